This design comes from an exercise in tuning for small area, a short achievable clock period and few clock cycles on the open sky130 flow, not from production work.
At most, simulation tests tie the RTL to the original design; equivalence was not proved.
Order is by start time. A run may have started before the one above it ended, and the first run may already hold edits.
Not every run is shown, and edits may drop behaviour that the tests do not exercise.
The RTL of runs 2, 4 to 6, 9, 12, 13 and 17 was laid out without a check of its function.
Power figures rest on the tool's default switching activity, not on a simulated workload.

<file path="run.sh">
#!/bin/bash
# synth_recipe.tcl (not shown) runs the flow's synth.tcl, then flattens the netlist and writes it again
# the make line also repeats each setting of config.mk as NAME=value (left out here)
make -C /OpenROAD-flow-scripts/flow DESIGN_CONFIG=/design/flow/config.mk WORK_HOME=/design/flow/orfs CLKGATE_MAP_FILE= SYNTH_SCRIPT=/design/flow/synth_recipe.tcl finish
</file>
<file path="config.mk">
export PLATFORM = sky130hd
export DESIGN_NAME = seq_mult
export DESIGN_NICKNAME = seq_mult
export VERILOG_FILES = /design/flow/design.v
export SDC_FILE = /design/flow/constraint.sdc
export NUM_CORES = 4
export LEC_CHECK = 0
export CAP_MARGIN = 20
export CORE_MARGIN = 2
export CORE_UTILIZATION = 40
export PLACE_DENSITY = 0.6
export SLEW_MARGIN = 20
</file>
<file path="constraint.sdc">
create_clock -name core_clock -period 3.3 [get_ports {clk}]
set_input_delay 0.6600 -clock core_clock [delete_from_list [all_inputs] [get_ports {clk}]]
set_output_delay 0.6600 -clock core_clock [all_outputs]
set_load 0.01 [all_outputs]
</file>
<file path="design.v">
module seq_mult(d, done, clk, a, b, go, reset);
  parameter n=32, log2n=5;
  output [2*n-1:0] d;
  output reg done;
	input clk;
	input [n-1:0] a, b;
	input go, reset;
	reg c;
	reg [n-1:0] p, q, m;
	reg [log2n:0]count;
	reg [n:0] sum;
	reg [log2n:0] count_n;
	always @(posedge clk, posedge reset)
		if(reset == 1) begin
			done <= 0;
		end
    else if(reset == 0) begin
			if(go) begin
				c <= 0;
        p <= 0;
				q <= a;
				m <= b;
				done <= 0;
				count <= n;
      end
			else if (!done) begin
				if (q[0] == 0) begin
					sum = 0 + p; 
				end
				else begin
					sum = m + p; 
				end
				{c,p,q} <= {sum,q} >> 1;
				count_n = count - 1;
				count <= count_n;
				if (count_n == 0) begin
					done <= 1;
				end
			end
		end
	assign d = {p,q};
endmodule
</file>
==> reports/metrics.cfg, run 1 <==
[worst_setup_path]
crit_arrival_ns = 3.03
crit_type = reg -> reg
cpMostUsedCell = a21oi_1
r2r-start = p[0]$_SDFFCE_PP0P_
critical_path.endpoint_type = flop
cp_max_fo = 4
crit_required_ns = 3.42
crit_family = compound AO/OA/AOI/OAI gates
r2r_cells = 9
crit_chain = ha_1 -> fa_1 -> a21o_1 -> nand4_1 -> a21oi_1 -> o211ai_2 -> a21oi_1 -> or3_1 -> a32o_1
critical_path.slowest_cell = edfxtp_1
rr_endpoint = p[27]$_SDFFCE_PP0P_
rrSetupSlack_ns = 0.40
startpoint_type = flop
slowest_delay_ns = 0.42
path_buf_inv = 0

[timing]
hold_ws_ns = 0.5654
final.period_utilization_pct = 87.99
slew-limit-headroom_pct = 59.10
fmax_ghz = 0.3444
finClkSkew_ns = 0.008039
hold_viol = 0
worst_slew_pin_slew_ns = 0.6135
finalSetupTns_ns = 0
rsz0062_at_grt = false
setup_viol_count_final = 0
min_period_ns = 2.904
finalMaxSlewViolations = 0

[logic_synthesis]
avgSynthCellArea_um2 = 11.93
synthFlopType = edfxtp_1
yosysWarnings = 1
synthArstFlopShare_pct = 0.9709
synth_edf_count = 102
seq_area_frac_synth_pct = 52.74
synth_fp_nets = 593
ys_ff_latch = 103
synth_area_um2 = 5856
synthCells = 491
yosysUniqueCellTypes = 60

[clocking]
cts_tree = done
root_buffer = clkbuf_16
cts_hold_buffers = 0
clkLatencyLatePin_ns = 0.36
clkSinkCount = 103
post_cts_resized = 0
cts_buffer_depth = 2
htree_levels = 3
cts_buffers = 9
clk_pin_slew_worst_paths_ns = 0.07
cts_setup_buffers = 0

[final_layout]
antennaDiodeCount = 0
final_cell_mix = 130 x clkdlybuf4s50_1, 102 x edfxtp_1, 36 x nor2_1
final_common_cell = clkdlybuf4s50_1
instances_no_fill = 814
syn2layout_area_growth_pct = 31.09
fin_util_pct = 53.22
finalNetCount = 727
drive_above_1_share_pct = 12.06

[grt]
grt_pass1_vias = 4612
grt_first_pass_wirelength_um = 23650
grt_usage_pct = 19.13
grt_max_degree = 49
grt_antenna_before_repair = 0
grt_overflow = 0

[die]
die_area_um2 = 15620
io_pins = 132
die_w_um = 125.0
rows = 44
start_util_pct = 40.60
core_um2 = 14420
die_h_um = 125.0

[route]
drt-met1-wl_um = 6633
vias = 4421
drt-initial-drc-count = 300
route.met2.wl_um = 6606
drtAntennaViolNets = 0
met3_length_um = 1221
wl_per_cell_um = 18.08
dr.pass1.iters = 4
finalWirelength_um = 14710
viasPerCell = 5.431
dr.max_layer_used = met4
drcViolationCount = 0

[place]
placedCellCount = 798
place.gp.congestion = 0.8896
port-buffer-count = 131
dp_hpwl_um = 10490

[run]
max-cap-violations = 0

[outcome]
status = timing/DRC/antenna clean

[power]
leakagePower_nw = 2.877
p_per_area_nw_per_um2 = 481.7
total_power_mw = 3.698
ir_drop_v = 0.0003143

[min_path]
hold_class = in -> async

-- stage by stage --
step	setup WS, ns	instance area (um^2)
after floorplan	0.3767	5867
after global placement	0.4449	7405
after detailed placement	0.4245	7405
after CTS	0.4055	7676
after global routing	0.2090	7676
final	0.3965	7676
-- worst register-to-register path: stages, from the launching register on --
cell and delay (ns):
edfxtp_1 0.42, ha_1 0.25, fa_1 0.41, a21o_1 0.22, nand4_1 0.19, a21oi_1 0.14
o211ai_2 0.28, a21oi_1 0.14, or3_1 0.37, a32o_1 0.25
-- flip-flops by register name, indices dropped and copies added (netlist names) --
signal	cells
m	32
p	32
q	32
count	6
done	1
-- cells in the mapped netlist, types with 2 or more instances --
cell,number,share of area [%]
nor4_1,2,0.21
o21a_1,6,0.77
a32o_1,8,1.4
mux2_2,31,6.0
and3_1,5,0.53
edfxtp_1,102,52
mux2i_1,9,1.5
nand2_1,34,2.2
a21oi_1,33,2.8
nor2_1,37,2.4
or3_1,9,0.96
o21bai_1,6,0.77
o21ai_1,6,0.51
nand4_1,8,0.85
a21oi_2,5,0.75
o31ai_1,4,0.51
xnor2_1,13,1.9
nand3_1,7,0.60
inv_1,10,0.64
a211oi_1,8,1.0
o211ai_2,2,0.43
buf_2,4,0.34
ha_1,34,7.3
o211ai_1,2,0.26
and2_1,2,0.21
nor3_1,6,0.51
clkbuf_1,8,0.51
a21o_1,16,2.1
nor2b_1,2,0.21
buf_1,5,0.32
nand2b_1,7,0.75
xor2_1,6,0.90
a221o_1,3,0.51
o21ai_0,25,2.1
-- cell families after synthesis --
| family | Yosys count | share of synthesized area [%] |
|---|---|---|
| adder cells (fa/ha/maj) | 35 | 7.607 |
| XOR/XNOR | 19 | 2.842 |
| multiplexers | 41 | 7.692 |
| AND/OR/NAND/NOR | 128 | 10.96 |
| AO/OA/AOI/OAI | 137 | 16.28 |
| buffers and inverters | 28 | 1.880 |
| flip-flops | 103 | 52.74 |
-- layer usage --
| metal | vias to the layer above | GRT usage, % |
|---|---|---|
| li1 | 2163 | - |
| met1 | 2107 | 25.29 |
| met2 | 133 | 29.48 |
| met3 | 18 | 6.504 |
| met4 | 0 | 6.797 |
| met5 | - | 0 |
-- area by class of cell --
type	count	area (um^2)
clock buffers	10	229.0
flip-flops and latches	103	3088
repair buffers	140	1374
fillers	1316	6748
well taps	184	230.2
clock inverters	6	42.54
inverters	11	41.29
multi-input cells	360	2671
-- worst max-delay path by stage --
stage          cells after the start                   to  slack (ns)                from
2_1_floorplan                      3       m[0]$_DFFE_PP_        0.38                  go
3_3_place_gp                       9  p[27]$_SDFFCE_PP0P_        0.44  p[0]$_SDFFCE_PP0P_
3_5_place_dp                       9  p[27]$_SDFFCE_PP0P_        0.42  p[0]$_SDFFCE_PP0P_
4_1_cts                            9  p[27]$_SDFFCE_PP0P_        0.41  p[0]$_SDFFCE_PP0P_
5_1_grt                            9  p[27]$_SDFFCE_PP0P_        0.21  p[0]$_SDFFCE_PP0P_
6_report                           9  p[27]$_SDFFCE_PP0P_        0.40  p[0]$_SDFFCE_PP0P_
-- power by group --
group / switching, mW / total, mW / internal [mW]
clock network: 0.508 / 1.02 / 0.515
logic: 0.521 / 1.02 / 0.500
registers: 0.0754 / 1.65 / 1.58
Testbench counts, summed over its fixed seeds: cycles 79,208.
==> run 2, diff against run 1 <==
==> design.v (replaced) <==
module seq_mult(d, done, clk, a, b, go, reset);
  output [63:0] d;
  output reg done;
  input clk;
  input [31:0] a, b;
  input go, reset;
  reg [31:0] m;               
  reg [31:0] q;               
  reg [3:0] e1, e2, ng;      
  reg [33:0] s, c;           
  reg [7:0] slo, clo;        
  reg cin;                    
  reg first;                  
  reg [1:0] cnt;
  function [11:0] benc(input [8:0] v);
    integer i;
    begin
      for (i = 0; i < 4; i = i + 1) begin
        benc[i] = v[2*i+1] ^ v[2*i];
        benc[4+i] = (v[2*i+2] & ~v[2*i+1] & ~v[2*i]) | (~v[2*i+2] & v[2*i+1] & v[2*i]);
        benc[8+i] = v[2*i+2];
      end
    end
  endfunction
  wire [11:0] enc_go = benc({a[7:0], 1'b0});
  wire [11:0] enc_nx = benc(q[15:7]);
  wire last = cnt == 2'd3;
  wire [33:0] si = first ? 34'd1 << 33 : s;
  wire [33:0] ci = first ? 34'd0 : c;
  wire [31:0] ar = m & {32{last & q[7]}};
  wire [32:0] mx = {1'b0, m};
  wire [32:0] m2 = {m, 1'b0};
  wire [32:0] pp0 = (mx & {33{e1[0]}} | m2 & {33{e2[0]}}) ^ {33{ng[0]}};
  wire [32:0] pp1 = (mx & {33{e1[1]}} | m2 & {33{e2[1]}}) ^ {33{ng[1]}};
  wire [32:0] pp2 = (mx & {33{e1[2]}} | m2 & {33{e2[2]}}) ^ {33{ng[2]}};
  wire [32:0] pp3 = (mx & {33{e1[3]}} | m2 & {33{e2[3]}}) ^ {33{ng[3]}};
  wire hs1;
  wire hc2;
  wire hs3;
  wire hc4;
  wire fs5;
  wire fc6;
  wire fs7;
  wire fc8;
  wire fs9;
  wire fc10;
  wire fs11;
  wire fc12;
  wire fs13;
  wire fc14;
  wire fs15;
  wire fc16;
  wire fs17;
  wire fc18;
  wire fs19;
  wire fc20;
  wire fs21;
  wire fc22;
  wire fs23;
  wire fc24;
  wire fs25;
  wire fc26;
  wire fs27;
  wire fc28;
  wire fs29;
  wire fc30;
  wire fs31;
  wire fc32;
  wire fs33;
  wire fc34;
  wire fs35;
  wire fc36;
  wire fs37;
  wire fc38;
  wire fs39;
  wire fc40;
  wire fs41;
  wire fc42;
  wire fs43;
  wire fc44;
  wire fs45;
  wire fc46;
  wire fs47;
  wire fc48;
  wire fs49;
  wire fc50;
  wire fs51;
  wire fc52;
  wire fs53;
  wire fc54;
  wire fs55;
  wire fc56;
  wire hs57;
  wire hc58;
  wire hs59;
  wire hc60;
  wire fs61;
  wire fc62;
  wire hs63;
  wire hc64;
  wire fs65;
  wire fc66;
  wire hs67;
  wire hc68;
  wire fs69;
  wire fc70;
  wire fs71;
  wire fc72;
  wire fs73;
  wire fc74;
  wire fs75;
  wire fc76;
  wire fs77;
  wire fc78;
  wire fs79;
  wire fc80;
  wire fs81;
  wire fc82;
  wire fs83;
  wire fc84;
  wire fs85;
  wire fc86;
  wire fs87;
  wire fc88;
  wire fs89;
  wire fc90;
  wire fs91;
  wire fc92;
  wire fs93;
  wire fc94;
  wire fs95;
  wire fc96;
  wire fs97;
  wire fc98;
  wire fs99;
  wire fc100;
  wire fs101;
  wire fc102;
  wire fs103;
  wire fc104;
  wire fs105;
  wire fc106;
  wire fs107;
  wire fc108;
  wire fs109;
  wire fc110;
  wire fs111;
  wire fc112;
  wire fs113;
  wire fc114;
  wire fs115;
  wire fc116;
  wire fs117;
  wire fc118;
  wire fs119;
  wire fc120;
  wire fs121;
  wire fc122;
  wire fs123;
  wire fc124;
  wire fs125;
  wire fc126;
  wire fs127;
  wire fc128;
  wire fs129;
  wire fc130;
  wire fs131;
  wire fc132;
  wire fs133;
  wire fc134;
  wire fs135;
  wire fc136;
  wire fs137;
  wire fc138;
  wire fs139;
  wire fc140;
  wire fs141;
  wire fc142;
  wire fs143;
  wire fc144;
  wire fs145;
  wire fc146;
  wire fs147;
  wire fc148;
  wire fs149;
  wire fc150;
  wire fs151;
  wire fc152;
  wire fs153;
  wire fc154;
  wire fs155;
  wire fc156;
  wire fs157;
  wire fc158;
  wire fs159;
  wire fc160;
  wire fs161;
  wire fc162;
  wire fs163;
  wire fc164;
  wire fs165;
  wire fc166;
  wire fs167;
  wire fc168;
  wire fs169;
  wire fc170;
  wire fs171;
  wire fc172;
  wire fs173;
  wire fc174;
  wire fs175;
  wire fc176;
  wire fs177;
  wire fc178;
  wire fs179;
  wire fc180;
  wire fs181;
  wire fc182;
  wire fs183;
  wire fc184;
  wire fs185;
  wire fc186;
  wire hs187;
  wire hc188;
  wire hs189;
  wire hc190;
  wire hs191;
  wire hc192;
  wire fs193;
  wire fc194;
  wire fs195;
  wire fc196;
  wire fs197;
  wire fc198;
  wire fs199;
  wire fc200;
  wire fs201;
  wire fc202;
  wire fs203;
  wire fc204;
  wire fs205;
  wire fc206;
  wire fs207;
  wire fc208;
  wire fs209;
  wire fc210;
  wire fs211;
  wire fc212;
  wire fs213;
  wire fc214;
  wire fs215;
  wire fc216;
  wire fs217;
  wire fc218;
  wire fs219;
  wire fc220;
  wire fs221;
  wire fc222;
  wire fs223;
  wire fc224;
  wire fs225;
  wire fc226;
  wire fs227;
  wire fc228;
  wire fs229;
  wire fc230;
  wire fs231;
  wire fc232;
  wire fs233;
  wire fc234;
  wire fs235;
  wire fc236;
  wire fs237;
  wire fc238;
  wire fs239;
  wire fc240;
  wire fs241;
  wire fc242;
  wire fs243;
  wire fc244;
  wire fs245;
  wire fc246;
  wire fs247;
  wire fc248;
  wire fs249;
  wire fc250;
  wire fs251;
  wire fc252;
  wire fs253;
  wire fc254;
  wire fs255;
  wire fc256;
  wire fs257;
  wire fc258;
  wire fs259;
  wire fc260;
  wire fs261;
  wire fc262;
  wire fs263;
  wire fc264;
  wire hs265;
  wire hc266;
  wire hs267;
  wire hc268;
  wire fs269;
  wire fc270;
  wire fs271;
  wire fc272;
  wire fs273;
  wire fc274;
  wire fs275;
  wire fc276;
  wire fs277;
  wire fc278;
  wire fs279;
  wire fc280;
  wire fs281;
  wire fc282;
  wire fs283;
  wire fc284;
  wire fs285;
  wire fc286;
  wire fs287;
  wire fc288;
  wire fs289;
  wire fc290;
  wire fs291;
  wire fc292;
  wire fs293;
  wire fc294;
  wire fs295;
  wire fc296;
  wire fs297;
  wire fc298;
  wire fs299;
  wire fc300;
  wire fs301;
  wire fc302;
  wire fs303;
  wire fc304;
  wire fs305;
  wire fc306;
  wire fs307;
  wire fc308;
  wire fs309;
  wire fc310;
  wire fs311;
  wire fc312;
  wire fs313;
  wire fc314;
  wire fs315;
  wire fc316;
  wire fs317;
  wire fc318;
  wire fs319;
  wire fc320;
  wire fs321;
  wire fc322;
  wire fs323;
  wire fc324;
  wire fs325;
  wire fc326;
  wire fs327;
  wire fc328;
  wire fs329;
  wire fc330;
  wire fs331;
  wire fc332;
  wire fs333;
  wire fc334;
  wire fs335;
  wire fc336;
  wire fs337;
  wire fc338;
  wire fs339;
  wire fc340;
  wire fs341;
  wire fc342;
  wire fs343;
  wire fc344;
  wire fs345;
  wire fc346;
  assign hs1 = ng[3] ^ ci[6];
  assign hc2 = ng[3] & ci[6];
  assign hs3 = ci[7] ^ si[7];
  assign hc4 = ci[7] & si[7];
  assign fs5 = ci[8] ^ si[8] ^ ar[0];
  assign fc6 = (ci[8] & si[8]) | (ci[8] & ar[0]) | (si[8] & ar[0]);
  assign fs7 = ci[9] ^ si[9] ^ ar[1];
  assign fc8 = (ci[9] & si[9]) | (ci[9] & ar[1]) | (si[9] & ar[1]);
  assign fs9 = ci[10] ^ si[10] ^ ar[2];
  assign fc10 = (ci[10] & si[10]) | (ci[10] & ar[2]) | (si[10] & ar[2]);
  assign fs11 = ci[11] ^ si[11] ^ ar[3];
  assign fc12 = (ci[11] & si[11]) | (ci[11] & ar[3]) | (si[11] & ar[3]);
  assign fs13 = ci[12] ^ si[12] ^ ar[4];
  assign fc14 = (ci[12] & si[12]) | (ci[12] & ar[4]) | (si[12] & ar[4]);
  assign fs15 = ci[13] ^ si[13] ^ ar[5];
  assign fc16 = (ci[13] & si[13]) | (ci[13] & ar[5]) | (si[13] & ar[5]);
  assign fs17 = ci[14] ^ si[14] ^ ar[6];
  assign fc18 = (ci[14] & si[14]) | (ci[14] & ar[6]) | (si[14] & ar[6]);
  assign fs19 = ci[15] ^ si[15] ^ ar[7];
  assign fc20 = (ci[15] & si[15]) | (ci[15] & ar[7]) | (si[15] & ar[7]);
  assign fs21 = ci[16] ^ si[16] ^ ar[8];
  assign fc22 = (ci[16] & si[16]) | (ci[16] & ar[8]) | (si[16] & ar[8]);
  assign fs23 = ci[17] ^ si[17] ^ ar[9];
  assign fc24 = (ci[17] & si[17]) | (ci[17] & ar[9]) | (si[17] & ar[9]);
  assign fs25 = ci[18] ^ si[18] ^ ar[10];
  assign fc26 = (ci[18] & si[18]) | (ci[18] & ar[10]) | (si[18] & ar[10]);
  assign fs27 = ci[19] ^ si[19] ^ ar[11];
  assign fc28 = (ci[19] & si[19]) | (ci[19] & ar[11]) | (si[19] & ar[11]);
  assign fs29 = ci[20] ^ si[20] ^ ar[12];
  assign fc30 = (ci[20] & si[20]) | (ci[20] & ar[12]) | (si[20] & ar[12]);
  assign fs31 = ci[21] ^ si[21] ^ ar[13];
  assign fc32 = (ci[21] & si[21]) | (ci[21] & ar[13]) | (si[21] & ar[13]);
  assign fs33 = ci[22] ^ si[22] ^ ar[14];
  assign fc34 = (ci[22] & si[22]) | (ci[22] & ar[14]) | (si[22] & ar[14]);
  assign fs35 = ci[23] ^ si[23] ^ ar[15];
  assign fc36 = (ci[23] & si[23]) | (ci[23] & ar[15]) | (si[23] & ar[15]);
  assign fs37 = ci[24] ^ si[24] ^ ar[16];
  assign fc38 = (ci[24] & si[24]) | (ci[24] & ar[16]) | (si[24] & ar[16]);
  assign fs39 = ci[25] ^ si[25] ^ ar[17];
  assign fc40 = (ci[25] & si[25]) | (ci[25] & ar[17]) | (si[25] & ar[17]);
  assign fs41 = ci[26] ^ si[26] ^ ar[18];
  assign fc42 = (ci[26] & si[26]) | (ci[26] & ar[18]) | (si[26] & ar[18]);
  assign fs43 = ci[27] ^ si[27] ^ ar[19];
  assign fc44 = (ci[27] & si[27]) | (ci[27] & ar[19]) | (si[27] & ar[19]);
  assign fs45 = ci[28] ^ si[28] ^ ar[20];
  assign fc46 = (ci[28] & si[28]) | (ci[28] & ar[20]) | (si[28] & ar[20]);
  assign fs47 = ci[29] ^ si[29] ^ ar[21];
  assign fc48 = (ci[29] & si[29]) | (ci[29] & ar[21]) | (si[29] & ar[21]);
  assign fs49 = ci[30] ^ si[30] ^ ar[22];
  assign fc50 = (ci[30] & si[30]) | (ci[30] & ar[22]) | (si[30] & ar[22]);
  assign fs51 = ci[31] ^ si[31] ^ ar[23];
  assign fc52 = (ci[31] & si[31]) | (ci[31] & ar[23]) | (si[31] & ar[23]);
  assign fs53 = ci[32] ^ si[32] ^ ar[24];
  assign fc54 = (ci[32] & si[32]) | (ci[32] & ar[24]) | (si[32] & ar[24]);
  assign fs55 = ~ng[0] ^ ci[33] ^ si[33];
  assign fc56 = (~ng[0] & ci[33]) | (~ng[0] & si[33]) | (ci[33] & si[33]);
  assign hs57 = ng[1] ^ ci[2];
  assign hc58 = ng[1] & ci[2];
  assign hs59 = ci[3] ^ si[3];
  assign hc60 = ci[3] & si[3];
  assign fs61 = ng[2] ^ ci[4] ^ si[4];
  assign fc62 = (ng[2] & ci[4]) | (ng[2] & si[4]) | (ci[4] & si[4]);
  assign hs63 = hc60 ^ fs61;
  assign hc64 = hc60 & fs61;
  assign fs65 = ci[5] ^ si[5] ^ fc62;
  assign fc66 = (ci[5] & si[5]) | (ci[5] & fc62) | (si[5] & fc62);
  assign hs67 = pp0[5] ^ pp1[3];
  assign hc68 = pp0[5] & pp1[3];
  assign fs69 = si[6] ^ hs1 ^ pp0[6];
  assign fc70 = (si[6] & hs1) | (si[6] & pp0[6]) | (hs1 & pp0[6]);
  assign fs71 = pp1[4] ^ pp2[2] ^ pp3[0];
  assign fc72 = (pp1[4] & pp2[2]) | (pp1[4] & pp3[0]) | (pp2[2] & pp3[0]);
  assign fs73 = hc2 ^ hs3 ^ pp0[7];
  assign fc74 = (hc2 & hs3) | (hc2 & pp0[7]) | (hs3 & pp0[7]);
  assign fs75 = pp1[5] ^ pp2[3] ^ pp3[1];
  assign fc76 = (pp1[5] & pp2[3]) | (pp1[5] & pp3[1]) | (pp2[3] & pp3[1]);
  assign fs77 = hc4 ^ pp0[8] ^ pp1[6];
  assign fc78 = (hc4 & pp0[8]) | (hc4 & pp1[6]) | (pp0[8] & pp1[6]);
  assign fs79 = pp2[4] ^ pp3[2] ^ fs5;
  assign fc80 = (pp2[4] & pp3[2]) | (pp2[4] & fs5) | (pp3[2] & fs5);
  assign fs81 = pp0[9] ^ pp1[7] ^ pp2[5];
  assign fc82 = (pp0[9] & pp1[7]) | (pp0[9] & pp2[5]) | (pp1[7] & pp2[5]);
  assign fs83 = pp3[3] ^ fc6 ^ fs7;
  assign fc84 = (pp3[3] & fc6) | (pp3[3] & fs7) | (fc6 & fs7);
  assign fs85 = pp0[10] ^ pp1[8] ^ pp2[6];
  assign fc86 = (pp0[10] & pp1[8]) | (pp0[10] & pp2[6]) | (pp1[8] & pp2[6]);
  assign fs87 = pp3[4] ^ fc8 ^ fs9;
  assign fc88 = (pp3[4] & fc8) | (pp3[4] & fs9) | (fc8 & fs9);
  assign fs89 = pp0[11] ^ pp1[9] ^ pp2[7];
  assign fc90 = (pp0[11] & pp1[9]) | (pp0[11] & pp2[7]) | (pp1[9] & pp2[7]);
  assign fs91 = pp3[5] ^ fc10 ^ fs11;
  assign fc92 = (pp3[5] & fc10) | (pp3[5] & fs11) | (fc10 & fs11);
  assign fs93 = pp0[12] ^ pp1[10] ^ pp2[8];
  assign fc94 = (pp0[12] & pp1[10]) | (pp0[12] & pp2[8]) | (pp1[10] & pp2[8]);
  assign fs95 = pp3[6] ^ fc12 ^ fs13;
  assign fc96 = (pp3[6] & fc12) | (pp3[6] & fs13) | (fc12 & fs13);
  assign fs97 = pp0[13] ^ pp1[11] ^ pp2[9];
  assign fc98 = (pp0[13] & pp1[11]) | (pp0[13] & pp2[9]) | (pp1[11] & pp2[9]);
  assign fs99 = pp3[7] ^ fc14 ^ fs15;
  assign fc100 = (pp3[7] & fc14) | (pp3[7] & fs15) | (fc14 & fs15);
  assign fs101 = pp0[14] ^ pp1[12] ^ pp2[10];
  assign fc102 = (pp0[14] & pp1[12]) | (pp0[14] & pp2[10]) | (pp1[12] & pp2[10]);
  assign fs103 = pp3[8] ^ fc16 ^ fs17;
  assign fc104 = (pp3[8] & fc16) | (pp3[8] & fs17) | (fc16 & fs17);
  assign fs105 = pp0[15] ^ pp1[13] ^ pp2[11];
  assign fc106 = (pp0[15] & pp1[13]) | (pp0[15] & pp2[11]) | (pp1[13] & pp2[11]);
  assign fs107 = pp3[9] ^ fc18 ^ fs19;
  assign fc108 = (pp3[9] & fc18) | (pp3[9] & fs19) | (fc18 & fs19);
  assign fs109 = pp0[16] ^ pp1[14] ^ pp2[12];
  assign fc110 = (pp0[16] & pp1[14]) | (pp0[16] & pp2[12]) | (pp1[14] & pp2[12]);
  assign fs111 = pp3[10] ^ fc20 ^ fs21;
  assign fc112 = (pp3[10] & fc20) | (pp3[10] & fs21) | (fc20 & fs21);
  assign fs113 = pp0[17] ^ pp1[15] ^ pp2[13];
  assign fc114 = (pp0[17] & pp1[15]) | (pp0[17] & pp2[13]) | (pp1[15] & pp2[13]);
  assign fs115 = pp3[11] ^ fc22 ^ fs23;
  assign fc116 = (pp3[11] & fc22) | (pp3[11] & fs23) | (fc22 & fs23);
  assign fs117 = pp0[18] ^ pp1[16] ^ pp2[14];
  assign fc118 = (pp0[18] & pp1[16]) | (pp0[18] & pp2[14]) | (pp1[16] & pp2[14]);
  assign fs119 = pp3[12] ^ fc24 ^ fs25;
  assign fc120 = (pp3[12] & fc24) | (pp3[12] & fs25) | (fc24 & fs25);
  assign fs121 = pp0[19] ^ pp1[17] ^ pp2[15];
  assign fc122 = (pp0[19] & pp1[17]) | (pp0[19] & pp2[15]) | (pp1[17] & pp2[15]);
  assign fs123 = pp3[13] ^ fc26 ^ fs27;
  assign fc124 = (pp3[13] & fc26) | (pp3[13] & fs27) | (fc26 & fs27);
  assign fs125 = pp0[20] ^ pp1[18] ^ pp2[16];
  assign fc126 = (pp0[20] & pp1[18]) | (pp0[20] & pp2[16]) | (pp1[18] & pp2[16]);
  assign fs127 = pp3[14] ^ fc28 ^ fs29;
  assign fc128 = (pp3[14] & fc28) | (pp3[14] & fs29) | (fc28 & fs29);
  assign fs129 = pp0[21] ^ pp1[19] ^ pp2[17];
  assign fc130 = (pp0[21] & pp1[19]) | (pp0[21] & pp2[17]) | (pp1[19] & pp2[17]);
  assign fs131 = pp3[15] ^ fc30 ^ fs31;
  assign fc132 = (pp3[15] & fc30) | (pp3[15] & fs31) | (fc30 & fs31);
  assign fs133 = pp0[22] ^ pp1[20] ^ pp2[18];
  assign fc134 = (pp0[22] & pp1[20]) | (pp0[22] & pp2[18]) | (pp1[20] & pp2[18]);
  assign fs135 = pp3[16] ^ fc32 ^ fs33;
  assign fc136 = (pp3[16] & fc32) | (pp3[16] & fs33) | (fc32 & fs33);
  assign fs137 = pp0[23] ^ pp1[21] ^ pp2[19];
  assign fc138 = (pp0[23] & pp1[21]) | (pp0[23] & pp2[19]) | (pp1[21] & pp2[19]);
  assign fs139 = pp3[17] ^ fc34 ^ fs35;
  assign fc140 = (pp3[17] & fc34) | (pp3[17] & fs35) | (fc34 & fs35);
  assign fs141 = pp0[24] ^ pp1[22] ^ pp2[20];
  assign fc142 = (pp0[24] & pp1[22]) | (pp0[24] & pp2[20]) | (pp1[22] & pp2[20]);
  assign fs143 = pp3[18] ^ fc36 ^ fs37;
  assign fc144 = (pp3[18] & fc36) | (pp3[18] & fs37) | (fc36 & fs37);
  assign fs145 = pp0[25] ^ pp1[23] ^ pp2[21];
  assign fc146 = (pp0[25] & pp1[23]) | (pp0[25] & pp2[21]) | (pp1[23] & pp2[21]);
  assign fs147 = pp3[19] ^ fc38 ^ fs39;
  assign fc148 = (pp3[19] & fc38) | (pp3[19] & fs39) | (fc38 & fs39);
  assign fs149 = pp0[26] ^ pp1[24] ^ pp2[22];
  assign fc150 = (pp0[26] & pp1[24]) | (pp0[26] & pp2[22]) | (pp1[24] & pp2[22]);
  assign fs151 = pp3[20] ^ fc40 ^ fs41;
  assign fc152 = (pp3[20] & fc40) | (pp3[20] & fs41) | (fc40 & fs41);
  assign fs153 = pp0[27] ^ pp1[25] ^ pp2[23];
  assign fc154 = (pp0[27] & pp1[25]) | (pp0[27] & pp2[23]) | (pp1[25] & pp2[23]);
  assign fs155 = pp3[21] ^ fc42 ^ fs43;
  assign fc156 = (pp3[21] & fc42) | (pp3[21] & fs43) | (fc42 & fs43);
  assign fs157 = pp0[28] ^ pp1[26] ^ pp2[24];
  assign fc158 = (pp0[28] & pp1[26]) | (pp0[28] & pp2[24]) | (pp1[26] & pp2[24]);
  assign fs159 = pp3[22] ^ fc44 ^ fs45;
  assign fc160 = (pp3[22] & fc44) | (pp3[22] & fs45) | (fc44 & fs45);
  assign fs161 = pp0[29] ^ pp1[27] ^ pp2[25];
  assign fc162 = (pp0[29] & pp1[27]) | (pp0[29] & pp2[25]) | (pp1[27] & pp2[25]);
  assign fs163 = pp3[23] ^ fc46 ^ fs47;
  assign fc164 = (pp3[23] & fc46) | (pp3[23] & fs47) | (fc46 & fs47);
  assign fs165 = pp0[30] ^ pp1[28] ^ pp2[26];
  assign fc166 = (pp0[30] & pp1[28]) | (pp0[30] & pp2[26]) | (pp1[28] & pp2[26]);
  assign fs167 = pp3[24] ^ fc48 ^ fs49;
  assign fc168 = (pp3[24] & fc48) | (pp3[24] & fs49) | (fc48 & fs49);
  assign fs169 = pp0[31] ^ pp1[29] ^ pp2[27];
  assign fc170 = (pp0[31] & pp1[29]) | (pp0[31] & pp2[27]) | (pp1[29] & pp2[27]);
  assign fs171 = pp3[25] ^ fc50 ^ fs51;
  assign fc172 = (pp3[25] & fc50) | (pp3[25] & fs51) | (fc50 & fs51);
  assign fs173 = pp0[32] ^ pp1[30] ^ pp2[28];
  assign fc174 = (pp0[32] & pp1[30]) | (pp0[32] & pp2[28]) | (pp1[30] & pp2[28]);
  assign fs175 = pp3[26] ^ fc52 ^ fs53;
  assign fc176 = (pp3[26] & fc52) | (pp3[26] & fs53) | (fc52 & fs53);
  assign fs177 = ar[25] ^ fs55 ^ pp1[31];
  assign fc178 = (ar[25] & fs55) | (ar[25] & pp1[31]) | (fs55 & pp1[31]);
  assign fs179 = pp2[29] ^ pp3[27] ^ fc54;
  assign fc180 = (pp2[29] & pp3[27]) | (pp2[29] & fc54) | (pp3[27] & fc54);
  assign fs181 = 1'b1 ^ ar[26] ^ fc56;
  assign fc182 = (1'b1 & ar[26]) | (1'b1 & fc56) | (ar[26] & fc56);
  assign fs183 = pp1[32] ^ pp2[30] ^ pp3[28];
  assign fc184 = (pp1[32] & pp2[30]) | (pp1[32] & pp3[28]) | (pp2[30] & pp3[28]);
  assign fs185 = ~ng[1] ^ ar[27] ^ pp2[31];
  assign fc186 = (~ng[1] & ar[27]) | (~ng[1] & pp2[31]) | (ar[27] & pp2[31]);
  assign hs187 = 1'b1 ^ ar[28];
  assign hc188 = 1'b1 & ar[28];
  assign hs189 = ng[0] ^ ci[0];
  assign hc190 = ng[0] & ci[0];
  assign hs191 = ci[1] ^ si[1];
  assign hc192 = ci[1] & si[1];
  assign fs193 = si[2] ^ hc192 ^ hs57;
  assign fc194 = (si[2] & hc192) | (si[2] & hs57) | (hc192 & hs57);
  assign fs195 = hc58 ^ hs59 ^ pp0[3];
  assign fc196 = (hc58 & hs59) | (hc58 & pp0[3]) | (hs59 & pp0[3]);
  assign fs197 = pp0[4] ^ pp1[2] ^ pp2[0];
  assign fc198 = (pp0[4] & pp1[2]) | (pp0[4] & pp2[0]) | (pp1[2] & pp2[0]);
  assign fs199 = pp2[1] ^ hc64 ^ hs67;
  assign fc200 = (pp2[1] & hc64) | (pp2[1] & hs67) | (hc64 & hs67);
  assign fs201 = hc68 ^ fc66 ^ fs69;
  assign fc202 = (hc68 & fc66) | (hc68 & fs69) | (fc66 & fs69);
  assign fs203 = fc70 ^ fc72 ^ fs73;
  assign fc204 = (fc70 & fc72) | (fc70 & fs73) | (fc72 & fs73);
  assign fs205 = fc74 ^ fc76 ^ fs77;
  assign fc206 = (fc74 & fc76) | (fc74 & fs77) | (fc76 & fs77);
  assign fs207 = fc78 ^ fs81 ^ fc80;
  assign fc208 = (fc78 & fs81) | (fc78 & fc80) | (fs81 & fc80);
  assign fs209 = fc82 ^ fs85 ^ fc84;
  assign fc210 = (fc82 & fs85) | (fc82 & fc84) | (fs85 & fc84);
  assign fs211 = fc86 ^ fs89 ^ fc88;
  assign fc212 = (fc86 & fs89) | (fc86 & fc88) | (fs89 & fc88);
  assign fs213 = fc90 ^ fs93 ^ fc92;
  assign fc214 = (fc90 & fs93) | (fc90 & fc92) | (fs93 & fc92);
  assign fs215 = fc94 ^ fs97 ^ fc96;
  assign fc216 = (fc94 & fs97) | (fc94 & fc96) | (fs97 & fc96);
  assign fs217 = fc98 ^ fs101 ^ fc100;
  assign fc218 = (fc98 & fs101) | (fc98 & fc100) | (fs101 & fc100);
  assign fs219 = fc102 ^ fs105 ^ fc104;
  assign fc220 = (fc102 & fs105) | (fc102 & fc104) | (fs105 & fc104);
  assign fs221 = fc106 ^ fs109 ^ fc108;
  assign fc222 = (fc106 & fs109) | (fc106 & fc108) | (fs109 & fc108);
  assign fs223 = fc110 ^ fs113 ^ fc112;
  assign fc224 = (fc110 & fs113) | (fc110 & fc112) | (fs113 & fc112);
  assign fs225 = fc114 ^ fs117 ^ fc116;
  assign fc226 = (fc114 & fs117) | (fc114 & fc116) | (fs117 & fc116);
  assign fs227 = fc118 ^ fs121 ^ fc120;
  assign fc228 = (fc118 & fs121) | (fc118 & fc120) | (fs121 & fc120);
  assign fs229 = fc122 ^ fs125 ^ fc124;
  assign fc230 = (fc122 & fs125) | (fc122 & fc124) | (fs125 & fc124);
  assign fs231 = fc126 ^ fs129 ^ fc128;
  assign fc232 = (fc126 & fs129) | (fc126 & fc128) | (fs129 & fc128);
  assign fs233 = fc130 ^ fs133 ^ fc132;
  assign fc234 = (fc130 & fs133) | (fc130 & fc132) | (fs133 & fc132);
  assign fs235 = fc134 ^ fs137 ^ fc136;
  assign fc236 = (fc134 & fs137) | (fc134 & fc136) | (fs137 & fc136);
  assign fs237 = fc138 ^ fs141 ^ fc140;
  assign fc238 = (fc138 & fs141) | (fc138 & fc140) | (fs141 & fc140);
  assign fs239 = fc142 ^ fs145 ^ fc144;
  assign fc240 = (fc142 & fs145) | (fc142 & fc144) | (fs145 & fc144);
  assign fs241 = fc146 ^ fs149 ^ fc148;
  assign fc242 = (fc146 & fs149) | (fc146 & fc148) | (fs149 & fc148);
  assign fs243 = fc150 ^ fs153 ^ fc152;
  assign fc244 = (fc150 & fs153) | (fc150 & fc152) | (fs153 & fc152);
  assign fs245 = fc154 ^ fs157 ^ fc156;
  assign fc246 = (fc154 & fs157) | (fc154 & fc156) | (fs157 & fc156);
  assign fs247 = fc158 ^ fs161 ^ fc160;
  assign fc248 = (fc158 & fs161) | (fc158 & fc160) | (fs161 & fc160);
  assign fs249 = fc162 ^ fs165 ^ fc164;
  assign fc250 = (fc162 & fs165) | (fc162 & fc164) | (fs165 & fc164);
  assign fs251 = fc166 ^ fs169 ^ fc168;
  assign fc252 = (fc166 & fs169) | (fc166 & fc168) | (fs169 & fc168);
  assign fs253 = fc170 ^ fs173 ^ fc172;
  assign fc254 = (fc170 & fs173) | (fc170 & fc172) | (fs173 & fc172);
  assign fs255 = fc174 ^ fs177 ^ fc176;
  assign fc256 = (fc174 & fs177) | (fc174 & fc176) | (fs177 & fc176);
  assign fs257 = fs181 ^ fc178 ^ fc180;
  assign fc258 = (fs181 & fc178) | (fs181 & fc180) | (fc178 & fc180);
  assign fs259 = pp3[29] ^ fc182 ^ fc184;
  assign fc260 = (pp3[29] & fc182) | (pp3[29] & fc184) | (fc182 & fc184);
  assign fs261 = hs187 ^ pp2[32] ^ pp3[30];
  assign fc262 = (hs187 & pp2[32]) | (hs187 & pp3[30]) | (pp2[32] & pp3[30]);
  assign fs263 = ~ng[2] ^ ar[29] ^ hc188;
  assign fc264 = (~ng[2] & ar[29]) | (~ng[2] & hc188) | (ar[29] & hc188);
  assign hs265 = 1'b1 ^ ar[30];
  assign hc266 = 1'b1 & ar[30];
  assign hs267 = si[0] ^ hs189;
  assign hc268 = si[0] & hs189;
  assign fs269 = hc190 ^ hs191 ^ hc268;
  assign fc270 = (hc190 & hs191) | (hc190 & hc268) | (hs191 & hc268);
  assign fs271 = pp0[2] ^ pp1[0] ^ fs193;
  assign fc272 = (pp0[2] & pp1[0]) | (pp0[2] & fs193) | (pp1[0] & fs193);
  assign fs273 = pp1[1] ^ fc194 ^ fs195;
  assign fc274 = (pp1[1] & fc194) | (pp1[1] & fs195) | (fc194 & fs195);
  assign fs275 = hs63 ^ fc196 ^ fs197;
  assign fc276 = (hs63 & fc196) | (hs63 & fs197) | (fc196 & fs197);
  assign fs277 = fs65 ^ fc198 ^ fs199;
  assign fc278 = (fs65 & fc198) | (fs65 & fs199) | (fc198 & fs199);
  assign fs279 = fs71 ^ fc200 ^ fs201;
  assign fc280 = (fs71 & fc200) | (fs71 & fs201) | (fc200 & fs201);
  assign fs281 = fs75 ^ fc202 ^ fs203;
  assign fc282 = (fs75 & fc202) | (fs75 & fs203) | (fc202 & fs203);
  assign fs283 = fs79 ^ fc204 ^ fs205;
  assign fc284 = (fs79 & fc204) | (fs79 & fs205) | (fc204 & fs205);
  assign fs285 = fs83 ^ fc206 ^ fs207;
  assign fc286 = (fs83 & fc206) | (fs83 & fs207) | (fc206 & fs207);
  assign fs287 = fs87 ^ fc208 ^ fs209;
  assign fc288 = (fs87 & fc208) | (fs87 & fs209) | (fc208 & fs209);
  assign fs289 = fs91 ^ fc210 ^ fs211;
  assign fc290 = (fs91 & fc210) | (fs91 & fs211) | (fc210 & fs211);
  assign fs291 = fs95 ^ fc212 ^ fs213;
  assign fc292 = (fs95 & fc212) | (fs95 & fs213) | (fc212 & fs213);
  assign fs293 = fs99 ^ fc214 ^ fs215;
  assign fc294 = (fs99 & fc214) | (fs99 & fs215) | (fc214 & fs215);
  assign fs295 = fs103 ^ fc216 ^ fs217;
  assign fc296 = (fs103 & fc216) | (fs103 & fs217) | (fc216 & fs217);
  assign fs297 = fs107 ^ fc218 ^ fs219;
  assign fc298 = (fs107 & fc218) | (fs107 & fs219) | (fc218 & fs219);
  assign fs299 = fs111 ^ fc220 ^ fs221;
  assign fc300 = (fs111 & fc220) | (fs111 & fs221) | (fc220 & fs221);
  assign fs301 = fs115 ^ fc222 ^ fs223;
  assign fc302 = (fs115 & fc222) | (fs115 & fs223) | (fc222 & fs223);
  assign fs303 = fs119 ^ fc224 ^ fs225;
  assign fc304 = (fs119 & fc224) | (fs119 & fs225) | (fc224 & fs225);
  assign fs305 = fs123 ^ fc226 ^ fs227;
  assign fc306 = (fs123 & fc226) | (fs123 & fs227) | (fc226 & fs227);
  assign fs307 = fs127 ^ fc228 ^ fs229;
  assign fc308 = (fs127 & fc228) | (fs127 & fs229) | (fc228 & fs229);
  assign fs309 = fs131 ^ fc230 ^ fs231;
  assign fc310 = (fs131 & fc230) | (fs131 & fs231) | (fc230 & fs231);
  assign fs311 = fs135 ^ fc232 ^ fs233;
  assign fc312 = (fs135 & fc232) | (fs135 & fs233) | (fc232 & fs233);
  assign fs313 = fs139 ^ fc234 ^ fs235;
  assign fc314 = (fs139 & fc234) | (fs139 & fs235) | (fc234 & fs235);
  assign fs315 = fs143 ^ fc236 ^ fs237;
  assign fc316 = (fs143 & fc236) | (fs143 & fs237) | (fc236 & fs237);
  assign fs317 = fs147 ^ fc238 ^ fs239;
  assign fc318 = (fs147 & fc238) | (fs147 & fs239) | (fc238 & fs239);
  assign fs319 = fs151 ^ fc240 ^ fs241;
  assign fc320 = (fs151 & fc240) | (fs151 & fs241) | (fc240 & fs241);
  assign fs321 = fs155 ^ fc242 ^ fs243;
  assign fc322 = (fs155 & fc242) | (fs155 & fs243) | (fc242 & fs243);
  assign fs323 = fs159 ^ fc244 ^ fs245;
  assign fc324 = (fs159 & fc244) | (fs159 & fs245) | (fc244 & fs245);
  assign fs325 = fs163 ^ fc246 ^ fs247;
  assign fc326 = (fs163 & fc246) | (fs163 & fs247) | (fc246 & fs247);
  assign fs327 = fs167 ^ fc248 ^ fs249;
  assign fc328 = (fs167 & fc248) | (fs167 & fs249) | (fc248 & fs249);
  assign fs329 = fs171 ^ fc250 ^ fs251;
  assign fc330 = (fs171 & fc250) | (fs171 & fs251) | (fc250 & fs251);
  assign fs331 = fs175 ^ fc252 ^ fs253;
  assign fc332 = (fs175 & fc252) | (fs175 & fs253) | (fc252 & fs253);
  assign fs333 = fs179 ^ fc254 ^ fs255;
  assign fc334 = (fs179 & fc254) | (fs179 & fs255) | (fc254 & fs255);
  assign fs335 = fs183 ^ fc256 ^ fs257;
  assign fc336 = (fs183 & fc256) | (fs183 & fs257) | (fc256 & fs257);
  assign fs337 = fs185 ^ fc258 ^ fs259;
  assign fc338 = (fs185 & fc258) | (fs185 & fs259) | (fc258 & fs259);
  assign fs339 = fc186 ^ fs261 ^ fc260;
  assign fc340 = (fc186 & fs261) | (fc186 & fc260) | (fs261 & fc260);
  assign fs341 = pp3[31] ^ fs263 ^ fc262;
  assign fc342 = (pp3[31] & fs263) | (pp3[31] & fc262) | (fs263 & fc262);
  assign fs343 = hs265 ^ pp3[32] ^ fc264;
  assign fc344 = (hs265 & pp3[32]) | (hs265 & fc264) | (pp3[32] & fc264);
  assign fs345 = ~ng[3] ^ ar[31] ^ hc266;
  assign fc346 = (~ng[3] & ar[31]) | (~ng[3] & hc266) | (ar[31] & hc266);
  wire [41:0] ts = {1'b0, 1'b1, fc344, fc342, fc340, fc338, fc336, fc334, fc332, fc330, fc328, fc326, fc324, fc322, fc320, fc318, fc316, fc314, fc312, fc310, fc308, fc306, fc304, fc302, fc300, fc298, fc296, fc294, fc292, fc290, fc288, fc286, fc284, fc282, fc280, fc278, fc276, fc274, fc272, fc270, pp0[1], pp0[0]};
  wire [41:0] tc = {1'b0, fc346, fs345, fs343, fs341, fs339, fs337, fs335, fs333, fs331, fs329, fs327, fs325, fs323, fs321, fs319, fs317, fs315, fs313, fs311, fs309, fs307, fs305, fs303, fs301, fs299, fs297, fs295, fs293, fs291, fs289, fs287, fs285, fs283, fs281, fs279, fs277, fs275, fs273, fs271, fs269, hs267};
  wire [8:0] lo = slo + clo + (cin & ~first);
  always @(posedge clk, posedge reset)
    if (reset) begin
      done <= 1'b0;
      first <= 1'b0;
      cnt <= 2'd0;
    end else if (go) begin
      done <= 1'b0;
      first <= 1'b1;
      cnt <= 2'd0;
    end else if (!done) begin
      done <= last;
      first <= 1'b0;
      cnt <= cnt + 2'd1;
    end
  always @(posedge clk)
    if (go) begin
      m <= b;
      q <= a;
      {ng, e2, e1} <= enc_go;
    end else if (!done) begin
      q <= {lo[7:0], q[31:8]};
      {ng, e2, e1} <= enc_nx;
    end
  always @(posedge clk)
    if (!done) begin
      s <= ts[41:8];
      c <= tc[41:8];
      slo <= ts[7:0];
      clo <= tc[7:0];
      cin <= lo[8] & ~first;
    end
  wire [41:0] top = {s, slo} + {c, clo} + cin;
  assign d = {top[39:0], q[31:8]};
endmodule
==> run 2 against run 1 <==
Against the previous run:
- now fails the layout checks on negative setup slack
- utilization fell by 1.8 points
- synthesized cell count grew to 2.7 times the previous value
- critical path depth increased by 6
- maximum frequency fell by 27%
- sequential share of layout area down 15 points
- wire length increased to 2.6 times the previous value
- global-route usage increased by 1.4 points
- die area increased by 140%
- non-clock buffer count rose by 183
- count of clock-buffer cells in the layout increased by 7
==> reports/metrics.cfg, run 2 <==
[grt]
grt_first_pass_wirelength_um = 61060  ; was 23650 um
grt_usage_pct = 20.49  ; was 19.13%
grt_pass1_vias = 11170  ; was 4612
grt_overflow = 0  ; unchanged
grt_max_degree = 56  ; was 49
grt_antenna_before_repair = 0  ; unchanged

[timing]
finClkSkew_ns = 0.01384  ; was 0.008039 ns
min_period_ns = 3.956  ; was 2.904 ns
rsz0062_at_grt = true  ; was false
hold_viol = 0  ; unchanged
hold_ws_ns = 0.3877  ; was 0.5654 ns
worst_slew_pin_slew_ns = 0.9029  ; was 0.6135 ns
setup_viol_count_final = 28  ; was 0
layout_setup_ws_ns = -0.6562  ; was 0.3965 ns
final.period_utilization_pct = 119.9  ; was 87.99%
finalMaxSlewViolations = 0  ; unchanged
fmax_ghz = 0.2528  ; was 0.3444 GHz
slew-limit-headroom_pct = 39.81  ; was 59.10%

[worst_setup_path]
rrSetupSlack_ns = 0.08  ; was 0.40 ns
startpoint_type = flop  ; unchanged
crit_chain = inv_2 -> fa_2 -> inv_2 -> fa_2 -> nand2_2 -> o21ai_4 -> o31ai_4 -> a21oi_4 -> o21ai_2 -> a32o_2 -> o41ai_4 -> buf_4 -> a31oi_4 -> xnor2_1 -> buf_2  ; was ha_1 -> fa_1 -> a21o_1 -> nand4_1 -> a21oi_1 -> o211ai_2 -> a21oi_1 -> or3_1 -> a32o_1
path_buf_inv = 4  ; was 0
crit_type = reg -> out  ; was reg -> reg
r2r_cells = 9  ; unchanged
r2r-start = cnt[0]$_DFFE_PP0P_  ; was p[0]$_SDFFCE_PP0P_
crit_arrival_ns = 3.30  ; was 3.03 ns
slowest_delay_ns = 0.40  ; was 0.42 ns
critical_path.endpoint_type = primary output  ; was flop
crit_family = compound AO/OA/AOI/OAI gates  ; unchanged
crit_required_ns = 2.64  ; was 3.42 ns
cp_max_fo = 3  ; was 4
critical_path.slowest_cell = fa_2  ; was edfxtp_1
rr_endpoint = c[2]$_DFFE_PN_  ; was p[27]$_SDFFCE_PP0P_

[final_layout]
fin_util_pct = 51.45  ; was 53.22%
top_register = c
final_cell_mix = 178 x buf_4, 160 x fa_1, 153 x xnor2_1  ; was 130 x clkdlybuf4s50_1, 102 x edfxtp_1, 36 x nor2_1
fillers = 3201  ; was 1316
syn2layout_area_growth_pct = 26.91  ; was 31.09%
largestRegisters = c (33), m (32), s (32)  ; was m (32), p (32), q (32)
drive_above_1_share_pct = 22.58  ; was 12.06%
final_common_cell = buf_4  ; was clkdlybuf4s50_1
largest_register_ffs = 33
finalNetCount = 1848  ; was 727
antennaDiodeCount = 0  ; unchanged

[clocking]
cts_buffer_depth = 2  ; unchanged
htree_levels = 4  ; was 3
root_buffer = clkbuf_16  ; unchanged
clkSinkCount = 154  ; was 103
cts_hold_buffers = 0  ; unchanged
cts_buffers = 17  ; was 9
clkLatencyLatePin_ns = 0.45  ; was 0.36 ns
cts_tree = done  ; unchanged
clk_pin_slew_worst_paths_ns = 0.07  ; about the same

[min_path]
hold_class = in -> async  ; unchanged

[route]
vias = 10660  ; was 4421
drcViolationCount = 0  ; unchanged
viasPerCell = 5.220  ; was 5.431
dr.pass1.iters = 5  ; was 4
finalWirelength_um = 38280  ; was 14710 um
drtAntennaViolNets = 0  ; unchanged
wl_per_cell_um = 18.75  ; was 18.08 um
drt-initial-drc-count = 726  ; was 300

[die]
rows = 69  ; was 44
die_w_um = 193.9  ; was 125.0 um
io_pins = 132  ; unchanged
die_area_um2 = 37580  ; was 15620 um^2
core_um2 = 35570  ; was 14420 um^2
die_h_um = 193.9  ; was 125.0 um
start_util_pct = 40.54  ; was 40.60%

[logic_synthesis]
synth_edf_count = 150  ; was 102
ys_ff_latch = 154  ; was 103
synthCells = 1330  ; was 491
synthFlopType = edfxtp_1  ; unchanged
avgSynthCellArea_um2 = 10.84  ; was 11.93 um^2
synth_area_leader_cell = edfxtp_1  ; unchanged
yosysMostFrequentCell = fa_1  ; was edfxtp_1
yosysUniqueCellTypes = 57  ; was 60
yosysWarnings = 1  ; unchanged
synth_top_area_share_pct = 31.24  ; was 52.31%
synth_fp_nets = 1610  ; was 593
synth_area_um2 = 14420  ; was 5856 um^2
seq_area_frac_synth_pct = 31.93  ; was 52.74%
synthArstFlopShare_pct = 2.597  ; was 0.9709%
ys_top_cells_by_count = 163 x fa_1, 160 x xnor2_1, 150 x edfxtp_1  ; was 102 x edfxtp_1, 37 x nor2_1, 34 x ha_1, 34 x nand2_1, 33 x a21oi_1
synthTopCellsByArea = edfxtp_1 31%, fa_1 23%, xnor2_1 9.7%  ; was edfxtp_1 52%, ha_1 7.3%, mux2_2 6.0%

[place]
place.gp.congestion = 0.8723  ; was 0.8896
port-buffer-count = 131  ; unchanged
place_ws_ns = -0.7580  ; was 0.4245 ns
dp_hpwl_um = 29780  ; was 10490 um

[outcome]
status = finished with violations  ; was timing/DRC/antenna clean
check-failures = negative setup slack

[run]
max-cap-violations = 0  ; unchanged

[run 2: changes by cell type after synthesis, moves of 27 or more]
cell      delta
nor2b_1     +61
edfxtp_1    +48
inv_1      +131
fa_1       +162
xnor2_1    +147
nand2_1     +27
clkbuf_1    +63
a22oi_1    +124
[run 2: cell families (layout without fill, tap and decap cells)]
family          Yosys count  count (layout)  share of synthesized area [%]
fa+ha+maj               213             213                          26.97
simple gates            225             225                          8.044
mux                      22              22                          1.701
buf+inv                 247             498                          6.612
flops                   154             154                          31.93
xor+xnor                186             186                          11.30
compound gates          283             283                          13.44
[run 2: worst register-to-register path, delay by kind of cell, from the launching register on]
| kind | cells | cell delay (ns) |
|---|---|---|
| flip-flops | 1 | 0.39 |
| adder cells (fa/ha/maj) | 5 | 1.95 |
| buffers and inverters | 3 | 0.38 |
| AND/OR/NAND/NOR | 1 | 0.23 |
[run 2: worst max path at each step]
stage / end / cells after the start / slack, ns / start
2_1_floorplan: c[1]$_DFFE_PN_ / 9 / 0.01 / q[7]$_DFFE_PP_
3_3_place_gp: d[63] / 13 / -0.75 / slo[0]$_DFFE_PN_
3_5_place_dp: d[63] / 13 / -0.76 / slo[0]$_DFFE_PN_
4_1_cts: d[60] / 15 / -0.77 / cin$_DFFE_PN_
5_1_grt: d[60] / 15 / -0.82 / cin$_DFFE_PN_
6_report: d[60] / 15 / -0.66 / cin$_DFFE_PN_
[run 2: layout make-up]
class                           count  area [um^2]  area share, %
Sequential cell                   154         4608          25.18
Multi-Input combinational cell    929         9239          50.49
Clock buffer                       17        425.4          2.325
Clock inverter                     15        155.1         0.8479
Tap cell                          461        576.8          3.152
Timing Repair Buffer              323         2758          15.07
Inverter                          143        536.8          2.933
[run 2: timing repair]
action,4_1_cts,5_1_grt
buffers inserted,14,4
gates cloned,0,0
gates resized for setup,176,49
setup endpoints to repair,35,47
pin swaps,34,35
[run 2: per-stage QoR]
stage | area, um^2 | setup TNS (ns) | instances
final | 18300 | -7.646 | 2042
after global routing | 18300 | -12.22 | 2042
after CTS | 18090 | -9.666 | 2039
after detailed placement | 17330 | -11.79 | 1993
after global placement | 17330 | -11.99 | 1993
after floorplan | 14430 | 0 | 1330
[run 2: layer usage]
metal  GRT usage, %  part of all wire [%]
met1          30.15                    47
met2          31.72                    45
met3          3.722                   5.9
met4          4.349                   1.6
met5              0                     0
Power of run 2 is not shown: the default activity estimate is doubtful for this run.
==> run 3, diff against run 2 <==
==> design.v (replaced) <==
module seq_mult(d, done, clk, a, b, go, reset);
  output [63:0] d;
  output reg done;
  input clk;
  input [31:0] a, b;
  input go, reset;
  reg [31:0] m;               
  reg [31:0] q;               
  reg [31:0] hi;              
  reg [3:0] e1, e2, ng;      
  reg [34:0] s, c;           
  reg [7:0] slo;             
  reg [7:1] clo;             
  reg cin;                    
  reg first;                  
  reg [2:0] cnt;
  function [11:0] benc(input [8:0] v);
    integer i;
    begin
      for (i = 0; i < 4; i = i + 1) begin
        benc[i] = v[2*i+1] ^ v[2*i];
        benc[4+i] = (v[2*i+2] & ~v[2*i+1] & ~v[2*i]) | (~v[2*i+2] & v[2*i+1] & v[2*i]);
        benc[8+i] = v[2*i+2];
      end
    end
  endfunction
  wire [11:0] enc_go = benc({a[8:1], 1'b0});
  wire [11:0] enc_nx = benc({q[16] & ~(cnt == 3'd2), q[15:8]});
  wire [34:0] si = first ? {3'd0, m & {32{q[0]}}} : s;
  wire [34:0] ci = first ? 35'd1 << 34 : c;
  wire [32:0] mx = {1'b0, m};
  wire [32:0] m2 = {m, 1'b0};
  wire [32:0] pp0 = (mx & {33{e1[0]}} | m2 & {33{e2[0]}}) ^ {33{ng[0]}};
  wire [32:0] pp1 = (mx & {33{e1[1]}} | m2 & {33{e2[1]}}) ^ {33{ng[1]}};
  wire [32:0] pp2 = (mx & {33{e1[2]}} | m2 & {33{e2[2]}}) ^ {33{ng[2]}};
  wire [32:0] pp3 = (mx & {33{e1[3]}} | m2 & {33{e2[3]}}) ^ {33{ng[3]}};
  wire hs1;
  wire hc2;
  wire hs3;
  wire hc4;
  wire hs5;
  wire hc6;
  wire hs7;
  wire hc8;
  wire hs9;
  wire hc10;
  wire hs11;
  wire hc12;
  wire hs13;
  wire hc14;
  wire hs15;
  wire hc16;
  wire hs17;
  wire hc18;
  wire hs19;
  wire hc20;
  wire hs21;
  wire hc22;
  wire hs23;
  wire hc24;
  wire hs25;
  wire hc26;
  wire hs27;
  wire hc28;
  wire hs29;
  wire hc30;
  wire hs31;
  wire hc32;
  wire hs33;
  wire hc34;
  wire hs35;
  wire hc36;
  wire hs37;
  wire hc38;
  wire hs39;
  wire hc40;
  wire hs41;
  wire hc42;
  wire hs43;
  wire hc44;
  wire hs45;
  wire hc46;
  wire hs47;
  wire hc48;
  wire hs49;
  wire hc50;
  wire hs51;
  wire hc52;
  wire hs53;
  wire hc54;
  wire hs55;
  wire hc56;
  wire hs57;
  wire hc58;
  wire hs59;
  wire hc60;
  wire fs61;
  wire fc62;
  wire hs63;
  wire hc64;
  wire fs65;
  wire fc66;
  wire hs67;
  wire hc68;
  wire fs69;
  wire fc70;
  wire fs71;
  wire fc72;
  wire fs73;
  wire fc74;
  wire fs75;
  wire fc76;
  wire fs77;
  wire fc78;
  wire fs79;
  wire fc80;
  wire fs81;
  wire fc82;
  wire fs83;
  wire fc84;
  wire fs85;
  wire fc86;
  wire fs87;
  wire fc88;
  wire fs89;
  wire fc90;
  wire fs91;
  wire fc92;
  wire fs93;
  wire fc94;
  wire fs95;
  wire fc96;
  wire fs97;
  wire fc98;
  wire fs99;
  wire fc100;
  wire fs101;
  wire fc102;
  wire fs103;
  wire fc104;
  wire fs105;
  wire fc106;
  wire fs107;
  wire fc108;
  wire fs109;
  wire fc110;
  wire fs111;
  wire fc112;
  wire fs113;
  wire fc114;
  wire fs115;
  wire fc116;
  wire fs117;
  wire fc118;
  wire fs119;
  wire fc120;
  wire fs121;
  wire fc122;
  wire fs123;
  wire fc124;
  wire fs125;
  wire fc126;
  wire fs127;
  wire fc128;
  wire fs129;
  wire fc130;
  wire fs131;
  wire fc132;
  wire fs133;
  wire fc134;
  wire fs135;
  wire fc136;
  wire fs137;
  wire fc138;
  wire fs139;
  wire fc140;
  wire fs141;
  wire fc142;
  wire fs143;
  wire fc144;
  wire fs145;
  wire fc146;
  wire fs147;
  wire fc148;
  wire fs149;
  wire fc150;
  wire fs151;
  wire fc152;
  wire fs153;
  wire fc154;
  wire fs155;
  wire fc156;
  wire fs157;
  wire fc158;
  wire fs159;
  wire fc160;
  wire fs161;
  wire fc162;
  wire fs163;
  wire fc164;
  wire fs165;
  wire fc166;
  wire fs167;
  wire fc168;
  wire fs169;
  wire fc170;
  wire fs171;
  wire fc172;
  wire fs173;
  wire fc174;
  wire fs175;
  wire fc176;
  wire fs177;
  wire fc178;
  wire fs179;
  wire fc180;
  wire fs181;
  wire fc182;
  wire hs183;
  wire hc184;
  wire hs185;
  wire hc186;
  wire hs187;
  wire hc188;
  wire hs189;
  wire hc190;
  wire fs191;
  wire fc192;
  wire fs193;
  wire fc194;
  wire fs195;
  wire fc196;
  wire fs197;
  wire fc198;
  wire fs199;
  wire fc200;
  wire fs201;
  wire fc202;
  wire fs203;
  wire fc204;
  wire fs205;
  wire fc206;
  wire fs207;
  wire fc208;
  wire fs209;
  wire fc210;
  wire fs211;
  wire fc212;
  wire fs213;
  wire fc214;
  wire fs215;
  wire fc216;
  wire fs217;
  wire fc218;
  wire fs219;
  wire fc220;
  wire fs221;
  wire fc222;
  wire fs223;
  wire fc224;
  wire fs225;
  wire fc226;
  wire fs227;
  wire fc228;
  wire fs229;
  wire fc230;
  wire fs231;
  wire fc232;
  wire fs233;
  wire fc234;
  wire fs235;
  wire fc236;
  wire fs237;
  wire fc238;
  wire fs239;
  wire fc240;
  wire fs241;
  wire fc242;
  wire fs243;
  wire fc244;
  wire fs245;
  wire fc246;
  wire fs247;
  wire fc248;
  wire fs249;
  wire fc250;
  wire fs251;
  wire fc252;
  wire fs253;
  wire fc254;
  wire fs255;
  wire fc256;
  wire fs257;
  wire fc258;
  wire fs259;
  wire fc260;
  wire hs261;
  wire hc262;
  wire fs263;
  wire fc264;
  wire fs265;
  wire fc266;
  wire fs267;
  wire fc268;
  wire fs269;
  wire fc270;
  wire fs271;
  wire fc272;
  wire fs273;
  wire fc274;
  wire fs275;
  wire fc276;
  wire fs277;
  wire fc278;
  wire fs279;
  wire fc280;
  wire fs281;
  wire fc282;
  wire fs283;
  wire fc284;
  wire fs285;
  wire fc286;
  wire fs287;
  wire fc288;
  wire fs289;
  wire fc290;
  wire fs291;
  wire fc292;
  wire fs293;
  wire fc294;
  wire fs295;
  wire fc296;
  wire fs297;
  wire fc298;
  wire fs299;
  wire fc300;
  wire fs301;
  wire fc302;
  wire fs303;
  wire fc304;
  wire fs305;
  wire fc306;
  wire fs307;
  wire fc308;
  wire fs309;
  wire fc310;
  wire fs311;
  wire fc312;
  wire fs313;
  wire fc314;
  wire fs315;
  wire fc316;
  wire fs317;
  wire fc318;
  wire fs319;
  wire fc320;
  wire fs321;
  wire fc322;
  wire fs323;
  wire fc324;
  wire fs325;
  wire fc326;
  wire fs327;
  wire fc328;
  wire fs329;
  wire fc330;
  wire fs331;
  wire fc332;
  wire fs333;
  wire fc334;
  wire fs335;
  wire fc336;
  wire fs337;
  wire fc338;
  wire hs339;
  wire hc340;
  assign hs1 = ng[3] ^ ci[7];
  assign hc2 = ng[3] & ci[7];
  assign hs3 = ci[8] ^ si[8];
  assign hc4 = ci[8] & si[8];
  assign hs5 = ci[9] ^ si[9];
  assign hc6 = ci[9] & si[9];
  assign hs7 = ci[10] ^ si[10];
  assign hc8 = ci[10] & si[10];
  assign hs9 = ci[11] ^ si[11];
  assign hc10 = ci[11] & si[11];
  assign hs11 = ci[12] ^ si[12];
  assign hc12 = ci[12] & si[12];
  assign hs13 = ci[13] ^ si[13];
  assign hc14 = ci[13] & si[13];
  assign hs15 = ci[14] ^ si[14];
  assign hc16 = ci[14] & si[14];
  assign hs17 = ci[15] ^ si[15];
  assign hc18 = ci[15] & si[15];
  assign hs19 = ci[16] ^ si[16];
  assign hc20 = ci[16] & si[16];
  assign hs21 = ci[17] ^ si[17];
  assign hc22 = ci[17] & si[17];
  assign hs23 = ci[18] ^ si[18];
  assign hc24 = ci[18] & si[18];
  assign hs25 = ci[19] ^ si[19];
  assign hc26 = ci[19] & si[19];
  assign hs27 = ci[20] ^ si[20];
  assign hc28 = ci[20] & si[20];
  assign hs29 = ci[21] ^ si[21];
  assign hc30 = ci[21] & si[21];
  assign hs31 = ci[22] ^ si[22];
  assign hc32 = ci[22] & si[22];
  assign hs33 = ci[23] ^ si[23];
  assign hc34 = ci[23] & si[23];
  assign hs35 = ci[24] ^ si[24];
  assign hc36 = ci[24] & si[24];
  assign hs37 = ci[25] ^ si[25];
  assign hc38 = ci[25] & si[25];
  assign hs39 = ci[26] ^ si[26];
  assign hc40 = ci[26] & si[26];
  assign hs41 = ci[27] ^ si[27];
  assign hc42 = ci[27] & si[27];
  assign hs43 = ci[28] ^ si[28];
  assign hc44 = ci[28] & si[28];
  assign hs45 = ci[29] ^ si[29];
  assign hc46 = ci[29] & si[29];
  assign hs47 = ci[30] ^ si[30];
  assign hc48 = ci[30] & si[30];
  assign hs49 = ci[31] ^ si[31];
  assign hc50 = ci[31] & si[31];
  assign hs51 = ci[32] ^ si[32];
  assign hc52 = ci[32] & si[32];
  assign hs53 = ci[33] ^ si[33];
  assign hc54 = ci[33] & si[33];
  assign hs55 = ~ng[0] ^ ci[34];
  assign hc56 = ~ng[0] & ci[34];
  assign hs57 = ng[1] ^ ci[3];
  assign hc58 = ng[1] & ci[3];
  assign hs59 = ci[4] ^ si[4];
  assign hc60 = ci[4] & si[4];
  assign fs61 = ng[2] ^ ci[5] ^ si[5];
  assign fc62 = (ng[2] & ci[5]) | (ng[2] & si[5]) | (ci[5] & si[5]);
  assign hs63 = pp0[4] ^ pp1[2];
  assign hc64 = pp0[4] & pp1[2];
  assign fs65 = ci[6] ^ si[6] ^ pp0[5];
  assign fc66 = (ci[6] & si[6]) | (ci[6] & pp0[5]) | (si[6] & pp0[5]);
  assign hs67 = pp1[3] ^ pp2[1];
  assign hc68 = pp1[3] & pp2[1];
  assign fs69 = si[7] ^ pp0[6] ^ pp1[4];
  assign fc70 = (si[7] & pp0[6]) | (si[7] & pp1[4]) | (pp0[6] & pp1[4]);
  assign fs71 = pp2[2] ^ pp3[0] ^ hs1;
  assign fc72 = (pp2[2] & pp3[0]) | (pp2[2] & hs1) | (pp3[0] & hs1);
  assign fs73 = pp0[7] ^ pp1[5] ^ pp2[3];
  assign fc74 = (pp0[7] & pp1[5]) | (pp0[7] & pp2[3]) | (pp1[5] & pp2[3]);
  assign fs75 = pp3[1] ^ hc2 ^ hs3;
  assign fc76 = (pp3[1] & hc2) | (pp3[1] & hs3) | (hc2 & hs3);
  assign fs77 = pp0[8] ^ pp1[6] ^ pp2[4];
  assign fc78 = (pp0[8] & pp1[6]) | (pp0[8] & pp2[4]) | (pp1[6] & pp2[4]);
  assign fs79 = pp3[2] ^ hc4 ^ hs5;
  assign fc80 = (pp3[2] & hc4) | (pp3[2] & hs5) | (hc4 & hs5);
  assign fs81 = pp0[9] ^ pp1[7] ^ pp2[5];
  assign fc82 = (pp0[9] & pp1[7]) | (pp0[9] & pp2[5]) | (pp1[7] & pp2[5]);
  assign fs83 = pp3[3] ^ hc6 ^ hs7;
  assign fc84 = (pp3[3] & hc6) | (pp3[3] & hs7) | (hc6 & hs7);
  assign fs85 = pp0[10] ^ pp1[8] ^ pp2[6];
  assign fc86 = (pp0[10] & pp1[8]) | (pp0[10] & pp2[6]) | (pp1[8] & pp2[6]);
  assign fs87 = pp3[4] ^ hc8 ^ hs9;
  assign fc88 = (pp3[4] & hc8) | (pp3[4] & hs9) | (hc8 & hs9);
  assign fs89 = pp0[11] ^ pp1[9] ^ pp2[7];
  assign fc90 = (pp0[11] & pp1[9]) | (pp0[11] & pp2[7]) | (pp1[9] & pp2[7]);
  assign fs91 = pp3[5] ^ hc10 ^ hs11;
  assign fc92 = (pp3[5] & hc10) | (pp3[5] & hs11) | (hc10 & hs11);
  assign fs93 = pp0[12] ^ pp1[10] ^ pp2[8];
  assign fc94 = (pp0[12] & pp1[10]) | (pp0[12] & pp2[8]) | (pp1[10] & pp2[8]);
  assign fs95 = pp3[6] ^ hc12 ^ hs13;
  assign fc96 = (pp3[6] & hc12) | (pp3[6] & hs13) | (hc12 & hs13);
  assign fs97 = pp0[13] ^ pp1[11] ^ pp2[9];
  assign fc98 = (pp0[13] & pp1[11]) | (pp0[13] & pp2[9]) | (pp1[11] & pp2[9]);
  assign fs99 = pp3[7] ^ hc14 ^ hs15;
  assign fc100 = (pp3[7] & hc14) | (pp3[7] & hs15) | (hc14 & hs15);
  assign fs101 = pp0[14] ^ pp1[12] ^ pp2[10];
  assign fc102 = (pp0[14] & pp1[12]) | (pp0[14] & pp2[10]) | (pp1[12] & pp2[10]);
  assign fs103 = pp3[8] ^ hc16 ^ hs17;
  assign fc104 = (pp3[8] & hc16) | (pp3[8] & hs17) | (hc16 & hs17);
  assign fs105 = pp0[15] ^ pp1[13] ^ pp2[11];
  assign fc106 = (pp0[15] & pp1[13]) | (pp0[15] & pp2[11]) | (pp1[13] & pp2[11]);
  assign fs107 = pp3[9] ^ hc18 ^ hs19;
  assign fc108 = (pp3[9] & hc18) | (pp3[9] & hs19) | (hc18 & hs19);
  assign fs109 = pp0[16] ^ pp1[14] ^ pp2[12];
  assign fc110 = (pp0[16] & pp1[14]) | (pp0[16] & pp2[12]) | (pp1[14] & pp2[12]);
  assign fs111 = pp3[10] ^ hc20 ^ hs21;
  assign fc112 = (pp3[10] & hc20) | (pp3[10] & hs21) | (hc20 & hs21);
  assign fs113 = pp0[17] ^ pp1[15] ^ pp2[13];
  assign fc114 = (pp0[17] & pp1[15]) | (pp0[17] & pp2[13]) | (pp1[15] & pp2[13]);
  assign fs115 = pp3[11] ^ hc22 ^ hs23;
  assign fc116 = (pp3[11] & hc22) | (pp3[11] & hs23) | (hc22 & hs23);
  assign fs117 = pp0[18] ^ pp1[16] ^ pp2[14];
  assign fc118 = (pp0[18] & pp1[16]) | (pp0[18] & pp2[14]) | (pp1[16] & pp2[14]);
  assign fs119 = pp3[12] ^ hc24 ^ hs25;
  assign fc120 = (pp3[12] & hc24) | (pp3[12] & hs25) | (hc24 & hs25);
  assign fs121 = pp0[19] ^ pp1[17] ^ pp2[15];
  assign fc122 = (pp0[19] & pp1[17]) | (pp0[19] & pp2[15]) | (pp1[17] & pp2[15]);
  assign fs123 = pp3[13] ^ hc26 ^ hs27;
  assign fc124 = (pp3[13] & hc26) | (pp3[13] & hs27) | (hc26 & hs27);
  assign fs125 = pp0[20] ^ pp1[18] ^ pp2[16];
  assign fc126 = (pp0[20] & pp1[18]) | (pp0[20] & pp2[16]) | (pp1[18] & pp2[16]);
  assign fs127 = pp3[14] ^ hc28 ^ hs29;
  assign fc128 = (pp3[14] & hc28) | (pp3[14] & hs29) | (hc28 & hs29);
  assign fs129 = pp0[21] ^ pp1[19] ^ pp2[17];
  assign fc130 = (pp0[21] & pp1[19]) | (pp0[21] & pp2[17]) | (pp1[19] & pp2[17]);
  assign fs131 = pp3[15] ^ hc30 ^ hs31;
  assign fc132 = (pp3[15] & hc30) | (pp3[15] & hs31) | (hc30 & hs31);
  assign fs133 = pp0[22] ^ pp1[20] ^ pp2[18];
  assign fc134 = (pp0[22] & pp1[20]) | (pp0[22] & pp2[18]) | (pp1[20] & pp2[18]);
  assign fs135 = pp3[16] ^ hc32 ^ hs33;
  assign fc136 = (pp3[16] & hc32) | (pp3[16] & hs33) | (hc32 & hs33);
  assign fs137 = pp0[23] ^ pp1[21] ^ pp2[19];
  assign fc138 = (pp0[23] & pp1[21]) | (pp0[23] & pp2[19]) | (pp1[21] & pp2[19]);
  assign fs139 = pp3[17] ^ hc34 ^ hs35;
  assign fc140 = (pp3[17] & hc34) | (pp3[17] & hs35) | (hc34 & hs35);
  assign fs141 = pp0[24] ^ pp1[22] ^ pp2[20];
  assign fc142 = (pp0[24] & pp1[22]) | (pp0[24] & pp2[20]) | (pp1[22] & pp2[20]);
  assign fs143 = pp3[18] ^ hc36 ^ hs37;
  assign fc144 = (pp3[18] & hc36) | (pp3[18] & hs37) | (hc36 & hs37);
  assign fs145 = pp0[25] ^ pp1[23] ^ pp2[21];
  assign fc146 = (pp0[25] & pp1[23]) | (pp0[25] & pp2[21]) | (pp1[23] & pp2[21]);
  assign fs147 = pp3[19] ^ hc38 ^ hs39;
  assign fc148 = (pp3[19] & hc38) | (pp3[19] & hs39) | (hc38 & hs39);
  assign fs149 = pp0[26] ^ pp1[24] ^ pp2[22];
  assign fc150 = (pp0[26] & pp1[24]) | (pp0[26] & pp2[22]) | (pp1[24] & pp2[22]);
  assign fs151 = pp3[20] ^ hc40 ^ hs41;
  assign fc152 = (pp3[20] & hc40) | (pp3[20] & hs41) | (hc40 & hs41);
  assign fs153 = pp0[27] ^ pp1[25] ^ pp2[23];
  assign fc154 = (pp0[27] & pp1[25]) | (pp0[27] & pp2[23]) | (pp1[25] & pp2[23]);
  assign fs155 = pp3[21] ^ hc42 ^ hs43;
  assign fc156 = (pp3[21] & hc42) | (pp3[21] & hs43) | (hc42 & hs43);
  assign fs157 = pp0[28] ^ pp1[26] ^ pp2[24];
  assign fc158 = (pp0[28] & pp1[26]) | (pp0[28] & pp2[24]) | (pp1[26] & pp2[24]);
  assign fs159 = pp3[22] ^ hc44 ^ hs45;
  assign fc160 = (pp3[22] & hc44) | (pp3[22] & hs45) | (hc44 & hs45);
  assign fs161 = pp0[29] ^ pp1[27] ^ pp2[25];
  assign fc162 = (pp0[29] & pp1[27]) | (pp0[29] & pp2[25]) | (pp1[27] & pp2[25]);
  assign fs163 = pp3[23] ^ hc46 ^ hs47;
  assign fc164 = (pp3[23] & hc46) | (pp3[23] & hs47) | (hc46 & hs47);
  assign fs165 = pp0[30] ^ pp1[28] ^ pp2[26];
  assign fc166 = (pp0[30] & pp1[28]) | (pp0[30] & pp2[26]) | (pp1[28] & pp2[26]);
  assign fs167 = pp3[24] ^ hc48 ^ hs49;
  assign fc168 = (pp3[24] & hc48) | (pp3[24] & hs49) | (hc48 & hs49);
  assign fs169 = pp0[31] ^ pp1[29] ^ pp2[27];
  assign fc170 = (pp0[31] & pp1[29]) | (pp0[31] & pp2[27]) | (pp1[29] & pp2[27]);
  assign fs171 = pp3[25] ^ hc50 ^ hs51;
  assign fc172 = (pp3[25] & hc50) | (pp3[25] & hs51) | (hc50 & hs51);
  assign fs173 = pp0[32] ^ pp1[30] ^ pp2[28];
  assign fc174 = (pp0[32] & pp1[30]) | (pp0[32] & pp2[28]) | (pp1[30] & pp2[28]);
  assign fs175 = pp3[26] ^ hc52 ^ hs53;
  assign fc176 = (pp3[26] & hc52) | (pp3[26] & hs53) | (hc52 & hs53);
  assign fs177 = si[34] ^ pp1[31] ^ pp2[29];
  assign fc178 = (si[34] & pp1[31]) | (si[34] & pp2[29]) | (pp1[31] & pp2[29]);
  assign fs179 = pp3[27] ^ hc54 ^ hs55;
  assign fc180 = (pp3[27] & hc54) | (pp3[27] & hs55) | (hc54 & hs55);
  assign fs181 = 1'b1 ^ pp1[32] ^ pp2[30];
  assign fc182 = (1'b1 & pp1[32]) | (1'b1 & pp2[30]) | (pp1[32] & pp2[30]);
  assign hs183 = pp3[28] ^ hc56;
  assign hc184 = pp3[28] & hc56;
  assign hs185 = ~ng[1] ^ pp2[31];
  assign hc186 = ~ng[1] & pp2[31];
  assign hs187 = ng[0] ^ ci[1];
  assign hc188 = ng[0] & ci[1];
  assign hs189 = ci[2] ^ si[2];
  assign hc190 = ci[2] & si[2];
  assign fs191 = si[3] ^ pp0[2] ^ pp1[0];
  assign fc192 = (si[3] & pp0[2]) | (si[3] & pp1[0]) | (pp0[2] & pp1[0]);
  assign fs193 = pp0[3] ^ pp1[1] ^ hc58;
  assign fc194 = (pp0[3] & pp1[1]) | (pp0[3] & hc58) | (pp1[1] & hc58);
  assign fs195 = pp2[0] ^ hc60 ^ hs63;
  assign fc196 = (pp2[0] & hc60) | (pp2[0] & hs63) | (hc60 & hs63);
  assign fs197 = fc62 ^ hc64 ^ hs67;
  assign fc198 = (fc62 & hc64) | (fc62 & hs67) | (hc64 & hs67);
  assign fs199 = hc68 ^ fc66 ^ fs69;
  assign fc200 = (hc68 & fc66) | (hc68 & fs69) | (fc66 & fs69);
  assign fs201 = fc70 ^ fc72 ^ fs73;
  assign fc202 = (fc70 & fc72) | (fc70 & fs73) | (fc72 & fs73);
  assign fs203 = fc74 ^ fc76 ^ fs77;
  assign fc204 = (fc74 & fc76) | (fc74 & fs77) | (fc76 & fs77);
  assign fs205 = fc78 ^ fc80 ^ fs81;
  assign fc206 = (fc78 & fc80) | (fc78 & fs81) | (fc80 & fs81);
  assign fs207 = fc82 ^ fc84 ^ fs85;
  assign fc208 = (fc82 & fc84) | (fc82 & fs85) | (fc84 & fs85);
  assign fs209 = fc86 ^ fc88 ^ fs89;
  assign fc210 = (fc86 & fc88) | (fc86 & fs89) | (fc88 & fs89);
  assign fs211 = fc90 ^ fc92 ^ fs93;
  assign fc212 = (fc90 & fc92) | (fc90 & fs93) | (fc92 & fs93);
  assign fs213 = fc94 ^ fc96 ^ fs97;
  assign fc214 = (fc94 & fc96) | (fc94 & fs97) | (fc96 & fs97);
  assign fs215 = fc98 ^ fc100 ^ fs101;
  assign fc216 = (fc98 & fc100) | (fc98 & fs101) | (fc100 & fs101);
  assign fs217 = fc102 ^ fc104 ^ fs105;
  assign fc218 = (fc102 & fc104) | (fc102 & fs105) | (fc104 & fs105);
  assign fs219 = fc106 ^ fc108 ^ fs109;
  assign fc220 = (fc106 & fc108) | (fc106 & fs109) | (fc108 & fs109);
  assign fs221 = fc110 ^ fc112 ^ fs113;
  assign fc222 = (fc110 & fc112) | (fc110 & fs113) | (fc112 & fs113);
  assign fs223 = fc114 ^ fc116 ^ fs117;
  assign fc224 = (fc114 & fc116) | (fc114 & fs117) | (fc116 & fs117);
  assign fs225 = fc118 ^ fc120 ^ fs121;
  assign fc226 = (fc118 & fc120) | (fc118 & fs121) | (fc120 & fs121);
  assign fs227 = fc122 ^ fc124 ^ fs125;
  assign fc228 = (fc122 & fc124) | (fc122 & fs125) | (fc124 & fs125);
  assign fs229 = fc126 ^ fc128 ^ fs129;
  assign fc230 = (fc126 & fc128) | (fc126 & fs129) | (fc128 & fs129);
  assign fs231 = fc130 ^ fc132 ^ fs133;
  assign fc232 = (fc130 & fc132) | (fc130 & fs133) | (fc132 & fs133);
  assign fs233 = fc134 ^ fc136 ^ fs137;
  assign fc234 = (fc134 & fc136) | (fc134 & fs137) | (fc136 & fs137);
  assign fs235 = fc138 ^ fc140 ^ fs141;
  assign fc236 = (fc138 & fc140) | (fc138 & fs141) | (fc140 & fs141);
  assign fs237 = fc142 ^ fc144 ^ fs145;
  assign fc238 = (fc142 & fc144) | (fc142 & fs145) | (fc144 & fs145);
  assign fs239 = fc146 ^ fc148 ^ fs149;
  assign fc240 = (fc146 & fc148) | (fc146 & fs149) | (fc148 & fs149);
  assign fs241 = fc150 ^ fc152 ^ fs153;
  assign fc242 = (fc150 & fc152) | (fc150 & fs153) | (fc152 & fs153);
  assign fs243 = fc154 ^ fc156 ^ fs157;
  assign fc244 = (fc154 & fc156) | (fc154 & fs157) | (fc156 & fs157);
  assign fs245 = fc158 ^ fc160 ^ fs161;
  assign fc246 = (fc158 & fc160) | (fc158 & fs161) | (fc160 & fs161);
  assign fs247 = fc162 ^ fc164 ^ fs165;
  assign fc248 = (fc162 & fc164) | (fc162 & fs165) | (fc164 & fs165);
  assign fs249 = fc166 ^ fc168 ^ fs169;
  assign fc250 = (fc166 & fc168) | (fc166 & fs169) | (fc168 & fs169);
  assign fs251 = fc170 ^ fc172 ^ fs173;
  assign fc252 = (fc170 & fc172) | (fc170 & fs173) | (fc172 & fs173);
  assign fs253 = fc174 ^ fc176 ^ fs177;
  assign fc254 = (fc174 & fc176) | (fc174 & fs177) | (fc176 & fs177);
  assign fs255 = hs183 ^ fc178 ^ fc180;
  assign fc256 = (hs183 & fc178) | (hs183 & fc180) | (fc178 & fc180);
  assign fs257 = pp3[29] ^ hs185 ^ hc184;
  assign fc258 = (pp3[29] & hs185) | (pp3[29] & hc184) | (hs185 & hc184);
  assign fs259 = 1'b1 ^ pp2[32] ^ pp3[30];
  assign fc260 = (1'b1 & pp2[32]) | (1'b1 & pp3[30]) | (pp2[32] & pp3[30]);
  assign hs261 = ci[0] ^ si[0];
  assign hc262 = ci[0] & si[0];
  assign fs263 = si[1] ^ pp0[0] ^ hc262;
  assign fc264 = (si[1] & pp0[0]) | (si[1] & hc262) | (pp0[0] & hc262);
  assign fs265 = pp0[1] ^ hc188 ^ hs189;
  assign fc266 = (pp0[1] & hc188) | (pp0[1] & hs189) | (hc188 & hs189);
  assign fs267 = hc190 ^ hs57 ^ fc266;
  assign fc268 = (hc190 & hs57) | (hc190 & fc266) | (hs57 & fc266);
  assign fs269 = hs59 ^ fc192 ^ fs193;
  assign fc270 = (hs59 & fc192) | (hs59 & fs193) | (fc192 & fs193);
  assign fs271 = fs61 ^ fc194 ^ fs195;
  assign fc272 = (fs61 & fc194) | (fs61 & fs195) | (fc194 & fs195);
  assign fs273 = fs65 ^ fc196 ^ fs197;
  assign fc274 = (fs65 & fc196) | (fs65 & fs197) | (fc196 & fs197);
  assign fs275 = fs71 ^ fc198 ^ fs199;
  assign fc276 = (fs71 & fc198) | (fs71 & fs199) | (fc198 & fs199);
  assign fs277 = fs75 ^ fc200 ^ fs201;
  assign fc278 = (fs75 & fc200) | (fs75 & fs201) | (fc200 & fs201);
  assign fs279 = fs79 ^ fc202 ^ fs203;
  assign fc280 = (fs79 & fc202) | (fs79 & fs203) | (fc202 & fs203);
  assign fs281 = fs83 ^ fc204 ^ fs205;
  assign fc282 = (fs83 & fc204) | (fs83 & fs205) | (fc204 & fs205);
  assign fs283 = fs87 ^ fc206 ^ fs207;
  assign fc284 = (fs87 & fc206) | (fs87 & fs207) | (fc206 & fs207);
  assign fs285 = fs91 ^ fc208 ^ fs209;
  assign fc286 = (fs91 & fc208) | (fs91 & fs209) | (fc208 & fs209);
  assign fs287 = fs95 ^ fc210 ^ fs211;
  assign fc288 = (fs95 & fc210) | (fs95 & fs211) | (fc210 & fs211);
  assign fs289 = fs99 ^ fc212 ^ fs213;
  assign fc290 = (fs99 & fc212) | (fs99 & fs213) | (fc212 & fs213);
  assign fs291 = fs103 ^ fc214 ^ fs215;
  assign fc292 = (fs103 & fc214) | (fs103 & fs215) | (fc214 & fs215);
  assign fs293 = fs107 ^ fc216 ^ fs217;
  assign fc294 = (fs107 & fc216) | (fs107 & fs217) | (fc216 & fs217);
  assign fs295 = fs111 ^ fc218 ^ fs219;
  assign fc296 = (fs111 & fc218) | (fs111 & fs219) | (fc218 & fs219);
  assign fs297 = fs115 ^ fc220 ^ fs221;
  assign fc298 = (fs115 & fc220) | (fs115 & fs221) | (fc220 & fs221);
  assign fs299 = fs119 ^ fc222 ^ fs223;
  assign fc300 = (fs119 & fc222) | (fs119 & fs223) | (fc222 & fs223);
  assign fs301 = fs123 ^ fc224 ^ fs225;
  assign fc302 = (fs123 & fc224) | (fs123 & fs225) | (fc224 & fs225);
  assign fs303 = fs127 ^ fc226 ^ fs227;
  assign fc304 = (fs127 & fc226) | (fs127 & fs227) | (fc226 & fs227);
  assign fs305 = fs131 ^ fc228 ^ fs229;
  assign fc306 = (fs131 & fc228) | (fs131 & fs229) | (fc228 & fs229);
  assign fs307 = fs135 ^ fc230 ^ fs231;
  assign fc308 = (fs135 & fc230) | (fs135 & fs231) | (fc230 & fs231);
  assign fs309 = fs139 ^ fc232 ^ fs233;
  assign fc310 = (fs139 & fc232) | (fs139 & fs233) | (fc232 & fs233);
  assign fs311 = fs143 ^ fc234 ^ fs235;
  assign fc312 = (fs143 & fc234) | (fs143 & fs235) | (fc234 & fs235);
  assign fs313 = fs147 ^ fc236 ^ fs237;
  assign fc314 = (fs147 & fc236) | (fs147 & fs237) | (fc236 & fs237);
  assign fs315 = fs151 ^ fc238 ^ fs239;
  assign fc316 = (fs151 & fc238) | (fs151 & fs239) | (fc238 & fs239);
  assign fs317 = fs155 ^ fc240 ^ fs241;
  assign fc318 = (fs155 & fc240) | (fs155 & fs241) | (fc240 & fs241);
  assign fs319 = fs159 ^ fc242 ^ fs243;
  assign fc320 = (fs159 & fc242) | (fs159 & fs243) | (fc242 & fs243);
  assign fs321 = fs163 ^ fc244 ^ fs245;
  assign fc322 = (fs163 & fc244) | (fs163 & fs245) | (fc244 & fs245);
  assign fs323 = fs167 ^ fc246 ^ fs247;
  assign fc324 = (fs167 & fc246) | (fs167 & fs247) | (fc246 & fs247);
  assign fs325 = fs171 ^ fc248 ^ fs249;
  assign fc326 = (fs171 & fc248) | (fs171 & fs249) | (fc248 & fs249);
  assign fs327 = fs175 ^ fc250 ^ fs251;
  assign fc328 = (fs175 & fc250) | (fs175 & fs251) | (fc250 & fs251);
  assign fs329 = fs179 ^ fc252 ^ fs253;
  assign fc330 = (fs179 & fc252) | (fs179 & fs253) | (fc252 & fs253);
  assign fs331 = fs181 ^ fc254 ^ fs255;
  assign fc332 = (fs181 & fc254) | (fs181 & fs255) | (fc254 & fs255);
  assign fs333 = fc182 ^ fs257 ^ fc256;
  assign fc334 = (fc182 & fs257) | (fc182 & fc256) | (fs257 & fc256);
  assign fs335 = hc186 ^ fs259 ^ fc258;
  assign fc336 = (hc186 & fs259) | (hc186 & fc258) | (fs259 & fc258);
  assign fs337 = ~ng[2] ^ pp3[31] ^ fc260;
  assign fc338 = (~ng[2] & pp3[31]) | (~ng[2] & fc260) | (pp3[31] & fc260);
  assign hs339 = 1'b1 ^ pp3[32];
  assign hc340 = 1'b1 & pp3[32];
  wire [42:0] ts = {1'b0, 1'b1, ~ng[3], fc338, fc336, fc334, fc332, fc330, fc328, fc326, fc324, fc322, fc320, fc318, fc316, fc314, fc312, fc310, fc308, fc306, fc304, fc302, fc300, fc298, fc296, fc294, fc292, fc290, fc288, fc286, fc284, fc282, fc280, fc278, fc276, fc274, fc272, fc270, fc268, fs191, fc264, hs187, hs261};
  wire [42:0] tc = {1'b0, 1'b0, hc340, hs339, fs337, fs335, fs333, fs331, fs329, fs327, fs325, fs323, fs321, fs319, fs317, fs315, fs313, fs311, fs309, fs307, fs305, fs303, fs301, fs299, fs297, fs295, fs293, fs291, fs289, fs287, fs285, fs283, fs281, fs279, fs277, fs275, fs273, fs271, fs269, fs267, fs265, fs263, 1'b0};
  wire [8:0] lo = slo + {clo, cin & ~first};
  wire [39:0] xa = {s[31:0], slo};
  wire [39:0] xb = {c[31:0], clo, cin};
  wire [39:0] kp0 = xa ^ xb;
  wire [39:0] kg0 = xa & xb;
  wire [39:0] kg1 = kg0 | (kp0 & {kg0[38:0], 1'd0});
  wire [39:0] kp1 = kp0 & {kp0[38:0], 1'd0};
  wire [39:0] kg2 = kg1 | (kp1 & {kg1[37:0], 2'd0});
  wire [39:0] kp2 = kp1 & {kp1[37:0], 2'd0};
  wire [39:0] kg3 = kg2 | (kp2 & {kg2[35:0], 4'd0});
  wire [39:0] kp3 = kp2 & {kp2[35:0], 4'd0};
  wire [39:0] kg4 = kg3 | (kp3 & {kg3[31:0], 8'd0});
  wire [39:0] kp4 = kp3 & {kp3[31:0], 8'd0};
  wire [39:0] kg5 = kg4 | (kp4 & {kg4[23:0], 16'd0});
  wire [39:0] kp5 = kp4 & {kp4[23:0], 16'd0};
  wire [39:0] kg6 = kg5 | (kp5 & {kg5[7:0], 32'd0});
  wire [39:0] kp6 = kp5 & {kp5[7:0], 32'd0};
  wire [39:0] sum = kp0 ^ {kg6[38:0], 1'b0};
  wire [31:0] top = sum[39:8];
  always @(posedge clk, posedge reset)
    if (reset)
      done <= 1'b0;
    else if (go)
      done <= 1'b0;
    else if (cnt == 3'd4)
      done <= 1'b1;
  always @(posedge clk)
    if (go) begin
      first <= 1'b1;
      cnt <= 3'd0;
      m <= b;
      q <= a;
      {ng, e2, e1} <= enc_go;
    end else begin
      first <= 1'b0;
      {ng, e2, e1} <= enc_nx;
      if (!done) begin
        cnt <= cnt + 3'd1;
        q <= {lo[7:0], q[31:8]};
      end
    end
  always @(posedge clk) begin
    s <= ts[42:8];
    c <= tc[42:8];
    slo <= ts[7:0];
    clo <= tc[7:1];
    cin <= lo[8] & ~first;
    if (!done && cnt == 3'd4)
      hi <= top;
  end
  assign d = {hi, q};
endmodule
==> run 3 against run 2 <==
Against the previous run:
- synthesized cell count grew 0.53%
- count of clock-buffer cells in the layout up 1
- hold slack got worse by 0.069 ns
- highest routed layer unchanged
- the run now finishes clean
==> reports/metrics.cfg, run 3 <==
[outcome]
status = timing/DRC/antenna clean  ; was finished with violations

[clocking]
cts_setup_buffers = 0  ; was 14
clkLatencyLatePin_ns = 0.47  ; was 0.45 ns
root_buffer = clkbuf_16  ; unchanged
cts_buffer_depth = 2  ; unchanged
cts_buffers = 17  ; unchanged
htree_levels = 4  ; unchanged
clkSinkCount = 195  ; was 154
post_cts_resized = 0  ; was 176
cts_tree = done  ; unchanged
cts_hold_buffers = 0  ; unchanged
clk_pin_slew_worst_paths_ns = 0.08  ; was 0.07 ns

[timing]
hold_viol = 0  ; unchanged
hold_ws_ns = 0.3189  ; was 0.3877 ns
min_period_ns = 3.112  ; was 3.956 ns
finalSetupTns_ns = 0  ; was -7.646 ns
slew-limit-headroom_pct = 54.59  ; was 39.81%
setup_viol_count_final = 0  ; was 28
finClkSkew_ns = 0.01946  ; was 0.01384 ns
worst_slew_pin_slew_ns = 0.6640  ; was 0.9029 ns
finalMaxSlewViolations = 0  ; unchanged
rsz0062_at_grt = false  ; was true
fmax_ghz = 0.3214  ; was 0.2528 GHz
final.period_utilization_pct = 94.30  ; was 119.9%

[final_layout]
regArea_um2 = 4870  ; was 4608 um^2
final_cell_mix = 183 x inv_1, 162 x xnor2_1, 130 x clkdlybuf4s50_1  ; was 178 x buf_4, 160 x fa_1, 153 x xnor2_1
finalNetCount = 1702  ; was 1848
antennaDiodeCount = 0  ; unchanged
syn2layout_area_growth_pct = 16.90  ; was 26.91%
drive_above_1_share_pct = 6.889  ; was 22.58%
largestRegisters = c (33), s (33)  ; was c (33), m (32), s (32)
fillers = 3270  ; was 3201
final_common_cell = inv_1  ; was buf_4
multi_input_area_um2 = 8315  ; was 9239 um^2

[route]
vias = 10050  ; was 10660
viasPerCell = 5.292  ; was 5.220
dr.pass1.iters = 7  ; was 5
drt-initial-drc-count = 910  ; was 726
drt-met1-wl_um = 16850  ; was 18110 um
drcViolationCount = 0  ; unchanged
drtAntennaViolNets = 0  ; unchanged
dr.max_layer_used = met4  ; unchanged
route.met2.wl_um = 16670  ; was 17320 um
finalWirelength_um = 36860  ; was 38280 um
wl_per_cell_um = 19.42  ; was 18.75 um
met3_length_um = 2582  ; was 2242 um

[worst_setup_path]
cp_max_fo = 16  ; was 3
startpoint_type = flop  ; unchanged
path_buf_inv = 3  ; was 4
rrSetupSlack_ns = 0.19  ; was 0.08 ns
slowest_delay_ns = 0.52  ; was 0.40 ns
crit_family = adder cells  ; was compound AO/OA/AOI/OAI gates
endpoint = c[5]$_DFF_P_  ; was d[60]
crit_start = q[0]$_DFFE_PP_  ; was cin$_DFFE_PN_
r2r-start = q[0]$_DFFE_PP_  ; was cnt[0]$_DFFE_PP0P_
crit_required_ns = 3.64  ; was 2.64 ns
critical_path.slowest_cell = fa_1  ; was fa_2
cpMostUsedCell = fa_1
crit_chain = and2_1 -> buf_4 -> a22o_1 -> ha_1 -> inv_1 -> fa_1 -> fa_1 -> inv_1 -> fa_1  ; was inv_2 -> fa_2 -> inv_2 -> fa_2 -> nand2_2 -> o21ai_4 -> o31ai_4 -> a21oi_4 -> o21ai_2 -> a32o_2 -> o41ai_4 -> buf_4 -> a31oi_4 -> xnor2_1 -> buf_2
r2r_cells = 9  ; unchanged
rr_endpoint = c[5]$_DFF_P_  ; was c[2]$_DFFE_PN_
crit_arrival_ns = 3.45  ; was 3.30 ns
critical_path.endpoint_type = flop  ; was primary output
cp.depth = 9  ; was 15
crit_type = reg -> reg  ; was reg -> out

[die]
die_area_um2 = 37080  ; was 37580 um^2
die_h_um = 192.6  ; was 193.9 um
core_um2 = 35310  ; was 35570 um^2
io_pins = 132  ; unchanged
start_util_pct = 40.28  ; was 40.54%
rows = 69  ; unchanged
die_w_um = 192.6  ; was 193.9 um

[logic_synthesis]
synth_top_area_share_pct = 20.27  ; was 31.24%
ys_top_cells_by_count = 183 x inv_1, 162 x xnor2_1, 129 x fa_1  ; was 163 x fa_1, 160 x xnor2_1, 150 x edfxtp_1
yosysUniqueCellTypes = 59  ; was 57
synthFlopType = dfxtp_1  ; was edfxtp_1
seq_area_frac_synth_pct = 34.24  ; was 31.93%
avgSynthCellArea_um2 = 10.64  ; was 10.84 um^2
synth_edf_count = 96  ; was 150
synthCells = 1337  ; was 1330
synthTopCellsByArea = edfxtp_1 20%, fa_1 18%, dfxtp_1 14%  ; was edfxtp_1 31%, fa_1 23%, xnor2_1 9.7%
synth_area_leader_cell = edfxtp_1  ; unchanged
yosysMostFrequentCell = inv_1  ; was fa_1
synthArstFlopShare_pct = 0.5128  ; was 2.597%
synth_fp_nets = 1615  ; was 1610
yosysWarnings = 1  ; unchanged
ys_ff_latch = 195  ; was 154
synth_area_um2 = 14220  ; was 14420 um^2

[grt]
grt_pass1_vias = 10340  ; was 11170
grt_max_degree = 33  ; was 56
grt_antenna_before_repair = 0  ; unchanged
grt_first_pass_wirelength_um = 58570  ; was 61060 um
grt_overflow = 0  ; unchanged
grt_usage_pct = 20.89  ; was 20.49%

[min_path]
hold_class = in -> async  ; unchanged

[run]
max-cap-violations = 0  ; unchanged

[place]
dp_hpwl_um = 27370  ; was 29780 um
port-buffer-count = 131  ; unchanged
place.gp.congestion = 0.8620  ; was 0.8723

-- run 3: cell types whose count changed after synthesis, moves of 28 or more --
cell	previous run	this run
edfxtp_1	150	96
ha_1	50	82
fa_1	163	129
a22o_1	0	28
inv_1	141	183
dfxtp_1	0	98
-- run 3: how the worst min path moves through the flow --
stage,to,slack [ns],cells after the start
after global placement,cnt[0]$_SDFFE_PP0N_,0.52,2
after floorplan,done$_DFFE_PP0P_,0.39,1
after global routing,done$_DFFE_PP0P_,0.34,2
after CTS,done$_DFFE_PP0P_,0.30,2
final,done$_DFFE_PP0P_,0.32,2
after detailed placement,done$_DFFE_PP0P_,0.54,2
-- run 3: metal layers --
layer | up-vias | track usage [%]
met1 | 4967 | 28.95
met5 | - | 0
li1 | 4666 | -
met3 | 44 | 5.183
met4 | 0 | 5.725
met2 | 368 | 32.54
-- run 3: kinds of logic (layout without fill, tap and decap cells) --
| group | Yosys count | after routing | share of synthesized area (%) |
|---|---|---|---|
| AO/OA/AOI/OAI | 283 | 283 | 14.31 |
| XOR/XNOR | 177 | 177 | 10.90 |
| adder cells (fa/ha/maj) | 211 | 211 | 25.37 |
| buffers and inverters | 278 | 378 | 7.346 |
| flip-flops | 195 | 195 | 34.24 |
| multiplexers | 25 | 25 | 1.971 |
| AND/OR/NAND/NOR | 168 | 168 | 5.859 |
-- run 3: final cells by class --
cell class / instances / area share [%]
Inverter: 186 / 4.199
Clock inverter: 14 / 0.9633
Tap cell: 461 / 3.469
Clock buffer: 18 / 2.581
Timing Repair Buffer: 160 / 9.482
Sequential cell: 195 / 29.29
Multi-Input combinational cell: 864 / 50.02
-- run 3: per-stage QoR --
stage,setup slack [ns],std cells,utilization (%),area (um^2)
5_1_grt,0.01766,1898,47.09,16630
3_5_place_dp,0.2523,1866,45.42,16040
4_1_cts,0.1830,1898,47.09,16630
6_report,0.1882,1898,47.09,16630
2_1_floorplan,0.1461,1337,-,14220
3_3_place_gp,0.2713,1866,45.42,16040
Testbench counts for the RTL of run 3, summed over its fixed seeds: cycles 14,408.
Power of run 3 is not shown: the default activity estimate is doubtful for this run.
==> run 4, diff against run 3 <==
--- a/design.v
+++ b/design.v
@@ -13,6 +13,7 @@
   reg [7:1] clo;             
   reg cin;                    
   reg first;                  
+  reg fa0;                    
   reg [2:0] cnt;
   function [11:0] benc(input [8:0] v);
     integer i;
@@ -26,7 +27,7 @@
   endfunction
   wire [11:0] enc_go = benc({a[8:1], 1'b0});
   wire [11:0] enc_nx = benc({q[16] & ~(cnt == 3'd2), q[15:8]});
-  wire [34:0] si = first ? {3'd0, m & {32{q[0]}}} : s;
+  wire [34:0] si = {3'd0, m & {32{fa0}}} | s & {35{~first}};
   wire [34:0] ci = first ? 35'd1 << 34 : c;
   wire [32:0] mx = {1'b0, m};
   wire [32:0] m2 = {m, 1'b0};
@@ -436,140 +437,140 @@
   assign hc60 = ci[4] & si[4];
   assign fs61 = ng[2] ^ ci[5] ^ si[5];
   assign fc62 = (ng[2] & ci[5]) | (ng[2] & si[5]) | (ci[5] & si[5]);
-  assign hs63 = pp0[4] ^ pp1[2];
-  assign hc64 = pp0[4] & pp1[2];
+  assign hs63 = hc60 ^ pp0[4];
+  assign hc64 = hc60 & pp0[4];
   assign fs65 = ci[6] ^ si[6] ^ pp0[5];
   assign fc66 = (ci[6] & si[6]) | (ci[6] & pp0[5]) | (si[6] & pp0[5]);
   assign hs67 = pp1[3] ^ pp2[1];
   assign hc68 = pp1[3] & pp2[1];
-  assign fs69 = si[7] ^ pp0[6] ^ pp1[4];
-  assign fc70 = (si[7] & pp0[6]) | (si[7] & pp1[4]) | (pp0[6] & pp1[4]);
-  assign fs71 = pp2[2] ^ pp3[0] ^ hs1;
-  assign fc72 = (pp2[2] & pp3[0]) | (pp2[2] & hs1) | (pp3[0] & hs1);
-  assign fs73 = pp0[7] ^ pp1[5] ^ pp2[3];
-  assign fc74 = (pp0[7] & pp1[5]) | (pp0[7] & pp2[3]) | (pp1[5] & pp2[3]);
-  assign fs75 = pp3[1] ^ hc2 ^ hs3;
-  assign fc76 = (pp3[1] & hc2) | (pp3[1] & hs3) | (hc2 & hs3);
-  assign fs77 = pp0[8] ^ pp1[6] ^ pp2[4];
-  assign fc78 = (pp0[8] & pp1[6]) | (pp0[8] & pp2[4]) | (pp1[6] & pp2[4]);
-  assign fs79 = pp3[2] ^ hc4 ^ hs5;
-  assign fc80 = (pp3[2] & hc4) | (pp3[2] & hs5) | (hc4 & hs5);
-  assign fs81 = pp0[9] ^ pp1[7] ^ pp2[5];
-  assign fc82 = (pp0[9] & pp1[7]) | (pp0[9] & pp2[5]) | (pp1[7] & pp2[5]);
-  assign fs83 = pp3[3] ^ hc6 ^ hs7;
-  assign fc84 = (pp3[3] & hc6) | (pp3[3] & hs7) | (hc6 & hs7);
-  assign fs85 = pp0[10] ^ pp1[8] ^ pp2[6];
-  assign fc86 = (pp0[10] & pp1[8]) | (pp0[10] & pp2[6]) | (pp1[8] & pp2[6]);
-  assign fs87 = pp3[4] ^ hc8 ^ hs9;
-  assign fc88 = (pp3[4] & hc8) | (pp3[4] & hs9) | (hc8 & hs9);
-  assign fs89 = pp0[11] ^ pp1[9] ^ pp2[7];
-  assign fc90 = (pp0[11] & pp1[9]) | (pp0[11] & pp2[7]) | (pp1[9] & pp2[7]);
-  assign fs91 = pp3[5] ^ hc10 ^ hs11;
-  assign fc92 = (pp3[5] & hc10) | (pp3[5] & hs11) | (hc10 & hs11);
-  assign fs93 = pp0[12] ^ pp1[10] ^ pp2[8];
-  assign fc94 = (pp0[12] & pp1[10]) | (pp0[12] & pp2[8]) | (pp1[10] & pp2[8]);
-  assign fs95 = pp3[6] ^ hc12 ^ hs13;
-  assign fc96 = (pp3[6] & hc12) | (pp3[6] & hs13) | (hc12 & hs13);
-  assign fs97 = pp0[13] ^ pp1[11] ^ pp2[9];
-  assign fc98 = (pp0[13] & pp1[11]) | (pp0[13] & pp2[9]) | (pp1[11] & pp2[9]);
-  assign fs99 = pp3[7] ^ hc14 ^ hs15;
-  assign fc100 = (pp3[7] & hc14) | (pp3[7] & hs15) | (hc14 & hs15);
-  assign fs101 = pp0[14] ^ pp1[12] ^ pp2[10];
-  assign fc102 = (pp0[14] & pp1[12]) | (pp0[14] & pp2[10]) | (pp1[12] & pp2[10]);
-  assign fs103 = pp3[8] ^ hc16 ^ hs17;
-  assign fc104 = (pp3[8] & hc16) | (pp3[8] & hs17) | (hc16 & hs17);
-  assign fs105 = pp0[15] ^ pp1[13] ^ pp2[11];
-  assign fc106 = (pp0[15] & pp1[13]) | (pp0[15] & pp2[11]) | (pp1[13] & pp2[11]);
-  assign fs107 = pp3[9] ^ hc18 ^ hs19;
-  assign fc108 = (pp3[9] & hc18) | (pp3[9] & hs19) | (hc18 & hs19);
-  assign fs109 = pp0[16] ^ pp1[14] ^ pp2[12];
-  assign fc110 = (pp0[16] & pp1[14]) | (pp0[16] & pp2[12]) | (pp1[14] & pp2[12]);
-  assign fs111 = pp3[10] ^ hc20 ^ hs21;
-  assign fc112 = (pp3[10] & hc20) | (pp3[10] & hs21) | (hc20 & hs21);
-  assign fs113 = pp0[17] ^ pp1[15] ^ pp2[13];
-  assign fc114 = (pp0[17] & pp1[15]) | (pp0[17] & pp2[13]) | (pp1[15] & pp2[13]);
-  assign fs115 = pp3[11] ^ hc22 ^ hs23;
-  assign fc116 = (pp3[11] & hc22) | (pp3[11] & hs23) | (hc22 & hs23);
-  assign fs117 = pp0[18] ^ pp1[16] ^ pp2[14];
-  assign fc118 = (pp0[18] & pp1[16]) | (pp0[18] & pp2[14]) | (pp1[16] & pp2[14]);
-  assign fs119 = pp3[12] ^ hc24 ^ hs25;
-  assign fc120 = (pp3[12] & hc24) | (pp3[12] & hs25) | (hc24 & hs25);
-  assign fs121 = pp0[19] ^ pp1[17] ^ pp2[15];
-  assign fc122 = (pp0[19] & pp1[17]) | (pp0[19] & pp2[15]) | (pp1[17] & pp2[15]);
-  assign fs123 = pp3[13] ^ hc26 ^ hs27;
-  assign fc124 = (pp3[13] & hc26) | (pp3[13] & hs27) | (hc26 & hs27);
-  assign fs125 = pp0[20] ^ pp1[18] ^ pp2[16];
-  assign fc126 = (pp0[20] & pp1[18]) | (pp0[20] & pp2[16]) | (pp1[18] & pp2[16]);
-  assign fs127 = pp3[14] ^ hc28 ^ hs29;
-  assign fc128 = (pp3[14] & hc28) | (pp3[14] & hs29) | (hc28 & hs29);
-  assign fs129 = pp0[21] ^ pp1[19] ^ pp2[17];
-  assign fc130 = (pp0[21] & pp1[19]) | (pp0[21] & pp2[17]) | (pp1[19] & pp2[17]);
-  assign fs131 = pp3[15] ^ hc30 ^ hs31;
-  assign fc132 = (pp3[15] & hc30) | (pp3[15] & hs31) | (hc30 & hs31);
-  assign fs133 = pp0[22] ^ pp1[20] ^ pp2[18];
-  assign fc134 = (pp0[22] & pp1[20]) | (pp0[22] & pp2[18]) | (pp1[20] & pp2[18]);
-  assign fs135 = pp3[16] ^ hc32 ^ hs33;
-  assign fc136 = (pp3[16] & hc32) | (pp3[16] & hs33) | (hc32 & hs33);
-  assign fs137 = pp0[23] ^ pp1[21] ^ pp2[19];
-  assign fc138 = (pp0[23] & pp1[21]) | (pp0[23] & pp2[19]) | (pp1[21] & pp2[19]);
-  assign fs139 = pp3[17] ^ hc34 ^ hs35;
-  assign fc140 = (pp3[17] & hc34) | (pp3[17] & hs35) | (hc34 & hs35);
-  assign fs141 = pp0[24] ^ pp1[22] ^ pp2[20];
-  assign fc142 = (pp0[24] & pp1[22]) | (pp0[24] & pp2[20]) | (pp1[22] & pp2[20]);
-  assign fs143 = pp3[18] ^ hc36 ^ hs37;
-  assign fc144 = (pp3[18] & hc36) | (pp3[18] & hs37) | (hc36 & hs37);
-  assign fs145 = pp0[25] ^ pp1[23] ^ pp2[21];
-  assign fc146 = (pp0[25] & pp1[23]) | (pp0[25] & pp2[21]) | (pp1[23] & pp2[21]);
-  assign fs147 = pp3[19] ^ hc38 ^ hs39;
-  assign fc148 = (pp3[19] & hc38) | (pp3[19] & hs39) | (hc38 & hs39);
-  assign fs149 = pp0[26] ^ pp1[24] ^ pp2[22];
-  assign fc150 = (pp0[26] & pp1[24]) | (pp0[26] & pp2[22]) | (pp1[24] & pp2[22]);
-  assign fs151 = pp3[20] ^ hc40 ^ hs41;
-  assign fc152 = (pp3[20] & hc40) | (pp3[20] & hs41) | (hc40 & hs41);
-  assign fs153 = pp0[27] ^ pp1[25] ^ pp2[23];
-  assign fc154 = (pp0[27] & pp1[25]) | (pp0[27] & pp2[23]) | (pp1[25] & pp2[23]);
-  assign fs155 = pp3[21] ^ hc42 ^ hs43;
-  assign fc156 = (pp3[21] & hc42) | (pp3[21] & hs43) | (hc42 & hs43);
-  assign fs157 = pp0[28] ^ pp1[26] ^ pp2[24];
-  assign fc158 = (pp0[28] & pp1[26]) | (pp0[28] & pp2[24]) | (pp1[26] & pp2[24]);
-  assign fs159 = pp3[22] ^ hc44 ^ hs45;
-  assign fc160 = (pp3[22] & hc44) | (pp3[22] & hs45) | (hc44 & hs45);
-  assign fs161 = pp0[29] ^ pp1[27] ^ pp2[25];
-  assign fc162 = (pp0[29] & pp1[27]) | (pp0[29] & pp2[25]) | (pp1[27] & pp2[25]);
-  assign fs163 = pp3[23] ^ hc46 ^ hs47;
-  assign fc164 = (pp3[23] & hc46) | (pp3[23] & hs47) | (hc46 & hs47);
-  assign fs165 = pp0[30] ^ pp1[28] ^ pp2[26];
-  assign fc166 = (pp0[30] & pp1[28]) | (pp0[30] & pp2[26]) | (pp1[28] & pp2[26]);
-  assign fs167 = pp3[24] ^ hc48 ^ hs49;
-  assign fc168 = (pp3[24] & hc48) | (pp3[24] & hs49) | (hc48 & hs49);
-  assign fs169 = pp0[31] ^ pp1[29] ^ pp2[27];
-  assign fc170 = (pp0[31] & pp1[29]) | (pp0[31] & pp2[27]) | (pp1[29] & pp2[27]);
-  assign fs171 = pp3[25] ^ hc50 ^ hs51;
-  assign fc172 = (pp3[25] & hc50) | (pp3[25] & hs51) | (hc50 & hs51);
-  assign fs173 = pp0[32] ^ pp1[30] ^ pp2[28];
-  assign fc174 = (pp0[32] & pp1[30]) | (pp0[32] & pp2[28]) | (pp1[30] & pp2[28]);
-  assign fs175 = pp3[26] ^ hc52 ^ hs53;
-  assign fc176 = (pp3[26] & hc52) | (pp3[26] & hs53) | (hc52 & hs53);
-  assign fs177 = si[34] ^ pp1[31] ^ pp2[29];
-  assign fc178 = (si[34] & pp1[31]) | (si[34] & pp2[29]) | (pp1[31] & pp2[29]);
-  assign fs179 = pp3[27] ^ hc54 ^ hs55;
-  assign fc180 = (pp3[27] & hc54) | (pp3[27] & hs55) | (hc54 & hs55);
-  assign fs181 = 1'b1 ^ pp1[32] ^ pp2[30];
-  assign fc182 = (1'b1 & pp1[32]) | (1'b1 & pp2[30]) | (pp1[32] & pp2[30]);
-  assign hs183 = pp3[28] ^ hc56;
-  assign hc184 = pp3[28] & hc56;
+  assign fs69 = si[7] ^ hs1 ^ pp0[6];
+  assign fc70 = (si[7] & hs1) | (si[7] & pp0[6]) | (hs1 & pp0[6]);
+  assign fs71 = pp1[4] ^ pp2[2] ^ pp3[0];
+  assign fc72 = (pp1[4] & pp2[2]) | (pp1[4] & pp3[0]) | (pp2[2] & pp3[0]);
+  assign fs73 = hc2 ^ hs3 ^ pp0[7];
+  assign fc74 = (hc2 & hs3) | (hc2 & pp0[7]) | (hs3 & pp0[7]);
+  assign fs75 = pp1[5] ^ pp2[3] ^ pp3[1];
+  assign fc76 = (pp1[5] & pp2[3]) | (pp1[5] & pp3[1]) | (pp2[3] & pp3[1]);
+  assign fs77 = hc4 ^ hs5 ^ pp0[8];
+  assign fc78 = (hc4 & hs5) | (hc4 & pp0[8]) | (hs5 & pp0[8]);
+  assign fs79 = pp1[6] ^ pp2[4] ^ pp3[2];
+  assign fc80 = (pp1[6] & pp2[4]) | (pp1[6] & pp3[2]) | (pp2[4] & pp3[2]);
+  assign fs81 = hc6 ^ hs7 ^ pp0[9];
+  assign fc82 = (hc6 & hs7) | (hc6 & pp0[9]) | (hs7 & pp0[9]);
+  assign fs83 = pp1[7] ^ pp2[5] ^ pp3[3];
+  assign fc84 = (pp1[7] & pp2[5]) | (pp1[7] & pp3[3]) | (pp2[5] & pp3[3]);
+  assign fs85 = hc8 ^ hs9 ^ pp0[10];
+  assign fc86 = (hc8 & hs9) | (hc8 & pp0[10]) | (hs9 & pp0[10]);
+  assign fs87 = pp1[8] ^ pp2[6] ^ pp3[4];
+  assign fc88 = (pp1[8] & pp2[6]) | (pp1[8] & pp3[4]) | (pp2[6] & pp3[4]);
+  assign fs89 = hc10 ^ hs11 ^ pp0[11];
+  assign fc90 = (hc10 & hs11) | (hc10 & pp0[11]) | (hs11 & pp0[11]);
+  assign fs91 = pp1[9] ^ pp2[7] ^ pp3[5];
+  assign fc92 = (pp1[9] & pp2[7]) | (pp1[9] & pp3[5]) | (pp2[7] & pp3[5]);
+  assign fs93 = hc12 ^ hs13 ^ pp0[12];
+  assign fc94 = (hc12 & hs13) | (hc12 & pp0[12]) | (hs13 & pp0[12]);
+  assign fs95 = pp1[10] ^ pp2[8] ^ pp3[6];
+  assign fc96 = (pp1[10] & pp2[8]) | (pp1[10] & pp3[6]) | (pp2[8] & pp3[6]);
+  assign fs97 = hc14 ^ hs15 ^ pp0[13];
+  assign fc98 = (hc14 & hs15) | (hc14 & pp0[13]) | (hs15 & pp0[13]);
+  assign fs99 = pp1[11] ^ pp2[9] ^ pp3[7];
+  assign fc100 = (pp1[11] & pp2[9]) | (pp1[11] & pp3[7]) | (pp2[9] & pp3[7]);
+  assign fs101 = hc16 ^ hs17 ^ pp0[14];
+  assign fc102 = (hc16 & hs17) | (hc16 & pp0[14]) | (hs17 & pp0[14]);
+  assign fs103 = pp1[12] ^ pp2[10] ^ pp3[8];
+  assign fc104 = (pp1[12] & pp2[10]) | (pp1[12] & pp3[8]) | (pp2[10] & pp3[8]);
+  assign fs105 = hc18 ^ hs19 ^ pp0[15];
+  assign fc106 = (hc18 & hs19) | (hc18 & pp0[15]) | (hs19 & pp0[15]);
+  assign fs107 = pp1[13] ^ pp2[11] ^ pp3[9];
+  assign fc108 = (pp1[13] & pp2[11]) | (pp1[13] & pp3[9]) | (pp2[11] & pp3[9]);
+  assign fs109 = hc20 ^ hs21 ^ pp0[16];
+  assign fc110 = (hc20 & hs21) | (hc20 & pp0[16]) | (hs21 & pp0[16]);
+  assign fs111 = pp1[14] ^ pp2[12] ^ pp3[10];
+  assign fc112 = (pp1[14] & pp2[12]) | (pp1[14] & pp3[10]) | (pp2[12] & pp3[10]);
+  assign fs113 = hc22 ^ hs23 ^ pp0[17];
+  assign fc114 = (hc22 & hs23) | (hc22 & pp0[17]) | (hs23 & pp0[17]);
+  assign fs115 = pp1[15] ^ pp2[13] ^ pp3[11];
+  assign fc116 = (pp1[15] & pp2[13]) | (pp1[15] & pp3[11]) | (pp2[13] & pp3[11]);
+  assign fs117 = hc24 ^ hs25 ^ pp0[18];
+  assign fc118 = (hc24 & hs25) | (hc24 & pp0[18]) | (hs25 & pp0[18]);
+  assign fs119 = pp1[16] ^ pp2[14] ^ pp3[12];
+  assign fc120 = (pp1[16] & pp2[14]) | (pp1[16] & pp3[12]) | (pp2[14] & pp3[12]);
+  assign fs121 = hc26 ^ hs27 ^ pp0[19];
+  assign fc122 = (hc26 & hs27) | (hc26 & pp0[19]) | (hs27 & pp0[19]);
+  assign fs123 = pp1[17] ^ pp2[15] ^ pp3[13];
+  assign fc124 = (pp1[17] & pp2[15]) | (pp1[17] & pp3[13]) | (pp2[15] & pp3[13]);
+  assign fs125 = hc28 ^ hs29 ^ pp0[20];
+  assign fc126 = (hc28 & hs29) | (hc28 & pp0[20]) | (hs29 & pp0[20]);
+  assign fs127 = pp1[18] ^ pp2[16] ^ pp3[14];
+  assign fc128 = (pp1[18] & pp2[16]) | (pp1[18] & pp3[14]) | (pp2[16] & pp3[14]);
+  assign fs129 = hc30 ^ hs31 ^ pp0[21];
+  assign fc130 = (hc30 & hs31) | (hc30 & pp0[21]) | (hs31 & pp0[21]);
+  assign fs131 = pp1[19] ^ pp2[17] ^ pp3[15];
+  assign fc132 = (pp1[19] & pp2[17]) | (pp1[19] & pp3[15]) | (pp2[17] & pp3[15]);
+  assign fs133 = hc32 ^ hs33 ^ pp0[22];
+  assign fc134 = (hc32 & hs33) | (hc32 & pp0[22]) | (hs33 & pp0[22]);
+  assign fs135 = pp1[20] ^ pp2[18] ^ pp3[16];
+  assign fc136 = (pp1[20] & pp2[18]) | (pp1[20] & pp3[16]) | (pp2[18] & pp3[16]);
+  assign fs137 = hc34 ^ hs35 ^ pp0[23];
+  assign fc138 = (hc34 & hs35) | (hc34 & pp0[23]) | (hs35 & pp0[23]);
+  assign fs139 = pp1[21] ^ pp2[19] ^ pp3[17];
+  assign fc140 = (pp1[21] & pp2[19]) | (pp1[21] & pp3[17]) | (pp2[19] & pp3[17]);
+  assign fs141 = hc36 ^ hs37 ^ pp0[24];
+  assign fc142 = (hc36 & hs37) | (hc36 & pp0[24]) | (hs37 & pp0[24]);
+  assign fs143 = pp1[22] ^ pp2[20] ^ pp3[18];
+  assign fc144 = (pp1[22] & pp2[20]) | (pp1[22] & pp3[18]) | (pp2[20] & pp3[18]);
+  assign fs145 = hc38 ^ hs39 ^ pp0[25];
+  assign fc146 = (hc38 & hs39) | (hc38 & pp0[25]) | (hs39 & pp0[25]);
+  assign fs147 = pp1[23] ^ pp2[21] ^ pp3[19];
+  assign fc148 = (pp1[23] & pp2[21]) | (pp1[23] & pp3[19]) | (pp2[21] & pp3[19]);
+  assign fs149 = hc40 ^ hs41 ^ pp0[26];
+  assign fc150 = (hc40 & hs41) | (hc40 & pp0[26]) | (hs41 & pp0[26]);
+  assign fs151 = pp1[24] ^ pp2[22] ^ pp3[20];
+  assign fc152 = (pp1[24] & pp2[22]) | (pp1[24] & pp3[20]) | (pp2[22] & pp3[20]);
+  assign fs153 = hc42 ^ hs43 ^ pp0[27];
+  assign fc154 = (hc42 & hs43) | (hc42 & pp0[27]) | (hs43 & pp0[27]);
+  assign fs155 = pp1[25] ^ pp2[23] ^ pp3[21];
+  assign fc156 = (pp1[25] & pp2[23]) | (pp1[25] & pp3[21]) | (pp2[23] & pp3[21]);
+  assign fs157 = hc44 ^ hs45 ^ pp0[28];
+  assign fc158 = (hc44 & hs45) | (hc44 & pp0[28]) | (hs45 & pp0[28]);
+  assign fs159 = pp1[26] ^ pp2[24] ^ pp3[22];
+  assign fc160 = (pp1[26] & pp2[24]) | (pp1[26] & pp3[22]) | (pp2[24] & pp3[22]);
+  assign fs161 = hc46 ^ hs47 ^ pp0[29];
+  assign fc162 = (hc46 & hs47) | (hc46 & pp0[29]) | (hs47 & pp0[29]);
+  assign fs163 = pp1[27] ^ pp2[25] ^ pp3[23];
+  assign fc164 = (pp1[27] & pp2[25]) | (pp1[27] & pp3[23]) | (pp2[25] & pp3[23]);
+  assign fs165 = hc48 ^ hs49 ^ pp0[30];
+  assign fc166 = (hc48 & hs49) | (hc48 & pp0[30]) | (hs49 & pp0[30]);
+  assign fs167 = pp1[28] ^ pp2[26] ^ pp3[24];
+  assign fc168 = (pp1[28] & pp2[26]) | (pp1[28] & pp3[24]) | (pp2[26] & pp3[24]);
+  assign fs169 = hc50 ^ hs51 ^ pp0[31];
+  assign fc170 = (hc50 & hs51) | (hc50 & pp0[31]) | (hs51 & pp0[31]);
+  assign fs171 = pp1[29] ^ pp2[27] ^ pp3[25];
+  assign fc172 = (pp1[29] & pp2[27]) | (pp1[29] & pp3[25]) | (pp2[27] & pp3[25]);
+  assign fs173 = hc52 ^ hs53 ^ pp0[32];
+  assign fc174 = (hc52 & hs53) | (hc52 & pp0[32]) | (hs53 & pp0[32]);
+  assign fs175 = pp1[30] ^ pp2[28] ^ pp3[26];
+  assign fc176 = (pp1[30] & pp2[28]) | (pp1[30] & pp3[26]) | (pp2[28] & pp3[26]);
+  assign fs177 = si[34] ^ hc54 ^ hs55;
+  assign fc178 = (si[34] & hc54) | (si[34] & hs55) | (hc54 & hs55);
+  assign fs179 = pp1[31] ^ pp2[29] ^ pp3[27];
+  assign fc180 = (pp1[31] & pp2[29]) | (pp1[31] & pp3[27]) | (pp2[29] & pp3[27]);
+  assign fs181 = 1'b1 ^ hc56 ^ pp1[32];
+  assign fc182 = (1'b1 & hc56) | (1'b1 & pp1[32]) | (hc56 & pp1[32]);
+  assign hs183 = pp2[30] ^ pp3[28];
+  assign hc184 = pp2[30] & pp3[28];
   assign hs185 = ~ng[1] ^ pp2[31];
   assign hc186 = ~ng[1] & pp2[31];
   assign hs187 = ng[0] ^ ci[1];
   assign hc188 = ng[0] & ci[1];
   assign hs189 = ci[2] ^ si[2];
   assign hc190 = ci[2] & si[2];
-  assign fs191 = si[3] ^ pp0[2] ^ pp1[0];
-  assign fc192 = (si[3] & pp0[2]) | (si[3] & pp1[0]) | (pp0[2] & pp1[0]);
-  assign fs193 = pp0[3] ^ pp1[1] ^ hc58;
-  assign fc194 = (pp0[3] & pp1[1]) | (pp0[3] & hc58) | (pp1[1] & hc58);
-  assign fs195 = pp2[0] ^ hc60 ^ hs63;
-  assign fc196 = (pp2[0] & hc60) | (pp2[0] & hs63) | (hc60 & hs63);
+  assign fs191 = si[3] ^ hc190 ^ hs57;
+  assign fc192 = (si[3] & hc190) | (si[3] & hs57) | (hc190 & hs57);
+  assign fs193 = hc58 ^ hs59 ^ pp0[3];
+  assign fc194 = (hc58 & hs59) | (hc58 & pp0[3]) | (hs59 & pp0[3]);
+  assign fs195 = pp1[2] ^ pp2[0] ^ fs61;
+  assign fc196 = (pp1[2] & pp2[0]) | (pp1[2] & fs61) | (pp2[0] & fs61);
   assign fs197 = fc62 ^ hc64 ^ hs67;
   assign fc198 = (fc62 & hc64) | (fc62 & hs67) | (hc64 & hs67);
   assign fs199 = hc68 ^ fc66 ^ fs69;
@@ -588,8 +589,8 @@
   assign fc212 = (fc90 & fc92) | (fc90 & fs93) | (fc92 & fs93);
   assign fs213 = fc94 ^ fc96 ^ fs97;
   assign fc214 = (fc94 & fc96) | (fc94 & fs97) | (fc96 & fs97);
-  assign fs215 = fc98 ^ fc100 ^ fs101;
-  assign fc216 = (fc98 & fc100) | (fc98 & fs101) | (fc100 & fs101);
+  assign fs215 = fc100 ^ fc98 ^ fs101;
+  assign fc216 = (fc100 & fc98) | (fc100 & fs101) | (fc98 & fs101);
   assign fs217 = fc102 ^ fc104 ^ fs105;
   assign fc218 = (fc102 & fc104) | (fc102 & fs105) | (fc104 & fs105);
   assign fs219 = fc106 ^ fc108 ^ fs109;
@@ -630,22 +631,22 @@
   assign fc254 = (fc174 & fc176) | (fc174 & fs177) | (fc176 & fs177);
   assign fs255 = hs183 ^ fc178 ^ fc180;
   assign fc256 = (hs183 & fc178) | (hs183 & fc180) | (fc178 & fc180);
-  assign fs257 = pp3[29] ^ hs185 ^ hc184;
-  assign fc258 = (pp3[29] & hs185) | (pp3[29] & hc184) | (hs185 & hc184);
+  assign fs257 = pp3[29] ^ hc184 ^ hs185;
+  assign fc258 = (pp3[29] & hc184) | (pp3[29] & hs185) | (hc184 & hs185);
   assign fs259 = 1'b1 ^ pp2[32] ^ pp3[30];
   assign fc260 = (1'b1 & pp2[32]) | (1'b1 & pp3[30]) | (pp2[32] & pp3[30]);
   assign hs261 = ci[0] ^ si[0];
   assign hc262 = ci[0] & si[0];
-  assign fs263 = si[1] ^ pp0[0] ^ hc262;
-  assign fc264 = (si[1] & pp0[0]) | (si[1] & hc262) | (pp0[0] & hc262);
-  assign fs265 = pp0[1] ^ hc188 ^ hs189;
-  assign fc266 = (pp0[1] & hc188) | (pp0[1] & hs189) | (hc188 & hs189);
-  assign fs267 = hc190 ^ hs57 ^ fc266;
-  assign fc268 = (hc190 & hs57) | (hc190 & fc266) | (hs57 & fc266);
-  assign fs269 = hs59 ^ fc192 ^ fs193;
-  assign fc270 = (hs59 & fc192) | (hs59 & fs193) | (fc192 & fs193);
-  assign fs271 = fs61 ^ fc194 ^ fs195;
-  assign fc272 = (fs61 & fc194) | (fs61 & fs195) | (fc194 & fs195);
+  assign fs263 = si[1] ^ hc262 ^ hs187;
+  assign fc264 = (si[1] & hc262) | (si[1] & hs187) | (hc262 & hs187);
+  assign fs265 = hc188 ^ hs189 ^ pp0[1];
+  assign fc266 = (hc188 & hs189) | (hc188 & pp0[1]) | (hs189 & pp0[1]);
+  assign fs267 = pp0[2] ^ pp1[0] ^ fc266;
+  assign fc268 = (pp0[2] & pp1[0]) | (pp0[2] & fc266) | (pp1[0] & fc266);
+  assign fs269 = pp1[1] ^ fc192 ^ fs193;
+  assign fc270 = (pp1[1] & fc192) | (pp1[1] & fs193) | (fc192 & fs193);
+  assign fs271 = hs63 ^ fc194 ^ fs195;
+  assign fc272 = (hs63 & fc194) | (hs63 & fs195) | (fc194 & fs195);
   assign fs273 = fs65 ^ fc196 ^ fs197;
   assign fc274 = (fs65 & fc196) | (fs65 & fs197) | (fc196 & fs197);
   assign fs275 = fs71 ^ fc198 ^ fs199;
@@ -714,7 +715,7 @@
   assign fc338 = (~ng[2] & pp3[31]) | (~ng[2] & fc260) | (pp3[31] & fc260);
   assign hs339 = 1'b1 ^ pp3[32];
   assign hc340 = 1'b1 & pp3[32];
-  wire [42:0] ts = {1'b0, 1'b1, ~ng[3], fc338, fc336, fc334, fc332, fc330, fc328, fc326, fc324, fc322, fc320, fc318, fc316, fc314, fc312, fc310, fc308, fc306, fc304, fc302, fc300, fc298, fc296, fc294, fc292, fc290, fc288, fc286, fc284, fc282, fc280, fc278, fc276, fc274, fc272, fc270, fc268, fs191, fc264, hs187, hs261};
+  wire [42:0] ts = {1'b0, 1'b1, ~ng[3], fc338, fc336, fc334, fc332, fc330, fc328, fc326, fc324, fc322, fc320, fc318, fc316, fc314, fc312, fc310, fc308, fc306, fc304, fc302, fc300, fc298, fc296, fc294, fc292, fc290, fc288, fc286, fc284, fc282, fc280, fc278, fc276, fc274, fc272, fc270, fc268, fs191, fc264, pp0[0], hs261};
   wire [42:0] tc = {1'b0, 1'b0, hc340, hs339, fs337, fs335, fs333, fs331, fs329, fs327, fs325, fs323, fs321, fs319, fs317, fs315, fs313, fs311, fs309, fs307, fs305, fs303, fs301, fs299, fs297, fs295, fs293, fs291, fs289, fs287, fs285, fs283, fs281, fs279, fs277, fs275, fs273, fs271, fs269, fs267, fs265, fs263, 1'b0};
   wire [8:0] lo = slo + {clo, cin & ~first};
   wire [39:0] xa = {s[31:0], slo};
@@ -745,12 +746,14 @@
   always @(posedge clk)
     if (go) begin
       first <= 1'b1;
+      fa0 <= a[0];
       cnt <= 3'd0;
       m <= b;
       q <= a;
       {ng, e2, e1} <= enc_go;
     end else begin
       first <= 1'b0;
+      fa0 <= 1'b0;
       {ng, e2, e1} <= enc_nx;
       if (!done) begin
         cnt <= cnt + 3'd1;
==> run 4 against run 3 <==
Against the previous run:
- area after synthesis increased by 1.6%
- highest routed layer unchanged
- global-route usage is 0.39 points lower
- cell count grew 2.2%
- count of clock-buffer cells in the layout stayed put
- critical endpoint is now hi[28]$_DFFE_PP_
- die area rose by 1.6%
- setup slack better by 0.14 ns
- clock skew decreased by 0.0047 ns
- still clean
- maximum frequency is 4.6% higher
- first-iteration DRC count is 19% lower
- critical path depth did not move
==> reports/metrics.cfg, run 4 <==
[clocking]
cts_hold_buffers = 0  ; unchanged
root_buffer = clkbuf_16  ; unchanged
cts_setup_buffers = 0  ; unchanged
post_cts_resized = 0  ; unchanged
clkSinkCount = 196  ; was 195
cts_buffers = 17  ; unchanged
cts_buffer_depth = 2  ; unchanged
clk_pin_slew_worst_paths_ns = 0.08  ; about the same
clkLatencyLatePin_ns = 0.47  ; about the same
cts_tree = done  ; unchanged
htree_levels = 4  ; unchanged

[timing]
hold_viol = 0  ; unchanged
fmax_ghz = 0.3360  ; was 0.3214 GHz
min_period_ns = 2.976  ; was 3.112 ns
slew-limit-headroom_pct = 54.27  ; was 54.59%
finClkSkew_ns = 0.01475  ; was 0.01946 ns
final.period_utilization_pct = 90.18  ; was 94.30%
worst_slew_pin_slew_ns = 0.6859  ; was 0.6640 ns
rsz0062_at_grt = false  ; unchanged
finalSetupTns_ns = 0  ; unchanged
setup_viol_count_final = 0  ; unchanged
finalMaxSlewViolations = 0  ; unchanged

[final_layout]
largestRegisters = c (33), s (33)  ; unchanged
syn2layout_area_growth_pct = 17.24  ; was 16.90%
fillers = 3322  ; was 3270
final_common_cell = inv_1  ; unchanged
drive_above_1_share_pct = 7.854  ; was 6.889%
final_cell_mix = 182 x inv_1, 152 x xnor2_1, 130 x clkdlybuf4s50_1  ; was 183 x inv_1, 162 x xnor2_1, 130 x clkdlybuf4s50_1
fin_area_um2 = 16950  ; was 16630 um^2
finalNetCount = 1741  ; was 1702

[logic_synthesis]
synth_fp_nets = 1645  ; was 1615
synthTopCellsByArea = edfxtp_1 20%, fa_1 18%, dfxtp_1 14%  ; unchanged
synth_fa_ha_area_share_pct = 24.88  ; was 25.37%
synthFlopType = dfxtp_1  ; unchanged
avgSynthCellArea_um2 = 10.57  ; was 10.64 um^2
synth_edf_count = 96  ; unchanged
ys_ff_latch = 196  ; was 195
yosys.area_share.simple_pct = 6.389  ; was 5.859%
synthCells = 1368  ; was 1337
synthArstFlopShare_pct = 0.5102  ; was 0.5128%
synth-compound-area-share_pct = 14.90  ; was 14.31%
synth_area_um2 = 14450  ; was 14220 um^2
yosysWarnings = 1  ; unchanged
yosysMostFrequentCell = inv_1  ; unchanged
yosysUniqueCellTypes = 63  ; was 59
synth.area.mux_share_pct = 2.008  ; was 1.971%
synth_top_area_share_pct = 19.94  ; was 20.27%
synth_area_leader_cell = edfxtp_1  ; unchanged
synth_top_family_by_area = adder cells  ; unchanged
seq_area_frac_synth_pct = 33.83  ; was 34.24%
ys_top_cells_by_count = 182 x inv_1, 152 x xnor2_1, 129 x fa_1  ; was 183 x inv_1, 162 x xnor2_1, 129 x fa_1
synthXorXnorAreaFrac_pct = 10.54  ; was 10.90%

[place]
place_area_um2 = 16330  ; was 16040 um^2
port-buffer-count = 131  ; unchanged
place.gp.congestion = 0.8471  ; was 0.8620
dp_hpwl_um = 28420  ; was 27370 um

[route]
wl_per_cell_um = 19.37  ; was 19.42 um
drtAntennaViolNets = 0  ; unchanged
drt-initial-drc-count = 736  ; was 910
viasPerCell = 5.274  ; was 5.292
finalWirelength_um = 37560  ; was 36860 um
drcViolationCount = 0  ; unchanged
dr.pass1.iters = 5  ; was 7
vias = 10230  ; was 10050

[worst_setup_path]
rrSetupSlack_ns = 0.32  ; was 0.19 ns
cp.depth = 9  ; unchanged
crit_family = compound AO/OA/AOI/OAI gates  ; was adder cells
critical_path.endpoint_type = flop  ; unchanged
crit_arrival_ns = 3.17  ; was 3.45 ns
crit_type = reg -> reg  ; unchanged
slowest_delay_ns = 0.44  ; was 0.52 ns
r2r_cells = 9  ; unchanged
crit_required_ns = 3.50  ; was 3.64 ns
rr_endpoint = hi[28]$_DFFE_PP_  ; was c[5]$_DFF_P_
path_buf_inv = 1  ; was 3
cp_max_fo = 9  ; was 16
startpoint_type = flop  ; unchanged
crit_start = c[9]$_DFF_P_  ; was q[0]$_DFFE_PP_
critical_path.slowest_cell = ha_1  ; was fa_1
endpoint = hi[28]$_DFFE_PP_  ; was c[5]$_DFF_P_
crit_chain = ha_1 -> a21oi_1 -> o21ai_0 -> a22oi_1 -> nand4_1 -> o41ai_4 -> buf_4 -> o21a_1 -> o311ai_1  ; was and2_1 -> buf_4 -> a22o_1 -> ha_1 -> inv_1 -> fa_1 -> fa_1 -> inv_1 -> fa_1
r2r-start = c[9]$_DFF_P_  ; was q[0]$_DFFE_PP_

[min_path]
hold_class = in -> async  ; unchanged

[die]
start_util_pct = 40.64  ; was 40.28%
io_pins = 132  ; unchanged
core_um2 = 35570  ; was 35310 um^2
die_area_um2 = 37670  ; was 37080 um^2
die_w_um = 194.1  ; was 192.6 um
die_h_um = 194.1  ; was 192.6 um
rows = 69  ; unchanged

[run]
max-cap-violations = 0  ; unchanged

[grt]
grt_antenna_before_repair = 1  ; was 0
grt_usage_pct = 20.50  ; was 20.89%
grt_pass1_vias = 10630  ; was 10340
grt_first_pass_wirelength_um = 59650  ; was 58570 um
grt_max_degree = 67  ; was 33
grt_overflow = 0  ; unchanged

[outcome]
status = timing/DRC/antenna clean  ; unchanged

[run 4: cell types whose count changed in the layout (fill, tap and decap cells not counted), moves of 5 or more]
cell,change
xnor2_1,-10
xor2_1,+7
nand2_1,+5
buf_4,+15
[run 4: worst min-delay path by stage]
stage / start / to / slack [ns] / depth (start not counted)
floorplan: reset / done$_DFFE_PP0P_ / 0.39 / 1
global placement: cnt[0]$_SDFFE_PP0N_ / cnt[0]$_SDFFE_PP0N_ / 0.53 / 2
detailed placement: cnt[0]$_SDFFE_PP0N_ / cnt[0]$_SDFFE_PP0N_ / 0.53 / 2
CTS: reset / done$_DFFE_PP0P_ / 0.30 / 2
global route: reset / done$_DFFE_PP0P_ / 0.30 / 2
finish: reset / done$_DFFE_PP0P_ / 0.32 / 2
[run 4: kinds of logic (layout without fill, tap and decap cells)]
kind of cell               count (synthesis)  after routing
DFF                                      196            196
adders and majority gates                210            210
muxes                                     26             26
buffers and inverters                    283            392
AOI/OAI and AO/OA                        298            298
other                                      0              1
xor gates and xnor gates                 174            174
and+or+nand+nor                          181            181
[run 4: routing by layer]
metal	part of all wire [%]	track usage, %	up-vias
met1	44	26.68	5072
met4	2.1	6.425	0
met5	0	0	-
met3	5.7	4.436	41
met2	48	34.10	299
li1	-	-	4815
[run 4: metrics by stage]
step	hold slack [ns]	util, %	instances	setup slack (ns)
after CTS	0.3008	47.63	1938	0.3055
after global routing	0.2992	47.63	1938	0.1091
after global placement	0.5320	45.91	1906	0.3336
after detailed placement	0.5343	45.91	1906	0.3203
final	0.3232	47.64	1939	0.3240
after floorplan	0.3887	-	1368	0.2397
[run 4: cell type report]
type                    count  area (um^2)  area share [%]
clock inverters            14        172.7           1.019
clock buffers              18        439.2           2.592
diodes                      1        2.502         0.01477
flip-flops and latches    196         4892           28.87
multi-input cells         889         8494           50.13
well taps                 461        576.8           3.404
repair buffers            174         1669           9.850
inverters                 186        698.2           4.120
[run 4: worst reg2reg max path, delay by kind of cell, from the launching register on]
kind / cells / cell delay (ns)
DFF: 1 / 0.35
AOI/OAI and AO/OA: 6 / 1.34
and+or+nand+nor: 1 / 0.35
adders and majority gates: 1 / 0.45
buffers and inverters: 1 / 0.22
Power of run 4 is not shown: the default activity estimate is doubtful for this run.
==> run 5, diff against run 4 <==
==> design.v (replaced) <==
module seq_mult(d, done, clk, a, b, go, reset);
  output [63:0] d;
  output reg done;
  input clk;
  input [31:0] a, b;
  input go, reset;
  reg [31:0] m;               
  reg [31:0] q;               
  reg [31:0] hi;              
  reg [3:0] e1, e2, ng;      
  reg ngl;                    
  reg [33:0] s, c;           
  reg [7:0] slo;             
  reg [7:1] clo;             
  reg first;                  
  reg fa0;                    
  reg [2:0] cnt;
  function [11:0] benc(input [8:0] v);
    integer i;
    begin
      for (i = 0; i < 4; i = i + 1) begin
        benc[i] = v[2*i+1] ^ v[2*i];
        benc[4+i] = (v[2*i+2] & ~v[2*i+1] & ~v[2*i]) | (~v[2*i+2] & v[2*i+1] & v[2*i]);
        benc[8+i] = v[2*i+2];
      end
    end
  endfunction
  wire [11:0] enc_go = benc({a[8:1], 1'b0});
  wire [11:0] enc_nx = benc({q[16] & ~(cnt == 3'd2), q[15:8]});
  wire [9:0] lo = slo + {clo, 1'b0} + {ngl, 7'd0};
  wire [1:0] cy = lo[9:8] & {2{~first}};
  wire [33:0] si = {2'd0, m & {32{fa0}}} | s & {34{~first}};
  wire [33:0] ci = {first, 33'd0} | c & {34{~first}};
  wire [32:0] mx = {1'b0, m};
  wire [32:0] m2 = {m, 1'b0};
  wire [32:0] pp0 = (mx & {33{e1[0]}} | m2 & {33{e2[0]}}) ^ {33{ng[0]}};
  wire [32:0] pp1 = (mx & {33{e1[1]}} | m2 & {33{e2[1]}}) ^ {33{ng[1]}};
  wire [32:0] pp2 = (mx & {33{e1[2]}} | m2 & {33{e2[2]}}) ^ {33{ng[2]}};
  wire [32:0] pp3 = (mx & {33{e1[3]}} | m2 & {33{e2[3]}}) ^ {33{ng[3]}};
  wire hs1;
  wire hc2;
  wire hs3;
  wire hc4;
  wire fs5;
  wire fc6;
  wire hs7;
  wire hc8;
  wire fs9;
  wire fc10;
  wire fs11;
  wire fc12;
  wire fs13;
  wire fc14;
  wire fs15;
  wire fc16;
  wire fs17;
  wire fc18;
  wire fs19;
  wire fc20;
  wire fs21;
  wire fc22;
  wire fs23;
  wire fc24;
  wire fs25;
  wire fc26;
  wire fs27;
  wire fc28;
  wire fs29;
  wire fc30;
  wire fs31;
  wire fc32;
  wire fs33;
  wire fc34;
  wire fs35;
  wire fc36;
  wire fs37;
  wire fc38;
  wire fs39;
  wire fc40;
  wire fs41;
  wire fc42;
  wire fs43;
  wire fc44;
  wire fs45;
  wire fc46;
  wire fs47;
  wire fc48;
  wire fs49;
  wire fc50;
  wire fs51;
  wire fc52;
  wire fs53;
  wire fc54;
  wire fs55;
  wire fc56;
  wire fs57;
  wire fc58;
  wire fs59;
  wire fc60;
  wire fs61;
  wire fc62;
  wire fs63;
  wire fc64;
  wire fs65;
  wire fc66;
  wire fs67;
  wire fc68;
  wire fs69;
  wire fc70;
  wire fs71;
  wire fc72;
  wire fs73;
  wire fc74;
  wire fs75;
  wire fc76;
  wire fs77;
  wire fc78;
  wire fs79;
  wire fc80;
  wire fs81;
  wire fc82;
  wire fs83;
  wire fc84;
  wire fs85;
  wire fc86;
  wire fs87;
  wire fc88;
  wire fs89;
  wire fc90;
  wire hs91;
  wire hc92;
  wire hs93;
  wire hc94;
  wire fs95;
  wire fc96;
  wire hs97;
  wire hc98;
  wire fs99;
  wire fc100;
  wire hs101;
  wire hc102;
  wire fs103;
  wire fc104;
  wire fs105;
  wire fc106;
  wire fs107;
  wire fc108;
  wire fs109;
  wire fc110;
  wire fs111;
  wire fc112;
  wire fs113;
  wire fc114;
  wire fs115;
  wire fc116;
  wire fs117;
  wire fc118;
  wire fs119;
  wire fc120;
  wire fs121;
  wire fc122;
  wire fs123;
  wire fc124;
  wire fs125;
  wire fc126;
  wire fs127;
  wire fc128;
  wire fs129;
  wire fc130;
  wire fs131;
  wire fc132;
  wire fs133;
  wire fc134;
  wire fs135;
  wire fc136;
  wire fs137;
  wire fc138;
  wire fs139;
  wire fc140;
  wire fs141;
  wire fc142;
  wire fs143;
  wire fc144;
  wire fs145;
  wire fc146;
  wire fs147;
  wire fc148;
  wire fs149;
  wire fc150;
  wire fs151;
  wire fc152;
  wire fs153;
  wire fc154;
  wire fs155;
  wire fc156;
  wire fs157;
  wire fc158;
  wire fs159;
  wire fc160;
  wire fs161;
  wire fc162;
  wire fs163;
  wire fc164;
  wire fs165;
  wire fc166;
  wire fs167;
  wire fc168;
  wire fs169;
  wire fc170;
  wire fs171;
  wire fc172;
  wire fs173;
  wire fc174;
  wire fs175;
  wire fc176;
  wire fs177;
  wire fc178;
  wire fs179;
  wire fc180;
  wire fs181;
  wire fc182;
  wire fs183;
  wire fc184;
  wire fs185;
  wire fc186;
  wire fs187;
  wire fc188;
  wire fs189;
  wire fc190;
  wire fs191;
  wire fc192;
  wire fs193;
  wire fc194;
  wire fs195;
  wire fc196;
  wire hs197;
  wire hc198;
  wire fs199;
  wire fc200;
  wire hs201;
  wire hc202;
  wire hs203;
  wire hc204;
  wire fs205;
  wire fc206;
  wire fs207;
  wire fc208;
  wire fs209;
  wire fc210;
  wire fs211;
  wire fc212;
  wire fs213;
  wire fc214;
  wire fs215;
  wire fc216;
  wire fs217;
  wire fc218;
  wire fs219;
  wire fc220;
  wire fs221;
  wire fc222;
  wire fs223;
  wire fc224;
  wire fs225;
  wire fc226;
  wire fs227;
  wire fc228;
  wire fs229;
  wire fc230;
  wire fs231;
  wire fc232;
  wire fs233;
  wire fc234;
  wire fs235;
  wire fc236;
  wire fs237;
  wire fc238;
  wire fs239;
  wire fc240;
  wire fs241;
  wire fc242;
  wire fs243;
  wire fc244;
  wire fs245;
  wire fc246;
  wire fs247;
  wire fc248;
  wire fs249;
  wire fc250;
  wire fs251;
  wire fc252;
  wire fs253;
  wire fc254;
  wire fs255;
  wire fc256;
  wire fs257;
  wire fc258;
  wire fs259;
  wire fc260;
  wire fs261;
  wire fc262;
  wire fs263;
  wire fc264;
  wire fs265;
  wire fc266;
  wire fs267;
  wire fc268;
  wire fs269;
  wire fc270;
  wire fs271;
  wire fc272;
  wire fs273;
  wire fc274;
  wire fs275;
  wire fc276;
  wire fs277;
  wire fc278;
  wire fs279;
  wire fc280;
  wire fs281;
  wire fc282;
  wire hs283;
  wire hc284;
  wire hs285;
  wire hc286;
  assign hs1 = ci[4] ^ si[4];
  assign hc2 = ci[4] & si[4];
  assign hs3 = ng[2] ^ ci[5];
  assign hc4 = ng[2] & ci[5];
  assign fs5 = ci[6] ^ si[6] ^ pp0[5];
  assign fc6 = (ci[6] & si[6]) | (ci[6] & pp0[5]) | (si[6] & pp0[5]);
  assign hs7 = pp1[3] ^ pp2[1];
  assign hc8 = pp1[3] & pp2[1];
  assign fs9 = ci[7] ^ si[7] ^ pp0[6];
  assign fc10 = (ci[7] & si[7]) | (ci[7] & pp0[6]) | (si[7] & pp0[6]);
  assign fs11 = ci[8] ^ si[8] ^ pp0[7];
  assign fc12 = (ci[8] & si[8]) | (ci[8] & pp0[7]) | (si[8] & pp0[7]);
  assign fs13 = pp1[5] ^ pp2[3] ^ pp3[1];
  assign fc14 = (pp1[5] & pp2[3]) | (pp1[5] & pp3[1]) | (pp2[3] & pp3[1]);
  assign fs15 = ci[9] ^ si[9] ^ pp0[8];
  assign fc16 = (ci[9] & si[9]) | (ci[9] & pp0[8]) | (si[9] & pp0[8]);
  assign fs17 = ci[10] ^ si[10] ^ pp0[9];
  assign fc18 = (ci[10] & si[10]) | (ci[10] & pp0[9]) | (si[10] & pp0[9]);
  assign fs19 = pp1[7] ^ pp2[5] ^ pp3[3];
  assign fc20 = (pp1[7] & pp2[5]) | (pp1[7] & pp3[3]) | (pp2[5] & pp3[3]);
  assign fs21 = ci[11] ^ si[11] ^ pp0[10];
  assign fc22 = (ci[11] & si[11]) | (ci[11] & pp0[10]) | (si[11] & pp0[10]);
  assign fs23 = ci[12] ^ si[12] ^ pp0[11];
  assign fc24 = (ci[12] & si[12]) | (ci[12] & pp0[11]) | (si[12] & pp0[11]);
  assign fs25 = pp1[9] ^ pp2[7] ^ pp3[5];
  assign fc26 = (pp1[9] & pp2[7]) | (pp1[9] & pp3[5]) | (pp2[7] & pp3[5]);
  assign fs27 = ci[13] ^ si[13] ^ pp0[12];
  assign fc28 = (ci[13] & si[13]) | (ci[13] & pp0[12]) | (si[13] & pp0[12]);
  assign fs29 = ci[14] ^ si[14] ^ pp0[13];
  assign fc30 = (ci[14] & si[14]) | (ci[14] & pp0[13]) | (si[14] & pp0[13]);
  assign fs31 = pp1[11] ^ pp2[9] ^ pp3[7];
  assign fc32 = (pp1[11] & pp2[9]) | (pp1[11] & pp3[7]) | (pp2[9] & pp3[7]);
  assign fs33 = ci[15] ^ si[15] ^ pp0[14];
  assign fc34 = (ci[15] & si[15]) | (ci[15] & pp0[14]) | (si[15] & pp0[14]);
  assign fs35 = ci[16] ^ si[16] ^ pp0[15];
  assign fc36 = (ci[16] & si[16]) | (ci[16] & pp0[15]) | (si[16] & pp0[15]);
  assign fs37 = pp1[13] ^ pp2[11] ^ pp3[9];
  assign fc38 = (pp1[13] & pp2[11]) | (pp1[13] & pp3[9]) | (pp2[11] & pp3[9]);
  assign fs39 = ci[17] ^ si[17] ^ pp0[16];
  assign fc40 = (ci[17] & si[17]) | (ci[17] & pp0[16]) | (si[17] & pp0[16]);
  assign fs41 = ci[18] ^ si[18] ^ pp0[17];
  assign fc42 = (ci[18] & si[18]) | (ci[18] & pp0[17]) | (si[18] & pp0[17]);
  assign fs43 = pp1[15] ^ pp2[13] ^ pp3[11];
  assign fc44 = (pp1[15] & pp2[13]) | (pp1[15] & pp3[11]) | (pp2[13] & pp3[11]);
  assign fs45 = ci[19] ^ si[19] ^ pp0[18];
  assign fc46 = (ci[19] & si[19]) | (ci[19] & pp0[18]) | (si[19] & pp0[18]);
  assign fs47 = ci[20] ^ si[20] ^ pp0[19];
  assign fc48 = (ci[20] & si[20]) | (ci[20] & pp0[19]) | (si[20] & pp0[19]);
  assign fs49 = pp1[17] ^ pp2[15] ^ pp3[13];
  assign fc50 = (pp1[17] & pp2[15]) | (pp1[17] & pp3[13]) | (pp2[15] & pp3[13]);
  assign fs51 = ci[21] ^ si[21] ^ pp0[20];
  assign fc52 = (ci[21] & si[21]) | (ci[21] & pp0[20]) | (si[21] & pp0[20]);
  assign fs53 = ci[22] ^ si[22] ^ pp0[21];
  assign fc54 = (ci[22] & si[22]) | (ci[22] & pp0[21]) | (si[22] & pp0[21]);
  assign fs55 = pp1[19] ^ pp2[17] ^ pp3[15];
  assign fc56 = (pp1[19] & pp2[17]) | (pp1[19] & pp3[15]) | (pp2[17] & pp3[15]);
  assign fs57 = ci[23] ^ si[23] ^ pp0[22];
  assign fc58 = (ci[23] & si[23]) | (ci[23] & pp0[22]) | (si[23] & pp0[22]);
  assign fs59 = ci[24] ^ si[24] ^ pp0[23];
  assign fc60 = (ci[24] & si[24]) | (ci[24] & pp0[23]) | (si[24] & pp0[23]);
  assign fs61 = pp1[21] ^ pp2[19] ^ pp3[17];
  assign fc62 = (pp1[21] & pp2[19]) | (pp1[21] & pp3[17]) | (pp2[19] & pp3[17]);
  assign fs63 = ci[25] ^ si[25] ^ pp0[24];
  assign fc64 = (ci[25] & si[25]) | (ci[25] & pp0[24]) | (si[25] & pp0[24]);
  assign fs65 = ci[26] ^ si[26] ^ pp0[25];
  assign fc66 = (ci[26] & si[26]) | (ci[26] & pp0[25]) | (si[26] & pp0[25]);
  assign fs67 = pp1[23] ^ pp2[21] ^ pp3[19];
  assign fc68 = (pp1[23] & pp2[21]) | (pp1[23] & pp3[19]) | (pp2[21] & pp3[19]);
  assign fs69 = ci[27] ^ si[27] ^ pp0[26];
  assign fc70 = (ci[27] & si[27]) | (ci[27] & pp0[26]) | (si[27] & pp0[26]);
  assign fs71 = ci[28] ^ si[28] ^ pp0[27];
  assign fc72 = (ci[28] & si[28]) | (ci[28] & pp0[27]) | (si[28] & pp0[27]);
  assign fs73 = pp1[25] ^ pp2[23] ^ pp3[21];
  assign fc74 = (pp1[25] & pp2[23]) | (pp1[25] & pp3[21]) | (pp2[23] & pp3[21]);
  assign fs75 = ci[29] ^ si[29] ^ pp0[28];
  assign fc76 = (ci[29] & si[29]) | (ci[29] & pp0[28]) | (si[29] & pp0[28]);
  assign fs77 = ci[30] ^ si[30] ^ pp0[29];
  assign fc78 = (ci[30] & si[30]) | (ci[30] & pp0[29]) | (si[30] & pp0[29]);
  assign fs79 = pp1[27] ^ pp2[25] ^ pp3[23];
  assign fc80 = (pp1[27] & pp2[25]) | (pp1[27] & pp3[23]) | (pp2[25] & pp3[23]);
  assign fs81 = ci[31] ^ si[31] ^ pp0[30];
  assign fc82 = (ci[31] & si[31]) | (ci[31] & pp0[30]) | (si[31] & pp0[30]);
  assign fs83 = ci[32] ^ si[32] ^ pp0[31];
  assign fc84 = (ci[32] & si[32]) | (ci[32] & pp0[31]) | (si[32] & pp0[31]);
  assign fs85 = pp1[29] ^ pp2[27] ^ pp3[25];
  assign fc86 = (pp1[29] & pp2[27]) | (pp1[29] & pp3[25]) | (pp2[27] & pp3[25]);
  assign fs87 = ci[33] ^ si[33] ^ pp1[30];
  assign fc88 = (ci[33] & si[33]) | (ci[33] & pp1[30]) | (si[33] & pp1[30]);
  assign fs89 = ~ng[0] ^ pp0[32] ^ pp1[31];
  assign fc90 = (~ng[0] & pp0[32]) | (~ng[0] & pp1[31]) | (pp0[32] & pp1[31]);
  assign hs91 = pp2[29] ^ pp3[27];
  assign hc92 = pp2[29] & pp3[27];
  assign hs93 = ~ng[1] ^ pp1[32];
  assign hc94 = ~ng[1] & pp1[32];
  assign fs95 = ng[0] ^ ci[1] ^ si[1];
  assign fc96 = (ng[0] & ci[1]) | (ng[0] & si[1]) | (ci[1] & si[1]);
  assign hs97 = ci[2] ^ si[2];
  assign hc98 = ci[2] & si[2];
  assign fs99 = ng[1] ^ ci[3] ^ si[3];
  assign fc100 = (ng[1] & ci[3]) | (ng[1] & si[3]) | (ci[3] & si[3]);
  assign hs101 = pp0[2] ^ pp1[0];
  assign hc102 = pp0[2] & pp1[0];
  assign fs103 = pp0[3] ^ pp1[1] ^ hs1;
  assign fc104 = (pp0[3] & pp1[1]) | (pp0[3] & hs1) | (pp1[1] & hs1);
  assign fs105 = si[5] ^ pp0[4] ^ pp1[2];
  assign fc106 = (si[5] & pp0[4]) | (si[5] & pp1[2]) | (pp0[4] & pp1[2]);
  assign fs107 = pp2[0] ^ hc2 ^ hs3;
  assign fc108 = (pp2[0] & hc2) | (pp2[0] & hs3) | (hc2 & hs3);
  assign fs109 = hc4 ^ hs7 ^ fs5;
  assign fc110 = (hc4 & hs7) | (hc4 & fs5) | (hs7 & fs5);
  assign fs111 = pp1[4] ^ pp2[2] ^ pp3[0];
  assign fc112 = (pp1[4] & pp2[2]) | (pp1[4] & pp3[0]) | (pp2[2] & pp3[0]);
  assign fs113 = hc8 ^ fc6 ^ fs9;
  assign fc114 = (hc8 & fc6) | (hc8 & fs9) | (fc6 & fs9);
  assign fs115 = fc10 ^ fs11 ^ fs13;
  assign fc116 = (fc10 & fs11) | (fc10 & fs13) | (fs11 & fs13);
  assign fs117 = pp1[6] ^ pp2[4] ^ pp3[2];
  assign fc118 = (pp1[6] & pp2[4]) | (pp1[6] & pp3[2]) | (pp2[4] & pp3[2]);
  assign fs119 = fc12 ^ fc14 ^ fs15;
  assign fc120 = (fc12 & fc14) | (fc12 & fs15) | (fc14 & fs15);
  assign fs121 = fc16 ^ fs17 ^ fs19;
  assign fc122 = (fc16 & fs17) | (fc16 & fs19) | (fs17 & fs19);
  assign fs123 = pp1[8] ^ pp2[6] ^ pp3[4];
  assign fc124 = (pp1[8] & pp2[6]) | (pp1[8] & pp3[4]) | (pp2[6] & pp3[4]);
  assign fs125 = fc18 ^ fc20 ^ fs21;
  assign fc126 = (fc18 & fc20) | (fc18 & fs21) | (fc20 & fs21);
  assign fs127 = fc22 ^ fs23 ^ fs25;
  assign fc128 = (fc22 & fs23) | (fc22 & fs25) | (fs23 & fs25);
  assign fs129 = pp1[10] ^ pp2[8] ^ pp3[6];
  assign fc130 = (pp1[10] & pp2[8]) | (pp1[10] & pp3[6]) | (pp2[8] & pp3[6]);
  assign fs131 = fc24 ^ fc26 ^ fs27;
  assign fc132 = (fc24 & fc26) | (fc24 & fs27) | (fc26 & fs27);
  assign fs133 = fc28 ^ fs29 ^ fs31;
  assign fc134 = (fc28 & fs29) | (fc28 & fs31) | (fs29 & fs31);
  assign fs135 = pp1[12] ^ pp2[10] ^ pp3[8];
  assign fc136 = (pp1[12] & pp2[10]) | (pp1[12] & pp3[8]) | (pp2[10] & pp3[8]);
  assign fs137 = fc30 ^ fc32 ^ fs33;
  assign fc138 = (fc30 & fc32) | (fc30 & fs33) | (fc32 & fs33);
  assign fs139 = fc34 ^ fs35 ^ fs37;
  assign fc140 = (fc34 & fs35) | (fc34 & fs37) | (fs35 & fs37);
  assign fs141 = pp1[14] ^ pp2[12] ^ pp3[10];
  assign fc142 = (pp1[14] & pp2[12]) | (pp1[14] & pp3[10]) | (pp2[12] & pp3[10]);
  assign fs143 = fc36 ^ fc38 ^ fs39;
  assign fc144 = (fc36 & fc38) | (fc36 & fs39) | (fc38 & fs39);
  assign fs145 = fc40 ^ fs41 ^ fs43;
  assign fc146 = (fc40 & fs41) | (fc40 & fs43) | (fs41 & fs43);
  assign fs147 = pp1[16] ^ pp2[14] ^ pp3[12];
  assign fc148 = (pp1[16] & pp2[14]) | (pp1[16] & pp3[12]) | (pp2[14] & pp3[12]);
  assign fs149 = fc42 ^ fc44 ^ fs45;
  assign fc150 = (fc42 & fc44) | (fc42 & fs45) | (fc44 & fs45);
  assign fs151 = fc46 ^ fs47 ^ fs49;
  assign fc152 = (fc46 & fs47) | (fc46 & fs49) | (fs47 & fs49);
  assign fs153 = pp1[18] ^ pp2[16] ^ pp3[14];
  assign fc154 = (pp1[18] & pp2[16]) | (pp1[18] & pp3[14]) | (pp2[16] & pp3[14]);
  assign fs155 = fc48 ^ fc50 ^ fs51;
  assign fc156 = (fc48 & fc50) | (fc48 & fs51) | (fc50 & fs51);
  assign fs157 = fc52 ^ fs53 ^ fs55;
  assign fc158 = (fc52 & fs53) | (fc52 & fs55) | (fs53 & fs55);
  assign fs159 = pp1[20] ^ pp2[18] ^ pp3[16];
  assign fc160 = (pp1[20] & pp2[18]) | (pp1[20] & pp3[16]) | (pp2[18] & pp3[16]);
  assign fs161 = fc54 ^ fc56 ^ fs57;
  assign fc162 = (fc54 & fc56) | (fc54 & fs57) | (fc56 & fs57);
  assign fs163 = fc58 ^ fs59 ^ fs61;
  assign fc164 = (fc58 & fs59) | (fc58 & fs61) | (fs59 & fs61);
  assign fs165 = pp1[22] ^ pp2[20] ^ pp3[18];
  assign fc166 = (pp1[22] & pp2[20]) | (pp1[22] & pp3[18]) | (pp2[20] & pp3[18]);
  assign fs167 = fc60 ^ fc62 ^ fs63;
  assign fc168 = (fc60 & fc62) | (fc60 & fs63) | (fc62 & fs63);
  assign fs169 = fc64 ^ fs65 ^ fs67;
  assign fc170 = (fc64 & fs65) | (fc64 & fs67) | (fs65 & fs67);
  assign fs171 = pp1[24] ^ pp2[22] ^ pp3[20];
  assign fc172 = (pp1[24] & pp2[22]) | (pp1[24] & pp3[20]) | (pp2[22] & pp3[20]);
  assign fs173 = fc66 ^ fc68 ^ fs69;
  assign fc174 = (fc66 & fc68) | (fc66 & fs69) | (fc68 & fs69);
  assign fs175 = fc70 ^ fs71 ^ fs73;
  assign fc176 = (fc70 & fs71) | (fc70 & fs73) | (fs71 & fs73);
  assign fs177 = pp1[26] ^ pp2[24] ^ pp3[22];
  assign fc178 = (pp1[26] & pp2[24]) | (pp1[26] & pp3[22]) | (pp2[24] & pp3[22]);
  assign fs179 = fc72 ^ fc74 ^ fs75;
  assign fc180 = (fc72 & fc74) | (fc72 & fs75) | (fc74 & fs75);
  assign fs181 = fc76 ^ fs77 ^ fs79;
  assign fc182 = (fc76 & fs77) | (fc76 & fs79) | (fs77 & fs79);
  assign fs183 = pp1[28] ^ pp2[26] ^ pp3[24];
  assign fc184 = (pp1[28] & pp2[26]) | (pp1[28] & pp3[24]) | (pp2[26] & pp3[24]);
  assign fs185 = fc78 ^ fc80 ^ fs81;
  assign fc186 = (fc78 & fc80) | (fc78 & fs81) | (fc80 & fs81);
  assign fs187 = fc82 ^ fs83 ^ fs85;
  assign fc188 = (fc82 & fs83) | (fc82 & fs85) | (fs83 & fs85);
  assign fs189 = pp2[28] ^ pp3[26] ^ ~pp0[32];
  assign fc190 = (pp2[28] & pp3[26]) | (pp2[28] & ~pp0[32]) | (pp3[26] & ~pp0[32]);
  assign fs191 = fc84 ^ fc86 ^ fs87;
  assign fc192 = (fc84 & fc86) | (fc84 & fs87) | (fc86 & fs87);
  assign fs193 = hs91 ^ fc88 ^ fs89;
  assign fc194 = (hs91 & fc88) | (hs91 & fs89) | (fc88 & fs89);
  assign fs195 = pp2[30] ^ pp3[28] ^ ~pp1[32];
  assign fc196 = (pp2[30] & pp3[28]) | (pp2[30] & ~pp1[32]) | (pp3[28] & ~pp1[32]);
  assign hs197 = hc92 ^ fc90;
  assign hc198 = hc92 & fc90;
  assign fs199 = pp2[31] ^ pp3[29] ^ hs93;
  assign fc200 = (pp2[31] & pp3[29]) | (pp2[31] & hs93) | (pp3[29] & hs93);
  assign hs201 = pp3[30] ^ ~pp2[32];
  assign hc202 = pp3[30] & ~pp2[32];
  assign hs203 = ~ng[2] ^ pp2[32];
  assign hc204 = ~ng[2] & pp2[32];
  assign fs205 = ci[0] ^ si[0] ^ cy[0];
  assign fc206 = (ci[0] & si[0]) | (ci[0] & cy[0]) | (si[0] & cy[0]);
  assign fs207 = pp0[0] ^ cy[1] ^ fs95;
  assign fc208 = (pp0[0] & cy[1]) | (pp0[0] & fs95) | (cy[1] & fs95);
  assign fs209 = pp0[1] ^ hs97 ^ fc96;
  assign fc210 = (pp0[1] & hs97) | (pp0[1] & fc96) | (hs97 & fc96);
  assign fs211 = hc98 ^ hs101 ^ fs99;
  assign fc212 = (hc98 & hs101) | (hc98 & fs99) | (hs101 & fs99);
  assign fs213 = hc102 ^ fc100 ^ fs103;
  assign fc214 = (hc102 & fc100) | (hc102 & fs103) | (fc100 & fs103);
  assign fs215 = fs105 ^ fc104 ^ fs107;
  assign fc216 = (fs105 & fc104) | (fs105 & fs107) | (fc104 & fs107);
  assign fs217 = fc106 ^ fc108 ^ fs109;
  assign fc218 = (fc106 & fc108) | (fc106 & fs109) | (fc108 & fs109);
  assign fs219 = fs111 ^ fc110 ^ fs113;
  assign fc220 = (fs111 & fc110) | (fs111 & fs113) | (fc110 & fs113);
  assign fs221 = fc112 ^ fc114 ^ fs115;
  assign fc222 = (fc112 & fc114) | (fc112 & fs115) | (fc114 & fs115);
  assign fs223 = fs117 ^ fc116 ^ fs119;
  assign fc224 = (fs117 & fc116) | (fs117 & fs119) | (fc116 & fs119);
  assign fs225 = fc118 ^ fc120 ^ fs121;
  assign fc226 = (fc118 & fc120) | (fc118 & fs121) | (fc120 & fs121);
  assign fs227 = fs123 ^ fc122 ^ fs125;
  assign fc228 = (fs123 & fc122) | (fs123 & fs125) | (fc122 & fs125);
  assign fs229 = fc124 ^ fc126 ^ fs127;
  assign fc230 = (fc124 & fc126) | (fc124 & fs127) | (fc126 & fs127);
  assign fs231 = fs129 ^ fc128 ^ fs131;
  assign fc232 = (fs129 & fc128) | (fs129 & fs131) | (fc128 & fs131);
  assign fs233 = fc130 ^ fc132 ^ fs133;
  assign fc234 = (fc130 & fc132) | (fc130 & fs133) | (fc132 & fs133);
  assign fs235 = fs135 ^ fc134 ^ fs137;
  assign fc236 = (fs135 & fc134) | (fs135 & fs137) | (fc134 & fs137);
  assign fs237 = fc136 ^ fc138 ^ fs139;
  assign fc238 = (fc136 & fc138) | (fc136 & fs139) | (fc138 & fs139);
  assign fs239 = fs141 ^ fc140 ^ fs143;
  assign fc240 = (fs141 & fc140) | (fs141 & fs143) | (fc140 & fs143);
  assign fs241 = fc142 ^ fc144 ^ fs145;
  assign fc242 = (fc142 & fc144) | (fc142 & fs145) | (fc144 & fs145);
  assign fs243 = fs147 ^ fc146 ^ fs149;
  assign fc244 = (fs147 & fc146) | (fs147 & fs149) | (fc146 & fs149);
  assign fs245 = fc148 ^ fc150 ^ fs151;
  assign fc246 = (fc148 & fc150) | (fc148 & fs151) | (fc150 & fs151);
  assign fs247 = fs153 ^ fc152 ^ fs155;
  assign fc248 = (fs153 & fc152) | (fs153 & fs155) | (fc152 & fs155);
  assign fs249 = fc154 ^ fc156 ^ fs157;
  assign fc250 = (fc154 & fc156) | (fc154 & fs157) | (fc156 & fs157);
  assign fs251 = fs159 ^ fc158 ^ fs161;
  assign fc252 = (fs159 & fc158) | (fs159 & fs161) | (fc158 & fs161);
  assign fs253 = fc160 ^ fc162 ^ fs163;
  assign fc254 = (fc160 & fc162) | (fc160 & fs163) | (fc162 & fs163);
  assign fs255 = fs165 ^ fc164 ^ fs167;
  assign fc256 = (fs165 & fc164) | (fs165 & fs167) | (fc164 & fs167);
  assign fs257 = fc166 ^ fc168 ^ fs169;
  assign fc258 = (fc166 & fc168) | (fc166 & fs169) | (fc168 & fs169);
  assign fs259 = fs171 ^ fc170 ^ fs173;
  assign fc260 = (fs171 & fc170) | (fs171 & fs173) | (fc170 & fs173);
  assign fs261 = fc172 ^ fc174 ^ fs175;
  assign fc262 = (fc172 & fc174) | (fc172 & fs175) | (fc174 & fs175);
  assign fs263 = fs177 ^ fc176 ^ fs179;
  assign fc264 = (fs177 & fc176) | (fs177 & fs179) | (fc176 & fs179);
  assign fs265 = fc178 ^ fc180 ^ fs181;
  assign fc266 = (fc178 & fc180) | (fc178 & fs181) | (fc180 & fs181);
  assign fs267 = fs183 ^ fc182 ^ fs185;
  assign fc268 = (fs183 & fc182) | (fs183 & fs185) | (fc182 & fs185);
  assign fs269 = fc184 ^ fc186 ^ fs187;
  assign fc270 = (fc184 & fc186) | (fc184 & fs187) | (fc186 & fs187);
  assign fs271 = fs189 ^ fc188 ^ fs191;
  assign fc272 = (fs189 & fc188) | (fs189 & fs191) | (fc188 & fs191);
  assign fs273 = fc190 ^ fc192 ^ fs193;
  assign fc274 = (fc190 & fc192) | (fc190 & fs193) | (fc192 & fs193);
  assign fs275 = fs195 ^ hs197 ^ fc194;
  assign fc276 = (fs195 & hs197) | (fs195 & fc194) | (hs197 & fc194);
  assign fs277 = fc196 ^ hc198 ^ fs199;
  assign fc278 = (fc196 & hc198) | (fc196 & fs199) | (hc198 & fs199);
  assign fs279 = hc94 ^ hs201 ^ fc200;
  assign fc280 = (hc94 & hs201) | (hc94 & fc200) | (hs201 & fc200);
  assign fs281 = pp3[31] ^ hc202 ^ hs203;
  assign fc282 = (pp3[31] & hc202) | (pp3[31] & hs203) | (hc202 & hs203);
  assign hs283 = ~pp3[32] ^ hc204;
  assign hc284 = ~pp3[32] & hc204;
  assign hs285 = ~ng[3] ^ pp3[32];
  assign hc286 = ~ng[3] & pp3[32];
  wire [41:0] ts = {hc286, hs285, hs283, fs281, fc278, fs277, fc274, fc272, fc270, fc268, fc266, fc264, fc262, fc260, fc258, fc256, fc254, fc252, fc250, fc248, fc246, fc244, fc242, fc240, fc238, fc236, fc234, fc232, fc230, fc228, fc226, fc224, fc222, fc220, fc218, fc216, fc214, fc212, fc210, fc208, fc206, fs205};
  wire [41:0] tc = {1'b0, hc284, fc282, fc280, fs279, fc276, fs275, fs273, fs271, fs269, fs267, fs265, fs263, fs261, fs259, fs257, fs255, fs253, fs251, fs249, fs247, fs245, fs243, fs241, fs239, fs237, fs235, fs233, fs231, fs229, fs227, fs225, fs223, fs221, fs219, fs217, fs215, fs213, fs211, fs209, fs207, 1'b0};
  wire [39:0] xa = {s[31:0], slo};
  wire [39:0] xb = {c[31:0], clo, 1'b0};
  wire [39:0] kp0 = xa ^ xb;
  wire [39:0] kg0 = xa & xb;
  wire [39:0] kg1 = kg0 | (kp0 & {kg0[38:0], 1'd0});
  wire [39:0] kp1 = kp0 & {kp0[38:0], 1'd0};
  wire [39:0] kg2 = kg1 | (kp1 & {kg1[37:0], 2'd0});
  wire [39:0] kp2 = kp1 & {kp1[37:0], 2'd0};
  wire [39:0] kg3 = kg2 | (kp2 & {kg2[35:0], 4'd0});
  wire [39:0] kp3 = kp2 & {kp2[35:0], 4'd0};
  wire [39:0] kg4 = kg3 | (kp3 & {kg3[31:0], 8'd0});
  wire [39:0] kp4 = kp3 & {kp3[31:0], 8'd0};
  wire [39:0] kg5 = kg4 | (kp4 & {kg4[23:0], 16'd0});
  wire [39:0] kp5 = kp4 & {kp4[23:0], 16'd0};
  wire [39:0] kg6 = kg5 | (kp5 & {kg5[7:0], 32'd0});
  wire [39:0] kp6 = kp5 & {kp5[7:0], 32'd0};
  wire [39:0] sum = kp0 ^ {kg6[38:0], 1'b0};
  always @(posedge clk, posedge reset)
    if (reset)
      done <= 1'b0;
    else if (go)
      done <= 1'b0;
    else if (cnt == 3'd4)
      done <= 1'b1;
  always @(posedge clk)
    if (go) begin
      first <= 1'b1;
      fa0 <= a[0];
      cnt <= 3'd0;
      m <= b;
      q <= a;
      {ng, e2, e1} <= enc_go;
    end else begin
      first <= 1'b0;
      fa0 <= 1'b0;
      {ng, e2, e1} <= enc_nx;
      if (!done) begin
        cnt <= cnt + 3'd1;
        q <= {lo[7:0], q[31:8]};
      end
    end
  always @(posedge clk) begin
    s <= ts[41:8];
    c <= tc[41:8];
    slo <= ts[7:0];
    clo <= tc[7:1];
    ngl <= ng[3];
    if (!done && cnt == 3'd4)
      hi <= sum[39:8];
  end
  assign d = {hi, q};
endmodule
==> run 5 against run 4 <==
Against the previous run:
- via count rose by 1.8%
- highest routed layer unchanged
- critical path depth did not move
- clock skew rose by 0.0025 ns
==> reports/metrics.cfg, run 5 <==
[clocking]
root_buffer = clkbuf_16  ; unchanged
clkLatencyLatePin_ns = 0.46  ; was 0.47 ns
cts_buffers = 17  ; unchanged
clkSinkCount = 197  ; was 196
cts_tree = done  ; unchanged
cts_hold_buffers = 0  ; unchanged
cts_buffer_depth = 2  ; unchanged
htree_levels = 4  ; unchanged
clk_pin_slew_worst_paths_ns = 0.08  ; about the same

[worst_setup_path]
crit_required_ns = 3.50  ; about the same
startpoint_type = flop  ; unchanged
crit_arrival_ns = 3.37  ; was 3.17 ns
crit_chain = ha_1 -> inv_1 -> fa_1 -> a31o_2 -> a311oi_1 -> o211ai_1 -> a31oi_1 -> a41oi_1 -> xnor2_1  ; was ha_1 -> a21oi_1 -> o21ai_0 -> a22oi_1 -> nand4_1 -> o41ai_4 -> buf_4 -> o21a_1 -> o311ai_1
path_buf_inv = 1  ; unchanged
cp_max_fo = 4  ; was 9
crit_type = reg -> reg  ; unchanged
slowest_delay_ns = 0.49  ; was 0.44 ns
crit_family = compound AO/OA/AOI/OAI gates  ; unchanged
critical_path.endpoint_type = flop  ; unchanged
rrSetupSlack_ns = 0.13  ; was 0.32 ns
critical_path.slowest_cell = a31oi_1  ; was ha_1

[final_layout]
instances_no_fill = 1903  ; was 1939
top_register = s
fillers = 3326  ; was 3322
finalNetCount = 1691  ; was 1741
drive_above_1_share_pct = 6.588  ; was 7.854%
final_cell_mix = 158 x inv_1, 158 x xnor2_1, 136 x fa_1  ; was 182 x inv_1, 152 x xnor2_1, 130 x clkdlybuf4s50_1
syn2layout_area_growth_pct = 16.58  ; was 17.24%
largestRegisters = s (34), c (33)  ; was c (33), s (33)
largest_register_ffs = 34
multi_input_area_um2 = 8487  ; was 8494 um^2
regArea_um2 = 4911  ; was 4892 um^2
antennaDiodeCount = 0  ; was 1

[timing]
worst_slew_pin_slew_ns = 1.055  ; was 0.6859 ns
setup_viol_count_final = 0  ; unchanged
layout_setup_ws_ns = 0.1316  ; was 0.3240 ns
final.period_utilization_pct = 96.01  ; was 90.18%
finalSetupTns_ns = 0  ; unchanged
hold_viol = 0  ; unchanged
finClkSkew_ns = 0.01720  ; was 0.01475 ns
min_period_ns = 3.168  ; was 2.976 ns
slew-limit-headroom_pct = 29.65  ; was 54.27%
fmax_ghz = 0.3156  ; was 0.3360 GHz
finalMaxSlewViolations = 0  ; unchanged
rsz0062_at_grt = false  ; unchanged

[logic_synthesis]
avgSynthCellArea_um2 = 10.57  ; about the same
synth_edf_count = 96  ; unchanged
synth.area.mux_share_pct = 2.095  ; was 2.008%
synth_fa_ha_area_share_pct = 24.05  ; was 24.88%
synthFlopType = dfxtp_1  ; unchanged
ys_top_cells_by_count = 158 x inv_1, 158 x xnor2_1, 136 x fa_1  ; was 182 x inv_1, 152 x xnor2_1, 129 x fa_1
synth-compound-area-share_pct = 15.66  ; was 14.90%
synthArstFlopShare_pct = 0.5076  ; was 0.5102%
synthXorXnorAreaFrac_pct = 10.59  ; was 10.54%
ys_ff_latch = 197  ; was 196
synth_top_area_share_pct = 20.03  ; was 19.94%
yosysWarnings = 1  ; unchanged
synth_fp_nets = 1623  ; was 1645
synthCells = 1361  ; was 1368
yosys.area_share.simple_pct = 6.486  ; was 6.389%
yosysUniqueCellTypes = 62  ; was 63
synth_area_um2 = 14390  ; was 14450 um^2
seq_area_frac_synth_pct = 34.12  ; was 33.83%
synth_top_family_by_area = adder cells  ; unchanged
synth_area_leader_cell = edfxtp_1  ; unchanged
synthTopCellsByArea = edfxtp_1 20%, fa_1 19%, dfxtp_1 14%  ; was edfxtp_1 20%, fa_1 18%, dfxtp_1 14%

[grt]
grt_use_met1_pct = 29.77  ; was 26.68%
grt_antenna_before_repair = 0  ; was 1
grt_pass1_vias = 10860  ; was 10630
grt_usage_pct = 21.27  ; was 20.50%
grt_max_degree = 39  ; was 67
grtUsageMet3_pct = 3.514  ; was 4.436%
gr-max-usage-layer = met2  ; unchanged
grt_use_met2_pct = 33.82  ; was 34.10%
grt_overflow = 0  ; unchanged
grt_first_pass_wirelength_um = 62030  ; was 59650 um

[place]
dp_hpwl_um = 28600  ; was 28420 um
place_ws_ns = 0.1677  ; was 0.3203 ns
placedCellCount = 1871  ; was 1906
place.gp.congestion = 0.8503  ; was 0.8471
port-buffer-count = 131  ; unchanged

[min_path]
hold_class = in -> async  ; unchanged

[run]
max-cap-violations = 0  ; unchanged

[die]
rows = 69  ; unchanged
io_pins = 132  ; unchanged
die_h_um = 193.7  ; was 194.1 um
die_area_um2 = 37510  ; was 37670 um^2
core_um2 = 35480  ; was 35570 um^2
die_w_um = 193.7  ; was 194.1 um
start_util_pct = 40.56  ; was 40.64%

[route]
dr.pass1.iters = 5  ; unchanged
vias = 10410  ; was 10230
drtAntennaViolNets = 0  ; unchanged
drt-initial-drc-count = 897  ; was 736
finalWirelength_um = 39300  ; was 37560 um
wl_per_cell_um = 20.65  ; was 19.37 um
drcViolationCount = 0  ; unchanged
viasPerCell = 5.468  ; was 5.274

[outcome]
status = timing/DRC/antenna clean  ; unchanged

run 5: cell types whose count changed after synthesis, sizes merged, moves of 7 or more:
cell,delta
fa,+7
and2,+9
ha,-22
nand2,+7
inv,-23
nor2b,-7
run 5: path summary, 6_finish.rpt:
check                      cells past startpoint                   to                start
max                                            9     hi[31]$_DFFE_PP_       slo[5]$_DFF_P_
min in group core_clock                        2  cnt[0]$_SDFFE_PP0N_  cnt[0]$_SDFFE_PP0N_
min reg2reg                                    2  cnt[0]$_SDFFE_PP0N_  cnt[0]$_SDFFE_PP0N_
min                                            2     done$_DFFE_PP0P_                reset
max reg2reg                                    9     hi[31]$_DFFE_PP_       slo[5]$_DFF_P_
max in group asynchronous                      2     done$_DFFE_PP0P_                reset
run 5: layer usage:
metal	part of all wire (%)	vias up
li1	-	4760
met1	45	5195
met2	46	405
met3	6.7	46
met4	1.8	0
met5	0	-
run 5: layout make-up:
cell class	count	share of cell area [%]
multi-input combinational	898	50.59
clock buffer	18	2.558
tap	461	3.438
clock inverter	14	1.059
sequential	197	29.27
timing repair buffer	153	9.457
inverter	162	3.625
run 5: cell families after synthesis:
logic type	Yosys count
AOI/OAI and AO/OA	313
buffers and inverters	266
DFF	197
adders and majority gates	195
and+or+nand+nor	189
xor gates and xnor gates	174
muxes	27
run 5: repair_timing:
action | in CTS | in global routing
buffers inserted | 0 | 0
resized for setup | 0 | 1
endpoints found under the setup margin | 0 | 2
run 5: metrics by stage:
step	util (%)	hold WS [ns]	area [um^2]
4_1_cts	47.26	0.3272	16770
5_1_grt	47.28	0.3450	16780
2_1_floorplan	-	0.3290	14390
3_3_place_gp	45.55	0.5302	16160
3_5_place_dp	45.55	0.5420	16160
6_report	47.28	0.3538	16780
Power of run 5 is not shown: the default activity estimate is doubtful for this run.
==> run 6, diff against run 5 <==
--- a/design.v
+++ b/design.v
@@ -7,13 +7,11 @@
   reg [31:0] m;               
   reg [31:0] q;               
   reg [31:0] hi;              
-  reg [3:0] e1, e2, ng;      
+  reg [3:0] e1r, e2r, ngr;   
   reg ngl;                    
   reg [33:0] s, c;           
   reg [7:0] slo;             
   reg [7:1] clo;             
-  reg first;                  
-  reg fa0;                    
   reg [2:0] cnt;
   function [11:0] benc(input [8:0] v);
     integer i;
@@ -26,13 +24,17 @@
     end
   endfunction
   wire [11:0] enc_go = benc({a[8:1], 1'b0});
+  wire [11:0] enc_go1 = benc(a[16:8]);
   wire [11:0] enc_nx = benc({q[16] & ~(cnt == 3'd2), q[15:8]});
+  wire [3:0] e1, e2, ng;
+  assign {ng, e2, e1} = go ? enc_go : {ngr, e2r, e1r};
+  wire [31:0] mm = go ? b : m;
   wire [9:0] lo = slo + {clo, 1'b0} + {ngl, 7'd0};
-  wire [1:0] cy = lo[9:8] & {2{~first}};
-  wire [33:0] si = {2'd0, m & {32{fa0}}} | s & {34{~first}};
-  wire [33:0] ci = {first, 33'd0} | c & {34{~first}};
-  wire [32:0] mx = {1'b0, m};
-  wire [32:0] m2 = {m, 1'b0};
+  wire [1:0] cy = lo[9:8] & {2{~go}};
+  wire [33:0] si = {2'd0, b & {32{go & a[0]}}} | s & {34{~go}};
+  wire [33:0] ci = {go, 33'd0} | c & {34{~go}};
+  wire [32:0] mx = {1'b0, mm};
+  wire [32:0] m2 = {mm, 1'b0};
   wire [32:0] pp0 = (mx & {33{e1[0]}} | m2 & {33{e2[0]}}) ^ {33{ng[0]}};
   wire [32:0] pp1 = (mx & {33{e1[1]}} | m2 & {33{e2[1]}}) ^ {33{ng[1]}};
   wire [32:0] pp2 = (mx & {33{e1[2]}} | m2 & {33{e2[2]}}) ^ {33{ng[2]}};
@@ -637,16 +639,12 @@
       done <= 1'b1;
   always @(posedge clk)
     if (go) begin
-      first <= 1'b1;
-      fa0 <= a[0];
-      cnt <= 3'd0;
+      cnt <= 3'd1;
       m <= b;
-      q <= a;
-      {ng, e2, e1} <= enc_go;
+      q <= {lo[7:0], a[31:8]};
+      {ngr, e2r, e1r} <= enc_go1;
     end else begin
-      first <= 1'b0;
-      fa0 <= 1'b0;
-      {ng, e2, e1} <= enc_nx;
+      {ngr, e2r, e1r} <= enc_nx;
       if (!done) begin
         cnt <= cnt + 3'd1;
         q <= {lo[7:0], q[31:8]};
@@ -658,7 +656,7 @@
     slo <= ts[7:0];
     clo <= tc[7:1];
     ngl <= ng[3];
-    if (!done && cnt == 3'd4)
+    if (!go && !done && cnt == 3'd4)
       hi <= sum[39:8];
   end
   assign d = {hi, q};
==> run 6 against run 5 <==
Against the previous run:
- still clean on timing, DRC and antenna
- utilization is 6.3 points higher
- hold slack got worse by 0.0069 ns
- critical path depth grew 5
- flip-flop and latch count down 2
- cell count rose by 13%
- first-iteration DRC count shrank 22%
- wire length grew 6.0%
- maximum frequency fell by 1.5%
- cell area grew 14%
- critical path type is now in -> reg
- largest cell class unchanged
==> reports/metrics.cfg, run 6 <==
[outcome]
status = timing/DRC/antenna clean  ; unchanged

[grt]
grt_first_pass_wirelength_um = 66160  ; was 62030 um
grt_usage_pct = 22.35  ; was 21.27%
grt_overflow = 0  ; unchanged
grt_antenna_before_repair = 1  ; was 0
grt_pass1_vias = 11820  ; was 10860
grt_max_degree = 43  ; was 39

[timing]
worst_slew_pin_slew_ns = 0.5479  ; was 1.055 ns
slew-limit-headroom_pct = 63.19  ; was 29.65%
hold_viol = 0  ; unchanged
finClkSkew_ns = 0.01304  ; was 0.01720 ns
min_period_ns = 3.218  ; was 3.168 ns
layout_setup_ws_ns = 0.08239  ; was 0.1316 ns
fmax_ghz = 0.3108  ; was 0.3156 GHz
finalMaxSlewViolations = 0  ; unchanged
final.period_utilization_pct = 97.50  ; was 96.01%
setup_viol_count_final = 0  ; unchanged
finalSetupTns_ns = 0  ; unchanged

[worst_setup_path]
crit_family = adder cells  ; was compound AO/OA/AOI/OAI gates
critical_path.slowest_cell = fa_1  ; was a31oi_1
critical_path.endpoint_type = flop  ; unchanged
crit_type = in -> reg  ; was reg -> reg
crit_arrival_ns = 3.55  ; was 3.37 ns
r2r_cells = 10  ; was 9
cp_max_fo = 5  ; was 4
slowest_delay_ns = 0.53  ; was 0.49 ns
cpMostUsedCell = fa_1
startpoint_type = input port  ; was flop
path_buf_inv = 7  ; was 1
rrSetupSlack_ns = 0.30  ; was 0.13 ns
crit_chain = clkdlybuf4s15_2 -> buf_6 -> or3b_4 -> a31oi_4 -> buf_12 -> buf_16 -> buf_8 -> a22oi_2 -> xnor2_1 -> ha_1 -> inv_2 -> fa_1 -> inv_1 -> fa_1  ; was ha_1 -> inv_1 -> fa_1 -> a31o_2 -> a311oi_1 -> o211ai_1 -> a31oi_1 -> a41oi_1 -> xnor2_1
r2r-start = e2r[0]$_DFF_P_  ; was slo[5]$_DFF_P_
crit_required_ns = 3.63  ; was 3.50 ns
rr_endpoint = c[21]$_DFF_P_  ; was hi[31]$_DFFE_PP_

[logic_synthesis]
ys_ff_latch = 195  ; was 197
yosysMostFrequentCell = inv_1
synthCells = 1433  ; was 1361
synthTopCellsByArea = fa_1 19%, dfxtp_1 18%, edfxtp_1 13%  ; was edfxtp_1 20%, fa_1 19%, dfxtp_1 14%
ys_top_cells_by_count = 171 x inv_1, 136 x fa_1, 130 x dfxtp_1  ; was 158 x inv_1, 158 x xnor2_1, 136 x fa_1
avgSynthCellArea_um2 = 10.15  ; was 10.57 um^2
synthArstFlopShare_pct = 0.5128  ; was 0.5076%
synth_area_leader_cell = fa_1  ; was edfxtp_1
seq_area_frac_synth_pct = 31.27  ; was 34.12%
synth_top_area_share_pct = 18.71  ; was 20.03%
yosysUniqueCellTypes = 64  ; was 62
synth_area_um2 = 14550  ; was 14390 um^2
synth_edf_count = 64  ; was 96
synthFlopType = dfxtp_1  ; unchanged
synth_fp_nets = 1695  ; was 1623
yosysWarnings = 1  ; unchanged

[route]
dr.pass1.iters = 5  ; unchanged
drtAntennaViolNets = 0  ; unchanged
vias = 11170  ; was 10410
wl_per_cell_um = 19.36  ; was 20.65 um
finalWirelength_um = 41640  ; was 39300 um
drt-initial-drc-count = 701  ; was 897
drcViolationCount = 0  ; unchanged
viasPerCell = 5.192  ; was 5.468

[final_layout]
final_cell_mix = 163 x inv_1, 135 x buf_4, 130 x dfxtp_1  ; was 158 x inv_1, 158 x xnor2_1, 136 x fa_1
top_register = s  ; unchanged
largestRegisters = s (34), c (33)  ; unchanged
drive_above_1_share_pct = 22.97  ; was 6.588%
syn2layout_area_growth_pct = 31.31  ; was 16.58%
finalNetCount = 1938  ; was 1691
instances_no_fill = 2151  ; was 1903
fillers = 3109  ; was 3326
final_common_cell = inv_1
largest_register_ffs = 34  ; unchanged

[power]
ir_drop_v = 0.0004997
p_per_area_nw_per_um2 = 961.4
leakagePower_nw = 8.022
total_power_mw = 18.37

[clocking]
cts_buffer_depth = 2  ; unchanged
root_buffer = clkbuf_16  ; unchanged
clk_pin_slew_worst_paths_ns = 0.08  ; about the same
cts_tree = done  ; unchanged
clkLatencyLatePin_ns = 0.46  ; about the same
cts_buffers = 17  ; unchanged
clkSinkCount = 195  ; was 197
htree_levels = 4  ; unchanged
cts_hold_buffers = 0  ; unchanged

[place]
place_ws_ns = -0.7249  ; was 0.1677 ns
placedCellCount = 2102  ; was 1871
dp_hpwl_um = 31420  ; was 28600 um
place.gp.congestion = 0.8730  ; was 0.8503
port-buffer-count = 131  ; unchanged

[die]
die_h_um = 194.7  ; was 193.7 um
die_w_um = 194.7  ; was 193.7 um
core_um2 = 35660  ; was 35480 um^2
io_pins = 132  ; unchanged
die_area_um2 = 37910  ; was 37510 um^2
rows = 69  ; unchanged
start_util_pct = 40.80  ; was 40.56%

[run]
max-cap-violations = 0  ; unchanged

[min_path]
hold_class = in -> async  ; unchanged

run 6: cell count changes after synthesis, sizes merged, moves of 31 or more:
cell,previous run,this run
clkbuf,79,33
edfxtp,96,64
mux2,25,56
o21ai,32,66
xnor2,158,115
xor2,16,69
run 6: power by group:
| group | total (mW) | internal (mW) | switching, mW |
|---|---|---|---|
| Sequential | 4.30 | 3.76 | 0.544 |
| Clock | 2.23 | 1.19 | 1.04 |
| Combinational | 11.8 | 5.09 | 6.74 |
| Total | 18.4 | 10.0 | 8.33 |
run 6: metal layers:
| layer | vias up | wire length, um | share of wire (%) | GRT usage, % |
|---|---|---|---|---|
| met1 | 5586 | 19200 | 46 | 30.72 |
| li1 | 5302 | - | - | - |
| met3 | 28 | 1626 | 3.9 | 2.551 |
| met2 | 253 | 20300 | 49 | 37.89 |
| met4 | 0 | 516 | 1.2 | 5.071 |
| met5 | - | 0 | 0 | 0 |
run 6: worst max-delay path by stage:
stage,startpoint,to,cells after the start
final,a[4],c[26]$_DFF_P_,14
after global routing,a[4],c[26]$_DFF_P_,14
after CTS,a[4],c[18]$_DFF_P_,12
after floorplan,go,c[3]$_DFF_P_,11
after global placement,a[6],c[18]$_DFF_P_,10
after detailed placement,a[6],c[18]$_DFF_P_,10
run 6: logic make-up after synthesis:
logic type | count (synthesis) | share of synthesized area [%]
muxes | 61 | 4.730
and+or+nand+nor | 238 | 8.015
AOI/OAI and AO/OA | 308 | 14.11
xor gates and xnor gates | 184 | 11.08
adders and majority gates | 195 | 23.79
buffers and inverters | 252 | 7.009
DFF | 195 | 31.27
run 6: layout make-up:
cell class                      instances  area (um^2)  area share, %
Inverter                              173        649.4          3.399
Sequential cell                       195         4549          23.81
Clock buffer                           18        450.4          2.358
Antenna cell                            1        2.502        0.01310
Timing Repair Buffer                  303         3044          15.93
Tap cell                              461        576.8          3.019
Clock inverter                         14        165.2         0.8645
Multi-Input combinational cell        986         9667          50.60
run 6: per-stage QoR:
step	hold slack, ns	utilization, %	cell area [um^2]
after floorplan	0.3855	-	15200
after global routing	0.3440	53.58	19100
final	0.3469	53.58	19100
after detailed placement	0.3965	50.45	17990
after global placement	0.3911	50.45	17990
after CTS	0.3405	53.29	19000
run 6: timing repair:
action | in CTS | in global routing
gates resized for setup | 31 | 30
endpoints found under the setup margin | 53 | 43
pin swaps | 45 | 41
gates cloned | 6 | 2
setup buffers | 10 | 1
hold endpoints to repair | 0 | 0
run 6: worst register-to-register path: cells and delay by family, from the launching register on:
family	cells	cell delay, ns
adders and majority gates	3	1.50
buffers and inverters	4	0.44
DFF	1	0.32
xor gates and xnor gates	1	0.15
AOI/OAI and AO/OA	2	0.46
==> run 7, diff against run 6 <==
--- a/design.v
+++ b/design.v
@@ -7,11 +7,13 @@
   reg [31:0] m;               
   reg [31:0] q;               
   reg [31:0] hi;              
-  reg [3:0] e1r, e2r, ngr;   
+  reg [3:0] e1, e2, ng;      
   reg ngl;                    
   reg [33:0] s, c;           
   reg [7:0] slo;             
   reg [7:1] clo;             
+  reg first;                  
+  reg fa0;                    
   reg [2:0] cnt;
   function [11:0] benc(input [8:0] v);
     integer i;
@@ -24,17 +26,13 @@
     end
   endfunction
   wire [11:0] enc_go = benc({a[8:1], 1'b0});
-  wire [11:0] enc_go1 = benc(a[16:8]);
   wire [11:0] enc_nx = benc({q[16] & ~(cnt == 3'd2), q[15:8]});
-  wire [3:0] e1, e2, ng;
-  assign {ng, e2, e1} = go ? enc_go : {ngr, e2r, e1r};
-  wire [31:0] mm = go ? b : m;
   wire [9:0] lo = slo + {clo, 1'b0} + {ngl, 7'd0};
-  wire [1:0] cy = lo[9:8] & {2{~go}};
-  wire [33:0] si = {2'd0, b & {32{go & a[0]}}} | s & {34{~go}};
-  wire [33:0] ci = {go, 33'd0} | c & {34{~go}};
-  wire [32:0] mx = {1'b0, mm};
-  wire [32:0] m2 = {mm, 1'b0};
+  wire [1:0] cy = lo[9:8] & {2{~first}};
+  wire [33:0] si = {2'd0, m & {32{fa0}}} | s & {34{~first}};
+  wire [33:0] ci = {first, 33'd0} | c & {34{~first}};
+  wire [32:0] mx = {1'b0, m};
+  wire [32:0] m2 = {m, 1'b0};
   wire [32:0] pp0 = (mx & {33{e1[0]}} | m2 & {33{e2[0]}}) ^ {33{ng[0]}};
   wire [32:0] pp1 = (mx & {33{e1[1]}} | m2 & {33{e2[1]}}) ^ {33{ng[1]}};
   wire [32:0] pp2 = (mx & {33{e1[2]}} | m2 & {33{e2[2]}}) ^ {33{ng[2]}};
@@ -617,8 +615,16 @@
   wire [39:0] xb = {c[31:0], clo, 1'b0};
   wire [39:0] kp0 = xa ^ xb;
   wire [39:0] kg0 = xa & xb;
-  wire [39:0] kg1 = kg0 | (kp0 & {kg0[38:0], 1'd0});
-  wire [39:0] kp1 = kp0 & {kp0[38:0], 1'd0};
+  wire [39:0] kg1, kp1;
+  assign kg1[0] = kg0[0];
+  assign kp1[0] = kp0[0];
+  genvar gi;
+  generate
+    for (gi = 1; gi < 40; gi = gi + 1) begin : kl1
+      assign kg1[gi] = xa[gi] & xb[gi] | xa[gi] & xa[gi-1] & xb[gi-1] | xb[gi] & xa[gi-1] & xb[gi-1];
+      assign kp1[gi] = (xa[gi] | xb[gi]) & (xa[gi-1] | xb[gi-1]);
+    end
+  endgenerate
   wire [39:0] kg2 = kg1 | (kp1 & {kg1[37:0], 2'd0});
   wire [39:0] kp2 = kp1 & {kp1[37:0], 2'd0};
   wire [39:0] kg3 = kg2 | (kp2 & {kg2[35:0], 4'd0});
@@ -639,12 +645,16 @@
       done <= 1'b1;
   always @(posedge clk)
     if (go) begin
-      cnt <= 3'd1;
+      first <= 1'b1;
+      fa0 <= a[0];
+      cnt <= 3'd0;
       m <= b;
-      q <= {lo[7:0], a[31:8]};
-      {ngr, e2r, e1r} <= enc_go1;
+      q <= a;
+      {ng, e2, e1} <= enc_go;
     end else begin
-      {ngr, e2r, e1r} <= enc_nx;
+      first <= 1'b0;
+      fa0 <= 1'b0;
+      {ng, e2, e1} <= enc_nx;
       if (!done) begin
         cnt <= cnt + 3'd1;
         q <= {lo[7:0], q[31:8]};
@@ -656,7 +666,7 @@
     slo <= ts[7:0];
     clo <= tc[7:1];
     ngl <= ng[3];
-    if (!go && !done && cnt == 3'd4)
+    if (!done && cnt == 3'd4)
       hi <= sum[39:8];
   end
   assign d = {hi, q};
--- a/config.mk
+++ b/config.mk
@@ -7,6 +7,7 @@
 export LEC_CHECK = 0
 export CAP_MARGIN = 20
 export CORE_MARGIN = 2
-export CORE_UTILIZATION = 40
-export PLACE_DENSITY = 0.6
+export CORE_UTILIZATION = 60
+export PLACE_DENSITY = 0.75
+export SETUP_SLACK_MARGIN = 0.3
 export SLEW_MARGIN = 20
==> run 7 against run 6 <==
Against the previous run:
- still clean on timing, DRC and antenna
- utilization up 17 points
- via count down 1.4%
- clock skew up 0.0063 ns
- area after synthesis up 2.5%
- maximum frequency up 13%
- non-clock buffer count down 145
- global-route usage up 6.9 points
- critical path type is now reg -> reg
- critical endpoint is now hi[31]$_DFFE_PP_
- highest routed layer is now met5
==> reports/metrics.cfg, run 7 <==
[outcome]
status = timing/DRC/antenna clean  ; unchanged

[final_layout]
largest_register_ffs = 34  ; unchanged
final_common_cell = inv_1  ; unchanged
top_register = s  ; unchanged
finalNetCount = 1840  ; was 1938
regArea_um2 = 4913  ; was 4549 um^2
syn2layout_area_growth_pct = 15.21  ; was 31.31%
fillers = 1840  ; was 3109
largestRegisters = s (34), c (33)  ; unchanged
final_cell_mix = 213 x inv_1, 155 x xnor2_1, 131 x fa_1  ; was 163 x inv_1, 135 x buf_4, 130 x dfxtp_1
drive_above_1_share_pct = 7.431  ; was 22.97%
multi_input_area_um2 = 8862  ; was 9667 um^2

[place]
port-buffer-count = 131  ; unchanged
dp_hpwl_um = 27800  ; was 31420 um
place.gp.congestion = 0.8880  ; was 0.8730

[worst_setup_path]
cp_max_fo = 4  ; was 5
crit_chain = inv_1 -> ha_1 -> nor4_2 -> o21ai_1 -> o311ai_2 -> o22ai_2 -> o41ai_4 -> a41oi_4 -> o31a_1 -> xnor2_1  ; was clkdlybuf4s15_2 -> buf_6 -> or3b_4 -> a31oi_4 -> buf_12 -> buf_16 -> buf_8 -> a22oi_2 -> xnor2_1 -> ha_1 -> inv_2 -> fa_1 -> inv_1 -> fa_1
crit_required_ns = 3.50  ; was 3.63 ns
crit_family = compound AO/OA/AOI/OAI gates  ; was adder cells
critical_path.endpoint_type = flop  ; unchanged
startpoint_type = flop  ; was input port
crit_arrival_ns = 3.05  ; was 3.55 ns
slowest_delay_ns = 0.46  ; was 0.53 ns
path_buf_inv = 1  ; was 7
critical_path.slowest_cell = o41ai_4  ; was fa_1
crit_type = reg -> reg  ; was in -> reg

[grt]
grt_first_pass_wirelength_um = 59710  ; was 66160 um
grt_usage_pct = 29.28  ; was 22.35%
grt_max_degree = 61  ; was 43
grt_antenna_before_repair = 4  ; was 1
grt_overflow = 0  ; unchanged
grt_pass1_vias = 11370  ; was 11820

[logic_synthesis]
yosysUniqueCellTypes = 67  ; was 64
synthFlopType = dfxtp_1  ; unchanged
ys_top_cells_by_count = 213 x inv_1, 155 x xnor2_1, 131 x fa_1  ; was 171 x inv_1, 136 x fa_1, 130 x dfxtp_1
synth_area_leader_cell = edfxtp_1  ; was fa_1
yosysMostFrequentCell = inv_1  ; unchanged
synth_fp_nets = 1753  ; was 1695
synth_area_um2 = 14920  ; was 14550 um^2
yosysWarnings = 1  ; unchanged
ys_ff_latch = 197  ; was 195
avgSynthCellArea_um2 = 10.21  ; was 10.15 um^2
synthCells = 1461  ; was 1433
synthArstFlopShare_pct = 0.5076  ; was 0.5128%
synthTopCellsByArea = edfxtp_1 19%, fa_1 18%, dfxtp_1 13%  ; was fa_1 19%, dfxtp_1 18%, edfxtp_1 13%
synth_edf_count = 96  ; was 64
synth_top_area_share_pct = 19.33  ; was 18.71%
seq_area_frac_synth_pct = 32.92  ; was 31.27%

[clocking]
cts_buffers = 17  ; unchanged
cts_hold_buffers = 0  ; unchanged
clkSinkCount = 197  ; was 195
root_buffer = clkbuf_16  ; unchanged
clk_pin_slew_worst_paths_ns = 0.08  ; about the same
cts_tree = done  ; unchanged
clkLatencyLatePin_ns = 0.45  ; was 0.46 ns
htree_levels = 4  ; unchanged
cts_buffer_depth = 2  ; unchanged

[timing]
finalSetupTns_ns = 0  ; unchanged
finalMaxSlewViolations = 0  ; unchanged
worst_slew_pin_slew_ns = 1.017  ; was 0.5479 ns
final.period_utilization_pct = 86.37  ; was 97.50%
slew-limit-headroom_pct = 32.05  ; was 63.19%
hold_viol = 0  ; unchanged
finClkSkew_ns = 0.01938  ; was 0.01304 ns
fmax_ghz = 0.3509  ; was 0.3108 GHz
min_period_ns = 2.850  ; was 3.218 ns
setup_viol_count_final = 0  ; unchanged
rsz0062_at_grt = false

[route]
dr.pass1.iters = 9  ; was 5
drcViolationCount = 0  ; unchanged
viasPerCell = 5.841  ; was 5.192
drt-initial-drc-count = 1198  ; was 701
drtAntennaViolNets = 0  ; unchanged
finalWirelength_um = 36880  ; was 41640 um
vias = 11020  ; was 11170
wl_per_cell_um = 19.56  ; was 19.36 um

[die]
start_util_pct = 61.15  ; was 40.80%
rows = 57  ; was 69
die_w_um = 161.7  ; was 194.7 um
die_h_um = 161.7  ; was 194.7 um
io_pins = 132  ; unchanged
core_um2 = 24390  ; was 35660 um^2
die_area_um2 = 26140  ; was 37910 um^2

[run]
max-cap-violations = 0  ; unchanged

[min_path]
hold_class = in -> async  ; unchanged

## run 7: final timing paths
kind                                           from             endpoint  slack (ns)  cells after the start
worst max-delay path                 slo[6]$_DFF_P_     hi[31]$_DFFE_PP_        0.45                     10
worst min-delay path                          reset     done$_DFFE_PP0P_        0.34                      2
worst max register to register       slo[6]$_DFF_P_     hi[31]$_DFFE_PP_        0.45                     10
worst min register to register  cnt[0]$_SDFFE_PP0N_  cnt[0]$_SDFFE_PP0N_        0.56                      2
max in group asynchronous                     reset     done$_DFFE_PP0P_        2.87                      2
min in group core_clock         cnt[0]$_SDFFE_PP0N_  cnt[0]$_SDFFE_PP0N_        0.56                      2
## run 7: cell families after synthesis
family,count (synthesis),share of synthesized area (%)
AOI/OAI and AO/OA,304,14.48
xor gates and xnor gates,179,10.51
adders and majority gates,225,25.47
buffers and inverters,307,7.734
DFF,197,32.92
muxes,27,2.022
and+or+nand+nor,222,6.870
## run 7: what timing repair did
action | CTS | global route
gates resized for setup | 0 | 2
endpoints found under the setup margin | 0 | 3
setup buffers | 0 | 0
## run 7: final cells by class
class	count	area share [%]
Timing Repair Buffer	158	9.305
Inverter	217	4.740
Clock buffer	17	2.476
Antenna cell	1	0.01456
Tap cell	324	2.359
Multi-Input combinational cell	957	51.57
Sequential cell	197	28.59
Clock inverter	15	0.9393
## run 7: per-stage QoR
stage                     instance area, um^2  utilization (%)  hold WS (ns)  instances  worst slack, ns
after detailed placement                16590            68.02        0.5469       1853           0.4518
after global routing                    17180            70.44        0.3494       1885           0.3123
after CTS                               17180            70.43        0.3331       1885           0.4397
after floorplan                         14920                -        0.3300       1461           0.3343
final                                   17180            70.45        0.3380       1886           0.4498
after global placement                  16590            68.02        0.5296       1853           0.5172
## run 7: routing by layer
metal  wire length (um)  track usage (%)  up-vias
li1                   -                -     5042
met4               1287            11.18        6
met2              16810            45.82      515
met3               3421            7.303       92
met5                 37                0        -
met1              15330            39.69     5361
Testbench counts for the RTL of run 7, summed over its fixed seeds: cycles 14,408.
Power of run 7 is not shown: the default activity estimate is doubtful for this run.
==> run 8, diff against run 7 <==
--- a/config.mk
+++ b/config.mk
@@ -7,7 +7,7 @@
 export LEC_CHECK = 0
 export CAP_MARGIN = 20
 export CORE_MARGIN = 2
-export CORE_UTILIZATION = 60
-export PLACE_DENSITY = 0.75
+export CORE_UTILIZATION = 40
+export PLACE_DENSITY = 0.6
 export SETUP_SLACK_MARGIN = 0.3
 export SLEW_MARGIN = 20
==> run 8 against run 7 <==
Against the previous run:
- still clean
- sequential share of layout area down 0.40 points
- first-iteration DRC count down 29%
- non-clock buffer count up 4
- via count down 2.8%
- die area up 49%
- cell area up 1.4%
- synthesized cell count unchanged
- maximum frequency up 1.1%
- highest routed layer is now met4
==> reports/metrics.cfg, run 8 <==
[worst_setup_path]
cp_max_fo = 4  ; unchanged
critical_path.endpoint_type = flop  ; unchanged
crit_arrival_ns = 3.05  ; about the same
rrSetupSlack_ns = 0.48  ; was 0.45 ns
crit_required_ns = 3.53  ; was 3.50 ns
crit_start = slo[6]$_DFF_P_  ; unchanged
crit_chain = inv_1 -> ha_1 -> nor4_2 -> o21ai_1 -> o311ai_2 -> o22ai_2 -> o41ai_4 -> a41oi_4 -> o31a_1 -> xnor2_1  ; unchanged
r2r-start = slo[6]$_DFF_P_  ; unchanged
path_buf_inv = 1  ; unchanged
startpoint_type = flop  ; unchanged
crit_type = reg -> reg  ; unchanged
crit_family = compound AO/OA/AOI/OAI gates  ; unchanged
slowest_delay_ns = 0.45  ; was 0.46 ns
critical_path.slowest_cell = o41ai_4  ; unchanged

[logic_synthesis]
yosysUniqueCellTypes = 67  ; unchanged
synthArstFlopShare_pct = 0.5076  ; unchanged
avgSynthCellArea_um2 = 10.21  ; unchanged
synth_area_um2 = 14920  ; unchanged
yosysMostFrequentCell = inv_1  ; unchanged
synthTopCellsByArea = edfxtp_1 19%, fa_1 18%, dfxtp_1 13%  ; unchanged
seq_area_frac_synth_pct = 32.92  ; unchanged
ys_ff_latch = 197  ; unchanged
synthCells = 1461  ; unchanged
synthFlopType = dfxtp_1  ; unchanged
synth_edf_count = 96  ; unchanged
synth_fp_nets = 1753  ; unchanged
synth_area_leader_cell = edfxtp_1  ; unchanged
ys_top_cells_by_count = 213 x inv_1, 155 x xnor2_1, 131 x fa_1  ; unchanged
synth_top_area_share_pct = 19.33  ; unchanged
yosysWarnings = 1  ; unchanged

[clocking]
cts_hold_buffers = 0  ; unchanged
clkLatencyLatePin_ns = 0.48  ; was 0.45 ns
root_buffer = clkbuf_16  ; unchanged
clkSinkCount = 197  ; unchanged
cts_buffers = 17  ; unchanged
cts_tree = done  ; unchanged
clk_pin_slew_worst_paths_ns = 0.09  ; was 0.08 ns
cts_buffer_depth = 2  ; unchanged
htree_levels = 4  ; unchanged

[route]
drtAntennaViolNets = 0  ; unchanged
drt-initial-drc-count = 854  ; was 1198
vias = 10710  ; was 11020
viasPerCell = 5.266  ; was 5.841
finalWirelength_um = 38490  ; was 36880 um
dr.pass1.iters = 6  ; was 9
drcViolationCount = 0  ; unchanged
wl_per_cell_um = 18.93  ; was 19.56 um

[run]
max-cap-violations = 0  ; unchanged

[timing]
finClkSkew_ns = 0.02104  ; was 0.01938 ns
final.period_utilization_pct = 85.44  ; was 86.37%
finalSetupTns_ns = 0  ; unchanged
fmax_ghz = 0.3547  ; was 0.3509 GHz
rsz0062_at_grt = false  ; unchanged
min_period_ns = 2.819  ; was 2.850 ns
hold_viol = 0  ; unchanged
slew-limit-headroom_pct = 56.02  ; was 32.05%
setup_viol_count_final = 0  ; unchanged
hold_ws_ns = 0.3243  ; was 0.3380 ns
finalMaxSlewViolations = 0  ; unchanged
worst_slew_pin_slew_ns = 0.6495  ; was 1.017 ns

[die]
rows = 70  ; was 57
io_pins = 132  ; unchanged
core_um2 = 36700  ; was 24390 um^2
start_util_pct = 40.64  ; was 61.15%
die_w_um = 197.1  ; was 161.7 um
die_area_um2 = 38850  ; was 26140 um^2
die_h_um = 197.1  ; was 161.7 um

[final_layout]
fin_util_pct = 47.50  ; was 70.45%
multi_input_area_um2 = 8866  ; was 8862 um^2
drive_above_1_share_pct = 7.732  ; was 7.431%
finalNetCount = 1844  ; was 1840
largest_register_ffs = 34  ; unchanged
fillers = 3335  ; was 1840
final_cell_mix = 213 x inv_1, 155 x xnor2_1, 131 x fa_1  ; unchanged
largestRegisters = s (34), c (33)  ; unchanged
top_register = s  ; unchanged
regArea_um2 = 4915  ; was 4913 um^2
antennaDiodeCount = 0  ; was 1
syn2layout_area_growth_pct = 16.88  ; was 15.21%
final_common_cell = inv_1  ; unchanged

[grt]
grt_antenna_before_repair = 0  ; was 4
grt_overflow = 0  ; unchanged
grt_pass1_vias = 11020  ; was 11370
grt_first_pass_wirelength_um = 61410  ; was 59710 um
grt_usage_pct = 20.72  ; was 29.28%
grt_max_degree = 53  ; was 61

[min_path]
hold_class = in -> async  ; unchanged

[place]
place.gp.congestion = 0.8468  ; was 0.8880
port-buffer-count = 131  ; unchanged
dp_hpwl_um = 28970  ; was 27800 um

[outcome]
status = timing/DRC/antenna clean  ; unchanged

run 8: area by class of cell:
| type | instances | share of cell area [%] |
|---|---|---|
| timing repair buffer | 162 | 9.416 |
| clock buffer | 17 | 2.440 |
| multi-input combinational | 957 | 50.86 |
| clock inverter | 15 | 1.062 |
| sequential | 197 | 28.19 |
| inverter | 217 | 4.672 |
| tap | 468 | 3.359 |
run 8: per-layer routing:
layer	wire length [um]	share of wire [%]	global-route usage [%]
met5	0	0	0
met4	928	2.4	6.544
met3	2497	6.5	4.064
met2	17660	46	33.31
met1	17400	45	28.27
run 8: timing repair:
item / CTS / global route
buffers inserted: 0 / 0
gates resized for setup: 0 / 3
setup endpoints to repair: 0 / 2
run 8: metrics by stage:
step / cells / cell area, um^2 / setup slack (ns)
final: 2033 / 17430 / 0.4805
after global routing: 2033 / 17430 / 0.3486
after CTS: 2033 / 17420 / 0.4472
after detailed placement: 2001 / 16810 / 0.4546
after global placement: 2001 / 16810 / 0.5153
after floorplan: 1461 / 14920 / 0.3343
run 8: final timing paths:
path,endpoint,cells after the start
max,hi[31]$_DFFE_PP_,10
min,done$_DFFE_PP0P_,2
min reg2reg,cnt[0]$_SDFFE_PP0N_,2
max reg2reg,hi[31]$_DFFE_PP_,10
min in group core_clock,cnt[0]$_SDFFE_PP0N_,2
max in group asynchronous,done$_DFFE_PP0P_,2
run 8: logic make-up after synthesis:
group           Yosys count  synth area share, %
mux                      27                2.022
fa+ha+maj               225                25.47
simple gates            222                6.870
buf+inv                 307                7.734
flops                   197                32.92
xor+xnor                179                10.51
compound gates          304                14.48
Power of run 8 is not shown: the default activity estimate is doubtful for this run.
==> run 9, diff against run 8 <==
==> design.v (replaced) <==
module seq_mult(d, done, clk, a, b, go, reset);
  output [63:0] d;
  output reg done;
  input clk;
  input [31:0] a, b;
  input go, reset;
  reg [31:0] m;               
  reg [31:0] q;               
  reg [31:0] hi;              
  reg [3:0] e1, e2, ng;      
  reg ngl;                    
  reg [33:0] s, c;           
  reg [7:0] slo;             
  reg [7:1] clo;             
  reg first;                  
  reg fa0;                    
  reg [2:0] cnt;
  function [11:0] benc(input [8:0] v);
    integer i;
    begin
      for (i = 0; i < 4; i = i + 1) begin
        benc[i] = v[2*i+1] ^ v[2*i];
        benc[4+i] = (v[2*i+2] & ~v[2*i+1] & ~v[2*i]) | (~v[2*i+2] & v[2*i+1] & v[2*i]);
        benc[8+i] = v[2*i+2];
      end
    end
  endfunction
  wire [11:0] enc_go = benc({a[8:1], 1'b0});
  wire [11:0] enc_nx = benc({q[16] & ~(cnt == 3'd2), q[15:8]});
  wire [9:0] lo = slo + {clo, 1'b0} + {ngl, 7'd0};
  wire [1:0] cy = lo[9:8] & {2{~first}};
  wire [33:0] si = {2'd0, m & {32{fa0}}} | s & {34{~first}};
  wire [33:0] ci = {first, 33'd0} | c & {34{~first}};
  wire [32:0] mx = {1'b0, m};
  wire [32:0] m2 = {m, 1'b0};
  wire [32:0] pp0 = (mx & {33{e1[0]}} | m2 & {33{e2[0]}}) ^ {33{ng[0]}};
  wire [32:0] pp1 = (mx & {33{e1[1]}} | m2 & {33{e2[1]}}) ^ {33{ng[1]}};
  wire [32:0] pp2 = (mx & {33{e1[2]}} | m2 & {33{e2[2]}}) ^ {33{ng[2]}};
  wire [32:0] pp3 = (mx & {33{e1[3]}} | m2 & {33{e2[3]}}) ^ {33{ng[3]}};
  wire hs1;
  wire hc2;
  wire hs3;
  wire hc4;
  wire fs5;
  wire fc6;
  wire ft7;
  wire hs8;
  wire hc9;
  wire fs10;
  wire fc11;
  wire ft12;
  wire fs13;
  wire fc14;
  wire ft15;
  wire fs16;
  wire fc17;
  wire ft18;
  wire fs19;
  wire fc20;
  wire ft21;
  wire fs22;
  wire fc23;
  wire ft24;
  wire fs25;
  wire fc26;
  wire ft27;
  wire fs28;
  wire fc29;
  wire ft30;
  wire fs31;
  wire fc32;
  wire ft33;
  wire fs34;
  wire fc35;
  wire ft36;
  wire fs37;
  wire fc38;
  wire ft39;
  wire fs40;
  wire fc41;
  wire ft42;
  wire fs43;
  wire fc44;
  wire ft45;
  wire fs46;
  wire fc47;
  wire ft48;
  wire fs49;
  wire fc50;
  wire ft51;
  wire fs52;
  wire fc53;
  wire ft54;
  wire fs55;
  wire fc56;
  wire ft57;
  wire fs58;
  wire fc59;
  wire ft60;
  wire fs61;
  wire fc62;
  wire ft63;
  wire fs64;
  wire fc65;
  wire ft66;
  wire fs67;
  wire fc68;
  wire ft69;
  wire fs70;
  wire fc71;
  wire ft72;
  wire fs73;
  wire fc74;
  wire ft75;
  wire fs76;
  wire fc77;
  wire ft78;
  wire fs79;
  wire fc80;
  wire ft81;
  wire fs82;
  wire fc83;
  wire ft84;
  wire fs85;
  wire fc86;
  wire ft87;
  wire fs88;
  wire fc89;
  wire ft90;
  wire fs91;
  wire fc92;
  wire ft93;
  wire fs94;
  wire fc95;
  wire ft96;
  wire fs97;
  wire fc98;
  wire ft99;
  wire fs100;
  wire fc101;
  wire ft102;
  wire fs103;
  wire fc104;
  wire ft105;
  wire fs106;
  wire fc107;
  wire ft108;
  wire fs109;
  wire fc110;
  wire ft111;
  wire fs112;
  wire fc113;
  wire ft114;
  wire fs115;
  wire fc116;
  wire ft117;
  wire fs118;
  wire fc119;
  wire ft120;
  wire fs121;
  wire fc122;
  wire ft123;
  wire fs124;
  wire fc125;
  wire ft126;
  wire fs127;
  wire fc128;
  wire ft129;
  wire fs130;
  wire fc131;
  wire ft132;
  wire hs133;
  wire hc134;
  wire hs135;
  wire hc136;
  wire fs137;
  wire fc138;
  wire ft139;
  wire hs140;
  wire hc141;
  wire fs142;
  wire fc143;
  wire ft144;
  wire hs145;
  wire hc146;
  wire fs147;
  wire fc148;
  wire ft149;
  wire fs150;
  wire fc151;
  wire ft152;
  wire fs153;
  wire fc154;
  wire ft155;
  wire fs156;
  wire fc157;
  wire ft158;
  wire fs159;
  wire fc160;
  wire ft161;
  wire fs162;
  wire fc163;
  wire ft164;
  wire fs165;
  wire fc166;
  wire ft167;
  wire fs168;
  wire fc169;
  wire ft170;
  wire fs171;
  wire fc172;
  wire ft173;
  wire fs174;
  wire fc175;
  wire ft176;
  wire fs177;
  wire fc178;
  wire ft179;
  wire fs180;
  wire fc181;
  wire ft182;
  wire fs183;
  wire fc184;
  wire ft185;
  wire fs186;
  wire fc187;
  wire ft188;
  wire fs189;
  wire fc190;
  wire ft191;
  wire fs192;
  wire fc193;
  wire ft194;
  wire fs195;
  wire fc196;
  wire ft197;
  wire fs198;
  wire fc199;
  wire ft200;
  wire fs201;
  wire fc202;
  wire ft203;
  wire fs204;
  wire fc205;
  wire ft206;
  wire fs207;
  wire fc208;
  wire ft209;
  wire fs210;
  wire fc211;
  wire ft212;
  wire fs213;
  wire fc214;
  wire ft215;
  wire fs216;
  wire fc217;
  wire ft218;
  wire fs219;
  wire fc220;
  wire ft221;
  wire fs222;
  wire fc223;
  wire ft224;
  wire fs225;
  wire fc226;
  wire ft227;
  wire fs228;
  wire fc229;
  wire ft230;
  wire fs231;
  wire fc232;
  wire ft233;
  wire fs234;
  wire fc235;
  wire ft236;
  wire fs237;
  wire fc238;
  wire ft239;
  wire fs240;
  wire fc241;
  wire ft242;
  wire fs243;
  wire fc244;
  wire ft245;
  wire fs246;
  wire fc247;
  wire ft248;
  wire fs249;
  wire fc250;
  wire ft251;
  wire fs252;
  wire fc253;
  wire ft254;
  wire fs255;
  wire fc256;
  wire ft257;
  wire fs258;
  wire fc259;
  wire ft260;
  wire fs261;
  wire fc262;
  wire ft263;
  wire fs264;
  wire fc265;
  wire ft266;
  wire fs267;
  wire fc268;
  wire ft269;
  wire fs270;
  wire fc271;
  wire ft272;
  wire fs273;
  wire fc274;
  wire ft275;
  wire fs276;
  wire fc277;
  wire ft278;
  wire fs279;
  wire fc280;
  wire ft281;
  wire fs282;
  wire fc283;
  wire ft284;
  wire fs285;
  wire fc286;
  wire ft287;
  wire hs288;
  wire hc289;
  wire fs290;
  wire fc291;
  wire ft292;
  wire hs293;
  wire hc294;
  wire hs295;
  wire hc296;
  wire fs297;
  wire fc298;
  wire ft299;
  wire fs300;
  wire fc301;
  wire ft302;
  wire fs303;
  wire fc304;
  wire ft305;
  wire fs306;
  wire fc307;
  wire ft308;
  wire fs309;
  wire fc310;
  wire ft311;
  wire fs312;
  wire fc313;
  wire ft314;
  wire fs315;
  wire fc316;
  wire ft317;
  wire fs318;
  wire fc319;
  wire ft320;
  wire fs321;
  wire fc322;
  wire ft323;
  wire fs324;
  wire fc325;
  wire ft326;
  wire fs327;
  wire fc328;
  wire ft329;
  wire fs330;
  wire fc331;
  wire ft332;
  wire fs333;
  wire fc334;
  wire ft335;
  wire fs336;
  wire fc337;
  wire ft338;
  wire fs339;
  wire fc340;
  wire ft341;
  wire fs342;
  wire fc343;
  wire ft344;
  wire fs345;
  wire fc346;
  wire ft347;
  wire fs348;
  wire fc349;
  wire ft350;
  wire fs351;
  wire fc352;
  wire ft353;
  wire fs354;
  wire fc355;
  wire ft356;
  wire fs357;
  wire fc358;
  wire ft359;
  wire fs360;
  wire fc361;
  wire ft362;
  wire fs363;
  wire fc364;
  wire ft365;
  wire fs366;
  wire fc367;
  wire ft368;
  wire fs369;
  wire fc370;
  wire ft371;
  wire fs372;
  wire fc373;
  wire ft374;
  wire fs375;
  wire fc376;
  wire ft377;
  wire fs378;
  wire fc379;
  wire ft380;
  wire fs381;
  wire fc382;
  wire ft383;
  wire fs384;
  wire fc385;
  wire ft386;
  wire fs387;
  wire fc388;
  wire ft389;
  wire fs390;
  wire fc391;
  wire ft392;
  wire fs393;
  wire fc394;
  wire ft395;
  wire fs396;
  wire fc397;
  wire ft398;
  wire fs399;
  wire fc400;
  wire ft401;
  wire fs402;
  wire fc403;
  wire ft404;
  wire fs405;
  wire fc406;
  wire ft407;
  wire fs408;
  wire fc409;
  wire ft410;
  wire fs411;
  wire fc412;
  wire ft413;
  wire hs414;
  wire hc415;
  wire hs416;
  wire hc417;
  assign hs1 = ci[4] ^ si[4];
  assign hc2 = hs1 ? 1'b0 : ci[4];
  assign hs3 = ng[2] ^ ci[5];
  assign hc4 = hs3 ? 1'b0 : ng[2];
  assign ft7 = ci[6] ^ si[6];
  assign fs5 = ft7 ^ pp0[5];
  assign fc6 = ft7 ? pp0[5] : ci[6];
  assign hs8 = pp1[3] ^ pp2[1];
  assign hc9 = hs8 ? 1'b0 : pp1[3];
  assign ft12 = ci[7] ^ si[7];
  assign fs10 = ft12 ^ pp0[6];
  assign fc11 = ft12 ? pp0[6] : ci[7];
  assign ft15 = ci[8] ^ si[8];
  assign fs13 = ft15 ^ pp0[7];
  assign fc14 = ft15 ? pp0[7] : ci[8];
  assign ft18 = pp1[5] ^ pp2[3];
  assign fs16 = ft18 ^ pp3[1];
  assign fc17 = ft18 ? pp3[1] : pp1[5];
  assign ft21 = ci[9] ^ si[9];
  assign fs19 = ft21 ^ pp0[8];
  assign fc20 = ft21 ? pp0[8] : ci[9];
  assign ft24 = ci[10] ^ si[10];
  assign fs22 = ft24 ^ pp0[9];
  assign fc23 = ft24 ? pp0[9] : ci[10];
  assign ft27 = pp1[7] ^ pp2[5];
  assign fs25 = ft27 ^ pp3[3];
  assign fc26 = ft27 ? pp3[3] : pp1[7];
  assign ft30 = ci[11] ^ si[11];
  assign fs28 = ft30 ^ pp0[10];
  assign fc29 = ft30 ? pp0[10] : ci[11];
  assign ft33 = ci[12] ^ si[12];
  assign fs31 = ft33 ^ pp0[11];
  assign fc32 = ft33 ? pp0[11] : ci[12];
  assign ft36 = pp1[9] ^ pp2[7];
  assign fs34 = ft36 ^ pp3[5];
  assign fc35 = ft36 ? pp3[5] : pp1[9];
  assign ft39 = ci[13] ^ si[13];
  assign fs37 = ft39 ^ pp0[12];
  assign fc38 = ft39 ? pp0[12] : ci[13];
  assign ft42 = ci[14] ^ si[14];
  assign fs40 = ft42 ^ pp0[13];
  assign fc41 = ft42 ? pp0[13] : ci[14];
  assign ft45 = pp1[11] ^ pp2[9];
  assign fs43 = ft45 ^ pp3[7];
  assign fc44 = ft45 ? pp3[7] : pp1[11];
  assign ft48 = ci[15] ^ si[15];
  assign fs46 = ft48 ^ pp0[14];
  assign fc47 = ft48 ? pp0[14] : ci[15];
  assign ft51 = ci[16] ^ si[16];
  assign fs49 = ft51 ^ pp0[15];
  assign fc50 = ft51 ? pp0[15] : ci[16];
  assign ft54 = pp1[13] ^ pp2[11];
  assign fs52 = ft54 ^ pp3[9];
  assign fc53 = ft54 ? pp3[9] : pp1[13];
  assign ft57 = ci[17] ^ si[17];
  assign fs55 = ft57 ^ pp0[16];
  assign fc56 = ft57 ? pp0[16] : ci[17];
  assign ft60 = ci[18] ^ si[18];
  assign fs58 = ft60 ^ pp0[17];
  assign fc59 = ft60 ? pp0[17] : ci[18];
  assign ft63 = pp1[15] ^ pp2[13];
  assign fs61 = ft63 ^ pp3[11];
  assign fc62 = ft63 ? pp3[11] : pp1[15];
  assign ft66 = ci[19] ^ si[19];
  assign fs64 = ft66 ^ pp0[18];
  assign fc65 = ft66 ? pp0[18] : ci[19];
  assign ft69 = ci[20] ^ si[20];
  assign fs67 = ft69 ^ pp0[19];
  assign fc68 = ft69 ? pp0[19] : ci[20];
  assign ft72 = pp1[17] ^ pp2[15];
  assign fs70 = ft72 ^ pp3[13];
  assign fc71 = ft72 ? pp3[13] : pp1[17];
  assign ft75 = ci[21] ^ si[21];
  assign fs73 = ft75 ^ pp0[20];
  assign fc74 = ft75 ? pp0[20] : ci[21];
  assign ft78 = ci[22] ^ si[22];
  assign fs76 = ft78 ^ pp0[21];
  assign fc77 = ft78 ? pp0[21] : ci[22];
  assign ft81 = pp1[19] ^ pp2[17];
  assign fs79 = ft81 ^ pp3[15];
  assign fc80 = ft81 ? pp3[15] : pp1[19];
  assign ft84 = ci[23] ^ si[23];
  assign fs82 = ft84 ^ pp0[22];
  assign fc83 = ft84 ? pp0[22] : ci[23];
  assign ft87 = ci[24] ^ si[24];
  assign fs85 = ft87 ^ pp0[23];
  assign fc86 = ft87 ? pp0[23] : ci[24];
  assign ft90 = pp1[21] ^ pp2[19];
  assign fs88 = ft90 ^ pp3[17];
  assign fc89 = ft90 ? pp3[17] : pp1[21];
  assign ft93 = ci[25] ^ si[25];
  assign fs91 = ft93 ^ pp0[24];
  assign fc92 = ft93 ? pp0[24] : ci[25];
  assign ft96 = ci[26] ^ si[26];
  assign fs94 = ft96 ^ pp0[25];
  assign fc95 = ft96 ? pp0[25] : ci[26];
  assign ft99 = pp1[23] ^ pp2[21];
  assign fs97 = ft99 ^ pp3[19];
  assign fc98 = ft99 ? pp3[19] : pp1[23];
  assign ft102 = ci[27] ^ si[27];
  assign fs100 = ft102 ^ pp0[26];
  assign fc101 = ft102 ? pp0[26] : ci[27];
  assign ft105 = ci[28] ^ si[28];
  assign fs103 = ft105 ^ pp0[27];
  assign fc104 = ft105 ? pp0[27] : ci[28];
  assign ft108 = pp1[25] ^ pp2[23];
  assign fs106 = ft108 ^ pp3[21];
  assign fc107 = ft108 ? pp3[21] : pp1[25];
  assign ft111 = ci[29] ^ si[29];
  assign fs109 = ft111 ^ pp0[28];
  assign fc110 = ft111 ? pp0[28] : ci[29];
  assign ft114 = ci[30] ^ si[30];
  assign fs112 = ft114 ^ pp0[29];
  assign fc113 = ft114 ? pp0[29] : ci[30];
  assign ft117 = pp1[27] ^ pp2[25];
  assign fs115 = ft117 ^ pp3[23];
  assign fc116 = ft117 ? pp3[23] : pp1[27];
  assign ft120 = ci[31] ^ si[31];
  assign fs118 = ft120 ^ pp0[30];
  assign fc119 = ft120 ? pp0[30] : ci[31];
  assign ft123 = ci[32] ^ si[32];
  assign fs121 = ft123 ^ pp0[31];
  assign fc122 = ft123 ? pp0[31] : ci[32];
  assign ft126 = pp1[29] ^ pp2[27];
  assign fs124 = ft126 ^ pp3[25];
  assign fc125 = ft126 ? pp3[25] : pp1[29];
  assign ft129 = ci[33] ^ si[33];
  assign fs127 = ft129 ^ pp1[30];
  assign fc128 = ft129 ? pp1[30] : ci[33];
  assign ft132 = ~ng[0] ^ pp0[32];
  assign fs130 = ft132 ^ pp1[31];
  assign fc131 = ft132 ? pp1[31] : ~ng[0];
  assign hs133 = pp2[29] ^ pp3[27];
  assign hc134 = hs133 ? 1'b0 : pp2[29];
  assign hs135 = ~ng[1] ^ pp1[32];
  assign hc136 = hs135 ? 1'b0 : ~ng[1];
  assign ft139 = ng[0] ^ ci[1];
  assign fs137 = ft139 ^ si[1];
  assign fc138 = ft139 ? si[1] : ng[0];
  assign hs140 = ci[2] ^ si[2];
  assign hc141 = hs140 ? 1'b0 : ci[2];
  assign ft144 = ng[1] ^ ci[3];
  assign fs142 = ft144 ^ si[3];
  assign fc143 = ft144 ? si[3] : ng[1];
  assign hs145 = pp0[2] ^ pp1[0];
  assign hc146 = hs145 ? 1'b0 : pp0[2];
  assign ft149 = pp0[3] ^ pp1[1];
  assign fs147 = ft149 ^ hs1;
  assign fc148 = ft149 ? hs1 : pp0[3];
  assign ft152 = si[5] ^ pp0[4];
  assign fs150 = ft152 ^ pp1[2];
  assign fc151 = ft152 ? pp1[2] : si[5];
  assign ft155 = pp2[0] ^ hc2;
  assign fs153 = ft155 ^ hs3;
  assign fc154 = ft155 ? hs3 : pp2[0];
  assign ft158 = hc4 ^ hs8;
  assign fs156 = ft158 ^ fs5;
  assign fc157 = ft158 ? fs5 : hc4;
  assign ft161 = pp1[4] ^ pp2[2];
  assign fs159 = ft161 ^ pp3[0];
  assign fc160 = ft161 ? pp3[0] : pp1[4];
  assign ft164 = hc9 ^ fc6;
  assign fs162 = ft164 ^ fs10;
  assign fc163 = ft164 ? fs10 : hc9;
  assign ft167 = fc11 ^ fs13;
  assign fs165 = ft167 ^ fs16;
  assign fc166 = ft167 ? fs16 : fc11;
  assign ft170 = pp1[6] ^ pp2[4];
  assign fs168 = ft170 ^ pp3[2];
  assign fc169 = ft170 ? pp3[2] : pp1[6];
  assign ft173 = fc14 ^ fc17;
  assign fs171 = ft173 ^ fs19;
  assign fc172 = ft173 ? fs19 : fc14;
  assign ft176 = fc20 ^ fs22;
  assign fs174 = ft176 ^ fs25;
  assign fc175 = ft176 ? fs25 : fc20;
  assign ft179 = pp1[8] ^ pp2[6];
  assign fs177 = ft179 ^ pp3[4];
  assign fc178 = ft179 ? pp3[4] : pp1[8];
  assign ft182 = fc23 ^ fc26;
  assign fs180 = ft182 ^ fs28;
  assign fc181 = ft182 ? fs28 : fc23;
  assign ft185 = fc29 ^ fs31;
  assign fs183 = ft185 ^ fs34;
  assign fc184 = ft185 ? fs34 : fc29;
  assign ft188 = pp1[10] ^ pp2[8];
  assign fs186 = ft188 ^ pp3[6];
  assign fc187 = ft188 ? pp3[6] : pp1[10];
  assign ft191 = fc32 ^ fc35;
  assign fs189 = ft191 ^ fs37;
  assign fc190 = ft191 ? fs37 : fc32;
  assign ft194 = fc38 ^ fs40;
  assign fs192 = ft194 ^ fs43;
  assign fc193 = ft194 ? fs43 : fc38;
  assign ft197 = pp1[12] ^ pp2[10];
  assign fs195 = ft197 ^ pp3[8];
  assign fc196 = ft197 ? pp3[8] : pp1[12];
  assign ft200 = fc41 ^ fc44;
  assign fs198 = ft200 ^ fs46;
  assign fc199 = ft200 ? fs46 : fc41;
  assign ft203 = fc47 ^ fs49;
  assign fs201 = ft203 ^ fs52;
  assign fc202 = ft203 ? fs52 : fc47;
  assign ft206 = pp1[14] ^ pp2[12];
  assign fs204 = ft206 ^ pp3[10];
  assign fc205 = ft206 ? pp3[10] : pp1[14];
  assign ft209 = fc50 ^ fc53;
  assign fs207 = ft209 ^ fs55;
  assign fc208 = ft209 ? fs55 : fc50;
  assign ft212 = fc56 ^ fs58;
  assign fs210 = ft212 ^ fs61;
  assign fc211 = ft212 ? fs61 : fc56;
  assign ft215 = pp1[16] ^ pp2[14];
  assign fs213 = ft215 ^ pp3[12];
  assign fc214 = ft215 ? pp3[12] : pp1[16];
  assign ft218 = fc59 ^ fc62;
  assign fs216 = ft218 ^ fs64;
  assign fc217 = ft218 ? fs64 : fc59;
  assign ft221 = fc65 ^ fs67;
  assign fs219 = ft221 ^ fs70;
  assign fc220 = ft221 ? fs70 : fc65;
  assign ft224 = pp1[18] ^ pp2[16];
  assign fs222 = ft224 ^ pp3[14];
  assign fc223 = ft224 ? pp3[14] : pp1[18];
  assign ft227 = fc68 ^ fc71;
  assign fs225 = ft227 ^ fs73;
  assign fc226 = ft227 ? fs73 : fc68;
  assign ft230 = fc74 ^ fs76;
  assign fs228 = ft230 ^ fs79;
  assign fc229 = ft230 ? fs79 : fc74;
  assign ft233 = pp1[20] ^ pp2[18];
  assign fs231 = ft233 ^ pp3[16];
  assign fc232 = ft233 ? pp3[16] : pp1[20];
  assign ft236 = fc77 ^ fc80;
  assign fs234 = ft236 ^ fs82;
  assign fc235 = ft236 ? fs82 : fc77;
  assign ft239 = fc83 ^ fs85;
  assign fs237 = ft239 ^ fs88;
  assign fc238 = ft239 ? fs88 : fc83;
  assign ft242 = pp1[22] ^ pp2[20];
  assign fs240 = ft242 ^ pp3[18];
  assign fc241 = ft242 ? pp3[18] : pp1[22];
  assign ft245 = fc86 ^ fc89;
  assign fs243 = ft245 ^ fs91;
  assign fc244 = ft245 ? fs91 : fc86;
  assign ft248 = fc92 ^ fs94;
  assign fs246 = ft248 ^ fs97;
  assign fc247 = ft248 ? fs97 : fc92;
  assign ft251 = pp1[24] ^ pp2[22];
  assign fs249 = ft251 ^ pp3[20];
  assign fc250 = ft251 ? pp3[20] : pp1[24];
  assign ft254 = fc95 ^ fc98;
  assign fs252 = ft254 ^ fs100;
  assign fc253 = ft254 ? fs100 : fc95;
  assign ft257 = fc101 ^ fs103;
  assign fs255 = ft257 ^ fs106;
  assign fc256 = ft257 ? fs106 : fc101;
  assign ft260 = pp1[26] ^ pp2[24];
  assign fs258 = ft260 ^ pp3[22];
  assign fc259 = ft260 ? pp3[22] : pp1[26];
  assign ft263 = fc104 ^ fc107;
  assign fs261 = ft263 ^ fs109;
  assign fc262 = ft263 ? fs109 : fc104;
  assign ft266 = fc110 ^ fs112;
  assign fs264 = ft266 ^ fs115;
  assign fc265 = ft266 ? fs115 : fc110;
  assign ft269 = pp1[28] ^ pp2[26];
  assign fs267 = ft269 ^ pp3[24];
  assign fc268 = ft269 ? pp3[24] : pp1[28];
  assign ft272 = fc113 ^ fc116;
  assign fs270 = ft272 ^ fs118;
  assign fc271 = ft272 ? fs118 : fc113;
  assign ft275 = fc119 ^ fs121;
  assign fs273 = ft275 ^ fs124;
  assign fc274 = ft275 ? fs124 : fc119;
  assign ft278 = pp2[28] ^ pp3[26];
  assign fs276 = ft278 ^ ~pp0[32];
  assign fc277 = ft278 ? ~pp0[32] : pp2[28];
  assign ft281 = fc122 ^ fc125;
  assign fs279 = ft281 ^ fs127;
  assign fc280 = ft281 ? fs127 : fc122;
  assign ft284 = hs133 ^ fc128;
  assign fs282 = ft284 ^ fs130;
  assign fc283 = ft284 ? fs130 : hs133;
  assign ft287 = pp2[30] ^ pp3[28];
  assign fs285 = ft287 ^ ~pp1[32];
  assign fc286 = ft287 ? ~pp1[32] : pp2[30];
  assign hs288 = hc134 ^ fc131;
  assign hc289 = hs288 ? 1'b0 : hc134;
  assign ft292 = pp2[31] ^ pp3[29];
  assign fs290 = ft292 ^ hs135;
  assign fc291 = ft292 ? hs135 : pp2[31];
  assign hs293 = pp3[30] ^ ~pp2[32];
  assign hc294 = hs293 ? 1'b0 : pp3[30];
  assign hs295 = ~ng[2] ^ pp2[32];
  assign hc296 = hs295 ? 1'b0 : ~ng[2];
  assign ft299 = ci[0] ^ si[0];
  assign fs297 = ft299 ^ cy[0];
  assign fc298 = ft299 ? cy[0] : ci[0];
  assign ft302 = pp0[0] ^ cy[1];
  assign fs300 = ft302 ^ fs137;
  assign fc301 = ft302 ? fs137 : pp0[0];
  assign ft305 = pp0[1] ^ hs140;
  assign fs303 = ft305 ^ fc138;
  assign fc304 = ft305 ? fc138 : pp0[1];
  assign ft308 = hc141 ^ hs145;
  assign fs306 = ft308 ^ fs142;
  assign fc307 = ft308 ? fs142 : hc141;
  assign ft311 = hc146 ^ fc143;
  assign fs309 = ft311 ^ fs147;
  assign fc310 = ft311 ? fs147 : hc146;
  assign ft314 = fs150 ^ fc148;
  assign fs312 = ft314 ^ fs153;
  assign fc313 = ft314 ? fs153 : fs150;
  assign ft317 = fc151 ^ fc154;
  assign fs315 = ft317 ^ fs156;
  assign fc316 = ft317 ? fs156 : fc151;
  assign ft320 = fs159 ^ fc157;
  assign fs318 = ft320 ^ fs162;
  assign fc319 = ft320 ? fs162 : fs159;
  assign ft323 = fc160 ^ fc163;
  assign fs321 = ft323 ^ fs165;
  assign fc322 = ft323 ? fs165 : fc160;
  assign ft326 = fs168 ^ fc166;
  assign fs324 = ft326 ^ fs171;
  assign fc325 = ft326 ? fs171 : fs168;
  assign ft329 = fc169 ^ fc172;
  assign fs327 = ft329 ^ fs174;
  assign fc328 = ft329 ? fs174 : fc169;
  assign ft332 = fs177 ^ fc175;
  assign fs330 = ft332 ^ fs180;
  assign fc331 = ft332 ? fs180 : fs177;
  assign ft335 = fc178 ^ fc181;
  assign fs333 = ft335 ^ fs183;
  assign fc334 = ft335 ? fs183 : fc178;
  assign ft338 = fs186 ^ fc184;
  assign fs336 = ft338 ^ fs189;
  assign fc337 = ft338 ? fs189 : fs186;
  assign ft341 = fc187 ^ fc190;
  assign fs339 = ft341 ^ fs192;
  assign fc340 = ft341 ? fs192 : fc187;
  assign ft344 = fs195 ^ fc193;
  assign fs342 = ft344 ^ fs198;
  assign fc343 = ft344 ? fs198 : fs195;
  assign ft347 = fc196 ^ fc199;
  assign fs345 = ft347 ^ fs201;
  assign fc346 = ft347 ? fs201 : fc196;
  assign ft350 = fs204 ^ fc202;
  assign fs348 = ft350 ^ fs207;
  assign fc349 = ft350 ? fs207 : fs204;
  assign ft353 = fc205 ^ fc208;
  assign fs351 = ft353 ^ fs210;
  assign fc352 = ft353 ? fs210 : fc205;
  assign ft356 = fs213 ^ fc211;
  assign fs354 = ft356 ^ fs216;
  assign fc355 = ft356 ? fs216 : fs213;
  assign ft359 = fc214 ^ fc217;
  assign fs357 = ft359 ^ fs219;
  assign fc358 = ft359 ? fs219 : fc214;
  assign ft362 = fs222 ^ fc220;
  assign fs360 = ft362 ^ fs225;
  assign fc361 = ft362 ? fs225 : fs222;
  assign ft365 = fc223 ^ fc226;
  assign fs363 = ft365 ^ fs228;
  assign fc364 = ft365 ? fs228 : fc223;
  assign ft368 = fs231 ^ fc229;
  assign fs366 = ft368 ^ fs234;
  assign fc367 = ft368 ? fs234 : fs231;
  assign ft371 = fc232 ^ fc235;
  assign fs369 = ft371 ^ fs237;
  assign fc370 = ft371 ? fs237 : fc232;
  assign ft374 = fs240 ^ fc238;
  assign fs372 = ft374 ^ fs243;
  assign fc373 = ft374 ? fs243 : fs240;
  assign ft377 = fc241 ^ fc244;
  assign fs375 = ft377 ^ fs246;
  assign fc376 = ft377 ? fs246 : fc241;
  assign ft380 = fs249 ^ fc247;
  assign fs378 = ft380 ^ fs252;
  assign fc379 = ft380 ? fs252 : fs249;
  assign ft383 = fc250 ^ fc253;
  assign fs381 = ft383 ^ fs255;
  assign fc382 = ft383 ? fs255 : fc250;
  assign ft386 = fs258 ^ fc256;
  assign fs384 = ft386 ^ fs261;
  assign fc385 = ft386 ? fs261 : fs258;
  assign ft389 = fc259 ^ fc262;
  assign fs387 = ft389 ^ fs264;
  assign fc388 = ft389 ? fs264 : fc259;
  assign ft392 = fs267 ^ fc265;
  assign fs390 = ft392 ^ fs270;
  assign fc391 = ft392 ? fs270 : fs267;
  assign ft395 = fc268 ^ fc271;
  assign fs393 = ft395 ^ fs273;
  assign fc394 = ft395 ? fs273 : fc268;
  assign ft398 = fs276 ^ fc274;
  assign fs396 = ft398 ^ fs279;
  assign fc397 = ft398 ? fs279 : fs276;
  assign ft401 = fc277 ^ fc280;
  assign fs399 = ft401 ^ fs282;
  assign fc400 = ft401 ? fs282 : fc277;
  assign ft404 = fs285 ^ hs288;
  assign fs402 = ft404 ^ fc283;
  assign fc403 = ft404 ? fc283 : fs285;
  assign ft407 = fc286 ^ hc289;
  assign fs405 = ft407 ^ fs290;
  assign fc406 = ft407 ? fs290 : fc286;
  assign ft410 = hc136 ^ hs293;
  assign fs408 = ft410 ^ fc291;
  assign fc409 = ft410 ? fc291 : hc136;
  assign ft413 = pp3[31] ^ hc294;
  assign fs411 = ft413 ^ hs295;
  assign fc412 = ft413 ? hs295 : pp3[31];
  assign hs414 = ~pp3[32] ^ hc296;
  assign hc415 = hs414 ? 1'b0 : ~pp3[32];
  assign hs416 = ~ng[3] ^ pp3[32];
  assign hc417 = hs416 ? 1'b0 : ~ng[3];
  wire [41:0] ts = {hc417, hs416, hs414, fs411, fc406, fs405, fc400, fc397, fc394, fc391, fc388, fc385, fc382, fc379, fc376, fc373, fc370, fc367, fc364, fc361, fc358, fc355, fc352, fc349, fc346, fc343, fc340, fc337, fc334, fc331, fc328, fc325, fc322, fc319, fc316, fc313, fc310, fc307, fc304, fc301, fc298, fs297};
  wire [41:0] tc = {1'b0, hc415, fc412, fc409, fs408, fc403, fs402, fs399, fs396, fs393, fs390, fs387, fs384, fs381, fs378, fs375, fs372, fs369, fs366, fs363, fs360, fs357, fs354, fs351, fs348, fs345, fs342, fs339, fs336, fs333, fs330, fs327, fs324, fs321, fs318, fs315, fs312, fs309, fs306, fs303, fs300, 1'b0};
  wire [39:0] xa = {s[31:0], slo};
  wire [39:0] xb = {c[31:0], clo, 1'b0};
  genvar gi;
  wire [39:0] kp0 = xa ^ xb;
  wire [39:0] kg0;
  generate
    for (gi = 0; gi < 40; gi = gi + 1) begin : kl0
      assign kg0[gi] = kp0[gi] ? 1'b0 : xa[gi];
    end
  endgenerate
  wire [39:0] kg1, kp1;
  assign kg1[0] = kg0[0];
  assign kp1[0] = kp0[0];
  generate
    for (gi = 1; gi < 40; gi = gi + 1) begin : kl1
      assign kg1[gi] = xa[gi] & xb[gi] | xa[gi] & xa[gi-1] & xb[gi-1] | xb[gi] & xa[gi-1] & xb[gi-1];
      assign kp1[gi] = (xa[gi] | xb[gi]) & (xa[gi-1] | xb[gi-1]);
    end
  endgenerate
  wire [39:0] kg2 = kg1 | (kp1 & {kg1[37:0], 2'd0});
  wire [39:0] kp2 = kp1 & {kp1[37:0], 2'd0};
  wire [39:0] kg3 = kg2 | (kp2 & {kg2[35:0], 4'd0});
  wire [39:0] kp3 = kp2 & {kp2[35:0], 4'd0};
  wire [39:0] kg4 = kg3 | (kp3 & {kg3[31:0], 8'd0});
  wire [39:0] kp4 = kp3 & {kp3[31:0], 8'd0};
  wire [39:0] kg5 = kg4 | (kp4 & {kg4[23:0], 16'd0});
  wire [39:0] kp5 = kp4 & {kp4[23:0], 16'd0};
  wire [39:0] kg6 = kg5 | (kp5 & {kg5[7:0], 32'd0});
  wire [39:0] kp6 = kp5 & {kp5[7:0], 32'd0};
  wire [39:0] sum = kp0 ^ {kg6[38:0], 1'b0};
  always @(posedge clk, posedge reset)
    if (reset)
      done <= 1'b0;
    else if (go)
      done <= 1'b0;
    else if (cnt == 3'd4)
      done <= 1'b1;
  always @(posedge clk)
    if (go) begin
      first <= 1'b1;
      fa0 <= a[0];
      cnt <= 3'd0;
      m <= b;
      q <= a;
      {ng, e2, e1} <= enc_go;
    end else begin
      first <= 1'b0;
      fa0 <= 1'b0;
      {ng, e2, e1} <= enc_nx;
      if (!done) begin
        cnt <= cnt + 3'd1;
        q <= {lo[7:0], q[31:8]};
      end
    end
  always @(posedge clk) begin
    s <= ts[41:8];
    c <= tc[41:8];
    slo <= ts[7:0];
    clo <= tc[7:1];
    ngl <= ng[3];
    if (!done && cnt == 3'd4)
      hi <= sum[39:8];
  end
  assign d = {hi, q};
endmodule
==> run 9 against run 8 <==
Against the previous run:
- highest routed layer unchanged
- critical path type unchanged
- critical path depth increased by 1
- still clean
- flip-flop and latch count unchanged
- die area increased by 8.9%
- setup slack improved by 0.0065 ns
- clock skew decreased by 0.010 ns
- register-to-register slack about the same
==> reports/metrics.cfg, run 9 <==
[logic_synthesis]
yosys.area_share.simple_pct = 9.698  ; was 6.870%
synth_fp_nets = 1944  ; was 1753
synth_area_um2 = 16270  ; was 14920 um^2
synthCells = 1783  ; was 1461
synthArstFlopShare_pct = 0.5076  ; unchanged
synth_fa_ha_area_share_pct = 11.61  ; was 25.47%
avgSynthCellArea_um2 = 9.125  ; was 10.21 um^2
seq_area_frac_synth_pct = 30.18  ; was 32.92%
synth.area.mux_share_pct = 2.061  ; was 2.022%
yosysWarnings = 1  ; unchanged
synth_area_leader_cell = edfxtp_1  ; unchanged
synthTopCellsByArea = edfxtp_1 18%, xnor2_1 17%, dfxtp_1 12%  ; was edfxtp_1 19%, fa_1 18%, dfxtp_1 13%
synthXorXnorAreaFrac_pct = 22.50  ; was 10.51%
yosysUniqueCellTypes = 76  ; was 67
ys_ff_latch = 197  ; unchanged
synthFlopType = dfxtp_1  ; unchanged
yosysMostFrequentCell = xnor2_1  ; was inv_1
synth-compound-area-share_pct = 18.00  ; was 14.48%
synth_top_area_share_pct = 17.72  ; was 19.33%
synth_edf_count = 96  ; unchanged
synth_top_family_by_area = XOR/XNOR gates  ; was adder cells
ys_top_cells_by_count = 316 x xnor2_1, 147 x nand2_1, 113 x a22oi_1  ; was 213 x inv_1, 155 x xnor2_1, 131 x fa_1

[grt]
grt_pass1_vias = 12700  ; was 11020
grt_overflow = 0  ; unchanged
gr-max-usage-layer = met2  ; unchanged
grt_max_degree = 65  ; was 53
grt_first_pass_wirelength_um = 70790  ; was 61410 um
grt_use_met2_pct = 33.65  ; was 33.31%
grt_antenna_before_repair = 0  ; unchanged
grtUsageMet3_pct = 4.435  ; was 4.064%
grt_use_met1_pct = 29.93  ; was 28.27%
grt_usage_pct = 21.51  ; was 20.72%

[route]
drcViolationCount = 0  ; unchanged
viasPerCell = 5.422  ; was 5.266
drtAntennaViolNets = 0  ; unchanged
dr.pass1.iters = 5  ; was 6
drt-initial-drc-count = 891  ; was 854
vias = 13020  ; was 10710
wl_per_cell_um = 18.59  ; was 18.93 um
finalWirelength_um = 44640  ; was 38490 um

[timing]
rsz0062_at_grt = false  ; unchanged
slew-limit-headroom_pct = 33.78  ; was 56.02%
final.period_utilization_pct = 85.24  ; was 85.44%
finClkSkew_ns = 0.01085  ; was 0.02104 ns
finalSetupTns_ns = 0  ; unchanged
finalMaxSlewViolations = 0  ; unchanged
layout_setup_ws_ns = 0.4870  ; was 0.4805 ns
hold_viol = 0  ; unchanged
min_period_ns = 2.813  ; was 2.819 ns
setup_viol_count_final = 0  ; unchanged
worst_slew_pin_slew_ns = 0.9933  ; was 0.6495 ns
fmax_ghz = 0.3555  ; was 0.3547 GHz

[worst_setup_path]
critical_path.endpoint_type = flop  ; unchanged
crit_required_ns = 3.50  ; was 3.53 ns
crit_type = reg -> reg  ; unchanged
crit_arrival_ns = 3.01  ; was 3.05 ns
cp_max_fo = 5  ; was 4
startpoint_type = flop  ; unchanged

[final_layout]
largest_register_ffs = 34  ; unchanged
top_register = s  ; unchanged
final_common_cell = xnor2_1  ; was inv_1
antennaDiodeCount = 0  ; unchanged
fillers = 3846  ; was 3335
syn2layout_area_growth_pct = 14.46  ; was 16.88%
largestRegisters = s (34), c (33)  ; unchanged
drive_above_1_share_pct = 8.209  ; was 7.732%
final_cell_mix = 316 x xnor2_1, 147 x nand2_1, 130 x clkdlybuf4s50_1  ; was 213 x inv_1, 155 x xnor2_1, 131 x fa_1
instances_no_fill = 2401  ; was 2033
regArea_um2 = 4917  ; was 4915 um^2
fin_area_um2 = 18620  ; was 17430 um^2
multi_input_area_um2 = 10410  ; was 8866 um^2
finalNetCount = 2024  ; was 1844

[die]
start_util_pct = 40.76  ; was 40.64%
die_h_um = 205.7  ; was 197.1 um
core_um2 = 39910  ; was 36700 um^2
rows = 73  ; was 70
die_w_um = 205.7  ; was 197.1 um
io_pins = 132  ; unchanged
die_area_um2 = 42300  ; was 38850 um^2

[clocking]
cts_hold_buffers = 0  ; unchanged
cts_tree = done  ; unchanged
htree_levels = 4  ; unchanged
cts_buffers = 17  ; unchanged
clkLatencyLatePin_ns = 0.46  ; was 0.48 ns
root_buffer = clkbuf_16  ; unchanged
clkSinkCount = 197  ; unchanged
cts_buffer_depth = 2  ; unchanged
clk_pin_slew_worst_paths_ns = 0.08  ; was 0.09 ns

[run]
max-cap-violations = 0  ; unchanged

[place]
placedCellCount = 2368  ; was 2001
dp_hpwl_um = 34210  ; was 28970 um
place_area_um2 = 17990  ; was 16810 um^2
place_ws_ns = 0.3571  ; was 0.4546 ns
port-buffer-count = 131  ; unchanged
place.gp.congestion = 0.8572  ; was 0.8468

[min_path]
hold_class = in -> async  ; unchanged

[outcome]
status = timing/DRC/antenna clean  ; unchanged

[run 9: final timing paths]
| kind | startpoint | end | slack, ns | cells past startpoint |
|---|---|---|---|---|
| hold / removal | reset | done$_DFFE_PP0P_ | 0.33 | 2 |
| setup / recovery | c[4]$_DFF_P_ | hi[21]$_DFFE_PP_ | 0.49 | 11 |
| setup reg to reg | c[4]$_DFF_P_ | hi[21]$_DFFE_PP_ | 0.49 | 11 |
| max in group asynchronous | reset | done$_DFFE_PP0P_ | 2.88 | 2 |
| hold reg to reg | cnt[0]$_SDFFE_PP0N_ | cnt[0]$_SDFFE_PP0N_ | 0.55 | 2 |
| min in group core_clock | cnt[0]$_SDFFE_PP0N_ | cnt[0]$_SDFFE_PP0N_ | 0.55 | 2 |
[run 9: worst max-delay path, stage by stage, from the launching register on]
cell       delay [ns]
dfxtp_1          0.39
inv_1            0.08
ha_1             0.24
nor4_2           0.32
inv_1            0.09
a31oi_1          0.24
o2111ai_1        0.28
a211oi_2         0.25
buf_4            0.17
a21oi_2          0.10
o31ai_1          0.29
xor2_1           0.10
[run 9: routing by layer]
layer | vias up | share of wire (%)
met3 | 39 | 6.8
met5 | - | 0
met4 | 0 | 1.6
met2 | 373 | 44
met1 | 6222 | 47
li1 | 6385 | -
[run 9: area by class of cell]
class                           instances  share of cell area [%]
Inverter                              107                   2.157
Timing Repair Buffer                  159                   8.694
Sequential cell                       197                   26.41
Clock inverter                         13                  0.9675
Clock buffer                           19                   2.325
Tap cell                              525                   3.528
Multi-Input combinational cell       1381                   55.92
[run 9: cells by family (layout without fill, tap and decap cells)]
kind of cell    Yosys count  after routing
mux                      30             30
xor+xnor                400            400
fa+ha+maj               163            163
buf+inv                 205            298
flops                   197            197
compound gates          434            434
simple gates            354            354
[run 9: what timing repair did]
action / 4_1_cts / 5_1_grt
gates resized for setup: 0 / 4
setup endpoints to repair: 0 / 11
endpoints found under the hold margin: 0 / 0
setup buffers: 0 / 1
[run 9: through the flow]
| step | hold slack, ns | utilization (%) |
|---|---|---|
| floorplan | 0.3319 | - |
| global placement | 0.5271 | 45.06 |
| detailed placement | 0.5432 | 45.06 |
| CTS | 0.3039 | 46.60 |
| global route | 0.3243 | 46.65 |
| finish | 0.3296 | 46.65 |
Power of run 9 is not shown: the default activity estimate is doubtful for this run.
==> run 10, diff against run 9 <==
==> design.v: back to that of run 7 <==
--- a/config.mk
+++ b/config.mk
@@ -9,5 +9,5 @@
 export CORE_MARGIN = 2
 export CORE_UTILIZATION = 40
 export PLACE_DENSITY = 0.6
-export SETUP_SLACK_MARGIN = 0.3
+export SETUP_SLACK_MARGIN = 1.0
 export SLEW_MARGIN = 20
==> run 10 against run 9 <==
Against the previous run:
- sequential share of layout area down 1.2 points
- highest routed layer is now met5
- via count shrank 13%
- cell area grew 5.7%
- critical endpoint is now c[10]$_DFF_P_
- non-clock buffer count grew 106
- count of clock-buffer cells in the layout fell by 2
- still clean on timing, DRC and antenna
==> reports/metrics.cfg, run 10 <==
[logic_synthesis]
synth_area_leader_cell = edfxtp_1  ; unchanged
ys_top_cells_by_count = 213 x inv_1, 155 x xnor2_1, 131 x fa_1  ; was 316 x xnor2_1, 147 x nand2_1, 113 x a22oi_1
synthFlopType = dfxtp_1  ; unchanged
yosysMostFrequentCell = inv_1  ; was xnor2_1
synth_fp_nets = 1753  ; was 1944
synthCells = 1461  ; was 1783
synthTopCellsByArea = edfxtp_1 19%, fa_1 18%, dfxtp_1 13%  ; was edfxtp_1 18%, xnor2_1 17%, dfxtp_1 12%
ys_ff_latch = 197  ; unchanged
synthArstFlopShare_pct = 0.5076  ; unchanged
seq_area_frac_synth_pct = 32.92  ; was 30.18%
synth_area_um2 = 14920  ; was 16270 um^2
synth_top_area_share_pct = 19.33  ; was 17.72%
yosysWarnings = 1  ; unchanged
avgSynthCellArea_um2 = 10.21  ; was 9.125 um^2
yosysUniqueCellTypes = 67  ; was 76
synth_edf_count = 96  ; unchanged

[final_layout]
largestRegisters = s (34), c (33)  ; unchanged
final_cell_mix = 172 x inv_1, 130 x clkdlybuf4s50_1, 117 x xnor2_1  ; was 316 x xnor2_1, 147 x nand2_1, 130 x clkdlybuf4s50_1
final_common_cell = inv_1  ; was xnor2_1
regArea_um2 = 4961  ; was 4917 um^2
drive_above_1_share_pct = 28.72  ; was 8.209%
fillers = 3140  ; was 3846
finalNetCount = 1947  ; was 2024
largest_register_ffs = 34  ; unchanged
multi_input_area_um2 = 10000  ; was 10410 um^2
top_register = s  ; unchanged
antennaDiodeCount = 0  ; unchanged
syn2layout_area_growth_pct = 31.98  ; was 14.46%

[die]
io_pins = 132  ; unchanged
die_w_um = 197.1  ; was 205.7 um
die_h_um = 197.1  ; was 205.7 um
core_um2 = 36700  ; was 39910 um^2
rows = 70  ; was 73
die_area_um2 = 38850  ; was 42300 um^2
start_util_pct = 40.64  ; was 40.76%

[route]
finalWirelength_um = 43560  ; was 44640 um
drtAntennaViolNets = 0  ; unchanged
viasPerCell = 5.318  ; was 5.422
drcViolationCount = 0  ; unchanged
drt-initial-drc-count = 813  ; was 891
wl_per_cell_um = 20.39  ; was 18.59 um
met3_length_um = 2752  ; was 3025 um
route.met2.wl_um = 20290  ; was 19700 um
dr.max_layer_used = met5  ; was met4
vias = 11360  ; was 13020
drt-met1-wl_um = 19380  ; was 21190 um
dr.pass1.iters = 7  ; was 5

[timing]
min_period_ns = 2.655  ; was 2.813 ns
finalMaxSlewViolations = 0  ; unchanged
worst_slew_pin_slew_ns = 0.8335  ; was 0.9933 ns
slew-limit-headroom_pct = 43.92  ; was 33.78%
final.period_utilization_pct = 80.45  ; was 85.24%
finalSetupTns_ns = 0  ; unchanged
rsz0062_at_grt = true  ; was false
hold_viol = 0  ; unchanged
setup_viol_count_final = 0  ; unchanged
finClkSkew_ns = 0.01596  ; was 0.01085 ns
fmax_ghz = 0.3767  ; was 0.3555 GHz

[clocking]
clkLatencyLatePin_ns = 0.47  ; was 0.46 ns
cts_tree = done  ; unchanged
htree_levels = 4  ; unchanged
clkSinkCount = 197  ; unchanged
clk_pin_slew_worst_paths_ns = 0.09  ; was 0.08 ns
cts_buffers = 17  ; unchanged
root_buffer = clkbuf_16  ; unchanged
cts_hold_buffers = 0  ; unchanged
cts_buffer_depth = 2  ; unchanged

[worst_setup_path]
crit_arrival_ns = 3.00  ; was 3.01 ns
crit_type = reg -> reg  ; unchanged
rrSetupSlack_ns = 0.65  ; was 0.49 ns
crit_required_ns = 3.64  ; was 3.50 ns
cp_max_fo = 5  ; unchanged
r2r_cells = 8  ; was 11
startpoint_type = flop  ; unchanged
r2r-start = e2[0]$_DFF_P_  ; was c[4]$_DFF_P_
rr_endpoint = c[10]$_DFF_P_  ; was hi[21]$_DFFE_PP_
critical_path.endpoint_type = flop  ; unchanged

[grt]
grt_usage_pct = 23.09  ; was 21.51%
grt_overflow = 0  ; unchanged
grt_first_pass_wirelength_um = 68080  ; was 70790 um
grt_antenna_before_repair = 1  ; was 0
grt_max_degree = 93  ; was 65
grt_pass1_vias = 12040  ; was 12700

[outcome]
status = timing/DRC/antenna clean  ; unchanged

[place]
dp_hpwl_um = 29710  ; was 34210 um
port-buffer-count = 131  ; unchanged
place.gp.congestion = 0.8647  ; was 0.8572

[min_path]
hold_class = in -> async  ; unchanged

[run]
max-cap-violations = 0  ; unchanged

run 10: cell count changes after synthesis, moves of 52 or more:
cell,delta
o21ai_0,-54
xnor2_1,-161
fa_1,+129
maj3_1,-63
inv_1,+111
clkbuf_1,+63
a21oi_1,-52
nand2_1,-68
run 10: area by class of cell:
| type | count | share of cell area (%) |
|---|---|---|
| multi-input combinational | 957 | 50.81 |
| clock inverter | 15 | 0.7500 |
| inverter | 217 | 4.220 |
| clock buffer | 17 | 2.161 |
| timing repair buffer | 265 | 13.88 |
| tap | 468 | 2.975 |
| sequential | 197 | 25.20 |
run 10: timing repair:
item                                   CTS  global route
setup endpoints to repair               91            95
gates cloned                             7             2
pin swaps                               71            58
setup buffers                           79            20
resized for setup                      123            70
endpoints found under the hold margin    0             0
run 10: critical path: stages, from the launching register on:
cell     delay [ns]
dfxtp_4        0.50
buf_16         0.18
a22oi_2        0.08
xnor2_1        0.15
fa_1           0.54
inv_1          0.05
fa_1           0.50
inv_1          0.06
fa_1           0.47
run 10: cell families (layout without fill, tap and decap cells):
kind of cell	after synthesis	count (layout)	share of synthesized area (%)
and+or+nand+nor	222	222	6.870
DFF	197	197	32.92
muxes	27	27	2.022
adders and majority gates	225	225	25.47
AOI/OAI and AO/OA	304	304	14.48
xor gates and xnor gates	179	179	10.51
buffers and inverters	307	514	7.734
run 10: metal layers:
layer	GRT usage, %	vias up
li1	-	5263
met1	31.07	5648
met2	37.46	379
met3	4.712	68
met4	7.268	2
met5	0	-
run 10: worst max-delay path by stage:
stage / startpoint / end / slack [ns] / cells past startpoint
floorplan: e2[0]$_DFF_P_ / c[5]$_DFF_P_ / 0.75 / 9
global placement: c[1]$_DFF_P_ / hi[28]$_DFFE_PP_ / 0.44 / 10
detailed placement: c[1]$_DFF_P_ / hi[28]$_DFFE_PP_ / 0.45 / 10
CTS: e2[0]$_DFF_P_ / c[3]$_DFF_P_ / 0.65 / 8
global route: e2[0]$_DFF_P_ / c[3]$_DFF_P_ / 0.57 / 8
finish: e2[0]$_DFF_P_ / c[10]$_DFF_P_ / 0.65 / 8
run 10: per-stage QoR:
stage | util [%] | hold WS, ns | worst slack (ns) | cell area, um^2 | instances
2_1_floorplan | - | 0.3457 | 0.7464 | 15840 | 1461
3_3_place_gp | 47.36 | 0.5312 | 0.4425 | 17380 | 1996
3_5_place_dp | 47.36 | 0.5336 | 0.4465 | 17380 | 1996
4_1_cts | 52.34 | 0.2942 | 0.6544 | 19210 | 2114
5_1_grt | 53.64 | 0.3171 | 0.5745 | 19690 | 2136
6_report | 53.64 | 0.3156 | 0.6453 | 19690 | 2136
Testbench counts for the RTL of run 10, summed over its fixed seeds: cycles 14,408.
Power of run 10 is not shown: the default activity estimate is doubtful for this run.
==> run 11, diff against run 10 <==
--- a/config.mk
+++ b/config.mk
@@ -9,5 +9,5 @@
 export CORE_MARGIN = 2
 export CORE_UTILIZATION = 40
 export PLACE_DENSITY = 0.6
-export SETUP_SLACK_MARGIN = 1.0
+export SETUP_SLACK_MARGIN = 0.6
 export SLEW_MARGIN = 20
==> run 11 against run 10 <==
Against the previous run:
- still clean on timing, DRC and antenna
- wire length shrank 1.6%
- cell area decreased by 4.0%
- first-iteration DRC count is 15% higher
- flip-flop and latch count unchanged
- non-clock buffer count fell by 17
- critical path depth is 2 lower
- setup slack got worse by 0.093 ns
- highest routed layer unchanged
==> reports/metrics.cfg, run 11 <==
[outcome]
status = timing/DRC/antenna clean  ; unchanged

[worst_setup_path]
crit_type = reg -> reg  ; unchanged
rrSetupSlack_ns = 0.55  ; was 0.65 ns
rr_endpoint = c[14]$_DFF_P_  ; was c[10]$_DFF_P_
critical_path.slowest_cell = edfxtp_1  ; was fa_1
cpMostUsedCell = fa_1  ; unchanged
crit_chain = a22oi_1 -> xnor2_1 -> fa_1 -> fa_1 -> inv_1 -> fa_1  ; was buf_16 -> a22oi_2 -> xnor2_1 -> fa_1 -> inv_1 -> fa_1 -> inv_1 -> fa_1
cp_max_fo = 6  ; was 5
crit_required_ns = 3.64  ; about the same
startpoint_type = flop  ; unchanged
r2r_cells = 6  ; was 8
slowest_delay_ns = 0.56  ; was 0.54 ns
crit_start = m[17]$_DFFE_PP_  ; was e2[0]$_DFF_P_
crit_family = adder cells  ; unchanged
crit_arrival_ns = 3.09  ; was 3.00 ns
critical_path.endpoint_type = flop  ; unchanged
r2r-start = m[17]$_DFFE_PP_  ; was e2[0]$_DFF_P_
path_buf_inv = 1  ; was 3

[final_layout]
largestRegisters = s (34), c (33)  ; unchanged
top_register = s  ; unchanged
regArea_um2 = 4965  ; was 4961 um^2
drive_above_1_share_pct = 19.69  ; was 28.72%
largest_register_ffs = 34  ; unchanged
final_cell_mix = 200 x inv_1, 140 x xnor2_1, 130 x clkdlybuf4s50_1  ; was 172 x inv_1, 130 x clkdlybuf4s50_1, 117 x xnor2_1
multi_input_area_um2 = 9378  ; was 10000 um^2
final_common_cell = inv_1  ; unchanged
fillers = 3236  ; was 3140
syn2layout_area_growth_pct = 26.63  ; was 31.98%
finalNetCount = 1930  ; was 1947
antennaDiodeCount = 0  ; unchanged
instances_no_fill = 2119  ; was 2136

[grt]
grt_antenna_before_repair = 2  ; was 1
grt_overflow = 0  ; unchanged
grt_pass1_vias = 11630  ; was 12040
grt_max_degree = 93  ; unchanged
grt_usage_pct = 21.53  ; was 23.09%
grt_first_pass_wirelength_um = 63930  ; was 68080 um

[route]
wl_per_cell_um = 20.22  ; was 20.39 um
drt-initial-drc-count = 933  ; was 813
drtAntennaViolNets = 0  ; unchanged
drcViolationCount = 0  ; unchanged
vias = 11410  ; was 11360
finalWirelength_um = 42840  ; was 43560 um
dr.pass1.iters = 6  ; was 7
viasPerCell = 5.386  ; was 5.318

[clocking]
root_buffer = clkbuf_16  ; unchanged
clkLatencyLatePin_ns = 0.46  ; was 0.47 ns
cts_buffer_depth = 2  ; unchanged
cts_hold_buffers = 0  ; unchanged
clk_pin_slew_worst_paths_ns = 0.08  ; was 0.09 ns
clkSinkCount = 197  ; unchanged
htree_levels = 4  ; unchanged
cts_buffers = 17  ; unchanged
cts_tree = done  ; unchanged

[logic_synthesis]
yosysMostFrequentCell = inv_1  ; unchanged
synth_top_area_share_pct = 19.33  ; unchanged
synth_area_um2 = 14920  ; unchanged
synthCells = 1461  ; unchanged
avgSynthCellArea_um2 = 10.21  ; unchanged
synth_area_leader_cell = edfxtp_1  ; unchanged
yosysUniqueCellTypes = 67  ; unchanged
seq_area_frac_synth_pct = 32.92  ; unchanged
ys_ff_latch = 197  ; unchanged
synth_edf_count = 96  ; unchanged
synthTopCellsByArea = edfxtp_1 19%, fa_1 18%, dfxtp_1 13%  ; unchanged
ys_top_cells_by_count = 213 x inv_1, 155 x xnor2_1, 131 x fa_1  ; unchanged
synthArstFlopShare_pct = 0.5076  ; unchanged
synth_fp_nets = 1753  ; unchanged
synthFlopType = dfxtp_1  ; unchanged
yosysWarnings = 1  ; unchanged

[timing]
slew-limit-headroom_pct = 46.20  ; was 43.92%
finalSetupTns_ns = 0  ; unchanged
hold_viol = 0  ; unchanged
rsz0062_at_grt = true  ; unchanged
finClkSkew_ns = 0.01530  ; was 0.01596 ns
finalMaxSlewViolations = 0  ; unchanged
layout_setup_ws_ns = 0.5521  ; was 0.6453 ns
worst_slew_pin_slew_ns = 0.7944  ; was 0.8335 ns
setup_viol_count_final = 0  ; unchanged
final.period_utilization_pct = 83.27  ; was 80.45%
fmax_ghz = 0.3639  ; was 0.3767 GHz
min_period_ns = 2.748  ; was 2.655 ns

[place]
place_ws_ns = 0.3976  ; was 0.4465 ns
placedCellCount = 1998  ; was 1996
port-buffer-count = 131  ; unchanged
place.gp.congestion = 0.8417  ; was 0.8647
dp_hpwl_um = 29040  ; was 29710 um

[die]
core_um2 = 36700  ; unchanged
die_h_um = 197.1  ; unchanged
rows = 70  ; unchanged
start_util_pct = 40.64  ; unchanged
io_pins = 132  ; unchanged
die_w_um = 197.1  ; unchanged
die_area_um2 = 38850  ; unchanged

[min_path]
hold_class = in -> async  ; unchanged

[run]
max-cap-violations = 0  ; unchanged

[run 11: cell counts after synthesis]
Identical to the previous run, type by type.
[run 11: through the flow]
stage	utilization, %	area [um^2]	hold WS [ns]
after detailed placement	45.79	16800	0.5518
after global placement	45.79	16800	0.5337
after global routing	51.47	18890	0.3087
after CTS	48.90	17940	0.3033
after floorplan	-	14950	0.3300
final	51.47	18890	0.3212
[run 11: logic make-up after synthesis]
kind of cell,Yosys count,synth area share [%]
buffers and inverters,307,7.734
AOI/OAI and AO/OA,304,14.48
adders and majority gates,225,25.47
and+or+nand+nor,222,6.870
DFF,197,32.92
xor gates and xnor gates,179,10.51
muxes,27,2.022
[run 11: final cells by class]
type                       count  share of cell area (%)
tap                          468                   3.100
sequential                   197                   26.29
timing repair buffer         248                   13.27
multi-input combinational    957                   49.65
inverter                     217                   4.365
clock inverter                14                  0.9473
clock buffer                  18                   2.385
[run 11: how the worst max path moves through the flow]
stage | endpoint | slack (ns) | cells past startpoint
floorplan | c[0]$_DFF_P_ | 0.60 | 8
global placement | hi[31]$_DFFE_PP_ | 0.51 | 10
detailed placement | hi[31]$_DFFE_PP_ | 0.40 | 10
CTS | c[12]$_DFF_P_ | 0.59 | 7
global route | c[14]$_DFF_P_ | 0.46 | 6
finish | c[14]$_DFF_P_ | 0.55 | 6
[run 11: timing repair]
item,4_1_cts,5_1_grt
setup buffers,46,35
pin swaps,16,74
endpoints found under the setup margin,44,65
gates resized for setup,35,131
gates cloned,2,6
[run 11: worst reg2reg max path: cells and delay by family (launching register included)]
kind | cells | cell delay, ns
compound gates | 1 | 0.28
xor+xnor | 1 | 0.19
fa+ha+maj | 3 | 1.55
buf+inv | 1 | 0.05
flops | 1 | 0.56
[run 11: layer usage]
layer | vias to the layer above | track usage [%] | part of all wire (%)
met4 | 4 | 7.742 | 3.3
met2 | 456 | 34.94 | 46
met5 | - | 0 | 0.061
met3 | 86 | 3.927 | 6.7
li1 | 5232 | - | -
met1 | 5634 | 28.87 | 44
Power of run 11 is not shown: the default activity estimate is doubtful for this run.
==> run 12, diff against run 11 <==
==> design.v (replaced) <==
module seq_mult(d, done, clk, a, b, go, reset);
  output [63:0] d;
  output reg done;
  input clk;
  input [31:0] a, b;
  input go, reset;
  reg [31:0] m;               
  reg [31:0] q;               
  reg [31:0] hi;              
  reg [3:0] e1r, e2r, ngr;   
  reg ngl;                    
  reg [33:0] s, c;           
  reg [7:0] slo;             
  reg [7:1] clo;             
  reg [2:0] cnt;
  function [11:0] benc(input [8:0] v);
    integer i;
    begin
      for (i = 0; i < 4; i = i + 1) begin
        benc[i] = v[2*i+1] ^ v[2*i];
        benc[4+i] = (v[2*i+2] & ~v[2*i+1] & ~v[2*i]) | (~v[2*i+2] & v[2*i+1] & v[2*i]);
        benc[8+i] = v[2*i+2];
      end
    end
  endfunction
  wire [11:0] enc_go = benc({a[8:1], 1'b0});
  wire [11:0] enc_go1 = benc(a[16:8]);
  wire [11:0] enc_nx = benc({q[16] & ~(cnt == 3'd2), q[15:8]});
  wire [3:0] e1, e2, ng;
  assign {ng, e2, e1} = go ? enc_go : {ngr, e2r, e1r};
  wire [31:0] mm = go ? b : m;
  wire [9:0] lo = slo + {clo, 1'b0} + {ngl, 7'd0};
  wire [1:0] cy = lo[9:8] & {2{~go}};
  wire [33:0] si = {2'd0, b & {32{go & a[0]}}} | s & {34{~go}};
  wire [33:0] ci = {go, 33'd0} | c & {34{~go}};
  wire [32:0] mx = {1'b0, mm};
  wire [32:0] m2 = {mm, 1'b0};
  wire [32:0] pp0 = (mx & {33{e1[0]}} | m2 & {33{e2[0]}}) ^ {33{ng[0]}};
  wire [32:0] pp1 = (mx & {33{e1[1]}} | m2 & {33{e2[1]}}) ^ {33{ng[1]}};
  wire [32:0] pp2 = (mx & {33{e1[2]}} | m2 & {33{e2[2]}}) ^ {33{ng[2]}};
  wire [32:0] pp3 = (mx & {33{e1[3]}} | m2 & {33{e2[3]}}) ^ {33{ng[3]}};
  wire hs1;
  wire hc2;
  wire hs3;
  wire hc4;
  wire fs5;
  wire fc6;
  wire ft7;
  wire hs8;
  wire hc9;
  wire fs10;
  wire fc11;
  wire ft12;
  wire fs13;
  wire fc14;
  wire ft15;
  wire fs16;
  wire fc17;
  wire ft18;
  wire fs19;
  wire fc20;
  wire ft21;
  wire fs22;
  wire fc23;
  wire ft24;
  wire fs25;
  wire fc26;
  wire ft27;
  wire fs28;
  wire fc29;
  wire ft30;
  wire fs31;
  wire fc32;
  wire ft33;
  wire fs34;
  wire fc35;
  wire ft36;
  wire fs37;
  wire fc38;
  wire ft39;
  wire fs40;
  wire fc41;
  wire ft42;
  wire fs43;
  wire fc44;
  wire ft45;
  wire fs46;
  wire fc47;
  wire ft48;
  wire fs49;
  wire fc50;
  wire ft51;
  wire fs52;
  wire fc53;
  wire ft54;
  wire fs55;
  wire fc56;
  wire ft57;
  wire fs58;
  wire fc59;
  wire ft60;
  wire fs61;
  wire fc62;
  wire ft63;
  wire fs64;
  wire fc65;
  wire ft66;
  wire fs67;
  wire fc68;
  wire ft69;
  wire fs70;
  wire fc71;
  wire ft72;
  wire fs73;
  wire fc74;
  wire ft75;
  wire fs76;
  wire fc77;
  wire ft78;
  wire fs79;
  wire fc80;
  wire ft81;
  wire fs82;
  wire fc83;
  wire ft84;
  wire fs85;
  wire fc86;
  wire ft87;
  wire fs88;
  wire fc89;
  wire ft90;
  wire fs91;
  wire fc92;
  wire ft93;
  wire fs94;
  wire fc95;
  wire ft96;
  wire fs97;
  wire fc98;
  wire ft99;
  wire fs100;
  wire fc101;
  wire ft102;
  wire fs103;
  wire fc104;
  wire ft105;
  wire fs106;
  wire fc107;
  wire ft108;
  wire fs109;
  wire fc110;
  wire ft111;
  wire fs112;
  wire fc113;
  wire ft114;
  wire fs115;
  wire fc116;
  wire ft117;
  wire fs118;
  wire fc119;
  wire ft120;
  wire fs121;
  wire fc122;
  wire ft123;
  wire fs124;
  wire fc125;
  wire ft126;
  wire fs127;
  wire fc128;
  wire ft129;
  wire fs130;
  wire fc131;
  wire ft132;
  wire hs133;
  wire hc134;
  wire hs135;
  wire hc136;
  wire fs137;
  wire fc138;
  wire ft139;
  wire hs140;
  wire hc141;
  wire fs142;
  wire fc143;
  wire ft144;
  wire hs145;
  wire hc146;
  wire fs147;
  wire fc148;
  wire ft149;
  wire fs150;
  wire fc151;
  wire ft152;
  wire fs153;
  wire fc154;
  wire ft155;
  wire fs156;
  wire fc157;
  wire ft158;
  wire fs159;
  wire fc160;
  wire ft161;
  wire fs162;
  wire fc163;
  wire ft164;
  wire fs165;
  wire fc166;
  wire ft167;
  wire fs168;
  wire fc169;
  wire ft170;
  wire fs171;
  wire fc172;
  wire ft173;
  wire fs174;
  wire fc175;
  wire ft176;
  wire fs177;
  wire fc178;
  wire ft179;
  wire fs180;
  wire fc181;
  wire ft182;
  wire fs183;
  wire fc184;
  wire ft185;
  wire fs186;
  wire fc187;
  wire ft188;
  wire fs189;
  wire fc190;
  wire ft191;
  wire fs192;
  wire fc193;
  wire ft194;
  wire fs195;
  wire fc196;
  wire ft197;
  wire fs198;
  wire fc199;
  wire ft200;
  wire fs201;
  wire fc202;
  wire ft203;
  wire fs204;
  wire fc205;
  wire ft206;
  wire fs207;
  wire fc208;
  wire ft209;
  wire fs210;
  wire fc211;
  wire ft212;
  wire fs213;
  wire fc214;
  wire ft215;
  wire fs216;
  wire fc217;
  wire ft218;
  wire fs219;
  wire fc220;
  wire ft221;
  wire fs222;
  wire fc223;
  wire ft224;
  wire fs225;
  wire fc226;
  wire ft227;
  wire fs228;
  wire fc229;
  wire ft230;
  wire fs231;
  wire fc232;
  wire ft233;
  wire fs234;
  wire fc235;
  wire ft236;
  wire fs237;
  wire fc238;
  wire ft239;
  wire fs240;
  wire fc241;
  wire ft242;
  wire fs243;
  wire fc244;
  wire ft245;
  wire fs246;
  wire fc247;
  wire ft248;
  wire fs249;
  wire fc250;
  wire ft251;
  wire fs252;
  wire fc253;
  wire ft254;
  wire fs255;
  wire fc256;
  wire ft257;
  wire fs258;
  wire fc259;
  wire ft260;
  wire fs261;
  wire fc262;
  wire ft263;
  wire fs264;
  wire fc265;
  wire ft266;
  wire fs267;
  wire fc268;
  wire ft269;
  wire fs270;
  wire fc271;
  wire ft272;
  wire fs273;
  wire fc274;
  wire ft275;
  wire fs276;
  wire fc277;
  wire ft278;
  wire fs279;
  wire fc280;
  wire ft281;
  wire fs282;
  wire fc283;
  wire ft284;
  wire fs285;
  wire fc286;
  wire ft287;
  wire hs288;
  wire hc289;
  wire fs290;
  wire fc291;
  wire ft292;
  wire hs293;
  wire hc294;
  wire hs295;
  wire hc296;
  wire fs297;
  wire fc298;
  wire ft299;
  wire fs300;
  wire fc301;
  wire ft302;
  wire fs303;
  wire fc304;
  wire ft305;
  wire fs306;
  wire fc307;
  wire ft308;
  wire fs309;
  wire fc310;
  wire ft311;
  wire fs312;
  wire fc313;
  wire ft314;
  wire fs315;
  wire fc316;
  wire ft317;
  wire fs318;
  wire fc319;
  wire ft320;
  wire fs321;
  wire fc322;
  wire ft323;
  wire fs324;
  wire fc325;
  wire ft326;
  wire fs327;
  wire fc328;
  wire ft329;
  wire fs330;
  wire fc331;
  wire ft332;
  wire fs333;
  wire fc334;
  wire ft335;
  wire fs336;
  wire fc337;
  wire ft338;
  wire fs339;
  wire fc340;
  wire ft341;
  wire fs342;
  wire fc343;
  wire ft344;
  wire fs345;
  wire fc346;
  wire ft347;
  wire fs348;
  wire fc349;
  wire ft350;
  wire fs351;
  wire fc352;
  wire ft353;
  wire fs354;
  wire fc355;
  wire ft356;
  wire fs357;
  wire fc358;
  wire ft359;
  wire fs360;
  wire fc361;
  wire ft362;
  wire fs363;
  wire fc364;
  wire ft365;
  wire fs366;
  wire fc367;
  wire ft368;
  wire fs369;
  wire fc370;
  wire ft371;
  wire fs372;
  wire fc373;
  wire ft374;
  wire fs375;
  wire fc376;
  wire ft377;
  wire fs378;
  wire fc379;
  wire ft380;
  wire fs381;
  wire fc382;
  wire ft383;
  wire fs384;
  wire fc385;
  wire ft386;
  wire fs387;
  wire fc388;
  wire ft389;
  wire fs390;
  wire fc391;
  wire ft392;
  wire fs393;
  wire fc394;
  wire ft395;
  wire fs396;
  wire fc397;
  wire ft398;
  wire fs399;
  wire fc400;
  wire ft401;
  wire fs402;
  wire fc403;
  wire ft404;
  wire fs405;
  wire fc406;
  wire ft407;
  wire fs408;
  wire fc409;
  wire ft410;
  wire fs411;
  wire fc412;
  wire ft413;
  wire hs414;
  wire hc415;
  wire hs416;
  wire hc417;
  assign hs1 = ci[4] ^ si[4];
  assign hc2 = hs1 ? 1'b0 : ci[4];
  assign hs3 = ng[2] ^ ci[5];
  assign hc4 = hs3 ? 1'b0 : ng[2];
  assign ft7 = ci[6] ^ si[6];
  assign fs5 = ft7 ^ pp0[5];
  assign fc6 = ft7 ? pp0[5] : ci[6];
  assign hs8 = pp1[3] ^ pp2[1];
  assign hc9 = hs8 ? 1'b0 : pp1[3];
  assign ft12 = ci[7] ^ si[7];
  assign fs10 = ft12 ^ pp0[6];
  assign fc11 = ft12 ? pp0[6] : ci[7];
  assign ft15 = ci[8] ^ si[8];
  assign fs13 = ft15 ^ pp0[7];
  assign fc14 = ft15 ? pp0[7] : ci[8];
  assign ft18 = pp1[5] ^ pp2[3];
  assign fs16 = ft18 ^ pp3[1];
  assign fc17 = ft18 ? pp3[1] : pp1[5];
  assign ft21 = ci[9] ^ si[9];
  assign fs19 = ft21 ^ pp0[8];
  assign fc20 = ft21 ? pp0[8] : ci[9];
  assign ft24 = ci[10] ^ si[10];
  assign fs22 = ft24 ^ pp0[9];
  assign fc23 = ft24 ? pp0[9] : ci[10];
  assign ft27 = pp1[7] ^ pp2[5];
  assign fs25 = ft27 ^ pp3[3];
  assign fc26 = ft27 ? pp3[3] : pp1[7];
  assign ft30 = ci[11] ^ si[11];
  assign fs28 = ft30 ^ pp0[10];
  assign fc29 = ft30 ? pp0[10] : ci[11];
  assign ft33 = ci[12] ^ si[12];
  assign fs31 = ft33 ^ pp0[11];
  assign fc32 = ft33 ? pp0[11] : ci[12];
  assign ft36 = pp1[9] ^ pp2[7];
  assign fs34 = ft36 ^ pp3[5];
  assign fc35 = ft36 ? pp3[5] : pp1[9];
  assign ft39 = ci[13] ^ si[13];
  assign fs37 = ft39 ^ pp0[12];
  assign fc38 = ft39 ? pp0[12] : ci[13];
  assign ft42 = ci[14] ^ si[14];
  assign fs40 = ft42 ^ pp0[13];
  assign fc41 = ft42 ? pp0[13] : ci[14];
  assign ft45 = pp1[11] ^ pp2[9];
  assign fs43 = ft45 ^ pp3[7];
  assign fc44 = ft45 ? pp3[7] : pp1[11];
  assign ft48 = ci[15] ^ si[15];
  assign fs46 = ft48 ^ pp0[14];
  assign fc47 = ft48 ? pp0[14] : ci[15];
  assign ft51 = ci[16] ^ si[16];
  assign fs49 = ft51 ^ pp0[15];
  assign fc50 = ft51 ? pp0[15] : ci[16];
  assign ft54 = pp1[13] ^ pp2[11];
  assign fs52 = ft54 ^ pp3[9];
  assign fc53 = ft54 ? pp3[9] : pp1[13];
  assign ft57 = ci[17] ^ si[17];
  assign fs55 = ft57 ^ pp0[16];
  assign fc56 = ft57 ? pp0[16] : ci[17];
  assign ft60 = ci[18] ^ si[18];
  assign fs58 = ft60 ^ pp0[17];
  assign fc59 = ft60 ? pp0[17] : ci[18];
  assign ft63 = pp1[15] ^ pp2[13];
  assign fs61 = ft63 ^ pp3[11];
  assign fc62 = ft63 ? pp3[11] : pp1[15];
  assign ft66 = ci[19] ^ si[19];
  assign fs64 = ft66 ^ pp0[18];
  assign fc65 = ft66 ? pp0[18] : ci[19];
  assign ft69 = ci[20] ^ si[20];
  assign fs67 = ft69 ^ pp0[19];
  assign fc68 = ft69 ? pp0[19] : ci[20];
  assign ft72 = pp1[17] ^ pp2[15];
  assign fs70 = ft72 ^ pp3[13];
  assign fc71 = ft72 ? pp3[13] : pp1[17];
  assign ft75 = ci[21] ^ si[21];
  assign fs73 = ft75 ^ pp0[20];
  assign fc74 = ft75 ? pp0[20] : ci[21];
  assign ft78 = ci[22] ^ si[22];
  assign fs76 = ft78 ^ pp0[21];
  assign fc77 = ft78 ? pp0[21] : ci[22];
  assign ft81 = pp1[19] ^ pp2[17];
  assign fs79 = ft81 ^ pp3[15];
  assign fc80 = ft81 ? pp3[15] : pp1[19];
  assign ft84 = ci[23] ^ si[23];
  assign fs82 = ft84 ^ pp0[22];
  assign fc83 = ft84 ? pp0[22] : ci[23];
  assign ft87 = ci[24] ^ si[24];
  assign fs85 = ft87 ^ pp0[23];
  assign fc86 = ft87 ? pp0[23] : ci[24];
  assign ft90 = pp1[21] ^ pp2[19];
  assign fs88 = ft90 ^ pp3[17];
  assign fc89 = ft90 ? pp3[17] : pp1[21];
  assign ft93 = ci[25] ^ si[25];
  assign fs91 = ft93 ^ pp0[24];
  assign fc92 = ft93 ? pp0[24] : ci[25];
  assign ft96 = ci[26] ^ si[26];
  assign fs94 = ft96 ^ pp0[25];
  assign fc95 = ft96 ? pp0[25] : ci[26];
  assign ft99 = pp1[23] ^ pp2[21];
  assign fs97 = ft99 ^ pp3[19];
  assign fc98 = ft99 ? pp3[19] : pp1[23];
  assign ft102 = ci[27] ^ si[27];
  assign fs100 = ft102 ^ pp0[26];
  assign fc101 = ft102 ? pp0[26] : ci[27];
  assign ft105 = ci[28] ^ si[28];
  assign fs103 = ft105 ^ pp0[27];
  assign fc104 = ft105 ? pp0[27] : ci[28];
  assign ft108 = pp1[25] ^ pp2[23];
  assign fs106 = ft108 ^ pp3[21];
  assign fc107 = ft108 ? pp3[21] : pp1[25];
  assign ft111 = ci[29] ^ si[29];
  assign fs109 = ft111 ^ pp0[28];
  assign fc110 = ft111 ? pp0[28] : ci[29];
  assign ft114 = ci[30] ^ si[30];
  assign fs112 = ft114 ^ pp0[29];
  assign fc113 = ft114 ? pp0[29] : ci[30];
  assign ft117 = pp1[27] ^ pp2[25];
  assign fs115 = ft117 ^ pp3[23];
  assign fc116 = ft117 ? pp3[23] : pp1[27];
  assign ft120 = ci[31] ^ si[31];
  assign fs118 = ft120 ^ pp0[30];
  assign fc119 = ft120 ? pp0[30] : ci[31];
  assign ft123 = ci[32] ^ si[32];
  assign fs121 = ft123 ^ pp0[31];
  assign fc122 = ft123 ? pp0[31] : ci[32];
  assign ft126 = pp1[29] ^ pp2[27];
  assign fs124 = ft126 ^ pp3[25];
  assign fc125 = ft126 ? pp3[25] : pp1[29];
  assign ft129 = ci[33] ^ si[33];
  assign fs127 = ft129 ^ pp1[30];
  assign fc128 = ft129 ? pp1[30] : ci[33];
  assign ft132 = ~ng[0] ^ pp0[32];
  assign fs130 = ft132 ^ pp1[31];
  assign fc131 = ft132 ? pp1[31] : ~ng[0];
  assign hs133 = pp2[29] ^ pp3[27];
  assign hc134 = hs133 ? 1'b0 : pp2[29];
  assign hs135 = ~ng[1] ^ pp1[32];
  assign hc136 = hs135 ? 1'b0 : ~ng[1];
  assign ft139 = ng[0] ^ ci[1];
  assign fs137 = ft139 ^ si[1];
  assign fc138 = ft139 ? si[1] : ng[0];
  assign hs140 = ci[2] ^ si[2];
  assign hc141 = hs140 ? 1'b0 : ci[2];
  assign ft144 = ng[1] ^ ci[3];
  assign fs142 = ft144 ^ si[3];
  assign fc143 = ft144 ? si[3] : ng[1];
  assign hs145 = pp0[2] ^ pp1[0];
  assign hc146 = hs145 ? 1'b0 : pp0[2];
  assign ft149 = pp0[3] ^ pp1[1];
  assign fs147 = ft149 ^ hs1;
  assign fc148 = ft149 ? hs1 : pp0[3];
  assign ft152 = si[5] ^ pp0[4];
  assign fs150 = ft152 ^ pp1[2];
  assign fc151 = ft152 ? pp1[2] : si[5];
  assign ft155 = pp2[0] ^ hc2;
  assign fs153 = ft155 ^ hs3;
  assign fc154 = ft155 ? hs3 : pp2[0];
  assign ft158 = hc4 ^ hs8;
  assign fs156 = ft158 ^ fs5;
  assign fc157 = ft158 ? fs5 : hc4;
  assign ft161 = pp1[4] ^ pp2[2];
  assign fs159 = ft161 ^ pp3[0];
  assign fc160 = ft161 ? pp3[0] : pp1[4];
  assign ft164 = hc9 ^ fc6;
  assign fs162 = ft164 ^ fs10;
  assign fc163 = ft164 ? fs10 : hc9;
  assign ft167 = fc11 ^ fs13;
  assign fs165 = ft167 ^ fs16;
  assign fc166 = ft167 ? fs16 : fc11;
  assign ft170 = pp1[6] ^ pp2[4];
  assign fs168 = ft170 ^ pp3[2];
  assign fc169 = ft170 ? pp3[2] : pp1[6];
  assign ft173 = fc14 ^ fc17;
  assign fs171 = ft173 ^ fs19;
  assign fc172 = ft173 ? fs19 : fc14;
  assign ft176 = fc20 ^ fs22;
  assign fs174 = ft176 ^ fs25;
  assign fc175 = ft176 ? fs25 : fc20;
  assign ft179 = pp1[8] ^ pp2[6];
  assign fs177 = ft179 ^ pp3[4];
  assign fc178 = ft179 ? pp3[4] : pp1[8];
  assign ft182 = fc23 ^ fc26;
  assign fs180 = ft182 ^ fs28;
  assign fc181 = ft182 ? fs28 : fc23;
  assign ft185 = fc29 ^ fs31;
  assign fs183 = ft185 ^ fs34;
  assign fc184 = ft185 ? fs34 : fc29;
  assign ft188 = pp1[10] ^ pp2[8];
  assign fs186 = ft188 ^ pp3[6];
  assign fc187 = ft188 ? pp3[6] : pp1[10];
  assign ft191 = fc32 ^ fc35;
  assign fs189 = ft191 ^ fs37;
  assign fc190 = ft191 ? fs37 : fc32;
  assign ft194 = fc38 ^ fs40;
  assign fs192 = ft194 ^ fs43;
  assign fc193 = ft194 ? fs43 : fc38;
  assign ft197 = pp1[12] ^ pp2[10];
  assign fs195 = ft197 ^ pp3[8];
  assign fc196 = ft197 ? pp3[8] : pp1[12];
  assign ft200 = fc41 ^ fc44;
  assign fs198 = ft200 ^ fs46;
  assign fc199 = ft200 ? fs46 : fc41;
  assign ft203 = fc47 ^ fs49;
  assign fs201 = ft203 ^ fs52;
  assign fc202 = ft203 ? fs52 : fc47;
  assign ft206 = pp1[14] ^ pp2[12];
  assign fs204 = ft206 ^ pp3[10];
  assign fc205 = ft206 ? pp3[10] : pp1[14];
  assign ft209 = fc50 ^ fc53;
  assign fs207 = ft209 ^ fs55;
  assign fc208 = ft209 ? fs55 : fc50;
  assign ft212 = fc56 ^ fs58;
  assign fs210 = ft212 ^ fs61;
  assign fc211 = ft212 ? fs61 : fc56;
  assign ft215 = pp1[16] ^ pp2[14];
  assign fs213 = ft215 ^ pp3[12];
  assign fc214 = ft215 ? pp3[12] : pp1[16];
  assign ft218 = fc59 ^ fc62;
  assign fs216 = ft218 ^ fs64;
  assign fc217 = ft218 ? fs64 : fc59;
  assign ft221 = fc65 ^ fs67;
  assign fs219 = ft221 ^ fs70;
  assign fc220 = ft221 ? fs70 : fc65;
  assign ft224 = pp1[18] ^ pp2[16];
  assign fs222 = ft224 ^ pp3[14];
  assign fc223 = ft224 ? pp3[14] : pp1[18];
  assign ft227 = fc68 ^ fc71;
  assign fs225 = ft227 ^ fs73;
  assign fc226 = ft227 ? fs73 : fc68;
  assign ft230 = fc74 ^ fs76;
  assign fs228 = ft230 ^ fs79;
  assign fc229 = ft230 ? fs79 : fc74;
  assign ft233 = pp1[20] ^ pp2[18];
  assign fs231 = ft233 ^ pp3[16];
  assign fc232 = ft233 ? pp3[16] : pp1[20];
  assign ft236 = fc77 ^ fc80;
  assign fs234 = ft236 ^ fs82;
  assign fc235 = ft236 ? fs82 : fc77;
  assign ft239 = fc83 ^ fs85;
  assign fs237 = ft239 ^ fs88;
  assign fc238 = ft239 ? fs88 : fc83;
  assign ft242 = pp1[22] ^ pp2[20];
  assign fs240 = ft242 ^ pp3[18];
  assign fc241 = ft242 ? pp3[18] : pp1[22];
  assign ft245 = fc86 ^ fc89;
  assign fs243 = ft245 ^ fs91;
  assign fc244 = ft245 ? fs91 : fc86;
  assign ft248 = fc92 ^ fs94;
  assign fs246 = ft248 ^ fs97;
  assign fc247 = ft248 ? fs97 : fc92;
  assign ft251 = pp1[24] ^ pp2[22];
  assign fs249 = ft251 ^ pp3[20];
  assign fc250 = ft251 ? pp3[20] : pp1[24];
  assign ft254 = fc95 ^ fc98;
  assign fs252 = ft254 ^ fs100;
  assign fc253 = ft254 ? fs100 : fc95;
  assign ft257 = fc101 ^ fs103;
  assign fs255 = ft257 ^ fs106;
  assign fc256 = ft257 ? fs106 : fc101;
  assign ft260 = pp1[26] ^ pp2[24];
  assign fs258 = ft260 ^ pp3[22];
  assign fc259 = ft260 ? pp3[22] : pp1[26];
  assign ft263 = fc104 ^ fc107;
  assign fs261 = ft263 ^ fs109;
  assign fc262 = ft263 ? fs109 : fc104;
  assign ft266 = fc110 ^ fs112;
  assign fs264 = ft266 ^ fs115;
  assign fc265 = ft266 ? fs115 : fc110;
  assign ft269 = pp1[28] ^ pp2[26];
  assign fs267 = ft269 ^ pp3[24];
  assign fc268 = ft269 ? pp3[24] : pp1[28];
  assign ft272 = fc113 ^ fc116;
  assign fs270 = ft272 ^ fs118;
  assign fc271 = ft272 ? fs118 : fc113;
  assign ft275 = fc119 ^ fs121;
  assign fs273 = ft275 ^ fs124;
  assign fc274 = ft275 ? fs124 : fc119;
  assign ft278 = pp2[28] ^ pp3[26];
  assign fs276 = ft278 ^ ~pp0[32];
  assign fc277 = ft278 ? ~pp0[32] : pp2[28];
  assign ft281 = fc122 ^ fc125;
  assign fs279 = ft281 ^ fs127;
  assign fc280 = ft281 ? fs127 : fc122;
  assign ft284 = hs133 ^ fc128;
  assign fs282 = ft284 ^ fs130;
  assign fc283 = ft284 ? fs130 : hs133;
  assign ft287 = pp2[30] ^ pp3[28];
  assign fs285 = ft287 ^ ~pp1[32];
  assign fc286 = ft287 ? ~pp1[32] : pp2[30];
  assign hs288 = hc134 ^ fc131;
  assign hc289 = hs288 ? 1'b0 : hc134;
  assign ft292 = pp2[31] ^ pp3[29];
  assign fs290 = ft292 ^ hs135;
  assign fc291 = ft292 ? hs135 : pp2[31];
  assign hs293 = pp3[30] ^ ~pp2[32];
  assign hc294 = hs293 ? 1'b0 : pp3[30];
  assign hs295 = ~ng[2] ^ pp2[32];
  assign hc296 = hs295 ? 1'b0 : ~ng[2];
  assign ft299 = ci[0] ^ si[0];
  assign fs297 = ft299 ^ cy[0];
  assign fc298 = ft299 ? cy[0] : ci[0];
  assign ft302 = pp0[0] ^ cy[1];
  assign fs300 = ft302 ^ fs137;
  assign fc301 = ft302 ? fs137 : pp0[0];
  assign ft305 = pp0[1] ^ hs140;
  assign fs303 = ft305 ^ fc138;
  assign fc304 = ft305 ? fc138 : pp0[1];
  assign ft308 = hc141 ^ hs145;
  assign fs306 = ft308 ^ fs142;
  assign fc307 = ft308 ? fs142 : hc141;
  assign ft311 = hc146 ^ fc143;
  assign fs309 = ft311 ^ fs147;
  assign fc310 = ft311 ? fs147 : hc146;
  assign ft314 = fs150 ^ fc148;
  assign fs312 = ft314 ^ fs153;
  assign fc313 = ft314 ? fs153 : fs150;
  assign ft317 = fc151 ^ fc154;
  assign fs315 = ft317 ^ fs156;
  assign fc316 = ft317 ? fs156 : fc151;
  assign ft320 = fs159 ^ fc157;
  assign fs318 = ft320 ^ fs162;
  assign fc319 = ft320 ? fs162 : fs159;
  assign ft323 = fc160 ^ fc163;
  assign fs321 = ft323 ^ fs165;
  assign fc322 = ft323 ? fs165 : fc160;
  assign ft326 = fs168 ^ fc166;
  assign fs324 = ft326 ^ fs171;
  assign fc325 = ft326 ? fs171 : fs168;
  assign ft329 = fc169 ^ fc172;
  assign fs327 = ft329 ^ fs174;
  assign fc328 = ft329 ? fs174 : fc169;
  assign ft332 = fs177 ^ fc175;
  assign fs330 = ft332 ^ fs180;
  assign fc331 = ft332 ? fs180 : fs177;
  assign ft335 = fc178 ^ fc181;
  assign fs333 = ft335 ^ fs183;
  assign fc334 = ft335 ? fs183 : fc178;
  assign ft338 = fs186 ^ fc184;
  assign fs336 = ft338 ^ fs189;
  assign fc337 = ft338 ? fs189 : fs186;
  assign ft341 = fc187 ^ fc190;
  assign fs339 = ft341 ^ fs192;
  assign fc340 = ft341 ? fs192 : fc187;
  assign ft344 = fs195 ^ fc193;
  assign fs342 = ft344 ^ fs198;
  assign fc343 = ft344 ? fs198 : fs195;
  assign ft347 = fc196 ^ fc199;
  assign fs345 = ft347 ^ fs201;
  assign fc346 = ft347 ? fs201 : fc196;
  assign ft350 = fs204 ^ fc202;
  assign fs348 = ft350 ^ fs207;
  assign fc349 = ft350 ? fs207 : fs204;
  assign ft353 = fc205 ^ fc208;
  assign fs351 = ft353 ^ fs210;
  assign fc352 = ft353 ? fs210 : fc205;
  assign ft356 = fs213 ^ fc211;
  assign fs354 = ft356 ^ fs216;
  assign fc355 = ft356 ? fs216 : fs213;
  assign ft359 = fc214 ^ fc217;
  assign fs357 = ft359 ^ fs219;
  assign fc358 = ft359 ? fs219 : fc214;
  assign ft362 = fs222 ^ fc220;
  assign fs360 = ft362 ^ fs225;
  assign fc361 = ft362 ? fs225 : fs222;
  assign ft365 = fc223 ^ fc226;
  assign fs363 = ft365 ^ fs228;
  assign fc364 = ft365 ? fs228 : fc223;
  assign ft368 = fs231 ^ fc229;
  assign fs366 = ft368 ^ fs234;
  assign fc367 = ft368 ? fs234 : fs231;
  assign ft371 = fc232 ^ fc235;
  assign fs369 = ft371 ^ fs237;
  assign fc370 = ft371 ? fs237 : fc232;
  assign ft374 = fs240 ^ fc238;
  assign fs372 = ft374 ^ fs243;
  assign fc373 = ft374 ? fs243 : fs240;
  assign ft377 = fc241 ^ fc244;
  assign fs375 = ft377 ^ fs246;
  assign fc376 = ft377 ? fs246 : fc241;
  assign ft380 = fs249 ^ fc247;
  assign fs378 = ft380 ^ fs252;
  assign fc379 = ft380 ? fs252 : fs249;
  assign ft383 = fc250 ^ fc253;
  assign fs381 = ft383 ^ fs255;
  assign fc382 = ft383 ? fs255 : fc250;
  assign ft386 = fs258 ^ fc256;
  assign fs384 = ft386 ^ fs261;
  assign fc385 = ft386 ? fs261 : fs258;
  assign ft389 = fc259 ^ fc262;
  assign fs387 = ft389 ^ fs264;
  assign fc388 = ft389 ? fs264 : fc259;
  assign ft392 = fs267 ^ fc265;
  assign fs390 = ft392 ^ fs270;
  assign fc391 = ft392 ? fs270 : fs267;
  assign ft395 = fc268 ^ fc271;
  assign fs393 = ft395 ^ fs273;
  assign fc394 = ft395 ? fs273 : fc268;
  assign ft398 = fs276 ^ fc274;
  assign fs396 = ft398 ^ fs279;
  assign fc397 = ft398 ? fs279 : fs276;
  assign ft401 = fc277 ^ fc280;
  assign fs399 = ft401 ^ fs282;
  assign fc400 = ft401 ? fs282 : fc277;
  assign ft404 = fs285 ^ hs288;
  assign fs402 = ft404 ^ fc283;
  assign fc403 = ft404 ? fc283 : fs285;
  assign ft407 = fc286 ^ hc289;
  assign fs405 = ft407 ^ fs290;
  assign fc406 = ft407 ? fs290 : fc286;
  assign ft410 = hc136 ^ hs293;
  assign fs408 = ft410 ^ fc291;
  assign fc409 = ft410 ? fc291 : hc136;
  assign ft413 = pp3[31] ^ hc294;
  assign fs411 = ft413 ^ hs295;
  assign fc412 = ft413 ? hs295 : pp3[31];
  assign hs414 = ~pp3[32] ^ hc296;
  assign hc415 = hs414 ? 1'b0 : ~pp3[32];
  assign hs416 = ~ng[3] ^ pp3[32];
  assign hc417 = hs416 ? 1'b0 : ~ng[3];
  wire [41:0] ts = {hc417, hs416, hs414, fs411, fc406, fs405, fc400, fc397, fc394, fc391, fc388, fc385, fc382, fc379, fc376, fc373, fc370, fc367, fc364, fc361, fc358, fc355, fc352, fc349, fc346, fc343, fc340, fc337, fc334, fc331, fc328, fc325, fc322, fc319, fc316, fc313, fc310, fc307, fc304, fc301, fc298, fs297};
  wire [41:0] tc = {1'b0, hc415, fc412, fc409, fs408, fc403, fs402, fs399, fs396, fs393, fs390, fs387, fs384, fs381, fs378, fs375, fs372, fs369, fs366, fs363, fs360, fs357, fs354, fs351, fs348, fs345, fs342, fs339, fs336, fs333, fs330, fs327, fs324, fs321, fs318, fs315, fs312, fs309, fs306, fs303, fs300, 1'b0};
  wire [39:0] xa = {s[31:0], slo};
  wire [39:0] xb = {c[31:0], clo, 1'b0};
  genvar gi;
  wire [39:0] kp0 = xa ^ xb;
  wire [39:0] kg0;
  generate
    for (gi = 0; gi < 40; gi = gi + 1) begin : kl0
      assign kg0[gi] = kp0[gi] ? 1'b0 : xa[gi];
    end
  endgenerate
  wire [39:0] kg1 = kg0 | (kp0 & {kg0[38:0], 1'd0});
  wire [39:0] kp1 = kp0 & {kp0[38:0], 1'd0};
  wire [39:0] kg2 = kg1 | (kp1 & {kg1[37:0], 2'd0});
  wire [39:0] kp2 = kp1 & {kp1[37:0], 2'd0};
  wire [39:0] kg3 = kg2 | (kp2 & {kg2[35:0], 4'd0});
  wire [39:0] kp3 = kp2 & {kp2[35:0], 4'd0};
  wire [39:0] kg4 = kg3 | (kp3 & {kg3[31:0], 8'd0});
  wire [39:0] kp4 = kp3 & {kp3[31:0], 8'd0};
  wire [39:0] kg5 = kg4 | (kp4 & {kg4[23:0], 16'd0});
  wire [39:0] kp5 = kp4 & {kp4[23:0], 16'd0};
  wire [39:0] kg6 = kg5 | (kp5 & {kg5[7:0], 32'd0});
  wire [39:0] kp6 = kp5 & {kp5[7:0], 32'd0};
  wire [39:0] sum = kp0 ^ {kg6[38:0], 1'b0};
  always @(posedge clk, posedge reset)
    if (reset)
      done <= 1'b0;
    else if (go)
      done <= 1'b0;
    else if (cnt == 3'd4)
      done <= 1'b1;
  always @(posedge clk)
    if (go) begin
      cnt <= 3'd1;
      m <= b;
      q <= {lo[7:0], a[31:8]};
      {ngr, e2r, e1r} <= enc_go1;
    end else begin
      {ngr, e2r, e1r} <= enc_nx;
      if (!done) begin
        cnt <= cnt + 3'd1;
        q <= {lo[7:0], q[31:8]};
      end
    end
  always @(posedge clk) begin
    s <= ts[41:8];
    c <= tc[41:8];
    slo <= ts[7:0];
    clo <= tc[7:1];
    ngl <= ng[3];
    if (!go && !done && cnt == 3'd4)
      hi <= sum[39:8];
  end
  assign d = {hi, q};
endmodule
--- a/config.mk
+++ b/config.mk
@@ -9,5 +9,5 @@
 export CORE_MARGIN = 2
 export CORE_UTILIZATION = 40
 export PLACE_DENSITY = 0.6
-export SETUP_SLACK_MARGIN = 0.6
+export SETUP_SLACK_MARGIN = 0.3
 export SLEW_MARGIN = 20
==> run 12 against run 11 <==
Against the previous run:
- non-clock buffer count grew 197
- hold slack lost 0.017 ns
- still clean on timing, DRC and antenna
- synthesized cell count grew 13%
- area after synthesis grew 7.7%
- count of clock-buffer cells in the layout grew 1
- flip-flop and latch count shrank 2
- wire length grew 15%
- cell count grew 22%
- via count grew 20%
- global-route usage grew 2.2 points
- sequential share of layout area shrank 5.0 points
- cell area grew 14%
==> reports/metrics.cfg, run 12 <==
[timing]
finalMaxSlewViolations = 0  ; unchanged
min_period_ns = 3.134  ; was 2.748 ns
slew-limit-headroom_pct = 58.87  ; was 46.20%
layout_setup_ws_ns = 0.1660  ; was 0.5521 ns
rsz0062_at_grt = true  ; unchanged
worst_slew_pin_slew_ns = 0.6105  ; was 0.7944 ns
finalSetupTns_ns = 0  ; unchanged
final.period_utilization_pct = 94.97  ; was 83.27%
setup_viol_count_final = 0  ; unchanged
hold_viol = 0  ; unchanged
fmax_ghz = 0.3191  ; was 0.3639 GHz
finClkSkew_ns = 0.01508  ; was 0.01530 ns

[outcome]
status = timing/DRC/antenna clean  ; unchanged

[clocking]
cts_tree = done  ; unchanged
htree_levels = 4  ; unchanged
cts_hold_buffers = 0  ; unchanged
cts_buffer_depth = 2  ; unchanged
clk_pin_slew_worst_paths_ns = 0.08  ; about the same
cts_buffers = 17  ; unchanged
root_buffer = clkbuf_16  ; unchanged
clkSinkCount = 195  ; was 197
clkLatencyLatePin_ns = 0.48  ; was 0.46 ns

[min_path]
hold_class = in -> async  ; unchanged

[grt]
grt_overflow = 0  ; unchanged
grt_pass1_vias = 13690  ; was 11630
grt_max_degree = 38  ; was 93
grt_antenna_before_repair = 1  ; was 2
grtUsageMet3_pct = 3.651  ; was 3.927%
grt_use_met1_pct = 30.62  ; was 28.87%
gr-max-usage-layer = met2  ; unchanged
grt_usage_pct = 23.78  ; was 21.53%
grt_use_met2_pct = 40.79  ; was 34.94%
grt_first_pass_wirelength_um = 76620  ; was 63930 um

[worst_setup_path]
startpoint_type = flop  ; unchanged
crit_type = reg -> reg  ; unchanged
cp_max_fo = 3  ; was 6
crit_arrival_ns = 3.36  ; was 3.09 ns
rrSetupSlack_ns = 0.17  ; was 0.55 ns
critical_path.endpoint_type = flop  ; unchanged
crit_required_ns = 3.52  ; was 3.64 ns

[final_layout]
largest_register_ffs = 34  ; unchanged
final_cell_mix = 331 x xnor2_1, 274 x buf_4, 122 x clkdlybuf4s50_1  ; was 200 x inv_1, 140 x xnor2_1, 130 x clkdlybuf4s50_1
antennaDiodeCount = 0  ; unchanged
top_register = s  ; unchanged
largestRegisters = s (34), c (33)  ; unchanged
instances_no_fill = 2580  ; was 2119
syn2layout_area_growth_pct = 33.61  ; was 26.63%
drive_above_1_share_pct = 28.32  ; was 19.69%
fillers = 3557  ; was 3236
finalNetCount = 2171  ; was 1930
final_common_cell = xnor2_1  ; was inv_1
fin_area_um2 = 21450  ; was 18890 um^2

[route]
wl_per_cell_um = 19.02  ; was 20.22 um
drcViolationCount = 0  ; unchanged
viasPerCell = 5.295  ; was 5.386
drt-initial-drc-count = 912  ; was 933
dr.pass1.iters = 5  ; was 6
vias = 13660  ; was 11410
drtAntennaViolNets = 0  ; unchanged
finalWirelength_um = 49070  ; was 42840 um

[place]
place.gp.congestion = 0.8592  ; was 0.8417
port-buffer-count = 131  ; unchanged
placedCellCount = 2519  ; was 1998
dp_hpwl_um = 35890  ; was 29040 um
place_area_um2 = 20070  ; was 16800 um^2
place_ws_ns = -0.3571  ; was 0.3976 ns

[die]
die_h_um = 204.4  ; was 197.1 um
core_um2 = 39640  ; was 36700 um^2
die_w_um = 204.4  ; was 197.1 um
io_pins = 132  ; unchanged
die_area_um2 = 41760  ; was 38850 um^2
start_util_pct = 40.51  ; was 40.64%
rows = 73  ; was 70

[power]
sw_frac_of_total_pct = 42.41
ir_drop_v = 0.0003964
pwr-share-clk_pct = 8.4
switchingPower_mw = 10.42
leakagePower_nw = 8.646
seq_power_share_pct = 18.7
p_per_area_nw_per_um2 = 1145
p_int_mw = 14.15
combinationalPowerShare_pct = 72.9

[logic_synthesis]
yosysWarnings = 1  ; unchanged
synthTopCellsByArea = xnor2_1 19%, dfxtp_1 16%, edfxtp_1 12%  ; was edfxtp_1 19%, fa_1 18%, dfxtp_1 13%
synth_edf_count = 64  ; was 96
ys_top_cells_by_count = 348 x xnor2_1, 130 x dfxtp_1, 107 x nand2_1  ; was 213 x inv_1, 155 x xnor2_1, 131 x fa_1
seq_area_frac_synth_pct = 28.33  ; was 32.92%
synthFlopType = dfxtp_1  ; unchanged
synth_area_um2 = 16060  ; was 14920 um^2
synth_fp_nets = 1786  ; was 1753
avgSynthCellArea_um2 = 9.691  ; was 10.21 um^2
yosysMostFrequentCell = xnor2_1  ; was inv_1
yosysUniqueCellTypes = 78  ; was 67
synth_area_leader_cell = xnor2_1  ; was edfxtp_1
synthCells = 1657  ; was 1461
synth_top_area_share_pct = 18.98  ; was 19.33%
synthArstFlopShare_pct = 0.5128  ; was 0.5076%
ys_ff_latch = 195  ; was 197

[run]
max-cap-violations = 0  ; unchanged

-- run 12: cell types whose count changed after synthesis, sizes merged, moves of 44 or more --
cell,before,now
xnor2,155,365
clkbuf,78,24
inv,216,59
buf,12,56
fa,131,2
xor2,24,94
maj3,0,111
-- run 12: final cells by class --
class	count	area, um^2	share of cell area, %
well taps	525	656.9	3.062
clock buffers	19	464.2	2.164
flip-flops and latches	195	4561	21.26
repair buffers	445	4129	19.25
clock inverters	13	96.34	0.4491
inverters	59	221.5	1.032
multi-input cells	1324	11330	52.79
-- run 12: critical path, cell delays in order, from the launching register on --
cell and delay, ns:
dfxtp_2 0.35, ha_4 0.27, mux2_4 0.29, a211o_1 0.28
a311oi_2 0.34, o21ai_1 0.14, or3b_4 0.40, a41oi_4 0.20
buf_12 0.16, o31ai_4 0.06, buf_4 0.14, mux2i_1 0.15
xnor2_1 0.09
-- run 12: metal layers --
metal / wire length, um / vias to the layer above / part of all wire [%]
met2: 23800 / 307 / 49
met3: 2052 / 66 / 4.2
met1: 22130 / 6651 / 45
li1: - / 6636 / -
met4: 1071 / 2 / 2.2
met5: 13 / - / 0.026
-- run 12: final timing paths --
| kind | from | endpoint | cells past startpoint |
|---|---|---|---|
| hold / removal | reset | done$_DFFE_PP0P_ | 2 |
| setup / recovery | c[13]$_DFF_P_ | hi[30]$_DFFE_PP_ | 12 |
| setup reg to reg | c[13]$_DFF_P_ | hi[30]$_DFFE_PP_ | 12 |
| max in group asynchronous | reset | done$_DFFE_PP0P_ | 2 |
| hold reg to reg | slo[0]$_DFF_P_ | q[24]$_DFFE_PP_ | 0 |
| min in group core_clock | slo[0]$_DFF_P_ | q[24]$_DFFE_PP_ | 0 |
-- run 12: through the flow --
| stage | power (mW) | util, % | hold slack (ns) |
|---|---|---|---|
| after global routing | 26.36 | 54.12 | 0.3037 |
| after detailed placement | 20.98 | 50.64 | 0.3906 |
| final | 24.57 | 54.12 | 0.3042 |
| after global placement | 20.70 | 50.64 | 0.3897 |
| after floorplan | 15.54 | - | 0.3855 |
| after CTS | 24.12 | 53.64 | 0.2907 |
-- run 12: cell families (layout without fill, tap and decap cells) --
family                   count (synthesis)  after routing  share of synthesized area, %
AND/OR/NAND/NOR                        288            288                         8.594
XOR/XNOR                               461            461                         26.12
adder cells (fa/ha/maj)                173            173                         12.05
AO/OA/AOI/OAI                          327            327                         14.94
multiplexers                            74             75                         5.665
flip-flops                             195            195                         28.33
buffers and inverters                  139            536                         4.293
-- run 12: what timing repair did --
action | 4_1_cts | 5_1_grt
buffers inserted | 15 | 7
resized for setup | 76 | 29
endpoints found under the setup margin | 54 | 52
cloned | 7 | 0
pin swaps | 36 | 36
-- run 12: power groups by stage --
| stage | Sequential (mW) | Combinational (mW) | Clock, mW |
|---|---|---|---|
| after floorplan | 4.41 | 11.1 | 0 |
| after global placement | 4.57 | 16.1 | 0 |
| after detailed placement | 4.57 | 16.4 | 0 |
| after CTS | 4.57 | 17.4 | 2.12 |
| after global routing | 4.68 | 19.5 | 2.20 |
| final | 4.59 | 17.9 | 2.07 |
==> run 13, diff against run 12 <==
--- a/config.mk
+++ b/config.mk
@@ -9,5 +9,4 @@
 export CORE_MARGIN = 2
 export CORE_UTILIZATION = 40
 export PLACE_DENSITY = 0.6
-export SETUP_SLACK_MARGIN = 0.3
 export SLEW_MARGIN = 20
==> run 13 against run 12 <==
Against the previous run:
- largest cell class unchanged
- global-route usage shrank 1.5 points
- utilization is 2.7 points lower
- still clean on timing, DRC and antenna
- register-to-register slack worse by 0.10 ns
- flip-flop and latch count unchanged
==> reports/metrics.cfg, run 13 <==
[final_layout]
regArea_um2 = 4549  ; was 4561 um^2
drive_above_1_share_pct = 22.12  ; was 28.32%
final_cell_mix = 346 x xnor2_1, 230 x buf_4, 130 x dfxtp_1  ; was 331 x xnor2_1, 274 x buf_4, 122 x clkdlybuf4s50_1
top_register = s  ; unchanged
fillers = 3661  ; was 3557
fin_util_pct = 51.40  ; was 54.12%
largestRegisters = s (34), c (33)  ; unchanged
finalNetCount = 2105  ; was 2171
syn2layout_area_growth_pct = 26.89  ; was 33.61%
fin_area_um2 = 20380  ; was 21450 um^2
multi_input_area_um2 = 10970  ; was 11330 um^2
instances_no_fill = 2515  ; was 2580
largest_register_ffs = 34  ; unchanged
final_common_cell = xnor2_1  ; unchanged

[clocking]
clkLatencyLatePin_ns = 0.47  ; was 0.48 ns
htree_levels = 4  ; unchanged
cts_tree = done  ; unchanged
clkSinkCount = 195  ; unchanged
cts_buffer_depth = 2  ; unchanged
cts_buffers = 17  ; unchanged
root_buffer = clkbuf_16  ; unchanged
clk_pin_slew_worst_paths_ns = 0.08  ; about the same

[logic_synthesis]
yosysWarnings = 1  ; unchanged
ys_ff_latch = 195  ; unchanged
ys_top_cells_by_count = 348 x xnor2_1, 130 x dfxtp_1, 107 x nand2_1  ; unchanged
synth_top_area_share_pct = 18.98  ; unchanged
synthFlopType = dfxtp_1  ; unchanged
synthCells = 1657  ; unchanged
synth_fp_nets = 1786  ; unchanged
synthTopCellsByArea = xnor2_1 19%, dfxtp_1 16%, edfxtp_1 12%  ; unchanged
synth_edf_count = 64  ; unchanged
yosysMostFrequentCell = xnor2_1  ; unchanged
synth_area_leader_cell = xnor2_1  ; unchanged
seq_area_frac_synth_pct = 28.33  ; unchanged
synth_area_um2 = 16060  ; unchanged
synthArstFlopShare_pct = 0.5128  ; unchanged
yosysUniqueCellTypes = 78  ; unchanged
avgSynthCellArea_um2 = 9.691  ; unchanged

[timing]
hold_viol = 0  ; unchanged
slew-limit-headroom_pct = 64.27  ; was 58.87%
hold_ws_ns = 0.3205  ; was 0.3042 ns
min_period_ns = 3.234  ; was 3.134 ns
worst_slew_pin_slew_ns = 0.5322  ; was 0.6105 ns
rsz0062_at_grt = true  ; unchanged
setup_viol_count_final = 0  ; unchanged
fmax_ghz = 0.3092  ; was 0.3191 GHz
finClkSkew_ns = 0.01458  ; was 0.01508 ns
finalMaxSlewViolations = 0  ; unchanged
final.period_utilization_pct = 98.01  ; was 94.97%

[grt]
grtUsageMet3_pct = 4.225  ; was 3.651%
grt_use_met2_pct = 37.92  ; was 40.79%
grt_max_degree = 38  ; unchanged
gr-max-usage-layer = met2  ; unchanged
grt_overflow = 0  ; unchanged
grt_use_met1_pct = 28.92  ; was 30.62%
grt_pass1_vias = 13210  ; was 13690
grt_first_pass_wirelength_um = 72480  ; was 76620 um
grt_antenna_before_repair = 1  ; unchanged
grt_usage_pct = 22.31  ; was 23.78%

[route]
viasPerCell = 5.289  ; was 5.295
drcViolationCount = 0  ; unchanged
vias = 13300  ; was 13660
drtAntennaViolNets = 0  ; unchanged
drt-initial-drc-count = 715  ; was 912
wl_per_cell_um = 18.35  ; was 19.02 um
dr.pass1.iters = 5  ; unchanged
finalWirelength_um = 46140  ; was 49070 um

[run]
max-cap-violations = 0  ; unchanged

[die]
core_um2 = 39640  ; unchanged
rows = 73  ; unchanged
die_h_um = 204.4  ; unchanged
io_pins = 132  ; unchanged
die_w_um = 204.4  ; unchanged
die_area_um2 = 41760  ; unchanged
start_util_pct = 40.51  ; unchanged

[min_path]
hold_class = in -> async  ; unchanged

[place]
dp_hpwl_um = 35340  ; was 35890 um
place_area_um2 = 19670  ; was 20070 um^2
place.gp.congestion = 0.8589  ; was 0.8592
port-buffer-count = 131  ; unchanged
placedCellCount = 2481  ; was 2519

[worst_setup_path]
r2r_cells = 10  ; was 12
rr_endpoint = hi[28]$_DFFE_PP_  ; was hi[30]$_DFFE_PP_
r2r-start = s[13]$_DFF_P_  ; was c[13]$_DFF_P_
critical_path.endpoint_type = flop  ; unchanged
crit_arrival_ns = 3.44  ; was 3.36 ns
crit_start = s[13]$_DFF_P_  ; was c[13]$_DFF_P_
crit_type = reg -> reg  ; unchanged
endpoint = hi[28]$_DFFE_PP_  ; was hi[30]$_DFFE_PP_
crit_required_ns = 3.51  ; was 3.52 ns
rrSetupSlack_ns = 0.07  ; was 0.17 ns
startpoint_type = flop  ; unchanged
cp_max_fo = 3  ; unchanged

[power]
ir_drop_v = 0.0003741  ; was 0.0003964 V
leakagePower_nw = 8.042  ; was 8.646 nW
p_per_area_nw_per_um2 = 1134  ; was 1145 nW/um^2
total_power_mw = 23.11  ; was 24.57 mW

[outcome]
status = timing/DRC/antenna clean  ; unchanged

## run 13: logic make-up after synthesis
| group | after synthesis | synth area share (%) |
|---|---|---|
| AOI/OAI and AO/OA | 327 | 14.94 |
| xor gates and xnor gates | 461 | 26.12 |
| adders and majority gates | 173 | 12.05 |
| buffers and inverters | 139 | 4.293 |
| DFF | 195 | 28.33 |
| muxes | 74 | 5.665 |
| and+or+nand+nor | 288 | 8.594 |
## run 13: layer usage
metal,wire (um),part of all wire [%]
met5,0,0
met4,793,1.7
met3,2113,4.6
met2,22520,49
met1,20720,45
## run 13: worst max-delay path, cell delays in order, from the launching register on
cell      delay, ns
dfxtp_1        0.42
ha_4           0.24
mux2_1         0.31
a211o_1        0.33
a311oi_2       0.33
o21ai_1        0.11
or3b_4         0.39
a41oi_4        0.36
buf_6          0.16
nor3_4         0.04
o311a_1        0.29
## run 13: worst min-delay path by stage
stage / from / slack [ns] / endpoint / depth (start not counted)
3_3_place_gp: slo[0]$_DFF_P_ / 0.39 / q[24]$_DFFE_PP_ / 0
3_5_place_dp: slo[0]$_DFF_P_ / 0.40 / q[24]$_DFFE_PP_ / 0
2_1_floorplan: reset / 0.39 / done$_DFFE_PP0P_ / 1
6_report: reset / 0.32 / done$_DFFE_PP0P_ / 2
5_1_grt: reset / 0.33 / done$_DFFE_PP0P_ / 2
4_1_cts: reset / 0.31 / done$_DFFE_PP0P_ / 2
## run 13: repair_timing
| action | in CTS | in global routing |
|---|---|---|
| setup buffers | 0 | 1 |
| pin swaps | 0 | 5 |
| resized for setup | 2 | 25 |
| setup endpoints to repair | 4 | 15 |
| hold buffers | 0 | 0 |
## run 13: cell type report
cell class / count / area share (%)
antenna: 1 / 0.01228
timing repair buffer: 380 / 16.71
clock inverter: 14 / 0.7062
clock buffer: 18 / 2.106
inverter: 59 / 1.087
sequential: 195 / 22.33
multi-input combinational: 1323 / 53.83
tap: 525 / 3.224
## run 13: where the power goes
group	internal (mW)	total [mW]	switching [mW]
registers	3.77	4.49	0.716
logic	8.36	16.5	8.15
clock network	1.07	2.11	1.04
total	13.2	23.1	9.91
## run 13: stage by stage
| stage | worst slack [ns] | setup TNS, ns |
|---|---|---|
| floorplan | 0.03224 | 0 |
| detailed placement | -0.3677 | -16.59 |
| global placement | -0.3299 | -13.11 |
| CTS | 0.004732 | 0 |
| global route | -0.05823 | -0.08321 |
| finish | 0.06562 | 0 |
==> run 14, diff against run 13 <==
==> design.v: back to that of run 7 <==
==> flow/run.sh (new file) <==
#!/bin/bash
# The standard layout (standard.sh: standard synthesis and ORFS flow),
# except that buffer_ports puts sky130_fd_sc_hd__buf_1 cells on the ports
# instead of the delay buffers it picks by itself.
set -euo pipefail
cd "$(dirname "$0")/.."
bash standard.sh "BUFFER_PORTS_ARGS=-buffer_cell sky130_fd_sc_hd__buf_1" finish > make_finish.log 2>&1
==> standard.sh (new file) <==
#!/bin/bash
# synth_recipe.tcl (not shown) runs the flow's synth.tcl, then flattens the netlist and writes it again
# the make line also repeats each setting of config.mk as NAME=value (left out here)
make -C /OpenROAD-flow-scripts/flow DESIGN_CONFIG=/design/flow/config.mk WORK_HOME=/design/flow/orfs CLKGATE_MAP_FILE= SYNTH_SCRIPT=/design/flow/synth_recipe.tcl "${@:-finish}"
--- a/config.mk
+++ b/config.mk
@@ -9,4 +9,5 @@
 export CORE_MARGIN = 2
 export CORE_UTILIZATION = 40
 export PLACE_DENSITY = 0.6
+export SETUP_SLACK_MARGIN = 0.3
 export SLEW_MARGIN = 20
removed: run.sh
==> run 14 against run 13 <==
Against the previous run:
- cell area is 18% lower
- first-iteration DRC count is 17% higher
- largest cell class unchanged
- still clean
- critical path type unchanged
- synthesized cell count is 12% lower
- register-to-register slack better by 0.35 ns
==> reports/metrics.cfg, run 14 <==
[timing]
finalMaxSlewViolations = 0  ; unchanged
min_period_ns = 2.883  ; was 3.234 ns
finClkSkew_ns = 0.01407  ; was 0.01458 ns
hold_viol = 0  ; unchanged
rsz0062_at_grt = true  ; unchanged
finalSetupTns_ns = 0  ; unchanged
setup_viol_count_final = 0  ; unchanged
worst_slew_pin_slew_ns = 0.7581  ; was 0.5322 ns
slew-limit-headroom_pct = 48.99  ; was 64.27%
final.period_utilization_pct = 87.38  ; was 98.01%
fmax_ghz = 0.3468  ; was 0.3092 GHz

[min_path]
hold_depth = 1
min_to = m[1]$_DFFE_PP_
hold_class = in -> reg  ; was in -> async
hp-start = b[1]

[logic_synthesis]
synth_top_area_share_pct = 19.33  ; was 18.98%
yosysUniqueCellTypes = 67  ; was 78
yosysWarnings = 1  ; unchanged
avgSynthCellArea_um2 = 10.21  ; was 9.691 um^2
synth_fa_ha_area_share_pct = 25.47  ; was 12.05%
synthArstFlopShare_pct = 0.5076  ; was 0.5128%
seq_area_frac_synth_pct = 32.92  ; was 28.33%
synthXorXnorAreaFrac_pct = 10.51  ; was 26.12%
synthCells = 1461  ; was 1657
synth_fp_nets = 1753  ; was 1786
synthTopCellsByArea = edfxtp_1 19%, fa_1 18%, dfxtp_1 13%  ; was xnor2_1 19%, dfxtp_1 16%, edfxtp_1 12%
ys_ff_latch = 197  ; was 195
synth.area.mux_share_pct = 2.022  ; was 5.665%
synth_edf_count = 96  ; was 64
synth_top_family_by_area = adder cells  ; was XOR/XNOR gates
synth_area_um2 = 14920  ; was 16060 um^2
yosysMostFrequentCell = inv_1  ; was xnor2_1
synth_area_leader_cell = edfxtp_1  ; was xnor2_1
yosys.area_share.simple_pct = 6.870  ; was 8.594%
synthFlopType = dfxtp_1  ; unchanged
ys_top_cells_by_count = 213 x inv_1, 155 x xnor2_1, 131 x fa_1  ; was 348 x xnor2_1, 130 x dfxtp_1, 107 x nand2_1
synth-compound-area-share_pct = 14.48  ; was 14.94%

[clocking]
clk_pin_slew_worst_paths_ns = 0.08  ; about the same
cts_buffers = 17  ; unchanged
clkSinkCount = 197  ; was 195
root_buffer = clkbuf_16  ; unchanged
clkLatencyLatePin_ns = 0.47  ; about the same
cts_buffer_depth = 2  ; unchanged
cts_tree = done  ; unchanged
htree_levels = 4  ; unchanged

[grt]
grt_overflow = 0  ; unchanged
grt_usage_pct = 20.39  ; was 22.31%
grt_max_degree = 55  ; was 38
grt_pass1_vias = 10780  ; was 13210
grt_first_pass_wirelength_um = 60460  ; was 72480 um
grt_antenna_before_repair = 0  ; was 1

[route]
dr.pass1.iters = 5  ; unchanged
vias = 10690  ; was 13300
drcViolationCount = 0  ; unchanged
drt-initial-drc-count = 835  ; was 715
finalWirelength_um = 38480  ; was 46140 um
viasPerCell = 5.252  ; was 5.289
drtAntennaViolNets = 0  ; unchanged
wl_per_cell_um = 18.91  ; was 18.35 um

[run]
max-cap-violations = 0  ; unchanged

[worst_setup_path]
crit_arrival_ns = 3.10  ; was 3.44 ns
startpoint_type = flop  ; unchanged
r2r-start = slo[6]$_DFF_P_  ; was s[13]$_DFF_P_
critical_path.endpoint_type = flop  ; unchanged
crit_required_ns = 3.52  ; was 3.51 ns
cp_max_fo = 4  ; was 3
rrSetupSlack_ns = 0.42  ; was 0.07 ns
r2r_cells = 11  ; was 10
rr_endpoint = hi[31]$_DFFE_PP_  ; was hi[28]$_DFFE_PP_
crit_type = reg -> reg  ; unchanged

[die]
core_um2 = 36700  ; was 39640 um^2
die_w_um = 197.1  ; was 204.4 um
start_util_pct = 40.64  ; was 40.51%
rows = 70  ; was 73
die_h_um = 197.1  ; was 204.4 um
io_pins = 132  ; unchanged
die_area_um2 = 38850  ; was 41760 um^2

[final_layout]
largest_register_ffs = 34  ; unchanged
top_register = s  ; unchanged
syn2layout_area_growth_pct = 11.48  ; was 26.89%
final_common_cell = inv_1  ; was xnor2_1
finalNetCount = 1846  ; was 2105
antennaDiodeCount = 0  ; was 1
final_cell_mix = 213 x inv_1, 155 x xnor2_1, 131 x fa_1  ; was 346 x xnor2_1, 230 x buf_4, 130 x dfxtp_1
largestRegisters = s (34), c (33)  ; unchanged
fin_area_um2 = 16630  ; was 20380 um^2
drive_above_1_share_pct = 7.530  ; was 22.12%

[place]
place.gp.congestion = 0.8597  ; was 0.8589
place_area_um2 = 16020  ; was 19670 um^2
dp_hpwl_um = 29080  ; was 35340 um
port-buffer-count = 131  ; unchanged

[outcome]
status = timing/DRC/antenna clean  ; unchanged

-- run 14: cell types whose count changed in the layout (fill, tap and decap cells not counted), sizes merged, moves of 70 or more --
cell | before | now
xnor2 | 365 | 155
inv | 66 | 222
clkdlybuf4s50 | 129 | 0
fa | 2 | 131
maj3 | 111 | 0
buf | 250 | 162
xor2 | 94 | 24
-- run 14: worst max-delay path, stage by stage (launching register included) --
cell,delay (ns)
dfxtp_1,0.38
inv_1,0.07
ha_1,0.26
nor4_2,0.28
o21ai_1,0.12
o311ai_2,0.14
o22ai_4,0.18
o41ai_4,0.30
buf_4,0.20
a41oi_4,0.20
o31a_1,0.36
xnor2_1,0.13
-- run 14: through the flow --
step	cells	utilization (%)	hold WS (ns)	setup WS, ns
2_1_floorplan	1461	-	0.3300	0.3343
3_3_place_gp	2000	43.65	0.4884	0.5051
3_5_place_dp	2000	43.65	0.4818	0.4248
4_1_cts	2033	45.23	0.3373	0.4105
5_1_grt	2035	45.31	0.3494	0.2793
6_report	2035	45.31	0.3537	0.4165
-- run 14: cell families after synthesis --
kind of cell,Yosys count
buffers and inverters,307
AO/OA/AOI/OAI,304
adder cells (fa/ha/maj),225
AND/OR/NAND/NOR,222
flip-flops,197
XOR/XNOR,179
multiplexers,27
-- run 14: repair_timing --
item / 4_1_cts / 5_1_grt
buffers inserted: 0 / 2
setup endpoints to repair: 0 / 4
hold buffers: 1 / 0
gates resized for setup: 0 / 2
endpoints found under the hold margin: 1 / 0
-- run 14: final cells by class --
| cell class | instances | area (um^2) |
|---|---|---|
| Clock buffer | 19 | 432.9 |
| Clock inverter | 13 | 137.6 |
| Fill cell | 3465 | 20070 |
| Inverter | 217 | 814.5 |
| Multi-Input combinational cell | 957 | 8874 |
| Sequential cell | 197 | 4912 |
| Tap cell | 468 | 585.6 |
| Timing Repair Buffer | 164 | 870.8 |
-- run 14: per-layer routing --
layer  wire length, um  GRT usage, %
met1             17800         28.35
met2             17610         32.63
met3              2189         3.176
met4               886         6.711
met5                 0             0
-- run 14: how the worst max path moves through the flow --
stage / endpoint / startpoint / slack [ns]
after detailed placement: hi[31]$_DFFE_PP_ / slo[6]$_DFF_P_ / 0.42
final: hi[31]$_DFFE_PP_ / slo[6]$_DFF_P_ / 0.42
after floorplan: c[0]$_DFF_P_ / ng[3]$_DFF_P_ / 0.33
after global routing: slo[0]$_DFF_P_ / slo[2]$_DFF_P_ / 0.28
after CTS: hi[31]$_DFFE_PP_ / slo[6]$_DFF_P_ / 0.41
after global placement: slo[0]$_DFF_P_ / slo[2]$_DFF_P_ / 0.51
Testbench counts for the RTL of run 14, summed over its fixed seeds: cycles 14,408.
Power of run 14 is not shown: the default activity estimate is doubtful for this run.
==> run 15, diff against run 14 <==
==> flow/run.sh (replaced) <==
#!/bin/bash
# The standard layout (standard.sh: standard synthesis and ORFS flow),
# except that buffer_ports puts sky130_fd_sc_hd__buf_2 cells on the ports
# instead of the delay buffers it picks by itself.
set -euo pipefail
cd "$(dirname "$0")/.."
bash standard.sh "BUFFER_PORTS_ARGS=-buffer_cell sky130_fd_sc_hd__buf_2" finish > make_finish.log 2>&1
==> run 15 against run 14 <==
Against the previous run:
- count of clock-buffer cells in the layout fell by 2
- still clean on timing, DRC and antenna
- clock skew rose by 0.0073 ns
- wire length fell by 0.54%
- area after synthesis did not move
- hold slack improved by 0.0012 ns
==> reports/metrics.cfg, run 15 <==
[worst_setup_path]
crit_arrival_ns = 3.04  ; was 3.10 ns
rrSetupSlack_ns = 0.48  ; was 0.42 ns
crit_start = slo[6]$_DFF_P_  ; unchanged
critical_path.slowest_cell = o41ai_4  ; was dfxtp_1
slowest_delay_ns = 0.45  ; was 0.38 ns
rr_endpoint = hi[31]$_DFFE_PP_  ; unchanged
path_buf_inv = 1  ; was 2
startpoint_type = flop  ; unchanged
crit_family = compound AO/OA/AOI/OAI gates  ; unchanged
r2r-start = slo[6]$_DFF_P_  ; unchanged
cp_max_fo = 4  ; unchanged
crit_type = reg -> reg  ; unchanged
crit_chain = inv_1 -> ha_1 -> nor4_2 -> o21ai_1 -> o311ai_2 -> o22ai_2 -> o41ai_4 -> a41oi_4 -> o31a_1 -> xnor2_1  ; was inv_1 -> ha_1 -> nor4_2 -> o21ai_1 -> o311ai_2 -> o22ai_4 -> o41ai_4 -> buf_4 -> a41oi_4 -> o31a_1 -> xnor2_1
crit_required_ns = 3.52  ; about the same
endpoint = hi[31]$_DFFE_PP_  ; unchanged
r2r_cells = 10  ; was 11
critical_path.endpoint_type = flop  ; unchanged
cp.depth = 10  ; was 11

[die]
die_h_um = 197.1  ; unchanged
start_util_pct = 40.64  ; unchanged
die_area_um2 = 38850  ; unchanged
die_w_um = 197.1  ; unchanged
rows = 70  ; unchanged
core_um2 = 36700  ; unchanged
io_pins = 132  ; unchanged

[place]
dp_hpwl_um = 29040  ; was 29080 um
place.gp.congestion = 0.8675  ; was 0.8597
place_ws_ns = 0.4480  ; was 0.4248 ns
place_area_um2 = 16160  ; was 16020 um^2
port-buffer-count = 131  ; unchanged

[logic_synthesis]
yosysWarnings = 1  ; unchanged
synth_top_family_by_area = adder cells  ; unchanged
synthArstFlopShare_pct = 0.5076  ; unchanged
synth.area.mux_share_pct = 2.022  ; unchanged
ys_top_cells_by_count = 213 x inv_1, 155 x xnor2_1, 131 x fa_1  ; unchanged
synth_top_area_share_pct = 19.33  ; unchanged
synthTopCellsByArea = edfxtp_1 19%, fa_1 18%, dfxtp_1 13%  ; unchanged
synthXorXnorAreaFrac_pct = 10.51  ; unchanged
ys_ff_latch = 197  ; unchanged
seq_area_frac_synth_pct = 32.92  ; unchanged
yosysUniqueCellTypes = 67  ; unchanged
synth_fp_nets = 1753  ; unchanged
avgSynthCellArea_um2 = 10.21  ; unchanged
synth_area_um2 = 14920  ; unchanged
synth_area_leader_cell = edfxtp_1  ; unchanged
synth_fa_ha_area_share_pct = 25.47  ; unchanged
yosys.area_share.simple_pct = 6.870  ; unchanged
synthFlopType = dfxtp_1  ; unchanged
synthCells = 1461  ; unchanged
synth-compound-area-share_pct = 14.48  ; unchanged
synth_edf_count = 96  ; unchanged
yosysMostFrequentCell = inv_1  ; unchanged

[timing]
final.period_utilization_pct = 85.54  ; was 87.38%
finalMaxSlewViolations = 0  ; unchanged
finalSetupTns_ns = 0  ; unchanged
hold_viol = 0  ; unchanged
setup_viol_count_final = 0  ; unchanged
worst_slew_pin_slew_ns = 0.7094  ; was 0.7581 ns
min_period_ns = 2.823  ; was 2.883 ns
layout_setup_ws_ns = 0.4773  ; was 0.4165 ns
slew-limit-headroom_pct = 51.96  ; was 48.99%
finClkSkew_ns = 0.02141  ; was 0.01407 ns
fmax_ghz = 0.3543  ; was 0.3468 GHz
rsz0062_at_grt = true  ; unchanged

[final_layout]
regArea_um2 = 4912  ; unchanged
fin_area_um2 = 16800  ; was 16630 um^2
fillers = 3458  ; was 3465
fin_util_pct = 45.78  ; was 45.31%
largestRegisters = s (34), c (33)  ; unchanged
final_cell_mix = 213 x inv_1, 155 x xnor2_1, 131 x fa_1  ; unchanged
multi_input_area_um2 = 8872  ; was 8874 um^2
top_register = s  ; unchanged
antennaDiodeCount = 0  ; unchanged
syn2layout_area_growth_pct = 12.63  ; was 11.48%
finalNetCount = 1845  ; was 1846
largest_register_ffs = 34  ; unchanged
final_common_cell = inv_1  ; unchanged
drive_above_1_share_pct = 16.03  ; was 7.530%

[grt]
grt_first_pass_wirelength_um = 60690  ; was 60460 um
grt_usage_pct = 20.43  ; was 20.39%
grt_overflow = 0  ; unchanged
grt_pass1_vias = 11050  ; was 10780
grt_antenna_before_repair = 1  ; was 0
grt_max_degree = 70  ; was 55

[route]
viasPerCell = 5.342  ; was 5.252
drt-initial-drc-count = 746  ; was 835
vias = 10870  ; was 10690
drcViolationCount = 0  ; unchanged
drtAntennaViolNets = 0  ; unchanged
dr.pass1.iters = 5  ; unchanged
finalWirelength_um = 38270  ; was 38480 um
wl_per_cell_um = 18.82  ; was 18.91 um

[clocking]
clkLatencyLatePin_ns = 0.47  ; about the same
cts_setup_buffers = 0  ; unchanged
clkSinkCount = 197  ; unchanged
cts_tree = done  ; unchanged
clk_pin_slew_worst_paths_ns = 0.09  ; was 0.08 ns
cts_buffer_depth = 2  ; unchanged
root_buffer = clkbuf_16  ; unchanged
htree_levels = 4  ; unchanged
cts_buffers = 17  ; unchanged

[min_path]
hold_class = in -> reg  ; unchanged
hold_depth = 1  ; unchanged
hp-start = b[31]  ; was b[1]

[outcome]
status = timing/DRC/antenna clean  ; unchanged

[run]
max-cap-violations = 0  ; unchanged

## run 15: per-stage QoR
stage	hold slack, ns	instances
finish	0.3549	2034
global route	0.3515	2034
CTS	0.3336	2034
detailed placement	0.5037	2001
global placement	0.5077	2001
floorplan	0.3300	1461
## run 15: final cells by class
type	count	share of cell area (%)
inverters	217	4.848
clock buffers	17	2.532
flip-flops and latches	197	29.24
multi-input cells	957	52.81
clock inverters	15	1.125
well taps	468	3.486
repair buffers	163	5.958
## run 15: per-layer routing
metal  wire (um)  global-route usage [%]
met3        2378                   3.893
met2       17440                   32.78
met1       17560                   27.90
met4         887                   6.628
met5          11                       0
## run 15: what timing repair did
| action | CTS | global route |
|---|---|---|
| resized for setup | 0 | 3 |
| hold buffers | 1 | 0 |
| endpoints found under the setup margin | 0 | 3 |
| hold endpoints to repair | 1 | 0 |
## run 15: cells by family after synthesis
| logic type | Yosys count |
|---|---|
| simple gates | 222 |
| compound gates | 304 |
| fa+ha+maj | 225 |
| xor+xnor | 179 |
| flops | 197 |
| mux | 27 |
| buf+inv | 307 |
## run 15: worst register-to-register path, stage by stage, from the launching register on
cell and delay, ns:
dfxtp_1 0.38, inv_1 0.07, ha_1 0.25, nor4_2 0.26
o21ai_1 0.11, o311ai_2 0.12, o22ai_2 0.20, o41ai_4 0.46
a41oi_4 0.25, o31a_1 0.36, xnor2_1 0.13
## run 15: worst min-delay path by stage
stage / end
after floorplan: ngl$_DFF_P_
after global placement: done$_DFFE_PP0P_
after detailed placement: done$_DFFE_PP0P_
after CTS: m[31]$_DFFE_PP_
after global routing: m[6]$_DFFE_PP_
final: m[31]$_DFFE_PP_
Power of run 15 is not shown: the default activity estimate is doubtful for this run.
==> run 16, diff against run 15 <==
==> design.v (replaced) <==
module seq_mult(d, done, clk, a, b, go, reset);
  output [63:0] d;
  output reg done;
  input clk;
  input [31:0] a, b;
  input go, reset;
  reg [31:0] m;               
  reg [31:0] q;               
  reg [31:0] hi;              
  reg [3:0] e1, e2, ng;      
  reg ngl;                    
  reg [33:0] s, c;           
  reg [7:0] slo;             
  reg [7:1] clo;             
  reg first;                  
  reg fa0;                    
  reg [2:0] cnt;
  function [11:0] benc(input [8:0] v);
    integer i;
    begin
      for (i = 0; i < 4; i = i + 1) begin
        benc[i] = v[2*i+1] ^ v[2*i];
        benc[4+i] = (v[2*i+2] & ~v[2*i+1] & ~v[2*i]) | (~v[2*i+2] & v[2*i+1] & v[2*i]);
        benc[8+i] = v[2*i+2];
      end
    end
  endfunction
  wire [11:0] enc_go = benc({a[8:1], 1'b0});
  wire [11:0] enc_nx = benc({q[16] & ~(cnt == 3'd2), q[15:8]});
  wire [9:0] lo = slo + {clo, 1'b0} + {ngl, 7'd0};
  wire [1:0] cy = lo[9:8] & {2{~first}};
  wire [33:0] si = {2'd0, m & {32{fa0}}} | s & {34{~first}};
  wire [33:0] ci = {first, 33'd0} | c & {34{~first}};
  wire [32:0] mx = {1'b0, m};
  wire [32:0] m2 = {m, 1'b0};
  wire [32:0] pp0 = (mx & {33{e1[0]}} | m2 & {33{e2[0]}}) ^ {33{ng[0]}};
  wire [32:0] pp1 = (mx & {33{e1[1]}} | m2 & {33{e2[1]}}) ^ {33{ng[1]}};
  wire [32:0] pp2 = (mx & {33{e1[2]}} | m2 & {33{e2[2]}}) ^ {33{ng[2]}};
  wire [32:0] pp3 = (mx & {33{e1[3]}} | m2 & {33{e2[3]}}) ^ {33{ng[3]}};
  wire hs1;
  wire hc2;
  wire hs3;
  wire hc4;
  wire fs5;
  wire fc6;
  wire ft7;
  wire hs8;
  wire hc9;
  wire fs10;
  wire fc11;
  wire ft12;
  wire fs13;
  wire fc14;
  wire ft15;
  wire fs16;
  wire fc17;
  wire ft18;
  wire fs19;
  wire fc20;
  wire ft21;
  wire fs22;
  wire fc23;
  wire ft24;
  wire fs25;
  wire fc26;
  wire ft27;
  wire fs28;
  wire fc29;
  wire ft30;
  wire fs31;
  wire fc32;
  wire ft33;
  wire fs34;
  wire fc35;
  wire ft36;
  wire fs37;
  wire fc38;
  wire ft39;
  wire fs40;
  wire fc41;
  wire ft42;
  wire fs43;
  wire fc44;
  wire ft45;
  wire fs46;
  wire fc47;
  wire ft48;
  wire fs49;
  wire fc50;
  wire ft51;
  wire fs52;
  wire fc53;
  wire ft54;
  wire fs55;
  wire fc56;
  wire ft57;
  wire fs58;
  wire fc59;
  wire ft60;
  wire fs61;
  wire fc62;
  wire ft63;
  wire fs64;
  wire fc65;
  wire ft66;
  wire fs67;
  wire fc68;
  wire ft69;
  wire fs70;
  wire fc71;
  wire ft72;
  wire fs73;
  wire fc74;
  wire ft75;
  wire fs76;
  wire fc77;
  wire ft78;
  wire fs79;
  wire fc80;
  wire ft81;
  wire fs82;
  wire fc83;
  wire ft84;
  wire fs85;
  wire fc86;
  wire ft87;
  wire fs88;
  wire fc89;
  wire ft90;
  wire fs91;
  wire fc92;
  wire ft93;
  wire fs94;
  wire fc95;
  wire ft96;
  wire fs97;
  wire fc98;
  wire ft99;
  wire fs100;
  wire fc101;
  wire ft102;
  wire fs103;
  wire fc104;
  wire ft105;
  wire fs106;
  wire fc107;
  wire ft108;
  wire fs109;
  wire fc110;
  wire ft111;
  wire fs112;
  wire fc113;
  wire ft114;
  wire fs115;
  wire fc116;
  wire ft117;
  wire fs118;
  wire fc119;
  wire ft120;
  wire fs121;
  wire fc122;
  wire ft123;
  wire fs124;
  wire fc125;
  wire ft126;
  wire fs127;
  wire fc128;
  wire ft129;
  wire fs130;
  wire fc131;
  wire ft132;
  wire hs133;
  wire hc134;
  wire hs135;
  wire hc136;
  wire fs137;
  wire fc138;
  wire ft139;
  wire hs140;
  wire hc141;
  wire fs142;
  wire fc143;
  wire ft144;
  wire hs145;
  wire hc146;
  wire fs147;
  wire fc148;
  wire ft149;
  wire fs150;
  wire fc151;
  wire ft152;
  wire fs153;
  wire fc154;
  wire ft155;
  wire fs156;
  wire fc157;
  wire ft158;
  wire fs159;
  wire fc160;
  wire ft161;
  wire fs162;
  wire fc163;
  wire ft164;
  wire fs165;
  wire fc166;
  wire ft167;
  wire fs168;
  wire fc169;
  wire ft170;
  wire fs171;
  wire fc172;
  wire ft173;
  wire fs174;
  wire fc175;
  wire ft176;
  wire fs177;
  wire fc178;
  wire ft179;
  wire fs180;
  wire fc181;
  wire ft182;
  wire fs183;
  wire fc184;
  wire ft185;
  wire fs186;
  wire fc187;
  wire ft188;
  wire fs189;
  wire fc190;
  wire ft191;
  wire fs192;
  wire fc193;
  wire ft194;
  wire fs195;
  wire fc196;
  wire ft197;
  wire fs198;
  wire fc199;
  wire ft200;
  wire fs201;
  wire fc202;
  wire ft203;
  wire fs204;
  wire fc205;
  wire ft206;
  wire fs207;
  wire fc208;
  wire ft209;
  wire fs210;
  wire fc211;
  wire ft212;
  wire fs213;
  wire fc214;
  wire ft215;
  wire fs216;
  wire fc217;
  wire ft218;
  wire fs219;
  wire fc220;
  wire ft221;
  wire fs222;
  wire fc223;
  wire ft224;
  wire fs225;
  wire fc226;
  wire ft227;
  wire fs228;
  wire fc229;
  wire ft230;
  wire fs231;
  wire fc232;
  wire ft233;
  wire fs234;
  wire fc235;
  wire ft236;
  wire fs237;
  wire fc238;
  wire ft239;
  wire fs240;
  wire fc241;
  wire ft242;
  wire fs243;
  wire fc244;
  wire ft245;
  wire fs246;
  wire fc247;
  wire ft248;
  wire fs249;
  wire fc250;
  wire ft251;
  wire fs252;
  wire fc253;
  wire ft254;
  wire fs255;
  wire fc256;
  wire ft257;
  wire fs258;
  wire fc259;
  wire ft260;
  wire fs261;
  wire fc262;
  wire ft263;
  wire fs264;
  wire fc265;
  wire ft266;
  wire fs267;
  wire fc268;
  wire ft269;
  wire fs270;
  wire fc271;
  wire ft272;
  wire fs273;
  wire fc274;
  wire ft275;
  wire fs276;
  wire fc277;
  wire ft278;
  wire fs279;
  wire fc280;
  wire ft281;
  wire fs282;
  wire fc283;
  wire ft284;
  wire fs285;
  wire fc286;
  wire ft287;
  wire hs288;
  wire hc289;
  wire fs290;
  wire fc291;
  wire ft292;
  wire hs293;
  wire hc294;
  wire hs295;
  wire hc296;
  wire fs297;
  wire fc298;
  wire ft299;
  wire fs300;
  wire fc301;
  wire ft302;
  wire fs303;
  wire fc304;
  wire ft305;
  wire fs306;
  wire fc307;
  wire ft308;
  wire fs309;
  wire fc310;
  wire ft311;
  wire fs312;
  wire fc313;
  wire ft314;
  wire fs315;
  wire fc316;
  wire ft317;
  wire fs318;
  wire fc319;
  wire ft320;
  wire fs321;
  wire fc322;
  wire ft323;
  wire fs324;
  wire fc325;
  wire ft326;
  wire fs327;
  wire fc328;
  wire ft329;
  wire fs330;
  wire fc331;
  wire ft332;
  wire fs333;
  wire fc334;
  wire ft335;
  wire fs336;
  wire fc337;
  wire ft338;
  wire fs339;
  wire fc340;
  wire ft341;
  wire fs342;
  wire fc343;
  wire ft344;
  wire fs345;
  wire fc346;
  wire ft347;
  wire fs348;
  wire fc349;
  wire ft350;
  wire fs351;
  wire fc352;
  wire ft353;
  wire fs354;
  wire fc355;
  wire ft356;
  wire fs357;
  wire fc358;
  wire ft359;
  wire fs360;
  wire fc361;
  wire ft362;
  wire fs363;
  wire fc364;
  wire ft365;
  wire fs366;
  wire fc367;
  wire ft368;
  wire fs369;
  wire fc370;
  wire ft371;
  wire fs372;
  wire fc373;
  wire ft374;
  wire fs375;
  wire fc376;
  wire ft377;
  wire fs378;
  wire fc379;
  wire ft380;
  wire fs381;
  wire fc382;
  wire ft383;
  wire fs384;
  wire fc385;
  wire ft386;
  wire fs387;
  wire fc388;
  wire ft389;
  wire fs390;
  wire fc391;
  wire ft392;
  wire fs393;
  wire fc394;
  wire ft395;
  wire fs396;
  wire fc397;
  wire ft398;
  wire fs399;
  wire fc400;
  wire ft401;
  wire fs402;
  wire fc403;
  wire ft404;
  wire fs405;
  wire fc406;
  wire ft407;
  wire fs408;
  wire fc409;
  wire ft410;
  wire fs411;
  wire fc412;
  wire ft413;
  wire hs414;
  wire hc415;
  wire hs416;
  wire hc417;
  assign hs1 = ci[4] ^ si[4];
  assign hc2 = ci[4] & si[4];
  assign hs3 = ng[2] ^ ci[5];
  assign hc4 = ng[2] & ci[5];
  assign ft7 = ci[6] ^ si[6];
  assign fs5 = ft7 ^ pp0[5];
  assign fc6 = (ci[6] & si[6]) | (ft7 & pp0[5]);
  assign hs8 = pp1[3] ^ pp2[1];
  assign hc9 = pp1[3] & pp2[1];
  assign ft12 = ci[7] ^ si[7];
  assign fs10 = ft12 ^ pp0[6];
  assign fc11 = (ci[7] & si[7]) | (ft12 & pp0[6]);
  assign ft15 = ci[8] ^ si[8];
  assign fs13 = ft15 ^ pp0[7];
  assign fc14 = (ci[8] & si[8]) | (ft15 & pp0[7]);
  assign ft18 = pp1[5] ^ pp2[3];
  assign fs16 = ft18 ^ pp3[1];
  assign fc17 = (pp1[5] & pp2[3]) | (ft18 & pp3[1]);
  assign ft21 = ci[9] ^ si[9];
  assign fs19 = ft21 ^ pp0[8];
  assign fc20 = (ci[9] & si[9]) | (ft21 & pp0[8]);
  assign ft24 = ci[10] ^ si[10];
  assign fs22 = ft24 ^ pp0[9];
  assign fc23 = (ci[10] & si[10]) | (ft24 & pp0[9]);
  assign ft27 = pp1[7] ^ pp2[5];
  assign fs25 = ft27 ^ pp3[3];
  assign fc26 = (pp1[7] & pp2[5]) | (ft27 & pp3[3]);
  assign ft30 = ci[11] ^ si[11];
  assign fs28 = ft30 ^ pp0[10];
  assign fc29 = (ci[11] & si[11]) | (ft30 & pp0[10]);
  assign ft33 = ci[12] ^ si[12];
  assign fs31 = ft33 ^ pp0[11];
  assign fc32 = (ci[12] & si[12]) | (ft33 & pp0[11]);
  assign ft36 = pp1[9] ^ pp2[7];
  assign fs34 = ft36 ^ pp3[5];
  assign fc35 = (pp1[9] & pp2[7]) | (ft36 & pp3[5]);
  assign ft39 = ci[13] ^ si[13];
  assign fs37 = ft39 ^ pp0[12];
  assign fc38 = (ci[13] & si[13]) | (ft39 & pp0[12]);
  assign ft42 = ci[14] ^ si[14];
  assign fs40 = ft42 ^ pp0[13];
  assign fc41 = (ci[14] & si[14]) | (ft42 & pp0[13]);
  assign ft45 = pp1[11] ^ pp2[9];
  assign fs43 = ft45 ^ pp3[7];
  assign fc44 = (pp1[11] & pp2[9]) | (ft45 & pp3[7]);
  assign ft48 = ci[15] ^ si[15];
  assign fs46 = ft48 ^ pp0[14];
  assign fc47 = (ci[15] & si[15]) | (ft48 & pp0[14]);
  assign ft51 = ci[16] ^ si[16];
  assign fs49 = ft51 ^ pp0[15];
  assign fc50 = (ci[16] & si[16]) | (ft51 & pp0[15]);
  assign ft54 = pp1[13] ^ pp2[11];
  assign fs52 = ft54 ^ pp3[9];
  assign fc53 = (pp1[13] & pp2[11]) | (ft54 & pp3[9]);
  assign ft57 = ci[17] ^ si[17];
  assign fs55 = ft57 ^ pp0[16];
  assign fc56 = (ci[17] & si[17]) | (ft57 & pp0[16]);
  assign ft60 = ci[18] ^ si[18];
  assign fs58 = ft60 ^ pp0[17];
  assign fc59 = (ci[18] & si[18]) | (ft60 & pp0[17]);
  assign ft63 = pp1[15] ^ pp2[13];
  assign fs61 = ft63 ^ pp3[11];
  assign fc62 = (pp1[15] & pp2[13]) | (ft63 & pp3[11]);
  assign ft66 = ci[19] ^ si[19];
  assign fs64 = ft66 ^ pp0[18];
  assign fc65 = (ci[19] & si[19]) | (ft66 & pp0[18]);
  assign ft69 = ci[20] ^ si[20];
  assign fs67 = ft69 ^ pp0[19];
  assign fc68 = (ci[20] & si[20]) | (ft69 & pp0[19]);
  assign ft72 = pp1[17] ^ pp2[15];
  assign fs70 = ft72 ^ pp3[13];
  assign fc71 = (pp1[17] & pp2[15]) | (ft72 & pp3[13]);
  assign ft75 = ci[21] ^ si[21];
  assign fs73 = ft75 ^ pp0[20];
  assign fc74 = (ci[21] & si[21]) | (ft75 & pp0[20]);
  assign ft78 = ci[22] ^ si[22];
  assign fs76 = ft78 ^ pp0[21];
  assign fc77 = (ci[22] & si[22]) | (ft78 & pp0[21]);
  assign ft81 = pp1[19] ^ pp2[17];
  assign fs79 = ft81 ^ pp3[15];
  assign fc80 = (pp1[19] & pp2[17]) | (ft81 & pp3[15]);
  assign ft84 = ci[23] ^ si[23];
  assign fs82 = ft84 ^ pp0[22];
  assign fc83 = (ci[23] & si[23]) | (ft84 & pp0[22]);
  assign ft87 = ci[24] ^ si[24];
  assign fs85 = ft87 ^ pp0[23];
  assign fc86 = (ci[24] & si[24]) | (ft87 & pp0[23]);
  assign ft90 = pp1[21] ^ pp2[19];
  assign fs88 = ft90 ^ pp3[17];
  assign fc89 = (pp1[21] & pp2[19]) | (ft90 & pp3[17]);
  assign ft93 = ci[25] ^ si[25];
  assign fs91 = ft93 ^ pp0[24];
  assign fc92 = (ci[25] & si[25]) | (ft93 & pp0[24]);
  assign ft96 = ci[26] ^ si[26];
  assign fs94 = ft96 ^ pp0[25];
  assign fc95 = (ci[26] & si[26]) | (ft96 & pp0[25]);
  assign ft99 = pp1[23] ^ pp2[21];
  assign fs97 = ft99 ^ pp3[19];
  assign fc98 = (pp1[23] & pp2[21]) | (ft99 & pp3[19]);
  assign ft102 = ci[27] ^ si[27];
  assign fs100 = ft102 ^ pp0[26];
  assign fc101 = (ci[27] & si[27]) | (ft102 & pp0[26]);
  assign ft105 = ci[28] ^ si[28];
  assign fs103 = ft105 ^ pp0[27];
  assign fc104 = (ci[28] & si[28]) | (ft105 & pp0[27]);
  assign ft108 = pp1[25] ^ pp2[23];
  assign fs106 = ft108 ^ pp3[21];
  assign fc107 = (pp1[25] & pp2[23]) | (ft108 & pp3[21]);
  assign ft111 = ci[29] ^ si[29];
  assign fs109 = ft111 ^ pp0[28];
  assign fc110 = (ci[29] & si[29]) | (ft111 & pp0[28]);
  assign ft114 = ci[30] ^ si[30];
  assign fs112 = ft114 ^ pp0[29];
  assign fc113 = (ci[30] & si[30]) | (ft114 & pp0[29]);
  assign ft117 = pp1[27] ^ pp2[25];
  assign fs115 = ft117 ^ pp3[23];
  assign fc116 = (pp1[27] & pp2[25]) | (ft117 & pp3[23]);
  assign ft120 = ci[31] ^ si[31];
  assign fs118 = ft120 ^ pp0[30];
  assign fc119 = (ci[31] & si[31]) | (ft120 & pp0[30]);
  assign ft123 = ci[32] ^ si[32];
  assign fs121 = ft123 ^ pp0[31];
  assign fc122 = (ci[32] & si[32]) | (ft123 & pp0[31]);
  assign ft126 = pp1[29] ^ pp2[27];
  assign fs124 = ft126 ^ pp3[25];
  assign fc125 = (pp1[29] & pp2[27]) | (ft126 & pp3[25]);
  assign ft129 = ci[33] ^ si[33];
  assign fs127 = ft129 ^ pp1[30];
  assign fc128 = (ci[33] & si[33]) | (ft129 & pp1[30]);
  assign ft132 = ~ng[0] ^ pp0[32];
  assign fs130 = ft132 ^ pp1[31];
  assign fc131 = (~ng[0] & pp0[32]) | (ft132 & pp1[31]);
  assign hs133 = pp2[29] ^ pp3[27];
  assign hc134 = pp2[29] & pp3[27];
  assign hs135 = ~ng[1] ^ pp1[32];
  assign hc136 = ~ng[1] & pp1[32];
  assign ft139 = ng[0] ^ ci[1];
  assign fs137 = ft139 ^ si[1];
  assign fc138 = (ng[0] & ci[1]) | (ft139 & si[1]);
  assign hs140 = ci[2] ^ si[2];
  assign hc141 = ci[2] & si[2];
  assign ft144 = ng[1] ^ ci[3];
  assign fs142 = ft144 ^ si[3];
  assign fc143 = (ng[1] & ci[3]) | (ft144 & si[3]);
  assign hs145 = pp0[2] ^ pp1[0];
  assign hc146 = pp0[2] & pp1[0];
  assign ft149 = pp0[3] ^ pp1[1];
  assign fs147 = ft149 ^ hs1;
  assign fc148 = (pp0[3] & pp1[1]) | (ft149 & hs1);
  assign ft152 = si[5] ^ pp0[4];
  assign fs150 = ft152 ^ pp1[2];
  assign fc151 = (si[5] & pp0[4]) | (ft152 & pp1[2]);
  assign ft155 = pp2[0] ^ hc2;
  assign fs153 = ft155 ^ hs3;
  assign fc154 = (pp2[0] & hc2) | (ft155 & hs3);
  assign ft158 = hc4 ^ hs8;
  assign fs156 = ft158 ^ fs5;
  assign fc157 = (hc4 & hs8) | (ft158 & fs5);
  assign ft161 = pp1[4] ^ pp2[2];
  assign fs159 = ft161 ^ pp3[0];
  assign fc160 = (pp1[4] & pp2[2]) | (ft161 & pp3[0]);
  assign ft164 = hc9 ^ fc6;
  assign fs162 = ft164 ^ fs10;
  assign fc163 = (hc9 & fc6) | (ft164 & fs10);
  assign ft167 = fc11 ^ fs13;
  assign fs165 = ft167 ^ fs16;
  assign fc166 = (fc11 & fs13) | (ft167 & fs16);
  assign ft170 = pp1[6] ^ pp2[4];
  assign fs168 = ft170 ^ pp3[2];
  assign fc169 = (pp1[6] & pp2[4]) | (ft170 & pp3[2]);
  assign ft173 = fc14 ^ fc17;
  assign fs171 = ft173 ^ fs19;
  assign fc172 = (fc14 & fc17) | (ft173 & fs19);
  assign ft176 = fc20 ^ fs22;
  assign fs174 = ft176 ^ fs25;
  assign fc175 = (fc20 & fs22) | (ft176 & fs25);
  assign ft179 = pp1[8] ^ pp2[6];
  assign fs177 = ft179 ^ pp3[4];
  assign fc178 = (pp1[8] & pp2[6]) | (ft179 & pp3[4]);
  assign ft182 = fc23 ^ fc26;
  assign fs180 = ft182 ^ fs28;
  assign fc181 = (fc23 & fc26) | (ft182 & fs28);
  assign ft185 = fc29 ^ fs31;
  assign fs183 = ft185 ^ fs34;
  assign fc184 = (fc29 & fs31) | (ft185 & fs34);
  assign ft188 = pp1[10] ^ pp2[8];
  assign fs186 = ft188 ^ pp3[6];
  assign fc187 = (pp1[10] & pp2[8]) | (ft188 & pp3[6]);
  assign ft191 = fc32 ^ fc35;
  assign fs189 = ft191 ^ fs37;
  assign fc190 = (fc32 & fc35) | (ft191 & fs37);
  assign ft194 = fc38 ^ fs40;
  assign fs192 = ft194 ^ fs43;
  assign fc193 = (fc38 & fs40) | (ft194 & fs43);
  assign ft197 = pp1[12] ^ pp2[10];
  assign fs195 = ft197 ^ pp3[8];
  assign fc196 = (pp1[12] & pp2[10]) | (ft197 & pp3[8]);
  assign ft200 = fc41 ^ fc44;
  assign fs198 = ft200 ^ fs46;
  assign fc199 = (fc41 & fc44) | (ft200 & fs46);
  assign ft203 = fc47 ^ fs49;
  assign fs201 = ft203 ^ fs52;
  assign fc202 = (fc47 & fs49) | (ft203 & fs52);
  assign ft206 = pp1[14] ^ pp2[12];
  assign fs204 = ft206 ^ pp3[10];
  assign fc205 = (pp1[14] & pp2[12]) | (ft206 & pp3[10]);
  assign ft209 = fc50 ^ fc53;
  assign fs207 = ft209 ^ fs55;
  assign fc208 = (fc50 & fc53) | (ft209 & fs55);
  assign ft212 = fc56 ^ fs58;
  assign fs210 = ft212 ^ fs61;
  assign fc211 = (fc56 & fs58) | (ft212 & fs61);
  assign ft215 = pp1[16] ^ pp2[14];
  assign fs213 = ft215 ^ pp3[12];
  assign fc214 = (pp1[16] & pp2[14]) | (ft215 & pp3[12]);
  assign ft218 = fc59 ^ fc62;
  assign fs216 = ft218 ^ fs64;
  assign fc217 = (fc59 & fc62) | (ft218 & fs64);
  assign ft221 = fc65 ^ fs67;
  assign fs219 = ft221 ^ fs70;
  assign fc220 = (fc65 & fs67) | (ft221 & fs70);
  assign ft224 = pp1[18] ^ pp2[16];
  assign fs222 = ft224 ^ pp3[14];
  assign fc223 = (pp1[18] & pp2[16]) | (ft224 & pp3[14]);
  assign ft227 = fc68 ^ fc71;
  assign fs225 = ft227 ^ fs73;
  assign fc226 = (fc68 & fc71) | (ft227 & fs73);
  assign ft230 = fc74 ^ fs76;
  assign fs228 = ft230 ^ fs79;
  assign fc229 = (fc74 & fs76) | (ft230 & fs79);
  assign ft233 = pp1[20] ^ pp2[18];
  assign fs231 = ft233 ^ pp3[16];
  assign fc232 = (pp1[20] & pp2[18]) | (ft233 & pp3[16]);
  assign ft236 = fc77 ^ fc80;
  assign fs234 = ft236 ^ fs82;
  assign fc235 = (fc77 & fc80) | (ft236 & fs82);
  assign ft239 = fc83 ^ fs85;
  assign fs237 = ft239 ^ fs88;
  assign fc238 = (fc83 & fs85) | (ft239 & fs88);
  assign ft242 = pp1[22] ^ pp2[20];
  assign fs240 = ft242 ^ pp3[18];
  assign fc241 = (pp1[22] & pp2[20]) | (ft242 & pp3[18]);
  assign ft245 = fc86 ^ fc89;
  assign fs243 = ft245 ^ fs91;
  assign fc244 = (fc86 & fc89) | (ft245 & fs91);
  assign ft248 = fc92 ^ fs94;
  assign fs246 = ft248 ^ fs97;
  assign fc247 = (fc92 & fs94) | (ft248 & fs97);
  assign ft251 = pp1[24] ^ pp2[22];
  assign fs249 = ft251 ^ pp3[20];
  assign fc250 = (pp1[24] & pp2[22]) | (ft251 & pp3[20]);
  assign ft254 = fc95 ^ fc98;
  assign fs252 = ft254 ^ fs100;
  assign fc253 = (fc95 & fc98) | (ft254 & fs100);
  assign ft257 = fc101 ^ fs103;
  assign fs255 = ft257 ^ fs106;
  assign fc256 = (fc101 & fs103) | (ft257 & fs106);
  assign ft260 = pp1[26] ^ pp2[24];
  assign fs258 = ft260 ^ pp3[22];
  assign fc259 = (pp1[26] & pp2[24]) | (ft260 & pp3[22]);
  assign ft263 = fc104 ^ fc107;
  assign fs261 = ft263 ^ fs109;
  assign fc262 = (fc104 & fc107) | (ft263 & fs109);
  assign ft266 = fc110 ^ fs112;
  assign fs264 = ft266 ^ fs115;
  assign fc265 = (fc110 & fs112) | (ft266 & fs115);
  assign ft269 = pp1[28] ^ pp2[26];
  assign fs267 = ft269 ^ pp3[24];
  assign fc268 = (pp1[28] & pp2[26]) | (ft269 & pp3[24]);
  assign ft272 = fc113 ^ fc116;
  assign fs270 = ft272 ^ fs118;
  assign fc271 = (fc113 & fc116) | (ft272 & fs118);
  assign ft275 = fc119 ^ fs121;
  assign fs273 = ft275 ^ fs124;
  assign fc274 = (fc119 & fs121) | (ft275 & fs124);
  assign ft278 = pp2[28] ^ pp3[26];
  assign fs276 = ft278 ^ ~pp0[32];
  assign fc277 = (pp2[28] & pp3[26]) | (ft278 & ~pp0[32]);
  assign ft281 = fc122 ^ fc125;
  assign fs279 = ft281 ^ fs127;
  assign fc280 = (fc122 & fc125) | (ft281 & fs127);
  assign ft284 = hs133 ^ fc128;
  assign fs282 = ft284 ^ fs130;
  assign fc283 = (hs133 & fc128) | (ft284 & fs130);
  assign ft287 = pp2[30] ^ pp3[28];
  assign fs285 = ft287 ^ ~pp1[32];
  assign fc286 = (pp2[30] & pp3[28]) | (ft287 & ~pp1[32]);
  assign hs288 = hc134 ^ fc131;
  assign hc289 = hc134 & fc131;
  assign ft292 = pp2[31] ^ pp3[29];
  assign fs290 = ft292 ^ hs135;
  assign fc291 = (pp2[31] & pp3[29]) | (ft292 & hs135);
  assign hs293 = pp3[30] ^ ~pp2[32];
  assign hc294 = pp3[30] & ~pp2[32];
  assign hs295 = ~ng[2] ^ pp2[32];
  assign hc296 = ~ng[2] & pp2[32];
  assign ft299 = ci[0] ^ si[0];
  assign fs297 = ft299 ^ cy[0];
  assign fc298 = (ci[0] & si[0]) | (ft299 & cy[0]);
  assign ft302 = pp0[0] ^ cy[1];
  assign fs300 = ft302 ^ fs137;
  assign fc301 = (pp0[0] & cy[1]) | (ft302 & fs137);
  assign ft305 = pp0[1] ^ hs140;
  assign fs303 = ft305 ^ fc138;
  assign fc304 = (pp0[1] & hs140) | (ft305 & fc138);
  assign ft308 = hc141 ^ hs145;
  assign fs306 = ft308 ^ fs142;
  assign fc307 = (hc141 & hs145) | (ft308 & fs142);
  assign ft311 = hc146 ^ fc143;
  assign fs309 = ft311 ^ fs147;
  assign fc310 = (hc146 & fc143) | (ft311 & fs147);
  assign ft314 = fs150 ^ fc148;
  assign fs312 = ft314 ^ fs153;
  assign fc313 = (fs150 & fc148) | (ft314 & fs153);
  assign ft317 = fc151 ^ fc154;
  assign fs315 = ft317 ^ fs156;
  assign fc316 = (fc151 & fc154) | (ft317 & fs156);
  assign ft320 = fs159 ^ fc157;
  assign fs318 = ft320 ^ fs162;
  assign fc319 = (fs159 & fc157) | (ft320 & fs162);
  assign ft323 = fc160 ^ fc163;
  assign fs321 = ft323 ^ fs165;
  assign fc322 = (fc160 & fc163) | (ft323 & fs165);
  assign ft326 = fs168 ^ fc166;
  assign fs324 = ft326 ^ fs171;
  assign fc325 = (fs168 & fc166) | (ft326 & fs171);
  assign ft329 = fc169 ^ fc172;
  assign fs327 = ft329 ^ fs174;
  assign fc328 = (fc169 & fc172) | (ft329 & fs174);
  assign ft332 = fs177 ^ fc175;
  assign fs330 = ft332 ^ fs180;
  assign fc331 = (fs177 & fc175) | (ft332 & fs180);
  assign ft335 = fc178 ^ fc181;
  assign fs333 = ft335 ^ fs183;
  assign fc334 = (fc178 & fc181) | (ft335 & fs183);
  assign ft338 = fs186 ^ fc184;
  assign fs336 = ft338 ^ fs189;
  assign fc337 = (fs186 & fc184) | (ft338 & fs189);
  assign ft341 = fc187 ^ fc190;
  assign fs339 = ft341 ^ fs192;
  assign fc340 = (fc187 & fc190) | (ft341 & fs192);
  assign ft344 = fs195 ^ fc193;
  assign fs342 = ft344 ^ fs198;
  assign fc343 = (fs195 & fc193) | (ft344 & fs198);
  assign ft347 = fc196 ^ fc199;
  assign fs345 = ft347 ^ fs201;
  assign fc346 = (fc196 & fc199) | (ft347 & fs201);
  assign ft350 = fs204 ^ fc202;
  assign fs348 = ft350 ^ fs207;
  assign fc349 = (fs204 & fc202) | (ft350 & fs207);
  assign ft353 = fc205 ^ fc208;
  assign fs351 = ft353 ^ fs210;
  assign fc352 = (fc205 & fc208) | (ft353 & fs210);
  assign ft356 = fs213 ^ fc211;
  assign fs354 = ft356 ^ fs216;
  assign fc355 = (fs213 & fc211) | (ft356 & fs216);
  assign ft359 = fc214 ^ fc217;
  assign fs357 = ft359 ^ fs219;
  assign fc358 = (fc214 & fc217) | (ft359 & fs219);
  assign ft362 = fs222 ^ fc220;
  assign fs360 = ft362 ^ fs225;
  assign fc361 = (fs222 & fc220) | (ft362 & fs225);
  assign ft365 = fc223 ^ fc226;
  assign fs363 = ft365 ^ fs228;
  assign fc364 = (fc223 & fc226) | (ft365 & fs228);
  assign ft368 = fs231 ^ fc229;
  assign fs366 = ft368 ^ fs234;
  assign fc367 = (fs231 & fc229) | (ft368 & fs234);
  assign ft371 = fc232 ^ fc235;
  assign fs369 = ft371 ^ fs237;
  assign fc370 = (fc232 & fc235) | (ft371 & fs237);
  assign ft374 = fs240 ^ fc238;
  assign fs372 = ft374 ^ fs243;
  assign fc373 = (fs240 & fc238) | (ft374 & fs243);
  assign ft377 = fc241 ^ fc244;
  assign fs375 = ft377 ^ fs246;
  assign fc376 = (fc241 & fc244) | (ft377 & fs246);
  assign ft380 = fs249 ^ fc247;
  assign fs378 = ft380 ^ fs252;
  assign fc379 = (fs249 & fc247) | (ft380 & fs252);
  assign ft383 = fc250 ^ fc253;
  assign fs381 = ft383 ^ fs255;
  assign fc382 = (fc250 & fc253) | (ft383 & fs255);
  assign ft386 = fs258 ^ fc256;
  assign fs384 = ft386 ^ fs261;
  assign fc385 = (fs258 & fc256) | (ft386 & fs261);
  assign ft389 = fc259 ^ fc262;
  assign fs387 = ft389 ^ fs264;
  assign fc388 = (fc259 & fc262) | (ft389 & fs264);
  assign ft392 = fs267 ^ fc265;
  assign fs390 = ft392 ^ fs270;
  assign fc391 = (fs267 & fc265) | (ft392 & fs270);
  assign ft395 = fc268 ^ fc271;
  assign fs393 = ft395 ^ fs273;
  assign fc394 = (fc268 & fc271) | (ft395 & fs273);
  assign ft398 = fs276 ^ fc274;
  assign fs396 = ft398 ^ fs279;
  assign fc397 = (fs276 & fc274) | (ft398 & fs279);
  assign ft401 = fc277 ^ fc280;
  assign fs399 = ft401 ^ fs282;
  assign fc400 = (fc277 & fc280) | (ft401 & fs282);
  assign ft404 = fs285 ^ hs288;
  assign fs402 = ft404 ^ fc283;
  assign fc403 = (fs285 & hs288) | (ft404 & fc283);
  assign ft407 = fc286 ^ hc289;
  assign fs405 = ft407 ^ fs290;
  assign fc406 = (fc286 & hc289) | (ft407 & fs290);
  assign ft410 = hc136 ^ hs293;
  assign fs408 = ft410 ^ fc291;
  assign fc409 = (hc136 & hs293) | (ft410 & fc291);
  assign ft413 = pp3[31] ^ hc294;
  assign fs411 = ft413 ^ hs295;
  assign fc412 = (pp3[31] & hc294) | (ft413 & hs295);
  assign hs414 = ~pp3[32] ^ hc296;
  assign hc415 = ~pp3[32] & hc296;
  assign hs416 = ~ng[3] ^ pp3[32];
  assign hc417 = ~ng[3] & pp3[32];
  wire [41:0] ts = {hc417, hs416, hs414, fs411, fc406, fs405, fc400, fc397, fc394, fc391, fc388, fc385, fc382, fc379, fc376, fc373, fc370, fc367, fc364, fc361, fc358, fc355, fc352, fc349, fc346, fc343, fc340, fc337, fc334, fc331, fc328, fc325, fc322, fc319, fc316, fc313, fc310, fc307, fc304, fc301, fc298, fs297};
  wire [41:0] tc = {1'b0, hc415, fc412, fc409, fs408, fc403, fs402, fs399, fs396, fs393, fs390, fs387, fs384, fs381, fs378, fs375, fs372, fs369, fs366, fs363, fs360, fs357, fs354, fs351, fs348, fs345, fs342, fs339, fs336, fs333, fs330, fs327, fs324, fs321, fs318, fs315, fs312, fs309, fs306, fs303, fs300, 1'b0};
  wire [39:0] xa = {s[31:0], slo};
  wire [39:0] xb = {c[31:0], clo, 1'b0};
  wire [39:0] kp0 = xa ^ xb;
  wire [39:0] kg0 = xa & xb;
  wire [39:0] kg1, kp1;
  assign kg1[0] = kg0[0];
  assign kp1[0] = kp0[0];
  genvar gi;
  generate
    for (gi = 1; gi < 40; gi = gi + 1) begin : kl1
      assign kg1[gi] = xa[gi] & xb[gi] | xa[gi] & xa[gi-1] & xb[gi-1] | xb[gi] & xa[gi-1] & xb[gi-1];
      assign kp1[gi] = (xa[gi] | xb[gi]) & (xa[gi-1] | xb[gi-1]);
    end
  endgenerate
  wire [39:0] kg2 = kg1 | (kp1 & {kg1[37:0], 2'd0});
  wire [39:0] kp2 = kp1 & {kp1[37:0], 2'd0};
  wire [39:0] kg3 = kg2 | (kp2 & {kg2[35:0], 4'd0});
  wire [39:0] kp3 = kp2 & {kp2[35:0], 4'd0};
  wire [39:0] kg4 = kg3 | (kp3 & {kg3[31:0], 8'd0});
  wire [39:0] kp4 = kp3 & {kp3[31:0], 8'd0};
  wire [39:0] kg5 = kg4 | (kp4 & {kg4[23:0], 16'd0});
  wire [39:0] kp5 = kp4 & {kp4[23:0], 16'd0};
  wire [39:0] kg6 = kg5 | (kp5 & {kg5[7:0], 32'd0});
  wire [39:0] kp6 = kp5 & {kp5[7:0], 32'd0};
  wire [39:0] sum = kp0 ^ {kg6[38:0], 1'b0};
  always @(posedge clk, posedge reset)
    if (reset)
      done <= 1'b0;
    else if (go)
      done <= 1'b0;
    else if (cnt == 3'd4)
      done <= 1'b1;
  always @(posedge clk)
    if (go) begin
      first <= 1'b1;
      fa0 <= a[0];
      cnt <= 3'd0;
      m <= b;
      q <= a;
      {ng, e2, e1} <= enc_go;
    end else begin
      first <= 1'b0;
      fa0 <= 1'b0;
      {ng, e2, e1} <= enc_nx;
      if (!done) begin
        cnt <= cnt + 3'd1;
        q <= {lo[7:0], q[31:8]};
      end
    end
  always @(posedge clk) begin
    s <= ts[41:8];
    c <= tc[41:8];
    slo <= ts[7:0];
    clo <= tc[7:1];
    ngl <= ng[3];
    if (!done && cnt == 3'd4)
      hi <= sum[39:8];
  end
  assign d = {hi, q};
endmodule
==> run 16 against run 15 <==
Against the previous run:
- die area is 1.6% lower
- setup slack worse by 0.080 ns
- utilization hardly changed
- non-clock buffer count is 4 lower
- first-iteration DRC count is 30% higher
- area after synthesis is 1.6% lower
- via count is 4.1% lower
- maximum frequency is 2.8% lower
- critical path type unchanged
- critical endpoint is now hi[30]$_DFFE_PP_
==> reports/metrics.cfg, run 16 <==
[logic_synthesis]
ys_ff_latch = 197  ; unchanged
synth_fp_nets = 1693  ; was 1753
synth_area_leader_cell = edfxtp_1  ; unchanged
synth_area_um2 = 14680  ; was 14920 um^2
avgSynthCellArea_um2 = 10.48  ; was 10.21 um^2
synth_top_area_share_pct = 19.64  ; was 19.33%
yosysWarnings = 1  ; unchanged
synth_edf_count = 96  ; unchanged
synthCells = 1400  ; was 1461
synthTopCellsByArea = edfxtp_1 20%, fa_1 18%, dfxtp_1 14%  ; was edfxtp_1 19%, fa_1 18%, dfxtp_1 13%
ys_top_cells_by_count = 192 x inv_1, 157 x xnor2_1, 152 x a22oi_1  ; was 213 x inv_1, 155 x xnor2_1, 131 x fa_1
synthFlopType = dfxtp_1  ; unchanged
yosysUniqueCellTypes = 55  ; was 67
synthArstFlopShare_pct = 0.5076  ; unchanged
seq_area_frac_synth_pct = 33.46  ; was 32.92%
yosysMostFrequentCell = inv_1  ; unchanged

[worst_setup_path]
cp_max_fo = 5  ; was 4
r2r_cells = 10  ; unchanged
crit_arrival_ns = 3.11  ; was 3.04 ns
critical_path.endpoint_type = flop  ; unchanged
crit_type = reg -> reg  ; unchanged
r2r-start = c[4]$_DFF_P_  ; was slo[6]$_DFF_P_
rrSetupSlack_ns = 0.40  ; was 0.48 ns
startpoint_type = flop  ; unchanged
rr_endpoint = hi[30]$_DFFE_PP_  ; was hi[31]$_DFFE_PP_
crit_required_ns = 3.51  ; was 3.52 ns

[die]
die_h_um = 195.5  ; was 197.1 um
die_area_um2 = 38240  ; was 38850 um^2
core_um2 = 36350  ; was 36700 um^2
rows = 70  ; unchanged
io_pins = 132  ; unchanged
die_w_um = 195.5  ; was 197.1 um
start_util_pct = 40.38  ; was 40.64%

[timing]
finClkSkew_ns = 0.01426  ; was 0.02141 ns
finalMaxSlewViolations = 0  ; unchanged
final.period_utilization_pct = 87.97  ; was 85.54%
finalSetupTns_ns = 0  ; unchanged
hold_viol = 0  ; unchanged
fmax_ghz = 0.3445  ; was 0.3543 GHz
min_period_ns = 2.903  ; was 2.823 ns
worst_slew_pin_slew_ns = 0.6254  ; was 0.7094 ns
rsz0062_at_grt = true  ; unchanged
setup_viol_count_final = 0  ; unchanged
slew-limit-headroom_pct = 57.95  ; was 51.96%

[clocking]
htree_levels = 4  ; unchanged
cts_tree = done  ; unchanged
clkSinkCount = 197  ; unchanged
cts_buffers = 17  ; unchanged
cts_buffer_depth = 2  ; unchanged
clk_pin_slew_worst_paths_ns = 0.08  ; was 0.09 ns
clkLatencyLatePin_ns = 0.46  ; was 0.47 ns
root_buffer = clkbuf_16  ; unchanged

[grt]
grt_max_degree = 51  ; was 70
grt_antenna_before_repair = 1  ; unchanged
grt_pass1_vias = 10630  ; was 11050
grt_first_pass_wirelength_um = 60150  ; was 60690 um
grt_overflow = 0  ; unchanged
grt_usage_pct = 20.53  ; was 20.43%

[route]
vias = 10420  ; was 10870
drcViolationCount = 0  ; unchanged
viasPerCell = 5.281  ; was 5.342
drtAntennaViolNets = 0  ; unchanged
dr.pass1.iters = 5  ; unchanged
wl_per_cell_um = 19.21  ; was 18.82 um
drt-initial-drc-count = 967  ; was 746
finalWirelength_um = 37890  ; was 38270 um

[final_layout]
top_register = s  ; unchanged
final_common_cell = inv_1  ; unchanged
final_cell_mix = 192 x inv_1, 157 x xnor2_1, 152 x a22oi_1  ; was 213 x inv_1, 155 x xnor2_1, 131 x fa_1
largest_register_ffs = 34  ; unchanged
largestRegisters = s (34), c (33)  ; unchanged
fin_area_um2 = 16630  ; was 16800 um^2
drive_above_1_share_pct = 16.78  ; was 16.03%
finalNetCount = 1782  ; was 1845
multi_input_area_um2 = 8742  ; was 8872 um^2
fin_util_pct = 45.76  ; was 45.78%
fillers = 3412  ; was 3458
syn2layout_area_growth_pct = 13.33  ; was 12.63%
regArea_um2 = 4930  ; was 4912 um^2
instances_no_fill = 1972  ; was 2034

[run]
max-cap-violations = 0  ; unchanged

[min_path]
hold_depth = 1  ; unchanged
hp-start = b[2]  ; was b[31]
min_to = m[2]$_DFFE_PP_  ; was m[31]$_DFFE_PP_
hold_class = in -> reg  ; unchanged

[outcome]
status = timing/DRC/antenna clean  ; unchanged

[place]
port-buffer-count = 131  ; unchanged
placedCellCount = 1934  ; was 2001
place.gp.congestion = 0.8500  ; was 0.8675
dp_hpwl_um = 28030  ; was 29040 um
place_area_um2 = 15860  ; was 16160 um^2

==> run 16: per-stage QoR <==
stage / worst slack (ns) / hold slack [ns]
3_3_place_gp: 0.1366 / 0.4983
4_1_cts: 0.3003 / 0.3447
3_5_place_dp: 0.1393 / 0.4962
5_1_grt: 0.2854 / 0.3483
2_1_floorplan: 0.3108 / 0.3300
6_report: 0.3969 / 0.3691
==> run 16: worst max-delay path by stage <==
| stage | startpoint | to | slack [ns] | cells after the start |
|---|---|---|---|---|
| 2_1_floorplan | ng[3]$_DFF_P_ | c[0]$_DFF_P_ | 0.31 | 8 |
| 5_1_grt | slo[5]$_DFF_P_ | hi[29]$_DFFE_PP_ | 0.29 | 12 |
| 3_5_place_dp | c[3]$_DFF_P_ | hi[29]$_DFFE_PP_ | 0.14 | 9 |
| 4_1_cts | c[3]$_DFF_P_ | hi[30]$_DFFE_PP_ | 0.30 | 10 |
| 3_3_place_gp | c[3]$_DFF_P_ | hi[29]$_DFFE_PP_ | 0.14 | 9 |
| 6_report | c[4]$_DFF_P_ | hi[30]$_DFFE_PP_ | 0.40 | 10 |
==> run 16: cell families after synthesis <==
| group | Yosys count | share of synthesized area [%] |
|---|---|---|
| compound gates | 298 | 14.68 |
| buf+inv | 286 | 7.315 |
| fa+ha+maj | 226 | 25.97 |
| flops | 197 | 33.46 |
| simple gates | 186 | 5.781 |
| xor+xnor | 180 | 10.74 |
| mux | 27 | 2.055 |
==> run 16: layer usage <==
layer / wire length, um / vias to the layer above / track usage [%]
met3: 2238 / 38 / 3.972
met1: 17480 / 5167 / 28.60
met4: 658 / 0 / 6.050
li1: - / 4894 / -
met5: 0 / - / 0
met2: 17510 / 316 / 32.47
==> run 16: area by class of cell <==
class / count / share of cell area, %
diodes: 2 / 0.03009
flip-flops and latches: 197 / 29.64
multi-input cells: 917 / 52.56
inverters: 197 / 4.461
clock inverters: 15 / 1.467
repair buffers: 159 / 5.762
clock buffers: 17 / 2.558
well taps: 468 / 3.521
==> run 16: timing repair <==
item,in CTS,in global routing
setup endpoints to repair,40,11
pin swaps,2,5
setup buffers,1,2
resized for setup,5,16
hold buffers,1,0
hold endpoints to repair,1,0
==> run 16: critical path: stages (launching register included) <==
cell       delay, ns
dfxtp_4         0.37
inv_1           0.09
ha_2            0.22
or3_4           0.38
or4b_1          0.48
a21o_1          0.24
nand4bb_4       0.15
a31o_4          0.23
a21oi_4         0.09
o311ai_4        0.30
xor2_1          0.10
Testbench counts for the RTL of run 16, summed over its fixed seeds: cycles 14,408.
Power of run 16 is not shown: the default activity estimate is doubtful for this run.
==> run 17, diff against run 16 <==
--- a/design.v
+++ b/design.v
@@ -8,6 +8,7 @@
   reg [31:0] q;               
   reg [31:0] hi;              
   reg [3:0] e1, e2, ng;      
+  reg [3:0] e1n, e2n, ngn;   
   reg ngl;                    
   reg [33:0] s, c;           
   reg [7:0] slo;             
@@ -33,10 +34,10 @@
   wire [33:0] ci = {first, 33'd0} | c & {34{~first}};
   wire [32:0] mx = {1'b0, m};
   wire [32:0] m2 = {m, 1'b0};
-  wire [32:0] pp0 = (mx & {33{e1[0]}} | m2 & {33{e2[0]}}) ^ {33{ng[0]}};
-  wire [32:0] pp1 = (mx & {33{e1[1]}} | m2 & {33{e2[1]}}) ^ {33{ng[1]}};
-  wire [32:0] pp2 = (mx & {33{e1[2]}} | m2 & {33{e2[2]}}) ^ {33{ng[2]}};
-  wire [32:0] pp3 = (mx & {33{e1[3]}} | m2 & {33{e2[3]}}) ^ {33{ng[3]}};
+  wire [32:0] pp0 = (mx & {{16{~e1n[0]}}, {17{e1[0]}}} | m2 & {{16{~e2n[0]}}, {17{e2[0]}}}) ^ {{16{~ngn[0]}}, {17{ng[0]}}};
+  wire [32:0] pp1 = (mx & {{16{~e1n[1]}}, {17{e1[1]}}} | m2 & {{16{~e2n[1]}}, {17{e2[1]}}}) ^ {{16{~ngn[1]}}, {17{ng[1]}}};
+  wire [32:0] pp2 = (mx & {{16{~e1n[2]}}, {17{e1[2]}}} | m2 & {{16{~e2n[2]}}, {17{e2[2]}}}) ^ {{16{~ngn[2]}}, {17{ng[2]}}};
+  wire [32:0] pp3 = (mx & {{16{~e1n[3]}}, {17{e1[3]}}} | m2 & {{16{~e2n[3]}}, {17{e2[3]}}}) ^ {{16{~ngn[3]}}, {17{ng[3]}}};
   wire hs1;
   wire hc2;
   wire hs3;
@@ -913,10 +914,12 @@
       m <= b;
       q <= a;
       {ng, e2, e1} <= enc_go;
+      {ngn, e2n, e1n} <= ~enc_go;
     end else begin
       first <= 1'b0;
       fa0 <= 1'b0;
       {ng, e2, e1} <= enc_nx;
+      {ngn, e2n, e1n} <= ~enc_nx;
       if (!done) begin
         cnt <= cnt + 3'd1;
         q <= {lo[7:0], q[31:8]};
==> run 17 against run 16 <==
Against the previous run:
- still clean
- clock skew grew 0.0070 ns
- hold slack got worse by 0.084 ns
- non-clock buffer count up 16
- critical path depth down 4
- cell count rose by 3.2%
- count of clock-buffer cells in the layout rose by 16
- die area is 0.89% higher
- critical endpoint is now c[14]$_DFF_P_
- highest routed layer is now met5
==> reports/metrics.cfg, run 17 <==
[grt]
grt_use_met2_pct = 31.69  ; was 32.47%
grt_overflow = 0  ; unchanged
grt_max_degree = 58  ; was 51
gr-max-usage-layer = met2  ; unchanged
grt_usage_pct = 20.02  ; was 20.53%
grt_antenna_before_repair = 4  ; was 1
grtUsageMet3_pct = 3.850  ; was 3.972%
grt_pass1_vias = 10850  ; was 10630
grt_first_pass_wirelength_um = 60540  ; was 60150 um
grt_use_met1_pct = 28.48  ; was 28.60%

[worst_setup_path]
startpoint_type = flop  ; unchanged
crit_arrival_ns = 3.29  ; was 3.11 ns
critical_path.endpoint_type = flop  ; unchanged
crit_required_ns = 3.71  ; was 3.51 ns
cp_max_fo = 16  ; was 5
crit_type = reg -> reg  ; unchanged

[final_layout]
final_cell_mix = 218 x inv_1, 131 x fa_1, 130 x buf_2  ; was 192 x inv_1, 157 x xnor2_1, 152 x a22oi_1
fillers = 3324  ; was 3412
final_common_cell = inv_1  ; unchanged
top_register = s  ; unchanged
largestRegisters = s (34), c (33)  ; unchanged
largest_register_ffs = 34  ; unchanged
drive_above_1_share_pct = 17.44  ; was 16.78%
finalNetCount = 1841  ; was 1782
syn2layout_area_growth_pct = 14.80  ; was 13.33%

[logic_synthesis]
ys_top_cells_by_count = 218 x inv_1, 132 x fa_1, 115 x xnor2_1  ; was 192 x inv_1, 157 x xnor2_1, 152 x a22oi_1
ys_ff_latch = 209  ; was 197
synth_fp_nets = 1709  ; was 1693
synthArstFlopShare_pct = 0.4785  ; was 0.5076%
synthCells = 1415  ; was 1400
seq_area_frac_synth_pct = 34.78  ; was 33.46%
synthTopCellsByArea = edfxtp_1 19%, fa_1 18%, dfxtp_1 15%  ; was edfxtp_1 20%, fa_1 18%, dfxtp_1 14%
synthFlopType = dfxtp_1  ; unchanged
yosysUniqueCellTypes = 59  ; was 55
synth_top_area_share_pct = 19.47  ; was 19.64%
yosysMostFrequentCell = inv_1  ; unchanged
synth_area_um2 = 14810  ; was 14680 um^2
avgSynthCellArea_um2 = 10.46  ; was 10.48 um^2
synth_edf_count = 96  ; unchanged
synth_area_leader_cell = edfxtp_1  ; unchanged
yosysWarnings = 1  ; unchanged

[route]
dr.pass1.iters = 5  ; unchanged
drt-initial-drc-count = 733  ; was 967
finalWirelength_um = 37800  ; was 37890 um
drcViolationCount = 0  ; unchanged
wl_per_cell_um = 18.57  ; was 19.21 um
vias = 10530  ; was 10420
drtAntennaViolNets = 0  ; unchanged
viasPerCell = 5.172  ; was 5.281

[die]
start_util_pct = 40.54  ; was 40.38%
die_h_um = 196.4  ; was 195.5 um
die_w_um = 196.4  ; was 195.5 um
core_um2 = 36520  ; was 36350 um^2
die_area_um2 = 38570  ; was 38240 um^2
rows = 70  ; unchanged
io_pins = 132  ; unchanged

[timing]
finalMaxSlewViolations = 0  ; unchanged
worst_slew_pin_slew_ns = 0.6795  ; was 0.6254 ns
setup_viol_count_final = 0  ; unchanged
finalSetupTns_ns = 0  ; unchanged
min_period_ns = 2.882  ; was 2.903 ns
finClkSkew_ns = 0.02123  ; was 0.01426 ns
final.period_utilization_pct = 87.33  ; was 87.97%
slew-limit-headroom_pct = 54.63  ; was 57.95%
hold_viol = 0  ; unchanged
fmax_ghz = 0.3470  ; was 0.3445 GHz
rsz0062_at_grt = true  ; unchanged

[place]
place.gp.congestion = 0.8812  ; was 0.8500
dp_hpwl_um = 29270  ; was 28030 um
port-buffer-count = 131  ; unchanged

[clocking]
cts_tree = done  ; unchanged
cts_buffer_depth = 3  ; was 2
htree_levels = 1  ; was 4
clkLatencyLatePin_ns = 0.55  ; was 0.46 ns
cts_buffers = 24  ; was 17
clk_pin_slew_worst_paths_ns = 0.06  ; was 0.08 ns
root_buffer = clkbuf_16  ; unchanged
clkSinkCount = 209  ; was 197

[run]
max-cap-violations = 0  ; unchanged

[min_path]
hold_class = in -> reg  ; unchanged

[outcome]
status = timing/DRC/antenna clean  ; unchanged

-- run 17: area by class of cell --
type / count / area (um^2) / share of cell area [%]
multi-input cells: 909 / 8592 / 50.54
diodes: 3 / 7.507 / 0.04416
repair buffers: 175 / 1016 / 5.977
flip-flops and latches: 209 / 5155 / 30.33
clock inverters: 11 / 70.07 / 0.4122
inverters: 228 / 855.8 / 5.035
well taps: 468 / 585.6 / 3.445
clock buffers: 33 / 716.9 / 4.218
-- run 17: routing by layer --
| metal | up-vias | wire [um] | part of all wire [%] |
|---|---|---|---|
| met2 | 322 | 17110 | 45 |
| met5 | - | 13 | 0.034 |
| met1 | 5140 | 17460 | 46 |
| met4 | 2 | 694 | 1.8 |
| li1 | 5013 | - | - |
| met3 | 53 | 2523 | 6.7 |
-- run 17: final timing paths --
| kind | slack (ns) | cells after the start | to | startpoint |
|---|---|---|---|---|
| worst min-delay path | 0.29 | 1 | m[12]$_DFFE_PP_ | b[12] |
| worst min register to register | 0.55 | 2 | cnt[0]$_SDFFE_PP0N_ | cnt[0]$_SDFFE_PP0N_ |
| min in group asynchronous | 0.50 | 3 | done$_DFFE_PP0P_ | reset |
| worst max register to register | 0.42 | 6 | c[14]$_DFF_P_ | e2n[2]$_DFF_P_ |
| max in group asynchronous | 2.71 | 3 | done$_DFFE_PP0P_ | reset |
| worst max-delay path | 0.42 | 6 | c[14]$_DFF_P_ | e2n[2]$_DFF_P_ |
-- run 17: critical path, stage by stage (launching register included) --
cell and delay, ns:
dfxtp_1 0.71, o22ai_1 0.20, xor2_1 0.19, fa_1 0.54, fa_1 0.57, inv_1 0.06, fa_1 0.48
-- run 17: repair_timing --
item / 4_1_cts / 5_1_grt
setup buffers: 0 / 2
endpoints found under the setup margin: 4 / 33
hold buffers: 1 / 0
gates resized for setup: 3 / 11
hold endpoints to repair: 1 / 0
pin swaps: 0 / 4
-- run 17: stage by stage --
| step | hold WS (ns) | std cells | util (%) | setup slack [ns] | instance area (um^2) |
|---|---|---|---|---|---|
| global route | 0.2651 | 2035 | 46.54 | 0.2633 | 17000 |
| floorplan | 0.3290 | 1415 | - | 0.3359 | 14810 |
| finish | 0.2851 | 2036 | 46.54 | 0.4180 | 17000 |
| detailed placement | 0.5030 | 1986 | 44.17 | 0.2135 | 16130 |
| CTS | 0.2609 | 2031 | 46.39 | 0.2760 | 16940 |
| global placement | 0.5032 | 1986 | 44.17 | 0.2951 | 16130 |
-- run 17: cells by family after synthesis --
family | synth area share, %
flip-flops | 34.78
AND/OR/NAND/NOR | 5.813
multiplexers | 2.036
XOR/XNOR | 10.59
buffers and inverters | 7.528
AO/OA/AOI/OAI | 13.38
adder cells (fa/ha/maj) | 25.87
Power of run 17 is not shown: the default activity estimate is doubtful for this run.
==> run 18, diff against run 17 <==
--- a/design.v
+++ b/design.v
@@ -8,7 +8,6 @@
   reg [31:0] q;               
   reg [31:0] hi;              
   reg [3:0] e1, e2, ng;      
-  reg [3:0] e1n, e2n, ngn;   
   reg ngl;                    
   reg [33:0] s, c;           
   reg [7:0] slo;             
@@ -34,10 +33,10 @@
   wire [33:0] ci = {first, 33'd0} | c & {34{~first}};
   wire [32:0] mx = {1'b0, m};
   wire [32:0] m2 = {m, 1'b0};
-  wire [32:0] pp0 = (mx & {{16{~e1n[0]}}, {17{e1[0]}}} | m2 & {{16{~e2n[0]}}, {17{e2[0]}}}) ^ {{16{~ngn[0]}}, {17{ng[0]}}};
-  wire [32:0] pp1 = (mx & {{16{~e1n[1]}}, {17{e1[1]}}} | m2 & {{16{~e2n[1]}}, {17{e2[1]}}}) ^ {{16{~ngn[1]}}, {17{ng[1]}}};
-  wire [32:0] pp2 = (mx & {{16{~e1n[2]}}, {17{e1[2]}}} | m2 & {{16{~e2n[2]}}, {17{e2[2]}}}) ^ {{16{~ngn[2]}}, {17{ng[2]}}};
-  wire [32:0] pp3 = (mx & {{16{~e1n[3]}}, {17{e1[3]}}} | m2 & {{16{~e2n[3]}}, {17{e2[3]}}}) ^ {{16{~ngn[3]}}, {17{ng[3]}}};
+  wire [32:0] pp0 = (mx & {33{e1[0]}} | m2 & {33{e2[0]}}) ^ {33{ng[0]}};
+  wire [32:0] pp1 = (mx & {33{e1[1]}} | m2 & {33{e2[1]}}) ^ {33{ng[1]}};
+  wire [32:0] pp2 = (mx & {33{e1[2]}} | m2 & {33{e2[2]}}) ^ {33{ng[2]}};
+  wire [32:0] pp3 = (mx & {33{e1[3]}} | m2 & {33{e2[3]}}) ^ {33{ng[3]}};
   wire hs1;
   wire hc2;
   wire hs3;
@@ -914,12 +913,10 @@
       m <= b;
       q <= a;
       {ng, e2, e1} <= enc_go;
-      {ngn, e2n, e1n} <= ~enc_go;
     end else begin
       first <= 1'b0;
       fa0 <= 1'b0;
       {ng, e2, e1} <= enc_nx;
-      {ngn, e2n, e1n} <= ~enc_nx;
       if (!done) begin
         cnt <= cnt + 3'd1;
         q <= {lo[7:0], q[31:8]};
--- a/config.mk
+++ b/config.mk
@@ -9,5 +9,5 @@
 export CORE_MARGIN = 2
 export CORE_UTILIZATION = 40
 export PLACE_DENSITY = 0.6
-export SETUP_SLACK_MARGIN = 0.3
+export SETUP_SLACK_MARGIN = 0.45
 export SLEW_MARGIN = 20
==> run 18 against run 17 <==
Against the previous run:
- still clean
- sequential share of layout area fell by 1.1 points
- non-clock buffer count grew 12
- first-iteration DRC count shrank 1.9%
- flip-flop and latch count is 12 lower
- setup slack better by 0.076 ns
- clock skew fell by 0.0072 ns
- cell count down 1.8%
- via count grew 0.52%
==> reports/metrics.cfg, run 18 <==
[timing]
slew-limit-headroom_pct = 55.78  ; was 54.63%
finClkSkew_ns = 0.01402  ; was 0.02123 ns
hold_viol = 0  ; unchanged
min_period_ns = 2.806  ; was 2.882 ns
rsz0062_at_grt = true  ; unchanged
finalSetupTns_ns = 0  ; unchanged
layout_setup_ws_ns = 0.4938  ; was 0.4180 ns
fmax_ghz = 0.3564  ; was 0.3470 GHz
final.period_utilization_pct = 85.04  ; was 87.33%
finalMaxSlewViolations = 0  ; unchanged
worst_slew_pin_slew_ns = 0.6576  ; was 0.6795 ns
setup_viol_count_final = 0  ; unchanged

[logic_synthesis]
ys_ff_latch = 197  ; was 209
synth_fp_nets = 1693  ; was 1709
avgSynthCellArea_um2 = 10.48  ; was 10.46 um^2
synth.area.mux_share_pct = 2.055  ; was 2.036%
synthTopCellsByArea = edfxtp_1 20%, fa_1 18%, dfxtp_1 14%  ; was edfxtp_1 19%, fa_1 18%, dfxtp_1 15%
synthCells = 1400  ; was 1415
synth_top_area_share_pct = 19.64  ; was 19.47%
synth_edf_count = 96  ; unchanged
yosysMostFrequentCell = inv_1  ; unchanged
synth_top_family_by_area = adder cells  ; unchanged
synthArstFlopShare_pct = 0.5076  ; was 0.4785%
seq_area_frac_synth_pct = 33.46  ; was 34.78%
ys_top_cells_by_count = 192 x inv_1, 157 x xnor2_1, 152 x a22oi_1  ; was 218 x inv_1, 132 x fa_1, 115 x xnor2_1
synth-compound-area-share_pct = 14.68  ; was 13.38%
synthXorXnorAreaFrac_pct = 10.74  ; was 10.59%
synthFlopType = dfxtp_1  ; unchanged
yosysWarnings = 1  ; unchanged
synth_fa_ha_area_share_pct = 25.97  ; was 25.87%
yosys.area_share.simple_pct = 5.781  ; was 5.813%
yosysUniqueCellTypes = 55  ; was 59
synth_area_leader_cell = edfxtp_1  ; unchanged
synth_area_um2 = 14680  ; was 14810 um^2

[clocking]
cts_tree = done  ; unchanged
root_buffer = clkbuf_16  ; unchanged
clkLatencyLatePin_ns = 0.46  ; was 0.55 ns
clk_pin_slew_worst_paths_ns = 0.08  ; was 0.06 ns
cts_buffer_depth = 2  ; was 3
htree_levels = 4  ; was 1
cts_buffers = 17  ; was 24
clkSinkCount = 197  ; was 209

[worst_setup_path]
crit_type = reg -> reg  ; unchanged
crit_chain = inv_2 -> ha_4 -> or3_4 -> or4b_4 -> a21o_4 -> nand4bb_4 -> a31o_4 -> a21oi_1 -> o21ba_2 -> xnor2_1  ; was o22ai_1 -> xor2_1 -> fa_1 -> fa_1 -> inv_1 -> fa_1
critical_path.slowest_cell = or4b_4  ; was dfxtp_1
startpoint_type = flop  ; unchanged
crit_arrival_ns = 3.02  ; was 3.29 ns
slowest_delay_ns = 0.55  ; was 0.71 ns
rr_endpoint = hi[26]$_DFFE_PP_  ; was c[14]$_DFF_P_
crit_required_ns = 3.51  ; was 3.71 ns
critical_path.endpoint_type = flop  ; unchanged
cp_max_fo = 4  ; was 16
r2r_cells = 10  ; was 6
r2r-start = c[4]$_DFF_P_  ; was e2n[2]$_DFF_P_
crit_start = c[4]$_DFF_P_  ; was e2n[2]$_DFF_P_
rrSetupSlack_ns = 0.49  ; was 0.42 ns

[route]
viasPerCell = 5.293  ; was 5.172
drtAntennaViolNets = 0  ; unchanged
vias = 10590  ; was 10530
dr.pass1.iters = 5  ; unchanged
drt-initial-drc-count = 719  ; was 733
wl_per_cell_um = 19.30  ; was 18.57 um
drcViolationCount = 0  ; unchanged
finalWirelength_um = 38590  ; was 37800 um

[final_layout]
largestRegisters = s (34), c (33)  ; unchanged
largest_register_ffs = 34  ; unchanged
fin_area_um2 = 16840  ; was 17000 um^2
syn2layout_area_growth_pct = 14.78  ; was 14.80%
final_cell_mix = 190 x inv_1, 157 x xnor2_1, 152 x a22oi_1  ; was 218 x inv_1, 131 x fa_1, 130 x buf_2
finalNetCount = 1810  ; was 1841
top_register = s  ; unchanged
instances_no_fill = 2000  ; was 2036
final_common_cell = inv_1  ; unchanged
drive_above_1_share_pct = 18.95  ; was 17.44%

[place]
port-buffer-count = 131  ; unchanged
place.gp.congestion = 0.8602  ; was 0.8812
placedCellCount = 1936  ; was 1986
place_ws_ns = 0.09397  ; was 0.2135 ns
place_area_um2 = 15880  ; was 16130 um^2
dp_hpwl_um = 28160  ; was 29270 um

[die]
core_um2 = 36350  ; was 36520 um^2
rows = 70  ; unchanged
die_area_um2 = 38240  ; was 38570 um^2
die_h_um = 195.5  ; was 196.4 um
start_util_pct = 40.38  ; was 40.54%
io_pins = 132  ; unchanged
die_w_um = 195.5  ; was 196.4 um

[grt]
grt_usage_pct = 20.67  ; was 20.02%
grt_max_degree = 44  ; was 58
grt_overflow = 0  ; unchanged
grt_first_pass_wirelength_um = 60570  ; was 60540 um
grt_antenna_before_repair = 1  ; was 4
grt_pass1_vias = 10720  ; was 10850

[run]
max-cap-violations = 0  ; unchanged

[min_path]
hp-start = b[2]  ; was b[12]
hold_depth = 1  ; unchanged
hold_class = in -> reg  ; unchanged
min_to = m[2]$_DFFE_PP_  ; was m[12]$_DFFE_PP_

[outcome]
status = timing/DRC/antenna clean  ; unchanged

[run 18: worst max path at each step]
stage                            end  slack [ns]  cells past startpoint
floorplan               c[1]$_DFF_P_        0.46                      8
CTS                 hi[30]$_DFFE_PP_        0.45                     10
global placement    hi[29]$_DFFE_PP_        0.18                      9
finish              hi[26]$_DFFE_PP_        0.49                     10
global route          slo[0]$_DFF_P_        0.35                     14
detailed placement  hi[29]$_DFFE_PP_        0.09                      9
[run 18: final cells by class]
type                            count  area (um^2)
Clock buffer                       18        429.2
Fill cell                        3339        19500
Timing Repair Buffer              187         1187
Tap cell                          468        585.6
Clock inverter                     14        165.2
Sequential cell                   197         4926
Multi-Input combinational cell    917         8801
Antenna cell                        2        5.005
Inverter                          197        744.5
[run 18: stage by stage]
step | hold slack (ns) | utilization [%]
global placement | 0.4946 | 43.68
CTS | 0.3513 | 45.85
detailed placement | 0.4946 | 43.68
finish | 0.3709 | 46.34
global route | 0.3571 | 46.33
floorplan | 0.3300 | -
[run 18: cells by family (layout without fill, tap and decap cells)]
kind of cell               Yosys count  after routing
AOI/OAI and AO/OA                  298            298
buffers and inverters              286            416
adders and majority gates          226            226
DFF                                197            197
and+or+nand+nor                    186            186
xor gates and xnor gates           180            180
muxes                               27             27
other                                0              2
[run 18: worst max-delay path: cells and delay by family, from the launching register on]
kind | cells | cell delay, ns
and+or+nand+nor | 3 | 1.08
xor gates and xnor gates | 1 | 0.11
adders and majority gates | 1 | 0.15
DFF | 1 | 0.36
buffers and inverters | 1 | 0.06
AOI/OAI and AO/OA | 4 | 0.80
[run 18: what timing repair did]
item	in CTS	in global routing
setup buffers	15	14
resized for setup	23	17
hold endpoints to repair	1	0
endpoints found under the setup margin	71	34
pin swaps	11	14
hold buffers	1	0
[run 18: metal layers]
metal	global-route usage (%)	share of wire (%)
met4	6.927	1.9
met3	3.782	6.1
met1	28.55	46
met2	32.80	46
met5	0	0
Testbench counts for the RTL of run 18, summed over its fixed seeds: cycles 14,408.
Power of run 18 is not shown: the default activity estimate is doubtful for this run.
==> run 19, diff against run 18 <==
--- a/design.v
+++ b/design.v
@@ -875,29 +875,7 @@
   wire [41:0] tc = {1'b0, hc415, fc412, fc409, fs408, fc403, fs402, fs399, fs396, fs393, fs390, fs387, fs384, fs381, fs378, fs375, fs372, fs369, fs366, fs363, fs360, fs357, fs354, fs351, fs348, fs345, fs342, fs339, fs336, fs333, fs330, fs327, fs324, fs321, fs318, fs315, fs312, fs309, fs306, fs303, fs300, 1'b0};
   wire [39:0] xa = {s[31:0], slo};
   wire [39:0] xb = {c[31:0], clo, 1'b0};
-  wire [39:0] kp0 = xa ^ xb;
-  wire [39:0] kg0 = xa & xb;
-  wire [39:0] kg1, kp1;
-  assign kg1[0] = kg0[0];
-  assign kp1[0] = kp0[0];
-  genvar gi;
-  generate
-    for (gi = 1; gi < 40; gi = gi + 1) begin : kl1
-      assign kg1[gi] = xa[gi] & xb[gi] | xa[gi] & xa[gi-1] & xb[gi-1] | xb[gi] & xa[gi-1] & xb[gi-1];
-      assign kp1[gi] = (xa[gi] | xb[gi]) & (xa[gi-1] | xb[gi-1]);
-    end
-  endgenerate
-  wire [39:0] kg2 = kg1 | (kp1 & {kg1[37:0], 2'd0});
-  wire [39:0] kp2 = kp1 & {kp1[37:0], 2'd0};
-  wire [39:0] kg3 = kg2 | (kp2 & {kg2[35:0], 4'd0});
-  wire [39:0] kp3 = kp2 & {kp2[35:0], 4'd0};
-  wire [39:0] kg4 = kg3 | (kp3 & {kg3[31:0], 8'd0});
-  wire [39:0] kp4 = kp3 & {kp3[31:0], 8'd0};
-  wire [39:0] kg5 = kg4 | (kp4 & {kg4[23:0], 16'd0});
-  wire [39:0] kp5 = kp4 & {kp4[23:0], 16'd0};
-  wire [39:0] kg6 = kg5 | (kp5 & {kg5[7:0], 32'd0});
-  wire [39:0] kp6 = kp5 & {kp5[7:0], 32'd0};
-  wire [39:0] sum = kp0 ^ {kg6[38:0], 1'b0};
+  wire [39:0] sum = xa + xb;
   always @(posedge clk, posedge reset)
     if (reset)
       done <= 1'b0;
@@ -910,7 +888,6 @@
       first <= 1'b1;
       fa0 <= a[0];
       cnt <= 3'd0;
-      m <= b;
       q <= a;
       {ng, e2, e1} <= enc_go;
     end else begin
@@ -922,6 +899,8 @@
         q <= {lo[7:0], q[31:8]};
       end
     end
+  always @(posedge clk)
+    m <= b & {32{go}} | m & {32{~go}};
   always @(posedge clk) begin
     s <= ts[41:8];
     c <= tc[41:8];
==> run 19 against run 18 <==
Against the previous run:
- still clean
- sequential share of layout area up 1.6 points
- area after synthesis decreased by 3.7%
- flip-flop and latch count unchanged
- wire length is 5.7% lower
- non-clock buffer count fell by 26
- highest routed layer unchanged
==> reports/metrics.cfg, run 19 <==
[worst_setup_path]
r2r-start = slo[4]$_DFF_P_  ; was c[4]$_DFF_P_
crit_arrival_ns = 3.03  ; was 3.02 ns
crit_family = compound AO/OA/AOI/OAI gates  ; was simple AND/OR/NAND/NOR gates
crit_type = reg -> reg  ; unchanged
crit_chain = ha_4 -> inv_1 -> fa_2 -> a21boi_1 -> a311o_1 -> a211o_1 -> a211o_1 -> a21oi_4 -> and3_4 -> or3_4 -> o311ai_2  ; was inv_2 -> ha_4 -> or3_4 -> or4b_4 -> a21o_4 -> nand4bb_4 -> a31o_4 -> a21oi_1 -> o21ba_2 -> xnor2_1
cpMostUsedCell = a211o_1
slowest_delay_ns = 0.36  ; was 0.55 ns
startpoint_type = flop  ; unchanged
cp_max_fo = 4  ; unchanged
rr_endpoint = hi[30]$_DFFE_PP_  ; was hi[26]$_DFFE_PP_
r2r_cells = 11  ; was 10
critical_path.endpoint_type = flop  ; unchanged
endpoint = hi[30]$_DFFE_PP_  ; was hi[26]$_DFFE_PP_
path_buf_inv = 1  ; unchanged
crit_required_ns = 3.48  ; was 3.51 ns
cp.depth = 11  ; was 10
crit_start = slo[4]$_DFF_P_  ; was c[4]$_DFF_P_
rrSetupSlack_ns = 0.45  ; was 0.49 ns
critical_path.slowest_cell = dfxtp_2  ; was or4b_4

[die]
start_util_pct = 40.73  ; was 40.38%
die_area_um2 = 36860  ; was 38240 um^2
die_h_um = 192  ; was 195.5 um
core_um2 = 34710  ; was 36350 um^2
io_pins = 132  ; unchanged
die_w_um = 192  ; was 195.5 um
rows = 68  ; was 70

[grt]
grt_overflow = 0  ; unchanged
grt_antenna_before_repair = 0  ; was 1
grt_pass1_vias = 10240  ; was 10720
grt_max_degree = 66  ; was 44
grt_usage_pct = 20.40  ; was 20.67%
grt_first_pass_wirelength_um = 57860  ; was 60570 um

[final_layout]
drive_above_1_share_pct = 18.22  ; was 18.95%
final_cell_mix = 161 x xnor2_1, 152 x a22oi_1, 137 x inv_1  ; was 190 x inv_1, 157 x xnor2_1, 152 x a22oi_1
fin_area_um2 = 15960  ; was 16840 um^2
syn2layout_area_growth_pct = 12.89  ; was 14.78%
finalNetCount = 1666  ; was 1810
instances_no_fill = 1871  ; was 2000
final_common_cell = xnor2_1  ; was inv_1
fillers = 3297  ; was 3339
antennaDiodeCount = 0  ; was 2

[timing]
setup_viol_count_final = 0  ; unchanged
worst_slew_pin_slew_ns = 1.014  ; was 0.6576 ns
final.period_utilization_pct = 86.25  ; was 85.04%
rsz0062_at_grt = true  ; unchanged
min_period_ns = 2.846  ; was 2.806 ns
slew-limit-headroom_pct = 32.25  ; was 55.78%
fmax_ghz = 0.3513  ; was 0.3564 GHz
finalMaxSlewViolations = 0  ; unchanged
finalSetupTns_ns = 0  ; unchanged
layout_setup_ws_ns = 0.4536  ; was 0.4938 ns
finClkSkew_ns = 0.009597  ; was 0.01402 ns
hold_viol = 0  ; unchanged

[logic_synthesis]
ys_top_cells_by_count = 161 x xnor2_1, 152 x a22oi_1, 137 x inv_1  ; was 192 x inv_1, 157 x xnor2_1, 152 x a22oi_1
synthCells = 1329  ; was 1400
synthFlopType = dfxtp_1  ; unchanged
synthTopCellsByArea = edfxtp_1 20%, fa_1 19%, dfxtp_1 14%  ; was edfxtp_1 20%, fa_1 18%, dfxtp_1 14%
synth_edf_count = 96  ; unchanged
synth_area_um2 = 14140  ; was 14680 um^2
avgSynthCellArea_um2 = 10.64  ; was 10.48 um^2
yosysMostFrequentCell = xnor2_1  ; was inv_1
synth_area_leader_cell = edfxtp_1  ; unchanged
yosysUniqueCellTypes = 64  ; was 55
ys_ff_latch = 197  ; unchanged
synthArstFlopShare_pct = 0.5076  ; unchanged
synth_top_area_share_pct = 20.39  ; was 19.64%
yosysWarnings = 1  ; unchanged
synth_fp_nets = 1592  ; was 1693
seq_area_frac_synth_pct = 34.73  ; was 33.46%

[clocking]
htree_levels = 4  ; unchanged
cts_buffer_depth = 2  ; unchanged
clkLatencyLatePin_ns = 0.45  ; was 0.46 ns
root_buffer = clkbuf_16  ; unchanged
cts_tree = done  ; unchanged
cts_buffers = 17  ; unchanged
clkSinkCount = 197  ; unchanged
clk_pin_slew_worst_paths_ns = 0.08  ; about the same

[route]
dr.pass1.iters = 5  ; unchanged
dr.max_layer_used = met4  ; unchanged
viasPerCell = 5.394  ; was 5.293
drtAntennaViolNets = 0  ; unchanged
drt-met1-wl_um = 17640  ; was 17580 um
drcViolationCount = 0  ; unchanged
vias = 10090  ; was 10590
wl_per_cell_um = 19.45  ; was 19.30 um
met3_length_um = 2266  ; was 2373 um
route.met2.wl_um = 15880  ; was 17900 um
finalWirelength_um = 36390  ; was 38590 um
drt-initial-drc-count = 957  ; was 719

[place]
dp_hpwl_um = 27620  ; was 28160 um
place.gp.congestion = 0.8700  ; was 0.8602
place_ws_ns = 0.2495  ; was 0.09397 ns
placedCellCount = 1836  ; was 1936
place_area_um2 = 15260  ; was 15880 um^2
port-buffer-count = 131  ; unchanged

[outcome]
status = timing/DRC/antenna clean  ; unchanged

[run]
max-cap-violations = 0  ; unchanged

[min_path]
hold_class = in -> async  ; was in -> reg

-- run 19: changes by cell type after synthesis, sizes merged, moves of 8 or more --
cell / change
inv: -56
ha: -35
a21oi: +25
o211ai: -19
nor2: -16
buf: +11
nand4: +10
nand2b: -8
nand3: +8
o31ai: -8
-- run 19: repair_timing --
| item | CTS | global route |
|---|---|---|
| pin swaps | 5 | 9 |
| setup endpoints to repair | 52 | 48 |
| gates resized for setup | 13 | 24 |
| hold buffers | 0 | 0 |
| setup buffers | 0 | 3 |
-- run 19: layer usage --
layer	track usage (%)	vias to the layer above
li1	-	4684
met1	30.98	5016
met2	29.77	349
met3	3.800	43
met4	5.138	0
met5	0	-
-- run 19: cells by family (layout without fill, tap and decap cells) --
logic type	count (synthesis)	count (layout)	share of synthesized area (%)
buffers and inverters	247	334	6.691
AO/OA/AOI/OAI	300	300	14.78
AND/OR/NAND/NOR	185	185	6.151
multiplexers	26	26	2.053
flip-flops	197	197	34.73
adder cells (fa/ha/maj)	196	196	24.57
XOR/XNOR	178	178	11.03
-- run 19: worst min-delay path by stage --
stage / start / endpoint / cells past startpoint
detailed placement: reset / done$_DFFE_PP0P_ / 2
global route: reset / done$_DFFE_PP0P_ / 2
finish: reset / done$_DFFE_PP0P_ / 2
CTS: reset / done$_DFFE_PP0P_ / 2
floorplan: ng[3]$_DFF_P_ / ngl$_DFF_P_ / 0
global placement: reset / done$_DFFE_PP0P_ / 2
-- run 19: worst reg2reg max path: stages (launching register included) --
cell	delay, ns
dfxtp_2	0.36
ha_4	0.13
inv_1	0.04
fa_2	0.33
a21boi_1	0.13
a311o_1	0.32
a211o_1	0.30
a211o_1	0.32
a21oi_4	0.23
and3_4	0.23
or3_4	0.11
o311ai_2	0.07
-- run 19: per-stage QoR --
stage	utilization [%]	hold slack (ns)
floorplan	-	0.3300
global placement	43.96	0.4962
detailed placement	43.96	0.4981
CTS	45.67	0.006201
global route	45.98	0.001954
finish	45.98	0.02796
-- run 19: area by class of cell --
cell class	instances	area, um^2	share of cell area, %
Tap cell	455	569.3	3.567
Sequential cell	197	4921	30.83
Clock inverter	13	117.6	0.7369
Multi-Input combinational cell	885	8402	52.64
Timing Repair Buffer	161	983.4	6.162
Inverter	141	534.3	3.347
Clock buffer	19	432.9	2.712
Testbench counts for the RTL of run 19, summed over its fixed seeds: cycles 14,408.
Power of run 19 is not shown: the default activity estimate is doubtful for this run.
==> run 20, diff against run 19 <==
--- a/config.mk
+++ b/config.mk
@@ -9,5 +9,5 @@
 export CORE_MARGIN = 2
 export CORE_UTILIZATION = 40
 export PLACE_DENSITY = 0.6
-export SETUP_SLACK_MARGIN = 0.45
+export SETUP_SLACK_MARGIN = 0.6
 export SLEW_MARGIN = 20
==> run 20 against run 19 <==
Against the previous run:
- non-clock buffer count grew 59
- wire length is 4.8% higher
- sequential share of layout area shrank 1.4 points
- critical endpoint unchanged
==> reports/metrics.cfg, run 20 <==
[worst_setup_path]
crit_chain = ha_4 -> inv_2 -> fa_2 -> a21boi_2 -> a311o_1 -> a211o_1 -> a211o_1 -> a21oi_4 -> and3_4 -> or3_1 -> o311ai_1  ; was ha_4 -> inv_1 -> fa_2 -> a21boi_1 -> a311o_1 -> a211o_1 -> a211o_1 -> a21oi_4 -> and3_4 -> or3_4 -> o311ai_2
cp_max_fo = 4  ; unchanged
crit_arrival_ns = 3.09  ; was 3.03 ns
cpMostUsedCell = a211o_1  ; unchanged
critical_path.endpoint_type = flop  ; unchanged
startpoint_type = flop  ; unchanged
path_buf_inv = 1  ; unchanged
crit_type = reg -> reg  ; unchanged
slowest_delay_ns = 0.37  ; was 0.36 ns
crit_required_ns = 3.49  ; was 3.48 ns
critical_path.slowest_cell = dfxtp_4  ; was dfxtp_2
crit_family = compound AO/OA/AOI/OAI gates  ; unchanged

[logic_synthesis]
synth_fp_nets = 1592  ; unchanged
synthCells = 1329  ; unchanged
seq_area_frac_synth_pct = 34.73  ; unchanged
ys_top_cells_by_count = 161 x xnor2_1, 152 x a22oi_1, 137 x inv_1  ; unchanged
synthArstFlopShare_pct = 0.5076  ; unchanged
avgSynthCellArea_um2 = 10.64  ; unchanged
yosysWarnings = 1  ; unchanged
ys_ff_latch = 197  ; unchanged
synth_top_area_share_pct = 20.39  ; unchanged
synth_edf_count = 96  ; unchanged
synth_area_leader_cell = edfxtp_1  ; unchanged
yosysMostFrequentCell = xnor2_1  ; unchanged
synthFlopType = dfxtp_1  ; unchanged
synthTopCellsByArea = edfxtp_1 20%, fa_1 19%, dfxtp_1 14%  ; unchanged
yosysUniqueCellTypes = 64  ; unchanged
synth_area_um2 = 14140  ; unchanged

[route]
drcViolationCount = 0  ; unchanged
wl_per_cell_um = 19.75  ; was 19.45 um
drtAntennaViolNets = 0  ; unchanged
dr.pass1.iters = 5  ; unchanged
finalWirelength_um = 38120  ; was 36390 um
vias = 10490  ; was 10090
viasPerCell = 5.433  ; was 5.394
drt-initial-drc-count = 709  ; was 957

[clocking]
cts_buffers = 17  ; unchanged
clkSinkCount = 197  ; unchanged
htree_levels = 4  ; unchanged
clkLatencyLatePin_ns = 0.45  ; about the same
cts_tree = done  ; unchanged
cts_hold_buffers = 0  ; unchanged
cts_buffer_depth = 2  ; unchanged
clk_pin_slew_worst_paths_ns = 0.08  ; about the same
root_buffer = clkbuf_16  ; unchanged

[timing]
finClkSkew_ns = 0.01115  ; was 0.009597 ns
hold_ws_ns = 0.02373  ; was 0.02796 ns
rsz0062_at_grt = true  ; unchanged
finalMaxSlewViolations = 0  ; unchanged
min_period_ns = 2.902  ; was 2.846 ns
final.period_utilization_pct = 87.94  ; was 86.25%
finalSetupTns_ns = 0  ; unchanged
worst_slew_pin_slew_ns = 1.028  ; was 1.014 ns
fmax_ghz = 0.3446  ; was 0.3513 GHz
setup_viol_count_final = 0  ; unchanged
slew-limit-headroom_pct = 31.30  ; was 32.25%
hold_viol = 0  ; unchanged

[die]
start_util_pct = 40.73  ; unchanged
io_pins = 132  ; unchanged
core_um2 = 34710  ; unchanged
die_w_um = 192  ; unchanged
die_h_um = 192  ; unchanged
rows = 68  ; unchanged
die_area_um2 = 36860  ; unchanged

[final_layout]
final_common_cell = xnor2_1  ; unchanged
antennaDiodeCount = 0  ; unchanged
syn2layout_area_growth_pct = 18.68  ; was 12.89%
fin_util_pct = 48.33  ; was 45.98%
finalNetCount = 1725  ; was 1666
final_cell_mix = 155 x xnor2_1, 133 x inv_1, 132 x buf_2  ; was 161 x xnor2_1, 152 x a22oi_1, 137 x inv_1
drive_above_1_share_pct = 25.29  ; was 18.22%

[outcome]
status = timing/DRC/antenna clean  ; unchanged

[place]
place.gp.congestion = 0.8485  ; was 0.8700
port-buffer-count = 131  ; unchanged
dp_hpwl_um = 27650  ; was 27620 um

[grt]
grt_pass1_vias = 10270  ; was 10240
grt_overflow = 0  ; unchanged
grt_max_degree = 46  ; was 66
grt_first_pass_wirelength_um = 58120  ; was 57860 um
grt_antenna_before_repair = 0  ; unchanged
grt_usage_pct = 20.63  ; was 20.40%

[run]
max-cap-violations = 0  ; unchanged

[min_path]
hold_class = in -> async  ; unchanged

## run 20: cell counts after synthesis
No cell type changed its count.
## run 20: worst paths after layout
path / start / end / depth (start not counted) / slack [ns]
setup / recovery: slo[4]$_DFF_P_ / hi[30]$_DFFE_PP_ / 11 / 0.40
hold / removal: reset / done$_DFFE_PP0P_ / 2 / 0.02
setup reg to reg: slo[4]$_DFF_P_ / hi[30]$_DFFE_PP_ / 11 / 0.40
hold reg to reg: cnt[0]$_SDFFE_PP0N_ / cnt[0]$_SDFFE_PP0N_ / 2 / 0.55
max in group asynchronous: reset / done$_DFFE_PP0P_ / 2 / 3.19
min in group core_clock: b[13] / flop / 1 / 0.38
## run 20: cells by family (layout without fill, tap and decap cells)
group	count (synthesis)	in the layout	share of synthesized area, %
AOI/OAI and AO/OA	300	300	14.78
xor gates and xnor gates	178	178	11.03
adders and majority gates	196	196	24.57
buffers and inverters	247	393	6.691
DFF	197	197	34.73
muxes	26	26	2.053
and+or+nand+nor	185	185	6.151
## run 20: metrics by stage
| step | cells | area, um^2 | worst slack, ns |
|---|---|---|---|
| final | 1930 | 16780 | 0.3979 |
| after global routing | 1930 | 16780 | 0.2975 |
| after CTS | 1877 | 16030 | 0.4206 |
| after detailed placement | 1834 | 15260 | 0.2575 |
| after global placement | 1834 | 15260 | 0.2684 |
| after floorplan | 1329 | 14160 | 0.5910 |
## run 20: worst register-to-register path, delay by kind of cell (launching register included)
kind | cells | cell delay [ns]
adders and majority gates | 2 | 0.46
AOI/OAI and AO/OA | 6 | 1.46
DFF | 1 | 0.37
and+or+nand+nor | 2 | 0.34
buffers and inverters | 1 | 0.03
## run 20: repair_timing
item                                    CTS  global route
setup buffers                            11            51
pin swaps                                 7            49
gates cloned                              0             2
endpoints found under the setup margin   74            51
gates resized for setup                  28            81
## run 20: routing by layer
metal | GRT usage, % | up-vias | part of all wire, %
li1 | - | 4795 | -
met1 | 29.50 | 5226 | 46
met2 | 31.23 | 419 | 45
met3 | 4.202 | 46 | 7.9
met4 | 6.782 | 0 | 1.9
met5 | 0 | - | 0
## run 20: cell type report
type / instances / area (um^2)
tap: 455 / 569.3
inverter: 141 / 539.3
fill: 3203 / 17930
multi-input combinational: 885 / 8646
sequential: 197 / 4943
clock buffer: 18 / 429.2
timing repair buffer: 220 / 1494
clock inverter: 14 / 157.7
Power of run 20 is not shown: the default activity estimate is doubtful for this run.
==> run 21, diff against run 20 <==
--- a/config.mk
+++ b/config.mk
@@ -7,7 +7,7 @@
 export LEC_CHECK = 0
 export CAP_MARGIN = 20
 export CORE_MARGIN = 2
-export CORE_UTILIZATION = 40
-export PLACE_DENSITY = 0.6
-export SETUP_SLACK_MARGIN = 0.6
+export CORE_UTILIZATION = 50
+export PLACE_DENSITY = 0.7
+export SETUP_SLACK_MARGIN = 0.45
 export SLEW_MARGIN = 20
==> run 21 against run 20 <==
Against the previous run:
- still clean
- hold slack improved by 0.0082 ns
- non-clock buffer count fell by 59
- cell count fell by 7.0%
- critical endpoint unchanged
==> reports/metrics.cfg, run 21 <==
[grt]
grt_overflow = 0  ; unchanged
grt_first_pass_wirelength_um = 56550  ; was 58120 um
grt_usage_pct = 24.96  ; was 20.63%
grt_antenna_before_repair = 0  ; unchanged
grt_max_degree = 56  ; was 46
grt_pass1_vias = 10420  ; was 10270
gr-max-usage-layer = met2  ; unchanged
grt_use_met2_pct = 38.26  ; was 31.23%
grtUsageMet3_pct = 6.088  ; was 4.202%
grt_use_met1_pct = 35.65  ; was 29.50%

[worst_setup_path]
cp_max_fo = 4  ; unchanged
cpMostUsedCell = a211o_1  ; unchanged
startpoint_type = flop  ; unchanged
critical_path.endpoint_type = flop  ; unchanged
rrSetupSlack_ns = 0.37  ; was 0.40 ns
rr_endpoint = hi[30]$_DFFE_PP_  ; unchanged
r2r_cells = 11  ; unchanged
critical_path.slowest_cell = a211o_1  ; was dfxtp_4
crit_type = reg -> reg  ; unchanged
crit_arrival_ns = 3.11  ; was 3.09 ns
endpoint = hi[30]$_DFFE_PP_  ; unchanged
crit_chain = ha_4 -> inv_1 -> fa_2 -> a21boi_1 -> a311o_1 -> a211o_1 -> a211o_1 -> a21oi_4 -> and3_4 -> or3_4 -> o311ai_2  ; was ha_4 -> inv_2 -> fa_2 -> a21boi_2 -> a311o_1 -> a211o_1 -> a211o_1 -> a21oi_4 -> and3_4 -> or3_1 -> o311ai_1
slowest_delay_ns = 0.37  ; about the same
crit_required_ns = 3.48  ; was 3.49 ns
r2r-start = slo[4]$_DFF_P_  ; unchanged
crit_start = slo[4]$_DFF_P_  ; unchanged

[die]
die_w_um = 172.2  ; was 192 um
core_um2 = 27780  ; was 34710 um^2
die_h_um = 172.2  ; was 192 um
rows = 61  ; was 68
die_area_um2 = 29640  ; was 36860 um^2
io_pins = 132  ; unchanged
start_util_pct = 50.89  ; was 40.73%

[clocking]
clk_pin_slew_worst_paths_ns = 0.07  ; was 0.08 ns
cts_buffer_depth = 2  ; unchanged
root_buffer = clkbuf_16  ; unchanged
cts_buffers = 17  ; unchanged
cts_hold_buffers = 0  ; unchanged
cts_tree = done  ; unchanged
clkLatencyLatePin_ns = 0.45  ; about the same
htree_levels = 4  ; unchanged
clkSinkCount = 197  ; unchanged

[logic_synthesis]
synthArstFlopShare_pct = 0.5076  ; unchanged
yosysWarnings = 1  ; unchanged
yosysMostFrequentCell = xnor2_1  ; unchanged
ys_top_cells_by_count = 161 x xnor2_1, 152 x a22oi_1, 137 x inv_1  ; unchanged
synth_area_leader_cell = edfxtp_1  ; unchanged
synthCells = 1329  ; unchanged
synthFlopType = dfxtp_1  ; unchanged
synth_area_um2 = 14140  ; unchanged
seq_area_frac_synth_pct = 34.73  ; unchanged
synthTopCellsByArea = edfxtp_1 20%, fa_1 19%, dfxtp_1 14%  ; unchanged
avgSynthCellArea_um2 = 10.64  ; unchanged
yosysUniqueCellTypes = 64  ; unchanged
ys_ff_latch = 197  ; unchanged
synth_fp_nets = 1592  ; unchanged
synth_edf_count = 96  ; unchanged
synth_top_area_share_pct = 20.39  ; unchanged

[route]
drcViolationCount = 0  ; unchanged
wl_per_cell_um = 19.67  ; was 19.75 um
finalWirelength_um = 35280  ; was 38120 um
dr.pass1.iters = 6  ; was 5
viasPerCell = 5.701  ; was 5.433
drtAntennaViolNets = 0  ; unchanged
drt-initial-drc-count = 1038  ; was 709
vias = 10230  ; was 10490

[final_layout]
syn2layout_area_growth_pct = 12.97  ; was 18.68%
final_common_cell = xnor2_1  ; unchanged
finalNetCount = 1666  ; was 1725
final_cell_mix = 161 x xnor2_1, 152 x a22oi_1, 136 x inv_1  ; was 155 x xnor2_1, 133 x inv_1, 132 x buf_2
instances_no_fill = 1794  ; was 1930
fillers = 2377  ; was 3203
antennaDiodeCount = 0  ; unchanged
drive_above_1_share_pct = 18.01  ; was 25.29%

[timing]
final.period_utilization_pct = 88.91  ; was 87.94%
finalMaxSlewViolations = 0  ; unchanged
rsz0062_at_grt = true  ; unchanged
finalSetupTns_ns = 0  ; unchanged
slew-limit-headroom_pct = 34.34  ; was 31.30%
setup_viol_count_final = 0  ; unchanged
hold_viol = 0  ; unchanged
min_period_ns = 2.934  ; was 2.902 ns
finClkSkew_ns = 0.009669  ; was 0.01115 ns
fmax_ghz = 0.3408  ; was 0.3446 GHz
worst_slew_pin_slew_ns = 0.9825  ; was 1.028 ns

[place]
port-buffer-count = 131  ; unchanged
placedCellCount = 1757  ; was 1834
place.gp.congestion = 0.8945  ; was 0.8485
dp_hpwl_um = 26130  ; was 27650 um

[outcome]
status = timing/DRC/antenna clean  ; unchanged

[min_path]
hold_class = in -> async  ; unchanged

[run]
max-cap-violations = 0  ; unchanged

-- run 21: worst min path at each step --
stage                                   to  depth (start not counted)
after detailed placement  done$_DFFE_PP0P_                          2
after global routing      done$_DFFE_PP0P_                          2
after CTS                 done$_DFFE_PP0P_                          2
final                     done$_DFFE_PP0P_                          2
after floorplan                ngl$_DFF_P_                          0
after global placement    done$_DFFE_PP0P_                          2
-- run 21: cell families (layout without fill, tap and decap cells) --
logic type,after synthesis,after routing,share of synthesized area (%)
compound gates,300,300,14.78
buf+inv,247,334,6.691
flops,197,197,34.73
fa+ha+maj,196,196,24.57
simple gates,185,185,6.151
xor+xnor,178,178,11.03
mux,26,26,2.053
-- run 21: repair_timing --
item	4_1_cts	5_1_grt
setup endpoints to repair	16	35
resized for setup	12	22
pin swaps	2	17
setup buffers	0	5
-- run 21: area by class of cell --
type	count	area [um^2]	area share (%)
Clock buffer	22	496.7	3.110
Clock inverter	10	140.1	0.8775
Timing Repair Buffer	161	999.7	6.260
Sequential cell	197	4921	30.81
Tap cell	378	473.0	2.961
Inverter	141	531.8	3.330
Multi-Input combinational cell	885	8408	52.65
-- run 21: metal layers --
layer	routed length, um	up-vias
met4	523	0
li1	-	4675
met5	0	-
met1	15610	5040
met2	16040	469
met3	3108	43
-- run 21: stage by stage --
step / hold WS, ns / setup WS (ns) / util (%) / instance area [um^2]
floorplan: 0.3300 / 0.4615 / - / 14140
global placement: 0.4988 / 0.3282 / 54.57 / 15160
detailed placement: 0.4944 / 0.2786 / 54.57 / 15160
CTS: 0.01721 / 0.4284 / 56.99 / 15830
global route: 0.03529 / 0.2914 / 57.49 / 15970
finish: 0.03195 / 0.3661 / 57.49 / 15970
-- run 21: critical path, delay by kind of cell, from the launching register on --
kind / cells / cell delay [ns]
DFF: 1 / 0.36
and+or+nand+nor: 2 / 0.34
AOI/OAI and AO/OA: 6 / 1.47
buffers and inverters: 1 / 0.04
adders and majority gates: 2 / 0.46
Power of run 21 is not shown: the default activity estimate is doubtful for this run.
==> run 22, diff against run 21 <==
--- a/config.mk
+++ b/config.mk
@@ -7,7 +7,8 @@
 export LEC_CHECK = 0
 export CAP_MARGIN = 20
 export CORE_MARGIN = 2
-export CORE_UTILIZATION = 50
-export PLACE_DENSITY = 0.7
+export CORE_UTILIZATION = 40
+export GPL_ROUTABILITY_DRIVEN = 0
+export PLACE_DENSITY = 0.6
 export SETUP_SLACK_MARGIN = 0.45
 export SLEW_MARGIN = 20
==> run 22 against run 21 <==
Against the previous run:
- clock skew hardly changed
- wire length up 3.1%
- sequential share of layout area barely moved
- via count down 1.3%
- area after synthesis did not move
- non-clock buffer count unchanged
- critical path type unchanged
- flip-flop and latch count unchanged
- utilization decreased by 12 points
- still clean on timing, DRC and antenna
- setup slack gained 0.087 ns
- cell count is 4.3% higher
- first-iteration DRC count is 7.8% lower
- count of clock-buffer cells in the layout down 3
==> reports/metrics.cfg, run 22 <==
[outcome]
status = timing/DRC/antenna clean  ; unchanged

[grt]
grt_usage_pct = 20.40  ; was 24.96%
grt_first_pass_wirelength_um = 57860  ; was 56550 um
grt_overflow = 0  ; unchanged
grt_pass1_vias = 10240  ; was 10420
grt_antenna_before_repair = 0  ; unchanged
grt_max_degree = 66  ; was 56

[logic_synthesis]
yosysWarnings = 1  ; unchanged
synth_edf_count = 96  ; unchanged
avgSynthCellArea_um2 = 10.64  ; unchanged
synth_area_um2 = 14140  ; unchanged
synth-compound-area-share_pct = 14.78  ; unchanged
yosysMostFrequentCell = xnor2_1  ; unchanged
synthTopCellsByArea = edfxtp_1 20%, fa_1 19%, dfxtp_1 14%  ; unchanged
synth_fa_ha_area_share_pct = 24.57  ; unchanged
synth_top_family_by_area = adder cells  ; unchanged
synth_area_leader_cell = edfxtp_1  ; unchanged
synth_fp_nets = 1592  ; unchanged
seq_area_frac_synth_pct = 34.73  ; unchanged
yosys.area_share.simple_pct = 6.151  ; unchanged
synthCells = 1329  ; unchanged
synthXorXnorAreaFrac_pct = 11.03  ; unchanged
ys_ff_latch = 197  ; unchanged
synthArstFlopShare_pct = 0.5076  ; unchanged
synthFlopType = dfxtp_1  ; unchanged
synth.area.mux_share_pct = 2.053  ; unchanged
yosysUniqueCellTypes = 64  ; unchanged
ys_top_cells_by_count = 161 x xnor2_1, 152 x a22oi_1, 137 x inv_1  ; unchanged
synth_top_area_share_pct = 20.39  ; unchanged

[route]
finalWirelength_um = 36390  ; was 35280 um
viasPerCell = 5.394  ; was 5.701
drtAntennaViolNets = 0  ; unchanged
vias = 10090  ; was 10230
drt-initial-drc-count = 957  ; was 1038
wl_per_cell_um = 19.45  ; was 19.67 um
dr.pass1.iters = 5  ; was 6
drcViolationCount = 0  ; unchanged

[worst_setup_path]
crit_start = slo[4]$_DFF_P_  ; unchanged
startpoint_type = flop  ; unchanged
crit_required_ns = 3.48  ; about the same
cp_max_fo = 4  ; unchanged
slowest_delay_ns = 0.36  ; was 0.37 ns
cpMostUsedCell = a211o_1  ; unchanged
crit_type = reg -> reg  ; unchanged
crit_chain = ha_4 -> inv_1 -> fa_2 -> a21boi_1 -> a311o_1 -> a211o_1 -> a211o_1 -> a21oi_4 -> and3_4 -> or3_4 -> o311ai_2  ; unchanged
r2r-start = slo[4]$_DFF_P_  ; unchanged
crit_arrival_ns = 3.03  ; was 3.11 ns
critical_path.slowest_cell = dfxtp_2  ; was a211o_1
critical_path.endpoint_type = flop  ; unchanged

[place]
port-buffer-count = 131  ; unchanged
dp_hpwl_um = 27620  ; was 26130 um
placedCellCount = 1836  ; was 1757

[die]
die_w_um = 192  ; was 172.2 um
die_area_um2 = 36860  ; was 29640 um^2
io_pins = 132  ; unchanged
rows = 68  ; was 61
die_h_um = 192  ; was 172.2 um
core_um2 = 34710  ; was 27780 um^2
start_util_pct = 40.73  ; was 50.89%

[timing]
finalSetupTns_ns = 0  ; unchanged
fmax_ghz = 0.3513  ; was 0.3408 GHz
final.period_utilization_pct = 86.25  ; was 88.91%
finClkSkew_ns = 0.009597  ; was 0.009669 ns
slew-limit-headroom_pct = 32.25  ; was 34.34%
finalMaxSlewViolations = 0  ; unchanged
rsz0062_at_grt = true  ; unchanged
hold_viol = 0  ; unchanged
min_period_ns = 2.846  ; was 2.934 ns
worst_slew_pin_slew_ns = 1.014  ; was 0.9825 ns
setup_viol_count_final = 0  ; unchanged
hold_ws_ns = 0.02796  ; was 0.03195 ns

[clocking]
clk_pin_slew_worst_paths_ns = 0.08  ; was 0.07 ns
root_buffer = clkbuf_16  ; unchanged
cts_buffers = 17  ; unchanged
cts_hold_buffers = 0  ; unchanged
cts_tree = done  ; unchanged
cts_buffer_depth = 2  ; unchanged
clkSinkCount = 197  ; unchanged
htree_levels = 4  ; unchanged
clkLatencyLatePin_ns = 0.45  ; about the same

[final_layout]
syn2layout_area_growth_pct = 12.89  ; was 12.97%
antennaDiodeCount = 0  ; unchanged
drive_above_1_share_pct = 18.22  ; was 18.01%
instances_no_fill = 1871  ; was 1794
final_cell_mix = 161 x xnor2_1, 152 x a22oi_1, 137 x inv_1  ; was 161 x xnor2_1, 152 x a22oi_1, 136 x inv_1
multi_input_area_um2 = 8402  ; was 8408 um^2
finalNetCount = 1666  ; unchanged
fillers = 3297  ; was 2377
regArea_um2 = 4921  ; unchanged
final_common_cell = xnor2_1  ; unchanged

[run]
max-cap-violations = 0  ; unchanged

[min_path]
hold_class = in -> async  ; unchanged

-- run 22: cell counts after synthesis --
No cell type changed its count.
-- run 22: final cells by class --
class	count	area share, %
Clock buffer	19	2.712
Multi-Input combinational cell	885	52.64
Clock inverter	13	0.7369
Timing Repair Buffer	161	6.162
Tap cell	455	3.567
Inverter	141	3.347
Sequential cell	197	30.83
-- run 22: worst max-delay path, delay by kind of cell (launching register included) --
kind                     cells  cell delay [ns]
AND/OR/NAND/NOR              2             0.34
flip-flops                   1             0.36
buffers and inverters        1             0.04
adder cells (fa/ha/maj)      2             0.46
AO/OA/AOI/OAI                6             1.37
-- run 22: stage by stage --
step	setup WS, ns	utilization (%)	instance area, um^2
after global routing	0.3433	45.98	15960
after CTS	0.3816	45.67	15860
after floorplan	0.4615	-	14140
final	0.4536	45.98	15960
after global placement	0.2811	43.96	15260
after detailed placement	0.2495	43.96	15260
-- run 22: timing repair --
action                                  in CTS  in global routing
buffers inserted                             0                  3
endpoints found under the setup margin      52                 48
gates resized for setup                     13                 24
pin swaps                                    5                  9
-- run 22: path summary, 6_finish.rpt --
path	end	slack, ns	depth (start not counted)
setup / recovery	hi[30]$_DFFE_PP_	0.45	11
hold / removal	done$_DFFE_PP0P_	0.03	2
setup reg to reg	hi[30]$_DFFE_PP_	0.45	11
hold reg to reg	cnt[0]$_SDFFE_PP0N_	0.56	2
max in group asynchronous	done$_DFFE_PP0P_	3.19	2
min in group core_clock	flop	0.38	1
-- run 22: cell families after synthesis --
family                   after synthesis
AO/OA/AOI/OAI                        300
XOR/XNOR                             178
adder cells (fa/ha/maj)              196
buffers and inverters                247
flip-flops                           197
multiplexers                          26
AND/OR/NAND/NOR                      185
-- run 22: per-layer routing --
metal | up-vias | global-route usage, % | share of wire, %
li1 | 4684 | - | -
met2 | 349 | 29.77 | 44
met3 | 43 | 3.800 | 6.2
met1 | 5016 | 30.98 | 48
met4 | 0 | 5.138 | 1.6
met5 | - | 0 | 0
Power of run 22 is not shown: the default activity estimate is doubtful for this run.
==> run 23, diff against run 22 <==
==> flow/run.sh (replaced) <==
#!/bin/bash
# The standard layout (standard.sh: standard synthesis and ORFS flow),
# except that buffer_ports puts sky130_fd_sc_hd__buf_1 cells on the ports
# instead of the delay buffers it picks by itself.
set -euo pipefail
cd "$(dirname "$0")/.."
bash standard.sh "BUFFER_PORTS_ARGS=-buffer_cell sky130_fd_sc_hd__buf_1" finish > make_finish.log 2>&1
--- a/config.mk
+++ b/config.mk
@@ -8,7 +8,7 @@
 export CAP_MARGIN = 20
 export CORE_MARGIN = 2
 export CORE_UTILIZATION = 40
-export GPL_ROUTABILITY_DRIVEN = 0
+export CTS_BUF_LIST = sky130_fd_sc_hd__clkbuf_8
 export PLACE_DENSITY = 0.6
 export SETUP_SLACK_MARGIN = 0.45
 export SLEW_MARGIN = 20
==> run 23 against run 22 <==
Against the previous run:
- synthesized cell count is the same
- area after synthesis stayed put
- global-route usage shrank 0.053 points
- critical endpoint unchanged
- highest routed layer unchanged
==> reports/metrics.cfg, run 23 <==
[timing]
finClkSkew_ns = 0.01768  ; was 0.009597 ns
fmax_ghz = 0.3409  ; was 0.3513 GHz
finalMaxSlewViolations = 0  ; unchanged
final.period_utilization_pct = 88.89  ; was 86.25%
finalSetupTns_ns = 0  ; unchanged
hold_viol = 0  ; unchanged
slew-limit-headroom_pct = 30.22  ; was 32.25%
min_period_ns = 2.933  ; was 2.846 ns
worst_slew_pin_slew_ns = 1.044  ; was 1.014 ns
setup_viol_count_final = 0  ; unchanged
rsz0062_at_grt = true  ; unchanged

[logic_synthesis]
synth_fa_ha_area_share_pct = 24.57  ; unchanged
synth_top_area_share_pct = 20.39  ; unchanged
synth.area.mux_share_pct = 2.053  ; unchanged
synth_edf_count = 96  ; unchanged
synth_area_um2 = 14140  ; unchanged
synth_area_leader_cell = edfxtp_1  ; unchanged
synthXorXnorAreaFrac_pct = 11.03  ; unchanged
yosysWarnings = 1  ; unchanged
synthFlopType = dfxtp_1  ; unchanged
yosysMostFrequentCell = xnor2_1  ; unchanged
synth-compound-area-share_pct = 14.78  ; unchanged
avgSynthCellArea_um2 = 10.64  ; unchanged
synthCells = 1329  ; unchanged
synthArstFlopShare_pct = 0.5076  ; unchanged
synthTopCellsByArea = edfxtp_1 20%, fa_1 19%, dfxtp_1 14%  ; unchanged
yosys.area_share.simple_pct = 6.151  ; unchanged
synth_fp_nets = 1592  ; unchanged
ys_top_cells_by_count = 161 x xnor2_1, 152 x a22oi_1, 137 x inv_1  ; unchanged
synth_top_family_by_area = adder cells  ; unchanged
seq_area_frac_synth_pct = 34.73  ; unchanged
yosysUniqueCellTypes = 64  ; unchanged
ys_ff_latch = 197  ; unchanged

[die]
die_area_um2 = 36860  ; unchanged
die_h_um = 192  ; unchanged
rows = 68  ; unchanged
core_um2 = 34710  ; unchanged
io_pins = 132  ; unchanged
start_util_pct = 40.73  ; unchanged
die_w_um = 192  ; unchanged

[place]
dp_hpwl_um = 27740  ; was 27620 um
port-buffer-count = 131  ; unchanged
place.gp.congestion = 0.8763

[min_path]
hold_depth = 1
hold_class = in -> reg  ; was in -> async
hp-start = b[8]

[clocking]
htree_levels = 4  ; unchanged
clkSinkCount = 197  ; unchanged
cts_buffers = 17  ; unchanged
cts_buffer_depth = 2  ; unchanged
clkLatencyLatePin_ns = 0.50  ; was 0.45 ns
clk_pin_slew_worst_paths_ns = 0.12  ; was 0.08 ns
root_buffer = clkbuf_8  ; was clkbuf_16
cts_tree = done  ; unchanged

[grt]
grt_antenna_before_repair = 0  ; unchanged
grt_first_pass_wirelength_um = 57390  ; was 57860 um
grt_usage_pct = 20.35  ; was 20.40%
grt_pass1_vias = 10350  ; was 10240
grt_overflow = 0  ; unchanged
grt_max_degree = 36  ; was 66

[route]
wl_per_cell_um = 19.39  ; was 19.45 um
vias = 10150  ; was 10090
dr.pass1.iters = 5  ; unchanged
drtAntennaViolNets = 0  ; unchanged
drcViolationCount = 0  ; unchanged
viasPerCell = 5.393  ; was 5.394
drt-initial-drc-count = 837  ; was 957
finalWirelength_um = 36480  ; was 36390 um

[worst_setup_path]
crit_type = reg -> reg  ; unchanged
rrSetupSlack_ns = 0.37  ; was 0.45 ns
cp_max_fo = 4  ; unchanged
rr_endpoint = hi[30]$_DFFE_PP_  ; unchanged
startpoint_type = flop  ; unchanged
r2r-start = slo[4]$_DFF_P_  ; unchanged
r2r_cells = 11  ; unchanged
crit_arrival_ns = 3.16  ; was 3.03 ns
critical_path.endpoint_type = flop  ; unchanged
crit_required_ns = 3.52  ; was 3.48 ns

[outcome]
status = timing/DRC/antenna clean  ; unchanged

[final_layout]
fin_util_pct = 45.44  ; was 45.98%
syn2layout_area_growth_pct = 11.58  ; was 12.89%
regArea_um2 = 4921  ; unchanged
antennaDiodeCount = 0  ; unchanged
multi_input_area_um2 = 8457  ; was 8402 um^2
final_common_cell = xnor2_1  ; unchanged
drive_above_1_share_pct = 10.09  ; was 18.22%
final_cell_mix = 161 x xnor2_1, 152 x a22oi_1, 135 x inv_1  ; was 161 x xnor2_1, 152 x a22oi_1, 137 x inv_1
fillers = 3335  ; was 3297
finalNetCount = 1677  ; was 1666

[run]
max-cap-violations = 0  ; unchanged

-- run 23: cell type report --
type	count	share of cell area [%]
Clock buffer	17	1.483
Clock inverter	15	1.047
Inverter	141	3.371
Multi-Input combinational cell	885	53.61
Sequential cell	197	31.20
Tap cell	455	3.609
Timing Repair Buffer	172	5.679
-- run 23: worst max path at each step --
stage | from | end | slack (ns) | cells past startpoint
global route | slo[4]$_DFF_P_ | hi[28]$_DFFE_PP_ | 0.28 | 12
finish | slo[4]$_DFF_P_ | hi[30]$_DFFE_PP_ | 0.37 | 11
floorplan | e2[0]$_DFF_P_ | c[1]$_DFF_P_ | 0.46 | 8
CTS | slo[2]$_DFF_P_ | hi[28]$_DFFE_PP_ | 0.39 | 11
global placement | slo[5]$_DFF_P_ | hi[31]$_DFFE_PP_ | 0.26 | 11
detailed placement | slo[5]$_DFF_P_ | hi[31]$_DFFE_PP_ | 0.24 | 11
-- run 23: cells by family (layout without fill, tap and decap cells) --
group                      Yosys count  in the layout
adders and majority gates          196            196
muxes                               26             26
buffers and inverters              247            345
and+or+nand+nor                    185            185
AOI/OAI and AO/OA                  300            300
DFF                                197            197
xor gates and xnor gates           178            178
-- run 23: per-layer routing --
metal / GRT usage [%] / wire length (um)
met1: 29.38 / 16990
met2: 30.28 / 16200
met3: 4.805 / 2630
met4: 6.019 / 659
met5: 0 / 0
-- run 23: stage by stage --
step | cell area (um^2) | instances | hold slack [ns] | setup WS [ns]
finish | 15770 | 1882 | 0.3184 | 0.3667
global route | 15770 | 1882 | 0.2658 | 0.2848
CTS | 15580 | 1874 | 0.2777 | 0.3879
detailed placement | 15090 | 1838 | 0.4700 | 0.2382
global placement | 15090 | 1838 | 0.4692 | 0.2557
floorplan | 14140 | 1329 | 0.3300 | 0.4615
-- run 23: worst max-delay path, cell delays in order, from the launching register on --
cell	delay (ns)
dfxtp_2	0.37
ha_4	0.14
inv_2	0.03
fa_2	0.32
a21boi_2	0.16
a311o_1	0.32
a211o_1	0.30
a211o_1	0.32
a21oi_4	0.25
and3_4	0.23
or3_1	0.11
o311ai_1	0.11
-- run 23: what timing repair did --
item / CTS / global route
hold buffers: 1 / 0
gates cloned: 0 / 0
setup buffers: 3 / 8
hold endpoints to repair: 1 / 0
pin swaps: 5 / 18
resized for setup: 16 / 29
setup endpoints to repair: 56 / 52
Power of run 23 is not shown: the default activity estimate is doubtful for this run.
==> run 24, diff against run 23 <==
==> flow/run.sh (replaced) <==
#!/bin/bash
# The standard layout (standard.sh: standard synthesis and ORFS flow),
# except that buffer_ports puts sky130_fd_sc_hd__buf_2 cells on the ports
# instead of the delay buffers it picks by itself.
set -euo pipefail
cd "$(dirname "$0")/.."
bash standard.sh "BUFFER_PORTS_ARGS=-buffer_cell sky130_fd_sc_hd__buf_2" finish > make_finish.log 2>&1
--- a/config.mk
+++ b/config.mk
@@ -8,7 +8,7 @@
 export CAP_MARGIN = 20
 export CORE_MARGIN = 2
 export CORE_UTILIZATION = 40
-export CTS_BUF_LIST = sky130_fd_sc_hd__clkbuf_8
+export CTS_BUF_LIST = sky130_fd_sc_hd__clkbuf_8 sky130_fd_sc_hd__clkbuf_16
 export PLACE_DENSITY = 0.6
 export SETUP_SLACK_MARGIN = 0.45
 export SLEW_MARGIN = 20
==> run 24 against run 23 <==
Against the previous run:
- critical endpoint unchanged
- first-iteration DRC count is 14% higher
- still clean on timing, DRC and antenna
- global-route usage rose by 0.053 points
- clock skew down 0.0076 ns
- maximum frequency increased by 3.1%
- sequential share of layout area is 0.36 points lower
- critical path type unchanged
- register-to-register slack better by 0.09 ns
- largest cell class unchanged
- flip-flop and latch count did not move
==> reports/metrics.cfg, run 24 <==
[grt]
grt_first_pass_wirelength_um = 57860  ; was 57390 um
grt_pass1_vias = 10240  ; was 10350
grt_usage_pct = 20.40  ; was 20.35%
grt_antenna_before_repair = 0  ; unchanged
grt_overflow = 0  ; unchanged
grt_max_degree = 66  ; was 36

[logic_synthesis]
synth_top_area_share_pct = 20.39  ; unchanged
synthTopCellsByArea = edfxtp_1 20%, fa_1 19%, dfxtp_1 14%  ; unchanged
ys_top_cells_by_count = 161 x xnor2_1, 152 x a22oi_1, 137 x inv_1  ; unchanged
ys_ff_latch = 197  ; unchanged
synth_fp_nets = 1592  ; unchanged
synthFlopType = dfxtp_1  ; unchanged
synthCells = 1329  ; unchanged
yosysUniqueCellTypes = 64  ; unchanged
yosysMostFrequentCell = xnor2_1  ; unchanged
avgSynthCellArea_um2 = 10.64  ; unchanged
synth_edf_count = 96  ; unchanged
seq_area_frac_synth_pct = 34.73  ; unchanged
synth_area_leader_cell = edfxtp_1  ; unchanged
yosysWarnings = 1  ; unchanged
synth_area_um2 = 14140  ; unchanged
synthArstFlopShare_pct = 0.5076  ; unchanged

[clocking]
clkLatencyLatePin_ns = 0.45  ; was 0.50 ns
clk_pin_slew_worst_paths_ns = 0.08  ; was 0.12 ns
cts_hold_buffers = 0  ; was 1
root_buffer = clkbuf_16  ; was clkbuf_8
clkSinkCount = 197  ; unchanged
htree_levels = 4  ; unchanged
cts_buffers = 17  ; unchanged
cts_tree = done  ; unchanged
cts_buffer_depth = 2  ; unchanged

[final_layout]
finalNetCount = 1666  ; was 1677
antennaDiodeCount = 0  ; unchanged
drive_above_1_share_pct = 18.22  ; was 10.09%
final_common_cell = xnor2_1  ; unchanged
fillers = 3297  ; was 3335
syn2layout_area_growth_pct = 12.89  ; was 11.58%
final_cell_mix = 161 x xnor2_1, 152 x a22oi_1, 139 x inv_1  ; was 161 x xnor2_1, 152 x a22oi_1, 135 x inv_1

[min_path]
hold_class = in -> async  ; was in -> reg

[route]
drtAntennaViolNets = 0  ; unchanged
viasPerCell = 5.403  ; was 5.393
dr.pass1.iters = 5  ; unchanged
vias = 10110  ; was 10150
wl_per_cell_um = 19.46  ; was 19.39 um
finalWirelength_um = 36420  ; was 36480 um
drcViolationCount = 0  ; unchanged
drt-initial-drc-count = 957  ; was 837

[timing]
min_period_ns = 2.844  ; was 2.933 ns
rsz0062_at_grt = true  ; unchanged
hold_viol = 0  ; unchanged
slew-limit-headroom_pct = 32.81  ; was 30.22%
setup_viol_count_final = 0  ; unchanged
finClkSkew_ns = 0.01012  ; was 0.01768 ns
finalSetupTns_ns = 0  ; unchanged
worst_slew_pin_slew_ns = 1.005  ; was 1.044 ns
finalMaxSlewViolations = 0  ; unchanged
fmax_ghz = 0.3516  ; was 0.3409 GHz
final.period_utilization_pct = 86.18  ; was 88.89%

[worst_setup_path]
critical_path.endpoint_type = flop  ; unchanged
crit_type = reg -> reg  ; unchanged
crit_required_ns = 3.48  ; was 3.52 ns
crit_arrival_ns = 3.03  ; was 3.16 ns
startpoint_type = flop  ; unchanged
critical_path.slowest_cell = dfxtp_2  ; unchanged
slowest_delay_ns = 0.36  ; was 0.37 ns
cpMostUsedCell = a211o_1  ; unchanged
crit_chain = ha_4 -> inv_1 -> fa_2 -> a21boi_1 -> a311o_1 -> a211o_1 -> a211o_1 -> a21oi_4 -> and3_4 -> or3_4 -> o311ai_2  ; was ha_4 -> inv_2 -> fa_2 -> a21boi_2 -> a311o_1 -> a211o_1 -> a211o_1 -> a21oi_4 -> and3_4 -> or3_1 -> o311ai_1
cp_max_fo = 4  ; unchanged

[place]
place.gp.congestion = 0.8700  ; was 0.8763
port-buffer-count = 131  ; unchanged
dp_hpwl_um = 27620  ; was 27740 um

[die]
start_util_pct = 40.73  ; unchanged
io_pins = 132  ; unchanged
die_w_um = 192  ; unchanged
rows = 68  ; unchanged
core_um2 = 34710  ; unchanged
die_h_um = 192  ; unchanged
die_area_um2 = 36860  ; unchanged

[outcome]
status = timing/DRC/antenna clean  ; unchanged

[run]
max-cap-violations = 0  ; unchanged

[run 24: cell types whose count changed in the layout (fill, tap and decap cells not counted), moves of 3 or more]
| cell | previous run | this run |
|---|---|---|
| clkbuf_16 | 0 | 17 |
| clkbuf_8 | 17 | 0 |
| dfxtp_2 | 6 | 9 |
| inv_1 | 135 | 139 |
| buf_4 | 30 | 23 |
| ha_4 | 4 | 1 |
| buf_2 | 0 | 130 |
| buf_1 | 130 | 0 |
| buf_6 | 4 | 0 |
| inv_2 | 5 | 2 |
[run 24: what timing repair did]
action,CTS,global route
pin swaps,5,9
resized for setup,13,24
setup buffers,0,3
endpoints found under the setup margin,52,48
[run 24: layout make-up]
cell class,count,area [um^2],area share (%)
clock buffer,17,425.4,2.665
clock inverter,15,125.1,0.7839
tap,455,569.3,3.567
timing repair buffer,161,983.4,6.162
sequential,197,4921,30.83
multi-input combinational,885,8402,52.64
inverter,141,534.3,3.347
[run 24: cell families (layout without fill, tap and decap cells)]
kind of cell / after synthesis / after routing / share of synthesized area (%)
and+or+nand+nor: 185 / 185 / 6.151
AOI/OAI and AO/OA: 300 / 300 / 14.78
adders and majority gates: 196 / 196 / 24.57
DFF: 197 / 197 / 34.73
xor gates and xnor gates: 178 / 178 / 11.03
muxes: 26 / 26 / 2.053
buffers and inverters: 247 / 334 / 6.691
[run 24: critical path, delay by kind of cell (launching register included)]
kind	cells	cell delay (ns)
adders and majority gates	2	0.46
buffers and inverters	1	0.04
AOI/OAI and AO/OA	6	1.37
and+or+nand+nor	2	0.34
DFF	1	0.36
[run 24: path summary, 6_finish.rpt]
check                                    start                   to  slack [ns]  cells past startpoint
setup / recovery                slo[4]$_DFF_P_     hi[30]$_DFFE_PP_        0.46                     11
hold / removal                           reset     done$_DFFE_PP0P_        0.03                      2
setup reg to reg                slo[4]$_DFF_P_     hi[30]$_DFFE_PP_        0.46                     11
hold reg to reg            cnt[0]$_SDFFE_PP0N_  cnt[0]$_SDFFE_PP0N_        0.56                      2
max in group asynchronous                reset     done$_DFFE_PP0P_        3.19                      2
min in group core_clock                  b[31]                 flop        0.38                      1
[run 24: metal layers]
metal / global-route usage, % / wire [um]
met5: 0 / 0
met4: 5.138 / 587
met3: 3.800 / 2233
met2: 29.77 / 15920
met1: 30.98 / 17680
[run 24: stage by stage]
| step | worst slack, ns | util, % | instance area, um^2 | hold WS, ns | std cells |
|---|---|---|---|---|---|
| final | 0.4561 | 45.98 | 15960 | 0.02749 | 1871 |
| after global routing | 0.3433 | 45.98 | 15960 | 0.001863 | 1871 |
| after CTS | 0.3816 | 45.67 | 15860 | 0.005999 | 1868 |
| after detailed placement | 0.2495 | 43.96 | 15260 | 0.4981 | 1836 |
| after global placement | 0.2811 | 43.96 | 15260 | 0.4962 | 1836 |
| after floorplan | 0.4615 | - | 14140 | 0.3300 | 1329 |
Power of run 24 is not shown: the default activity estimate is doubtful for this run.
==> run 25, diff against run 24 <==
--- a/config.mk
+++ b/config.mk
@@ -8,7 +8,7 @@
 export CAP_MARGIN = 20
 export CORE_MARGIN = 2
 export CORE_UTILIZATION = 40
-export CTS_BUF_LIST = sky130_fd_sc_hd__clkbuf_8 sky130_fd_sc_hd__clkbuf_16
+export CTS_BUF_LIST = sky130_fd_sc_hd__clkbuf_8
 export PLACE_DENSITY = 0.6
 export SETUP_SLACK_MARGIN = 0.45
 export SLEW_MARGIN = 20
==> run 25 against run 24 <==
Against the previous run:
- cell area down 1.1%
- via count down 0.29%
- flip-flop and latch count unchanged
- critical path depth unchanged
- non-clock buffer count up 2
- still clean on timing, DRC and antenna
- global-route usage down 0.099 points
- wire length down 0.23%
- maximum frequency down 0.62%
- hold slack better by 0.30 ns
- cell count up 0.11%
- register-to-register slack worse by 0.02 ns
- synthesized cell count unchanged
==> reports/metrics.cfg, run 25 <==
[logic_synthesis]
synth_fa_ha_area_share_pct = 24.57  ; unchanged
synthFlopType = dfxtp_1  ; unchanged
ys_top_cells_by_count = 161 x xnor2_1, 152 x a22oi_1, 137 x inv_1  ; unchanged
synthXorXnorAreaFrac_pct = 11.03  ; unchanged
yosysMostFrequentCell = xnor2_1  ; unchanged
synth_top_family_by_area = adder cells  ; unchanged
synthTopCellsByArea = edfxtp_1 20%, fa_1 19%, dfxtp_1 14%  ; unchanged
synth_area_um2 = 14140  ; unchanged
synth_fp_nets = 1592  ; unchanged
synth_area_leader_cell = edfxtp_1  ; unchanged
synth_edf_count = 96  ; unchanged
ys_ff_latch = 197  ; unchanged
synthCells = 1329  ; unchanged
synth_top_area_share_pct = 20.39  ; unchanged
synth.area.mux_share_pct = 2.053  ; unchanged
avgSynthCellArea_um2 = 10.64  ; unchanged
synthArstFlopShare_pct = 0.5076  ; unchanged
yosysUniqueCellTypes = 64  ; unchanged
yosysWarnings = 1  ; unchanged
yosys.area_share.simple_pct = 6.151  ; unchanged
synth-compound-area-share_pct = 14.78  ; unchanged
seq_area_frac_synth_pct = 34.73  ; unchanged

[place]
dp_hpwl_um = 27620  ; unchanged
place_ws_ns = 0.2495  ; unchanged
port-buffer-count = 131  ; unchanged
place.gp.congestion = 0.8700  ; unchanged

[grt]
grt_overflow = 0  ; unchanged
grt_first_pass_wirelength_um = 57720  ; was 57860 um
grt_antenna_before_repair = 0  ; unchanged
grt_pass1_vias = 10260  ; was 10240
grt_usage_pct = 20.30  ; was 20.40%
grt_max_degree = 66  ; unchanged

[worst_setup_path]
crit_type = reg -> reg  ; unchanged
cp_max_fo = 4  ; unchanged
rrSetupSlack_ns = 0.44  ; was 0.46 ns
critical_path.endpoint_type = flop  ; unchanged
crit_start = slo[4]$_DFF_P_  ; unchanged
crit_arrival_ns = 3.09  ; was 3.03 ns
r2r-start = slo[4]$_DFF_P_  ; unchanged
startpoint_type = flop  ; unchanged
crit_required_ns = 3.53  ; was 3.48 ns

[clocking]
cts_buffers = 17  ; unchanged
clkLatencyLatePin_ns = 0.49  ; was 0.45 ns
clkSinkCount = 197  ; unchanged
clk_pin_slew_worst_paths_ns = 0.11  ; was 0.08 ns
htree_levels = 4  ; unchanged
root_buffer = clkbuf_8  ; was clkbuf_16
cts_buffer_depth = 2  ; unchanged
cts_tree = done  ; unchanged

[timing]
fmax_ghz = 0.3494  ; was 0.3516 GHz
final.period_utilization_pct = 86.72  ; was 86.18%
worst_slew_pin_slew_ns = 1.018  ; was 1.005 ns
hold_viol = 0  ; unchanged
finalMaxSlewViolations = 0  ; unchanged
setup_viol_count_final = 0  ; unchanged
min_period_ns = 2.862  ; was 2.844 ns
layout_setup_ws_ns = 0.4382  ; was 0.4561 ns
finClkSkew_ns = 0.01270  ; was 0.01012 ns
finalSetupTns_ns = 0  ; unchanged
rsz0062_at_grt = true  ; unchanged
slew-limit-headroom_pct = 32.11  ; was 32.81%

[route]
drt-initial-drc-count = 824  ; was 957
vias = 10080  ; was 10110
drtAntennaViolNets = 0  ; unchanged
wl_per_cell_um = 19.40  ; was 19.46 um
dr.pass1.iters = 7  ; was 5
viasPerCell = 5.382  ; was 5.403
finalWirelength_um = 36330  ; was 36420 um
drcViolationCount = 0  ; unchanged

[die]
rows = 68  ; unchanged
start_util_pct = 40.73  ; unchanged
die_h_um = 192  ; unchanged
die_area_um2 = 36860  ; unchanged
die_w_um = 192  ; unchanged
io_pins = 132  ; unchanged
core_um2 = 34710  ; unchanged

[outcome]
status = timing/DRC/antenna clean  ; unchanged

[final_layout]
drive_above_1_share_pct = 18.27  ; was 18.22%
fillers = 3321  ; was 3297
finalNetCount = 1668  ; was 1666
syn2layout_area_growth_pct = 11.69  ; was 12.89%
final_common_cell = xnor2_1  ; unchanged
antennaDiodeCount = 0  ; unchanged
final_cell_mix = 161 x xnor2_1, 152 x a22oi_1, 139 x inv_1  ; unchanged

[min_path]
hp-start = b[31]
hold_class = in -> reg  ; was in -> async

[run]
max-cap-violations = 0  ; unchanged

-- run 25: path summary, 6_finish.rpt --
path                                             to  depth (start not counted)
max in group asynchronous          done$_DFFE_PP0P_                          3
worst max register to register     hi[30]$_DFFE_PP_                         11
min in group asynchronous          done$_DFFE_PP0P_                          3
worst max-delay path               hi[30]$_DFFE_PP_                         11
worst min-delay path                           flop                          1
worst min register to register  cnt[0]$_SDFFE_PP0N_                          2
-- run 25: routing by layer --
| metal | part of all wire [%] | GRT usage, % | up-vias |
|---|---|---|---|
| met4 | 1.7 | 5.314 | 0 |
| met5 | 0 | 0 | - |
| li1 | - | - | 4682 |
| met2 | 44 | 29.64 | 347 |
| met3 | 6.3 | 3.782 | 42 |
| met1 | 48 | 30.73 | 5009 |
-- run 25: what timing repair did --
action | in CTS | in global routing
endpoints found under the setup margin | 52 | 49
pin swaps | 5 | 9
gates resized for setup | 15 | 22
hold endpoints to repair | 1 | 0
buffers inserted | 0 | 4
hold buffers | 1 | 0
-- run 25: logic make-up after synthesis --
logic type      count (synthesis)
mux                            26
fa+ha+maj                     196
xor+xnor                      178
flops                         197
compound gates                300
simple gates                  185
buf+inv                       247
-- run 25: layout make-up --
type | count | area, um^2 | share of cell area, %
Tap cell | 455 | 569.3 | 3.605
Sequential cell | 197 | 4921 | 31.16
Clock buffer | 17 | 234.0 | 1.482
Timing Repair Buffer | 163 | 1001 | 6.339
Clock inverter | 15 | 125.1 | 0.7924
Inverter | 141 | 534.3 | 3.384
Multi-Input combinational cell | 885 | 8406 | 53.23
-- run 25: critical path, cell delays in order, from the launching register on --
cell and delay (ns):
dfxtp_2 0.37, ha_4 0.13, inv_1 0.04, fa_2 0.33, a21boi_1 0.13, a311o_1 0.31
a211o_1 0.30, a211o_1 0.32, a21oi_4 0.24, and3_4 0.23, or3_4 0.11, o311ai_2 0.07
-- run 25: per-stage QoR --
step	util (%)	instances	instance area, um^2	hold WS (ns)
after floorplan	-	1329	14140	0.3300
after global placement	43.96	1836	15260	0.4962
after detailed placement	43.96	1836	15260	0.4981
after CTS	45.16	1869	15680	0.3076
after global routing	45.49	1873	15790	0.2984
final	45.49	1873	15790	0.3319
Power of run 25 is not shown: the default activity estimate is doubtful for this run.
==> run 26, diff against run 25 <==
--- a/config.mk
+++ b/config.mk
@@ -5,10 +5,10 @@
 export SDC_FILE = /design/flow/constraint.sdc
 export NUM_CORES = 4
 export LEC_CHECK = 0
-export CAP_MARGIN = 20
+export CAP_MARGIN = 5
 export CORE_MARGIN = 2
 export CORE_UTILIZATION = 40
 export CTS_BUF_LIST = sky130_fd_sc_hd__clkbuf_8
 export PLACE_DENSITY = 0.6
 export SETUP_SLACK_MARGIN = 0.45
-export SLEW_MARGIN = 20
+export SLEW_MARGIN = 5
==> run 26 against run 25 <==
Against the previous run:
- critical path type unchanged
- non-clock buffer count stayed put
- flip-flop and latch count stayed put
- register-to-register slack hardly changed
- die area stayed put
- hold slack stayed put
==> reports/metrics.cfg, run 26 <==
[die]
rows = 68  ; unchanged
io_pins = 132  ; unchanged
die_h_um = 192  ; unchanged
core_um2 = 34710  ; unchanged
die_area_um2 = 36860  ; unchanged
start_util_pct = 40.73  ; unchanged
die_w_um = 192  ; unchanged

[final_layout]
drive_above_1_share_pct = 18.27  ; unchanged
antennaDiodeCount = 0  ; unchanged
finalNetCount = 1668  ; unchanged
syn2layout_area_growth_pct = 11.69  ; unchanged
fin_area_um2 = 15790  ; unchanged
fin_util_pct = 45.49  ; unchanged
final_common_cell = xnor2_1  ; unchanged
final_cell_mix = 161 x xnor2_1, 152 x a22oi_1, 139 x inv_1  ; unchanged

[timing]
worst_slew_pin_slew_ns = 1.018  ; unchanged
rsz0062_at_grt = true  ; unchanged
finClkSkew_ns = 0.01270  ; unchanged
slew-limit-headroom_pct = 32.11  ; unchanged
hold_viol = 0  ; unchanged
finalSetupTns_ns = 0  ; unchanged
final.period_utilization_pct = 86.72  ; unchanged
finalMaxSlewViolations = 0  ; unchanged
setup_viol_count_final = 0  ; unchanged
hold_ws_ns = 0.3319  ; unchanged
fmax_ghz = 0.3494  ; unchanged
min_period_ns = 2.862  ; unchanged

[logic_synthesis]
ys_top_cells_by_count = 161 x xnor2_1, 152 x a22oi_1, 137 x inv_1  ; unchanged
synth_area_leader_cell = edfxtp_1  ; unchanged
synthCells = 1329  ; unchanged
seq_area_frac_synth_pct = 34.73  ; unchanged
synth_area_um2 = 14140  ; unchanged
ys_ff_latch = 197  ; unchanged
yosysWarnings = 1  ; unchanged
synth_edf_count = 96  ; unchanged
yosysMostFrequentCell = xnor2_1  ; unchanged
yosysUniqueCellTypes = 64  ; unchanged
synthFlopType = dfxtp_1  ; unchanged
synth_top_area_share_pct = 20.39  ; unchanged
synth_fp_nets = 1592  ; unchanged
synthTopCellsByArea = edfxtp_1 20%, fa_1 19%, dfxtp_1 14%  ; unchanged
synthArstFlopShare_pct = 0.5076  ; unchanged
avgSynthCellArea_um2 = 10.64  ; unchanged

[worst_setup_path]
crit_arrival_ns = 3.09  ; about the same
slowest_delay_ns = 0.37  ; about the same
cpMostUsedCell = a211o_1  ; unchanged
critical_path.slowest_cell = dfxtp_2  ; unchanged
startpoint_type = flop  ; unchanged
crit_chain = ha_4 -> inv_1 -> fa_2 -> a21boi_1 -> a311o_1 -> a211o_1 -> a211o_1 -> a21oi_4 -> and3_4 -> or3_4 -> o311ai_2  ; unchanged
cp_max_fo = 4  ; unchanged
crit_type = reg -> reg  ; unchanged
critical_path.endpoint_type = flop  ; unchanged
crit_required_ns = 3.53  ; about the same
path_buf_inv = 1  ; unchanged
crit_family = compound AO/OA/AOI/OAI gates  ; unchanged

[clocking]
clkSinkCount = 197  ; unchanged
cts_tree = done  ; unchanged
cts_buffer_depth = 2  ; unchanged
clkLatencyLatePin_ns = 0.49  ; about the same
clk_pin_slew_worst_paths_ns = 0.11  ; about the same
htree_levels = 4  ; unchanged
cts_buffers = 17  ; unchanged
root_buffer = clkbuf_8  ; unchanged

[place]
dp_hpwl_um = 27620  ; unchanged
place.gp.congestion = 0.8700  ; unchanged
port-buffer-count = 131  ; unchanged
place_area_um2 = 15260  ; unchanged

[route]
finalWirelength_um = 36330  ; unchanged
dr.pass1.iters = 7  ; unchanged
drcViolationCount = 0  ; unchanged
viasPerCell = 5.382  ; unchanged
drt-initial-drc-count = 824  ; unchanged
vias = 10080  ; unchanged
drtAntennaViolNets = 0  ; unchanged
wl_per_cell_um = 19.40  ; unchanged

[grt]
grt_overflow = 0  ; unchanged
grt_max_degree = 66  ; unchanged
grt_pass1_vias = 10260  ; unchanged
grt_antenna_before_repair = 0  ; unchanged
grt_first_pass_wirelength_um = 57720  ; unchanged
grt_usage_pct = 20.30  ; unchanged

[run]
max-cap-violations = 0  ; unchanged

[min_path]
hold_class = in -> reg  ; unchanged

[outcome]
status = timing/DRC/antenna clean  ; unchanged

-- run 26: cell counts after synthesis --
No cell type changed its count.
-- run 26: metrics by stage --
step / worst slack [ns] / std cells
after floorplan: 0.4615 / 1329
final: 0.4382 / 1873
after detailed placement: 0.2495 / 1836
after CTS: 0.3799 / 1869
after global placement: 0.2811 / 1836
after global routing: 0.3304 / 1873
-- run 26: repair_timing --
action	4_1_cts	5_1_grt
buffers inserted	0	4
endpoints found under the hold margin	1	0
gates resized for setup	15	22
pin swaps	5	9
hold buffers	1	0
endpoints found under the setup margin	52	49
-- run 26: path summary, 6_finish.rpt --
kind	from	end	slack (ns)	cells past startpoint
max in group asynchronous	reset	done$_DFFE_PP0P_	2.69	3
max	slo[4]$_DFF_P_	hi[30]$_DFFE_PP_	0.44	11
max reg2reg	slo[4]$_DFF_P_	hi[30]$_DFFE_PP_	0.44	11
min	b[31]	flop	0.33	1
min in group asynchronous	reset	done$_DFFE_PP0P_	0.53	3
min reg2reg	cnt[0]$_SDFFE_PP0N_	cnt[0]$_SDFFE_PP0N_	0.57	2
-- run 26: final cells by class --
cell class / instances / area, um^2
flip-flops and latches: 197 / 4921
well taps: 455 / 569.3
repair buffers: 163 / 1001
fillers: 3321 / 18920
multi-input cells: 885 / 8406
clock buffers: 17 / 234.0
inverters: 141 / 534.3
clock inverters: 15 / 125.1
-- run 26: worst register-to-register path, stage by stage (launching register included) --
cell and delay, ns:
dfxtp_2 0.37, ha_4 0.13, inv_1 0.04, fa_2 0.33, a21boi_1 0.13, a311o_1 0.31, a211o_1 0.31, a211o_1 0.32
a21oi_4 0.24, and3_4 0.23, or3_4 0.11, o311ai_2 0.07
-- run 26: per-layer routing --
metal  track usage (%)  wire, um  vias up
met2             29.64     15840      347
met4             5.314       622        0
li1                  -         -     4682
met5                 0         0        -
met1             30.73     17600     5009
met3             3.782      2275       42
-- run 26: cells by family (layout without fill, tap and decap cells) --
group,count (synthesis),in the layout,synth area share (%)
AOI/OAI and AO/OA,300,300,14.78
buffers and inverters,247,336,6.691
DFF,197,197,34.73
adders and majority gates,196,196,24.57
and+or+nand+nor,185,185,6.151
xor gates and xnor gates,178,178,11.03
muxes,26,26,2.053
Power of run 26 is not shown: the default activity estimate is doubtful for this run.
==> run 27, diff against run 26 <==
==> config.mk (replaced) <==
export PLATFORM = sky130hd
export DESIGN_NAME = seq_mult
export DESIGN_NICKNAME = seq_mult
export VERILOG_FILES = /design/flow/design.v
export SDC_FILE = /design/flow/constraint.sdc
export NUM_CORES = 4
export LEC_CHECK = 0
export CAP_MARGIN = 20
export CORE_MARGIN = 2
export CORE_UTILIZATION = 40
export CTS_BUF_LIST = sky130_fd_sc_hd__clkbuf_8
export PLACE_DENSITY = 0.6
export SETUP_SLACK_MARGIN = 0.3
export SLEW_MARGIN = 20
==> run 27 against run 26 <==
Against the previous run:
- critical endpoint unchanged
- flip-flop and latch count unchanged
- cell area down 0.32%
- highest routed layer unchanged
- setup slack worse by 0.17 ns
- maximum frequency down 5.5%
==> reports/metrics.cfg, run 27 <==
[logic_synthesis]
yosysWarnings = 1  ; unchanged
ys_ff_latch = 197  ; unchanged
synth_top_area_share_pct = 20.39  ; unchanged
synthCells = 1329  ; unchanged
synth_fp_nets = 1592  ; unchanged
avgSynthCellArea_um2 = 10.64  ; unchanged
synth_edf_count = 96  ; unchanged
ys_top_cells_by_count = 161 x xnor2_1, 152 x a22oi_1, 137 x inv_1  ; unchanged
synthTopCellsByArea = edfxtp_1 20%, fa_1 19%, dfxtp_1 14%  ; unchanged
synthArstFlopShare_pct = 0.5076  ; unchanged
yosysUniqueCellTypes = 64  ; unchanged
synth_area_leader_cell = edfxtp_1  ; unchanged
yosysMostFrequentCell = xnor2_1  ; unchanged
synthFlopType = dfxtp_1  ; unchanged
seq_area_frac_synth_pct = 34.73  ; unchanged
synth_area_um2 = 14140  ; unchanged

[final_layout]
finalNetCount = 1672  ; was 1668
syn2layout_area_growth_pct = 11.33  ; was 11.69%
regArea_um2 = 4918  ; was 4921 um^2
fin_area_um2 = 15740  ; was 15790 um^2
drive_above_1_share_pct = 17.86  ; was 18.27%
multi_input_area_um2 = 8353  ; was 8406 um^2
final_cell_mix = 161 x xnor2_1, 152 x a22oi_1, 138 x inv_1  ; was 161 x xnor2_1, 152 x a22oi_1, 139 x inv_1
antennaDiodeCount = 0  ; unchanged
final_common_cell = xnor2_1  ; unchanged
fillers = 3343  ; was 3321

[timing]
worst_slew_pin_slew_ns = 1.061  ; was 1.018 ns
slew-limit-headroom_pct = 29.26  ; was 32.11%
finalSetupTns_ns = 0  ; unchanged
finalMaxSlewViolations = 0  ; unchanged
fmax_ghz = 0.3304  ; was 0.3494 GHz
hold_viol = 0  ; unchanged
layout_setup_ws_ns = 0.2731  ; was 0.4382 ns
rsz0062_at_grt = true  ; unchanged
finClkSkew_ns = 0.01400  ; was 0.01270 ns
min_period_ns = 3.027  ; was 2.862 ns
final.period_utilization_pct = 91.72  ; was 86.72%
setup_viol_count_final = 0  ; unchanged

[worst_setup_path]
crit_type = reg -> reg  ; unchanged
crit_arrival_ns = 3.24  ; was 3.09 ns
startpoint_type = flop  ; unchanged
critical_path.endpoint_type = flop  ; unchanged
crit_required_ns = 3.51  ; was 3.53 ns
cp_max_fo = 4  ; unchanged

[place]
dp_hpwl_um = 28690  ; was 27620 um
place_ws_ns = 0.2111  ; was 0.2495 ns
port-buffer-count = 131  ; unchanged
place_area_um2 = 15270  ; was 15260 um^2
place.gp.congestion = 0.8596  ; was 0.8700

[run]
max-cap-violations = 0  ; unchanged

[clocking]
htree_levels = 4  ; unchanged
cts_buffer_depth = 2  ; unchanged
cts_tree = done  ; unchanged
cts_buffers = 17  ; unchanged
clk_pin_slew_worst_paths_ns = 0.11  ; about the same
clkLatencyLatePin_ns = 0.49  ; about the same
clkSinkCount = 197  ; unchanged
root_buffer = clkbuf_8  ; unchanged

[route]
drtAntennaViolNets = 0  ; unchanged
drt-initial-drc-count = 837  ; was 824
vias = 10150  ; was 10080
finalWirelength_um = 37470  ; was 36330 um
dr.pass1.iters = 5  ; was 7
wl_per_cell_um = 19.96  ; was 19.40 um
viasPerCell = 5.408  ; was 5.382
drcViolationCount = 0  ; unchanged

[die]
die_w_um = 192  ; unchanged
core_um2 = 34710  ; unchanged
die_h_um = 192  ; unchanged
rows = 68  ; unchanged
start_util_pct = 40.73  ; unchanged
die_area_um2 = 36860  ; unchanged
io_pins = 132  ; unchanged

[grt]
grt_overflow = 0  ; unchanged
grt_max_degree = 42  ; was 66
grt_first_pass_wirelength_um = 59510  ; was 57720 um
grt_usage_pct = 21.19  ; was 20.30%
grt_pass1_vias = 10580  ; was 10260
grt_antenna_before_repair = 0  ; unchanged

[outcome]
status = timing/DRC/antenna clean  ; unchanged

[min_path]
hold_class = in -> reg  ; unchanged

## run 27: final cells by class
class | count | share of cell area, %
clock buffer | 17 | 1.487
clock inverter | 15 | 0.8188
inverter | 141 | 3.363
multi-input combinational | 885 | 53.07
sequential | 197 | 31.25
tap | 455 | 3.617
timing repair buffer | 167 | 6.392
## run 27: path summary, 6_finish.rpt
kind / start / endpoint / slack, ns / cells past startpoint
setup / recovery: slo[4]$_DFF_P_ / hi[30]$_DFFE_PP_ / 0.27 / 11
hold / removal: b[8] / flop / 0.33 / 1
setup reg to reg: slo[4]$_DFF_P_ / hi[30]$_DFFE_PP_ / 0.27 / 11
hold reg to reg: cnt[0]$_SDFFE_PP0N_ / cnt[0]$_SDFFE_PP0N_ / 0.56 / 2
max in group asynchronous: reset / done$_DFFE_PP0P_ / 2.67 / 3
min in group asynchronous: reset / done$_DFFE_PP0P_ / 0.54 / 3
## run 27: what timing repair did
| item | CTS | global route |
|---|---|---|
| hold buffers | 1 | 0 |
| gates resized for setup | 3 | 17 |
| pin swaps | 0 | 7 |
| endpoints found under the setup margin | 13 | 12 |
| setup buffers | 0 | 3 |
| endpoints found under the hold margin | 1 | 0 |
## run 27: cells by family after synthesis
group / Yosys count / share of synthesized area, %
fa+ha+maj: 196 / 24.57
buf+inv: 247 / 6.691
mux: 26 / 2.053
simple gates: 185 / 6.151
compound gates: 300 / 14.78
flops: 197 / 34.73
xor+xnor: 178 / 11.03
## run 27: metrics by stage
step	util, %	std cells	hold WS, ns
finish	45.34	1877	0.3314
global route	45.34	1877	0.2951
CTS	45.10	1874	0.3087
detailed placement	43.99	1841	0.5039
global placement	43.99	1841	0.4943
floorplan	-	1329	0.3300
## run 27: per-layer routing
layer / vias to the layer above / share of wire (%) / global-route usage [%]
met5: - / 0 / 0
met1: 5069 / 46 / 30.34
met4: 0 / 2.2 / 6.430
met2: 366 / 45 / 32.49
met3: 46 / 6.7 / 4.056
li1: 4669 / - / -
## run 27: critical path, stage by stage, from the launching register on
cell	delay (ns)
dfxtp_2	0.37
ha_4	0.14
inv_1	0.05
fa_2	0.33
a21boi_1	0.13
a311o_1	0.37
a211o_1	0.34
a211o_1	0.37
a21oi_4	0.24
and3_4	0.22
or3_4	0.11
o311ai_2	0.09
Power of run 27 is not shown: the default activity estimate is doubtful for this run.
==> run 28, diff against run 27 <==
--- a/config.mk
+++ b/config.mk
@@ -9,6 +9,6 @@
 export CORE_MARGIN = 2
 export CORE_UTILIZATION = 40
 export CTS_BUF_LIST = sky130_fd_sc_hd__clkbuf_8
-export PLACE_DENSITY = 0.6
-export SETUP_SLACK_MARGIN = 0.3
+export PLACE_DENSITY = 0.72
+export SETUP_SLACK_MARGIN = 0.45
 export SLEW_MARGIN = 20
==> run 28 against run 27 <==
Against the previous run:
- non-clock buffer count shrank 1
- via count grew 1.2%
- cell count is essentially flat
- flip-flop and latch count is the same
- first-iteration DRC count grew 11%
- wire length shrank 5.0%
- cell area grew 0.86%
- area after synthesis is the same
- setup slack gained 0.14 ns
- global-route usage shrank 1.3 points
- maximum frequency grew 4.9%
- critical path depth is the same
- critical path type unchanged
==> reports/metrics.cfg, run 28 <==
[worst_setup_path]
rrSetupSlack_ns = 0.42  ; was 0.27 ns
crit_start = slo[4]$_DFF_P_  ; unchanged
slowest_delay_ns = 0.37  ; about the same
rr_endpoint = hi[30]$_DFFE_PP_  ; unchanged
r2r-start = slo[4]$_DFF_P_  ; unchanged
crit_chain = ha_4 -> inv_2 -> fa_2 -> a21boi_2 -> a311o_1 -> a211o_1 -> a211o_1 -> a21oi_4 -> and3_4 -> or3_4 -> o311ai_2  ; was ha_4 -> inv_1 -> fa_2 -> a21boi_1 -> a311o_1 -> a211o_1 -> a211o_1 -> a21oi_4 -> and3_4 -> or3_4 -> o311ai_2
cp_max_fo = 4  ; unchanged
critical_path.endpoint_type = flop  ; unchanged
critical_path.slowest_cell = dfxtp_2  ; unchanged
crit_type = reg -> reg  ; unchanged
crit_required_ns = 3.53  ; was 3.51 ns
cpMostUsedCell = a211o_1  ; unchanged
crit_arrival_ns = 3.11  ; was 3.24 ns
r2r_cells = 11  ; unchanged
startpoint_type = flop  ; unchanged
endpoint = hi[30]$_DFFE_PP_  ; unchanged

[logic_synthesis]
synthTopCellsByArea = edfxtp_1 20%, fa_1 19%, dfxtp_1 14%  ; unchanged
synth_fp_nets = 1592  ; unchanged
synth_edf_count = 96  ; unchanged
yosysWarnings = 1  ; unchanged
ys_top_cells_by_count = 161 x xnor2_1, 152 x a22oi_1, 137 x inv_1  ; unchanged
yosysMostFrequentCell = xnor2_1  ; unchanged
ys_ff_latch = 197  ; unchanged
synthFlopType = dfxtp_1  ; unchanged
synth_top_area_share_pct = 20.39  ; unchanged
seq_area_frac_synth_pct = 34.73  ; unchanged
avgSynthCellArea_um2 = 10.64  ; unchanged
synthCells = 1329  ; unchanged
synthArstFlopShare_pct = 0.5076  ; unchanged
synth_area_leader_cell = edfxtp_1  ; unchanged
synth_area_um2 = 14140  ; unchanged
yosysUniqueCellTypes = 64  ; unchanged

[clocking]
root_buffer = clkbuf_8  ; unchanged
cts_tree = done  ; unchanged
cts_buffers = 17  ; unchanged
htree_levels = 4  ; unchanged
cts_buffer_depth = 2  ; unchanged
clkLatencyLatePin_ns = 0.49  ; about the same
clkSinkCount = 197  ; unchanged
clk_pin_slew_worst_paths_ns = 0.11  ; about the same

[final_layout]
antennaDiodeCount = 0  ; unchanged
final_common_cell = xnor2_1  ; unchanged
regArea_um2 = 4923  ; was 4918 um^2
fillers = 3210  ; was 3343
final_cell_mix = 161 x xnor2_1, 152 x a22oi_1, 137 x inv_1  ; was 161 x xnor2_1, 152 x a22oi_1, 138 x inv_1
drive_above_1_share_pct = 18.37  ; was 17.86%
finalNetCount = 1671  ; was 1672
syn2layout_area_growth_pct = 12.28  ; was 11.33%
multi_input_area_um2 = 8382  ; was 8353 um^2

[grt]
grt_overflow = 0  ; unchanged
grt_usage_pct = 19.88  ; was 21.19%
grt_max_degree = 66  ; was 42
grt_first_pass_wirelength_um = 56570  ; was 59510 um
grt_pass1_vias = 10350  ; was 10580
grt_antenna_before_repair = 0  ; unchanged

[die]
start_util_pct = 40.73  ; unchanged
core_um2 = 34710  ; unchanged
die_area_um2 = 36860  ; unchanged
die_w_um = 192  ; unchanged
rows = 68  ; unchanged
die_h_um = 192  ; unchanged
io_pins = 132  ; unchanged

[timing]
fmax_ghz = 0.3467  ; was 0.3304 GHz
worst_slew_pin_slew_ns = 0.9332  ; was 1.061 ns
rsz0062_at_grt = true  ; unchanged
slew-limit-headroom_pct = 37.64  ; was 29.26%
hold_viol = 0  ; unchanged
finClkSkew_ns = 0.01748  ; was 0.01400 ns
finalMaxSlewViolations = 0  ; unchanged
min_period_ns = 2.885  ; was 3.027 ns
final.period_utilization_pct = 87.41  ; was 91.72%
setup_viol_count_final = 0  ; unchanged
finalSetupTns_ns = 0  ; unchanged

[place]
place.gp.congestion = 0.8801  ; was 0.8596
dp_hpwl_um = 26990  ; was 28690 um
port-buffer-count = 131  ; unchanged

[route]
dr.pass1.iters = 6  ; was 5
viasPerCell = 5.478  ; was 5.408
drt-initial-drc-count = 932  ; was 837
vias = 10280  ; was 10150
drcViolationCount = 0  ; unchanged
finalWirelength_um = 35600  ; was 37470 um
drtAntennaViolNets = 0  ; unchanged
wl_per_cell_um = 18.98  ; was 19.96 um

[outcome]
status = timing/DRC/antenna clean  ; unchanged

[min_path]
hold_class = in -> reg  ; unchanged

[run]
max-cap-violations = 0  ; unchanged

run 28: cell types whose count changed in the layout (fill, tap and decap cells not counted), sizes merged:
cell	previous run	this run
clkinv	9	5
bufinv	0	3
buf	166	165
clkbuf	17	18
run 28: logic make-up (layout without fill, tap and decap cells):
kind of cell	Yosys count	in the layout	share of synthesized area, %
buf+inv	247	339	6.691
compound gates	300	300	14.78
mux	26	26	2.053
simple gates	185	185	6.151
flops	197	197	34.73
xor+xnor	178	178	11.03
fa+ha+maj	196	196	24.57
run 28: critical path, delay by kind of cell (launching register included):
kind | cells | cell delay (ns)
buffers and inverters | 1 | 0.03
DFF | 1 | 0.37
AOI/OAI and AO/OA | 6 | 1.41
adders and majority gates | 2 | 0.48
and+or+nand+nor | 2 | 0.33
run 28: how the worst min path moves through the flow:
stage	start	to	slack [ns]	depth (start not counted)
finish	b[31]	flop	0.33	1
global route	b[11]	flop	0.31	1
CTS	b[31]	flop	0.30	1
detailed placement	reset	done$_DFFE_PP0P_	0.50	2
global placement	reset	done$_DFFE_PP0P_	0.50	2
floorplan	ng[3]$_DFF_P_	ngl$_DFF_P_	0.33	0
run 28: layer usage:
layer / wire, um / track usage, % / vias up
met1: 16200 / 28.75 / 5144
met4: 652 / 5.666 / 0
met2: 16240 / 30.62 / 406
li1: - / - / 4677
met5: 0 / 0 / -
met3: 2501 / 3.453 / 49
run 28: layout make-up:
cell class              count  area share [%]
clock buffers              18           1.561
clock inverters            14           1.096
inverters                 141           3.334
multi-input cells         885           52.80
flip-flops and latches    197           31.02
well taps                 455           3.586
repair buffers            166           6.605
run 28: repair_timing:
| action | 4_1_cts | 5_1_grt |
|---|---|---|
| gates resized for setup | 13 | 18 |
| pin swaps | 1 | 10 |
| hold buffers | 1 | 0 |
| endpoints found under the hold margin | 1 | 0 |
| setup buffers | 0 | 7 |
| endpoints found under the setup margin | 11 | 39 |
run 28: per-stage QoR:
step | std cells | worst slack (ns) | instance area (um^2) | hold WS (ns) | utilization [%]
2_1_floorplan | 1329 | 0.4615 | 14140 | 0.3300 | -
4_1_cts | 1869 | 0.3907 | 15760 | 0.3008 | 45.39
6_report | 1876 | 0.4154 | 15870 | 0.3337 | 45.73
3_5_place_dp | 1836 | 0.2649 | 15280 | 0.4953 | 44.03
5_1_grt | 1876 | 0.3205 | 15870 | 0.3060 | 45.73
3_3_place_gp | 1836 | 0.3231 | 15280 | 0.4970 | 44.03
Power of run 28 is not shown: the default activity estimate is doubtful for this run.

[re-timing with driven ports]
The flow's constraints put no driver on any port. The routed layouts listed below were extracted and timed again, unchanged, in two steps. Step 1 (the two cells are an assumption about what drives the block):
set clk [get_ports {clk}]
set_driving_cell -lib_cell sky130_fd_sc_hd__clkbuf_16 $clk
set_driving_cell -lib_cell sky130_fd_sc_hd__buf_2 [delete_from_list [all_inputs] $clk]
Step 2, shift: input delay + t, output delay - t, t = (earliest + latest rising clock arrival at the registers) / 2. This alone moves slack from input paths to output paths. Slacks: ideal / step 1 / step 2; pairs: ideal / step 1.
run	t, ns	setup WS [ns]	hold slack, ns
run 1	0.401	0.396 / 0.396 / 0.396	0.565 / 0.566 / 0.580
run 2	0.486	-0.656 / -0.704 / -0.218	0.388 / 0.371 / 0.548
run 3	0.510	0.188 / 0.188 / 0.188	0.319 / 0.290 / 0.558
run 4	0.510	0.324 / 0.324 / 0.324	0.323 / 0.295 / 0.548
run 5	0.508	0.132 / 0.132 / 0.132	0.354 / 0.325 / 0.560
run 6	0.502	0.082 / 0.091 / -0.411	0.347 / 0.318 / 0.433
run 7	0.488	0.450 / 0.450 / 0.450	0.338 / 0.308 / 0.565
run 8	0.518	0.481 / 0.481 / 0.481	0.324 / 0.299 / 0.557
run 9	0.512	0.487 / 0.487 / 0.487	0.330 / 0.312 / 0.550
run 10	0.516	0.645 / 0.645 / 0.645	0.316 / 0.285 / 0.556
run 11	0.510	0.552 / 0.552 / 0.552	0.321 / 0.296 / 0.557
run 12	0.529	0.166 / 0.166 / -0.158	0.304 / 0.270 / 0.409
run 13	0.512	0.066 / 0.066 / -0.428	0.321 / 0.290 / 0.410
run 14	0.512	0.417 / 0.417 / 0.417	0.354 / 0.327 / 0.564
run 15	0.514	0.477 / 0.477 / 0.477	0.355 / 0.326 / 0.556
run 16	0.510	0.397 / 0.397 / 0.397	0.369 / 0.337 / 0.553
run 17	0.590	0.418 / 0.418 / 0.418	0.285 / 0.258 / 0.552
run 18	0.504	0.494 / 0.494 / 0.494	0.371 / 0.339 / 0.553
run 19	0.498	0.454 / 0.454 / 0.454	0.028 / -0.003 / 0.495
run 20	0.495	0.398 / 0.398 / 0.398	0.024 / -0.004 / 0.491
run 21	0.493	0.366 / 0.366 / 0.366	0.032 / 0.002 / 0.495
run 22	0.498	0.454 / 0.454 / 0.454	0.028 / -0.003 / 0.495
run 23	0.534	0.367 / 0.367 / 0.367	0.318 / 0.304 / 0.571
run 24	0.497	0.456 / 0.456 / 0.456	0.027 / -0.004 / 0.494
run 25	0.533	0.438 / 0.438 / 0.438	0.332 / 0.312 / 0.565
run 26	0.533	0.438 / 0.438 / 0.438	0.332 / 0.312 / 0.565
run 27	0.534	0.273 / 0.273 / 0.273	0.331 / 0.309 / 0.563
run 28	0.532	0.415 / 0.415 / 0.415	0.334 / 0.306 / 0.565
With both steps, setup timing fails in run 6, run 12 and run 13, where it was met with ideal ports. For run 13, which loses most, drivers alone change the setup slack by 0.000 ns; drivers and shift together by -0.494 ns.
